Context: an optimization exercise on an open-source flow, tuned for a short achievable clock period and few clock cycles. The choices shown serve that exercise and are no tape-out recipe. At most, simulation tests tie the RTL to the original design; equivalence was not proved. The runs stand in the order in which they began. Some may have run side by side, so a run need not build on the results above it, and the first need not be the original design. The series may have gaps, and a smaller design here may also do less where the tests do not look. The RTL of runs 1 to 3, 5 and 6 was laid out without a check of its function. The flow treats the clock pin as an ideal source, which a real chip does not have. Power figures rest on the tool's default switching activity, not on a simulated workload.

## flow/run.sh

```bash
#!/bin/bash
# synth_recipe.tcl (not shown) runs the flow's synth.tcl, then flattens the netlist and writes it again
# the make line also repeats each setting of config.mk as NAME=value (left out here)
make -C /OpenROAD-flow-scripts/flow DESIGN_CONFIG=/design/flow/config.mk WORK_HOME=/design/flow/orfs CLKGATE_MAP_FILE= SYNTH_SCRIPT=/design/flow/synth_recipe.tcl finish
```

## flow/config.mk

```make
export PLATFORM = sky130hd
export DESIGN_NAME = CPU
export DESIGN_NICKNAME = CPU
export VERILOG_FILES = /design/flow/design.v
export SDC_FILE = /design/flow/constraint.sdc
export NUM_CORES = 8
export LEC_CHECK = 0
export ABC_CLOCK_PERIOD_IN_PS = 3000
export CAP_MARGIN = 20
export CORE_MARGIN = 2
export CORE_UTILIZATION = 40
export SETUP_SLACK_MARGIN = 5
export SLEW_MARGIN = 20
```

## flow/constraint.sdc

```tcl
create_clock -name core_clock -period 12.0 [get_ports {clk}]
set_input_delay 2.4000 -clock core_clock [delete_from_list [all_inputs] [get_ports {clk}]]
set_output_delay 2.4000 -clock core_clock [all_outputs]
set_load 0.01 [all_outputs]
```

## flow/design.v

```verilog
module CPU(clk,
            rst_n,
            wen_D,
            addr_D,
            wdata_D,
            rdata_D,
            addr_I,
            rdata_I);
    input         clk, rst_n ;
    output        wen_D  ;
    output [31:0] addr_D ;
    output [31:0] wdata_D;
    input  [31:0] rdata_D;
    output [31:0] addr_I ;
    input  [31:0] rdata_I;
    localparam [31:0] RESET_PC = 32'h00010000;
    reg  [31:0] pc_f;
    reg         id_v;
    reg  [31:0] id_ir;
    reg  [31:0] id_pc;
    reg         e_v;
    reg  [4:0]  e_rd;
    reg         e_wr;         
    reg         e_ld, e_st, e_br, e_jalr, e_mul, e_div, e_rem;
    reg  [2:0]  e_f3;
    reg         e_pred;       
    reg  [31:0] e_alt;        
    reg  [31:0] e_imm;
    reg  [31:0] e_pass;       
    reg  [31:0] e_rf1, e_rf2;
    reg  [2:0]  e_fa;         
    reg  [3:0]  e_fb;         
    reg  [2:0]  e_fs;         
    reg  [6:0]  e_op;         
    reg         m_wr;
    reg  [4:0]  m_rd;
    reg         m_ld, m_mul;
    reg  [31:0] m_res;
    reg  [31:0] m_wdata;
    reg         m_wen;
    reg         w_wr;
    reg  [4:0]  w_rd;
    reg  [31:0] w_res;
    wire [31:0] rf [0:31];
    wire [6:0] opc  = id_ir[6:0];
    wire [4:0] d_rd  = id_ir[11:7];
    wire [2:0] d_f3  = id_ir[14:12];
    wire [4:0] d_rs1 = id_ir[19:15];
    wire [4:0] d_rs2 = id_ir[24:20];
    wire d_lui   = (opc == 7'b0110111);
    wire d_auipc = (opc == 7'b0010111);
    wire d_jal   = (opc == 7'b1101111);
    wire d_jalr  = (opc == 7'b1100111);
    wire d_br    = (opc == 7'b1100011);
    wire d_ld    = (opc == 7'b0000011);
    wire d_st    = (opc == 7'b0100011);
    wire d_opi   = (opc == 7'b0010011);
    wire d_op    = (opc == 7'b0110011);
    wire d_md    = d_op & id_ir[25];
    wire d_mul   = d_md & (d_f3 == 3'b000);
    wire d_div   = d_md & d_f3[2];            
    wire d_rem   = d_f3[1];
    wire d_use1  = d_jalr | d_br | d_ld | d_st | d_opi | d_op;
    wire d_use2  = d_br | d_st | d_op;
    wire d_wr    = (d_lui | d_auipc | d_jal | d_jalr | d_ld | d_opi | d_op) & (d_rd != 5'd0);
    wire [31:0] immI = {{20{id_ir[31]}}, id_ir[31:20]};
    wire [31:0] immS = {{20{id_ir[31]}}, id_ir[31:25], id_ir[11:7]};
    wire [31:0] immB = {{19{id_ir[31]}}, id_ir[31], id_ir[7], id_ir[30:25], id_ir[11:8], 1'b0};
    wire [31:0] immU = {id_ir[31:12], 12'b0};
    wire [31:0] immJ = {{11{id_ir[31]}}, id_ir[31], id_ir[19:12], id_ir[20], id_ir[30:21], 1'b0};
    wire [31:0] id_pc4   = id_pc + 32'd4;
    wire [31:0] id_btgt  = id_pc + immB;
    wire [31:0] id_jtgt  = id_pc + immJ;
    wire [31:0] id_auipc = id_pc + immU;
    wire d_sub = d_op & ~id_ir[25] & id_ir[30];
    wire d_sll = d_opi & (d_f3 == 3'b001);
    wire d_srl = d_opi & (d_f3 == 3'b101) & ~id_ir[30];
    wire d_sra = d_opi & (d_f3 == 3'b101) & id_ir[30];
    wire d_slt = d_opi & (d_f3 == 3'b010);
    wire d_pass = d_lui | d_auipc | d_jal | d_jalr;
    wire d_add = ~(d_sub | d_sll | d_srl | d_sra | d_slt | d_pass);
    wire        d_useimm = ~(d_op | d_br);
    wire [31:0] d_imm = d_st ? immS : immI;
    wire [31:0] d_passv = d_lui ? immU : d_auipc ? id_auipc : id_pc4;
    wire [31:0] rf1 = (d_rs1 == 5'd0) ? 32'd0 : (w_wr && w_rd == d_rs1) ? w_res : rf[d_rs1];
    wire [31:0] rf2 = (d_rs2 == 5'd0) ? 32'd0 : (w_wr && w_rd == d_rs2) ? w_res : rf[d_rs2];
    wire hit1_e = e_v & e_wr & (e_rd == d_rs1);
    wire hit2_e = e_v & e_wr & (e_rd == d_rs2);
    wire hit1_m = m_wr & (m_rd == d_rs1);
    wire hit2_m = m_wr & (m_rd == d_rs2);
    wire lu_hazard = e_v & e_wr & (e_ld | e_mul) &
                     ((d_use1 & (e_rd == d_rs1)) | (d_use2 & (e_rd == d_rs2)));
    wire [31:0] ra = ({32{e_fa[2]}} & m_res) | ({32{e_fa[1]}} & w_res) | ({32{e_fa[0]}} & e_rf1);
    wire [31:0] rs = ({32{e_fs[2]}} & m_res) | ({32{e_fs[1]}} & w_res) | ({32{e_fs[0]}} & e_rf2);
    wire [31:0] rb = ({32{e_fb[3]}} & e_imm) | ({32{e_fb[2]}} & m_res) |
                     ({32{e_fb[1]}} & w_res) | ({32{e_fb[0]}} & e_rf2);
    wire [31:0] sum  = ra + rb;
    wire [31:0] diff = ra - rb;
    wire        slt  = $signed(ra) < $signed(rb);
    wire [31:0] shl  = ra << rb[4:0];
    wire [31:0] shr  = ra >> rb[4:0];
    wire [31:0] sha  = $signed(ra) >>> rb[4:0];
    wire [31:0] alu = ({32{e_op[0]}} & sum) | ({32{e_op[1]}} & diff) | ({32{e_op[2]}} & shl) |
                      ({32{e_op[3]}} & shr) | ({32{e_op[4]}} & sha) | {31'd0, e_op[5] & slt} |
                      ({32{e_op[6]}} & e_pass);
    wire br_eq = (ra == rs);
    wire br_lt = $signed(ra) < $signed(rs);
    wire br_taken = e_f3[2] ? (br_lt ^ e_f3[0]) : (br_eq ^ e_f3[0]);
    wire [31:0] jalr_tgt = sum & ~32'd1;
    wire ex_redirect = e_v & ((e_br & (br_taken ^ e_pred)) | e_jalr);
    wire [31:0] ex_target = e_jalr ? jalr_tgt : e_alt;
    reg         dv_busy;
    reg  [31:0] dv_r, dv_d, dv_q;
    reg  [4:0]  dv_n;           
    function [4:0] msb32(input [31:0] x);
        integer i;
        begin
            msb32 = 5'd0;
            for (i = 0; i < 32; i = i + 1)
                if (x[i]) msb32 = i[4:0];
        end
    endfunction
    wire        dv_bz = (rs == 32'd0);
    wire        dv_lt = (ra < rs);
    wire [4:0]  dv_s  = msb32(ra) - msb32(rs);
    wire [31:0] dv_d0 = rs << dv_s;
    localparam DIV_K = 2;
    reg  [31:0] st_r [0:DIV_K];
    reg  [31:0] st_d [0:DIV_K];
    reg  [31:0] st_q [0:DIV_K];
    integer j;
    always @(*) begin
        st_r[0] = dv_r; st_d[0] = dv_d; st_q[0] = dv_q;
        for (j = 0; j < DIV_K; j = j + 1) begin
            if (j <= dv_n) begin
                if (st_r[j] >= st_d[j]) begin
                    st_r[j+1] = st_r[j] - st_d[j];
                    st_q[j+1] = {st_q[j][30:0], 1'b1};
                end else begin
                    st_r[j+1] = st_r[j];
                    st_q[j+1] = {st_q[j][30:0], 1'b0};
                end
                st_d[j+1] = st_d[j] >> 1;
            end else begin
                st_r[j+1] = st_r[j];
                st_q[j+1] = st_q[j];
                st_d[j+1] = st_d[j];
            end
        end
    end
    wire        dv_last = (dv_n < DIV_K);
    wire        e_dv    = e_v & e_div;
    wire        dv_quick = dv_bz | dv_lt;
    wire        dv_done = dv_busy ? dv_last : dv_quick;
    wire [31:0] dv_quick_res = e_rem ? ra : (dv_bz ? 32'hFFFFFFFF : 32'd0);
    wire [31:0] dv_res = dv_busy ? (e_rem ? st_r[DIV_K] : st_q[DIV_K]) : dv_quick_res;
    wire ex_hold = e_dv & ~dv_done;
    always @(posedge clk or negedge rst_n) begin
        if (!rst_n) begin
            dv_busy <= 1'b0;
            dv_r <= 32'd0; dv_d <= 32'd0; dv_q <= 32'd0; dv_n <= 5'd0;
        end else if (e_dv) begin
            if (!dv_busy) begin
                dv_busy <= ~dv_quick;
                dv_r <= ra;
                dv_d <= dv_d0;
                dv_q <= 32'd0;
                dv_n <= dv_s;
            end else begin
                dv_busy <= ~dv_last;
                dv_r <= st_r[DIV_K];
                dv_d <= st_d[DIV_K];
                dv_q <= st_q[DIV_K];
                dv_n <= dv_n - DIV_K;
            end
        end
    end
    wire [75-1:0] mul_rows;
    mul_stage1 mul1(.a(ra), .b(rs), .r(mul_rows));
    reg  [75-1:0] m_mrows;
    wire [31:0] ex_res = e_div ? dv_res : alu;
    wire [31:0] mul_p;
    mul_stage2 mul2(.r(m_mrows), .p(mul_p));
    assign addr_D  = m_res;
    assign wdata_D = m_wdata;
    assign wen_D   = m_wen;
    assign addr_I  = pc_f;
    wire id_stall = id_v & (ex_hold | lu_hazard);
    wire id_go    = id_v & ~id_stall & ~ex_redirect;        
    wire id_redirect = id_go & (d_jal | (d_br & id_ir[31]));
    wire [31:0] id_target = d_jal ? id_jtgt : id_btgt;
    always @(posedge clk or negedge rst_n) begin
        if (!rst_n) begin
            pc_f  <= RESET_PC;
            id_v  <= 1'b0;
            id_ir <= 32'd0;
            id_pc <= 32'd0;
        end else begin
            if (ex_redirect) begin
                pc_f <= ex_target;
                id_v <= 1'b0;
            end else if (id_stall) begin
                pc_f <= pc_f;
            end else if (id_redirect) begin
                pc_f <= id_target;
                id_v <= 1'b0;
            end else begin
                pc_f  <= pc_f + 32'd4;
                id_v  <= 1'b1;
                id_ir <= rdata_I;
                id_pc <= pc_f;
            end
        end
    end
    always @(posedge clk or negedge rst_n) begin
        if (!rst_n) begin
            e_v <= 1'b0; e_rd <= 5'd0; e_wr <= 1'b0;
            e_ld <= 1'b0; e_st <= 1'b0; e_br <= 1'b0; e_jalr <= 1'b0;
            e_mul <= 1'b0; e_div <= 1'b0; e_rem <= 1'b0; e_f3 <= 3'd0; e_pred <= 1'b0;
            e_alt <= 32'd0; e_imm <= 32'd0; e_pass <= 32'd0; e_rf1 <= 32'd0; e_rf2 <= 32'd0;
            e_fa <= 3'd0; e_fb <= 4'd0; e_fs <= 3'd0; e_op <= 7'd0;
        end else if (!ex_hold) begin
            e_v    <= id_go;
            e_rd   <= d_rd;
            e_wr   <= d_wr;
            e_ld   <= d_ld;
            e_st   <= d_st;
            e_br   <= d_br;
            e_jalr <= d_jalr;
            e_mul  <= d_mul;
            e_div  <= d_div;
            e_rem  <= d_rem;
            e_f3   <= d_f3;
            e_pred <= id_ir[31];
            e_alt  <= id_ir[31] ? id_pc4 : id_btgt;
            e_imm  <= d_imm;
            e_pass <= d_passv;
            e_rf1  <= rf1;
            e_rf2  <= rf2;
            e_fa   <= {hit1_e, ~hit1_e & hit1_m, ~hit1_e & ~hit1_m};
            e_fs   <= {hit2_e, ~hit2_e & hit2_m, ~hit2_e & ~hit2_m};
            e_fb   <= d_useimm ? 4'b1000 : {1'b0, hit2_e, ~hit2_e & hit2_m, ~hit2_e & ~hit2_m};
            e_op   <= {d_pass, d_slt, d_sra, d_srl, d_sll, d_sub, d_add};
        end
    end
    always @(posedge clk or negedge rst_n) begin
        if (!rst_n) begin
            m_wr <= 1'b0; m_rd <= 5'd0; m_ld <= 1'b0; m_mul <= 1'b0;
            m_res <= 32'd0; m_wdata <= 32'd0; m_wen <= 1'b0;
            m_mrows <= {75{1'b0}};
        end else begin
            m_wr    <= e_v & e_wr & ~ex_hold;
            m_rd    <= e_rd;
            m_ld    <= e_ld;
            m_mul   <= e_mul;
            m_res   <= ex_res;
            m_wdata <= rs;
            m_wen   <= e_v & e_st;
            m_mrows <= mul_rows;
        end
    end
    always @(posedge clk or negedge rst_n) begin
        if (!rst_n) begin
            w_wr <= 1'b0; w_rd <= 5'd0; w_res <= 32'd0;
        end else begin
            w_wr  <= m_wr;
            w_rd  <= m_rd;
            w_res <= m_ld ? rdata_D : m_mul ? mul_p : m_res;
        end
    end
    assign rf[0] = 32'd0;
    genvar g;
    generate
        for (g = 1; g < 32; g = g + 1) begin : regs
            localparam [31:0] INIT = (g == 2) ? 32'hbffffff0 : (g == 3) ? 32'h10008000 : 32'd0;
            reg [31:0] q;
            always @(posedge clk or negedge rst_n) begin
                if (!rst_n)
                    q <= INIT;
                else if (w_wr && w_rd == g)
                    q <= w_res;
            end
            assign rf[g] = q;
        end
    endgenerate
endmodule
module mul_stage1(input [31:0] a, input [31:0] b, output [74:0] r);
  wire one0 = b[0] ^ 1'b0;
  wire two0 = (b[1] & ~b[0] & ~1'b0) | (~b[1] & b[0] & 1'b0);
  wire neg0 = b[1];
  wire pp0_0 = ((one0 & a[0]) | (two0 & 1'b0)) ^ neg0;
  wire pp0_1 = ((one0 & a[1]) | (two0 & a[0])) ^ neg0;
  wire pp0_2 = ((one0 & a[2]) | (two0 & a[1])) ^ neg0;
  wire pp0_3 = ((one0 & a[3]) | (two0 & a[2])) ^ neg0;
  wire pp0_4 = ((one0 & a[4]) | (two0 & a[3])) ^ neg0;
  wire pp0_5 = ((one0 & a[5]) | (two0 & a[4])) ^ neg0;
  wire pp0_6 = ((one0 & a[6]) | (two0 & a[5])) ^ neg0;
  wire pp0_7 = ((one0 & a[7]) | (two0 & a[6])) ^ neg0;
  wire pp0_8 = ((one0 & a[8]) | (two0 & a[7])) ^ neg0;
  wire pp0_9 = ((one0 & a[9]) | (two0 & a[8])) ^ neg0;
  wire pp0_10 = ((one0 & a[10]) | (two0 & a[9])) ^ neg0;
  wire pp0_11 = ((one0 & a[11]) | (two0 & a[10])) ^ neg0;
  wire pp0_12 = ((one0 & a[12]) | (two0 & a[11])) ^ neg0;
  wire pp0_13 = ((one0 & a[13]) | (two0 & a[12])) ^ neg0;
  wire pp0_14 = ((one0 & a[14]) | (two0 & a[13])) ^ neg0;
  wire pp0_15 = ((one0 & a[15]) | (two0 & a[14])) ^ neg0;
  wire pp0_16 = ((one0 & a[16]) | (two0 & a[15])) ^ neg0;
  wire pp0_17 = ((one0 & a[17]) | (two0 & a[16])) ^ neg0;
  wire pp0_18 = ((one0 & a[18]) | (two0 & a[17])) ^ neg0;
  wire pp0_19 = ((one0 & a[19]) | (two0 & a[18])) ^ neg0;
  wire pp0_20 = ((one0 & a[20]) | (two0 & a[19])) ^ neg0;
  wire pp0_21 = ((one0 & a[21]) | (two0 & a[20])) ^ neg0;
  wire pp0_22 = ((one0 & a[22]) | (two0 & a[21])) ^ neg0;
  wire pp0_23 = ((one0 & a[23]) | (two0 & a[22])) ^ neg0;
  wire pp0_24 = ((one0 & a[24]) | (two0 & a[23])) ^ neg0;
  wire pp0_25 = ((one0 & a[25]) | (two0 & a[24])) ^ neg0;
  wire pp0_26 = ((one0 & a[26]) | (two0 & a[25])) ^ neg0;
  wire pp0_27 = ((one0 & a[27]) | (two0 & a[26])) ^ neg0;
  wire pp0_28 = ((one0 & a[28]) | (two0 & a[27])) ^ neg0;
  wire pp0_29 = ((one0 & a[29]) | (two0 & a[28])) ^ neg0;
  wire pp0_30 = ((one0 & a[30]) | (two0 & a[29])) ^ neg0;
  wire pp0_31 = ((one0 & a[31]) | (two0 & a[30])) ^ neg0;
  wire one1 = b[2] ^ b[1];
  wire two1 = (b[3] & ~b[2] & ~b[1]) | (~b[3] & b[2] & b[1]);
  wire neg1 = b[3];
  wire pp1_2 = ((one1 & a[0]) | (two1 & 1'b0)) ^ neg1;
  wire pp1_3 = ((one1 & a[1]) | (two1 & a[0])) ^ neg1;
  wire pp1_4 = ((one1 & a[2]) | (two1 & a[1])) ^ neg1;
  wire pp1_5 = ((one1 & a[3]) | (two1 & a[2])) ^ neg1;
  wire pp1_6 = ((one1 & a[4]) | (two1 & a[3])) ^ neg1;
  wire pp1_7 = ((one1 & a[5]) | (two1 & a[4])) ^ neg1;
  wire pp1_8 = ((one1 & a[6]) | (two1 & a[5])) ^ neg1;
  wire pp1_9 = ((one1 & a[7]) | (two1 & a[6])) ^ neg1;
  wire pp1_10 = ((one1 & a[8]) | (two1 & a[7])) ^ neg1;
  wire pp1_11 = ((one1 & a[9]) | (two1 & a[8])) ^ neg1;
  wire pp1_12 = ((one1 & a[10]) | (two1 & a[9])) ^ neg1;
  wire pp1_13 = ((one1 & a[11]) | (two1 & a[10])) ^ neg1;
  wire pp1_14 = ((one1 & a[12]) | (two1 & a[11])) ^ neg1;
  wire pp1_15 = ((one1 & a[13]) | (two1 & a[12])) ^ neg1;
  wire pp1_16 = ((one1 & a[14]) | (two1 & a[13])) ^ neg1;
  wire pp1_17 = ((one1 & a[15]) | (two1 & a[14])) ^ neg1;
  wire pp1_18 = ((one1 & a[16]) | (two1 & a[15])) ^ neg1;
  wire pp1_19 = ((one1 & a[17]) | (two1 & a[16])) ^ neg1;
  wire pp1_20 = ((one1 & a[18]) | (two1 & a[17])) ^ neg1;
  wire pp1_21 = ((one1 & a[19]) | (two1 & a[18])) ^ neg1;
  wire pp1_22 = ((one1 & a[20]) | (two1 & a[19])) ^ neg1;
  wire pp1_23 = ((one1 & a[21]) | (two1 & a[20])) ^ neg1;
  wire pp1_24 = ((one1 & a[22]) | (two1 & a[21])) ^ neg1;
  wire pp1_25 = ((one1 & a[23]) | (two1 & a[22])) ^ neg1;
  wire pp1_26 = ((one1 & a[24]) | (two1 & a[23])) ^ neg1;
  wire pp1_27 = ((one1 & a[25]) | (two1 & a[24])) ^ neg1;
  wire pp1_28 = ((one1 & a[26]) | (two1 & a[25])) ^ neg1;
  wire pp1_29 = ((one1 & a[27]) | (two1 & a[26])) ^ neg1;
  wire pp1_30 = ((one1 & a[28]) | (two1 & a[27])) ^ neg1;
  wire pp1_31 = ((one1 & a[29]) | (two1 & a[28])) ^ neg1;
  wire one2 = b[4] ^ b[3];
  wire two2 = (b[5] & ~b[4] & ~b[3]) | (~b[5] & b[4] & b[3]);
  wire neg2 = b[5];
  wire pp2_4 = ((one2 & a[0]) | (two2 & 1'b0)) ^ neg2;
  wire pp2_5 = ((one2 & a[1]) | (two2 & a[0])) ^ neg2;
  wire pp2_6 = ((one2 & a[2]) | (two2 & a[1])) ^ neg2;
  wire pp2_7 = ((one2 & a[3]) | (two2 & a[2])) ^ neg2;
  wire pp2_8 = ((one2 & a[4]) | (two2 & a[3])) ^ neg2;
  wire pp2_9 = ((one2 & a[5]) | (two2 & a[4])) ^ neg2;
  wire pp2_10 = ((one2 & a[6]) | (two2 & a[5])) ^ neg2;
  wire pp2_11 = ((one2 & a[7]) | (two2 & a[6])) ^ neg2;
  wire pp2_12 = ((one2 & a[8]) | (two2 & a[7])) ^ neg2;
  wire pp2_13 = ((one2 & a[9]) | (two2 & a[8])) ^ neg2;
  wire pp2_14 = ((one2 & a[10]) | (two2 & a[9])) ^ neg2;
  wire pp2_15 = ((one2 & a[11]) | (two2 & a[10])) ^ neg2;
  wire pp2_16 = ((one2 & a[12]) | (two2 & a[11])) ^ neg2;
  wire pp2_17 = ((one2 & a[13]) | (two2 & a[12])) ^ neg2;
  wire pp2_18 = ((one2 & a[14]) | (two2 & a[13])) ^ neg2;
  wire pp2_19 = ((one2 & a[15]) | (two2 & a[14])) ^ neg2;
  wire pp2_20 = ((one2 & a[16]) | (two2 & a[15])) ^ neg2;
  wire pp2_21 = ((one2 & a[17]) | (two2 & a[16])) ^ neg2;
  wire pp2_22 = ((one2 & a[18]) | (two2 & a[17])) ^ neg2;
  wire pp2_23 = ((one2 & a[19]) | (two2 & a[18])) ^ neg2;
  wire pp2_24 = ((one2 & a[20]) | (two2 & a[19])) ^ neg2;
  wire pp2_25 = ((one2 & a[21]) | (two2 & a[20])) ^ neg2;
  wire pp2_26 = ((one2 & a[22]) | (two2 & a[21])) ^ neg2;
  wire pp2_27 = ((one2 & a[23]) | (two2 & a[22])) ^ neg2;
  wire pp2_28 = ((one2 & a[24]) | (two2 & a[23])) ^ neg2;
  wire pp2_29 = ((one2 & a[25]) | (two2 & a[24])) ^ neg2;
  wire pp2_30 = ((one2 & a[26]) | (two2 & a[25])) ^ neg2;
  wire pp2_31 = ((one2 & a[27]) | (two2 & a[26])) ^ neg2;
  wire one3 = b[6] ^ b[5];
  wire two3 = (b[7] & ~b[6] & ~b[5]) | (~b[7] & b[6] & b[5]);
  wire neg3 = b[7];
  wire pp3_6 = ((one3 & a[0]) | (two3 & 1'b0)) ^ neg3;
  wire pp3_7 = ((one3 & a[1]) | (two3 & a[0])) ^ neg3;
  wire pp3_8 = ((one3 & a[2]) | (two3 & a[1])) ^ neg3;
  wire pp3_9 = ((one3 & a[3]) | (two3 & a[2])) ^ neg3;
  wire pp3_10 = ((one3 & a[4]) | (two3 & a[3])) ^ neg3;
  wire pp3_11 = ((one3 & a[5]) | (two3 & a[4])) ^ neg3;
  wire pp3_12 = ((one3 & a[6]) | (two3 & a[5])) ^ neg3;
  wire pp3_13 = ((one3 & a[7]) | (two3 & a[6])) ^ neg3;
  wire pp3_14 = ((one3 & a[8]) | (two3 & a[7])) ^ neg3;
  wire pp3_15 = ((one3 & a[9]) | (two3 & a[8])) ^ neg3;
  wire pp3_16 = ((one3 & a[10]) | (two3 & a[9])) ^ neg3;
  wire pp3_17 = ((one3 & a[11]) | (two3 & a[10])) ^ neg3;
  wire pp3_18 = ((one3 & a[12]) | (two3 & a[11])) ^ neg3;
  wire pp3_19 = ((one3 & a[13]) | (two3 & a[12])) ^ neg3;
  wire pp3_20 = ((one3 & a[14]) | (two3 & a[13])) ^ neg3;
  wire pp3_21 = ((one3 & a[15]) | (two3 & a[14])) ^ neg3;
  wire pp3_22 = ((one3 & a[16]) | (two3 & a[15])) ^ neg3;
  wire pp3_23 = ((one3 & a[17]) | (two3 & a[16])) ^ neg3;
  wire pp3_24 = ((one3 & a[18]) | (two3 & a[17])) ^ neg3;
  wire pp3_25 = ((one3 & a[19]) | (two3 & a[18])) ^ neg3;
  wire pp3_26 = ((one3 & a[20]) | (two3 & a[19])) ^ neg3;
  wire pp3_27 = ((one3 & a[21]) | (two3 & a[20])) ^ neg3;
  wire pp3_28 = ((one3 & a[22]) | (two3 & a[21])) ^ neg3;
  wire pp3_29 = ((one3 & a[23]) | (two3 & a[22])) ^ neg3;
  wire pp3_30 = ((one3 & a[24]) | (two3 & a[23])) ^ neg3;
  wire pp3_31 = ((one3 & a[25]) | (two3 & a[24])) ^ neg3;
  wire one4 = b[8] ^ b[7];
  wire two4 = (b[9] & ~b[8] & ~b[7]) | (~b[9] & b[8] & b[7]);
  wire neg4 = b[9];
  wire pp4_8 = ((one4 & a[0]) | (two4 & 1'b0)) ^ neg4;
  wire pp4_9 = ((one4 & a[1]) | (two4 & a[0])) ^ neg4;
  wire pp4_10 = ((one4 & a[2]) | (two4 & a[1])) ^ neg4;
  wire pp4_11 = ((one4 & a[3]) | (two4 & a[2])) ^ neg4;
  wire pp4_12 = ((one4 & a[4]) | (two4 & a[3])) ^ neg4;
  wire pp4_13 = ((one4 & a[5]) | (two4 & a[4])) ^ neg4;
  wire pp4_14 = ((one4 & a[6]) | (two4 & a[5])) ^ neg4;
  wire pp4_15 = ((one4 & a[7]) | (two4 & a[6])) ^ neg4;
  wire pp4_16 = ((one4 & a[8]) | (two4 & a[7])) ^ neg4;
  wire pp4_17 = ((one4 & a[9]) | (two4 & a[8])) ^ neg4;
  wire pp4_18 = ((one4 & a[10]) | (two4 & a[9])) ^ neg4;
  wire pp4_19 = ((one4 & a[11]) | (two4 & a[10])) ^ neg4;
  wire pp4_20 = ((one4 & a[12]) | (two4 & a[11])) ^ neg4;
  wire pp4_21 = ((one4 & a[13]) | (two4 & a[12])) ^ neg4;
  wire pp4_22 = ((one4 & a[14]) | (two4 & a[13])) ^ neg4;
  wire pp4_23 = ((one4 & a[15]) | (two4 & a[14])) ^ neg4;
  wire pp4_24 = ((one4 & a[16]) | (two4 & a[15])) ^ neg4;
  wire pp4_25 = ((one4 & a[17]) | (two4 & a[16])) ^ neg4;
  wire pp4_26 = ((one4 & a[18]) | (two4 & a[17])) ^ neg4;
  wire pp4_27 = ((one4 & a[19]) | (two4 & a[18])) ^ neg4;
  wire pp4_28 = ((one4 & a[20]) | (two4 & a[19])) ^ neg4;
  wire pp4_29 = ((one4 & a[21]) | (two4 & a[20])) ^ neg4;
  wire pp4_30 = ((one4 & a[22]) | (two4 & a[21])) ^ neg4;
  wire pp4_31 = ((one4 & a[23]) | (two4 & a[22])) ^ neg4;
  wire one5 = b[10] ^ b[9];
  wire two5 = (b[11] & ~b[10] & ~b[9]) | (~b[11] & b[10] & b[9]);
  wire neg5 = b[11];
  wire pp5_10 = ((one5 & a[0]) | (two5 & 1'b0)) ^ neg5;
  wire pp5_11 = ((one5 & a[1]) | (two5 & a[0])) ^ neg5;
  wire pp5_12 = ((one5 & a[2]) | (two5 & a[1])) ^ neg5;
  wire pp5_13 = ((one5 & a[3]) | (two5 & a[2])) ^ neg5;
  wire pp5_14 = ((one5 & a[4]) | (two5 & a[3])) ^ neg5;
  wire pp5_15 = ((one5 & a[5]) | (two5 & a[4])) ^ neg5;
  wire pp5_16 = ((one5 & a[6]) | (two5 & a[5])) ^ neg5;
  wire pp5_17 = ((one5 & a[7]) | (two5 & a[6])) ^ neg5;
  wire pp5_18 = ((one5 & a[8]) | (two5 & a[7])) ^ neg5;
  wire pp5_19 = ((one5 & a[9]) | (two5 & a[8])) ^ neg5;
  wire pp5_20 = ((one5 & a[10]) | (two5 & a[9])) ^ neg5;
  wire pp5_21 = ((one5 & a[11]) | (two5 & a[10])) ^ neg5;
  wire pp5_22 = ((one5 & a[12]) | (two5 & a[11])) ^ neg5;
  wire pp5_23 = ((one5 & a[13]) | (two5 & a[12])) ^ neg5;
  wire pp5_24 = ((one5 & a[14]) | (two5 & a[13])) ^ neg5;
  wire pp5_25 = ((one5 & a[15]) | (two5 & a[14])) ^ neg5;
  wire pp5_26 = ((one5 & a[16]) | (two5 & a[15])) ^ neg5;
  wire pp5_27 = ((one5 & a[17]) | (two5 & a[16])) ^ neg5;
  wire pp5_28 = ((one5 & a[18]) | (two5 & a[17])) ^ neg5;
  wire pp5_29 = ((one5 & a[19]) | (two5 & a[18])) ^ neg5;
  wire pp5_30 = ((one5 & a[20]) | (two5 & a[19])) ^ neg5;
  wire pp5_31 = ((one5 & a[21]) | (two5 & a[20])) ^ neg5;
  wire one6 = b[12] ^ b[11];
  wire two6 = (b[13] & ~b[12] & ~b[11]) | (~b[13] & b[12] & b[11]);
  wire neg6 = b[13];
  wire pp6_12 = ((one6 & a[0]) | (two6 & 1'b0)) ^ neg6;
  wire pp6_13 = ((one6 & a[1]) | (two6 & a[0])) ^ neg6;
  wire pp6_14 = ((one6 & a[2]) | (two6 & a[1])) ^ neg6;
  wire pp6_15 = ((one6 & a[3]) | (two6 & a[2])) ^ neg6;
  wire pp6_16 = ((one6 & a[4]) | (two6 & a[3])) ^ neg6;
  wire pp6_17 = ((one6 & a[5]) | (two6 & a[4])) ^ neg6;
  wire pp6_18 = ((one6 & a[6]) | (two6 & a[5])) ^ neg6;
  wire pp6_19 = ((one6 & a[7]) | (two6 & a[6])) ^ neg6;
  wire pp6_20 = ((one6 & a[8]) | (two6 & a[7])) ^ neg6;
  wire pp6_21 = ((one6 & a[9]) | (two6 & a[8])) ^ neg6;
  wire pp6_22 = ((one6 & a[10]) | (two6 & a[9])) ^ neg6;
  wire pp6_23 = ((one6 & a[11]) | (two6 & a[10])) ^ neg6;
  wire pp6_24 = ((one6 & a[12]) | (two6 & a[11])) ^ neg6;
  wire pp6_25 = ((one6 & a[13]) | (two6 & a[12])) ^ neg6;
  wire pp6_26 = ((one6 & a[14]) | (two6 & a[13])) ^ neg6;
  wire pp6_27 = ((one6 & a[15]) | (two6 & a[14])) ^ neg6;
  wire pp6_28 = ((one6 & a[16]) | (two6 & a[15])) ^ neg6;
  wire pp6_29 = ((one6 & a[17]) | (two6 & a[16])) ^ neg6;
  wire pp6_30 = ((one6 & a[18]) | (two6 & a[17])) ^ neg6;
  wire pp6_31 = ((one6 & a[19]) | (two6 & a[18])) ^ neg6;
  wire one7 = b[14] ^ b[13];
  wire two7 = (b[15] & ~b[14] & ~b[13]) | (~b[15] & b[14] & b[13]);
  wire neg7 = b[15];
  wire pp7_14 = ((one7 & a[0]) | (two7 & 1'b0)) ^ neg7;
  wire pp7_15 = ((one7 & a[1]) | (two7 & a[0])) ^ neg7;
  wire pp7_16 = ((one7 & a[2]) | (two7 & a[1])) ^ neg7;
  wire pp7_17 = ((one7 & a[3]) | (two7 & a[2])) ^ neg7;
  wire pp7_18 = ((one7 & a[4]) | (two7 & a[3])) ^ neg7;
  wire pp7_19 = ((one7 & a[5]) | (two7 & a[4])) ^ neg7;
  wire pp7_20 = ((one7 & a[6]) | (two7 & a[5])) ^ neg7;
  wire pp7_21 = ((one7 & a[7]) | (two7 & a[6])) ^ neg7;
  wire pp7_22 = ((one7 & a[8]) | (two7 & a[7])) ^ neg7;
  wire pp7_23 = ((one7 & a[9]) | (two7 & a[8])) ^ neg7;
  wire pp7_24 = ((one7 & a[10]) | (two7 & a[9])) ^ neg7;
  wire pp7_25 = ((one7 & a[11]) | (two7 & a[10])) ^ neg7;
  wire pp7_26 = ((one7 & a[12]) | (two7 & a[11])) ^ neg7;
  wire pp7_27 = ((one7 & a[13]) | (two7 & a[12])) ^ neg7;
  wire pp7_28 = ((one7 & a[14]) | (two7 & a[13])) ^ neg7;
  wire pp7_29 = ((one7 & a[15]) | (two7 & a[14])) ^ neg7;
  wire pp7_30 = ((one7 & a[16]) | (two7 & a[15])) ^ neg7;
  wire pp7_31 = ((one7 & a[17]) | (two7 & a[16])) ^ neg7;
  wire one8 = b[16] ^ b[15];
  wire two8 = (b[17] & ~b[16] & ~b[15]) | (~b[17] & b[16] & b[15]);
  wire neg8 = b[17];
  wire pp8_16 = ((one8 & a[0]) | (two8 & 1'b0)) ^ neg8;
  wire pp8_17 = ((one8 & a[1]) | (two8 & a[0])) ^ neg8;
  wire pp8_18 = ((one8 & a[2]) | (two8 & a[1])) ^ neg8;
  wire pp8_19 = ((one8 & a[3]) | (two8 & a[2])) ^ neg8;
  wire pp8_20 = ((one8 & a[4]) | (two8 & a[3])) ^ neg8;
  wire pp8_21 = ((one8 & a[5]) | (two8 & a[4])) ^ neg8;
  wire pp8_22 = ((one8 & a[6]) | (two8 & a[5])) ^ neg8;
  wire pp8_23 = ((one8 & a[7]) | (two8 & a[6])) ^ neg8;
  wire pp8_24 = ((one8 & a[8]) | (two8 & a[7])) ^ neg8;
  wire pp8_25 = ((one8 & a[9]) | (two8 & a[8])) ^ neg8;
  wire pp8_26 = ((one8 & a[10]) | (two8 & a[9])) ^ neg8;
  wire pp8_27 = ((one8 & a[11]) | (two8 & a[10])) ^ neg8;
  wire pp8_28 = ((one8 & a[12]) | (two8 & a[11])) ^ neg8;
  wire pp8_29 = ((one8 & a[13]) | (two8 & a[12])) ^ neg8;
  wire pp8_30 = ((one8 & a[14]) | (two8 & a[13])) ^ neg8;
  wire pp8_31 = ((one8 & a[15]) | (two8 & a[14])) ^ neg8;
  wire one9 = b[18] ^ b[17];
  wire two9 = (b[19] & ~b[18] & ~b[17]) | (~b[19] & b[18] & b[17]);
  wire neg9 = b[19];
  wire pp9_18 = ((one9 & a[0]) | (two9 & 1'b0)) ^ neg9;
  wire pp9_19 = ((one9 & a[1]) | (two9 & a[0])) ^ neg9;
  wire pp9_20 = ((one9 & a[2]) | (two9 & a[1])) ^ neg9;
  wire pp9_21 = ((one9 & a[3]) | (two9 & a[2])) ^ neg9;
  wire pp9_22 = ((one9 & a[4]) | (two9 & a[3])) ^ neg9;
  wire pp9_23 = ((one9 & a[5]) | (two9 & a[4])) ^ neg9;
  wire pp9_24 = ((one9 & a[6]) | (two9 & a[5])) ^ neg9;
  wire pp9_25 = ((one9 & a[7]) | (two9 & a[6])) ^ neg9;
  wire pp9_26 = ((one9 & a[8]) | (two9 & a[7])) ^ neg9;
  wire pp9_27 = ((one9 & a[9]) | (two9 & a[8])) ^ neg9;
  wire pp9_28 = ((one9 & a[10]) | (two9 & a[9])) ^ neg9;
  wire pp9_29 = ((one9 & a[11]) | (two9 & a[10])) ^ neg9;
  wire pp9_30 = ((one9 & a[12]) | (two9 & a[11])) ^ neg9;
  wire pp9_31 = ((one9 & a[13]) | (two9 & a[12])) ^ neg9;
  wire one10 = b[20] ^ b[19];
  wire two10 = (b[21] & ~b[20] & ~b[19]) | (~b[21] & b[20] & b[19]);
  wire neg10 = b[21];
  wire pp10_20 = ((one10 & a[0]) | (two10 & 1'b0)) ^ neg10;
  wire pp10_21 = ((one10 & a[1]) | (two10 & a[0])) ^ neg10;
  wire pp10_22 = ((one10 & a[2]) | (two10 & a[1])) ^ neg10;
  wire pp10_23 = ((one10 & a[3]) | (two10 & a[2])) ^ neg10;
  wire pp10_24 = ((one10 & a[4]) | (two10 & a[3])) ^ neg10;
  wire pp10_25 = ((one10 & a[5]) | (two10 & a[4])) ^ neg10;
  wire pp10_26 = ((one10 & a[6]) | (two10 & a[5])) ^ neg10;
  wire pp10_27 = ((one10 & a[7]) | (two10 & a[6])) ^ neg10;
  wire pp10_28 = ((one10 & a[8]) | (two10 & a[7])) ^ neg10;
  wire pp10_29 = ((one10 & a[9]) | (two10 & a[8])) ^ neg10;
  wire pp10_30 = ((one10 & a[10]) | (two10 & a[9])) ^ neg10;
  wire pp10_31 = ((one10 & a[11]) | (two10 & a[10])) ^ neg10;
  wire one11 = b[22] ^ b[21];
  wire two11 = (b[23] & ~b[22] & ~b[21]) | (~b[23] & b[22] & b[21]);
  wire neg11 = b[23];
  wire pp11_22 = ((one11 & a[0]) | (two11 & 1'b0)) ^ neg11;
  wire pp11_23 = ((one11 & a[1]) | (two11 & a[0])) ^ neg11;
  wire pp11_24 = ((one11 & a[2]) | (two11 & a[1])) ^ neg11;
  wire pp11_25 = ((one11 & a[3]) | (two11 & a[2])) ^ neg11;
  wire pp11_26 = ((one11 & a[4]) | (two11 & a[3])) ^ neg11;
  wire pp11_27 = ((one11 & a[5]) | (two11 & a[4])) ^ neg11;
  wire pp11_28 = ((one11 & a[6]) | (two11 & a[5])) ^ neg11;
  wire pp11_29 = ((one11 & a[7]) | (two11 & a[6])) ^ neg11;
  wire pp11_30 = ((one11 & a[8]) | (two11 & a[7])) ^ neg11;
  wire pp11_31 = ((one11 & a[9]) | (two11 & a[8])) ^ neg11;
  wire one12 = b[24] ^ b[23];
  wire two12 = (b[25] & ~b[24] & ~b[23]) | (~b[25] & b[24] & b[23]);
  wire neg12 = b[25];
  wire pp12_24 = ((one12 & a[0]) | (two12 & 1'b0)) ^ neg12;
  wire pp12_25 = ((one12 & a[1]) | (two12 & a[0])) ^ neg12;
  wire pp12_26 = ((one12 & a[2]) | (two12 & a[1])) ^ neg12;
  wire pp12_27 = ((one12 & a[3]) | (two12 & a[2])) ^ neg12;
  wire pp12_28 = ((one12 & a[4]) | (two12 & a[3])) ^ neg12;
  wire pp12_29 = ((one12 & a[5]) | (two12 & a[4])) ^ neg12;
  wire pp12_30 = ((one12 & a[6]) | (two12 & a[5])) ^ neg12;
  wire pp12_31 = ((one12 & a[7]) | (two12 & a[6])) ^ neg12;
  wire one13 = b[26] ^ b[25];
  wire two13 = (b[27] & ~b[26] & ~b[25]) | (~b[27] & b[26] & b[25]);
  wire neg13 = b[27];
  wire pp13_26 = ((one13 & a[0]) | (two13 & 1'b0)) ^ neg13;
  wire pp13_27 = ((one13 & a[1]) | (two13 & a[0])) ^ neg13;
  wire pp13_28 = ((one13 & a[2]) | (two13 & a[1])) ^ neg13;
  wire pp13_29 = ((one13 & a[3]) | (two13 & a[2])) ^ neg13;
  wire pp13_30 = ((one13 & a[4]) | (two13 & a[3])) ^ neg13;
  wire pp13_31 = ((one13 & a[5]) | (two13 & a[4])) ^ neg13;
  wire one14 = b[28] ^ b[27];
  wire two14 = (b[29] & ~b[28] & ~b[27]) | (~b[29] & b[28] & b[27]);
  wire neg14 = b[29];
  wire pp14_28 = ((one14 & a[0]) | (two14 & 1'b0)) ^ neg14;
  wire pp14_29 = ((one14 & a[1]) | (two14 & a[0])) ^ neg14;
  wire pp14_30 = ((one14 & a[2]) | (two14 & a[1])) ^ neg14;
  wire pp14_31 = ((one14 & a[3]) | (two14 & a[2])) ^ neg14;
  wire one15 = b[30] ^ b[29];
  wire two15 = (b[31] & ~b[30] & ~b[29]) | (~b[31] & b[30] & b[29]);
  wire neg15 = b[31];
  wire pp15_30 = ((one15 & a[0]) | (two15 & 1'b0)) ^ neg15;
  wire pp15_31 = ((one15 & a[1]) | (two15 & a[0])) ^ neg15;
  wire xs1;
  assign xs1 = pp0_2 ^ pp1_2 ^ neg1;
  wire xc2;
  assign xc2 = (pp0_2 & pp1_2) | (pp0_2 & neg1) | (pp1_2 & neg1);
  wire xs3;
  assign xs3 = pp0_4 ^ pp1_4 ^ pp2_4;
  wire xc4;
  assign xc4 = (pp0_4 & pp1_4) | (pp0_4 & pp2_4) | (pp1_4 & pp2_4);
  wire xs5;
  assign xs5 = pp0_5 ^ pp1_5 ^ pp2_5;
  wire xc6;
  assign xc6 = (pp0_5 & pp1_5) | (pp0_5 & pp2_5) | (pp1_5 & pp2_5);
  wire xs7;
  assign xs7 = pp0_6 ^ pp1_6 ^ pp2_6;
  wire xc8;
  assign xc8 = (pp0_6 & pp1_6) | (pp0_6 & pp2_6) | (pp1_6 & pp2_6);
  wire xs9;
  assign xs9 = pp3_6 ^ neg3;
  wire xc10;
  assign xc10 = pp3_6 & neg3;
  wire xs11;
  assign xs11 = pp0_7 ^ pp1_7 ^ pp2_7;
  wire xc12;
  assign xc12 = (pp0_7 & pp1_7) | (pp0_7 & pp2_7) | (pp1_7 & pp2_7);
  wire xs13;
  assign xs13 = pp0_8 ^ pp1_8 ^ pp2_8;
  wire xc14;
  assign xc14 = (pp0_8 & pp1_8) | (pp0_8 & pp2_8) | (pp1_8 & pp2_8);
  wire xs15;
  assign xs15 = pp3_8 ^ pp4_8 ^ neg4;
  wire xc16;
  assign xc16 = (pp3_8 & pp4_8) | (pp3_8 & neg4) | (pp4_8 & neg4);
  wire xs17;
  assign xs17 = pp0_9 ^ pp1_9 ^ pp2_9;
  wire xc18;
  assign xc18 = (pp0_9 & pp1_9) | (pp0_9 & pp2_9) | (pp1_9 & pp2_9);
  wire xs19;
  assign xs19 = pp3_9 ^ pp4_9;
  wire xc20;
  assign xc20 = pp3_9 & pp4_9;
  wire xs21;
  assign xs21 = pp0_10 ^ pp1_10 ^ pp2_10;
  wire xc22;
  assign xc22 = (pp0_10 & pp1_10) | (pp0_10 & pp2_10) | (pp1_10 & pp2_10);
  wire xs23;
  assign xs23 = pp3_10 ^ pp4_10 ^ pp5_10;
  wire xc24;
  assign xc24 = (pp3_10 & pp4_10) | (pp3_10 & pp5_10) | (pp4_10 & pp5_10);
  wire xs25;
  assign xs25 = pp0_11 ^ pp1_11 ^ pp2_11;
  wire xc26;
  assign xc26 = (pp0_11 & pp1_11) | (pp0_11 & pp2_11) | (pp1_11 & pp2_11);
  wire xs27;
  assign xs27 = pp3_11 ^ pp4_11 ^ pp5_11;
  wire xc28;
  assign xc28 = (pp3_11 & pp4_11) | (pp3_11 & pp5_11) | (pp4_11 & pp5_11);
  wire xs29;
  assign xs29 = pp0_12 ^ pp1_12 ^ pp2_12;
  wire xc30;
  assign xc30 = (pp0_12 & pp1_12) | (pp0_12 & pp2_12) | (pp1_12 & pp2_12);
  wire xs31;
  assign xs31 = pp3_12 ^ pp4_12 ^ pp5_12;
  wire xc32;
  assign xc32 = (pp3_12 & pp4_12) | (pp3_12 & pp5_12) | (pp4_12 & pp5_12);
  wire xs33;
  assign xs33 = pp6_12 ^ neg6;
  wire xc34;
  assign xc34 = pp6_12 & neg6;
  wire xs35;
  assign xs35 = pp0_13 ^ pp1_13 ^ pp2_13;
  wire xc36;
  assign xc36 = (pp0_13 & pp1_13) | (pp0_13 & pp2_13) | (pp1_13 & pp2_13);
  wire xs37;
  assign xs37 = pp3_13 ^ pp4_13 ^ pp5_13;
  wire xc38;
  assign xc38 = (pp3_13 & pp4_13) | (pp3_13 & pp5_13) | (pp4_13 & pp5_13);
  wire xs39;
  assign xs39 = pp0_14 ^ pp1_14 ^ pp2_14;
  wire xc40;
  assign xc40 = (pp0_14 & pp1_14) | (pp0_14 & pp2_14) | (pp1_14 & pp2_14);
  wire xs41;
  assign xs41 = pp3_14 ^ pp4_14 ^ pp5_14;
  wire xc42;
  assign xc42 = (pp3_14 & pp4_14) | (pp3_14 & pp5_14) | (pp4_14 & pp5_14);
  wire xs43;
  assign xs43 = pp6_14 ^ pp7_14 ^ neg7;
  wire xc44;
  assign xc44 = (pp6_14 & pp7_14) | (pp6_14 & neg7) | (pp7_14 & neg7);
  wire xs45;
  assign xs45 = pp0_15 ^ pp1_15 ^ pp2_15;
  wire xc46;
  assign xc46 = (pp0_15 & pp1_15) | (pp0_15 & pp2_15) | (pp1_15 & pp2_15);
  wire xs47;
  assign xs47 = pp3_15 ^ pp4_15 ^ pp5_15;
  wire xc48;
  assign xc48 = (pp3_15 & pp4_15) | (pp3_15 & pp5_15) | (pp4_15 & pp5_15);
  wire xs49;
  assign xs49 = pp6_15 ^ pp7_15;
  wire xc50;
  assign xc50 = pp6_15 & pp7_15;
  wire xs51;
  assign xs51 = pp0_16 ^ pp1_16 ^ pp2_16;
  wire xc52;
  assign xc52 = (pp0_16 & pp1_16) | (pp0_16 & pp2_16) | (pp1_16 & pp2_16);
  wire xs53;
  assign xs53 = pp3_16 ^ pp4_16 ^ pp5_16;
  wire xc54;
  assign xc54 = (pp3_16 & pp4_16) | (pp3_16 & pp5_16) | (pp4_16 & pp5_16);
  wire xs55;
  assign xs55 = pp6_16 ^ pp7_16 ^ pp8_16;
  wire xc56;
  assign xc56 = (pp6_16 & pp7_16) | (pp6_16 & pp8_16) | (pp7_16 & pp8_16);
  wire xs57;
  assign xs57 = pp0_17 ^ pp1_17 ^ pp2_17;
  wire xc58;
  assign xc58 = (pp0_17 & pp1_17) | (pp0_17 & pp2_17) | (pp1_17 & pp2_17);
  wire xs59;
  assign xs59 = pp3_17 ^ pp4_17 ^ pp5_17;
  wire xc60;
  assign xc60 = (pp3_17 & pp4_17) | (pp3_17 & pp5_17) | (pp4_17 & pp5_17);
  wire xs61;
  assign xs61 = pp6_17 ^ pp7_17 ^ pp8_17;
  wire xc62;
  assign xc62 = (pp6_17 & pp7_17) | (pp6_17 & pp8_17) | (pp7_17 & pp8_17);
  wire xs63;
  assign xs63 = pp0_18 ^ pp1_18 ^ pp2_18;
  wire xc64;
  assign xc64 = (pp0_18 & pp1_18) | (pp0_18 & pp2_18) | (pp1_18 & pp2_18);
  wire xs65;
  assign xs65 = pp3_18 ^ pp4_18 ^ pp5_18;
  wire xc66;
  assign xc66 = (pp3_18 & pp4_18) | (pp3_18 & pp5_18) | (pp4_18 & pp5_18);
  wire xs67;
  assign xs67 = pp6_18 ^ pp7_18 ^ pp8_18;
  wire xc68;
  assign xc68 = (pp6_18 & pp7_18) | (pp6_18 & pp8_18) | (pp7_18 & pp8_18);
  wire xs69;
  assign xs69 = pp9_18 ^ neg9;
  wire xc70;
  assign xc70 = pp9_18 & neg9;
  wire xs71;
  assign xs71 = pp0_19 ^ pp1_19 ^ pp2_19;
  wire xc72;
  assign xc72 = (pp0_19 & pp1_19) | (pp0_19 & pp2_19) | (pp1_19 & pp2_19);
  wire xs73;
  assign xs73 = pp3_19 ^ pp4_19 ^ pp5_19;
  wire xc74;
  assign xc74 = (pp3_19 & pp4_19) | (pp3_19 & pp5_19) | (pp4_19 & pp5_19);
  wire xs75;
  assign xs75 = pp6_19 ^ pp7_19 ^ pp8_19;
  wire xc76;
  assign xc76 = (pp6_19 & pp7_19) | (pp6_19 & pp8_19) | (pp7_19 & pp8_19);
  wire xs77;
  assign xs77 = pp0_20 ^ pp1_20 ^ pp2_20;
  wire xc78;
  assign xc78 = (pp0_20 & pp1_20) | (pp0_20 & pp2_20) | (pp1_20 & pp2_20);
  wire xs79;
  assign xs79 = pp3_20 ^ pp4_20 ^ pp5_20;
  wire xc80;
  assign xc80 = (pp3_20 & pp4_20) | (pp3_20 & pp5_20) | (pp4_20 & pp5_20);
  wire xs81;
  assign xs81 = pp6_20 ^ pp7_20 ^ pp8_20;
  wire xc82;
  assign xc82 = (pp6_20 & pp7_20) | (pp6_20 & pp8_20) | (pp7_20 & pp8_20);
  wire xs83;
  assign xs83 = pp9_20 ^ pp10_20 ^ neg10;
  wire xc84;
  assign xc84 = (pp9_20 & pp10_20) | (pp9_20 & neg10) | (pp10_20 & neg10);
  wire xs85;
  assign xs85 = pp0_21 ^ pp1_21 ^ pp2_21;
  wire xc86;
  assign xc86 = (pp0_21 & pp1_21) | (pp0_21 & pp2_21) | (pp1_21 & pp2_21);
  wire xs87;
  assign xs87 = pp3_21 ^ pp4_21 ^ pp5_21;
  wire xc88;
  assign xc88 = (pp3_21 & pp4_21) | (pp3_21 & pp5_21) | (pp4_21 & pp5_21);
  wire xs89;
  assign xs89 = pp6_21 ^ pp7_21 ^ pp8_21;
  wire xc90;
  assign xc90 = (pp6_21 & pp7_21) | (pp6_21 & pp8_21) | (pp7_21 & pp8_21);
  wire xs91;
  assign xs91 = pp9_21 ^ pp10_21;
  wire xc92;
  assign xc92 = pp9_21 & pp10_21;
  wire xs93;
  assign xs93 = pp0_22 ^ pp1_22 ^ pp2_22;
  wire xc94;
  assign xc94 = (pp0_22 & pp1_22) | (pp0_22 & pp2_22) | (pp1_22 & pp2_22);
  wire xs95;
  assign xs95 = pp3_22 ^ pp4_22 ^ pp5_22;
  wire xc96;
  assign xc96 = (pp3_22 & pp4_22) | (pp3_22 & pp5_22) | (pp4_22 & pp5_22);
  wire xs97;
  assign xs97 = pp6_22 ^ pp7_22 ^ pp8_22;
  wire xc98;
  assign xc98 = (pp6_22 & pp7_22) | (pp6_22 & pp8_22) | (pp7_22 & pp8_22);
  wire xs99;
  assign xs99 = pp9_22 ^ pp10_22 ^ pp11_22;
  wire xc100;
  assign xc100 = (pp9_22 & pp10_22) | (pp9_22 & pp11_22) | (pp10_22 & pp11_22);
  wire xs101;
  assign xs101 = pp0_23 ^ pp1_23 ^ pp2_23;
  wire xc102;
  assign xc102 = (pp0_23 & pp1_23) | (pp0_23 & pp2_23) | (pp1_23 & pp2_23);
  wire xs103;
  assign xs103 = pp3_23 ^ pp4_23 ^ pp5_23;
  wire xc104;
  assign xc104 = (pp3_23 & pp4_23) | (pp3_23 & pp5_23) | (pp4_23 & pp5_23);
  wire xs105;
  assign xs105 = pp6_23 ^ pp7_23 ^ pp8_23;
  wire xc106;
  assign xc106 = (pp6_23 & pp7_23) | (pp6_23 & pp8_23) | (pp7_23 & pp8_23);
  wire xs107;
  assign xs107 = pp9_23 ^ pp10_23 ^ pp11_23;
  wire xc108;
  assign xc108 = (pp9_23 & pp10_23) | (pp9_23 & pp11_23) | (pp10_23 & pp11_23);
  wire xs109;
  assign xs109 = pp0_24 ^ pp1_24 ^ pp2_24;
  wire xc110;
  assign xc110 = (pp0_24 & pp1_24) | (pp0_24 & pp2_24) | (pp1_24 & pp2_24);
  wire xs111;
  assign xs111 = pp3_24 ^ pp4_24 ^ pp5_24;
  wire xc112;
  assign xc112 = (pp3_24 & pp4_24) | (pp3_24 & pp5_24) | (pp4_24 & pp5_24);
  wire xs113;
  assign xs113 = pp6_24 ^ pp7_24 ^ pp8_24;
  wire xc114;
  assign xc114 = (pp6_24 & pp7_24) | (pp6_24 & pp8_24) | (pp7_24 & pp8_24);
  wire xs115;
  assign xs115 = pp9_24 ^ pp10_24 ^ pp11_24;
  wire xc116;
  assign xc116 = (pp9_24 & pp10_24) | (pp9_24 & pp11_24) | (pp10_24 & pp11_24);
  wire xs117;
  assign xs117 = pp12_24 ^ neg12;
  wire xc118;
  assign xc118 = pp12_24 & neg12;
  wire xs119;
  assign xs119 = pp0_25 ^ pp1_25 ^ pp2_25;
  wire xc120;
  assign xc120 = (pp0_25 & pp1_25) | (pp0_25 & pp2_25) | (pp1_25 & pp2_25);
  wire xs121;
  assign xs121 = pp3_25 ^ pp4_25 ^ pp5_25;
  wire xc122;
  assign xc122 = (pp3_25 & pp4_25) | (pp3_25 & pp5_25) | (pp4_25 & pp5_25);
  wire xs123;
  assign xs123 = pp6_25 ^ pp7_25 ^ pp8_25;
  wire xc124;
  assign xc124 = (pp6_25 & pp7_25) | (pp6_25 & pp8_25) | (pp7_25 & pp8_25);
  wire xs125;
  assign xs125 = pp9_25 ^ pp10_25 ^ pp11_25;
  wire xc126;
  assign xc126 = (pp9_25 & pp10_25) | (pp9_25 & pp11_25) | (pp10_25 & pp11_25);
  wire xs127;
  assign xs127 = pp0_26 ^ pp1_26 ^ pp2_26;
  wire xc128;
  assign xc128 = (pp0_26 & pp1_26) | (pp0_26 & pp2_26) | (pp1_26 & pp2_26);
  wire xs129;
  assign xs129 = pp3_26 ^ pp4_26 ^ pp5_26;
  wire xc130;
  assign xc130 = (pp3_26 & pp4_26) | (pp3_26 & pp5_26) | (pp4_26 & pp5_26);
  wire xs131;
  assign xs131 = pp6_26 ^ pp7_26 ^ pp8_26;
  wire xc132;
  assign xc132 = (pp6_26 & pp7_26) | (pp6_26 & pp8_26) | (pp7_26 & pp8_26);
  wire xs133;
  assign xs133 = pp9_26 ^ pp10_26 ^ pp11_26;
  wire xc134;
  assign xc134 = (pp9_26 & pp10_26) | (pp9_26 & pp11_26) | (pp10_26 & pp11_26);
  wire xs135;
  assign xs135 = pp12_26 ^ pp13_26 ^ neg13;
  wire xc136;
  assign xc136 = (pp12_26 & pp13_26) | (pp12_26 & neg13) | (pp13_26 & neg13);
  wire xs137;
  assign xs137 = pp0_27 ^ pp1_27 ^ pp2_27;
  wire xc138;
  assign xc138 = (pp0_27 & pp1_27) | (pp0_27 & pp2_27) | (pp1_27 & pp2_27);
  wire xs139;
  assign xs139 = pp3_27 ^ pp4_27 ^ pp5_27;
  wire xc140;
  assign xc140 = (pp3_27 & pp4_27) | (pp3_27 & pp5_27) | (pp4_27 & pp5_27);
  wire xs141;
  assign xs141 = pp6_27 ^ pp7_27 ^ pp8_27;
  wire xc142;
  assign xc142 = (pp6_27 & pp7_27) | (pp6_27 & pp8_27) | (pp7_27 & pp8_27);
  wire xs143;
  assign xs143 = pp9_27 ^ pp10_27 ^ pp11_27;
  wire xc144;
  assign xc144 = (pp9_27 & pp10_27) | (pp9_27 & pp11_27) | (pp10_27 & pp11_27);
  wire xs145;
  assign xs145 = pp12_27 ^ pp13_27;
  wire xc146;
  assign xc146 = pp12_27 & pp13_27;
  wire xs147;
  assign xs147 = pp0_28 ^ pp1_28 ^ pp2_28;
  wire xc148;
  assign xc148 = (pp0_28 & pp1_28) | (pp0_28 & pp2_28) | (pp1_28 & pp2_28);
  wire xs149;
  assign xs149 = pp3_28 ^ pp4_28 ^ pp5_28;
  wire xc150;
  assign xc150 = (pp3_28 & pp4_28) | (pp3_28 & pp5_28) | (pp4_28 & pp5_28);
  wire xs151;
  assign xs151 = pp6_28 ^ pp7_28 ^ pp8_28;
  wire xc152;
  assign xc152 = (pp6_28 & pp7_28) | (pp6_28 & pp8_28) | (pp7_28 & pp8_28);
  wire xs153;
  assign xs153 = pp9_28 ^ pp10_28 ^ pp11_28;
  wire xc154;
  assign xc154 = (pp9_28 & pp10_28) | (pp9_28 & pp11_28) | (pp10_28 & pp11_28);
  wire xs155;
  assign xs155 = pp12_28 ^ pp13_28 ^ pp14_28;
  wire xc156;
  assign xc156 = (pp12_28 & pp13_28) | (pp12_28 & pp14_28) | (pp13_28 & pp14_28);
  wire xs157;
  assign xs157 = pp0_29 ^ pp1_29 ^ pp2_29;
  wire xc158;
  assign xc158 = (pp0_29 & pp1_29) | (pp0_29 & pp2_29) | (pp1_29 & pp2_29);
  wire xs159;
  assign xs159 = pp3_29 ^ pp4_29 ^ pp5_29;
  wire xc160;
  assign xc160 = (pp3_29 & pp4_29) | (pp3_29 & pp5_29) | (pp4_29 & pp5_29);
  wire xs161;
  assign xs161 = pp6_29 ^ pp7_29 ^ pp8_29;
  wire xc162;
  assign xc162 = (pp6_29 & pp7_29) | (pp6_29 & pp8_29) | (pp7_29 & pp8_29);
  wire xs163;
  assign xs163 = pp9_29 ^ pp10_29 ^ pp11_29;
  wire xc164;
  assign xc164 = (pp9_29 & pp10_29) | (pp9_29 & pp11_29) | (pp10_29 & pp11_29);
  wire xs165;
  assign xs165 = pp12_29 ^ pp13_29 ^ pp14_29;
  wire xc166;
  assign xc166 = (pp12_29 & pp13_29) | (pp12_29 & pp14_29) | (pp13_29 & pp14_29);
  wire xs167;
  assign xs167 = pp0_30 ^ pp1_30 ^ pp2_30;
  wire xc168;
  assign xc168 = (pp0_30 & pp1_30) | (pp0_30 & pp2_30) | (pp1_30 & pp2_30);
  wire xs169;
  assign xs169 = pp3_30 ^ pp4_30 ^ pp5_30;
  wire xc170;
  assign xc170 = (pp3_30 & pp4_30) | (pp3_30 & pp5_30) | (pp4_30 & pp5_30);
  wire xs171;
  assign xs171 = pp6_30 ^ pp7_30 ^ pp8_30;
  wire xc172;
  assign xc172 = (pp6_30 & pp7_30) | (pp6_30 & pp8_30) | (pp7_30 & pp8_30);
  wire xs173;
  assign xs173 = pp9_30 ^ pp10_30 ^ pp11_30;
  wire xc174;
  assign xc174 = (pp9_30 & pp10_30) | (pp9_30 & pp11_30) | (pp10_30 & pp11_30);
  wire xs175;
  assign xs175 = pp12_30 ^ pp13_30 ^ pp14_30;
  wire xc176;
  assign xc176 = (pp12_30 & pp13_30) | (pp12_30 & pp14_30) | (pp13_30 & pp14_30);
  wire xs177;
  assign xs177 = pp15_30 ^ neg15;
  wire xc178;
  assign xc178 = pp15_30 & neg15;
  wire xs179;
  assign xs179 = pp0_31 ^ pp1_31 ^ pp2_31;
  wire xs180;
  assign xs180 = pp3_31 ^ pp4_31 ^ pp5_31;
  wire xs181;
  assign xs181 = pp6_31 ^ pp7_31 ^ pp8_31;
  wire xs182;
  assign xs182 = pp9_31 ^ pp10_31 ^ pp11_31;
  wire xs183;
  assign xs183 = pp12_31 ^ pp13_31 ^ pp14_31;
  wire xs184;
  assign xs184 = xc2 ^ pp0_3 ^ pp1_3;
  wire xc185;
  assign xc185 = (xc2 & pp0_3) | (xc2 & pp1_3) | (pp0_3 & pp1_3);
  wire xs186;
  assign xs186 = xc6 ^ xs7 ^ xs9;
  wire xc187;
  assign xc187 = (xc6 & xs7) | (xc6 & xs9) | (xs7 & xs9);
  wire xs188;
  assign xs188 = xc8 ^ xc10 ^ xs11;
  wire xc189;
  assign xc189 = (xc8 & xc10) | (xc8 & xs11) | (xc10 & xs11);
  wire xs190;
  assign xs190 = xc12 ^ xs13 ^ xs15;
  wire xc191;
  assign xc191 = (xc12 & xs13) | (xc12 & xs15) | (xs13 & xs15);
  wire xs192;
  assign xs192 = xc14 ^ xc16 ^ xs17;
  wire xc193;
  assign xc193 = (xc14 & xc16) | (xc14 & xs17) | (xc16 & xs17);
  wire xs194;
  assign xs194 = xc18 ^ xc20 ^ xs21;
  wire xc195;
  assign xc195 = (xc18 & xc20) | (xc18 & xs21) | (xc20 & xs21);
  wire xs196;
  assign xs196 = xs23 ^ neg5;
  wire xc197;
  assign xc197 = xs23 & neg5;
  wire xs198;
  assign xs198 = xc22 ^ xc24 ^ xs25;
  wire xc199;
  assign xc199 = (xc22 & xc24) | (xc22 & xs25) | (xc24 & xs25);
  wire xs200;
  assign xs200 = xc26 ^ xc28 ^ xs29;
  wire xc201;
  assign xc201 = (xc26 & xc28) | (xc26 & xs29) | (xc28 & xs29);
  wire xs202;
  assign xs202 = xs31 ^ xs33;
  wire xc203;
  assign xc203 = xs31 & xs33;
  wire xs204;
  assign xs204 = xc30 ^ xc32 ^ xc34;
  wire xc205;
  assign xc205 = (xc30 & xc32) | (xc30 & xc34) | (xc32 & xc34);
  wire xs206;
  assign xs206 = xs35 ^ xs37 ^ pp6_13;
  wire xc207;
  assign xc207 = (xs35 & xs37) | (xs35 & pp6_13) | (xs37 & pp6_13);
  wire xs208;
  assign xs208 = xc36 ^ xc38 ^ xs39;
  wire xc209;
  assign xc209 = (xc36 & xc38) | (xc36 & xs39) | (xc38 & xs39);
  wire xs210;
  assign xs210 = xs41 ^ xs43;
  wire xc211;
  assign xc211 = xs41 & xs43;
  wire xs212;
  assign xs212 = xc40 ^ xc42 ^ xc44;
  wire xc213;
  assign xc213 = (xc40 & xc42) | (xc40 & xc44) | (xc42 & xc44);
  wire xs214;
  assign xs214 = xs45 ^ xs47 ^ xs49;
  wire xc215;
  assign xc215 = (xs45 & xs47) | (xs45 & xs49) | (xs47 & xs49);
  wire xs216;
  assign xs216 = xc46 ^ xc48 ^ xc50;
  wire xc217;
  assign xc217 = (xc46 & xc48) | (xc46 & xc50) | (xc48 & xc50);
  wire xs218;
  assign xs218 = xs51 ^ xs53 ^ xs55;
  wire xc219;
  assign xc219 = (xs51 & xs53) | (xs51 & xs55) | (xs53 & xs55);
  wire xs220;
  assign xs220 = xc52 ^ xc54 ^ xc56;
  wire xc221;
  assign xc221 = (xc52 & xc54) | (xc52 & xc56) | (xc54 & xc56);
  wire xs222;
  assign xs222 = xs57 ^ xs59 ^ xs61;
  wire xc223;
  assign xc223 = (xs57 & xs59) | (xs57 & xs61) | (xs59 & xs61);
  wire xs224;
  assign xs224 = xc58 ^ xc60 ^ xc62;
  wire xc225;
  assign xc225 = (xc58 & xc60) | (xc58 & xc62) | (xc60 & xc62);
  wire xs226;
  assign xs226 = xs63 ^ xs65 ^ xs67;
  wire xc227;
  assign xc227 = (xs63 & xs65) | (xs63 & xs67) | (xs65 & xs67);
  wire xs228;
  assign xs228 = xc64 ^ xc66 ^ xc68;
  wire xc229;
  assign xc229 = (xc64 & xc66) | (xc64 & xc68) | (xc66 & xc68);
  wire xs230;
  assign xs230 = xc70 ^ xs71 ^ xs73;
  wire xc231;
  assign xc231 = (xc70 & xs71) | (xc70 & xs73) | (xs71 & xs73);
  wire xs232;
  assign xs232 = xs75 ^ pp9_19;
  wire xc233;
  assign xc233 = xs75 & pp9_19;
  wire xs234;
  assign xs234 = xc72 ^ xc74 ^ xc76;
  wire xc235;
  assign xc235 = (xc72 & xc74) | (xc72 & xc76) | (xc74 & xc76);
  wire xs236;
  assign xs236 = xs77 ^ xs79 ^ xs81;
  wire xc237;
  assign xc237 = (xs77 & xs79) | (xs77 & xs81) | (xs79 & xs81);
  wire xs238;
  assign xs238 = xc78 ^ xc80 ^ xc82;
  wire xc239;
  assign xc239 = (xc78 & xc80) | (xc78 & xc82) | (xc80 & xc82);
  wire xs240;
  assign xs240 = xc84 ^ xs85 ^ xs87;
  wire xc241;
  assign xc241 = (xc84 & xs85) | (xc84 & xs87) | (xs85 & xs87);
  wire xs242;
  assign xs242 = xs89 ^ xs91;
  wire xc243;
  assign xc243 = xs89 & xs91;
  wire xs244;
  assign xs244 = xc86 ^ xc88 ^ xc90;
  wire xc245;
  assign xc245 = (xc86 & xc88) | (xc86 & xc90) | (xc88 & xc90);
  wire xs246;
  assign xs246 = xc92 ^ xs93 ^ xs95;
  wire xc247;
  assign xc247 = (xc92 & xs93) | (xc92 & xs95) | (xs93 & xs95);
  wire xs248;
  assign xs248 = xs97 ^ xs99 ^ neg11;
  wire xc249;
  assign xc249 = (xs97 & xs99) | (xs97 & neg11) | (xs99 & neg11);
  wire xs250;
  assign xs250 = xc94 ^ xc96 ^ xc98;
  wire xc251;
  assign xc251 = (xc94 & xc96) | (xc94 & xc98) | (xc96 & xc98);
  wire xs252;
  assign xs252 = xc100 ^ xs101 ^ xs103;
  wire xc253;
  assign xc253 = (xc100 & xs101) | (xc100 & xs103) | (xs101 & xs103);
  wire xs254;
  assign xs254 = xs105 ^ xs107;
  wire xc255;
  assign xc255 = xs105 & xs107;
  wire xs256;
  assign xs256 = xc102 ^ xc104 ^ xc106;
  wire xc257;
  assign xc257 = (xc102 & xc104) | (xc102 & xc106) | (xc104 & xc106);
  wire xs258;
  assign xs258 = xc108 ^ xs109 ^ xs111;
  wire xc259;
  assign xc259 = (xc108 & xs109) | (xc108 & xs111) | (xs109 & xs111);
  wire xs260;
  assign xs260 = xs113 ^ xs115 ^ xs117;
  wire xc261;
  assign xc261 = (xs113 & xs115) | (xs113 & xs117) | (xs115 & xs117);
  wire xs262;
  assign xs262 = xc110 ^ xc112 ^ xc114;
  wire xc263;
  assign xc263 = (xc110 & xc112) | (xc110 & xc114) | (xc112 & xc114);
  wire xs264;
  assign xs264 = xc116 ^ xc118 ^ xs119;
  wire xc265;
  assign xc265 = (xc116 & xc118) | (xc116 & xs119) | (xc118 & xs119);
  wire xs266;
  assign xs266 = xs121 ^ xs123 ^ xs125;
  wire xc267;
  assign xc267 = (xs121 & xs123) | (xs121 & xs125) | (xs123 & xs125);
  wire xs268;
  assign xs268 = xc120 ^ xc122 ^ xc124;
  wire xc269;
  assign xc269 = (xc120 & xc122) | (xc120 & xc124) | (xc122 & xc124);
  wire xs270;
  assign xs270 = xc126 ^ xs127 ^ xs129;
  wire xc271;
  assign xc271 = (xc126 & xs127) | (xc126 & xs129) | (xs127 & xs129);
  wire xs272;
  assign xs272 = xs131 ^ xs133 ^ xs135;
  wire xc273;
  assign xc273 = (xs131 & xs133) | (xs131 & xs135) | (xs133 & xs135);
  wire xs274;
  assign xs274 = xc128 ^ xc130 ^ xc132;
  wire xc275;
  assign xc275 = (xc128 & xc130) | (xc128 & xc132) | (xc130 & xc132);
  wire xs276;
  assign xs276 = xc134 ^ xc136 ^ xs137;
  wire xc277;
  assign xc277 = (xc134 & xc136) | (xc134 & xs137) | (xc136 & xs137);
  wire xs278;
  assign xs278 = xs139 ^ xs141 ^ xs143;
  wire xc279;
  assign xc279 = (xs139 & xs141) | (xs139 & xs143) | (xs141 & xs143);
  wire xs280;
  assign xs280 = xc138 ^ xc140 ^ xc142;
  wire xc281;
  assign xc281 = (xc138 & xc140) | (xc138 & xc142) | (xc140 & xc142);
  wire xs282;
  assign xs282 = xc144 ^ xc146 ^ xs147;
  wire xc283;
  assign xc283 = (xc144 & xc146) | (xc144 & xs147) | (xc146 & xs147);
  wire xs284;
  assign xs284 = xs149 ^ xs151 ^ xs153;
  wire xc285;
  assign xc285 = (xs149 & xs151) | (xs149 & xs153) | (xs151 & xs153);
  wire xs286;
  assign xs286 = xs155 ^ neg14;
  wire xc287;
  assign xc287 = xs155 & neg14;
  wire xs288;
  assign xs288 = xc148 ^ xc150 ^ xc152;
  wire xc289;
  assign xc289 = (xc148 & xc150) | (xc148 & xc152) | (xc150 & xc152);
  wire xs290;
  assign xs290 = xc154 ^ xc156 ^ xs157;
  wire xc291;
  assign xc291 = (xc154 & xc156) | (xc154 & xs157) | (xc156 & xs157);
  wire xs292;
  assign xs292 = xs159 ^ xs161 ^ xs163;
  wire xc293;
  assign xc293 = (xs159 & xs161) | (xs159 & xs163) | (xs161 & xs163);
  wire xs294;
  assign xs294 = xc158 ^ xc160 ^ xc162;
  wire xc295;
  assign xc295 = (xc158 & xc160) | (xc158 & xc162) | (xc160 & xc162);
  wire xs296;
  assign xs296 = xc164 ^ xc166 ^ xs167;
  wire xc297;
  assign xc297 = (xc164 & xc166) | (xc164 & xs167) | (xc166 & xs167);
  wire xs298;
  assign xs298 = xs169 ^ xs171 ^ xs173;
  wire xc299;
  assign xc299 = (xs169 & xs171) | (xs169 & xs173) | (xs171 & xs173);
  wire xs300;
  assign xs300 = xs175 ^ xs177;
  wire xc301;
  assign xc301 = xs175 & xs177;
  wire xs302;
  assign xs302 = xc168 ^ xc170 ^ xc172;
  wire xs303;
  assign xs303 = xc174 ^ xc176 ^ xc178;
  wire xs304;
  assign xs304 = xs179 ^ xs180 ^ xs181;
  wire xs305;
  assign xs305 = xs182 ^ xs183 ^ pp15_31;
  wire xs306;
  assign xs306 = xc185 ^ xs3 ^ neg2;
  wire xc307;
  assign xc307 = (xc185 & xs3) | (xc185 & neg2) | (xs3 & neg2);
  wire xs308;
  assign xs308 = xc187 ^ xs188 ^ pp3_7;
  wire xc309;
  assign xc309 = (xc187 & xs188) | (xc187 & pp3_7) | (xs188 & pp3_7);
  wire xs310;
  assign xs310 = xc191 ^ xs192 ^ xs19;
  wire xc311;
  assign xc311 = (xc191 & xs192) | (xc191 & xs19) | (xs192 & xs19);
  wire xs312;
  assign xs312 = xc193 ^ xs194 ^ xs196;
  wire xc313;
  assign xc313 = (xc193 & xs194) | (xc193 & xs196) | (xs194 & xs196);
  wire xs314;
  assign xs314 = xc195 ^ xc197 ^ xs198;
  wire xc315;
  assign xc315 = (xc195 & xc197) | (xc195 & xs198) | (xc197 & xs198);
  wire xs316;
  assign xs316 = xc199 ^ xs200 ^ xs202;
  wire xc317;
  assign xc317 = (xc199 & xs200) | (xc199 & xs202) | (xs200 & xs202);
  wire xs318;
  assign xs318 = xc201 ^ xc203 ^ xs204;
  wire xc319;
  assign xc319 = (xc201 & xc203) | (xc201 & xs204) | (xc203 & xs204);
  wire xs320;
  assign xs320 = xc205 ^ xc207 ^ xs208;
  wire xc321;
  assign xc321 = (xc205 & xc207) | (xc205 & xs208) | (xc207 & xs208);
  wire xs322;
  assign xs322 = xc209 ^ xc211 ^ xs212;
  wire xc323;
  assign xc323 = (xc209 & xc211) | (xc209 & xs212) | (xc211 & xs212);
  wire xs324;
  assign xs324 = xc213 ^ xc215 ^ xs216;
  wire xc325;
  assign xc325 = (xc213 & xc215) | (xc213 & xs216) | (xc215 & xs216);
  wire xs326;
  assign xs326 = xs218 ^ neg8;
  wire xc327;
  assign xc327 = xs218 & neg8;
  wire xs328;
  assign xs328 = xc217 ^ xc219 ^ xs220;
  wire xc329;
  assign xc329 = (xc217 & xc219) | (xc217 & xs220) | (xc219 & xs220);
  wire xs330;
  assign xs330 = xc221 ^ xc223 ^ xs224;
  wire xc331;
  assign xc331 = (xc221 & xc223) | (xc221 & xs224) | (xc223 & xs224);
  wire xs332;
  assign xs332 = xs226 ^ xs69;
  wire xc333;
  assign xc333 = xs226 & xs69;
  wire xs334;
  assign xs334 = xc225 ^ xc227 ^ xs228;
  wire xc335;
  assign xc335 = (xc225 & xc227) | (xc225 & xs228) | (xc227 & xs228);
  wire xs336;
  assign xs336 = xs230 ^ xs232;
  wire xc337;
  assign xc337 = xs230 & xs232;
  wire xs338;
  assign xs338 = xc229 ^ xc231 ^ xc233;
  wire xc339;
  assign xc339 = (xc229 & xc231) | (xc229 & xc233) | (xc231 & xc233);
  wire xs340;
  assign xs340 = xs234 ^ xs236 ^ xs83;
  wire xc341;
  assign xc341 = (xs234 & xs236) | (xs234 & xs83) | (xs236 & xs83);
  wire xs342;
  assign xs342 = xc235 ^ xc237 ^ xs238;
  wire xc343;
  assign xc343 = (xc235 & xc237) | (xc235 & xs238) | (xc237 & xs238);
  wire xs344;
  assign xs344 = xs240 ^ xs242;
  wire xc345;
  assign xc345 = xs240 & xs242;
  wire xs346;
  assign xs346 = xc239 ^ xc241 ^ xc243;
  wire xc347;
  assign xc347 = (xc239 & xc241) | (xc239 & xc243) | (xc241 & xc243);
  wire xs348;
  assign xs348 = xs244 ^ xs246 ^ xs248;
  wire xc349;
  assign xc349 = (xs244 & xs246) | (xs244 & xs248) | (xs246 & xs248);
  wire xs350;
  assign xs350 = xc245 ^ xc247 ^ xc249;
  wire xc351;
  assign xc351 = (xc245 & xc247) | (xc245 & xc249) | (xc247 & xc249);
  wire xs352;
  assign xs352 = xs250 ^ xs252 ^ xs254;
  wire xc353;
  assign xc353 = (xs250 & xs252) | (xs250 & xs254) | (xs252 & xs254);
  wire xs354;
  assign xs354 = xc251 ^ xc253 ^ xc255;
  wire xc355;
  assign xc355 = (xc251 & xc253) | (xc251 & xc255) | (xc253 & xc255);
  wire xs356;
  assign xs356 = xs256 ^ xs258 ^ xs260;
  wire xc357;
  assign xc357 = (xs256 & xs258) | (xs256 & xs260) | (xs258 & xs260);
  wire xs358;
  assign xs358 = xc257 ^ xc259 ^ xc261;
  wire xc359;
  assign xc359 = (xc257 & xc259) | (xc257 & xc261) | (xc259 & xc261);
  wire xs360;
  assign xs360 = xs262 ^ xs264 ^ xs266;
  wire xc361;
  assign xc361 = (xs262 & xs264) | (xs262 & xs266) | (xs264 & xs266);
  wire xs362;
  assign xs362 = xc263 ^ xc265 ^ xc267;
  wire xc363;
  assign xc363 = (xc263 & xc265) | (xc263 & xc267) | (xc265 & xc267);
  wire xs364;
  assign xs364 = xs268 ^ xs270 ^ xs272;
  wire xc365;
  assign xc365 = (xs268 & xs270) | (xs268 & xs272) | (xs270 & xs272);
  wire xs366;
  assign xs366 = xc269 ^ xc271 ^ xc273;
  wire xc367;
  assign xc367 = (xc269 & xc271) | (xc269 & xc273) | (xc271 & xc273);
  wire xs368;
  assign xs368 = xs274 ^ xs276 ^ xs278;
  wire xc369;
  assign xc369 = (xs274 & xs276) | (xs274 & xs278) | (xs276 & xs278);
  wire xs370;
  assign xs370 = xc275 ^ xc277 ^ xc279;
  wire xc371;
  assign xc371 = (xc275 & xc277) | (xc275 & xc279) | (xc277 & xc279);
  wire xs372;
  assign xs372 = xs280 ^ xs282 ^ xs284;
  wire xc373;
  assign xc373 = (xs280 & xs282) | (xs280 & xs284) | (xs282 & xs284);
  wire xs374;
  assign xs374 = xc281 ^ xc283 ^ xc285;
  wire xc375;
  assign xc375 = (xc281 & xc283) | (xc281 & xc285) | (xc283 & xc285);
  wire xs376;
  assign xs376 = xc287 ^ xs288 ^ xs290;
  wire xc377;
  assign xc377 = (xc287 & xs288) | (xc287 & xs290) | (xs288 & xs290);
  wire xs378;
  assign xs378 = xs292 ^ xs165;
  wire xc379;
  assign xc379 = xs292 & xs165;
  wire xs380;
  assign xs380 = xc289 ^ xc291 ^ xc293;
  wire xc381;
  assign xc381 = (xc289 & xc291) | (xc289 & xc293) | (xc291 & xc293);
  wire xs382;
  assign xs382 = xs294 ^ xs296 ^ xs298;
  wire xc383;
  assign xc383 = (xs294 & xs296) | (xs294 & xs298) | (xs296 & xs298);
  wire xs384;
  assign xs384 = xc295 ^ xc297 ^ xc299;
  wire xs385;
  assign xs385 = xc301 ^ xs302 ^ xs303;
  wire xs386;
  assign xs386 = xs304 ^ xs305;
  wire xs387;
  assign xs387 = xc307 ^ xc4 ^ xs5;
  wire xc388;
  assign xc388 = (xc307 & xc4) | (xc307 & xs5) | (xc4 & xs5);
  wire xs389;
  assign xs389 = xc309 ^ xc189 ^ xs190;
  wire xc390;
  assign xc390 = (xc309 & xc189) | (xc309 & xs190) | (xc189 & xs190);
  wire xs391;
  assign xs391 = xc313 ^ xs314 ^ xs27;
  wire xc392;
  assign xc392 = (xc313 & xs314) | (xc313 & xs27) | (xs314 & xs27);
  wire xs393;
  assign xs393 = xc317 ^ xs318 ^ xs206;
  wire xc394;
  assign xc394 = (xc317 & xs318) | (xc317 & xs206) | (xs318 & xs206);
  wire xs395;
  assign xs395 = xc319 ^ xs320 ^ xs210;
  wire xc396;
  assign xc396 = (xc319 & xs320) | (xc319 & xs210) | (xs320 & xs210);
  wire xs397;
  assign xs397 = xc321 ^ xs322 ^ xs214;
  wire xc398;
  assign xc398 = (xc321 & xs322) | (xc321 & xs214) | (xs322 & xs214);
  wire xs399;
  assign xs399 = xc323 ^ xs324 ^ xs326;
  wire xc400;
  assign xc400 = (xc323 & xs324) | (xc323 & xs326) | (xs324 & xs326);
  wire xs401;
  assign xs401 = xc325 ^ xc327 ^ xs328;
  wire xc402;
  assign xc402 = (xc325 & xc327) | (xc325 & xs328) | (xc327 & xs328);
  wire xs403;
  assign xs403 = xc329 ^ xs330 ^ xs332;
  wire xc404;
  assign xc404 = (xc329 & xs330) | (xc329 & xs332) | (xs330 & xs332);
  wire xs405;
  assign xs405 = xc331 ^ xc333 ^ xs334;
  wire xc406;
  assign xc406 = (xc331 & xc333) | (xc331 & xs334) | (xc333 & xs334);
  wire xs407;
  assign xs407 = xc335 ^ xc337 ^ xs338;
  wire xc408;
  assign xc408 = (xc335 & xc337) | (xc335 & xs338) | (xc337 & xs338);
  wire xs409;
  assign xs409 = xc339 ^ xc341 ^ xs342;
  wire xc410;
  assign xc410 = (xc339 & xc341) | (xc339 & xs342) | (xc341 & xs342);
  wire xs411;
  assign xs411 = xc343 ^ xc345 ^ xs346;
  wire xc412;
  assign xc412 = (xc343 & xc345) | (xc343 & xs346) | (xc345 & xs346);
  wire xs413;
  assign xs413 = xc347 ^ xc349 ^ xs350;
  wire xc414;
  assign xc414 = (xc347 & xc349) | (xc347 & xs350) | (xc349 & xs350);
  wire xs415;
  assign xs415 = xc351 ^ xc353 ^ xs354;
  wire xc416;
  assign xc416 = (xc351 & xc353) | (xc351 & xs354) | (xc353 & xs354);
  wire xs417;
  assign xs417 = xc355 ^ xc357 ^ xs358;
  wire xc418;
  assign xc418 = (xc355 & xc357) | (xc355 & xs358) | (xc357 & xs358);
  wire xs419;
  assign xs419 = xs360 ^ pp12_25;
  wire xc420;
  assign xc420 = xs360 & pp12_25;
  wire xs421;
  assign xs421 = xc359 ^ xc361 ^ xs362;
  wire xc422;
  assign xc422 = (xc359 & xc361) | (xc359 & xs362) | (xc361 & xs362);
  wire xs423;
  assign xs423 = xc363 ^ xc365 ^ xs366;
  wire xc424;
  assign xc424 = (xc363 & xc365) | (xc363 & xs366) | (xc365 & xs366);
  wire xs425;
  assign xs425 = xs368 ^ xs145;
  wire xc426;
  assign xc426 = xs368 & xs145;
  wire xs427;
  assign xs427 = xc367 ^ xc369 ^ xs370;
  wire xc428;
  assign xc428 = (xc367 & xc369) | (xc367 & xs370) | (xc369 & xs370);
  wire xs429;
  assign xs429 = xs372 ^ xs286;
  wire xc430;
  assign xc430 = xs372 & xs286;
  wire xs431;
  assign xs431 = xc371 ^ xc373 ^ xs374;
  wire xc432;
  assign xc432 = (xc371 & xc373) | (xc371 & xs374) | (xc373 & xs374);
  wire xs433;
  assign xs433 = xs376 ^ xs378;
  wire xc434;
  assign xc434 = xs376 & xs378;
  wire xs435;
  assign xs435 = xc375 ^ xc377 ^ xc379;
  wire xc436;
  assign xc436 = (xc375 & xc377) | (xc375 & xc379) | (xc377 & xc379);
  wire xs437;
  assign xs437 = xs380 ^ xs382 ^ xs300;
  wire xc438;
  assign xc438 = (xs380 & xs382) | (xs380 & xs300) | (xs382 & xs300);
  wire xs439;
  assign xs439 = xc381 ^ xc383 ^ xs384;
  wire xs440;
  assign xs440 = xs385 ^ xs386;
  assign r[0] = pp0_0;
  assign r[1] = neg0;
  assign r[2] = pp0_1;
  assign r[3] = xs1;
  assign r[4] = xs184;
  assign r[5] = xs306;
  assign r[6] = xs387;
  assign r[7] = xc388;
  assign r[8] = xs186;
  assign r[9] = xs308;
  assign r[10] = xs389;
  assign r[11] = xc390;
  assign r[12] = xs310;
  assign r[13] = xc311;
  assign r[14] = xs312;
  assign r[15] = xs391;
  assign r[16] = xc392;
  assign r[17] = xc315;
  assign r[18] = xs316;
  assign r[19] = xs393;
  assign r[20] = xc394;
  assign r[21] = xs395;
  assign r[22] = xc396;
  assign r[23] = xs397;
  assign r[24] = xc398;
  assign r[25] = xs399;
  assign r[26] = xc400;
  assign r[27] = xs401;
  assign r[28] = xs222;
  assign r[29] = xc402;
  assign r[30] = xs403;
  assign r[31] = xc404;
  assign r[32] = xs405;
  assign r[33] = xs336;
  assign r[34] = xc406;
  assign r[35] = xs407;
  assign r[36] = xs340;
  assign r[37] = xc408;
  assign r[38] = xs409;
  assign r[39] = xs344;
  assign r[40] = xc410;
  assign r[41] = xs411;
  assign r[42] = xs348;
  assign r[43] = xc412;
  assign r[44] = xs413;
  assign r[45] = xs352;
  assign r[46] = xc414;
  assign r[47] = xs415;
  assign r[48] = xs356;
  assign r[49] = xc416;
  assign r[50] = xs417;
  assign r[51] = xs419;
  assign r[52] = xc418;
  assign r[53] = xc420;
  assign r[54] = xs421;
  assign r[55] = xs364;
  assign r[56] = xc422;
  assign r[57] = xs423;
  assign r[58] = xs425;
  assign r[59] = xc424;
  assign r[60] = xc426;
  assign r[61] = xs427;
  assign r[62] = xs429;
  assign r[63] = xc428;
  assign r[64] = xc430;
  assign r[65] = xs431;
  assign r[66] = xs433;
  assign r[67] = xc432;
  assign r[68] = xc434;
  assign r[69] = xs435;
  assign r[70] = xs437;
  assign r[71] = xc436;
  assign r[72] = xc438;
  assign r[73] = xs439;
  assign r[74] = xs440;
endmodule
module mul_stage2(input [74:0] r, output [31:0] p);
  wire ys441;
  assign ys441 = r[16] ^ r[17] ^ r[18];
  wire yc442;
  assign yc442 = (r[16] & r[17]) | (r[16] & r[18]) | (r[17] & r[18]);
  wire ys443;
  assign ys443 = r[26] ^ r[27] ^ r[28];
  wire yc444;
  assign yc444 = (r[26] & r[27]) | (r[26] & r[28]) | (r[27] & r[28]);
  wire ys445;
  assign ys445 = r[31] ^ r[32] ^ r[33];
  wire yc446;
  assign yc446 = (r[31] & r[32]) | (r[31] & r[33]) | (r[32] & r[33]);
  wire ys447;
  assign ys447 = r[34] ^ r[35] ^ r[36];
  wire yc448;
  assign yc448 = (r[34] & r[35]) | (r[34] & r[36]) | (r[35] & r[36]);
  wire ys449;
  assign ys449 = r[37] ^ r[38] ^ r[39];
  wire yc450;
  assign yc450 = (r[37] & r[38]) | (r[37] & r[39]) | (r[38] & r[39]);
  wire ys451;
  assign ys451 = r[40] ^ r[41] ^ r[42];
  wire yc452;
  assign yc452 = (r[40] & r[41]) | (r[40] & r[42]) | (r[41] & r[42]);
  wire ys453;
  assign ys453 = r[43] ^ r[44] ^ r[45];
  wire yc454;
  assign yc454 = (r[43] & r[44]) | (r[43] & r[45]) | (r[44] & r[45]);
  wire ys455;
  assign ys455 = r[46] ^ r[47] ^ r[48];
  wire yc456;
  assign yc456 = (r[46] & r[47]) | (r[46] & r[48]) | (r[47] & r[48]);
  wire ys457;
  assign ys457 = r[49] ^ r[50] ^ r[51];
  wire yc458;
  assign yc458 = (r[49] & r[50]) | (r[49] & r[51]) | (r[50] & r[51]);
  wire ys459;
  assign ys459 = r[52] ^ r[53] ^ r[54];
  wire yc460;
  assign yc460 = (r[52] & r[53]) | (r[52] & r[54]) | (r[53] & r[54]);
  wire ys461;
  assign ys461 = r[56] ^ r[57] ^ r[58];
  wire yc462;
  assign yc462 = (r[56] & r[57]) | (r[56] & r[58]) | (r[57] & r[58]);
  wire ys463;
  assign ys463 = r[59] ^ r[60] ^ r[61];
  wire yc464;
  assign yc464 = (r[59] & r[60]) | (r[59] & r[61]) | (r[60] & r[61]);
  wire ys465;
  assign ys465 = r[63] ^ r[64] ^ r[65];
  wire yc466;
  assign yc466 = (r[63] & r[64]) | (r[63] & r[65]) | (r[64] & r[65]);
  wire ys467;
  assign ys467 = r[67] ^ r[68] ^ r[69];
  wire yc468;
  assign yc468 = (r[67] & r[68]) | (r[67] & r[69]) | (r[68] & r[69]);
  wire ys469;
  assign ys469 = r[71] ^ r[72] ^ r[73];
  wire ys470;
  assign ys470 = yc444 ^ r[29] ^ r[30];
  wire yc471;
  assign yc471 = (yc444 & r[29]) | (yc444 & r[30]) | (r[29] & r[30]);
  wire ys472;
  assign ys472 = yc458 ^ ys459 ^ r[55];
  wire yc473;
  assign yc473 = (yc458 & ys459) | (yc458 & r[55]) | (ys459 & r[55]);
  wire ys474;
  assign ys474 = yc462 ^ ys463 ^ r[62];
  wire yc475;
  assign yc475 = (yc462 & ys463) | (yc462 & r[62]) | (ys463 & r[62]);
  wire ys476;
  assign ys476 = yc464 ^ ys465 ^ r[66];
  wire yc477;
  assign yc477 = (yc464 & ys465) | (yc464 & r[66]) | (ys465 & r[66]);
  wire ys478;
  assign ys478 = yc466 ^ ys467 ^ r[70];
  wire yc479;
  assign yc479 = (yc466 & ys467) | (yc466 & r[70]) | (ys467 & r[70]);
  wire ys480;
  assign ys480 = yc468 ^ ys469 ^ r[74];
  wire ys481;
  assign ys481 = yc473 ^ yc460 ^ ys461;
  wire yc482;
  assign yc482 = (yc473 & yc460) | (yc473 & ys461) | (yc460 & ys461);
  wire [31:0] sa = {yc479, yc477, yc475, yc482, ys481, ys472, yc456, yc454, yc452, yc450, yc448, yc446, yc471, ys470, ys443, r[24], r[22], r[20], yc442, ys441, r[15], r[13], r[11], r[10], r[9], r[7], r[6], r[5], r[4], r[3], r[2], r[0]};
  wire [31:0] sb = {ys480, ys478, ys476, ys474, 1'b0, 1'b0, ys457, ys455, ys453, ys451, ys449, ys447, ys445, 1'b0, 1'b0, r[25], r[23], r[21], r[19], 1'b0, 1'b0, r[14], r[12], 1'b0, 1'b0, r[8], 1'b0, 1'b0, 1'b0, 1'b0, 1'b0, r[1]};
  assign p = sa + sb;
endmodule
```

==> out/qor.txt, run 1 <==
CP required - 12.64 ns
Crit-path cells - a22oi_1 > and2_2 > buf_4 > inv_1 > buf_4 > ha_1 > inv_1 > a21oi_1 > o31ai_1 > a311oi_1 > o311ai_0 > o41ai_1 > nor2_1 > mux2i_1 > nor4_1 > a211oi_1
Area grow syn2layout - 11.07%
Syn_nets - 12,046
Critical path's top delay family - compound AO/OA/AOI/OAI gates
CTS root buf - clkbuf_16
Fraction of layout cells with a size suffix above 1 - 17.39%
Drt pass-1 iters - 14
Critical-path top delay cell - o41ai_1
Clk sinks - 1,549
Slew headroom - 17.05%
Vias in the first global route - 99,598
DRC viols - 0
Setup crit start - m_res[11]
Dominant cell type by area after synthesis - dfrtp_1
Top post-synthesis cells by area - dfrtp_1 36%, mux2_2 11%, a22oi_1 4.6%
Mapped Cells - 11,502
Initial core utilization - 40.14%
Leakage power - 51.31 nW
Synth Flop Type - dfrtp_1
CTS Buffer Depth - 4
Iter 0 DRT Violations - 18,549
R2R depth - 16
Worst-Margin Slew - 1.210 ns
Final Max Tran Viols - 0
Arrival time worst endpoint - 7.50 ns
Period utilisation layout - 57.16%
Avg Vias per Cell - 7.083
FF+latch count, synth - 1,549
Share of synthesized registers carrying an async set or reset - 100.0%
Fill cells - 25,438
Finish-stage setup viols - 0
Core footprint - 264,900 um^2
Storage element area - 38,820 um^2
Congestion Overflow GR - 0
Crit Path Max Fanout - 36
Remaining antenna violation count - 0
Seq/Total Area, Yosys - 36.50%
EDFF count, synth - 0
Setup tns final - 0 ns
Warnings, synthesis - 4
Outcome - finished clean
Hold Path End - m_ld
Reg-to-reg slack, setup - 5.14 ns
First-pass GRT wire length - 761,900 um
Worst-path clk slew - 0.06 ns
Initial antenna violation count - 43
Max frequency - 0.1458 GHz
Post-DR wirelength/cell - 36.89 um
Worst stage delay on the critical path - 0.93 ns
Critical path class - reg2reg
Pwr Density - 216.2 nW/um^2
Die width - 519.5 um
Nets - 11,656
Port bufs - 162
Worst-Skew Late Latency - 0.92 ns
Crit path buf inv count - 4
Worst R2R End - m_res[29]
Overall power - 25.52 mW
Hold depth - 0
TritonCTS clock tree - built
Post-Route WL - 546,400 um
Mean post-synth cell area - 9.243 um^2
Post-synth top area share - 35.75%
Multi-input logic area - 62,690 um^2
Pin count of the biggest net entering global routing - 163
CP startpoint kind - flop
FP Rows - 189
# IOs - 163
Number of max-cap violations - 0
Die area - 269,900 um^2
H-tree depth - 4
Worst vdd ir - 0.2585 mV
Endpoint class of the critical path - flop
Hold path start - e_ld
Worst R2R Start - m_res[11]
Die Y - 519.5 um
Mapped Area - 106,300 um^2
Unique masters post-synth - 96
GRT Total Usage - 38.92%
Routability cong. - 1.027
Fin. Hold Viols - 0
Minimum clock period - 6.859 ns
CTS Buf Count - 185
# hold bufs at CTS - 0
Clk_skew - 0.1174 ns
Hpwl dp - 344,800 um
Vias post-DR - 104,905
RSZ-0062 raised after global routing - false
Hold Crit Class - reg2reg
[cells in the mapped netlist, types with 114 or more instances]
| cell type | instances |
|---|---|
| dfrtp_1 | 1519 |
| mux2_2 | 1040 |
| nand2_1 | 965 |
| a21oi_1 | 952 |
| clkbuf_1 | 905 |
| o21ai_0 | 797 |
| a22oi_1 | 646 |
| nor2_1 | 623 |
| inv_1 | 370 |
| ha_1 | 268 |
| xnor2_1 | 248 |
| nand4_1 | 220 |
| fa_1 | 210 |
| o22ai_1 | 208 |
| nand3_1 | 204 |
| nor3_1 | 195 |
| a221oi_1 | 182 |
| mux2i_1 | 166 |
| a22o_1 | 160 |
| buf_1 | 145 |
| xor2_1 | 133 |
| a222oi_1 | 114 |
[cells in the final DEF (no fill, tap or decap), types with 267 or more instances in the layout]
| cell | Yosys | final |
|---|---|---|
| a22oi_1 | 646 | 646 |
| nor2_1 | 623 | 548 |
| mux2_2 | 1040 | 1040 |
| o21ai_0 | 797 | 789 |
| ha_1 | 268 | 267 |
| buf_4 | 4 | 346 |
| nand2_1 | 965 | 950 |
| dfrtp_1 | 1519 | 1504 |
| a21oi_1 | 952 | 949 |
| inv_1 | 370 | 366 |
[cell families after synthesis]
| logic type | share of synthesized area, % |
|---|---|
| flops | 36.50 |
| fa+ha+maj | 7.363 |
| xor+xnor | 3.139 |
| mux | 13.56 |
| compound gates | 23.24 |
| buf+inv | 5.362 |
| simple gates | 10.84 |
[power breakdown]
| group | total (mW) | internal (mW) | switching (mW) |
|---|---|---|---|
| Combinational | 12.8 | 4.66 | 8.19 |
| Sequential | 6.84 | 5.87 | 0.964 |
| Clock | 5.84 | 3.40 | 2.44 |
| Total | 25.5 | 13.9 | 11.6 |
[metal layers]
metal	GRT usage [%]	share of wire, %	vias to the layer above
met3	13.88	13	2748
li1	-	-	41850
met1	48.43	36	51547
met5	0.5441	0.090	-
met2	55.09	41	8717
met4	29.12	9.4	43
[registers in the layout (all words and copies together), names as in the netlist, 4 cells and up]
signal	flops
id_ir	32
e_pass	32
w_res	32
m_res	32
id_pc	32
e_fb	4
e_rf1	32
e_rf2	32
w_rd	5
dv_n	5
pc_f	32
dv_r	32
m_rd	5
e_imm	11
e_op	7
m_mrows	75
dv_q	32
regs.q	992
dv_d	32
e_alt	32
e_rd	5
m_wdata	31
[what timing repair did]
item | 4_1_cts | 5_1_grt
resized for setup | 13 | 21
endpoints found under the setup margin | 141 | 168
buffers inserted | 0 | 14
pin swaps | 0 | 3
[metrics by stage]
| stage | instances | utilization, % | hold slack, ns | instance area [um^2] | worst slack, ns |
|---|---|---|---|---|---|
| finish | 14810 | 44.58 | 0.4141 | 118100 | 5.141 |
| global route | 14790 | 44.56 | 0.4264 | 118000 | 5.005 |
| CTS | 14774 | 44.46 | 0.4122 | 117800 | 5.011 |
| detailed placement | 14443 | 42.14 | 0.3850 | 111600 | 4.157 |
| global placement | 14443 | 42.13 | 0.3875 | 111600 | 4.273 |
| floorplan | 11502 | - | 0.3660 | 106300 | 5.898 |
[cell type report]
| cell class | instances | area share, % |
|---|---|---|
| multi-input cells | 8463 | 53.09 |
| flip-flops and latches | 1549 | 32.88 |
| clock inverters | 71 | 0.7227 |
| clock buffers | 260 | 4.457 |
| diodes | 21 | 0.04451 |
| repair buffers | 521 | 3.810 |
| inverters | 392 | 1.253 |
| well taps | 3533 | 3.744 |
[how the worst max path moves through the flow]
stage | to | slack [ns] | cells after the start
after floorplan | m_res[18] | 5.90 | 26
after global placement | dv_d[6] | 4.27 | 19
after detailed placement | dv_d[6] | 4.16 | 19
after CTS | id_pc[1] | 5.01 | 15
after global routing | m_res[29] | 5.00 | 25
final | m_res[29] | 5.14 | 16
==> run 2: changes to the inputs <==
==> flow/flow/run.sh (new file) <==
#!/bin/bash
set -euo pipefail
MARGIN=$(cat flow/margin.txt)
bash standard.sh SETUP_SLACK_MARGIN=$MARGIN finish > flow_make.log 2>&1
==> flow/flow/margin.txt (new file) <==
8.3
==> flow/standard.sh (new file) <==
#!/bin/bash
# synth_recipe.tcl (not shown) runs the flow's synth.tcl, then flattens the netlist and writes it again
# the make line also repeats each setting of config.mk as NAME=value (left out here)
make -C /OpenROAD-flow-scripts/flow DESIGN_CONFIG=/design/flow/config.mk WORK_HOME=/design/flow/orfs CLKGATE_MAP_FILE= SYNTH_SCRIPT=/design/flow/synth_recipe.tcl "${@:-finish}"
==> flow/config.mk (replaced) <==
export PLATFORM = sky130hd
export DESIGN_NAME = CPU
export DESIGN_NICKNAME = CPU
export VERILOG_FILES = /design/flow/design.v
export SDC_FILE = /design/flow/constraint.sdc
export NUM_CORES = 8
export LEC_CHECK = 0
export ABC_CLOCK_PERIOD_IN_PS = 3500
export CAP_MARGIN = 20
export CORE_MARGIN = 2
export CORE_UTILIZATION = 40
export SLEW_MARGIN = 20
removed: flow/run.sh
==> out/qor.txt, run 2 <==
Largest register FFs - 992 (unchanged)
Share of synthesized registers carrying an async set or reset - 100.0% (unchanged)
CTS root buf - clkbuf_16
Die width - 519.5 um (unchanged)
DP Cell Count - 14,484 (+0.28%)
Pin count of the biggest net entering global routing - 184 (+13%)
Finish-stage setup viols - 0 (unchanged)
Multi-input logic area - 68,350 um^2 (+9.0%)
Slew headroom - 7.601% (-9.5 points)
CTS Buffer Depth - 4 (unchanged)
Crit Path Max Fanout - 5 (-86%)
Pwr Density - 250.2 nW/um^2 (+16%)
Sequential share of power - 20.1% (-6.7 points)
Leakage power - 59.62 nW (+16%)
Mapped Area - 106,300 um^2 (unchanged)
Worst-Skew Late Latency - 0.95 ns (+0.03 ns)
Outcome - finished clean
Nets - 12,528 (+7.5%)
Warnings, synthesis - 4 (unchanged)
Worst-path clk slew - 0.07 ns (about the same)
CTS Buf Count - 182 (-1.6%)
Seq/Total Area, Yosys - 36.50% (unchanged)
Clock network power share - 17.3% (-5.6 points)
Port bufs - 162 (unchanged)
Fraction of layout cells with a size suffix above 1 - 32.61% (+15 points)
Dominant cell type by area after synthesis - dfrtp_1
Top-count cell post-synth - dfrtp_1
Worst stage delay on the critical path - 0.85 ns (-0.08 ns)
CP startpoint kind - flop
Critical path's top delay family - compound AO/OA/AOI/OAI gates
Final std cells w/o fill - 15,710 (+6.1%)
Worst vdd ir - 0.3999 mV (+55%)
Number of max-cap violations - 0 (unchanged)
Arrival time worst endpoint - 6.56 ns (-0.94 ns)
CP required - 12.71 ns (+0.07 ns)
P_int - 18.71 mW (+34%)
Period utilisation layout - 48.80% (-8.4 points)
Psw - 15.21 mW (+31%)
First-pass GRT wire length - 846,000 um (+11%)
Sw frac - 44.84% (-0.59 points)
Congestion Overflow GR - 0 (unchanged)
FP Rows - 189 (unchanged)
Clk_skew - 0.1144 ns (-0.002983 ns)
Syn_nets - 12,046 (unchanged)
Most common cell after layout, fill and taps aside - dfrtp_1
Post-Route WL - 622,300 um (+14%)
Setup tns final - 0 ns (unchanged)
GRT Total Usage - 43.78% (+4.9 points)
Post-synth top area share - 35.75% (unchanged)
Storage element area - 38,950 um^2 (+0.32%)
Overall power - 33.92 mW (+33%)
Most frequent cells in the layout - 1,424 x dfrtp_1, 1,021 x mux2_2, 846 x a21oi_1
Endpoint class of the critical path - flop
Drt pass-1 iters - 22 (+8)
Commonest cells in the netlist - 1,519 x dfrtp_1, 1,040 x mux2_2, 965 x nand2_1
DRC viols - 0 (unchanged)
Minimum clock period - 5.857 ns (-1.003 ns)
RSZ-0062 raised after global routing - true
Fill cells - 23,710 (-6.8%)
Die area - 269,900 um^2 (unchanged)
EDFF count, synth - 0 (unchanged)
Vias in the first global route - 106,380 (+6.8%)
FF+latch count, synth - 1,549 (unchanged)
CP dominant cell by count - o21ai_1
Routability cong. - 1.022 (-0.44%)
Synth Flop Type - dfrtp_1
Top Registers - regs.q: 992 flops, m_mrows: 75 flops
Top post-synthesis cells by area - dfrtp_1 36%, mux2_2 11%, a22oi_1 4.6%
Final Max Tran Viols - 0 (unchanged)
Vias post-DR - 114,715 (+9.4%)
Core footprint - 264,900 um^2 (unchanged)
Mean post-synth cell area - 9.243 um^2 (unchanged)
Worst-Margin Slew - 1.377 ns (+0.1671 ns)
Area grow syn2layout - 27.49%
Die Y - 519.5 um (unchanged)
Critical-path top delay cell - fa_4
TritonCTS clock tree - built
Comb pwr share - 62.6% (+12 points)
Initial antenna violation count - 45 (+4.7%)
Post-DR wirelength/cell - 39.61 um (+7.4%)
Crit path buf inv count - 5 (+1)
Hold Crit Class - reg2reg
Clk sinks - 1,549 (unchanged)
Hpwl dp - 364,300 um (+5.7%)
Iter 0 DRT Violations - 22,921 (+24%)
Max frequency - 0.1708 GHz (+17%)
Fin. Hold Viols - 0 (unchanged)
Final WS setup - 6.143 ns (+1.003 ns)
Mapped Cells - 11,502 (unchanged)
Initial core utilization - 40.14% (unchanged)
Remaining antenna violation count - 0 (unchanged)
H-tree depth - 4 (unchanged)
Avg Vias per Cell - 7.302 (+3.1%)
Setup WS pre-CTS - 4.432 ns (+0.2754 ns)
# IOs - 163 (unchanged)
Most flop-heavy register - regs.q
Critical path class - reg2reg
Unique masters post-synth - 96 (unchanged)
==> run 2: cell counts after synthesis <==
Identical to the previous run, type by type.
==> run 2: area by class of cell <==
type	instances	share of cell area, %
Multi-Input combinational cell	8475	50.43
Inverter	392	1.195
Tap cell	3533	3.262
Sequential cell	1549	28.74
Clock inverter	66	0.6167
Clock buffer	258	3.851
Timing Repair Buffer	1384	11.81
Antenna cell	53	0.09785
==> run 2: metrics by stage <==
step                      instance area (um^2)  hold WS, ns  util, %
after detailed placement                113100       0.3807    42.69
after global placement                  113100       0.3825    42.68
after CTS                               131300       0.3940    49.56
after floorplan                         108300       0.3660        -
after global routing                    135400       0.4091    51.13
final                                   135500       0.3914    51.17
==> run 2: kinds of logic after synthesis <==
| family | count (synthesis) | synth area share, % |
|---|---|---|
| buffers and inverters | 1490 | 5.362 |
| AO/OA/AOI/OAI | 3769 | 23.24 |
| adder cells (fa/ha/maj) | 505 | 7.363 |
| multiplexers | 1280 | 13.56 |
| AND/OR/NAND/NOR | 2528 | 10.84 |
| XOR/XNOR | 381 | 3.139 |
| flip-flops | 1549 | 36.50 |
==> run 2: routing by layer <==
metal | track usage, % | share of wire [%] | up-vias
li1 | - | - | 43705
met1 | 53.38 | 35 | 55901
met2 | 58.15 | 38 | 11271
met3 | 21.72 | 16 | 3790
met4 | 33.72 | 11 | 48
met5 | 1.211 | 0.11 | -
==> run 2: final timing paths <==
kind,start,to,slack [ns],depth (start not counted)
setup reg to reg,e_fs[0],dv_d[19],6.14,25
setup / recovery,e_fs[0],dv_d[19],6.14,25
hold / removal,m_wr,w_wr,0.39,0
hold reg to reg,m_wr,w_wr,0.39,0
max in group asynchronous,rst_n,regs[28].q[3],8.54,3
min in group asynchronous,rst_n,regs[19].q[14],1.47,1
==> run 2: power groups by stage <==
| stage | sequential, mW | clock, mW | combinational [mW] |
|---|---|---|---|
| after floorplan | 6.41 | 0 | 9.03 |
| after global placement | 6.87 | 0 | 12.6 |
| after detailed placement | 6.88 | 0 | 12.7 |
| after CTS | 6.71 | 5.83 | 18.9 |
| after global routing | 6.83 | 6.04 | 22.0 |
| final | 6.82 | 5.85 | 21.2 |
==> run 2: repair_timing <==
| action | 4_1_cts | 5_1_grt |
|---|---|---|
| hold endpoints to repair | 0 | 0 |
| resized for setup | 1680 | 675 |
| buffers inserted | 580 | 145 |
| cloned | 103 | 20 |
| pin swaps | 295 | 293 |
| hold buffers | 0 | 0 |
| endpoints found under the setup margin | 797 | 1379 |
==> run 3: changes to the inputs <==
==> flow/design.v (replaced) <==
module CPU(clk,
            rst_n,
            wen_D,
            addr_D,
            wdata_D,
            rdata_D,
            addr_I,
            rdata_I);
    input         clk, rst_n ;
    output        wen_D  ;
    output [31:0] addr_D ;
    output [31:0] wdata_D;
    input  [31:0] rdata_D;
    output [31:0] addr_I ;
    input  [31:0] rdata_I;
    localparam [31:0] RESET_PC = 32'h00010000;
    reg  [31:0] pc_f;
    reg         x_v;
    reg  [4:0]  x_rd;
    reg         x_wr;         
    reg         x_ld, x_st, x_br, x_jalr, x_jrok, x_mul, x_div, x_rem, x_pop;
    reg  [2:0]  x_f3;
    reg         x_pred;       
    reg  [31:0] x_alt;        
    reg  [31:0] x_imm;
    reg  [31:0] x_pass;       
    reg  [31:0] x_rf1, x_rf2;
    reg  [3:0]  x_fa;         
    reg  [3:0]  x_fs;         
    reg         x_useimm;
    reg  [5:0]  x_op;         
    reg         m_wr;
    reg  [4:0]  m_rd;
    reg         m_ld, m_mul;
    reg  [31:0] m_res;
    reg  [31:0] m_wdata;
    reg         m_wen;
    reg         w_wr;
    reg  [4:0]  w_rd;
    reg  [31:0] w_res;
    wire [31:0] rf [0:31];
    wire [31:0] fi = rdata_I;
    wire [6:0] opc   = fi[6:0];
    wire [4:0] f_rd  = fi[11:7];
    wire [2:0] f_f3  = fi[14:12];
    wire [4:0] f_rs1 = fi[19:15];
    wire [4:0] f_rs2 = fi[24:20];
    wire f_lui   = (opc == 7'b0110111);
    wire f_auipc = (opc == 7'b0010111);
    wire f_jal   = (opc == 7'b1101111);
    wire f_jalr  = (opc == 7'b1100111);
    wire f_br    = (opc == 7'b1100011);
    wire f_ld    = (opc == 7'b0000011);
    wire f_st    = (opc == 7'b0100011);
    wire f_opi   = (opc == 7'b0010011);
    wire f_op    = (opc == 7'b0110011);
    wire f_md    = f_op & fi[25];
    wire f_mul   = f_md & ~f_f3[2];
    wire f_div   = f_md & f_f3[2];            
    wire f_pop   = f_lui | f_auipc | f_jal | f_jalr;    
    wire f_use1  = f_jalr | f_br | f_ld | f_st | f_opi | f_op;
    wire f_use2  = f_br | f_st | f_op;
    wire f_wr    = (f_pop | f_ld | f_opi | f_op) & (f_rd != 5'd0);
    wire [31:0] immI = {{20{fi[31]}}, fi[31:20]};
    wire [31:0] immS = {{20{fi[31]}}, fi[31:25], fi[11:7]};
    wire [31:0] immB = {{19{fi[31]}}, fi[31], fi[7], fi[30:25], fi[11:8], 1'b0};
    wire [31:0] immU = {fi[31:12], 12'b0};
    wire [31:0] immJ = {{11{fi[31]}}, fi[31], fi[19:12], fi[20], fi[30:21], 1'b0};
    wire [31:0] f_pc4   = pc_f + 32'd4;
    wire [31:0] f_btgt  = pc_f + immB;
    wire [31:0] f_jtgt  = pc_f + immJ;
    wire [31:0] f_auipcv = pc_f + immU;
    wire f_sub = f_op & ~fi[25] & fi[30];
    wire f_sll = f_opi & (f_f3 == 3'b001);
    wire f_srl = f_opi & (f_f3 == 3'b101) & ~fi[30];
    wire f_sra = f_opi & (f_f3 == 3'b101) & fi[30];
    wire f_slt = f_opi & (f_f3 == 3'b010);
    wire f_add = ~(f_sub | f_sll | f_srl | f_sra | f_slt);
    wire [31:0] rf1 = (w_wr && w_rd == f_rs1) ? w_res : rf[f_rs1];
    wire [31:0] rf2 = (w_wr && w_rd == f_rs2) ? w_res : rf[f_rs2];
    wire hit1_x = x_v & x_wr & (x_rd == f_rs1);
    wire hit2_x = x_v & x_wr & (x_rd == f_rs2);
    wire hit1_m = m_wr & (m_rd == f_rs1);
    wire hit2_m = m_wr & (m_rd == f_rs2);
    wire f_dep_x = (f_use1 & hit1_x) | (f_use2 & hit2_x);
    wire f_haz   = f_dep_x & (x_mul | (x_ld & f_md));
    wire jr_x = x_v & x_wr & (x_rd == f_rs1);
    wire jr_m = m_wr & (m_rd == f_rs1);
    wire jr_w = w_wr & (w_rd == f_rs1);
    wire jr_0 = (f_rs1 == 5'd0);
    wire jr_1 = (f_rs1 == 5'd1);
    wire jsel_x = jr_x & x_pop;
    wire jsel_m = ~jr_x & jr_m & ~(m_ld | m_mul);
    wire jsel_w = ~jr_x & ~jr_m & jr_w;
    wire jsel_0 = jr_0;
    wire jsel_1 = ~jr_x & ~jr_m & ~jr_w & jr_1;
    wire [31:0] jt_x = x_pass + immI;
    wire [31:0] jt_m = m_res + immI;
    wire [31:0] jt_w = w_res + immI;
    wire [31:0] jt_1 = rf[1] + immI;
    wire f_jrok = f_jalr & (jsel_x | jsel_m | jsel_w | jsel_0 | jsel_1);
    wire f_bt = f_br & fi[31];
    wire f_take = f_jal | f_bt | f_jrok;
    wire [31:0] f_tgt = ({32{f_jal}} & f_jtgt) | ({32{f_bt}} & f_btgt) |
                        ({32{f_jalr}} & ((({32{jsel_x}} & jt_x) | ({32{jsel_m}} & jt_m) |
                                          ({32{jsel_w}} & jt_w) | ({32{jsel_1}} & jt_1) |
                                          ({32{jsel_0}} & immI)) & ~32'd1));
    wire [31:0] mul_p;                  
    reg  [119-1:0] m_mrows;
    mul_stage2 mul2(.r(m_mrows), .p(mul_p));
    wire [31:0] ra_e = ({32{x_fa[2]}} & m_res) | ({32{x_fa[1]}} & w_res) | ({32{x_fa[0]}} & x_rf1);
    wire [31:0] rs_e = ({32{x_fs[2]}} & m_res) | ({32{x_fs[1]}} & w_res) | ({32{x_fs[0]}} & x_rf2);
    wire [31:0] ra = ({32{x_fa[3]}} & rdata_D) | ra_e;
    wire [31:0] rs = ({32{x_fs[3]}} & rdata_D) | rs_e;
    wire [31:0] rb = x_useimm ? x_imm : rs;
    wire [31:0] sum  = ra + rb;
    wire [31:0] diff = ra - rs;
    wire        slt  = $signed(ra) < $signed(x_imm);
    wire [31:0] shl  = ra << x_imm[4:0];
    wire [31:0] shr  = ra >> x_imm[4:0];
    wire [31:0] sha  = $signed(ra) >>> x_imm[4:0];
    wire [31:0] alu = ({32{x_op[0]}} & sum) | ({32{x_op[1]}} & diff) | ({32{x_op[2]}} & shl) |
                      ({32{x_op[3]}} & shr) | ({32{x_op[4]}} & sha) | {31'd0, x_op[5] & slt};
    wire br_eq = (ra == rs);
    wire br_lt = $signed(ra) < $signed(rs);
    wire br_taken = x_f3[2] ? (br_lt ^ x_f3[0]) : (br_eq ^ x_f3[0]);
    wire [31:0] jalr_tgt = sum & ~32'd1;
    wire x_redirect = x_v & ((x_br & (br_taken ^ x_pred)) | (x_jalr & ~x_jrok));
    wire [31:0] x_target = x_jalr ? jalr_tgt : x_alt;
    reg         dv_busy;
    reg  [31:0] dv_r;           
    reg  [31:0] dv_a;           
    reg  [31:0] dv_q;           
    reg  [2:0]  dv_n;           
    reg  [35:0] dv_m1, dv_m3, dv_m5, dv_m7, dv_m9, dv_m11, dv_m13, dv_m15;    
    wire [31:0] da = ra_e;
    wire [31:0] db = rs_e;
    wire        dv_bz  = (db == 32'd0);
    wire        dv_lt  = (da < db);
    wire        dv_one = (da[31:1] < db);              
    wire [31:0] dv_a1  = da - db;
    wire        dv_quick = dv_bz | dv_one;
    wire [31:0] dv_qq = dv_bz ? 32'hFFFFFFFF : {31'd0, ~dv_lt};
    wire [31:0] dv_qr = (dv_bz | dv_lt) ? da : dv_a1;
    wire [8:1]  dv_fit;
    genvar gn;
    generate
        for (gn = 1; gn < 8; gn = gn + 1) begin : dfit
            assign dv_fit[gn] = ((da >> (4 * gn)) < db);
        end
    endgenerate
    assign dv_fit[8] = 1'b1;
    wire [8:1]  dv_nd = dv_fit & ~{dv_fit[7:1], 1'b0};      
    reg  [2:0]  dv_nd1;
    reg  [31:0] dv_r0, dv_a0;
    integer u;
    always @(*) begin
        dv_nd1 = 3'd0; dv_r0 = 32'd0; dv_a0 = 32'd0;
        for (u = 1; u < 8; u = u + 1) begin
            dv_nd1 = dv_nd1 | ({3{dv_nd[u]}} & (u - 1));
            dv_r0  = dv_r0  | ({32{dv_nd[u]}} & (da >> (4 * u)));
            dv_a0  = dv_a0  | ({32{dv_nd[u]}} & (da << (32 - 4 * u)));
        end
        dv_nd1 = dv_nd1 | {3{dv_nd[8]}};
        dv_a0  = dv_a0  | ({32{dv_nd[8]}} & da);
    end
    wire [35:0] b1  = {4'd0, db};
    wire [35:0] b3  = b1 + {b1[34:0], 1'b0};
    wire [35:0] b5  = b1 + {b1[33:0], 2'b0};
    wire [35:0] b7  = {b1[32:0], 3'b0} - b1;
    wire [35:0] b9  = {b1[32:0], 3'b0} + b1;
    wire [35:0] b11 = {b1[32:0], 3'b0} + b3;
    wire [35:0] b13 = {b1[32:0], 3'b0} + b5;
    wire [35:0] b15 = {b1[31:0], 4'b0} - b1;
    wire [35:0] rx = {dv_r, dv_a[31:28]};
    wire [35:0] mk [1:15];
    assign mk[1] = dv_m1;  assign mk[2] = {dv_m1[34:0], 1'b0};  assign mk[3] = dv_m3;
    assign mk[4] = {dv_m1[33:0], 2'b0};  assign mk[5] = dv_m5;  assign mk[6] = {dv_m3[34:0], 1'b0};
    assign mk[7] = dv_m7;  assign mk[8] = {dv_m1[32:0], 3'b0};  assign mk[9] = dv_m9;
    assign mk[10] = {dv_m5[34:0], 1'b0};  assign mk[11] = dv_m11;  assign mk[12] = {dv_m3[33:0], 2'b0};
    assign mk[13] = dv_m13;  assign mk[14] = {dv_m7[34:0], 1'b0};  assign mk[15] = dv_m15;
    wire [36:0] dt [1:15];
    wire [15:0] ge;
    assign ge[0] = 1'b1;
    genvar gk;
    generate
        for (gk = 1; gk < 16; gk = gk + 1) begin : dsub
            assign dt[gk] = {1'b0, rx} - {1'b0, mk[gk]};
            assign ge[gk] = ~dt[gk][36];
        end
    endgenerate
    reg  [3:0]  dv_dig;
    reg  [31:0] dv_rn;
    integer t;
    always @(*) begin
        dv_dig = 4'd0;
        dv_rn  = rx[31:0];
        for (t = 1; t < 16; t = t + 1)
            if (ge[t]) begin
                dv_dig = t[3:0];
                dv_rn  = dt[t][31:0];
            end
    end
    wire        dv_last = (dv_n == 3'd0);
    wire [31:0] dv_qn   = {dv_q[27:0], dv_dig};
    wire        x_dv    = x_v & x_div;
    wire        dv_done = dv_busy ? dv_last : dv_quick;
    wire [31:0] dv_res  = dv_busy ? (x_rem ? dv_rn : dv_qn) : (x_rem ? dv_qr : dv_qq);
    wire        x_hold  = x_dv & ~dv_done;
    always @(posedge clk or negedge rst_n) begin
        if (!rst_n) begin
            dv_busy <= 1'b0;
            dv_r <= 32'd0; dv_a <= 32'd0; dv_q <= 32'd0; dv_n <= 3'd0;
            dv_m1 <= 36'd0; dv_m3 <= 36'd0; dv_m5 <= 36'd0; dv_m7 <= 36'd0;
            dv_m9 <= 36'd0; dv_m11 <= 36'd0; dv_m13 <= 36'd0; dv_m15 <= 36'd0;
        end else if (x_dv) begin
            if (!dv_busy) begin
                dv_busy <= ~dv_quick;
                dv_r  <= dv_r0;
                dv_a  <= dv_a0;
                dv_q  <= 32'd0;
                dv_n  <= dv_nd1;
                dv_m1 <= b1;  dv_m3 <= b3;  dv_m5 <= b5;  dv_m7 <= b7;
                dv_m9 <= b9;  dv_m11 <= b11;  dv_m13 <= b13;  dv_m15 <= b15;
            end else begin
                dv_busy <= ~dv_last;
                dv_r  <= dv_rn;
                dv_a  <= {dv_a[27:0], 4'd0};
                dv_q  <= dv_qn;
                dv_n  <= dv_n - 3'd1;
            end
        end
    end
    wire [119-1:0] mul_rows;
    mul_stage1 mul1(.a(ra_e), .b(rs_e), .r(mul_rows));
    wire [31:0] x_res = x_div ? dv_res : x_pop ? x_pass : alu;
    assign addr_D  = m_res;
    assign wdata_D = m_wdata;
    assign wen_D   = m_wen;
    assign addr_I  = pc_f;
    wire f_stall = x_hold | f_haz;
    wire f_go    = ~f_stall & ~x_redirect;       
    always @(posedge clk or negedge rst_n) begin
        if (!rst_n)
            pc_f <= RESET_PC;
        else if (x_redirect)
            pc_f <= x_target;
        else if (f_stall)
            pc_f <= pc_f;
        else if (f_take)
            pc_f <= f_tgt;
        else
            pc_f <= f_pc4;
    end
    always @(posedge clk or negedge rst_n) begin
        if (!rst_n) begin
            x_v <= 1'b0; x_rd <= 5'd0; x_wr <= 1'b0;
            x_ld <= 1'b0; x_st <= 1'b0; x_br <= 1'b0; x_jalr <= 1'b0; x_jrok <= 1'b0;
            x_mul <= 1'b0; x_div <= 1'b0; x_rem <= 1'b0; x_pop <= 1'b0; x_f3 <= 3'd0;
            x_pred <= 1'b0; x_alt <= 32'd0; x_imm <= 32'd0; x_pass <= 32'd0;
            x_rf1 <= 32'd0; x_rf2 <= 32'd0;
            x_fa <= 4'd0; x_fs <= 4'd0; x_useimm <= 1'b0; x_op <= 6'd0;
        end else if (!x_hold) begin
            x_v    <= f_go;
            x_rd   <= f_rd;
            x_wr   <= f_wr;
            x_ld   <= f_ld;
            x_st   <= f_st;
            x_br   <= f_br;
            x_jalr <= f_jalr;
            x_jrok <= f_jrok;
            x_mul  <= f_mul;
            x_div  <= f_div;
            x_rem  <= f_f3[1];
            x_pop  <= f_pop;
            x_f3   <= f_f3;
            x_pred <= fi[31];
            x_alt  <= fi[31] ? f_pc4 : f_btgt;
            x_imm  <= f_st ? immS : immI;
            x_pass <= f_lui ? immU : f_auipc ? f_auipcv : f_pc4;
            x_rf1  <= rf1;
            x_rf2  <= rf2;
            x_fa   <= {hit1_x & x_ld, hit1_x & ~x_ld, ~hit1_x & hit1_m, ~hit1_x & ~hit1_m};
            x_fs   <= {hit2_x & x_ld, hit2_x & ~x_ld, ~hit2_x & hit2_m, ~hit2_x & ~hit2_m};
            x_useimm <= ~(f_op | f_br);
            x_op   <= {f_slt, f_sra, f_srl, f_sll, f_sub, f_add};
        end
    end
    always @(posedge clk or negedge rst_n) begin
        if (!rst_n) begin
            m_wr <= 1'b0; m_rd <= 5'd0; m_ld <= 1'b0; m_mul <= 1'b0;
            m_res <= 32'd0; m_wdata <= 32'd0; m_wen <= 1'b0;
            m_mrows <= {119{1'b0}};
        end else begin
            m_wr    <= x_v & x_wr & ~x_hold;
            m_rd    <= x_rd;
            m_ld    <= x_ld;
            m_mul   <= x_mul;
            m_res   <= x_res;
            m_wdata <= rs;
            m_wen   <= x_v & x_st;
            m_mrows <= mul_rows;
        end
    end
    always @(posedge clk or negedge rst_n) begin
        if (!rst_n) begin
            w_wr <= 1'b0; w_rd <= 5'd0; w_res <= 32'd0;
        end else begin
            w_wr  <= m_wr;
            w_rd  <= m_rd;
            w_res <= m_ld ? rdata_D : m_mul ? mul_p : m_res;
        end
    end
    assign rf[0] = 32'd0;
    genvar g;
    generate
        for (g = 1; g < 32; g = g + 1) begin : regs
            localparam [31:0] INIT = (g == 2) ? 32'hbffffff0 : (g == 3) ? 32'h10008000 : 32'd0;
            reg [31:0] q;
            always @(posedge clk or negedge rst_n) begin
                if (!rst_n)
                    q <= INIT;
                else if (w_wr && w_rd == g)
                    q <= w_res;
            end
            assign rf[g] = q;
        end
    endgenerate
endmodule
module mul_stage1(input [31:0] a, input [31:0] b, output [118:0] r);
  wire one0 = b[0] ^ 1'b0;
  wire two0 = (b[1] & ~b[0] & ~1'b0) | (~b[1] & b[0] & 1'b0);
  wire neg0 = b[1];
  wire pp0_0 = ((one0 & a[0]) | (two0 & 1'b0)) ^ neg0;
  wire pp0_1 = ((one0 & a[1]) | (two0 & a[0])) ^ neg0;
  wire pp0_2 = ((one0 & a[2]) | (two0 & a[1])) ^ neg0;
  wire pp0_3 = ((one0 & a[3]) | (two0 & a[2])) ^ neg0;
  wire pp0_4 = ((one0 & a[4]) | (two0 & a[3])) ^ neg0;
  wire pp0_5 = ((one0 & a[5]) | (two0 & a[4])) ^ neg0;
  wire pp0_6 = ((one0 & a[6]) | (two0 & a[5])) ^ neg0;
  wire pp0_7 = ((one0 & a[7]) | (two0 & a[6])) ^ neg0;
  wire pp0_8 = ((one0 & a[8]) | (two0 & a[7])) ^ neg0;
  wire pp0_9 = ((one0 & a[9]) | (two0 & a[8])) ^ neg0;
  wire pp0_10 = ((one0 & a[10]) | (two0 & a[9])) ^ neg0;
  wire pp0_11 = ((one0 & a[11]) | (two0 & a[10])) ^ neg0;
  wire pp0_12 = ((one0 & a[12]) | (two0 & a[11])) ^ neg0;
  wire pp0_13 = ((one0 & a[13]) | (two0 & a[12])) ^ neg0;
  wire pp0_14 = ((one0 & a[14]) | (two0 & a[13])) ^ neg0;
  wire pp0_15 = ((one0 & a[15]) | (two0 & a[14])) ^ neg0;
  wire pp0_16 = ((one0 & a[16]) | (two0 & a[15])) ^ neg0;
  wire pp0_17 = ((one0 & a[17]) | (two0 & a[16])) ^ neg0;
  wire pp0_18 = ((one0 & a[18]) | (two0 & a[17])) ^ neg0;
  wire pp0_19 = ((one0 & a[19]) | (two0 & a[18])) ^ neg0;
  wire pp0_20 = ((one0 & a[20]) | (two0 & a[19])) ^ neg0;
  wire pp0_21 = ((one0 & a[21]) | (two0 & a[20])) ^ neg0;
  wire pp0_22 = ((one0 & a[22]) | (two0 & a[21])) ^ neg0;
  wire pp0_23 = ((one0 & a[23]) | (two0 & a[22])) ^ neg0;
  wire pp0_24 = ((one0 & a[24]) | (two0 & a[23])) ^ neg0;
  wire pp0_25 = ((one0 & a[25]) | (two0 & a[24])) ^ neg0;
  wire pp0_26 = ((one0 & a[26]) | (two0 & a[25])) ^ neg0;
  wire pp0_27 = ((one0 & a[27]) | (two0 & a[26])) ^ neg0;
  wire pp0_28 = ((one0 & a[28]) | (two0 & a[27])) ^ neg0;
  wire pp0_29 = ((one0 & a[29]) | (two0 & a[28])) ^ neg0;
  wire pp0_30 = ((one0 & a[30]) | (two0 & a[29])) ^ neg0;
  wire pp0_31 = ((one0 & a[31]) | (two0 & a[30])) ^ neg0;
  wire one1 = b[2] ^ b[1];
  wire two1 = (b[3] & ~b[2] & ~b[1]) | (~b[3] & b[2] & b[1]);
  wire neg1 = b[3];
  wire pp1_2 = ((one1 & a[0]) | (two1 & 1'b0)) ^ neg1;
  wire pp1_3 = ((one1 & a[1]) | (two1 & a[0])) ^ neg1;
  wire pp1_4 = ((one1 & a[2]) | (two1 & a[1])) ^ neg1;
  wire pp1_5 = ((one1 & a[3]) | (two1 & a[2])) ^ neg1;
  wire pp1_6 = ((one1 & a[4]) | (two1 & a[3])) ^ neg1;
  wire pp1_7 = ((one1 & a[5]) | (two1 & a[4])) ^ neg1;
  wire pp1_8 = ((one1 & a[6]) | (two1 & a[5])) ^ neg1;
  wire pp1_9 = ((one1 & a[7]) | (two1 & a[6])) ^ neg1;
  wire pp1_10 = ((one1 & a[8]) | (two1 & a[7])) ^ neg1;
  wire pp1_11 = ((one1 & a[9]) | (two1 & a[8])) ^ neg1;
  wire pp1_12 = ((one1 & a[10]) | (two1 & a[9])) ^ neg1;
  wire pp1_13 = ((one1 & a[11]) | (two1 & a[10])) ^ neg1;
  wire pp1_14 = ((one1 & a[12]) | (two1 & a[11])) ^ neg1;
  wire pp1_15 = ((one1 & a[13]) | (two1 & a[12])) ^ neg1;
  wire pp1_16 = ((one1 & a[14]) | (two1 & a[13])) ^ neg1;
  wire pp1_17 = ((one1 & a[15]) | (two1 & a[14])) ^ neg1;
  wire pp1_18 = ((one1 & a[16]) | (two1 & a[15])) ^ neg1;
  wire pp1_19 = ((one1 & a[17]) | (two1 & a[16])) ^ neg1;
  wire pp1_20 = ((one1 & a[18]) | (two1 & a[17])) ^ neg1;
  wire pp1_21 = ((one1 & a[19]) | (two1 & a[18])) ^ neg1;
  wire pp1_22 = ((one1 & a[20]) | (two1 & a[19])) ^ neg1;
  wire pp1_23 = ((one1 & a[21]) | (two1 & a[20])) ^ neg1;
  wire pp1_24 = ((one1 & a[22]) | (two1 & a[21])) ^ neg1;
  wire pp1_25 = ((one1 & a[23]) | (two1 & a[22])) ^ neg1;
  wire pp1_26 = ((one1 & a[24]) | (two1 & a[23])) ^ neg1;
  wire pp1_27 = ((one1 & a[25]) | (two1 & a[24])) ^ neg1;
  wire pp1_28 = ((one1 & a[26]) | (two1 & a[25])) ^ neg1;
  wire pp1_29 = ((one1 & a[27]) | (two1 & a[26])) ^ neg1;
  wire pp1_30 = ((one1 & a[28]) | (two1 & a[27])) ^ neg1;
  wire pp1_31 = ((one1 & a[29]) | (two1 & a[28])) ^ neg1;
  wire one2 = b[4] ^ b[3];
  wire two2 = (b[5] & ~b[4] & ~b[3]) | (~b[5] & b[4] & b[3]);
  wire neg2 = b[5];
  wire pp2_4 = ((one2 & a[0]) | (two2 & 1'b0)) ^ neg2;
  wire pp2_5 = ((one2 & a[1]) | (two2 & a[0])) ^ neg2;
  wire pp2_6 = ((one2 & a[2]) | (two2 & a[1])) ^ neg2;
  wire pp2_7 = ((one2 & a[3]) | (two2 & a[2])) ^ neg2;
  wire pp2_8 = ((one2 & a[4]) | (two2 & a[3])) ^ neg2;
  wire pp2_9 = ((one2 & a[5]) | (two2 & a[4])) ^ neg2;
  wire pp2_10 = ((one2 & a[6]) | (two2 & a[5])) ^ neg2;
  wire pp2_11 = ((one2 & a[7]) | (two2 & a[6])) ^ neg2;
  wire pp2_12 = ((one2 & a[8]) | (two2 & a[7])) ^ neg2;
  wire pp2_13 = ((one2 & a[9]) | (two2 & a[8])) ^ neg2;
  wire pp2_14 = ((one2 & a[10]) | (two2 & a[9])) ^ neg2;
  wire pp2_15 = ((one2 & a[11]) | (two2 & a[10])) ^ neg2;
  wire pp2_16 = ((one2 & a[12]) | (two2 & a[11])) ^ neg2;
  wire pp2_17 = ((one2 & a[13]) | (two2 & a[12])) ^ neg2;
  wire pp2_18 = ((one2 & a[14]) | (two2 & a[13])) ^ neg2;
  wire pp2_19 = ((one2 & a[15]) | (two2 & a[14])) ^ neg2;
  wire pp2_20 = ((one2 & a[16]) | (two2 & a[15])) ^ neg2;
  wire pp2_21 = ((one2 & a[17]) | (two2 & a[16])) ^ neg2;
  wire pp2_22 = ((one2 & a[18]) | (two2 & a[17])) ^ neg2;
  wire pp2_23 = ((one2 & a[19]) | (two2 & a[18])) ^ neg2;
  wire pp2_24 = ((one2 & a[20]) | (two2 & a[19])) ^ neg2;
  wire pp2_25 = ((one2 & a[21]) | (two2 & a[20])) ^ neg2;
  wire pp2_26 = ((one2 & a[22]) | (two2 & a[21])) ^ neg2;
  wire pp2_27 = ((one2 & a[23]) | (two2 & a[22])) ^ neg2;
  wire pp2_28 = ((one2 & a[24]) | (two2 & a[23])) ^ neg2;
  wire pp2_29 = ((one2 & a[25]) | (two2 & a[24])) ^ neg2;
  wire pp2_30 = ((one2 & a[26]) | (two2 & a[25])) ^ neg2;
  wire pp2_31 = ((one2 & a[27]) | (two2 & a[26])) ^ neg2;
  wire one3 = b[6] ^ b[5];
  wire two3 = (b[7] & ~b[6] & ~b[5]) | (~b[7] & b[6] & b[5]);
  wire neg3 = b[7];
  wire pp3_6 = ((one3 & a[0]) | (two3 & 1'b0)) ^ neg3;
  wire pp3_7 = ((one3 & a[1]) | (two3 & a[0])) ^ neg3;
  wire pp3_8 = ((one3 & a[2]) | (two3 & a[1])) ^ neg3;
  wire pp3_9 = ((one3 & a[3]) | (two3 & a[2])) ^ neg3;
  wire pp3_10 = ((one3 & a[4]) | (two3 & a[3])) ^ neg3;
  wire pp3_11 = ((one3 & a[5]) | (two3 & a[4])) ^ neg3;
  wire pp3_12 = ((one3 & a[6]) | (two3 & a[5])) ^ neg3;
  wire pp3_13 = ((one3 & a[7]) | (two3 & a[6])) ^ neg3;
  wire pp3_14 = ((one3 & a[8]) | (two3 & a[7])) ^ neg3;
  wire pp3_15 = ((one3 & a[9]) | (two3 & a[8])) ^ neg3;
  wire pp3_16 = ((one3 & a[10]) | (two3 & a[9])) ^ neg3;
  wire pp3_17 = ((one3 & a[11]) | (two3 & a[10])) ^ neg3;
  wire pp3_18 = ((one3 & a[12]) | (two3 & a[11])) ^ neg3;
  wire pp3_19 = ((one3 & a[13]) | (two3 & a[12])) ^ neg3;
  wire pp3_20 = ((one3 & a[14]) | (two3 & a[13])) ^ neg3;
  wire pp3_21 = ((one3 & a[15]) | (two3 & a[14])) ^ neg3;
  wire pp3_22 = ((one3 & a[16]) | (two3 & a[15])) ^ neg3;
  wire pp3_23 = ((one3 & a[17]) | (two3 & a[16])) ^ neg3;
  wire pp3_24 = ((one3 & a[18]) | (two3 & a[17])) ^ neg3;
  wire pp3_25 = ((one3 & a[19]) | (two3 & a[18])) ^ neg3;
  wire pp3_26 = ((one3 & a[20]) | (two3 & a[19])) ^ neg3;
  wire pp3_27 = ((one3 & a[21]) | (two3 & a[20])) ^ neg3;
  wire pp3_28 = ((one3 & a[22]) | (two3 & a[21])) ^ neg3;
  wire pp3_29 = ((one3 & a[23]) | (two3 & a[22])) ^ neg3;
  wire pp3_30 = ((one3 & a[24]) | (two3 & a[23])) ^ neg3;
  wire pp3_31 = ((one3 & a[25]) | (two3 & a[24])) ^ neg3;
  wire one4 = b[8] ^ b[7];
  wire two4 = (b[9] & ~b[8] & ~b[7]) | (~b[9] & b[8] & b[7]);
  wire neg4 = b[9];
  wire pp4_8 = ((one4 & a[0]) | (two4 & 1'b0)) ^ neg4;
  wire pp4_9 = ((one4 & a[1]) | (two4 & a[0])) ^ neg4;
  wire pp4_10 = ((one4 & a[2]) | (two4 & a[1])) ^ neg4;
  wire pp4_11 = ((one4 & a[3]) | (two4 & a[2])) ^ neg4;
  wire pp4_12 = ((one4 & a[4]) | (two4 & a[3])) ^ neg4;
  wire pp4_13 = ((one4 & a[5]) | (two4 & a[4])) ^ neg4;
  wire pp4_14 = ((one4 & a[6]) | (two4 & a[5])) ^ neg4;
  wire pp4_15 = ((one4 & a[7]) | (two4 & a[6])) ^ neg4;
  wire pp4_16 = ((one4 & a[8]) | (two4 & a[7])) ^ neg4;
  wire pp4_17 = ((one4 & a[9]) | (two4 & a[8])) ^ neg4;
  wire pp4_18 = ((one4 & a[10]) | (two4 & a[9])) ^ neg4;
  wire pp4_19 = ((one4 & a[11]) | (two4 & a[10])) ^ neg4;
  wire pp4_20 = ((one4 & a[12]) | (two4 & a[11])) ^ neg4;
  wire pp4_21 = ((one4 & a[13]) | (two4 & a[12])) ^ neg4;
  wire pp4_22 = ((one4 & a[14]) | (two4 & a[13])) ^ neg4;
  wire pp4_23 = ((one4 & a[15]) | (two4 & a[14])) ^ neg4;
  wire pp4_24 = ((one4 & a[16]) | (two4 & a[15])) ^ neg4;
  wire pp4_25 = ((one4 & a[17]) | (two4 & a[16])) ^ neg4;
  wire pp4_26 = ((one4 & a[18]) | (two4 & a[17])) ^ neg4;
  wire pp4_27 = ((one4 & a[19]) | (two4 & a[18])) ^ neg4;
  wire pp4_28 = ((one4 & a[20]) | (two4 & a[19])) ^ neg4;
  wire pp4_29 = ((one4 & a[21]) | (two4 & a[20])) ^ neg4;
  wire pp4_30 = ((one4 & a[22]) | (two4 & a[21])) ^ neg4;
  wire pp4_31 = ((one4 & a[23]) | (two4 & a[22])) ^ neg4;
  wire one5 = b[10] ^ b[9];
  wire two5 = (b[11] & ~b[10] & ~b[9]) | (~b[11] & b[10] & b[9]);
  wire neg5 = b[11];
  wire pp5_10 = ((one5 & a[0]) | (two5 & 1'b0)) ^ neg5;
  wire pp5_11 = ((one5 & a[1]) | (two5 & a[0])) ^ neg5;
  wire pp5_12 = ((one5 & a[2]) | (two5 & a[1])) ^ neg5;
  wire pp5_13 = ((one5 & a[3]) | (two5 & a[2])) ^ neg5;
  wire pp5_14 = ((one5 & a[4]) | (two5 & a[3])) ^ neg5;
  wire pp5_15 = ((one5 & a[5]) | (two5 & a[4])) ^ neg5;
  wire pp5_16 = ((one5 & a[6]) | (two5 & a[5])) ^ neg5;
  wire pp5_17 = ((one5 & a[7]) | (two5 & a[6])) ^ neg5;
  wire pp5_18 = ((one5 & a[8]) | (two5 & a[7])) ^ neg5;
  wire pp5_19 = ((one5 & a[9]) | (two5 & a[8])) ^ neg5;
  wire pp5_20 = ((one5 & a[10]) | (two5 & a[9])) ^ neg5;
  wire pp5_21 = ((one5 & a[11]) | (two5 & a[10])) ^ neg5;
  wire pp5_22 = ((one5 & a[12]) | (two5 & a[11])) ^ neg5;
  wire pp5_23 = ((one5 & a[13]) | (two5 & a[12])) ^ neg5;
  wire pp5_24 = ((one5 & a[14]) | (two5 & a[13])) ^ neg5;
  wire pp5_25 = ((one5 & a[15]) | (two5 & a[14])) ^ neg5;
  wire pp5_26 = ((one5 & a[16]) | (two5 & a[15])) ^ neg5;
  wire pp5_27 = ((one5 & a[17]) | (two5 & a[16])) ^ neg5;
  wire pp5_28 = ((one5 & a[18]) | (two5 & a[17])) ^ neg5;
  wire pp5_29 = ((one5 & a[19]) | (two5 & a[18])) ^ neg5;
  wire pp5_30 = ((one5 & a[20]) | (two5 & a[19])) ^ neg5;
  wire pp5_31 = ((one5 & a[21]) | (two5 & a[20])) ^ neg5;
  wire one6 = b[12] ^ b[11];
  wire two6 = (b[13] & ~b[12] & ~b[11]) | (~b[13] & b[12] & b[11]);
  wire neg6 = b[13];
  wire pp6_12 = ((one6 & a[0]) | (two6 & 1'b0)) ^ neg6;
  wire pp6_13 = ((one6 & a[1]) | (two6 & a[0])) ^ neg6;
  wire pp6_14 = ((one6 & a[2]) | (two6 & a[1])) ^ neg6;
  wire pp6_15 = ((one6 & a[3]) | (two6 & a[2])) ^ neg6;
  wire pp6_16 = ((one6 & a[4]) | (two6 & a[3])) ^ neg6;
  wire pp6_17 = ((one6 & a[5]) | (two6 & a[4])) ^ neg6;
  wire pp6_18 = ((one6 & a[6]) | (two6 & a[5])) ^ neg6;
  wire pp6_19 = ((one6 & a[7]) | (two6 & a[6])) ^ neg6;
  wire pp6_20 = ((one6 & a[8]) | (two6 & a[7])) ^ neg6;
  wire pp6_21 = ((one6 & a[9]) | (two6 & a[8])) ^ neg6;
  wire pp6_22 = ((one6 & a[10]) | (two6 & a[9])) ^ neg6;
  wire pp6_23 = ((one6 & a[11]) | (two6 & a[10])) ^ neg6;
  wire pp6_24 = ((one6 & a[12]) | (two6 & a[11])) ^ neg6;
  wire pp6_25 = ((one6 & a[13]) | (two6 & a[12])) ^ neg6;
  wire pp6_26 = ((one6 & a[14]) | (two6 & a[13])) ^ neg6;
  wire pp6_27 = ((one6 & a[15]) | (two6 & a[14])) ^ neg6;
  wire pp6_28 = ((one6 & a[16]) | (two6 & a[15])) ^ neg6;
  wire pp6_29 = ((one6 & a[17]) | (two6 & a[16])) ^ neg6;
  wire pp6_30 = ((one6 & a[18]) | (two6 & a[17])) ^ neg6;
  wire pp6_31 = ((one6 & a[19]) | (two6 & a[18])) ^ neg6;
  wire one7 = b[14] ^ b[13];
  wire two7 = (b[15] & ~b[14] & ~b[13]) | (~b[15] & b[14] & b[13]);
  wire neg7 = b[15];
  wire pp7_14 = ((one7 & a[0]) | (two7 & 1'b0)) ^ neg7;
  wire pp7_15 = ((one7 & a[1]) | (two7 & a[0])) ^ neg7;
  wire pp7_16 = ((one7 & a[2]) | (two7 & a[1])) ^ neg7;
  wire pp7_17 = ((one7 & a[3]) | (two7 & a[2])) ^ neg7;
  wire pp7_18 = ((one7 & a[4]) | (two7 & a[3])) ^ neg7;
  wire pp7_19 = ((one7 & a[5]) | (two7 & a[4])) ^ neg7;
  wire pp7_20 = ((one7 & a[6]) | (two7 & a[5])) ^ neg7;
  wire pp7_21 = ((one7 & a[7]) | (two7 & a[6])) ^ neg7;
  wire pp7_22 = ((one7 & a[8]) | (two7 & a[7])) ^ neg7;
  wire pp7_23 = ((one7 & a[9]) | (two7 & a[8])) ^ neg7;
  wire pp7_24 = ((one7 & a[10]) | (two7 & a[9])) ^ neg7;
  wire pp7_25 = ((one7 & a[11]) | (two7 & a[10])) ^ neg7;
  wire pp7_26 = ((one7 & a[12]) | (two7 & a[11])) ^ neg7;
  wire pp7_27 = ((one7 & a[13]) | (two7 & a[12])) ^ neg7;
  wire pp7_28 = ((one7 & a[14]) | (two7 & a[13])) ^ neg7;
  wire pp7_29 = ((one7 & a[15]) | (two7 & a[14])) ^ neg7;
  wire pp7_30 = ((one7 & a[16]) | (two7 & a[15])) ^ neg7;
  wire pp7_31 = ((one7 & a[17]) | (two7 & a[16])) ^ neg7;
  wire one8 = b[16] ^ b[15];
  wire two8 = (b[17] & ~b[16] & ~b[15]) | (~b[17] & b[16] & b[15]);
  wire neg8 = b[17];
  wire pp8_16 = ((one8 & a[0]) | (two8 & 1'b0)) ^ neg8;
  wire pp8_17 = ((one8 & a[1]) | (two8 & a[0])) ^ neg8;
  wire pp8_18 = ((one8 & a[2]) | (two8 & a[1])) ^ neg8;
  wire pp8_19 = ((one8 & a[3]) | (two8 & a[2])) ^ neg8;
  wire pp8_20 = ((one8 & a[4]) | (two8 & a[3])) ^ neg8;
  wire pp8_21 = ((one8 & a[5]) | (two8 & a[4])) ^ neg8;
  wire pp8_22 = ((one8 & a[6]) | (two8 & a[5])) ^ neg8;
  wire pp8_23 = ((one8 & a[7]) | (two8 & a[6])) ^ neg8;
  wire pp8_24 = ((one8 & a[8]) | (two8 & a[7])) ^ neg8;
  wire pp8_25 = ((one8 & a[9]) | (two8 & a[8])) ^ neg8;
  wire pp8_26 = ((one8 & a[10]) | (two8 & a[9])) ^ neg8;
  wire pp8_27 = ((one8 & a[11]) | (two8 & a[10])) ^ neg8;
  wire pp8_28 = ((one8 & a[12]) | (two8 & a[11])) ^ neg8;
  wire pp8_29 = ((one8 & a[13]) | (two8 & a[12])) ^ neg8;
  wire pp8_30 = ((one8 & a[14]) | (two8 & a[13])) ^ neg8;
  wire pp8_31 = ((one8 & a[15]) | (two8 & a[14])) ^ neg8;
  wire one9 = b[18] ^ b[17];
  wire two9 = (b[19] & ~b[18] & ~b[17]) | (~b[19] & b[18] & b[17]);
  wire neg9 = b[19];
  wire pp9_18 = ((one9 & a[0]) | (two9 & 1'b0)) ^ neg9;
  wire pp9_19 = ((one9 & a[1]) | (two9 & a[0])) ^ neg9;
  wire pp9_20 = ((one9 & a[2]) | (two9 & a[1])) ^ neg9;
  wire pp9_21 = ((one9 & a[3]) | (two9 & a[2])) ^ neg9;
  wire pp9_22 = ((one9 & a[4]) | (two9 & a[3])) ^ neg9;
  wire pp9_23 = ((one9 & a[5]) | (two9 & a[4])) ^ neg9;
  wire pp9_24 = ((one9 & a[6]) | (two9 & a[5])) ^ neg9;
  wire pp9_25 = ((one9 & a[7]) | (two9 & a[6])) ^ neg9;
  wire pp9_26 = ((one9 & a[8]) | (two9 & a[7])) ^ neg9;
  wire pp9_27 = ((one9 & a[9]) | (two9 & a[8])) ^ neg9;
  wire pp9_28 = ((one9 & a[10]) | (two9 & a[9])) ^ neg9;
  wire pp9_29 = ((one9 & a[11]) | (two9 & a[10])) ^ neg9;
  wire pp9_30 = ((one9 & a[12]) | (two9 & a[11])) ^ neg9;
  wire pp9_31 = ((one9 & a[13]) | (two9 & a[12])) ^ neg9;
  wire one10 = b[20] ^ b[19];
  wire two10 = (b[21] & ~b[20] & ~b[19]) | (~b[21] & b[20] & b[19]);
  wire neg10 = b[21];
  wire pp10_20 = ((one10 & a[0]) | (two10 & 1'b0)) ^ neg10;
  wire pp10_21 = ((one10 & a[1]) | (two10 & a[0])) ^ neg10;
  wire pp10_22 = ((one10 & a[2]) | (two10 & a[1])) ^ neg10;
  wire pp10_23 = ((one10 & a[3]) | (two10 & a[2])) ^ neg10;
  wire pp10_24 = ((one10 & a[4]) | (two10 & a[3])) ^ neg10;
  wire pp10_25 = ((one10 & a[5]) | (two10 & a[4])) ^ neg10;
  wire pp10_26 = ((one10 & a[6]) | (two10 & a[5])) ^ neg10;
  wire pp10_27 = ((one10 & a[7]) | (two10 & a[6])) ^ neg10;
  wire pp10_28 = ((one10 & a[8]) | (two10 & a[7])) ^ neg10;
  wire pp10_29 = ((one10 & a[9]) | (two10 & a[8])) ^ neg10;
  wire pp10_30 = ((one10 & a[10]) | (two10 & a[9])) ^ neg10;
  wire pp10_31 = ((one10 & a[11]) | (two10 & a[10])) ^ neg10;
  wire one11 = b[22] ^ b[21];
  wire two11 = (b[23] & ~b[22] & ~b[21]) | (~b[23] & b[22] & b[21]);
  wire neg11 = b[23];
  wire pp11_22 = ((one11 & a[0]) | (two11 & 1'b0)) ^ neg11;
  wire pp11_23 = ((one11 & a[1]) | (two11 & a[0])) ^ neg11;
  wire pp11_24 = ((one11 & a[2]) | (two11 & a[1])) ^ neg11;
  wire pp11_25 = ((one11 & a[3]) | (two11 & a[2])) ^ neg11;
  wire pp11_26 = ((one11 & a[4]) | (two11 & a[3])) ^ neg11;
  wire pp11_27 = ((one11 & a[5]) | (two11 & a[4])) ^ neg11;
  wire pp11_28 = ((one11 & a[6]) | (two11 & a[5])) ^ neg11;
  wire pp11_29 = ((one11 & a[7]) | (two11 & a[6])) ^ neg11;
  wire pp11_30 = ((one11 & a[8]) | (two11 & a[7])) ^ neg11;
  wire pp11_31 = ((one11 & a[9]) | (two11 & a[8])) ^ neg11;
  wire one12 = b[24] ^ b[23];
  wire two12 = (b[25] & ~b[24] & ~b[23]) | (~b[25] & b[24] & b[23]);
  wire neg12 = b[25];
  wire pp12_24 = ((one12 & a[0]) | (two12 & 1'b0)) ^ neg12;
  wire pp12_25 = ((one12 & a[1]) | (two12 & a[0])) ^ neg12;
  wire pp12_26 = ((one12 & a[2]) | (two12 & a[1])) ^ neg12;
  wire pp12_27 = ((one12 & a[3]) | (two12 & a[2])) ^ neg12;
  wire pp12_28 = ((one12 & a[4]) | (two12 & a[3])) ^ neg12;
  wire pp12_29 = ((one12 & a[5]) | (two12 & a[4])) ^ neg12;
  wire pp12_30 = ((one12 & a[6]) | (two12 & a[5])) ^ neg12;
  wire pp12_31 = ((one12 & a[7]) | (two12 & a[6])) ^ neg12;
  wire one13 = b[26] ^ b[25];
  wire two13 = (b[27] & ~b[26] & ~b[25]) | (~b[27] & b[26] & b[25]);
  wire neg13 = b[27];
  wire pp13_26 = ((one13 & a[0]) | (two13 & 1'b0)) ^ neg13;
  wire pp13_27 = ((one13 & a[1]) | (two13 & a[0])) ^ neg13;
  wire pp13_28 = ((one13 & a[2]) | (two13 & a[1])) ^ neg13;
  wire pp13_29 = ((one13 & a[3]) | (two13 & a[2])) ^ neg13;
  wire pp13_30 = ((one13 & a[4]) | (two13 & a[3])) ^ neg13;
  wire pp13_31 = ((one13 & a[5]) | (two13 & a[4])) ^ neg13;
  wire one14 = b[28] ^ b[27];
  wire two14 = (b[29] & ~b[28] & ~b[27]) | (~b[29] & b[28] & b[27]);
  wire neg14 = b[29];
  wire pp14_28 = ((one14 & a[0]) | (two14 & 1'b0)) ^ neg14;
  wire pp14_29 = ((one14 & a[1]) | (two14 & a[0])) ^ neg14;
  wire pp14_30 = ((one14 & a[2]) | (two14 & a[1])) ^ neg14;
  wire pp14_31 = ((one14 & a[3]) | (two14 & a[2])) ^ neg14;
  wire one15 = b[30] ^ b[29];
  wire two15 = (b[31] & ~b[30] & ~b[29]) | (~b[31] & b[30] & b[29]);
  wire neg15 = b[31];
  wire pp15_30 = ((one15 & a[0]) | (two15 & 1'b0)) ^ neg15;
  wire pp15_31 = ((one15 & a[1]) | (two15 & a[0])) ^ neg15;
  wire xs1;
  assign xs1 = pp0_24 ^ pp1_24;
  wire xc2;
  assign xc2 = pp0_24 & pp1_24;
  wire xs3;
  assign xs3 = pp0_25 ^ pp1_25;
  wire xc4;
  assign xc4 = pp0_25 & pp1_25;
  wire xs5;
  assign xs5 = pp0_26 ^ pp1_26 ^ pp2_26;
  wire xc6;
  assign xc6 = (pp0_26 & pp1_26) | (pp0_26 & pp2_26) | (pp1_26 & pp2_26);
  wire xs7;
  assign xs7 = pp3_26 ^ pp4_26;
  wire xc8;
  assign xc8 = pp3_26 & pp4_26;
  wire xs9;
  assign xs9 = pp0_27 ^ pp1_27 ^ pp2_27;
  wire xc10;
  assign xc10 = (pp0_27 & pp1_27) | (pp0_27 & pp2_27) | (pp1_27 & pp2_27);
  wire xs11;
  assign xs11 = pp3_27 ^ pp4_27;
  wire xc12;
  assign xc12 = pp3_27 & pp4_27;
  wire xs13;
  assign xs13 = pp0_28 ^ pp1_28 ^ pp2_28;
  wire xc14;
  assign xc14 = (pp0_28 & pp1_28) | (pp0_28 & pp2_28) | (pp1_28 & pp2_28);
  wire xs15;
  assign xs15 = pp3_28 ^ pp4_28 ^ pp5_28;
  wire xc16;
  assign xc16 = (pp3_28 & pp4_28) | (pp3_28 & pp5_28) | (pp4_28 & pp5_28);
  wire xs17;
  assign xs17 = pp6_28 ^ pp7_28;
  wire xc18;
  assign xc18 = pp6_28 & pp7_28;
  wire xs19;
  assign xs19 = pp0_29 ^ pp1_29 ^ pp2_29;
  wire xc20;
  assign xc20 = (pp0_29 & pp1_29) | (pp0_29 & pp2_29) | (pp1_29 & pp2_29);
  wire xs21;
  assign xs21 = pp3_29 ^ pp4_29 ^ pp5_29;
  wire xc22;
  assign xc22 = (pp3_29 & pp4_29) | (pp3_29 & pp5_29) | (pp4_29 & pp5_29);
  wire xs23;
  assign xs23 = pp6_29 ^ pp7_29;
  wire xc24;
  assign xc24 = pp6_29 & pp7_29;
  wire xs25;
  assign xs25 = pp0_30 ^ pp1_30 ^ pp2_30;
  wire xc26;
  assign xc26 = (pp0_30 & pp1_30) | (pp0_30 & pp2_30) | (pp1_30 & pp2_30);
  wire xs27;
  assign xs27 = pp3_30 ^ pp4_30 ^ pp5_30;
  wire xc28;
  assign xc28 = (pp3_30 & pp4_30) | (pp3_30 & pp5_30) | (pp4_30 & pp5_30);
  wire xs29;
  assign xs29 = pp6_30 ^ pp7_30 ^ pp8_30;
  wire xc30;
  assign xc30 = (pp6_30 & pp7_30) | (pp6_30 & pp8_30) | (pp7_30 & pp8_30);
  wire xs31;
  assign xs31 = pp9_30 ^ pp10_30;
  wire xc32;
  assign xc32 = pp9_30 & pp10_30;
  wire xs33;
  assign xs33 = pp0_31 ^ pp1_31 ^ pp2_31;
  wire xs34;
  assign xs34 = pp3_31 ^ pp4_31 ^ pp5_31;
  wire xs35;
  assign xs35 = pp6_31 ^ pp7_31 ^ pp8_31;
  wire xs36;
  assign xs36 = pp9_31 ^ pp10_31;
  wire xs37;
  assign xs37 = pp0_16 ^ pp1_16;
  wire xc38;
  assign xc38 = pp0_16 & pp1_16;
  wire xs39;
  assign xs39 = pp0_17 ^ pp1_17;
  wire xc40;
  assign xc40 = pp0_17 & pp1_17;
  wire xs41;
  assign xs41 = pp0_18 ^ pp1_18 ^ pp2_18;
  wire xc42;
  assign xc42 = (pp0_18 & pp1_18) | (pp0_18 & pp2_18) | (pp1_18 & pp2_18);
  wire xs43;
  assign xs43 = pp3_18 ^ pp4_18;
  wire xc44;
  assign xc44 = pp3_18 & pp4_18;
  wire xs45;
  assign xs45 = pp0_19 ^ pp1_19 ^ pp2_19;
  wire xc46;
  assign xc46 = (pp0_19 & pp1_19) | (pp0_19 & pp2_19) | (pp1_19 & pp2_19);
  wire xs47;
  assign xs47 = pp3_19 ^ pp4_19;
  wire xc48;
  assign xc48 = pp3_19 & pp4_19;
  wire xs49;
  assign xs49 = pp0_20 ^ pp1_20 ^ pp2_20;
  wire xc50;
  assign xc50 = (pp0_20 & pp1_20) | (pp0_20 & pp2_20) | (pp1_20 & pp2_20);
  wire xs51;
  assign xs51 = pp3_20 ^ pp4_20 ^ pp5_20;
  wire xc52;
  assign xc52 = (pp3_20 & pp4_20) | (pp3_20 & pp5_20) | (pp4_20 & pp5_20);
  wire xs53;
  assign xs53 = pp6_20 ^ pp7_20;
  wire xc54;
  assign xc54 = pp6_20 & pp7_20;
  wire xs55;
  assign xs55 = pp0_21 ^ pp1_21 ^ pp2_21;
  wire xc56;
  assign xc56 = (pp0_21 & pp1_21) | (pp0_21 & pp2_21) | (pp1_21 & pp2_21);
  wire xs57;
  assign xs57 = pp3_21 ^ pp4_21 ^ pp5_21;
  wire xc58;
  assign xc58 = (pp3_21 & pp4_21) | (pp3_21 & pp5_21) | (pp4_21 & pp5_21);
  wire xs59;
  assign xs59 = pp6_21 ^ pp7_21;
  wire xc60;
  assign xc60 = pp6_21 & pp7_21;
  wire xs61;
  assign xs61 = pp0_22 ^ pp1_22 ^ pp2_22;
  wire xc62;
  assign xc62 = (pp0_22 & pp1_22) | (pp0_22 & pp2_22) | (pp1_22 & pp2_22);
  wire xs63;
  assign xs63 = pp3_22 ^ pp4_22 ^ pp5_22;
  wire xc64;
  assign xc64 = (pp3_22 & pp4_22) | (pp3_22 & pp5_22) | (pp4_22 & pp5_22);
  wire xs65;
  assign xs65 = pp6_22 ^ pp7_22 ^ pp8_22;
  wire xc66;
  assign xc66 = (pp6_22 & pp7_22) | (pp6_22 & pp8_22) | (pp7_22 & pp8_22);
  wire xs67;
  assign xs67 = pp9_22 ^ pp10_22;
  wire xc68;
  assign xc68 = pp9_22 & pp10_22;
  wire xs69;
  assign xs69 = pp0_23 ^ pp1_23 ^ pp2_23;
  wire xc70;
  assign xc70 = (pp0_23 & pp1_23) | (pp0_23 & pp2_23) | (pp1_23 & pp2_23);
  wire xs71;
  assign xs71 = pp3_23 ^ pp4_23 ^ pp5_23;
  wire xc72;
  assign xc72 = (pp3_23 & pp4_23) | (pp3_23 & pp5_23) | (pp4_23 & pp5_23);
  wire xs73;
  assign xs73 = pp6_23 ^ pp7_23 ^ pp8_23;
  wire xc74;
  assign xc74 = (pp6_23 & pp7_23) | (pp6_23 & pp8_23) | (pp7_23 & pp8_23);
  wire xs75;
  assign xs75 = pp9_23 ^ pp10_23;
  wire xc76;
  assign xc76 = pp9_23 & pp10_23;
  wire xs77;
  assign xs77 = xs1 ^ pp2_24 ^ pp3_24;
  wire xc78;
  assign xc78 = (xs1 & pp2_24) | (xs1 & pp3_24) | (pp2_24 & pp3_24);
  wire xs79;
  assign xs79 = pp4_24 ^ pp5_24 ^ pp6_24;
  wire xc80;
  assign xc80 = (pp4_24 & pp5_24) | (pp4_24 & pp6_24) | (pp5_24 & pp6_24);
  wire xs81;
  assign xs81 = pp7_24 ^ pp8_24 ^ pp9_24;
  wire xc82;
  assign xc82 = (pp7_24 & pp8_24) | (pp7_24 & pp9_24) | (pp8_24 & pp9_24);
  wire xs83;
  assign xs83 = pp10_24 ^ pp11_24 ^ pp12_24;
  wire xc84;
  assign xc84 = (pp10_24 & pp11_24) | (pp10_24 & pp12_24) | (pp11_24 & pp12_24);
  wire xs85;
  assign xs85 = xc2 ^ xs3 ^ pp2_25;
  wire xc86;
  assign xc86 = (xc2 & xs3) | (xc2 & pp2_25) | (xs3 & pp2_25);
  wire xs87;
  assign xs87 = pp3_25 ^ pp4_25 ^ pp5_25;
  wire xc88;
  assign xc88 = (pp3_25 & pp4_25) | (pp3_25 & pp5_25) | (pp4_25 & pp5_25);
  wire xs89;
  assign xs89 = pp6_25 ^ pp7_25 ^ pp8_25;
  wire xc90;
  assign xc90 = (pp6_25 & pp7_25) | (pp6_25 & pp8_25) | (pp7_25 & pp8_25);
  wire xs91;
  assign xs91 = pp9_25 ^ pp10_25 ^ pp11_25;
  wire xc92;
  assign xc92 = (pp9_25 & pp10_25) | (pp9_25 & pp11_25) | (pp10_25 & pp11_25);
  wire xs93;
  assign xs93 = xc4 ^ xs5 ^ xs7;
  wire xc94;
  assign xc94 = (xc4 & xs5) | (xc4 & xs7) | (xs5 & xs7);
  wire xs95;
  assign xs95 = pp5_26 ^ pp6_26 ^ pp7_26;
  wire xc96;
  assign xc96 = (pp5_26 & pp6_26) | (pp5_26 & pp7_26) | (pp6_26 & pp7_26);
  wire xs97;
  assign xs97 = pp8_26 ^ pp9_26 ^ pp10_26;
  wire xc98;
  assign xc98 = (pp8_26 & pp9_26) | (pp8_26 & pp10_26) | (pp9_26 & pp10_26);
  wire xs99;
  assign xs99 = pp11_26 ^ pp12_26 ^ pp13_26;
  wire xc100;
  assign xc100 = (pp11_26 & pp12_26) | (pp11_26 & pp13_26) | (pp12_26 & pp13_26);
  wire xs101;
  assign xs101 = xc6 ^ xc8 ^ xs9;
  wire xc102;
  assign xc102 = (xc6 & xc8) | (xc6 & xs9) | (xc8 & xs9);
  wire xs103;
  assign xs103 = xs11 ^ pp5_27 ^ pp6_27;
  wire xc104;
  assign xc104 = (xs11 & pp5_27) | (xs11 & pp6_27) | (pp5_27 & pp6_27);
  wire xs105;
  assign xs105 = pp7_27 ^ pp8_27 ^ pp9_27;
  wire xc106;
  assign xc106 = (pp7_27 & pp8_27) | (pp7_27 & pp9_27) | (pp8_27 & pp9_27);
  wire xs107;
  assign xs107 = pp10_27 ^ pp11_27 ^ pp12_27;
  wire xc108;
  assign xc108 = (pp10_27 & pp11_27) | (pp10_27 & pp12_27) | (pp11_27 & pp12_27);
  wire xs109;
  assign xs109 = xc10 ^ xc12 ^ xs13;
  wire xc110;
  assign xc110 = (xc10 & xc12) | (xc10 & xs13) | (xc12 & xs13);
  wire xs111;
  assign xs111 = xs15 ^ xs17 ^ pp8_28;
  wire xc112;
  assign xc112 = (xs15 & xs17) | (xs15 & pp8_28) | (xs17 & pp8_28);
  wire xs113;
  assign xs113 = pp9_28 ^ pp10_28 ^ pp11_28;
  wire xc114;
  assign xc114 = (pp9_28 & pp10_28) | (pp9_28 & pp11_28) | (pp10_28 & pp11_28);
  wire xs115;
  assign xs115 = pp12_28 ^ pp13_28 ^ pp14_28;
  wire xc116;
  assign xc116 = (pp12_28 & pp13_28) | (pp12_28 & pp14_28) | (pp13_28 & pp14_28);
  wire xs117;
  assign xs117 = xc14 ^ xc16 ^ xc18;
  wire xc118;
  assign xc118 = (xc14 & xc16) | (xc14 & xc18) | (xc16 & xc18);
  wire xs119;
  assign xs119 = xs19 ^ xs21 ^ xs23;
  wire xc120;
  assign xc120 = (xs19 & xs21) | (xs19 & xs23) | (xs21 & xs23);
  wire xs121;
  assign xs121 = pp8_29 ^ pp9_29 ^ pp10_29;
  wire xc122;
  assign xc122 = (pp8_29 & pp9_29) | (pp8_29 & pp10_29) | (pp9_29 & pp10_29);
  wire xs123;
  assign xs123 = pp11_29 ^ pp12_29 ^ pp13_29;
  wire xc124;
  assign xc124 = (pp11_29 & pp12_29) | (pp11_29 & pp13_29) | (pp12_29 & pp13_29);
  wire xs125;
  assign xs125 = xc20 ^ xc22 ^ xc24;
  wire xc126;
  assign xc126 = (xc20 & xc22) | (xc20 & xc24) | (xc22 & xc24);
  wire xs127;
  assign xs127 = xs25 ^ xs27 ^ xs29;
  wire xc128;
  assign xc128 = (xs25 & xs27) | (xs25 & xs29) | (xs27 & xs29);
  wire xs129;
  assign xs129 = xs31 ^ pp11_30 ^ pp12_30;
  wire xc130;
  assign xc130 = (xs31 & pp11_30) | (xs31 & pp12_30) | (pp11_30 & pp12_30);
  wire xs131;
  assign xs131 = pp13_30 ^ pp14_30 ^ pp15_30;
  wire xc132;
  assign xc132 = (pp13_30 & pp14_30) | (pp13_30 & pp15_30) | (pp14_30 & pp15_30);
  wire xs133;
  assign xs133 = xc26 ^ xc28 ^ xc30;
  wire xs134;
  assign xs134 = xc32 ^ xs33 ^ xs34;
  wire xs135;
  assign xs135 = xs35 ^ xs36 ^ pp11_31;
  wire xs136;
  assign xs136 = pp12_31 ^ pp13_31 ^ pp14_31;
  wire xs137;
  assign xs137 = pp0_10 ^ pp1_10;
  wire xc138;
  assign xc138 = pp0_10 & pp1_10;
  wire xs139;
  assign xs139 = pp0_11 ^ pp1_11;
  wire xc140;
  assign xc140 = pp0_11 & pp1_11;
  wire xs141;
  assign xs141 = pp0_12 ^ pp1_12 ^ pp2_12;
  wire xc142;
  assign xc142 = (pp0_12 & pp1_12) | (pp0_12 & pp2_12) | (pp1_12 & pp2_12);
  wire xs143;
  assign xs143 = pp3_12 ^ pp4_12;
  wire xc144;
  assign xc144 = pp3_12 & pp4_12;
  wire xs145;
  assign xs145 = pp0_13 ^ pp1_13 ^ pp2_13;
  wire xc146;
  assign xc146 = (pp0_13 & pp1_13) | (pp0_13 & pp2_13) | (pp1_13 & pp2_13);
  wire xs147;
  assign xs147 = pp3_13 ^ pp4_13;
  wire xc148;
  assign xc148 = pp3_13 & pp4_13;
  wire xs149;
  assign xs149 = pp0_14 ^ pp1_14 ^ pp2_14;
  wire xc150;
  assign xc150 = (pp0_14 & pp1_14) | (pp0_14 & pp2_14) | (pp1_14 & pp2_14);
  wire xs151;
  assign xs151 = pp3_14 ^ pp4_14 ^ pp5_14;
  wire xc152;
  assign xc152 = (pp3_14 & pp4_14) | (pp3_14 & pp5_14) | (pp4_14 & pp5_14);
  wire xs153;
  assign xs153 = pp6_14 ^ pp7_14;
  wire xc154;
  assign xc154 = pp6_14 & pp7_14;
  wire xs155;
  assign xs155 = pp0_15 ^ pp1_15 ^ pp2_15;
  wire xc156;
  assign xc156 = (pp0_15 & pp1_15) | (pp0_15 & pp2_15) | (pp1_15 & pp2_15);
  wire xs157;
  assign xs157 = pp3_15 ^ pp4_15 ^ pp5_15;
  wire xc158;
  assign xc158 = (pp3_15 & pp4_15) | (pp3_15 & pp5_15) | (pp4_15 & pp5_15);
  wire xs159;
  assign xs159 = pp6_15 ^ pp7_15;
  wire xc160;
  assign xc160 = pp6_15 & pp7_15;
  wire xs161;
  assign xs161 = xs37 ^ pp2_16 ^ pp3_16;
  wire xc162;
  assign xc162 = (xs37 & pp2_16) | (xs37 & pp3_16) | (pp2_16 & pp3_16);
  wire xs163;
  assign xs163 = pp4_16 ^ pp5_16 ^ pp6_16;
  wire xc164;
  assign xc164 = (pp4_16 & pp5_16) | (pp4_16 & pp6_16) | (pp5_16 & pp6_16);
  wire xs165;
  assign xs165 = pp7_16 ^ pp8_16 ^ neg8;
  wire xc166;
  assign xc166 = (pp7_16 & pp8_16) | (pp7_16 & neg8) | (pp8_16 & neg8);
  wire xs167;
  assign xs167 = xc38 ^ xs39 ^ pp2_17;
  wire xc168;
  assign xc168 = (xc38 & xs39) | (xc38 & pp2_17) | (xs39 & pp2_17);
  wire xs169;
  assign xs169 = pp3_17 ^ pp4_17 ^ pp5_17;
  wire xc170;
  assign xc170 = (pp3_17 & pp4_17) | (pp3_17 & pp5_17) | (pp4_17 & pp5_17);
  wire xs171;
  assign xs171 = pp6_17 ^ pp7_17 ^ pp8_17;
  wire xc172;
  assign xc172 = (pp6_17 & pp7_17) | (pp6_17 & pp8_17) | (pp7_17 & pp8_17);
  wire xs173;
  assign xs173 = xc40 ^ xs41 ^ xs43;
  wire xc174;
  assign xc174 = (xc40 & xs41) | (xc40 & xs43) | (xs41 & xs43);
  wire xs175;
  assign xs175 = pp5_18 ^ pp6_18 ^ pp7_18;
  wire xc176;
  assign xc176 = (pp5_18 & pp6_18) | (pp5_18 & pp7_18) | (pp6_18 & pp7_18);
  wire xs177;
  assign xs177 = pp8_18 ^ pp9_18 ^ neg9;
  wire xc178;
  assign xc178 = (pp8_18 & pp9_18) | (pp8_18 & neg9) | (pp9_18 & neg9);
  wire xs179;
  assign xs179 = xc42 ^ xc44 ^ xs45;
  wire xc180;
  assign xc180 = (xc42 & xc44) | (xc42 & xs45) | (xc44 & xs45);
  wire xs181;
  assign xs181 = xs47 ^ pp5_19 ^ pp6_19;
  wire xc182;
  assign xc182 = (xs47 & pp5_19) | (xs47 & pp6_19) | (pp5_19 & pp6_19);
  wire xs183;
  assign xs183 = pp7_19 ^ pp8_19 ^ pp9_19;
  wire xc184;
  assign xc184 = (pp7_19 & pp8_19) | (pp7_19 & pp9_19) | (pp8_19 & pp9_19);
  wire xs185;
  assign xs185 = xc46 ^ xc48 ^ xs49;
  wire xc186;
  assign xc186 = (xc46 & xc48) | (xc46 & xs49) | (xc48 & xs49);
  wire xs187;
  assign xs187 = xs51 ^ xs53 ^ pp8_20;
  wire xc188;
  assign xc188 = (xs51 & xs53) | (xs51 & pp8_20) | (xs53 & pp8_20);
  wire xs189;
  assign xs189 = pp9_20 ^ pp10_20 ^ neg10;
  wire xc190;
  assign xc190 = (pp9_20 & pp10_20) | (pp9_20 & neg10) | (pp10_20 & neg10);
  wire xs191;
  assign xs191 = xc50 ^ xc52 ^ xc54;
  wire xc192;
  assign xc192 = (xc50 & xc52) | (xc50 & xc54) | (xc52 & xc54);
  wire xs193;
  assign xs193 = xs55 ^ xs57 ^ xs59;
  wire xc194;
  assign xc194 = (xs55 & xs57) | (xs55 & xs59) | (xs57 & xs59);
  wire xs195;
  assign xs195 = pp8_21 ^ pp9_21 ^ pp10_21;
  wire xc196;
  assign xc196 = (pp8_21 & pp9_21) | (pp8_21 & pp10_21) | (pp9_21 & pp10_21);
  wire xs197;
  assign xs197 = xc56 ^ xc58 ^ xc60;
  wire xc198;
  assign xc198 = (xc56 & xc58) | (xc56 & xc60) | (xc58 & xc60);
  wire xs199;
  assign xs199 = xs61 ^ xs63 ^ xs65;
  wire xc200;
  assign xc200 = (xs61 & xs63) | (xs61 & xs65) | (xs63 & xs65);
  wire xs201;
  assign xs201 = xs67 ^ pp11_22 ^ neg11;
  wire xc202;
  assign xc202 = (xs67 & pp11_22) | (xs67 & neg11) | (pp11_22 & neg11);
  wire xs203;
  assign xs203 = xc62 ^ xc64 ^ xc66;
  wire xc204;
  assign xc204 = (xc62 & xc64) | (xc62 & xc66) | (xc64 & xc66);
  wire xs205;
  assign xs205 = xc68 ^ xs69 ^ xs71;
  wire xc206;
  assign xc206 = (xc68 & xs69) | (xc68 & xs71) | (xs69 & xs71);
  wire xs207;
  assign xs207 = xs73 ^ xs75 ^ pp11_23;
  wire xc208;
  assign xc208 = (xs73 & xs75) | (xs73 & pp11_23) | (xs75 & pp11_23);
  wire xs209;
  assign xs209 = xc70 ^ xc72 ^ xc74;
  wire xc210;
  assign xc210 = (xc70 & xc72) | (xc70 & xc74) | (xc72 & xc74);
  wire xs211;
  assign xs211 = xc76 ^ xs77 ^ xs79;
  wire xc212;
  assign xc212 = (xc76 & xs77) | (xc76 & xs79) | (xs77 & xs79);
  wire xs213;
  assign xs213 = xs81 ^ xs83 ^ neg12;
  wire xc214;
  assign xc214 = (xs81 & xs83) | (xs81 & neg12) | (xs83 & neg12);
  wire xs215;
  assign xs215 = xc78 ^ xc80 ^ xc82;
  wire xc216;
  assign xc216 = (xc78 & xc80) | (xc78 & xc82) | (xc80 & xc82);
  wire xs217;
  assign xs217 = xc84 ^ xs85 ^ xs87;
  wire xc218;
  assign xc218 = (xc84 & xs85) | (xc84 & xs87) | (xs85 & xs87);
  wire xs219;
  assign xs219 = xs89 ^ xs91 ^ pp12_25;
  wire xc220;
  assign xc220 = (xs89 & xs91) | (xs89 & pp12_25) | (xs91 & pp12_25);
  wire xs221;
  assign xs221 = xc86 ^ xc88 ^ xc90;
  wire xc222;
  assign xc222 = (xc86 & xc88) | (xc86 & xc90) | (xc88 & xc90);
  wire xs223;
  assign xs223 = xc92 ^ xs93 ^ xs95;
  wire xc224;
  assign xc224 = (xc92 & xs93) | (xc92 & xs95) | (xs93 & xs95);
  wire xs225;
  assign xs225 = xs97 ^ xs99 ^ neg13;
  wire xc226;
  assign xc226 = (xs97 & xs99) | (xs97 & neg13) | (xs99 & neg13);
  wire xs227;
  assign xs227 = xc94 ^ xc96 ^ xc98;
  wire xc228;
  assign xc228 = (xc94 & xc96) | (xc94 & xc98) | (xc96 & xc98);
  wire xs229;
  assign xs229 = xc100 ^ xs101 ^ xs103;
  wire xc230;
  assign xc230 = (xc100 & xs101) | (xc100 & xs103) | (xs101 & xs103);
  wire xs231;
  assign xs231 = xs105 ^ xs107 ^ pp13_27;
  wire xc232;
  assign xc232 = (xs105 & xs107) | (xs105 & pp13_27) | (xs107 & pp13_27);
  wire xs233;
  assign xs233 = xc102 ^ xc104 ^ xc106;
  wire xc234;
  assign xc234 = (xc102 & xc104) | (xc102 & xc106) | (xc104 & xc106);
  wire xs235;
  assign xs235 = xc108 ^ xs109 ^ xs111;
  wire xc236;
  assign xc236 = (xc108 & xs109) | (xc108 & xs111) | (xs109 & xs111);
  wire xs237;
  assign xs237 = xs113 ^ xs115 ^ neg14;
  wire xc238;
  assign xc238 = (xs113 & xs115) | (xs113 & neg14) | (xs115 & neg14);
  wire xs239;
  assign xs239 = xc110 ^ xc112 ^ xc114;
  wire xc240;
  assign xc240 = (xc110 & xc112) | (xc110 & xc114) | (xc112 & xc114);
  wire xs241;
  assign xs241 = xc116 ^ xs117 ^ xs119;
  wire xc242;
  assign xc242 = (xc116 & xs117) | (xc116 & xs119) | (xs117 & xs119);
  wire xs243;
  assign xs243 = xs121 ^ xs123 ^ pp14_29;
  wire xc244;
  assign xc244 = (xs121 & xs123) | (xs121 & pp14_29) | (xs123 & pp14_29);
  wire xs245;
  assign xs245 = xc118 ^ xc120 ^ xc122;
  wire xc246;
  assign xc246 = (xc118 & xc120) | (xc118 & xc122) | (xc120 & xc122);
  wire xs247;
  assign xs247 = xc124 ^ xs125 ^ xs127;
  wire xc248;
  assign xc248 = (xc124 & xs125) | (xc124 & xs127) | (xs125 & xs127);
  wire xs249;
  assign xs249 = xs129 ^ xs131 ^ neg15;
  wire xc250;
  assign xc250 = (xs129 & xs131) | (xs129 & neg15) | (xs131 & neg15);
  wire xs251;
  assign xs251 = xc126 ^ xc128 ^ xc130;
  wire xs252;
  assign xs252 = xc132 ^ xs133 ^ xs134;
  wire xs253;
  assign xs253 = xs135 ^ xs136 ^ pp15_31;
  wire xs254;
  assign xs254 = pp0_6 ^ pp1_6;
  wire xc255;
  assign xc255 = pp0_6 & pp1_6;
  wire xs256;
  assign xs256 = pp0_7 ^ pp1_7;
  wire xc257;
  assign xc257 = pp0_7 & pp1_7;
  wire xs258;
  assign xs258 = pp0_8 ^ pp1_8 ^ pp2_8;
  wire xc259;
  assign xc259 = (pp0_8 & pp1_8) | (pp0_8 & pp2_8) | (pp1_8 & pp2_8);
  wire xs260;
  assign xs260 = pp3_8 ^ pp4_8;
  wire xc261;
  assign xc261 = pp3_8 & pp4_8;
  wire xs262;
  assign xs262 = pp0_9 ^ pp1_9 ^ pp2_9;
  wire xc263;
  assign xc263 = (pp0_9 & pp1_9) | (pp0_9 & pp2_9) | (pp1_9 & pp2_9);
  wire xs264;
  assign xs264 = pp3_9 ^ pp4_9;
  wire xc265;
  assign xc265 = pp3_9 & pp4_9;
  wire xs266;
  assign xs266 = xs137 ^ pp2_10 ^ pp3_10;
  wire xc267;
  assign xc267 = (xs137 & pp2_10) | (xs137 & pp3_10) | (pp2_10 & pp3_10);
  wire xs268;
  assign xs268 = pp4_10 ^ pp5_10 ^ neg5;
  wire xc269;
  assign xc269 = (pp4_10 & pp5_10) | (pp4_10 & neg5) | (pp5_10 & neg5);
  wire xs270;
  assign xs270 = xc138 ^ xs139 ^ pp2_11;
  wire xc271;
  assign xc271 = (xc138 & xs139) | (xc138 & pp2_11) | (xs139 & pp2_11);
  wire xs272;
  assign xs272 = pp3_11 ^ pp4_11 ^ pp5_11;
  wire xc273;
  assign xc273 = (pp3_11 & pp4_11) | (pp3_11 & pp5_11) | (pp4_11 & pp5_11);
  wire xs274;
  assign xs274 = xc140 ^ xs141 ^ xs143;
  wire xc275;
  assign xc275 = (xc140 & xs141) | (xc140 & xs143) | (xs141 & xs143);
  wire xs276;
  assign xs276 = pp5_12 ^ pp6_12 ^ neg6;
  wire xc277;
  assign xc277 = (pp5_12 & pp6_12) | (pp5_12 & neg6) | (pp6_12 & neg6);
  wire xs278;
  assign xs278 = xc142 ^ xc144 ^ xs145;
  wire xc279;
  assign xc279 = (xc142 & xc144) | (xc142 & xs145) | (xc144 & xs145);
  wire xs280;
  assign xs280 = xs147 ^ pp5_13 ^ pp6_13;
  wire xc281;
  assign xc281 = (xs147 & pp5_13) | (xs147 & pp6_13) | (pp5_13 & pp6_13);
  wire xs282;
  assign xs282 = xc146 ^ xc148 ^ xs149;
  wire xc283;
  assign xc283 = (xc146 & xc148) | (xc146 & xs149) | (xc148 & xs149);
  wire xs284;
  assign xs284 = xs151 ^ xs153 ^ neg7;
  wire xc285;
  assign xc285 = (xs151 & xs153) | (xs151 & neg7) | (xs153 & neg7);
  wire xs286;
  assign xs286 = xc150 ^ xc152 ^ xc154;
  wire xc287;
  assign xc287 = (xc150 & xc152) | (xc150 & xc154) | (xc152 & xc154);
  wire xs288;
  assign xs288 = xs155 ^ xs157 ^ xs159;
  wire xc289;
  assign xc289 = (xs155 & xs157) | (xs155 & xs159) | (xs157 & xs159);
  wire xs290;
  assign xs290 = xc156 ^ xc158 ^ xc160;
  wire xc291;
  assign xc291 = (xc156 & xc158) | (xc156 & xc160) | (xc158 & xc160);
  wire xs292;
  assign xs292 = xs161 ^ xs163 ^ xs165;
  wire xc293;
  assign xc293 = (xs161 & xs163) | (xs161 & xs165) | (xs163 & xs165);
  wire xs294;
  assign xs294 = xc162 ^ xc164 ^ xc166;
  wire xc295;
  assign xc295 = (xc162 & xc164) | (xc162 & xc166) | (xc164 & xc166);
  wire xs296;
  assign xs296 = xs167 ^ xs169 ^ xs171;
  wire xc297;
  assign xc297 = (xs167 & xs169) | (xs167 & xs171) | (xs169 & xs171);
  wire xs298;
  assign xs298 = xc168 ^ xc170 ^ xc172;
  wire xc299;
  assign xc299 = (xc168 & xc170) | (xc168 & xc172) | (xc170 & xc172);
  wire xs300;
  assign xs300 = xs173 ^ xs175 ^ xs177;
  wire xc301;
  assign xc301 = (xs173 & xs175) | (xs173 & xs177) | (xs175 & xs177);
  wire xs302;
  assign xs302 = xc174 ^ xc176 ^ xc178;
  wire xc303;
  assign xc303 = (xc174 & xc176) | (xc174 & xc178) | (xc176 & xc178);
  wire xs304;
  assign xs304 = xs179 ^ xs181 ^ xs183;
  wire xc305;
  assign xc305 = (xs179 & xs181) | (xs179 & xs183) | (xs181 & xs183);
  wire xs306;
  assign xs306 = xc180 ^ xc182 ^ xc184;
  wire xc307;
  assign xc307 = (xc180 & xc182) | (xc180 & xc184) | (xc182 & xc184);
  wire xs308;
  assign xs308 = xs185 ^ xs187 ^ xs189;
  wire xc309;
  assign xc309 = (xs185 & xs187) | (xs185 & xs189) | (xs187 & xs189);
  wire xs310;
  assign xs310 = xc186 ^ xc188 ^ xc190;
  wire xc311;
  assign xc311 = (xc186 & xc188) | (xc186 & xc190) | (xc188 & xc190);
  wire xs312;
  assign xs312 = xs191 ^ xs193 ^ xs195;
  wire xc313;
  assign xc313 = (xs191 & xs193) | (xs191 & xs195) | (xs193 & xs195);
  wire xs314;
  assign xs314 = xc192 ^ xc194 ^ xc196;
  wire xc315;
  assign xc315 = (xc192 & xc194) | (xc192 & xc196) | (xc194 & xc196);
  wire xs316;
  assign xs316 = xs197 ^ xs199 ^ xs201;
  wire xc317;
  assign xc317 = (xs197 & xs199) | (xs197 & xs201) | (xs199 & xs201);
  wire xs318;
  assign xs318 = xc198 ^ xc200 ^ xc202;
  wire xc319;
  assign xc319 = (xc198 & xc200) | (xc198 & xc202) | (xc200 & xc202);
  wire xs320;
  assign xs320 = xs203 ^ xs205 ^ xs207;
  wire xc321;
  assign xc321 = (xs203 & xs205) | (xs203 & xs207) | (xs205 & xs207);
  wire xs322;
  assign xs322 = xc204 ^ xc206 ^ xc208;
  wire xc323;
  assign xc323 = (xc204 & xc206) | (xc204 & xc208) | (xc206 & xc208);
  wire xs324;
  assign xs324 = xs209 ^ xs211 ^ xs213;
  wire xc325;
  assign xc325 = (xs209 & xs211) | (xs209 & xs213) | (xs211 & xs213);
  wire xs326;
  assign xs326 = xc210 ^ xc212 ^ xc214;
  wire xc327;
  assign xc327 = (xc210 & xc212) | (xc210 & xc214) | (xc212 & xc214);
  wire xs328;
  assign xs328 = xs215 ^ xs217 ^ xs219;
  wire xc329;
  assign xc329 = (xs215 & xs217) | (xs215 & xs219) | (xs217 & xs219);
  wire xs330;
  assign xs330 = xc216 ^ xc218 ^ xc220;
  wire xc331;
  assign xc331 = (xc216 & xc218) | (xc216 & xc220) | (xc218 & xc220);
  wire xs332;
  assign xs332 = xs221 ^ xs223 ^ xs225;
  wire xc333;
  assign xc333 = (xs221 & xs223) | (xs221 & xs225) | (xs223 & xs225);
  wire xs334;
  assign xs334 = xc222 ^ xc224 ^ xc226;
  wire xc335;
  assign xc335 = (xc222 & xc224) | (xc222 & xc226) | (xc224 & xc226);
  wire xs336;
  assign xs336 = xs227 ^ xs229 ^ xs231;
  wire xc337;
  assign xc337 = (xs227 & xs229) | (xs227 & xs231) | (xs229 & xs231);
  wire xs338;
  assign xs338 = xc228 ^ xc230 ^ xc232;
  wire xc339;
  assign xc339 = (xc228 & xc230) | (xc228 & xc232) | (xc230 & xc232);
  wire xs340;
  assign xs340 = xs233 ^ xs235 ^ xs237;
  wire xc341;
  assign xc341 = (xs233 & xs235) | (xs233 & xs237) | (xs235 & xs237);
  wire xs342;
  assign xs342 = xc234 ^ xc236 ^ xc238;
  wire xc343;
  assign xc343 = (xc234 & xc236) | (xc234 & xc238) | (xc236 & xc238);
  wire xs344;
  assign xs344 = xs239 ^ xs241 ^ xs243;
  wire xc345;
  assign xc345 = (xs239 & xs241) | (xs239 & xs243) | (xs241 & xs243);
  wire xs346;
  assign xs346 = xc240 ^ xc242 ^ xc244;
  wire xc347;
  assign xc347 = (xc240 & xc242) | (xc240 & xc244) | (xc242 & xc244);
  wire xs348;
  assign xs348 = xs245 ^ xs247 ^ xs249;
  wire xc349;
  assign xc349 = (xs245 & xs247) | (xs245 & xs249) | (xs247 & xs249);
  wire xs350;
  assign xs350 = xc246 ^ xc248 ^ xc250;
  wire xs351;
  assign xs351 = xs251 ^ xs252 ^ xs253;
  assign r[0] = pp0_0;
  assign r[1] = neg0;
  assign r[2] = pp0_1;
  assign r[3] = pp0_2;
  assign r[4] = pp1_2;
  assign r[5] = neg1;
  assign r[6] = pp0_3;
  assign r[7] = pp1_3;
  assign r[8] = pp0_4;
  assign r[9] = pp1_4;
  assign r[10] = pp2_4;
  assign r[11] = neg2;
  assign r[12] = pp0_5;
  assign r[13] = pp1_5;
  assign r[14] = pp2_5;
  assign r[15] = xs254;
  assign r[16] = pp2_6;
  assign r[17] = pp3_6;
  assign r[18] = neg3;
  assign r[19] = xc255;
  assign r[20] = xs256;
  assign r[21] = pp2_7;
  assign r[22] = pp3_7;
  assign r[23] = xc257;
  assign r[24] = xs258;
  assign r[25] = xs260;
  assign r[26] = neg4;
  assign r[27] = xc259;
  assign r[28] = xc261;
  assign r[29] = xs262;
  assign r[30] = xs264;
  assign r[31] = xc263;
  assign r[32] = xc265;
  assign r[33] = xs266;
  assign r[34] = xs268;
  assign r[35] = xc267;
  assign r[36] = xc269;
  assign r[37] = xs270;
  assign r[38] = xs272;
  assign r[39] = xc271;
  assign r[40] = xc273;
  assign r[41] = xs274;
  assign r[42] = xs276;
  assign r[43] = xc275;
  assign r[44] = xc277;
  assign r[45] = xs278;
  assign r[46] = xs280;
  assign r[47] = xc279;
  assign r[48] = xc281;
  assign r[49] = xs282;
  assign r[50] = xs284;
  assign r[51] = xc283;
  assign r[52] = xc285;
  assign r[53] = xs286;
  assign r[54] = xs288;
  assign r[55] = xc287;
  assign r[56] = xc289;
  assign r[57] = xs290;
  assign r[58] = xs292;
  assign r[59] = xc291;
  assign r[60] = xc293;
  assign r[61] = xs294;
  assign r[62] = xs296;
  assign r[63] = xc295;
  assign r[64] = xc297;
  assign r[65] = xs298;
  assign r[66] = xs300;
  assign r[67] = xc299;
  assign r[68] = xc301;
  assign r[69] = xs302;
  assign r[70] = xs304;
  assign r[71] = xc303;
  assign r[72] = xc305;
  assign r[73] = xs306;
  assign r[74] = xs308;
  assign r[75] = xc307;
  assign r[76] = xc309;
  assign r[77] = xs310;
  assign r[78] = xs312;
  assign r[79] = xc311;
  assign r[80] = xc313;
  assign r[81] = xs314;
  assign r[82] = xs316;
  assign r[83] = xc315;
  assign r[84] = xc317;
  assign r[85] = xs318;
  assign r[86] = xs320;
  assign r[87] = xc319;
  assign r[88] = xc321;
  assign r[89] = xs322;
  assign r[90] = xs324;
  assign r[91] = xc323;
  assign r[92] = xc325;
  assign r[93] = xs326;
  assign r[94] = xs328;
  assign r[95] = xc327;
  assign r[96] = xc329;
  assign r[97] = xs330;
  assign r[98] = xs332;
  assign r[99] = xc331;
  assign r[100] = xc333;
  assign r[101] = xs334;
  assign r[102] = xs336;
  assign r[103] = xc335;
  assign r[104] = xc337;
  assign r[105] = xs338;
  assign r[106] = xs340;
  assign r[107] = xc339;
  assign r[108] = xc341;
  assign r[109] = xs342;
  assign r[110] = xs344;
  assign r[111] = xc343;
  assign r[112] = xc345;
  assign r[113] = xs346;
  assign r[114] = xs348;
  assign r[115] = xc347;
  assign r[116] = xc349;
  assign r[117] = xs350;
  assign r[118] = xs351;
endmodule
module mul_stage2(input [118:0] r, output [31:0] p);
  wire ys352;
  assign ys352 = r[8] ^ r[9];
  wire yc353;
  assign yc353 = r[8] & r[9];
  wire ys354;
  assign ys354 = r[12] ^ r[13];
  wire yc355;
  assign yc355 = r[12] & r[13];
  wire ys356;
  assign ys356 = r[15] ^ r[16] ^ r[17];
  wire yc357;
  assign yc357 = (r[15] & r[16]) | (r[15] & r[17]) | (r[16] & r[17]);
  wire ys358;
  assign ys358 = r[19] ^ r[20] ^ r[21];
  wire yc359;
  assign yc359 = (r[19] & r[20]) | (r[19] & r[21]) | (r[20] & r[21]);
  wire ys360;
  assign ys360 = r[23] ^ r[24] ^ r[25];
  wire yc361;
  assign yc361 = (r[23] & r[24]) | (r[23] & r[25]) | (r[24] & r[25]);
  wire ys362;
  assign ys362 = r[27] ^ r[28] ^ r[29];
  wire yc363;
  assign yc363 = (r[27] & r[28]) | (r[27] & r[29]) | (r[28] & r[29]);
  wire ys364;
  assign ys364 = r[31] ^ r[32] ^ r[33];
  wire yc365;
  assign yc365 = (r[31] & r[32]) | (r[31] & r[33]) | (r[32] & r[33]);
  wire ys366;
  assign ys366 = r[35] ^ r[36] ^ r[37];
  wire yc367;
  assign yc367 = (r[35] & r[36]) | (r[35] & r[37]) | (r[36] & r[37]);
  wire ys368;
  assign ys368 = r[39] ^ r[40] ^ r[41];
  wire yc369;
  assign yc369 = (r[39] & r[40]) | (r[39] & r[41]) | (r[40] & r[41]);
  wire ys370;
  assign ys370 = r[43] ^ r[44] ^ r[45];
  wire yc371;
  assign yc371 = (r[43] & r[44]) | (r[43] & r[45]) | (r[44] & r[45]);
  wire ys372;
  assign ys372 = r[47] ^ r[48] ^ r[49];
  wire yc373;
  assign yc373 = (r[47] & r[48]) | (r[47] & r[49]) | (r[48] & r[49]);
  wire ys374;
  assign ys374 = r[51] ^ r[52] ^ r[53];
  wire yc375;
  assign yc375 = (r[51] & r[52]) | (r[51] & r[53]) | (r[52] & r[53]);
  wire ys376;
  assign ys376 = r[55] ^ r[56] ^ r[57];
  wire yc377;
  assign yc377 = (r[55] & r[56]) | (r[55] & r[57]) | (r[56] & r[57]);
  wire ys378;
  assign ys378 = r[59] ^ r[60] ^ r[61];
  wire yc379;
  assign yc379 = (r[59] & r[60]) | (r[59] & r[61]) | (r[60] & r[61]);
  wire ys380;
  assign ys380 = r[63] ^ r[64] ^ r[65];
  wire yc381;
  assign yc381 = (r[63] & r[64]) | (r[63] & r[65]) | (r[64] & r[65]);
  wire ys382;
  assign ys382 = r[67] ^ r[68] ^ r[69];
  wire yc383;
  assign yc383 = (r[67] & r[68]) | (r[67] & r[69]) | (r[68] & r[69]);
  wire ys384;
  assign ys384 = r[71] ^ r[72] ^ r[73];
  wire yc385;
  assign yc385 = (r[71] & r[72]) | (r[71] & r[73]) | (r[72] & r[73]);
  wire ys386;
  assign ys386 = r[75] ^ r[76] ^ r[77];
  wire yc387;
  assign yc387 = (r[75] & r[76]) | (r[75] & r[77]) | (r[76] & r[77]);
  wire ys388;
  assign ys388 = r[79] ^ r[80] ^ r[81];
  wire yc389;
  assign yc389 = (r[79] & r[80]) | (r[79] & r[81]) | (r[80] & r[81]);
  wire ys390;
  assign ys390 = r[83] ^ r[84] ^ r[85];
  wire yc391;
  assign yc391 = (r[83] & r[84]) | (r[83] & r[85]) | (r[84] & r[85]);
  wire ys392;
  assign ys392 = r[87] ^ r[88] ^ r[89];
  wire yc393;
  assign yc393 = (r[87] & r[88]) | (r[87] & r[89]) | (r[88] & r[89]);
  wire ys394;
  assign ys394 = r[91] ^ r[92] ^ r[93];
  wire yc395;
  assign yc395 = (r[91] & r[92]) | (r[91] & r[93]) | (r[92] & r[93]);
  wire ys396;
  assign ys396 = r[95] ^ r[96] ^ r[97];
  wire yc397;
  assign yc397 = (r[95] & r[96]) | (r[95] & r[97]) | (r[96] & r[97]);
  wire ys398;
  assign ys398 = r[99] ^ r[100] ^ r[101];
  wire yc399;
  assign yc399 = (r[99] & r[100]) | (r[99] & r[101]) | (r[100] & r[101]);
  wire ys400;
  assign ys400 = r[103] ^ r[104] ^ r[105];
  wire yc401;
  assign yc401 = (r[103] & r[104]) | (r[103] & r[105]) | (r[104] & r[105]);
  wire ys402;
  assign ys402 = r[107] ^ r[108] ^ r[109];
  wire yc403;
  assign yc403 = (r[107] & r[108]) | (r[107] & r[109]) | (r[108] & r[109]);
  wire ys404;
  assign ys404 = r[111] ^ r[112] ^ r[113];
  wire yc405;
  assign yc405 = (r[111] & r[112]) | (r[111] & r[113]) | (r[112] & r[113]);
  wire ys406;
  assign ys406 = r[115] ^ r[116] ^ r[117];
  wire ys407;
  assign ys407 = r[3] ^ r[4];
  wire yc408;
  assign yc408 = r[3] & r[4];
  wire ys409;
  assign ys409 = r[6] ^ r[7];
  wire yc410;
  assign yc410 = r[6] & r[7];
  wire ys411;
  assign ys411 = ys352 ^ r[10] ^ r[11];
  wire yc412;
  assign yc412 = (ys352 & r[10]) | (ys352 & r[11]) | (r[10] & r[11]);
  wire ys413;
  assign ys413 = yc353 ^ ys354 ^ r[14];
  wire yc414;
  assign yc414 = (yc353 & ys354) | (yc353 & r[14]) | (ys354 & r[14]);
  wire ys415;
  assign ys415 = yc355 ^ ys356 ^ r[18];
  wire yc416;
  assign yc416 = (yc355 & ys356) | (yc355 & r[18]) | (ys356 & r[18]);
  wire ys417;
  assign ys417 = yc357 ^ ys358 ^ r[22];
  wire yc418;
  assign yc418 = (yc357 & ys358) | (yc357 & r[22]) | (ys358 & r[22]);
  wire ys419;
  assign ys419 = yc359 ^ ys360 ^ r[26];
  wire yc420;
  assign yc420 = (yc359 & ys360) | (yc359 & r[26]) | (ys360 & r[26]);
  wire ys421;
  assign ys421 = yc361 ^ ys362 ^ r[30];
  wire yc422;
  assign yc422 = (yc361 & ys362) | (yc361 & r[30]) | (ys362 & r[30]);
  wire ys423;
  assign ys423 = yc363 ^ ys364 ^ r[34];
  wire yc424;
  assign yc424 = (yc363 & ys364) | (yc363 & r[34]) | (ys364 & r[34]);
  wire ys425;
  assign ys425 = yc365 ^ ys366 ^ r[38];
  wire yc426;
  assign yc426 = (yc365 & ys366) | (yc365 & r[38]) | (ys366 & r[38]);
  wire ys427;
  assign ys427 = yc367 ^ ys368 ^ r[42];
  wire yc428;
  assign yc428 = (yc367 & ys368) | (yc367 & r[42]) | (ys368 & r[42]);
  wire ys429;
  assign ys429 = yc369 ^ ys370 ^ r[46];
  wire yc430;
  assign yc430 = (yc369 & ys370) | (yc369 & r[46]) | (ys370 & r[46]);
  wire ys431;
  assign ys431 = yc371 ^ ys372 ^ r[50];
  wire yc432;
  assign yc432 = (yc371 & ys372) | (yc371 & r[50]) | (ys372 & r[50]);
  wire ys433;
  assign ys433 = yc373 ^ ys374 ^ r[54];
  wire yc434;
  assign yc434 = (yc373 & ys374) | (yc373 & r[54]) | (ys374 & r[54]);
  wire ys435;
  assign ys435 = yc375 ^ ys376 ^ r[58];
  wire yc436;
  assign yc436 = (yc375 & ys376) | (yc375 & r[58]) | (ys376 & r[58]);
  wire ys437;
  assign ys437 = yc377 ^ ys378 ^ r[62];
  wire yc438;
  assign yc438 = (yc377 & ys378) | (yc377 & r[62]) | (ys378 & r[62]);
  wire ys439;
  assign ys439 = yc379 ^ ys380 ^ r[66];
  wire yc440;
  assign yc440 = (yc379 & ys380) | (yc379 & r[66]) | (ys380 & r[66]);
  wire ys441;
  assign ys441 = yc381 ^ ys382 ^ r[70];
  wire yc442;
  assign yc442 = (yc381 & ys382) | (yc381 & r[70]) | (ys382 & r[70]);
  wire ys443;
  assign ys443 = yc383 ^ ys384 ^ r[74];
  wire yc444;
  assign yc444 = (yc383 & ys384) | (yc383 & r[74]) | (ys384 & r[74]);
  wire ys445;
  assign ys445 = yc385 ^ ys386 ^ r[78];
  wire yc446;
  assign yc446 = (yc385 & ys386) | (yc385 & r[78]) | (ys386 & r[78]);
  wire ys447;
  assign ys447 = yc387 ^ ys388 ^ r[82];
  wire yc448;
  assign yc448 = (yc387 & ys388) | (yc387 & r[82]) | (ys388 & r[82]);
  wire ys449;
  assign ys449 = yc389 ^ ys390 ^ r[86];
  wire yc450;
  assign yc450 = (yc389 & ys390) | (yc389 & r[86]) | (ys390 & r[86]);
  wire ys451;
  assign ys451 = yc391 ^ ys392 ^ r[90];
  wire yc452;
  assign yc452 = (yc391 & ys392) | (yc391 & r[90]) | (ys392 & r[90]);
  wire ys453;
  assign ys453 = yc393 ^ ys394 ^ r[94];
  wire yc454;
  assign yc454 = (yc393 & ys394) | (yc393 & r[94]) | (ys394 & r[94]);
  wire ys455;
  assign ys455 = yc395 ^ ys396 ^ r[98];
  wire yc456;
  assign yc456 = (yc395 & ys396) | (yc395 & r[98]) | (ys396 & r[98]);
  wire ys457;
  assign ys457 = yc397 ^ ys398 ^ r[102];
  wire yc458;
  assign yc458 = (yc397 & ys398) | (yc397 & r[102]) | (ys398 & r[102]);
  wire ys459;
  assign ys459 = yc399 ^ ys400 ^ r[106];
  wire yc460;
  assign yc460 = (yc399 & ys400) | (yc399 & r[106]) | (ys400 & r[106]);
  wire ys461;
  assign ys461 = yc401 ^ ys402 ^ r[110];
  wire yc462;
  assign yc462 = (yc401 & ys402) | (yc401 & r[110]) | (ys402 & r[110]);
  wire ys463;
  assign ys463 = yc403 ^ ys404 ^ r[114];
  wire yc464;
  assign yc464 = (yc403 & ys404) | (yc403 & r[114]) | (ys404 & r[114]);
  wire ys465;
  assign ys465 = yc405 ^ ys406 ^ r[118];
  wire [31:0] sa = {yc464, yc462, yc460, yc458, yc456, yc454, yc452, yc450, yc448, yc446, yc444, yc442, yc440, yc438, yc436, yc434, yc432, yc430, yc428, yc426, yc424, yc422, yc420, yc418, yc416, yc414, yc412, yc410, yc408, ys407, r[2], r[0]};
  wire [31:0] sb = {ys465, ys463, ys461, ys459, ys457, ys455, ys453, ys451, ys449, ys447, ys445, ys443, ys441, ys439, ys437, ys435, ys433, ys431, ys429, ys427, ys425, ys423, ys421, ys419, ys417, ys415, ys413, ys411, ys409, r[5], 1'b0, r[1]};
  assign p = sa + sb;
endmodule
==> flow/flow/margin.txt (replaced) <==
8.4
==> out/qor.txt, run 3 <==
Outcome - finished clean
Avg Vias per Cell - 7.046 (-3.5%)
EDFF count, synth - 0 (unchanged)
Critical-path top delay cell - or4_1
Die width - 628.6 um (+21%)
Finish-stage setup viols - 0 (unchanged)
Post-synthesis compound-gate area fraction - 26.26% (+3.0 points)
Most common cell after layout, fill and taps aside - dfrtp_1
Worst stage delay on the critical path - 0.48 ns (-0.37 ns)
Commonest cells in the netlist - 1,757 x dfrtp_1, 1,441 x nand2_1, 1,251 x ha_1
Post-Route WL - 952,900 um (+53%)
Initial antenna violation count - 88 (+96%)
Endpoint class of the critical path - flop
First-pass GRT wire length - 1,275,000 um (+51%)
Worst vdd ir - 0.2995 mV (-25%)
Mean post-synth cell area - 8.835 um^2 (-4.4%)
Clk_skew - 0.1175 ns (+0.003093 ns)
Clock network power share - 16.3% (-1.0 points)
RSZ-0062 raised after global routing - true
Most frequent cells in the layout - 1,670 x dfrtp_1, 1,209 x buf_4, 1,174 x nand2_1
Die Y - 628.6 um (+21%)
Post-Synth Simple-Gate Area - 12.40% (+1.6 points)
Period utilisation layout - 54.26% (+5.5 points)
Comb pwr share - 67.7% (+5.1 points)
Fin. Hold Viols - 0 (unchanged)
Hpwl dp - 617,300 um (+69%)
Most flop-heavy register - regs.q
Top Registers - regs.q: 992 flops, m_mrows: 119 flops, dv_m13: 36 flops
P_int - 22.44 mW (+20%)
Crit Path Max Fanout - 18 (+13)
Setup tns final - 0 ns (unchanged)
Top-count cell post-synth - dfrtp_1
Port bufs - 162 (unchanged)
Clk sinks - 1,787 (+15%)
Mapped Area - 156,000 um^2 (+47%)
CTS Buf Count - 216 (+19%)
Iter 0 DRT Violations - 27,531 (+20%)
Post-synth top area share - 28.18% (-7.6 points)
Hold Slack - 0.4095 ns (+0.01814 ns)
Max frequency - 0.1536 GHz (-10%)
Initial core utilization - 40.13% (about the same)
Warnings, synthesis - 1 (-3)
H-tree depth - 4 (unchanged)
TritonCTS clock tree - built
Dominant cell type by area after synthesis - dfrtp_1
Sw frac - 50.53% (+5.7 points)
Drt pass-1 iters - 17 (-23%)
Area grow syn2layout - 32.59%
Slew headroom - 16.31% (+8.7 points)
CP startpoint kind - flop
Multiplexer share of the synthesized area - 8.853% (-4.7 points)
DRC viols - 0 (unchanged)
Mapped Cells - 17,660 (+54%)
Fill cells - 34,861 (+47%)
Psw - 22.92 mW (+51%)
# IOs - 163 (unchanged)
Main combinational cell family by area after synthesis - compound AO/OA/AOI/OAI gates
Worst-path clk slew - 0.06 ns (about the same)
Arrival time worst endpoint - 7.32 ns (+0.76 ns)
Worst-Skew Late Latency - 1.01 ns (+0.06 ns)
Leakage power - 92.16 nW (+55%)
Routability cong. - 1.080 (+5.7%)
Fraction of layout cells with a size suffix above 1 - 33.03% (+0.42 points)
Overall power - 45.36 mW (+34%)
FF+latch count, synth - 1,787 (+15%)
Nets - 20,381 (+63%)
Number of max-cap violations - 0 (unchanged)
Seq/Total Area, Yosys - 28.68% (-7.8 points)
FP Rows - 229 (+21%)
Top post-synthesis cells by area - dfrtp_1 28%, ha_1 10%, mux2_2 7.8%
# hold bufs at CTS - 0 (unchanged)
CP required - 12.81 ns (+0.10 ns)
Largest register FFs - 992 (unchanged)
Minimum clock period - 6.511 ns (+0.6549 ns)
Final std cells w/o fill - 24,283 (+55%)
Adder-cell share of the synthesized area - 12.75% (+5.4 points)
GRT Total Usage - 45.41% (+1.6 points)
Remaining antenna violation count - 0 (unchanged)
Synth Flop Type - dfrtp_1
Pin count of the biggest net entering global routing - 189 (+2.7%)
Hold Crit Class - reg2reg
Congestion Overflow GR - 0 (unchanged)
CTS Buffer Depth - 4 (unchanged)
Unique masters post-synth - 109 (+14%)
CTS root buf - clkbuf_16
Vias post-DR - 171,089 (+49%)
Final Max Tran Viols - 0 (unchanged)
Core footprint - 388,800 um^2 (+47%)
DP Cell Count - 22,408 (+55%)
Syn_nets - 19,189 (+59%)
Share of synthesized registers carrying an async set or reset - 100.0% (unchanged)
Post-DR wirelength/cell - 39.24 um (-0.93%)
Post-synthesis xor/xnor area fraction - 6.449% (+3.3 points)
Vias in the first global route - 158,910 (+49%)
Worst-Margin Slew - 1.251 ns (-0.1259 ns)
Critical path class - reg2reg
Pwr Density - 219.3 nW/um^2 (-12%)
Die area - 395,100 um^2 (+46%)
Sequential share of power - 16.0% (-4.1 points)
## run 3: cell count changes in the layout (fill, tap and decap cells not counted), moves of 178 or more
cell and change:
a21o_1 +321, a221oi_2 +225, buf_4 +484, dfrtp_1 +246, ha_1 +828, inv_1 +304
nand2_1 +378, nand3_1 +222, nor2_1 +295, o21a_1 +187, o21ai_1 +214, xnor2_1 +498
xor2_1 +178
## run 3: cell type report
class	count	area [um^2]	share of cell area, %
Multi-Input combinational cell	14017	120800	58.37
Tap cell	5197	6502	3.143
Sequential cell	1787	44890	21.70
Antenna cell	50	125.1	0.06048
Clock buffer	298	6226	3.009
Timing Repair Buffer	2091	23820	11.51
Clock inverter	104	1471	0.7112
Timing Repair inverter	2	25.02	0.01210
Inverter	737	3062	1.480
## run 3: path summary, 6_finish.rpt
kind / start / endpoint / slack (ns) / cells past startpoint
max in group asynchronous: rst_n / dv_m5[30] / 8.50 / 3
worst min-delay path: m_wr / w_wr / 0.41 / 0
worst max-delay path: x_fs[2] / dv_m11[34] / 5.49 / 29
worst max register to register: x_fs[2] / dv_m11[34] / 5.49 / 29
worst min register to register: m_wr / w_wr / 0.41 / 0
min in group asynchronous: rst_n / m_wdata[25] / 1.33 / 1
## run 3: cells by family after synthesis
logic type	Yosys count
adders and majority gates	1463
muxes	1241
xor gates and xnor gates	1149
DFF	1787
AOI/OAI and AO/OA	5993
buffers and inverters	1872
and+or+nand+nor	4155
## run 3: routing by layer
layer  up-vias  GRT usage, %  share of wire, %
met5         -        0.6763             0.069
met4        62         40.00                11
met3      4734         18.20                14
met2     13823         62.02                39
met1     83902         54.72                36
li1      68568             -                 -
## run 3: power groups by stage
stage / Clock, mW / Sequential (mW) / Combinational (mW)
2_1_floorplan: 0 / 7.04 / 12.4
4_1_cts: 7.35 / 7.19 / 27.5
3_5_place_dp: 0 / 7.39 / 21.0
6_report: 7.39 / 7.28 / 30.7
3_3_place_gp: 0 / 7.38 / 21.1
5_1_grt: 7.60 / 7.27 / 31.0
## run 3: worst max-delay path: cells and delay by family, from the launching register on
family | cells | cell delay, ns
simple gates | 5 | 0.85
fa+ha+maj | 2 | 0.57
compound gates | 15 | 3.21
xor+xnor | 2 | 0.22
buf+inv | 5 | 0.99
flops | 1 | 0.43
## run 3: repair_timing
| action | in CTS | in global routing |
|---|---|---|
| gates resized for setup | 3515 | 1014 |
| pin swaps | 849 | 645 |
| setup buffers | 881 | 418 |
| setup endpoints to repair | 945 | 1582 |
| gates cloned | 105 | 19 |
## run 3: metrics by stage
step	area, um^2	worst slack, ns	utilization, %
after floorplan	161800	5.396	-
after global placement	168000	4.029	43.21
after detailed placement	168100	4.167	43.23
after CTS	198500	5.665	51.04
after global routing	206800	5.392	53.18
final	206900	5.489	53.21
==> run 4: changes to the inputs <==
--- a/flow/design.v
+++ b/flow/design.v
@@ -14,11 +14,14 @@
     output [31:0] addr_I ;
     input  [31:0] rdata_I;
     localparam [31:0] RESET_PC = 32'h00010000;
-    reg  [31:0] pc_f;
+    reg  [31:0] pc_f;         
+    reg  [31:0] pc_n;         
     reg         x_v;
     reg  [4:0]  x_rd;
     reg         x_wr;         
     reg         x_ld, x_st, x_br, x_jalr, x_jrok, x_mul, x_div, x_rem, x_pop;
+    reg         x_jlong;      
+    reg  [31:0] x_pc;
     reg  [2:0]  x_f3;
     reg         x_pred;       
     reg  [31:0] x_alt;        
@@ -33,6 +36,7 @@
     reg  [4:0]  m_rd;
     reg         m_ld, m_mul;
     reg  [31:0] m_res;
+    reg  [31:0] m_addr;       
     reg  [31:0] m_wdata;
     reg         m_wen;
     reg         w_wr;
@@ -66,10 +70,22 @@
     wire [31:0] immB = {{19{fi[31]}}, fi[31], fi[7], fi[30:25], fi[11:8], 1'b0};
     wire [31:0] immU = {fi[31:12], 12'b0};
     wire [31:0] immJ = {{11{fi[31]}}, fi[31], fi[19:12], fi[20], fi[30:21], 1'b0};
-    wire [31:0] f_pc4   = pc_f + 32'd4;
-    wire [31:0] f_btgt  = pc_f + immB;
-    wire [31:0] f_jtgt  = pc_f + immJ;
-    wire [31:0] f_auipcv = pc_f + immU;
+    wire [31:0] pc      = ~pc_n;
+    wire [31:0] f_pc4   = pc + 32'd4;
+    wire [31:0] f_auipcv = pc + immU;
+    function [31:0] sadd(input [31:0] base, input [18:0] hp1, input [18:0] hm1, input [12:0] off);
+        reg [13:0] lo;
+        begin
+            lo = {1'b0, base[12:0]} + {1'b0, off};
+            sadd[12:0] = lo[12:0];
+            sadd[31:13] = (lo[13] & ~off[12]) ? hp1 : (~lo[13] & off[12]) ? hm1 : base[31:13];
+        end
+    endfunction
+    wire [18:0] pc_hp1 = pc[31:13] + 19'd1;
+    wire [18:0] pc_hm1 = pc[31:13] - 19'd1;
+    wire [31:0] f_btgt  = sadd(pc, pc_hp1, pc_hm1, immB[12:0]);
+    wire [31:0] f_jtgt  = sadd(pc, pc_hp1, pc_hm1, immJ[12:0]);
+    wire        f_jfit  = (immJ[20:13] == {8{immJ[12]}});    
     wire f_sub = f_op & ~fi[25] & fi[30];
     wire f_sll = f_opi & (f_f3 == 3'b001);
     wire f_srl = f_opi & (f_f3 == 3'b101) & ~fi[30];
@@ -82,8 +98,8 @@
     wire hit2_x = x_v & x_wr & (x_rd == f_rs2);
     wire hit1_m = m_wr & (m_rd == f_rs1);
     wire hit2_m = m_wr & (m_rd == f_rs2);
-    wire f_dep_x = (f_use1 & hit1_x) | (f_use2 & hit2_x);
-    wire f_haz   = f_dep_x & (x_mul | (x_ld & f_md));
+    wire f_dep_x = (f_use1 & hit1_x) | (f_use2 & ~f_st & hit2_x);
+    wire f_haz   = (f_dep_x & (x_mul | x_ld)) | (f_st & hit2_x & x_mul);
     wire jr_x = x_v & x_wr & (x_rd == f_rs1);
     wire jr_m = m_wr & (m_rd == f_rs1);
     wire jr_w = w_wr & (w_rd == f_rs1);
@@ -94,24 +110,30 @@
     wire jsel_w = ~jr_x & ~jr_m & jr_w;
     wire jsel_0 = jr_0;
     wire jsel_1 = ~jr_x & ~jr_m & ~jr_w & jr_1;
-    wire [31:0] jt_x = x_pass + immI;
-    wire [31:0] jt_m = m_res + immI;
-    wire [31:0] jt_w = w_res + immI;
-    wire [31:0] jt_1 = rf[1] + immI;
+    wire [18:0] xp_hp1 = x_pass[31:13] + 19'd1, xp_hm1 = x_pass[31:13] - 19'd1;
+    wire [18:0] mr_hp1 = m_res[31:13] + 19'd1,  mr_hm1 = m_res[31:13] - 19'd1;
+    wire [18:0] wr_hp1 = w_res[31:13] + 19'd1,  wr_hm1 = w_res[31:13] - 19'd1;
+    wire [18:0] r1_hp1 = rf[1][31:13] + 19'd1,  r1_hm1 = rf[1][31:13] - 19'd1;
+    wire [31:0] jt_x = sadd(x_pass, xp_hp1, xp_hm1, immI[12:0]);
+    wire [31:0] jt_m = sadd(m_res,  mr_hp1, mr_hm1, immI[12:0]);
+    wire [31:0] jt_w = sadd(w_res,  wr_hp1, wr_hm1, immI[12:0]);
+    wire [31:0] jt_1 = sadd(rf[1],  r1_hp1, r1_hm1, immI[12:0]);
     wire f_jrok = f_jalr & (jsel_x | jsel_m | jsel_w | jsel_0 | jsel_1);
-    wire f_bt = f_br & fi[31];
-    wire f_take = f_jal | f_bt | f_jrok;
+    wire f_jok = f_jal & f_jfit;
+    wire f_bt = f_br & (fi[31] | (f_f3 == 3'b001));    
+    wire f_take = f_jok | f_bt | f_jrok;
     wire [31:0] f_tgt = ({32{f_jal}} & f_jtgt) | ({32{f_bt}} & f_btgt) |
                         ({32{f_jalr}} & ((({32{jsel_x}} & jt_x) | ({32{jsel_m}} & jt_m) |
                                           ({32{jsel_w}} & jt_w) | ({32{jsel_1}} & jt_1) |
                                           ({32{jsel_0}} & immI)) & ~32'd1));
     wire [31:0] mul_p;                  
-    reg  [119-1:0] m_mrows;
+    reg  [167-1:0] m_mrows;
     mul_stage2 mul2(.r(m_mrows), .p(mul_p));
     wire [31:0] ra_e = ({32{x_fa[2]}} & m_res) | ({32{x_fa[1]}} & w_res) | ({32{x_fa[0]}} & x_rf1);
     wire [31:0] rs_e = ({32{x_fs[2]}} & m_res) | ({32{x_fs[1]}} & w_res) | ({32{x_fs[0]}} & x_rf2);
-    wire [31:0] ra = ({32{x_fa[3]}} & rdata_D) | ra_e;
-    wire [31:0] rs = ({32{x_fs[3]}} & rdata_D) | rs_e;
+    wire [31:0] ra = ra_e;
+    wire [31:0] rs = rs_e;
+    wire [31:0] st_data = x_fs[3] ? rdata_D : rs_e;      
     wire [31:0] rb = x_useimm ? x_imm : rs;
     wire [31:0] sum  = ra + rb;
     wire [31:0] diff = ra - rs;
@@ -125,8 +147,9 @@
     wire br_lt = $signed(ra) < $signed(rs);
     wire br_taken = x_f3[2] ? (br_lt ^ x_f3[0]) : (br_eq ^ x_f3[0]);
     wire [31:0] jalr_tgt = sum & ~32'd1;
-    wire x_redirect = x_v & ((x_br & (br_taken ^ x_pred)) | (x_jalr & ~x_jrok));
-    wire [31:0] x_target = x_jalr ? jalr_tgt : x_alt;
+    wire [31:0] jlong_tgt = x_pc + x_imm;
+    wire x_redirect = x_v & ((x_br & (br_taken ^ x_pred)) | (x_jalr & ~x_jrok) | x_jlong);
+    wire [31:0] x_target = x_jalr ? jalr_tgt : x_jlong ? jlong_tgt : x_alt;
     reg         dv_busy;
     reg  [31:0] dv_r;           
     reg  [31:0] dv_a;           
@@ -169,8 +192,12 @@
     wire [35:0] b5  = b1 + {b1[33:0], 2'b0};
     wire [35:0] b7  = {b1[32:0], 3'b0} - b1;
     wire [35:0] b9  = {b1[32:0], 3'b0} + b1;
-    wire [35:0] b11 = {b1[32:0], 3'b0} + b3;
-    wire [35:0] b13 = {b1[32:0], 3'b0} + b5;
+    wire [35:0] c11s = {b1[32:0], 3'b0} ^ {b1[34:0], 1'b0} ^ b1;
+    wire [35:0] c11c = ({b1[32:0], 3'b0} & {b1[34:0], 1'b0}) | ({b1[32:0], 3'b0} & b1) | ({b1[34:0], 1'b0} & b1);
+    wire [35:0] c13s = {b1[32:0], 3'b0} ^ {b1[33:0], 2'b0} ^ b1;
+    wire [35:0] c13c = ({b1[32:0], 3'b0} & {b1[33:0], 2'b0}) | ({b1[32:0], 3'b0} & b1) | ({b1[33:0], 2'b0} & b1);
+    wire [35:0] b11 = c11s + {c11c[34:0], 1'b0};
+    wire [35:0] b13 = c13s + {c13c[34:0], 1'b0};
     wire [35:0] b15 = {b1[31:0], 4'b0} - b1;
     wire [35:0] rx = {dv_r, dv_a[31:28]};
     wire [35:0] mk [1:15];
@@ -231,31 +258,30 @@
             end
         end
     end
-    wire [119-1:0] mul_rows;
+    wire [167-1:0] mul_rows;
     mul_stage1 mul1(.a(ra_e), .b(rs_e), .r(mul_rows));
     wire [31:0] x_res = x_div ? dv_res : x_pop ? x_pass : alu;
-    assign addr_D  = m_res;
+    assign addr_D  = m_addr;
     assign wdata_D = m_wdata;
     assign wen_D   = m_wen;
     assign addr_I  = pc_f;
     wire f_stall = x_hold | f_haz;
     wire f_go    = ~f_stall & ~x_redirect;       
+    wire [31:0] pc_next = x_redirect ? x_target : f_stall ? pc : f_take ? f_tgt : f_pc4;
     always @(posedge clk or negedge rst_n) begin
-        if (!rst_n)
+        if (!rst_n) begin
             pc_f <= RESET_PC;
-        else if (x_redirect)
-            pc_f <= x_target;
-        else if (f_stall)
-            pc_f <= pc_f;
-        else if (f_take)
-            pc_f <= f_tgt;
-        else
-            pc_f <= f_pc4;
+            pc_n <= ~RESET_PC;
+        end else begin
+            pc_f <= pc_next;
+            pc_n <= ~pc_next;
+        end
     end
     always @(posedge clk or negedge rst_n) begin
         if (!rst_n) begin
             x_v <= 1'b0; x_rd <= 5'd0; x_wr <= 1'b0;
             x_ld <= 1'b0; x_st <= 1'b0; x_br <= 1'b0; x_jalr <= 1'b0; x_jrok <= 1'b0;
+            x_jlong <= 1'b0; x_pc <= 32'd0;
             x_mul <= 1'b0; x_div <= 1'b0; x_rem <= 1'b0; x_pop <= 1'b0; x_f3 <= 3'd0;
             x_pred <= 1'b0; x_alt <= 32'd0; x_imm <= 32'd0; x_pass <= 32'd0;
             x_rf1 <= 32'd0; x_rf2 <= 32'd0;
@@ -269,18 +295,20 @@
             x_br   <= f_br;
             x_jalr <= f_jalr;
             x_jrok <= f_jrok;
+            x_jlong <= f_jal & ~f_jfit;
+            x_pc   <= pc;
             x_mul  <= f_mul;
             x_div  <= f_div;
             x_rem  <= f_f3[1];
             x_pop  <= f_pop;
             x_f3   <= f_f3;
-            x_pred <= fi[31];
-            x_alt  <= fi[31] ? f_pc4 : f_btgt;
-            x_imm  <= f_st ? immS : immI;
+            x_pred <= f_bt;
+            x_alt  <= f_bt ? f_pc4 : f_btgt;
+            x_imm  <= f_st ? immS : f_jal ? immJ : immI;
             x_pass <= f_lui ? immU : f_auipc ? f_auipcv : f_pc4;
             x_rf1  <= rf1;
             x_rf2  <= rf2;
-            x_fa   <= {hit1_x & x_ld, hit1_x & ~x_ld, ~hit1_x & hit1_m, ~hit1_x & ~hit1_m};
+            x_fa   <= {1'b0, hit1_x & ~x_ld, ~hit1_x & hit1_m, ~hit1_x & ~hit1_m};
             x_fs   <= {hit2_x & x_ld, hit2_x & ~x_ld, ~hit2_x & hit2_m, ~hit2_x & ~hit2_m};
             x_useimm <= ~(f_op | f_br);
             x_op   <= {f_slt, f_sra, f_srl, f_sll, f_sub, f_add};
@@ -289,15 +317,17 @@
     always @(posedge clk or negedge rst_n) begin
         if (!rst_n) begin
             m_wr <= 1'b0; m_rd <= 5'd0; m_ld <= 1'b0; m_mul <= 1'b0;
-            m_res <= 32'd0; m_wdata <= 32'd0; m_wen <= 1'b0;
-            m_mrows <= {119{1'b0}};
+            m_res <= 32'd0; m_addr <= 32'd0; m_wdata <= 32'd0; m_wen <= 1'b0;
+            m_mrows <= {167{1'b0}};
         end else begin
             m_wr    <= x_v & x_wr & ~x_hold;
             m_rd    <= x_rd;
             m_ld    <= x_ld;
             m_mul   <= x_mul;
             m_res   <= x_res;
-            m_wdata <= rs;
+            if (x_ld | x_st)
+                m_addr <= sum;
+            m_wdata <= st_data;
             m_wen   <= x_v & x_st;
             m_mrows <= mul_rows;
         end
@@ -327,7 +357,7 @@
         end
     endgenerate
 endmodule
-module mul_stage1(input [31:0] a, input [31:0] b, output [118:0] r);
+module mul_stage1(input [31:0] a, input [31:0] b, output [166:0] r);
   wire one0 = b[0] ^ 1'b0;
   wire two0 = (b[1] & ~b[0] & ~1'b0) | (~b[1] & b[0] & 1'b0);
   wire neg0 = b[1];
@@ -1154,202 +1184,6 @@
   assign xs252 = xc132 ^ xs133 ^ xs134;
   wire xs253;
   assign xs253 = xs135 ^ xs136 ^ pp15_31;
-  wire xs254;
-  assign xs254 = pp0_6 ^ pp1_6;
-  wire xc255;
-  assign xc255 = pp0_6 & pp1_6;
-  wire xs256;
-  assign xs256 = pp0_7 ^ pp1_7;
-  wire xc257;
-  assign xc257 = pp0_7 & pp1_7;
-  wire xs258;
-  assign xs258 = pp0_8 ^ pp1_8 ^ pp2_8;
-  wire xc259;
-  assign xc259 = (pp0_8 & pp1_8) | (pp0_8 & pp2_8) | (pp1_8 & pp2_8);
-  wire xs260;
-  assign xs260 = pp3_8 ^ pp4_8;
-  wire xc261;
-  assign xc261 = pp3_8 & pp4_8;
-  wire xs262;
-  assign xs262 = pp0_9 ^ pp1_9 ^ pp2_9;
-  wire xc263;
-  assign xc263 = (pp0_9 & pp1_9) | (pp0_9 & pp2_9) | (pp1_9 & pp2_9);
-  wire xs264;
-  assign xs264 = pp3_9 ^ pp4_9;
-  wire xc265;
-  assign xc265 = pp3_9 & pp4_9;
-  wire xs266;
-  assign xs266 = xs137 ^ pp2_10 ^ pp3_10;
-  wire xc267;
-  assign xc267 = (xs137 & pp2_10) | (xs137 & pp3_10) | (pp2_10 & pp3_10);
-  wire xs268;
-  assign xs268 = pp4_10 ^ pp5_10 ^ neg5;
-  wire xc269;
-  assign xc269 = (pp4_10 & pp5_10) | (pp4_10 & neg5) | (pp5_10 & neg5);
-  wire xs270;
-  assign xs270 = xc138 ^ xs139 ^ pp2_11;
-  wire xc271;
-  assign xc271 = (xc138 & xs139) | (xc138 & pp2_11) | (xs139 & pp2_11);
-  wire xs272;
-  assign xs272 = pp3_11 ^ pp4_11 ^ pp5_11;
-  wire xc273;
-  assign xc273 = (pp3_11 & pp4_11) | (pp3_11 & pp5_11) | (pp4_11 & pp5_11);
-  wire xs274;
-  assign xs274 = xc140 ^ xs141 ^ xs143;
-  wire xc275;
-  assign xc275 = (xc140 & xs141) | (xc140 & xs143) | (xs141 & xs143);
-  wire xs276;
-  assign xs276 = pp5_12 ^ pp6_12 ^ neg6;
-  wire xc277;
-  assign xc277 = (pp5_12 & pp6_12) | (pp5_12 & neg6) | (pp6_12 & neg6);
-  wire xs278;
-  assign xs278 = xc142 ^ xc144 ^ xs145;
-  wire xc279;
-  assign xc279 = (xc142 & xc144) | (xc142 & xs145) | (xc144 & xs145);
-  wire xs280;
-  assign xs280 = xs147 ^ pp5_13 ^ pp6_13;
-  wire xc281;
-  assign xc281 = (xs147 & pp5_13) | (xs147 & pp6_13) | (pp5_13 & pp6_13);
-  wire xs282;
-  assign xs282 = xc146 ^ xc148 ^ xs149;
-  wire xc283;
-  assign xc283 = (xc146 & xc148) | (xc146 & xs149) | (xc148 & xs149);
-  wire xs284;
-  assign xs284 = xs151 ^ xs153 ^ neg7;
-  wire xc285;
-  assign xc285 = (xs151 & xs153) | (xs151 & neg7) | (xs153 & neg7);
-  wire xs286;
-  assign xs286 = xc150 ^ xc152 ^ xc154;
-  wire xc287;
-  assign xc287 = (xc150 & xc152) | (xc150 & xc154) | (xc152 & xc154);
-  wire xs288;
-  assign xs288 = xs155 ^ xs157 ^ xs159;
-  wire xc289;
-  assign xc289 = (xs155 & xs157) | (xs155 & xs159) | (xs157 & xs159);
-  wire xs290;
-  assign xs290 = xc156 ^ xc158 ^ xc160;
-  wire xc291;
-  assign xc291 = (xc156 & xc158) | (xc156 & xc160) | (xc158 & xc160);
-  wire xs292;
-  assign xs292 = xs161 ^ xs163 ^ xs165;
-  wire xc293;
-  assign xc293 = (xs161 & xs163) | (xs161 & xs165) | (xs163 & xs165);
-  wire xs294;
-  assign xs294 = xc162 ^ xc164 ^ xc166;
-  wire xc295;
-  assign xc295 = (xc162 & xc164) | (xc162 & xc166) | (xc164 & xc166);
-  wire xs296;
-  assign xs296 = xs167 ^ xs169 ^ xs171;
-  wire xc297;
-  assign xc297 = (xs167 & xs169) | (xs167 & xs171) | (xs169 & xs171);
-  wire xs298;
-  assign xs298 = xc168 ^ xc170 ^ xc172;
-  wire xc299;
-  assign xc299 = (xc168 & xc170) | (xc168 & xc172) | (xc170 & xc172);
-  wire xs300;
-  assign xs300 = xs173 ^ xs175 ^ xs177;
-  wire xc301;
-  assign xc301 = (xs173 & xs175) | (xs173 & xs177) | (xs175 & xs177);
-  wire xs302;
-  assign xs302 = xc174 ^ xc176 ^ xc178;
-  wire xc303;
-  assign xc303 = (xc174 & xc176) | (xc174 & xc178) | (xc176 & xc178);
-  wire xs304;
-  assign xs304 = xs179 ^ xs181 ^ xs183;
-  wire xc305;
-  assign xc305 = (xs179 & xs181) | (xs179 & xs183) | (xs181 & xs183);
-  wire xs306;
-  assign xs306 = xc180 ^ xc182 ^ xc184;
-  wire xc307;
-  assign xc307 = (xc180 & xc182) | (xc180 & xc184) | (xc182 & xc184);
-  wire xs308;
-  assign xs308 = xs185 ^ xs187 ^ xs189;
-  wire xc309;
-  assign xc309 = (xs185 & xs187) | (xs185 & xs189) | (xs187 & xs189);
-  wire xs310;
-  assign xs310 = xc186 ^ xc188 ^ xc190;
-  wire xc311;
-  assign xc311 = (xc186 & xc188) | (xc186 & xc190) | (xc188 & xc190);
-  wire xs312;
-  assign xs312 = xs191 ^ xs193 ^ xs195;
-  wire xc313;
-  assign xc313 = (xs191 & xs193) | (xs191 & xs195) | (xs193 & xs195);
-  wire xs314;
-  assign xs314 = xc192 ^ xc194 ^ xc196;
-  wire xc315;
-  assign xc315 = (xc192 & xc194) | (xc192 & xc196) | (xc194 & xc196);
-  wire xs316;
-  assign xs316 = xs197 ^ xs199 ^ xs201;
-  wire xc317;
-  assign xc317 = (xs197 & xs199) | (xs197 & xs201) | (xs199 & xs201);
-  wire xs318;
-  assign xs318 = xc198 ^ xc200 ^ xc202;
-  wire xc319;
-  assign xc319 = (xc198 & xc200) | (xc198 & xc202) | (xc200 & xc202);
-  wire xs320;
-  assign xs320 = xs203 ^ xs205 ^ xs207;
-  wire xc321;
-  assign xc321 = (xs203 & xs205) | (xs203 & xs207) | (xs205 & xs207);
-  wire xs322;
-  assign xs322 = xc204 ^ xc206 ^ xc208;
-  wire xc323;
-  assign xc323 = (xc204 & xc206) | (xc204 & xc208) | (xc206 & xc208);
-  wire xs324;
-  assign xs324 = xs209 ^ xs211 ^ xs213;
-  wire xc325;
-  assign xc325 = (xs209 & xs211) | (xs209 & xs213) | (xs211 & xs213);
-  wire xs326;
-  assign xs326 = xc210 ^ xc212 ^ xc214;
-  wire xc327;
-  assign xc327 = (xc210 & xc212) | (xc210 & xc214) | (xc212 & xc214);
-  wire xs328;
-  assign xs328 = xs215 ^ xs217 ^ xs219;
-  wire xc329;
-  assign xc329 = (xs215 & xs217) | (xs215 & xs219) | (xs217 & xs219);
-  wire xs330;
-  assign xs330 = xc216 ^ xc218 ^ xc220;
-  wire xc331;
-  assign xc331 = (xc216 & xc218) | (xc216 & xc220) | (xc218 & xc220);
-  wire xs332;
-  assign xs332 = xs221 ^ xs223 ^ xs225;
-  wire xc333;
-  assign xc333 = (xs221 & xs223) | (xs221 & xs225) | (xs223 & xs225);
-  wire xs334;
-  assign xs334 = xc222 ^ xc224 ^ xc226;
-  wire xc335;
-  assign xc335 = (xc222 & xc224) | (xc222 & xc226) | (xc224 & xc226);
-  wire xs336;
-  assign xs336 = xs227 ^ xs229 ^ xs231;
-  wire xc337;
-  assign xc337 = (xs227 & xs229) | (xs227 & xs231) | (xs229 & xs231);
-  wire xs338;
-  assign xs338 = xc228 ^ xc230 ^ xc232;
-  wire xc339;
-  assign xc339 = (xc228 & xc230) | (xc228 & xc232) | (xc230 & xc232);
-  wire xs340;
-  assign xs340 = xs233 ^ xs235 ^ xs237;
-  wire xc341;
-  assign xc341 = (xs233 & xs235) | (xs233 & xs237) | (xs235 & xs237);
-  wire xs342;
-  assign xs342 = xc234 ^ xc236 ^ xc238;
-  wire xc343;
-  assign xc343 = (xc234 & xc236) | (xc234 & xc238) | (xc236 & xc238);
-  wire xs344;
-  assign xs344 = xs239 ^ xs241 ^ xs243;
-  wire xc345;
-  assign xc345 = (xs239 & xs241) | (xs239 & xs243) | (xs241 & xs243);
-  wire xs346;
-  assign xs346 = xc240 ^ xc242 ^ xc244;
-  wire xc347;
-  assign xc347 = (xc240 & xc242) | (xc240 & xc244) | (xc242 & xc244);
-  wire xs348;
-  assign xs348 = xs245 ^ xs247 ^ xs249;
-  wire xc349;
-  assign xc349 = (xs245 & xs247) | (xs245 & xs249) | (xs247 & xs249);
-  wire xs350;
-  assign xs350 = xc246 ^ xc248 ^ xc250;
-  wire xs351;
-  assign xs351 = xs251 ^ xs252 ^ xs253;
   assign r[0] = pp0_0;
   assign r[1] = neg0;
   assign r[2] = pp0_1;
@@ -1365,112 +1199,356 @@
   assign r[12] = pp0_5;
   assign r[13] = pp1_5;
   assign r[14] = pp2_5;
-  assign r[15] = xs254;
-  assign r[16] = pp2_6;
-  assign r[17] = pp3_6;
-  assign r[18] = neg3;
-  assign r[19] = xc255;
-  assign r[20] = xs256;
-  assign r[21] = pp2_7;
-  assign r[22] = pp3_7;
-  assign r[23] = xc257;
-  assign r[24] = xs258;
-  assign r[25] = xs260;
-  assign r[26] = neg4;
-  assign r[27] = xc259;
-  assign r[28] = xc261;
-  assign r[29] = xs262;
-  assign r[30] = xs264;
-  assign r[31] = xc263;
-  assign r[32] = xc265;
-  assign r[33] = xs266;
-  assign r[34] = xs268;
-  assign r[35] = xc267;
-  assign r[36] = xc269;
-  assign r[37] = xs270;
-  assign r[38] = xs272;
-  assign r[39] = xc271;
-  assign r[40] = xc273;
-  assign r[41] = xs274;
-  assign r[42] = xs276;
-  assign r[43] = xc275;
-  assign r[44] = xc277;
-  assign r[45] = xs278;
-  assign r[46] = xs280;
-  assign r[47] = xc279;
-  assign r[48] = xc281;
-  assign r[49] = xs282;
-  assign r[50] = xs284;
-  assign r[51] = xc283;
-  assign r[52] = xc285;
-  assign r[53] = xs286;
-  assign r[54] = xs288;
-  assign r[55] = xc287;
-  assign r[56] = xc289;
-  assign r[57] = xs290;
-  assign r[58] = xs292;
-  assign r[59] = xc291;
-  assign r[60] = xc293;
-  assign r[61] = xs294;
-  assign r[62] = xs296;
-  assign r[63] = xc295;
-  assign r[64] = xc297;
-  assign r[65] = xs298;
-  assign r[66] = xs300;
-  assign r[67] = xc299;
-  assign r[68] = xc301;
-  assign r[69] = xs302;
-  assign r[70] = xs304;
-  assign r[71] = xc303;
-  assign r[72] = xc305;
-  assign r[73] = xs306;
-  assign r[74] = xs308;
-  assign r[75] = xc307;
-  assign r[76] = xc309;
-  assign r[77] = xs310;
-  assign r[78] = xs312;
-  assign r[79] = xc311;
-  assign r[80] = xc313;
-  assign r[81] = xs314;
-  assign r[82] = xs316;
-  assign r[83] = xc315;
-  assign r[84] = xc317;
-  assign r[85] = xs318;
-  assign r[86] = xs320;
-  assign r[87] = xc319;
-  assign r[88] = xc321;
-  assign r[89] = xs322;
-  assign r[90] = xs324;
-  assign r[91] = xc323;
-  assign r[92] = xc325;
-  assign r[93] = xs326;
-  assign r[94] = xs328;
-  assign r[95] = xc327;
-  assign r[96] = xc329;
-  assign r[97] = xs330;
-  assign r[98] = xs332;
-  assign r[99] = xc331;
-  assign r[100] = xc333;
-  assign r[101] = xs334;
-  assign r[102] = xs336;
-  assign r[103] = xc335;
-  assign r[104] = xc337;
-  assign r[105] = xs338;
-  assign r[106] = xs340;
-  assign r[107] = xc339;
-  assign r[108] = xc341;
-  assign r[109] = xs342;
-  assign r[110] = xs344;
-  assign r[111] = xc343;
-  assign r[112] = xc345;
-  assign r[113] = xs346;
-  assign r[114] = xs348;
-  assign r[115] = xc347;
-  assign r[116] = xc349;
-  assign r[117] = xs350;
-  assign r[118] = xs351;
+  assign r[15] = pp0_6;
+  assign r[16] = pp1_6;
+  assign r[17] = pp2_6;
+  assign r[18] = pp3_6;
+  assign r[19] = neg3;
+  assign r[20] = pp0_7;
+  assign r[21] = pp1_7;
+  assign r[22] = pp2_7;
+  assign r[23] = pp3_7;
+  assign r[24] = pp0_8;
+  assign r[25] = pp1_8;
+  assign r[26] = pp2_8;
+  assign r[27] = pp3_8;
+  assign r[28] = pp4_8;
+  assign r[29] = neg4;
+  assign r[30] = pp0_9;
+  assign r[31] = pp1_9;
+  assign r[32] = pp2_9;
+  assign r[33] = pp3_9;
+  assign r[34] = pp4_9;
+  assign r[35] = xs137;
+  assign r[36] = pp2_10;
+  assign r[37] = pp3_10;
+  assign r[38] = pp4_10;
+  assign r[39] = pp5_10;
+  assign r[40] = neg5;
+  assign r[41] = xc138;
+  assign r[42] = xs139;
+  assign r[43] = pp2_11;
+  assign r[44] = pp3_11;
+  assign r[45] = pp4_11;
+  assign r[46] = pp5_11;
+  assign r[47] = xc140;
+  assign r[48] = xs141;
+  assign r[49] = xs143;
+  assign r[50] = pp5_12;
+  assign r[51] = pp6_12;
+  assign r[52] = neg6;
+  assign r[53] = xc142;
+  assign r[54] = xc144;
+  assign r[55] = xs145;
+  assign r[56] = xs147;
+  assign r[57] = pp5_13;
+  assign r[58] = pp6_13;
+  assign r[59] = xc146;
+  assign r[60] = xc148;
+  assign r[61] = xs149;
+  assign r[62] = xs151;
+  assign r[63] = xs153;
+  assign r[64] = neg7;
+  assign r[65] = xc150;
+  assign r[66] = xc152;
+  assign r[67] = xc154;
+  assign r[68] = xs155;
+  assign r[69] = xs157;
+  assign r[70] = xs159;
+  assign r[71] = xc156;
+  assign r[72] = xc158;
+  assign r[73] = xc160;
+  assign r[74] = xs161;
+  assign r[75] = xs163;
+  assign r[76] = xs165;
+  assign r[77] = xc162;
+  assign r[78] = xc164;
+  assign r[79] = xc166;
+  assign r[80] = xs167;
+  assign r[81] = xs169;
+  assign r[82] = xs171;
+  assign r[83] = xc168;
+  assign r[84] = xc170;
+  assign r[85] = xc172;
+  assign r[86] = xs173;
+  assign r[87] = xs175;
+  assign r[88] = xs177;
+  assign r[89] = xc174;
+  assign r[90] = xc176;
+  assign r[91] = xc178;
+  assign r[92] = xs179;
+  assign r[93] = xs181;
+  assign r[94] = xs183;
+  assign r[95] = xc180;
+  assign r[96] = xc182;
+  assign r[97] = xc184;
+  assign r[98] = xs185;
+  assign r[99] = xs187;
+  assign r[100] = xs189;
+  assign r[101] = xc186;
+  assign r[102] = xc188;
+  assign r[103] = xc190;
+  assign r[104] = xs191;
+  assign r[105] = xs193;
+  assign r[106] = xs195;
+  assign r[107] = xc192;
+  assign r[108] = xc194;
+  assign r[109] = xc196;
+  assign r[110] = xs197;
+  assign r[111] = xs199;
+  assign r[112] = xs201;
+  assign r[113] = xc198;
+  assign r[114] = xc200;
+  assign r[115] = xc202;
+  assign r[116] = xs203;
+  assign r[117] = xs205;
+  assign r[118] = xs207;
+  assign r[119] = xc204;
+  assign r[120] = xc206;
+  assign r[121] = xc208;
+  assign r[122] = xs209;
+  assign r[123] = xs211;
+  assign r[124] = xs213;
+  assign r[125] = xc210;
+  assign r[126] = xc212;
+  assign r[127] = xc214;
+  assign r[128] = xs215;
+  assign r[129] = xs217;
+  assign r[130] = xs219;
+  assign r[131] = xc216;
+  assign r[132] = xc218;
+  assign r[133] = xc220;
+  assign r[134] = xs221;
+  assign r[135] = xs223;
+  assign r[136] = xs225;
+  assign r[137] = xc222;
+  assign r[138] = xc224;
+  assign r[139] = xc226;
+  assign r[140] = xs227;
+  assign r[141] = xs229;
+  assign r[142] = xs231;
+  assign r[143] = xc228;
+  assign r[144] = xc230;
+  assign r[145] = xc232;
+  assign r[146] = xs233;
+  assign r[147] = xs235;
+  assign r[148] = xs237;
+  assign r[149] = xc234;
+  assign r[150] = xc236;
+  assign r[151] = xc238;
+  assign r[152] = xs239;
+  assign r[153] = xs241;
+  assign r[154] = xs243;
+  assign r[155] = xc240;
+  assign r[156] = xc242;
+  assign r[157] = xc244;
+  assign r[158] = xs245;
+  assign r[159] = xs247;
+  assign r[160] = xs249;
+  assign r[161] = xc246;
+  assign r[162] = xc248;
+  assign r[163] = xc250;
+  assign r[164] = xs251;
+  assign r[165] = xs252;
+  assign r[166] = xs253;
 endmodule
-module mul_stage2(input [118:0] r, output [31:0] p);
+module mul_stage2(input [166:0] r, output [31:0] p);
+  wire ys254;
+  assign ys254 = r[15] ^ r[16];
+  wire yc255;
+  assign yc255 = r[15] & r[16];
+  wire ys256;
+  assign ys256 = r[20] ^ r[21];
+  wire yc257;
+  assign yc257 = r[20] & r[21];
+  wire ys258;
+  assign ys258 = r[24] ^ r[25] ^ r[26];
+  wire yc259;
+  assign yc259 = (r[24] & r[25]) | (r[24] & r[26]) | (r[25] & r[26]);
+  wire ys260;
+  assign ys260 = r[27] ^ r[28];
+  wire yc261;
+  assign yc261 = r[27] & r[28];
+  wire ys262;
+  assign ys262 = r[30] ^ r[31] ^ r[32];
+  wire yc263;
+  assign yc263 = (r[30] & r[31]) | (r[30] & r[32]) | (r[31] & r[32]);
+  wire ys264;
+  assign ys264 = r[33] ^ r[34];
+  wire yc265;
+  assign yc265 = r[33] & r[34];
+  wire ys266;
+  assign ys266 = r[35] ^ r[36] ^ r[37];
+  wire yc267;
+  assign yc267 = (r[35] & r[36]) | (r[35] & r[37]) | (r[36] & r[37]);
+  wire ys268;
+  assign ys268 = r[38] ^ r[39] ^ r[40];
+  wire yc269;
+  assign yc269 = (r[38] & r[39]) | (r[38] & r[40]) | (r[39] & r[40]);
+  wire ys270;
+  assign ys270 = r[41] ^ r[42] ^ r[43];
+  wire yc271;
+  assign yc271 = (r[41] & r[42]) | (r[41] & r[43]) | (r[42] & r[43]);
+  wire ys272;
+  assign ys272 = r[44] ^ r[45] ^ r[46];
+  wire yc273;
+  assign yc273 = (r[44] & r[45]) | (r[44] & r[46]) | (r[45] & r[46]);
+  wire ys274;
+  assign ys274 = r[47] ^ r[48] ^ r[49];
+  wire yc275;
+  assign yc275 = (r[47] & r[48]) | (r[47] & r[49]) | (r[48] & r[49]);
+  wire ys276;
+  assign ys276 = r[50] ^ r[51] ^ r[52];
+  wire yc277;
+  assign yc277 = (r[50] & r[51]) | (r[50] & r[52]) | (r[51] & r[52]);
+  wire ys278;
+  assign ys278 = r[53] ^ r[54] ^ r[55];
+  wire yc279;
+  assign yc279 = (r[53] & r[54]) | (r[53] & r[55]) | (r[54] & r[55]);
+  wire ys280;
+  assign ys280 = r[56] ^ r[57] ^ r[58];
+  wire yc281;
+  assign yc281 = (r[56] & r[57]) | (r[56] & r[58]) | (r[57] & r[58]);
+  wire ys282;
+  assign ys282 = r[59] ^ r[60] ^ r[61];
+  wire yc283;
+  assign yc283 = (r[59] & r[60]) | (r[59] & r[61]) | (r[60] & r[61]);
+  wire ys284;
+  assign ys284 = r[62] ^ r[63] ^ r[64];
+  wire yc285;
+  assign yc285 = (r[62] & r[63]) | (r[62] & r[64]) | (r[63] & r[64]);
+  wire ys286;
+  assign ys286 = r[65] ^ r[66] ^ r[67];
+  wire yc287;
+  assign yc287 = (r[65] & r[66]) | (r[65] & r[67]) | (r[66] & r[67]);
+  wire ys288;
+  assign ys288 = r[68] ^ r[69] ^ r[70];
+  wire yc289;
+  assign yc289 = (r[68] & r[69]) | (r[68] & r[70]) | (r[69] & r[70]);
+  wire ys290;
+  assign ys290 = r[71] ^ r[72] ^ r[73];
+  wire yc291;
+  assign yc291 = (r[71] & r[72]) | (r[71] & r[73]) | (r[72] & r[73]);
+  wire ys292;
+  assign ys292 = r[74] ^ r[75] ^ r[76];
+  wire yc293;
+  assign yc293 = (r[74] & r[75]) | (r[74] & r[76]) | (r[75] & r[76]);
+  wire ys294;
+  assign ys294 = r[77] ^ r[78] ^ r[79];
+  wire yc295;
+  assign yc295 = (r[77] & r[78]) | (r[77] & r[79]) | (r[78] & r[79]);
+  wire ys296;
+  assign ys296 = r[80] ^ r[81] ^ r[82];
+  wire yc297;
+  assign yc297 = (r[80] & r[81]) | (r[80] & r[82]) | (r[81] & r[82]);
+  wire ys298;
+  assign ys298 = r[83] ^ r[84] ^ r[85];
+  wire yc299;
+  assign yc299 = (r[83] & r[84]) | (r[83] & r[85]) | (r[84] & r[85]);
+  wire ys300;
+  assign ys300 = r[86] ^ r[87] ^ r[88];
+  wire yc301;
+  assign yc301 = (r[86] & r[87]) | (r[86] & r[88]) | (r[87] & r[88]);
+  wire ys302;
+  assign ys302 = r[89] ^ r[90] ^ r[91];
+  wire yc303;
+  assign yc303 = (r[89] & r[90]) | (r[89] & r[91]) | (r[90] & r[91]);
+  wire ys304;
+  assign ys304 = r[92] ^ r[93] ^ r[94];
+  wire yc305;
+  assign yc305 = (r[92] & r[93]) | (r[92] & r[94]) | (r[93] & r[94]);
+  wire ys306;
+  assign ys306 = r[95] ^ r[96] ^ r[97];
+  wire yc307;
+  assign yc307 = (r[95] & r[96]) | (r[95] & r[97]) | (r[96] & r[97]);
+  wire ys308;
+  assign ys308 = r[98] ^ r[99] ^ r[100];
+  wire yc309;
+  assign yc309 = (r[98] & r[99]) | (r[98] & r[100]) | (r[99] & r[100]);
+  wire ys310;
+  assign ys310 = r[101] ^ r[102] ^ r[103];
+  wire yc311;
+  assign yc311 = (r[101] & r[102]) | (r[101] & r[103]) | (r[102] & r[103]);
+  wire ys312;
+  assign ys312 = r[104] ^ r[105] ^ r[106];
+  wire yc313;
+  assign yc313 = (r[104] & r[105]) | (r[104] & r[106]) | (r[105] & r[106]);
+  wire ys314;
+  assign ys314 = r[107] ^ r[108] ^ r[109];
+  wire yc315;
+  assign yc315 = (r[107] & r[108]) | (r[107] & r[109]) | (r[108] & r[109]);
+  wire ys316;
+  assign ys316 = r[110] ^ r[111] ^ r[112];
+  wire yc317;
+  assign yc317 = (r[110] & r[111]) | (r[110] & r[112]) | (r[111] & r[112]);
+  wire ys318;
+  assign ys318 = r[113] ^ r[114] ^ r[115];
+  wire yc319;
+  assign yc319 = (r[113] & r[114]) | (r[113] & r[115]) | (r[114] & r[115]);
+  wire ys320;
+  assign ys320 = r[116] ^ r[117] ^ r[118];
+  wire yc321;
+  assign yc321 = (r[116] & r[117]) | (r[116] & r[118]) | (r[117] & r[118]);
+  wire ys322;
+  assign ys322 = r[119] ^ r[120] ^ r[121];
+  wire yc323;
+  assign yc323 = (r[119] & r[120]) | (r[119] & r[121]) | (r[120] & r[121]);
+  wire ys324;
+  assign ys324 = r[122] ^ r[123] ^ r[124];
+  wire yc325;
+  assign yc325 = (r[122] & r[123]) | (r[122] & r[124]) | (r[123] & r[124]);
+  wire ys326;
+  assign ys326 = r[125] ^ r[126] ^ r[127];
+  wire yc327;
+  assign yc327 = (r[125] & r[126]) | (r[125] & r[127]) | (r[126] & r[127]);
+  wire ys328;
+  assign ys328 = r[128] ^ r[129] ^ r[130];
+  wire yc329;
+  assign yc329 = (r[128] & r[129]) | (r[128] & r[130]) | (r[129] & r[130]);
+  wire ys330;
+  assign ys330 = r[131] ^ r[132] ^ r[133];
+  wire yc331;
+  assign yc331 = (r[131] & r[132]) | (r[131] & r[133]) | (r[132] & r[133]);
+  wire ys332;
+  assign ys332 = r[134] ^ r[135] ^ r[136];
+  wire yc333;
+  assign yc333 = (r[134] & r[135]) | (r[134] & r[136]) | (r[135] & r[136]);
+  wire ys334;
+  assign ys334 = r[137] ^ r[138] ^ r[139];
+  wire yc335;
+  assign yc335 = (r[137] & r[138]) | (r[137] & r[139]) | (r[138] & r[139]);
+  wire ys336;
+  assign ys336 = r[140] ^ r[141] ^ r[142];
+  wire yc337;
+  assign yc337 = (r[140] & r[141]) | (r[140] & r[142]) | (r[141] & r[142]);
+  wire ys338;
+  assign ys338 = r[143] ^ r[144] ^ r[145];
+  wire yc339;
+  assign yc339 = (r[143] & r[144]) | (r[143] & r[145]) | (r[144] & r[145]);
+  wire ys340;
+  assign ys340 = r[146] ^ r[147] ^ r[148];
+  wire yc341;
+  assign yc341 = (r[146] & r[147]) | (r[146] & r[148]) | (r[147] & r[148]);
+  wire ys342;
+  assign ys342 = r[149] ^ r[150] ^ r[151];
+  wire yc343;
+  assign yc343 = (r[149] & r[150]) | (r[149] & r[151]) | (r[150] & r[151]);
+  wire ys344;
+  assign ys344 = r[152] ^ r[153] ^ r[154];
+  wire yc345;
+  assign yc345 = (r[152] & r[153]) | (r[152] & r[154]) | (r[153] & r[154]);
+  wire ys346;
+  assign ys346 = r[155] ^ r[156] ^ r[157];
+  wire yc347;
+  assign yc347 = (r[155] & r[156]) | (r[155] & r[157]) | (r[156] & r[157]);
+  wire ys348;
+  assign ys348 = r[158] ^ r[159] ^ r[160];
+  wire yc349;
+  assign yc349 = (r[158] & r[159]) | (r[158] & r[160]) | (r[159] & r[160]);
+  wire ys350;
+  assign ys350 = r[161] ^ r[162] ^ r[163];
+  wire ys351;
+  assign ys351 = r[164] ^ r[165] ^ r[166];
   wire ys352;
   assign ys352 = r[8] ^ r[9];
   wire yc353;
@@ -1480,107 +1558,107 @@
   wire yc355;
   assign yc355 = r[12] & r[13];
   wire ys356;
-  assign ys356 = r[15] ^ r[16] ^ r[17];
+  assign ys356 = ys254 ^ r[17] ^ r[18];
   wire yc357;
-  assign yc357 = (r[15] & r[16]) | (r[15] & r[17]) | (r[16] & r[17]);
+  assign yc357 = (ys254 & r[17]) | (ys254 & r[18]) | (r[17] & r[18]);
   wire ys358;
-  assign ys358 = r[19] ^ r[20] ^ r[21];
+  assign ys358 = yc255 ^ ys256 ^ r[22];
   wire yc359;
-  assign yc359 = (r[19] & r[20]) | (r[19] & r[21]) | (r[20] & r[21]);
+  assign yc359 = (yc255 & ys256) | (yc255 & r[22]) | (ys256 & r[22]);
   wire ys360;
-  assign ys360 = r[23] ^ r[24] ^ r[25];
+  assign ys360 = yc257 ^ ys258 ^ ys260;
   wire yc361;
-  assign yc361 = (r[23] & r[24]) | (r[23] & r[25]) | (r[24] & r[25]);
+  assign yc361 = (yc257 & ys258) | (yc257 & ys260) | (ys258 & ys260);
   wire ys362;
-  assign ys362 = r[27] ^ r[28] ^ r[29];
+  assign ys362 = yc259 ^ yc261 ^ ys262;
   wire yc363;
-  assign yc363 = (r[27] & r[28]) | (r[27] & r[29]) | (r[28] & r[29]);
+  assign yc363 = (yc259 & yc261) | (yc259 & ys262) | (yc261 & ys262);
   wire ys364;
-  assign ys364 = r[31] ^ r[32] ^ r[33];
+  assign ys364 = yc263 ^ yc265 ^ ys266;
   wire yc365;
-  assign yc365 = (r[31] & r[32]) | (r[31] & r[33]) | (r[32] & r[33]);
+  assign yc365 = (yc263 & yc265) | (yc263 & ys266) | (yc265 & ys266);
   wire ys366;
-  assign ys366 = r[35] ^ r[36] ^ r[37];
+  assign ys366 = yc267 ^ yc269 ^ ys270;
   wire yc367;
-  assign yc367 = (r[35] & r[36]) | (r[35] & r[37]) | (r[36] & r[37]);
+  assign yc367 = (yc267 & yc269) | (yc267 & ys270) | (yc269 & ys270);
   wire ys368;
-  assign ys368 = r[39] ^ r[40] ^ r[41];
+  assign ys368 = yc271 ^ yc273 ^ ys274;
   wire yc369;
-  assign yc369 = (r[39] & r[40]) | (r[39] & r[41]) | (r[40] & r[41]);
+  assign yc369 = (yc271 & yc273) | (yc271 & ys274) | (yc273 & ys274);
   wire ys370;
-  assign ys370 = r[43] ^ r[44] ^ r[45];
+  assign ys370 = yc275 ^ yc277 ^ ys278;
   wire yc371;
-  assign yc371 = (r[43] & r[44]) | (r[43] & r[45]) | (r[44] & r[45]);
+  assign yc371 = (yc275 & yc277) | (yc275 & ys278) | (yc277 & ys278);
   wire ys372;
-  assign ys372 = r[47] ^ r[48] ^ r[49];
+  assign ys372 = yc279 ^ yc281 ^ ys282;
   wire yc373;
-  assign yc373 = (r[47] & r[48]) | (r[47] & r[49]) | (r[48] & r[49]);
+  assign yc373 = (yc279 & yc281) | (yc279 & ys282) | (yc281 & ys282);
   wire ys374;
-  assign ys374 = r[51] ^ r[52] ^ r[53];
+  assign ys374 = yc283 ^ yc285 ^ ys286;
   wire yc375;
-  assign yc375 = (r[51] & r[52]) | (r[51] & r[53]) | (r[52] & r[53]);
+  assign yc375 = (yc283 & yc285) | (yc283 & ys286) | (yc285 & ys286);
   wire ys376;
-  assign ys376 = r[55] ^ r[56] ^ r[57];
+  assign ys376 = yc287 ^ yc289 ^ ys290;
   wire yc377;
-  assign yc377 = (r[55] & r[56]) | (r[55] & r[57]) | (r[56] & r[57]);
+  assign yc377 = (yc287 & yc289) | (yc287 & ys290) | (yc289 & ys290);
   wire ys378;
-  assign ys378 = r[59] ^ r[60] ^ r[61];
+  assign ys378 = yc291 ^ yc293 ^ ys294;
   wire yc379;
-  assign yc379 = (r[59] & r[60]) | (r[59] & r[61]) | (r[60] & r[61]);
+  assign yc379 = (yc291 & yc293) | (yc291 & ys294) | (yc293 & ys294);
   wire ys380;
-  assign ys380 = r[63] ^ r[64] ^ r[65];
+  assign ys380 = yc295 ^ yc297 ^ ys298;
   wire yc381;
-  assign yc381 = (r[63] & r[64]) | (r[63] & r[65]) | (r[64] & r[65]);
+  assign yc381 = (yc295 & yc297) | (yc295 & ys298) | (yc297 & ys298);
   wire ys382;
-  assign ys382 = r[67] ^ r[68] ^ r[69];
+  assign ys382 = yc299 ^ yc301 ^ ys302;
   wire yc383;
-  assign yc383 = (r[67] & r[68]) | (r[67] & r[69]) | (r[68] & r[69]);
+  assign yc383 = (yc299 & yc301) | (yc299 & ys302) | (yc301 & ys302);
   wire ys384;
-  assign ys384 = r[71] ^ r[72] ^ r[73];
+  assign ys384 = yc303 ^ yc305 ^ ys306;
   wire yc385;
-  assign yc385 = (r[71] & r[72]) | (r[71] & r[73]) | (r[72] & r[73]);
+  assign yc385 = (yc303 & yc305) | (yc303 & ys306) | (yc305 & ys306);
   wire ys386;
-  assign ys386 = r[75] ^ r[76] ^ r[77];
+  assign ys386 = yc307 ^ yc309 ^ ys310;
   wire yc387;
-  assign yc387 = (r[75] & r[76]) | (r[75] & r[77]) | (r[76] & r[77]);
+  assign yc387 = (yc307 & yc309) | (yc307 & ys310) | (yc309 & ys310);
   wire ys388;
-  assign ys388 = r[79] ^ r[80] ^ r[81];
+  assign ys388 = yc311 ^ yc313 ^ ys314;
   wire yc389;
-  assign yc389 = (r[79] & r[80]) | (r[79] & r[81]) | (r[80] & r[81]);
+  assign yc389 = (yc311 & yc313) | (yc311 & ys314) | (yc313 & ys314);
   wire ys390;
-  assign ys390 = r[83] ^ r[84] ^ r[85];
+  assign ys390 = yc315 ^ yc317 ^ ys318;
   wire yc391;
-  assign yc391 = (r[83] & r[84]) | (r[83] & r[85]) | (r[84] & r[85]);
+  assign yc391 = (yc315 & yc317) | (yc315 & ys318) | (yc317 & ys318);
   wire ys392;
-  assign ys392 = r[87] ^ r[88] ^ r[89];
+  assign ys392 = yc319 ^ yc321 ^ ys322;
   wire yc393;
-  assign yc393 = (r[87] & r[88]) | (r[87] & r[89]) | (r[88] & r[89]);
+  assign yc393 = (yc319 & yc321) | (yc319 & ys322) | (yc321 & ys322);
   wire ys394;
-  assign ys394 = r[91] ^ r[92] ^ r[93];
+  assign ys394 = yc323 ^ yc325 ^ ys326;
   wire yc395;
-  assign yc395 = (r[91] & r[92]) | (r[91] & r[93]) | (r[92] & r[93]);
+  assign yc395 = (yc323 & yc325) | (yc323 & ys326) | (yc325 & ys326);
   wire ys396;
-  assign ys396 = r[95] ^ r[96] ^ r[97];
+  assign ys396 = yc327 ^ yc329 ^ ys330;
   wire yc397;
-  assign yc397 = (r[95] & r[96]) | (r[95] & r[97]) | (r[96] & r[97]);
+  assign yc397 = (yc327 & yc329) | (yc327 & ys330) | (yc329 & ys330);
   wire ys398;
-  assign ys398 = r[99] ^ r[100] ^ r[101];
+  assign ys398 = yc331 ^ yc333 ^ ys334;
   wire yc399;
-  assign yc399 = (r[99] & r[100]) | (r[99] & r[101]) | (r[100] & r[101]);
+  assign yc399 = (yc331 & yc333) | (yc331 & ys334) | (yc333 & ys334);
   wire ys400;
-  assign ys400 = r[103] ^ r[104] ^ r[105];
+  assign ys400 = yc335 ^ yc337 ^ ys338;
   wire yc401;
-  assign yc401 = (r[103] & r[104]) | (r[103] & r[105]) | (r[104] & r[105]);
+  assign yc401 = (yc335 & yc337) | (yc335 & ys338) | (yc337 & ys338);
   wire ys402;
-  assign ys402 = r[107] ^ r[108] ^ r[109];
+  assign ys402 = yc339 ^ yc341 ^ ys342;
   wire yc403;
-  assign yc403 = (r[107] & r[108]) | (r[107] & r[109]) | (r[108] & r[109]);
+  assign yc403 = (yc339 & yc341) | (yc339 & ys342) | (yc341 & ys342);
   wire ys404;
-  assign ys404 = r[111] ^ r[112] ^ r[113];
+  assign ys404 = yc343 ^ yc345 ^ ys346;
   wire yc405;
-  assign yc405 = (r[111] & r[112]) | (r[111] & r[113]) | (r[112] & r[113]);
+  assign yc405 = (yc343 & yc345) | (yc343 & ys346) | (yc345 & ys346);
   wire ys406;
-  assign ys406 = r[115] ^ r[116] ^ r[117];
+  assign ys406 = yc347 ^ yc349 ^ ys350;
   wire ys407;
   assign ys407 = r[3] ^ r[4];
   wire yc408;
@@ -1598,107 +1676,107 @@
   wire yc414;
   assign yc414 = (yc353 & ys354) | (yc353 & r[14]) | (ys354 & r[14]);
   wire ys415;
-  assign ys415 = yc355 ^ ys356 ^ r[18];
+  assign ys415 = yc355 ^ ys356 ^ r[19];
   wire yc416;
-  assign yc416 = (yc355 & ys356) | (yc355 & r[18]) | (ys356 & r[18]);
+  assign yc416 = (yc355 & ys356) | (yc355 & r[19]) | (ys356 & r[19]);
   wire ys417;
-  assign ys417 = yc357 ^ ys358 ^ r[22];
+  assign ys417 = yc357 ^ ys358 ^ r[23];
   wire yc418;
-  assign yc418 = (yc357 & ys358) | (yc357 & r[22]) | (ys358 & r[22]);
+  assign yc418 = (yc357 & ys358) | (yc357 & r[23]) | (ys358 & r[23]);
   wire ys419;
-  assign ys419 = yc359 ^ ys360 ^ r[26];
+  assign ys419 = yc359 ^ ys360 ^ r[29];
   wire yc420;
-  assign yc420 = (yc359 & ys360) | (yc359 & r[26]) | (ys360 & r[26]);
+  assign yc420 = (yc359 & ys360) | (yc359 & r[29]) | (ys360 & r[29]);
   wire ys421;
-  assign ys421 = yc361 ^ ys362 ^ r[30];
+  assign ys421 = yc361 ^ ys362 ^ ys264;
   wire yc422;
-  assign yc422 = (yc361 & ys362) | (yc361 & r[30]) | (ys362 & r[30]);
+  assign yc422 = (yc361 & ys362) | (yc361 & ys264) | (ys362 & ys264);
   wire ys423;
-  assign ys423 = yc363 ^ ys364 ^ r[34];
+  assign ys423 = yc363 ^ ys364 ^ ys268;
   wire yc424;
-  assign yc424 = (yc363 & ys364) | (yc363 & r[34]) | (ys364 & r[34]);
+  assign yc424 = (yc363 & ys364) | (yc363 & ys268) | (ys364 & ys268);
   wire ys425;
-  assign ys425 = yc365 ^ ys366 ^ r[38];
+  assign ys425 = yc365 ^ ys366 ^ ys272;
   wire yc426;
-  assign yc426 = (yc365 & ys366) | (yc365 & r[38]) | (ys366 & r[38]);
+  assign yc426 = (yc365 & ys366) | (yc365 & ys272) | (ys366 & ys272);
   wire ys427;
-  assign ys427 = yc367 ^ ys368 ^ r[42];
+  assign ys427 = yc367 ^ ys368 ^ ys276;
   wire yc428;
-  assign yc428 = (yc367 & ys368) | (yc367 & r[42]) | (ys368 & r[42]);
+  assign yc428 = (yc367 & ys368) | (yc367 & ys276) | (ys368 & ys276);
   wire ys429;
-  assign ys429 = yc369 ^ ys370 ^ r[46];
+  assign ys429 = yc369 ^ ys370 ^ ys280;
   wire yc430;
-  assign yc430 = (yc369 & ys370) | (yc369 & r[46]) | (ys370 & r[46]);
+  assign yc430 = (yc369 & ys370) | (yc369 & ys280) | (ys370 & ys280);
   wire ys431;
-  assign ys431 = yc371 ^ ys372 ^ r[50];
+  assign ys431 = yc371 ^ ys372 ^ ys284;
   wire yc432;
-  assign yc432 = (yc371 & ys372) | (yc371 & r[50]) | (ys372 & r[50]);
+  assign yc432 = (yc371 & ys372) | (yc371 & ys284) | (ys372 & ys284);
   wire ys433;
-  assign ys433 = yc373 ^ ys374 ^ r[54];
+  assign ys433 = yc373 ^ ys374 ^ ys288;
   wire yc434;
-  assign yc434 = (yc373 & ys374) | (yc373 & r[54]) | (ys374 & r[54]);
+  assign yc434 = (yc373 & ys374) | (yc373 & ys288) | (ys374 & ys288);
   wire ys435;
-  assign ys435 = yc375 ^ ys376 ^ r[58];
+  assign ys435 = yc375 ^ ys376 ^ ys292;
   wire yc436;
-  assign yc436 = (yc375 & ys376) | (yc375 & r[58]) | (ys376 & r[58]);
+  assign yc436 = (yc375 & ys376) | (yc375 & ys292) | (ys376 & ys292);
   wire ys437;
-  assign ys437 = yc377 ^ ys378 ^ r[62];
+  assign ys437 = yc377 ^ ys378 ^ ys296;
   wire yc438;
-  assign yc438 = (yc377 & ys378) | (yc377 & r[62]) | (ys378 & r[62]);
+  assign yc438 = (yc377 & ys378) | (yc377 & ys296) | (ys378 & ys296);
   wire ys439;
-  assign ys439 = yc379 ^ ys380 ^ r[66];
+  assign ys439 = yc379 ^ ys380 ^ ys300;
   wire yc440;
-  assign yc440 = (yc379 & ys380) | (yc379 & r[66]) | (ys380 & r[66]);
+  assign yc440 = (yc379 & ys380) | (yc379 & ys300) | (ys380 & ys300);
   wire ys441;
-  assign ys441 = yc381 ^ ys382 ^ r[70];
+  assign ys441 = yc381 ^ ys382 ^ ys304;
   wire yc442;
-  assign yc442 = (yc381 & ys382) | (yc381 & r[70]) | (ys382 & r[70]);
+  assign yc442 = (yc381 & ys382) | (yc381 & ys304) | (ys382 & ys304);
   wire ys443;
-  assign ys443 = yc383 ^ ys384 ^ r[74];
+  assign ys443 = yc383 ^ ys384 ^ ys308;
   wire yc444;
-  assign yc444 = (yc383 & ys384) | (yc383 & r[74]) | (ys384 & r[74]);
+  assign yc444 = (yc383 & ys384) | (yc383 & ys308) | (ys384 & ys308);
   wire ys445;
-  assign ys445 = yc385 ^ ys386 ^ r[78];
+  assign ys445 = yc385 ^ ys386 ^ ys312;
   wire yc446;
-  assign yc446 = (yc385 & ys386) | (yc385 & r[78]) | (ys386 & r[78]);
+  assign yc446 = (yc385 & ys386) | (yc385 & ys312) | (ys386 & ys312);
   wire ys447;
-  assign ys447 = yc387 ^ ys388 ^ r[82];
+  assign ys447 = yc387 ^ ys388 ^ ys316;
   wire yc448;
-  assign yc448 = (yc387 & ys388) | (yc387 & r[82]) | (ys388 & r[82]);
+  assign yc448 = (yc387 & ys388) | (yc387 & ys316) | (ys388 & ys316);
   wire ys449;
-  assign ys449 = yc389 ^ ys390 ^ r[86];
+  assign ys449 = yc389 ^ ys390 ^ ys320;
   wire yc450;
-  assign yc450 = (yc389 & ys390) | (yc389 & r[86]) | (ys390 & r[86]);
+  assign yc450 = (yc389 & ys390) | (yc389 & ys320) | (ys390 & ys320);
   wire ys451;
-  assign ys451 = yc391 ^ ys392 ^ r[90];
+  assign ys451 = yc391 ^ ys392 ^ ys324;
   wire yc452;
-  assign yc452 = (yc391 & ys392) | (yc391 & r[90]) | (ys392 & r[90]);
+  assign yc452 = (yc391 & ys392) | (yc391 & ys324) | (ys392 & ys324);
   wire ys453;
-  assign ys453 = yc393 ^ ys394 ^ r[94];
+  assign ys453 = yc393 ^ ys394 ^ ys328;
   wire yc454;
-  assign yc454 = (yc393 & ys394) | (yc393 & r[94]) | (ys394 & r[94]);
+  assign yc454 = (yc393 & ys394) | (yc393 & ys328) | (ys394 & ys328);
   wire ys455;
-  assign ys455 = yc395 ^ ys396 ^ r[98];
+  assign ys455 = yc395 ^ ys396 ^ ys332;
   wire yc456;
-  assign yc456 = (yc395 & ys396) | (yc395 & r[98]) | (ys396 & r[98]);
+  assign yc456 = (yc395 & ys396) | (yc395 & ys332) | (ys396 & ys332);
   wire ys457;
-  assign ys457 = yc397 ^ ys398 ^ r[102];
+  assign ys457 = yc397 ^ ys398 ^ ys336;
   wire yc458;
-  assign yc458 = (yc397 & ys398) | (yc397 & r[102]) | (ys398 & r[102]);
+  assign yc458 = (yc397 & ys398) | (yc397 & ys336) | (ys398 & ys336);
   wire ys459;
-  assign ys459 = yc399 ^ ys400 ^ r[106];
+  assign ys459 = yc399 ^ ys400 ^ ys340;
   wire yc460;
-  assign yc460 = (yc399 & ys400) | (yc399 & r[106]) | (ys400 & r[106]);
+  assign yc460 = (yc399 & ys400) | (yc399 & ys340) | (ys400 & ys340);
   wire ys461;
-  assign ys461 = yc401 ^ ys402 ^ r[110];
+  assign ys461 = yc401 ^ ys402 ^ ys344;
   wire yc462;
-  assign yc462 = (yc401 & ys402) | (yc401 & r[110]) | (ys402 & r[110]);
+  assign yc462 = (yc401 & ys402) | (yc401 & ys344) | (ys402 & ys344);
   wire ys463;
-  assign ys463 = yc403 ^ ys404 ^ r[114];
+  assign ys463 = yc403 ^ ys404 ^ ys348;
   wire yc464;
-  assign yc464 = (yc403 & ys404) | (yc403 & r[114]) | (ys404 & r[114]);
+  assign yc464 = (yc403 & ys404) | (yc403 & ys348) | (ys404 & ys348);
   wire ys465;
-  assign ys465 = yc405 ^ ys406 ^ r[118];
+  assign ys465 = yc405 ^ ys406 ^ ys351;
   wire [31:0] sa = {yc464, yc462, yc460, yc458, yc456, yc454, yc452, yc450, yc448, yc446, yc444, yc442, yc440, yc438, yc436, yc434, yc432, yc430, yc428, yc426, yc424, yc422, yc420, yc418, yc416, yc414, yc412, yc410, yc408, ys407, r[2], r[0]};
   wire [31:0] sb = {ys465, ys463, ys461, ys459, ys457, ys455, ys453, ys451, ys449, ys447, ys445, ys443, ys441, ys439, ys437, ys435, ys433, ys431, ys429, ys427, ys425, ys423, ys421, ys419, ys417, ys415, ys413, ys411, ys409, r[5], 1'b0, r[1]};
   assign p = sa + sb;
==> flow/flow/margin.txt (replaced) <==
7.8
==> out/qor.txt, run 4 <==
Outcome - finished clean
Die Y - 636.8 um (+1.3%)
Hold depth - 0 (unchanged)
Unique masters post-synth - 97 (-11%)
First-pass GRT wire length - 1,283,000 um (+0.61%)
Largest register FFs - 992 (unchanged)
Critical path class - reg2reg
CP startpoint kind - flop
Setup WS pre-CTS - 3.748 ns (-0.4191 ns)
Final WS setup - 6.640 ns (+1.152 ns)
Met2 wire length - 382,100 um (+3.9%)
Fraction of layout cells with a size suffix above 1 - 28.97% (-4.1 points)
Clk sinks - 1,940 (+8.6%)
Initial core utilization - 40.14% (about the same)
Iter 0 DRT Violations - 26,406 (-4.1%)
# hold bufs at CTS - 0 (unchanged)
Most common cell after layout, fill and taps aside - dfrtp_1
Hold path start - m_rd[4]
Worst-path clk slew - 0.07 ns (about the same)
# IOs - 163 (unchanged)
Max frequency - 0.1866 GHz (+21%)
EDFF count, synth - 0 (unchanged)
Fill cells - 35,963 (+3.2%)
Multi-input logic area - 118,000 um^2 (-2.2%)
Warnings, synthesis - 1 (unchanged)
TritonCTS clock tree - built
Syn_nets - 19,427 (+1.2%)
DRC viols - 0 (unchanged)
Post-route cell area - 209,000 um^2 (+1.0%)
H-tree depth - 4 (unchanged)
Vias in the first global route - 163,306 (+2.8%)
CTS Buffer Depth - 4 (unchanged)
Hpwl dp - 592,000 um (-4.1%)
Finish-stage setup viols - 0 (unchanged)
Reg-to-reg slack, setup - 6.64 ns (+1.15 ns)
Die area - 405,600 um^2 (+2.6%)
Mapped Area - 160,200 um^2 (+2.7%)
Mean post-synth cell area - 8.941 um^2 (+1.2%)
RSZ-0062 raised after global routing - true
DR top layer - met5
CTS root buf - clkbuf_16
Mapped Cells - 17,916 (+1.4%)
Port bufs - 162 (unchanged)
Setup tns final - 0 ns (unchanged)
Met1 wire length - 313,700 um (-7.5%)
Core footprint - 399,100 um^2 (+2.7%)
Nets - 20,487 (+0.52%)
GRT Total Usage - 44.33% (-1.1 points)
Post-Route WL - 944,700 um (-0.86%)
Worst R2R End - x_pass[13]
Top Registers - regs.q: 992 flops, m_mrows: 167 flops, dv_m13: 36 flops
Post-synth top area share - 29.35% (+1.2 points)
Commonest cells in the netlist - 1,879 x dfrtp_1, 1,389 x nand2_1, 1,225 x o21ai_0
R2R depth - 14 (-52%)
Hold Crit Class - reg2reg
Vias post-DR - 172,135 (+0.61%)
FF+latch count, synth - 1,940 (+8.6%)
Most frequent cells in the layout - 1,825 x dfrtp_1, 1,257 x nand2_1, 1,034 x buf_4
CP required - 12.80 ns (about the same)
Final Max Tran Viols - 0 (unchanged)
Avg Vias per Cell - 7.021 (-0.35%)
Worst-Skew Late Latency - 1.08 ns (+0.07 ns)
Slew headroom - 9.856% (-6.5 points)
Hold Slack - 0.4579 ns (+0.04837 ns)
Crit Path Max Fanout - 43 (+25)
Dominant cell type by area after synthesis - dfrtp_1
Endpoint class of the critical path - flop
Drt pass-1 iters - 14 (-3)
Clk_skew - 0.1420 ns (+0.02445 ns)
Worst-Margin Slew - 1.348 ns (+0.09681 ns)
Synth Flop Type - dfrtp_1
Area grow syn2layout - 30.46%
Remaining antenna violation count - 0 (unchanged)
Seq/Total Area, Yosys - 30.35% (+1.7 points)
DP Area - 170,600 um^2 (+1.5%)
Pwr Density - 199.6 nW/um^2 (-8.9%)
Post-DR wirelength/cell - 38.53 um (-1.8%)
Overall power - 41.72 mW (-8.0%)
Top-count cell post-synth - dfrtp_1
Hold Path End - w_rd[4]
Die width - 636.8 um (+1.3%)
Worst R2R Start - x_v
Pin count of the biggest net entering global routing - 168 (-11%)
Met3 wire len - 124,800 um (-9.3%)
Storage element area - 48,700 um^2 (+8.5%)
Congestion Overflow GR - 0 (unchanged)
Number of max-cap violations - 0 (unchanged)
Most flop-heavy register - regs.q
Worst vdd ir - 0.1626 mV (-46%)
Top post-synthesis cells by area - dfrtp_1 29%, ha_1 9.2%, mux2_2 7.2%
Minimum clock period - 5.360 ns (-1.152 ns)
Period utilisation layout - 44.67% (-9.6 points)
Share of synthesized registers carrying an async set or reset - 100.0% (unchanged)
Initial antenna violation count - 74 (-16%)
Leakage power - 93.51 nW (+1.5%)
FP Rows - 232 (+1.3%)
CTS Buf Count - 230 (+6.5%)
Routability cong. - 1.100 (+1.9%)
Arrival time worst endpoint - 6.16 ns (-1.16 ns)
Fin. Hold Viols - 0 (unchanged)
run 4: repair_timing:
item,CTS,global route
buffers inserted,843,317
setup endpoints to repair,784,746
endpoints found under the hold margin,0,0
pin swaps,758,726
gates resized for setup,2834,1057
cloned,134,13
run 4: cell families after synthesis:
family          after synthesis  share of synthesized area [%]
simple gates               4027                          11.64
compound gates             5963                          25.58
xor+xnor                   1186                          6.484
flops                      1940                          30.35
buf+inv                    2165                          5.088
fa+ha+maj                  1447                          12.58
mux                        1188                          8.281
run 4: area by class of cell:
type                    instances  area share, %
multi-input cells           13821          56.48
flip-flops and latches       1940          23.30
repair buffers               1985          11.18
clock buffers                 322          3.159
well taps                    5265          3.152
inverters                     997          1.942
clock inverters               112         0.6861
diodes                         74        0.08861
repair inverters                1       0.004191
run 4: through the flow:
stage | cells | util (%)
3_3_place_gp | 22697 | 42.74
2_1_floorplan | 17916 | -
6_report | 24517 | 52.36
3_5_place_dp | 22699 | 42.74
4_1_cts | 24110 | 50.37
5_1_grt | 24459 | 52.32
run 4: layer usage:
layer  vias up  GRT usage (%)
met5         -         0.4017
met4        42          43.47
met3      5643          16.89
met2     13924          64.17
met1     83778          49.28
li1      68748              -
run 4: worst max-delay path by stage:
stage                      startpoint          to  slack, ns  cells after the start
after floorplan           rdata_I[26]    pc_f[30]       6.66                     16
final                             x_v  x_pass[13]       6.64                     14
after global routing          x_fs[2]  dv_m13[30]       6.64                     21
after global placement    rdata_I[15]    pc_f[30]       3.88                     14
after detailed placement  rdata_I[15]    pc_f[30]       3.75                     14
after CTS                     x_fa[2]   m_res[30]       6.81                     23
run 4: report_power, final:
group / total [mW] / switching [mW] / internal (mW)
Sequential: 8.59 / 1.18 / 7.41
Clock: 7.71 / 3.34 / 4.37
Combinational: 25.4 / 15.5 / 9.92
run 4: worst max-delay path: stages (launching register included):
cell and delay (ns):
dfrtp_1 0.53, buf_4 0.34, and2_2 0.54, buf_4 0.76, nand2_1 0.16, a21oi_1 0.90
a211oi_1 0.20, o21ai_4 0.15, a21oi_4 0.07, a31o_4 0.33, buf_6 0.16, buf_16 0.13
buf_16 0.14, o211ai_1 0.50, o21ai_1 0.15
Testbench counts for the RTL of run 4, summed over its fixed seeds: cycles 57,178.
==> run 5: changes to the inputs <==
--- a/flow/design.v
+++ b/flow/design.v
@@ -24,18 +24,24 @@
     reg  [31:0] x_pc;
     reg  [2:0]  x_f3;
     reg         x_pred;       
+    reg  [3:0]  x_rdc;        
     reg  [31:0] x_alt;        
     reg  [31:0] x_imm;
     reg  [31:0] x_pass;       
     reg  [31:0] x_rf1, x_rf2;
-    reg  [3:0]  x_fa;         
-    reg  [3:0]  x_fs;         
+    reg  [4:0]  x_fa;         
+    reg  [4:0]  x_fs;         
+    reg  [3:0]  x_fam, x_fsm;   
+    reg  [3:0]  x_fad, x_fsd;   
+    reg         x_issum;      
     reg         x_useimm;
     reg  [5:0]  x_op;         
     reg         m_wr;
     reg  [4:0]  m_rd;
     reg         m_ld, m_mul;
-    reg  [31:0] m_res;
+    reg  [31:0] m_sum;        
+    reg  [31:0] m_oth;        
+    reg         m_issum;
     reg  [31:0] m_addr;       
     reg  [31:0] m_wdata;
     reg         m_wen;
@@ -98,6 +104,8 @@
     wire hit2_x = x_v & x_wr & (x_rd == f_rs2);
     wire hit1_m = m_wr & (m_rd == f_rs1);
     wire hit2_m = m_wr & (m_rd == f_rs2);
+    wire [3:0] src1 = {hit1_x & ~x_ld & x_issum, hit1_x & ~x_ld & ~x_issum, ~hit1_x & hit1_m, ~hit1_x & ~hit1_m};
+    wire [3:0] src2 = {hit2_x & ~x_ld & x_issum, hit2_x & ~x_ld & ~x_issum, ~hit2_x & hit2_m, ~hit2_x & ~hit2_m};
     wire f_dep_x = (f_use1 & hit1_x) | (f_use2 & ~f_st & hit2_x);
     wire f_haz   = (f_dep_x & (x_mul | x_ld)) | (f_st & hit2_x & x_mul);
     wire jr_x = x_v & x_wr & (x_rd == f_rs1);
@@ -122,18 +130,22 @@
     wire f_jok = f_jal & f_jfit;
     wire f_bt = f_br & (fi[31] | (f_f3 == 3'b001));    
     wire f_take = f_jok | f_bt | f_jrok;
-    wire [31:0] f_tgt = ({32{f_jal}} & f_jtgt) | ({32{f_bt}} & f_btgt) |
-                        ({32{f_jalr}} & ((({32{jsel_x}} & jt_x) | ({32{jsel_m}} & jt_m) |
-                                          ({32{jsel_w}} & jt_w) | ({32{jsel_1}} & jt_1) |
-                                          ({32{jsel_0}} & immI)) & ~32'd1));
+    wire [31:0] m_res = m_issum ? m_sum : m_oth;
     wire [31:0] mul_p;                  
-    reg  [167-1:0] m_mrows;
+    reg  [119-1:0] m_mrows;
     mul_stage2 mul2(.r(m_mrows), .p(mul_p));
-    wire [31:0] ra_e = ({32{x_fa[2]}} & m_res) | ({32{x_fa[1]}} & w_res) | ({32{x_fa[0]}} & x_rf1);
-    wire [31:0] rs_e = ({32{x_fs[2]}} & m_res) | ({32{x_fs[1]}} & w_res) | ({32{x_fs[0]}} & x_rf2);
+    function [31:0] fwd(input [3:0] sel, input [31:0] a, input [31:0] b, input [31:0] c, input [31:0] d);
+        fwd = ({32{sel[3]}} & a) | ({32{sel[2]}} & b) | ({32{sel[1]}} & c) | ({32{sel[0]}} & d);
+    endfunction
+    wire [31:0] ra_e = fwd(x_fa[3:0], m_sum, m_oth, w_res, x_rf1);
+    wire [31:0] rs_e = fwd(x_fs[3:0], m_sum, m_oth, w_res, x_rf2);
     wire [31:0] ra = ra_e;
     wire [31:0] rs = rs_e;
-    wire [31:0] st_data = x_fs[3] ? rdata_D : rs_e;      
+    wire [31:0] ma = fwd(x_fam, m_sum, m_oth, w_res, x_rf1);
+    wire [31:0] mb = fwd(x_fsm, m_sum, m_oth, w_res, x_rf2);
+    wire [31:0] da = fwd(x_fad, m_sum, m_oth, w_res, x_rf1);
+    wire [31:0] db = fwd(x_fsd, m_sum, m_oth, w_res, x_rf2);
+    wire [31:0] st_data = x_fs[4] ? rdata_D : rs_e;      
     wire [31:0] rb = x_useimm ? x_imm : rs;
     wire [31:0] sum  = ra + rb;
     wire [31:0] diff = ra - rs;
@@ -141,133 +153,148 @@
     wire [31:0] shl  = ra << x_imm[4:0];
     wire [31:0] shr  = ra >> x_imm[4:0];
     wire [31:0] sha  = $signed(ra) >>> x_imm[4:0];
-    wire [31:0] alu = ({32{x_op[0]}} & sum) | ({32{x_op[1]}} & diff) | ({32{x_op[2]}} & shl) |
-                      ({32{x_op[3]}} & shr) | ({32{x_op[4]}} & sha) | {31'd0, x_op[5] & slt};
+    wire [31:0] alu;
     wire br_eq = (ra == rs);
     wire br_lt = $signed(ra) < $signed(rs);
     wire br_taken = x_f3[2] ? (br_lt ^ x_f3[0]) : (br_eq ^ x_f3[0]);
     wire [31:0] jalr_tgt = sum & ~32'd1;
     wire [31:0] jlong_tgt = x_pc + x_imm;
-    wire x_redirect = x_v & ((x_br & (br_taken ^ x_pred)) | (x_jalr & ~x_jrok) | x_jlong);
+    wire x_redirect = x_v & ~x_hold & ((x_rdc[3] & br_eq) | (x_rdc[2] & ~br_eq) | (x_rdc[1] & br_lt) |
+                                       (x_rdc[0] & ~br_lt) | (x_jalr & ~x_jrok) | x_jlong);
     wire [31:0] x_target = x_jalr ? jalr_tgt : x_jlong ? jlong_tgt : x_alt;
     reg         dv_busy;
+    reg         dv_setup;
+    reg  [31:0] dv_x, dv_y;     
     reg  [31:0] dv_r;           
-    reg  [31:0] dv_a;           
+    reg  [32:0] dv_a;           
     reg  [31:0] dv_q;           
-    reg  [2:0]  dv_n;           
-    reg  [35:0] dv_m1, dv_m3, dv_m5, dv_m7, dv_m9, dv_m11, dv_m13, dv_m15;    
-    wire [31:0] da = ra_e;
-    wire [31:0] db = rs_e;
-    wire        dv_bz  = (db == 32'd0);
-    wire        dv_lt  = (da < db);
-    wire        dv_one = (da[31:1] < db);              
-    wire [31:0] dv_a1  = da - db;
+    reg  [3:0]  dv_n;           
+    reg  [34:0] dv_m1, dv_m3, dv_m5, dv_m7;    
+    reg         dv_rem, dv_wr;
+    reg  [4:0]  dv_rd;
+    wire        dv_bz  = (dv_y == 32'd0);
+    wire        dv_lt  = (dv_x < dv_y);
+    wire        dv_one = (dv_x[31:1] < dv_y);            
+    wire [31:0] dv_a1  = dv_x - dv_y;
     wire        dv_quick = dv_bz | dv_one;
     wire [31:0] dv_qq = dv_bz ? 32'hFFFFFFFF : {31'd0, ~dv_lt};
-    wire [31:0] dv_qr = (dv_bz | dv_lt) ? da : dv_a1;
-    wire [8:1]  dv_fit;
+    wire [31:0] dv_qr = (dv_bz | dv_lt) ? dv_x : dv_a1;
+    wire [31:0] dv_qres = dv_rem ? dv_qr : dv_qq;
+    wire [11:1] dv_fit;
     genvar gn;
     generate
-        for (gn = 1; gn < 8; gn = gn + 1) begin : dfit
-            assign dv_fit[gn] = ((da >> (4 * gn)) < db);
+        for (gn = 1; gn < 11; gn = gn + 1) begin : dfit
+            assign dv_fit[gn] = ((dv_x >> (3 * gn)) < dv_y);
         end
     endgenerate
-    assign dv_fit[8] = 1'b1;
-    wire [8:1]  dv_nd = dv_fit & ~{dv_fit[7:1], 1'b0};      
-    reg  [2:0]  dv_nd1;
-    reg  [31:0] dv_r0, dv_a0;
+    assign dv_fit[11] = 1'b1;
+    wire [11:1] dv_nd = dv_fit & ~{dv_fit[10:1], 1'b0};    
+    reg  [3:0]  dv_nd1;
+    reg  [31:0] dv_r0;
+    reg  [32:0] dv_a0;
     integer u;
     always @(*) begin
-        dv_nd1 = 3'd0; dv_r0 = 32'd0; dv_a0 = 32'd0;
-        for (u = 1; u < 8; u = u + 1) begin
-            dv_nd1 = dv_nd1 | ({3{dv_nd[u]}} & (u - 1));
-            dv_r0  = dv_r0  | ({32{dv_nd[u]}} & (da >> (4 * u)));
-            dv_a0  = dv_a0  | ({32{dv_nd[u]}} & (da << (32 - 4 * u)));
+        dv_nd1 = 4'd0; dv_r0 = 32'd0; dv_a0 = 33'd0;
+        for (u = 1; u < 11; u = u + 1) begin
+            dv_nd1 = dv_nd1 | ({4{dv_nd[u]}} & (u - 1));
+            dv_r0  = dv_r0  | ({32{dv_nd[u]}} & (dv_x >> (3 * u)));
+            dv_a0  = dv_a0  | ({33{dv_nd[u]}} & ({1'b0, dv_x} << (33 - 3 * u)));
         end
-        dv_nd1 = dv_nd1 | {3{dv_nd[8]}};
-        dv_a0  = dv_a0  | ({32{dv_nd[8]}} & da);
+        dv_nd1 = dv_nd1 | ({4{dv_nd[11]}} & 4'd10);
+        dv_a0  = dv_a0  | ({33{dv_nd[11]}} & {1'b0, dv_x});
     end
-    wire [35:0] b1  = {4'd0, db};
-    wire [35:0] b3  = b1 + {b1[34:0], 1'b0};
-    wire [35:0] b5  = b1 + {b1[33:0], 2'b0};
-    wire [35:0] b7  = {b1[32:0], 3'b0} - b1;
-    wire [35:0] b9  = {b1[32:0], 3'b0} + b1;
-    wire [35:0] c11s = {b1[32:0], 3'b0} ^ {b1[34:0], 1'b0} ^ b1;
-    wire [35:0] c11c = ({b1[32:0], 3'b0} & {b1[34:0], 1'b0}) | ({b1[32:0], 3'b0} & b1) | ({b1[34:0], 1'b0} & b1);
-    wire [35:0] c13s = {b1[32:0], 3'b0} ^ {b1[33:0], 2'b0} ^ b1;
-    wire [35:0] c13c = ({b1[32:0], 3'b0} & {b1[33:0], 2'b0}) | ({b1[32:0], 3'b0} & b1) | ({b1[33:0], 2'b0} & b1);
-    wire [35:0] b11 = c11s + {c11c[34:0], 1'b0};
-    wire [35:0] b13 = c13s + {c13c[34:0], 1'b0};
-    wire [35:0] b15 = {b1[31:0], 4'b0} - b1;
-    wire [35:0] rx = {dv_r, dv_a[31:28]};
-    wire [35:0] mk [1:15];
-    assign mk[1] = dv_m1;  assign mk[2] = {dv_m1[34:0], 1'b0};  assign mk[3] = dv_m3;
-    assign mk[4] = {dv_m1[33:0], 2'b0};  assign mk[5] = dv_m5;  assign mk[6] = {dv_m3[34:0], 1'b0};
-    assign mk[7] = dv_m7;  assign mk[8] = {dv_m1[32:0], 3'b0};  assign mk[9] = dv_m9;
-    assign mk[10] = {dv_m5[34:0], 1'b0};  assign mk[11] = dv_m11;  assign mk[12] = {dv_m3[33:0], 2'b0};
-    assign mk[13] = dv_m13;  assign mk[14] = {dv_m7[34:0], 1'b0};  assign mk[15] = dv_m15;
-    wire [36:0] dt [1:15];
-    wire [15:0] ge;
+    wire [34:0] b1 = {3'd0, dv_y};
+    wire [34:0] b3 = b1 + {b1[33:0], 1'b0};
+    wire [34:0] b5 = b1 + {b1[32:0], 2'b0};
+    wire [34:0] b7 = {b1[31:0], 3'b0} - b1;
+    wire [34:0] rx = {dv_r, dv_a[32:30]};
+    wire [34:0] mk [1:7];
+    assign mk[1] = dv_m1;  assign mk[2] = {dv_m1[33:0], 1'b0};  assign mk[3] = dv_m3;
+    assign mk[4] = {dv_m1[32:0], 2'b0};  assign mk[5] = dv_m5;  assign mk[6] = {dv_m3[33:0], 1'b0};
+    assign mk[7] = dv_m7;
+    wire [35:0] dt [1:7];
+    wire [7:0]  ge;
     assign ge[0] = 1'b1;
     genvar gk;
     generate
-        for (gk = 1; gk < 16; gk = gk + 1) begin : dsub
+        for (gk = 1; gk < 8; gk = gk + 1) begin : dsub
             assign dt[gk] = {1'b0, rx} - {1'b0, mk[gk]};
-            assign ge[gk] = ~dt[gk][36];
+            assign ge[gk] = (rx >= mk[gk]);
         end
     endgenerate
-    reg  [3:0]  dv_dig;
+    wire [7:0]  dv_sel = ge & ~{1'b0, ge[7:1]};          
+    reg  [2:0]  dv_dig;
     reg  [31:0] dv_rn;
     integer t;
     always @(*) begin
-        dv_dig = 4'd0;
-        dv_rn  = rx[31:0];
-        for (t = 1; t < 16; t = t + 1)
-            if (ge[t]) begin
-                dv_dig = t[3:0];
-                dv_rn  = dt[t][31:0];
-            end
+        dv_dig = 3'd0;
+        dv_rn  = {32{dv_sel[0]}} & rx[31:0];
+        for (t = 1; t < 8; t = t + 1) begin
+            dv_dig = dv_dig | ({3{dv_sel[t]}} & t[2:0]);
+            dv_rn  = dv_rn  | ({32{dv_sel[t]}} & dt[t][31:0]);
+        end
     end
-    wire        dv_last = (dv_n == 3'd0);
-    wire [31:0] dv_qn   = {dv_q[27:0], dv_dig};
-    wire        x_dv    = x_v & x_div;
-    wire        dv_done = dv_busy ? dv_last : dv_quick;
-    wire [31:0] dv_res  = dv_busy ? (x_rem ? dv_rn : dv_qn) : (x_rem ? dv_qr : dv_qq);
-    wire        x_hold  = x_dv & ~dv_done;
+    wire        dv_last = (dv_n == 4'd0);
+    wire [31:0] dv_qn   = {dv_q[28:0], dv_dig};
+    wire [31:0] dv_out  = dv_rem ? dv_rn : dv_qn;
+    wire        x_hold  = dv_busy;
+    wire        x_dv    = x_v & x_div & ~dv_busy;           
+    wire        dv_give = dv_busy & (dv_setup ? dv_quick : dv_last);
+    wire [31:0] dv_res  = dv_setup ? dv_qres : dv_out;
     always @(posedge clk or negedge rst_n) begin
         if (!rst_n) begin
-            dv_busy <= 1'b0;
-            dv_r <= 32'd0; dv_a <= 32'd0; dv_q <= 32'd0; dv_n <= 3'd0;
-            dv_m1 <= 36'd0; dv_m3 <= 36'd0; dv_m5 <= 36'd0; dv_m7 <= 36'd0;
-            dv_m9 <= 36'd0; dv_m11 <= 36'd0; dv_m13 <= 36'd0; dv_m15 <= 36'd0;
-        end else if (x_dv) begin
-            if (!dv_busy) begin
+            dv_busy <= 1'b0; dv_setup <= 1'b0; dv_rem <= 1'b0; dv_wr <= 1'b0; dv_rd <= 5'd0;
+            dv_x <= 32'd0; dv_y <= 32'd0;
+            dv_r <= 32'd0; dv_a <= 33'd0; dv_q <= 32'd0; dv_n <= 4'd0;
+            dv_m1 <= 35'd0; dv_m3 <= 35'd0; dv_m5 <= 35'd0; dv_m7 <= 35'd0;
+        end else if (dv_busy) begin
+            if (dv_setup) begin
+                dv_setup <= 1'b0;
                 dv_busy <= ~dv_quick;
                 dv_r  <= dv_r0;
                 dv_a  <= dv_a0;
                 dv_q  <= 32'd0;
                 dv_n  <= dv_nd1;
                 dv_m1 <= b1;  dv_m3 <= b3;  dv_m5 <= b5;  dv_m7 <= b7;
-                dv_m9 <= b9;  dv_m11 <= b11;  dv_m13 <= b13;  dv_m15 <= b15;
             end else begin
                 dv_busy <= ~dv_last;
                 dv_r  <= dv_rn;
-                dv_a  <= {dv_a[27:0], 4'd0};
+                dv_a  <= {dv_a[29:0], 3'd0};
                 dv_q  <= dv_qn;
-                dv_n  <= dv_n - 3'd1;
+                dv_n  <= dv_n - 4'd1;
             end
+        end else if (x_dv) begin
+            dv_busy  <= 1'b1;
+            dv_setup <= 1'b1;
+            dv_rem <= x_rem;
+            dv_wr  <= x_wr;
+            dv_rd  <= x_rd;
+            dv_x   <= da;
+            dv_y   <= db;
         end
     end
-    wire [167-1:0] mul_rows;
-    mul_stage1 mul1(.a(ra_e), .b(rs_e), .r(mul_rows));
-    wire [31:0] x_res = x_div ? dv_res : x_pop ? x_pass : alu;
+    wire [119-1:0] mul_rows;
+    mul_stage1 mul1(.a(ma), .b(mb), .r(mul_rows));
+    wire xs_on = ~x_hold;
+    assign alu = ({32{xs_on & x_op[1]}} & diff) | ({32{xs_on & x_op[2]}} & shl) |
+                 ({32{xs_on & x_op[3]}} & shr) | ({32{xs_on & x_op[4]}} & sha) |
+                 {31'd0, xs_on & x_op[5] & slt} | ({32{xs_on & x_pop}} & x_pass) |
+                 ({32{x_hold}} & dv_res);
     assign addr_D  = m_addr;
     assign wdata_D = m_wdata;
     assign wen_D   = m_wen;
     assign addr_I  = pc_f;
     wire f_stall = x_hold | f_haz;
     wire f_go    = ~f_stall & ~x_redirect;       
-    wire [31:0] pc_next = x_redirect ? x_target : f_stall ? pc : f_take ? f_tgt : f_pc4;
+    wire [31:0] pc_fnext = ({32{f_stall}} & pc) |
+                           ({32{~f_stall & f_jok}} & f_jtgt) | ({32{~f_stall & f_bt}} & f_btgt) |
+                           ({32{~f_stall & f_jalr & jsel_x}} & (jt_x & ~32'd1)) |
+                           ({32{~f_stall & f_jalr & jsel_m}} & (jt_m & ~32'd1)) |
+                           ({32{~f_stall & f_jalr & jsel_w}} & (jt_w & ~32'd1)) |
+                           ({32{~f_stall & f_jalr & jsel_1}} & (jt_1 & ~32'd1)) |
+                           ({32{~f_stall & f_jalr & jsel_0}} & (immI & ~32'd1)) |
+                           ({32{~f_stall & ~f_take}} & f_pc4);
+    wire [31:0] pc_next = x_redirect ? x_target : pc_fnext;
     always @(posedge clk or negedge rst_n) begin
         if (!rst_n) begin
             pc_f <= RESET_PC;
@@ -283,10 +310,19 @@
             x_ld <= 1'b0; x_st <= 1'b0; x_br <= 1'b0; x_jalr <= 1'b0; x_jrok <= 1'b0;
             x_jlong <= 1'b0; x_pc <= 32'd0;
             x_mul <= 1'b0; x_div <= 1'b0; x_rem <= 1'b0; x_pop <= 1'b0; x_f3 <= 3'd0;
-            x_pred <= 1'b0; x_alt <= 32'd0; x_imm <= 32'd0; x_pass <= 32'd0;
+            x_pred <= 1'b0; x_rdc <= 4'd0; x_alt <= 32'd0; x_imm <= 32'd0; x_pass <= 32'd0;
             x_rf1 <= 32'd0; x_rf2 <= 32'd0;
-            x_fa <= 4'd0; x_fs <= 4'd0; x_useimm <= 1'b0; x_op <= 6'd0;
-        end else if (!x_hold) begin
+            x_fa <= 5'd0; x_fs <= 5'd0; x_fam <= 4'd0; x_fsm <= 4'd0; x_fad <= 4'd0; x_fsd <= 4'd0; x_issum <= 1'b0; x_useimm <= 1'b0; x_op <= 6'd0;
+        end else if (x_hold) begin
+            if (x_fa[1]) begin
+                x_rf1 <= w_res; x_fa <= 5'b00001;
+                x_fam <= {3'b000, x_fam[1]}; x_fad <= {3'b000, x_fad[1]};
+            end
+            if (x_fs[1]) begin
+                x_rf2 <= w_res; x_fs <= 5'b00001;
+                x_fsm <= {3'b000, x_fsm[1]}; x_fsd <= {3'b000, x_fsd[1]};
+            end
+        end else begin
             x_v    <= f_go;
             x_rd   <= f_rd;
             x_wr   <= f_wr;
@@ -303,13 +339,20 @@
             x_pop  <= f_pop;
             x_f3   <= f_f3;
             x_pred <= f_bt;
+            x_rdc  <= {4{f_br}} & {~f_f3[2] & (f_f3[0] ~^ f_bt), ~f_f3[2] & (f_f3[0] ^ f_bt),
+                                   f_f3[2] & (f_f3[0] ~^ f_bt),  f_f3[2] & (f_f3[0] ^ f_bt)};
             x_alt  <= f_bt ? f_pc4 : f_btgt;
             x_imm  <= f_st ? immS : f_jal ? immJ : immI;
             x_pass <= f_lui ? immU : f_auipc ? f_auipcv : f_pc4;
             x_rf1  <= rf1;
             x_rf2  <= rf2;
-            x_fa   <= {1'b0, hit1_x & ~x_ld, ~hit1_x & hit1_m, ~hit1_x & ~hit1_m};
-            x_fs   <= {hit2_x & x_ld, hit2_x & ~x_ld, ~hit2_x & hit2_m, ~hit2_x & ~hit2_m};
+            x_fa   <= {1'b0, src1};
+            x_fs   <= {hit2_x & x_ld, src2};
+            x_fam  <= {4{f_mul}} & src1;
+            x_fsm  <= {4{f_mul}} & src2;
+            x_fad  <= {4{f_div}} & src1;
+            x_fsd  <= {4{f_div}} & src2;
+            x_issum <= f_add & ~f_pop & ~f_md;
             x_useimm <= ~(f_op | f_br);
             x_op   <= {f_slt, f_sra, f_srl, f_sll, f_sub, f_add};
         end
@@ -317,18 +360,25 @@
     always @(posedge clk or negedge rst_n) begin
         if (!rst_n) begin
             m_wr <= 1'b0; m_rd <= 5'd0; m_ld <= 1'b0; m_mul <= 1'b0;
-            m_res <= 32'd0; m_addr <= 32'd0; m_wdata <= 32'd0; m_wen <= 1'b0;
-            m_mrows <= {167{1'b0}};
+            m_sum <= 32'd0; m_oth <= 32'd0; m_issum <= 1'b0; m_addr <= 32'd0; m_wdata <= 32'd0; m_wen <= 1'b0;
+            m_mrows <= {119{1'b0}};
         end else begin
-            m_wr    <= x_v & x_wr & ~x_hold;
-            m_rd    <= x_rd;
-            m_ld    <= x_ld;
-            m_mul   <= x_mul;
-            m_res   <= x_res;
+            if (x_hold) begin
+                m_wr  <= dv_give & dv_wr;
+                m_rd  <= dv_rd;
+            end else begin
+                m_wr  <= x_v & x_wr & ~x_div;
+                m_rd  <= x_rd;
+            end
+            m_oth <= alu;
+            m_sum   <= sum;
+            m_issum <= x_issum & ~x_hold;
+            m_ld    <= x_v & x_ld & ~x_hold;
+            m_mul   <= x_v & x_mul & ~x_hold;
+            m_wen   <= x_v & x_st & ~x_hold;
             if (x_ld | x_st)
                 m_addr <= sum;
             m_wdata <= st_data;
-            m_wen   <= x_v & x_st;
             m_mrows <= mul_rows;
         end
     end
@@ -357,7 +407,7 @@
         end
     endgenerate
 endmodule
-module mul_stage1(input [31:0] a, input [31:0] b, output [166:0] r);
+module mul_stage1(input [31:0] a, input [31:0] b, output [118:0] r);
   wire one0 = b[0] ^ 1'b0;
   wire two0 = (b[1] & ~b[0] & ~1'b0) | (~b[1] & b[0] & 1'b0);
   wire neg0 = b[1];
@@ -1184,6 +1234,202 @@
   assign xs252 = xc132 ^ xs133 ^ xs134;
   wire xs253;
   assign xs253 = xs135 ^ xs136 ^ pp15_31;
+  wire xs254;
+  assign xs254 = pp0_6 ^ pp1_6;
+  wire xc255;
+  assign xc255 = pp0_6 & pp1_6;
+  wire xs256;
+  assign xs256 = pp0_7 ^ pp1_7;
+  wire xc257;
+  assign xc257 = pp0_7 & pp1_7;
+  wire xs258;
+  assign xs258 = pp0_8 ^ pp1_8 ^ pp2_8;
+  wire xc259;
+  assign xc259 = (pp0_8 & pp1_8) | (pp0_8 & pp2_8) | (pp1_8 & pp2_8);
+  wire xs260;
+  assign xs260 = pp3_8 ^ pp4_8;
+  wire xc261;
+  assign xc261 = pp3_8 & pp4_8;
+  wire xs262;
+  assign xs262 = pp0_9 ^ pp1_9 ^ pp2_9;
+  wire xc263;
+  assign xc263 = (pp0_9 & pp1_9) | (pp0_9 & pp2_9) | (pp1_9 & pp2_9);
+  wire xs264;
+  assign xs264 = pp3_9 ^ pp4_9;
+  wire xc265;
+  assign xc265 = pp3_9 & pp4_9;
+  wire xs266;
+  assign xs266 = xs137 ^ pp2_10 ^ pp3_10;
+  wire xc267;
+  assign xc267 = (xs137 & pp2_10) | (xs137 & pp3_10) | (pp2_10 & pp3_10);
+  wire xs268;
+  assign xs268 = pp4_10 ^ pp5_10 ^ neg5;
+  wire xc269;
+  assign xc269 = (pp4_10 & pp5_10) | (pp4_10 & neg5) | (pp5_10 & neg5);
+  wire xs270;
+  assign xs270 = xc138 ^ xs139 ^ pp2_11;
+  wire xc271;
+  assign xc271 = (xc138 & xs139) | (xc138 & pp2_11) | (xs139 & pp2_11);
+  wire xs272;
+  assign xs272 = pp3_11 ^ pp4_11 ^ pp5_11;
+  wire xc273;
+  assign xc273 = (pp3_11 & pp4_11) | (pp3_11 & pp5_11) | (pp4_11 & pp5_11);
+  wire xs274;
+  assign xs274 = xc140 ^ xs141 ^ xs143;
+  wire xc275;
+  assign xc275 = (xc140 & xs141) | (xc140 & xs143) | (xs141 & xs143);
+  wire xs276;
+  assign xs276 = pp5_12 ^ pp6_12 ^ neg6;
+  wire xc277;
+  assign xc277 = (pp5_12 & pp6_12) | (pp5_12 & neg6) | (pp6_12 & neg6);
+  wire xs278;
+  assign xs278 = xc142 ^ xc144 ^ xs145;
+  wire xc279;
+  assign xc279 = (xc142 & xc144) | (xc142 & xs145) | (xc144 & xs145);
+  wire xs280;
+  assign xs280 = xs147 ^ pp5_13 ^ pp6_13;
+  wire xc281;
+  assign xc281 = (xs147 & pp5_13) | (xs147 & pp6_13) | (pp5_13 & pp6_13);
+  wire xs282;
+  assign xs282 = xc146 ^ xc148 ^ xs149;
+  wire xc283;
+  assign xc283 = (xc146 & xc148) | (xc146 & xs149) | (xc148 & xs149);
+  wire xs284;
+  assign xs284 = xs151 ^ xs153 ^ neg7;
+  wire xc285;
+  assign xc285 = (xs151 & xs153) | (xs151 & neg7) | (xs153 & neg7);
+  wire xs286;
+  assign xs286 = xc150 ^ xc152 ^ xc154;
+  wire xc287;
+  assign xc287 = (xc150 & xc152) | (xc150 & xc154) | (xc152 & xc154);
+  wire xs288;
+  assign xs288 = xs155 ^ xs157 ^ xs159;
+  wire xc289;
+  assign xc289 = (xs155 & xs157) | (xs155 & xs159) | (xs157 & xs159);
+  wire xs290;
+  assign xs290 = xc156 ^ xc158 ^ xc160;
+  wire xc291;
+  assign xc291 = (xc156 & xc158) | (xc156 & xc160) | (xc158 & xc160);
+  wire xs292;
+  assign xs292 = xs161 ^ xs163 ^ xs165;
+  wire xc293;
+  assign xc293 = (xs161 & xs163) | (xs161 & xs165) | (xs163 & xs165);
+  wire xs294;
+  assign xs294 = xc162 ^ xc164 ^ xc166;
+  wire xc295;
+  assign xc295 = (xc162 & xc164) | (xc162 & xc166) | (xc164 & xc166);
+  wire xs296;
+  assign xs296 = xs167 ^ xs169 ^ xs171;
+  wire xc297;
+  assign xc297 = (xs167 & xs169) | (xs167 & xs171) | (xs169 & xs171);
+  wire xs298;
+  assign xs298 = xc168 ^ xc170 ^ xc172;
+  wire xc299;
+  assign xc299 = (xc168 & xc170) | (xc168 & xc172) | (xc170 & xc172);
+  wire xs300;
+  assign xs300 = xs173 ^ xs175 ^ xs177;
+  wire xc301;
+  assign xc301 = (xs173 & xs175) | (xs173 & xs177) | (xs175 & xs177);
+  wire xs302;
+  assign xs302 = xc174 ^ xc176 ^ xc178;
+  wire xc303;
+  assign xc303 = (xc174 & xc176) | (xc174 & xc178) | (xc176 & xc178);
+  wire xs304;
+  assign xs304 = xs179 ^ xs181 ^ xs183;
+  wire xc305;
+  assign xc305 = (xs179 & xs181) | (xs179 & xs183) | (xs181 & xs183);
+  wire xs306;
+  assign xs306 = xc180 ^ xc182 ^ xc184;
+  wire xc307;
+  assign xc307 = (xc180 & xc182) | (xc180 & xc184) | (xc182 & xc184);
+  wire xs308;
+  assign xs308 = xs185 ^ xs187 ^ xs189;
+  wire xc309;
+  assign xc309 = (xs185 & xs187) | (xs185 & xs189) | (xs187 & xs189);
+  wire xs310;
+  assign xs310 = xc186 ^ xc188 ^ xc190;
+  wire xc311;
+  assign xc311 = (xc186 & xc188) | (xc186 & xc190) | (xc188 & xc190);
+  wire xs312;
+  assign xs312 = xs191 ^ xs193 ^ xs195;
+  wire xc313;
+  assign xc313 = (xs191 & xs193) | (xs191 & xs195) | (xs193 & xs195);
+  wire xs314;
+  assign xs314 = xc192 ^ xc194 ^ xc196;
+  wire xc315;
+  assign xc315 = (xc192 & xc194) | (xc192 & xc196) | (xc194 & xc196);
+  wire xs316;
+  assign xs316 = xs197 ^ xs199 ^ xs201;
+  wire xc317;
+  assign xc317 = (xs197 & xs199) | (xs197 & xs201) | (xs199 & xs201);
+  wire xs318;
+  assign xs318 = xc198 ^ xc200 ^ xc202;
+  wire xc319;
+  assign xc319 = (xc198 & xc200) | (xc198 & xc202) | (xc200 & xc202);
+  wire xs320;
+  assign xs320 = xs203 ^ xs205 ^ xs207;
+  wire xc321;
+  assign xc321 = (xs203 & xs205) | (xs203 & xs207) | (xs205 & xs207);
+  wire xs322;
+  assign xs322 = xc204 ^ xc206 ^ xc208;
+  wire xc323;
+  assign xc323 = (xc204 & xc206) | (xc204 & xc208) | (xc206 & xc208);
+  wire xs324;
+  assign xs324 = xs209 ^ xs211 ^ xs213;
+  wire xc325;
+  assign xc325 = (xs209 & xs211) | (xs209 & xs213) | (xs211 & xs213);
+  wire xs326;
+  assign xs326 = xc210 ^ xc212 ^ xc214;
+  wire xc327;
+  assign xc327 = (xc210 & xc212) | (xc210 & xc214) | (xc212 & xc214);
+  wire xs328;
+  assign xs328 = xs215 ^ xs217 ^ xs219;
+  wire xc329;
+  assign xc329 = (xs215 & xs217) | (xs215 & xs219) | (xs217 & xs219);
+  wire xs330;
+  assign xs330 = xc216 ^ xc218 ^ xc220;
+  wire xc331;
+  assign xc331 = (xc216 & xc218) | (xc216 & xc220) | (xc218 & xc220);
+  wire xs332;
+  assign xs332 = xs221 ^ xs223 ^ xs225;
+  wire xc333;
+  assign xc333 = (xs221 & xs223) | (xs221 & xs225) | (xs223 & xs225);
+  wire xs334;
+  assign xs334 = xc222 ^ xc224 ^ xc226;
+  wire xc335;
+  assign xc335 = (xc222 & xc224) | (xc222 & xc226) | (xc224 & xc226);
+  wire xs336;
+  assign xs336 = xs227 ^ xs229 ^ xs231;
+  wire xc337;
+  assign xc337 = (xs227 & xs229) | (xs227 & xs231) | (xs229 & xs231);
+  wire xs338;
+  assign xs338 = xc228 ^ xc230 ^ xc232;
+  wire xc339;
+  assign xc339 = (xc228 & xc230) | (xc228 & xc232) | (xc230 & xc232);
+  wire xs340;
+  assign xs340 = xs233 ^ xs235 ^ xs237;
+  wire xc341;
+  assign xc341 = (xs233 & xs235) | (xs233 & xs237) | (xs235 & xs237);
+  wire xs342;
+  assign xs342 = xc234 ^ xc236 ^ xc238;
+  wire xc343;
+  assign xc343 = (xc234 & xc236) | (xc234 & xc238) | (xc236 & xc238);
+  wire xs344;
+  assign xs344 = xs239 ^ xs241 ^ xs243;
+  wire xc345;
+  assign xc345 = (xs239 & xs241) | (xs239 & xs243) | (xs241 & xs243);
+  wire xs346;
+  assign xs346 = xc240 ^ xc242 ^ xc244;
+  wire xc347;
+  assign xc347 = (xc240 & xc242) | (xc240 & xc244) | (xc242 & xc244);
+  wire xs348;
+  assign xs348 = xs245 ^ xs247 ^ xs249;
+  wire xc349;
+  assign xc349 = (xs245 & xs247) | (xs245 & xs249) | (xs247 & xs249);
+  wire xs350;
+  assign xs350 = xc246 ^ xc248 ^ xc250;
+  wire xs351;
+  assign xs351 = xs251 ^ xs252 ^ xs253;
   assign r[0] = pp0_0;
   assign r[1] = neg0;
   assign r[2] = pp0_1;
@@ -1199,356 +1445,112 @@
   assign r[12] = pp0_5;
   assign r[13] = pp1_5;
   assign r[14] = pp2_5;
-  assign r[15] = pp0_6;
-  assign r[16] = pp1_6;
-  assign r[17] = pp2_6;
-  assign r[18] = pp3_6;
-  assign r[19] = neg3;
-  assign r[20] = pp0_7;
-  assign r[21] = pp1_7;
-  assign r[22] = pp2_7;
-  assign r[23] = pp3_7;
-  assign r[24] = pp0_8;
-  assign r[25] = pp1_8;
-  assign r[26] = pp2_8;
-  assign r[27] = pp3_8;
-  assign r[28] = pp4_8;
-  assign r[29] = neg4;
-  assign r[30] = pp0_9;
-  assign r[31] = pp1_9;
-  assign r[32] = pp2_9;
-  assign r[33] = pp3_9;
-  assign r[34] = pp4_9;
-  assign r[35] = xs137;
-  assign r[36] = pp2_10;
-  assign r[37] = pp3_10;
-  assign r[38] = pp4_10;
-  assign r[39] = pp5_10;
-  assign r[40] = neg5;
-  assign r[41] = xc138;
-  assign r[42] = xs139;
-  assign r[43] = pp2_11;
-  assign r[44] = pp3_11;
-  assign r[45] = pp4_11;
-  assign r[46] = pp5_11;
-  assign r[47] = xc140;
-  assign r[48] = xs141;
-  assign r[49] = xs143;
-  assign r[50] = pp5_12;
-  assign r[51] = pp6_12;
-  assign r[52] = neg6;
-  assign r[53] = xc142;
-  assign r[54] = xc144;
-  assign r[55] = xs145;
-  assign r[56] = xs147;
-  assign r[57] = pp5_13;
-  assign r[58] = pp6_13;
-  assign r[59] = xc146;
-  assign r[60] = xc148;
-  assign r[61] = xs149;
-  assign r[62] = xs151;
-  assign r[63] = xs153;
-  assign r[64] = neg7;
-  assign r[65] = xc150;
-  assign r[66] = xc152;
-  assign r[67] = xc154;
-  assign r[68] = xs155;
-  assign r[69] = xs157;
-  assign r[70] = xs159;
-  assign r[71] = xc156;
-  assign r[72] = xc158;
-  assign r[73] = xc160;
-  assign r[74] = xs161;
-  assign r[75] = xs163;
-  assign r[76] = xs165;
-  assign r[77] = xc162;
-  assign r[78] = xc164;
-  assign r[79] = xc166;
-  assign r[80] = xs167;
-  assign r[81] = xs169;
-  assign r[82] = xs171;
-  assign r[83] = xc168;
-  assign r[84] = xc170;
-  assign r[85] = xc172;
-  assign r[86] = xs173;
-  assign r[87] = xs175;
-  assign r[88] = xs177;
-  assign r[89] = xc174;
-  assign r[90] = xc176;
-  assign r[91] = xc178;
-  assign r[92] = xs179;
-  assign r[93] = xs181;
-  assign r[94] = xs183;
-  assign r[95] = xc180;
-  assign r[96] = xc182;
-  assign r[97] = xc184;
-  assign r[98] = xs185;
-  assign r[99] = xs187;
-  assign r[100] = xs189;
-  assign r[101] = xc186;
-  assign r[102] = xc188;
-  assign r[103] = xc190;
-  assign r[104] = xs191;
-  assign r[105] = xs193;
-  assign r[106] = xs195;
-  assign r[107] = xc192;
-  assign r[108] = xc194;
-  assign r[109] = xc196;
-  assign r[110] = xs197;
-  assign r[111] = xs199;
-  assign r[112] = xs201;
-  assign r[113] = xc198;
-  assign r[114] = xc200;
-  assign r[115] = xc202;
-  assign r[116] = xs203;
-  assign r[117] = xs205;
-  assign r[118] = xs207;
-  assign r[119] = xc204;
-  assign r[120] = xc206;
-  assign r[121] = xc208;
-  assign r[122] = xs209;
-  assign r[123] = xs211;
-  assign r[124] = xs213;
-  assign r[125] = xc210;
-  assign r[126] = xc212;
-  assign r[127] = xc214;
-  assign r[128] = xs215;
-  assign r[129] = xs217;
-  assign r[130] = xs219;
-  assign r[131] = xc216;
-  assign r[132] = xc218;
-  assign r[133] = xc220;
-  assign r[134] = xs221;
-  assign r[135] = xs223;
-  assign r[136] = xs225;
-  assign r[137] = xc222;
-  assign r[138] = xc224;
-  assign r[139] = xc226;
-  assign r[140] = xs227;
-  assign r[141] = xs229;
-  assign r[142] = xs231;
-  assign r[143] = xc228;
-  assign r[144] = xc230;
-  assign r[145] = xc232;
-  assign r[146] = xs233;
-  assign r[147] = xs235;
-  assign r[148] = xs237;
-  assign r[149] = xc234;
-  assign r[150] = xc236;
-  assign r[151] = xc238;
-  assign r[152] = xs239;
-  assign r[153] = xs241;
-  assign r[154] = xs243;
-  assign r[155] = xc240;
-  assign r[156] = xc242;
-  assign r[157] = xc244;
-  assign r[158] = xs245;
-  assign r[159] = xs247;
-  assign r[160] = xs249;
-  assign r[161] = xc246;
-  assign r[162] = xc248;
-  assign r[163] = xc250;
-  assign r[164] = xs251;
-  assign r[165] = xs252;
-  assign r[166] = xs253;
+  assign r[15] = xs254;
+  assign r[16] = pp2_6;
+  assign r[17] = pp3_6;
+  assign r[18] = neg3;
+  assign r[19] = xc255;
+  assign r[20] = xs256;
+  assign r[21] = pp2_7;
+  assign r[22] = pp3_7;
+  assign r[23] = xc257;
+  assign r[24] = xs258;
+  assign r[25] = xs260;
+  assign r[26] = neg4;
+  assign r[27] = xc259;
+  assign r[28] = xc261;
+  assign r[29] = xs262;
+  assign r[30] = xs264;
+  assign r[31] = xc263;
+  assign r[32] = xc265;
+  assign r[33] = xs266;
+  assign r[34] = xs268;
+  assign r[35] = xc267;
+  assign r[36] = xc269;
+  assign r[37] = xs270;
+  assign r[38] = xs272;
+  assign r[39] = xc271;
+  assign r[40] = xc273;
+  assign r[41] = xs274;
+  assign r[42] = xs276;
+  assign r[43] = xc275;
+  assign r[44] = xc277;
+  assign r[45] = xs278;
+  assign r[46] = xs280;
+  assign r[47] = xc279;
+  assign r[48] = xc281;
+  assign r[49] = xs282;
+  assign r[50] = xs284;
+  assign r[51] = xc283;
+  assign r[52] = xc285;
+  assign r[53] = xs286;
+  assign r[54] = xs288;
+  assign r[55] = xc287;
+  assign r[56] = xc289;
+  assign r[57] = xs290;
+  assign r[58] = xs292;
+  assign r[59] = xc291;
+  assign r[60] = xc293;
+  assign r[61] = xs294;
+  assign r[62] = xs296;
+  assign r[63] = xc295;
+  assign r[64] = xc297;
+  assign r[65] = xs298;
+  assign r[66] = xs300;
+  assign r[67] = xc299;
+  assign r[68] = xc301;
+  assign r[69] = xs302;
+  assign r[70] = xs304;
+  assign r[71] = xc303;
+  assign r[72] = xc305;
+  assign r[73] = xs306;
+  assign r[74] = xs308;
+  assign r[75] = xc307;
+  assign r[76] = xc309;
+  assign r[77] = xs310;
+  assign r[78] = xs312;
+  assign r[79] = xc311;
+  assign r[80] = xc313;
+  assign r[81] = xs314;
+  assign r[82] = xs316;
+  assign r[83] = xc315;
+  assign r[84] = xc317;
+  assign r[85] = xs318;
+  assign r[86] = xs320;
+  assign r[87] = xc319;
+  assign r[88] = xc321;
+  assign r[89] = xs322;
+  assign r[90] = xs324;
+  assign r[91] = xc323;
+  assign r[92] = xc325;
+  assign r[93] = xs326;
+  assign r[94] = xs328;
+  assign r[95] = xc327;
+  assign r[96] = xc329;
+  assign r[97] = xs330;
+  assign r[98] = xs332;
+  assign r[99] = xc331;
+  assign r[100] = xc333;
+  assign r[101] = xs334;
+  assign r[102] = xs336;
+  assign r[103] = xc335;
+  assign r[104] = xc337;
+  assign r[105] = xs338;
+  assign r[106] = xs340;
+  assign r[107] = xc339;
+  assign r[108] = xc341;
+  assign r[109] = xs342;
+  assign r[110] = xs344;
+  assign r[111] = xc343;
+  assign r[112] = xc345;
+  assign r[113] = xs346;
+  assign r[114] = xs348;
+  assign r[115] = xc347;
+  assign r[116] = xc349;
+  assign r[117] = xs350;
+  assign r[118] = xs351;
 endmodule
-module mul_stage2(input [166:0] r, output [31:0] p);
-  wire ys254;
-  assign ys254 = r[15] ^ r[16];
-  wire yc255;
-  assign yc255 = r[15] & r[16];
-  wire ys256;
-  assign ys256 = r[20] ^ r[21];
-  wire yc257;
-  assign yc257 = r[20] & r[21];
-  wire ys258;
-  assign ys258 = r[24] ^ r[25] ^ r[26];
-  wire yc259;
-  assign yc259 = (r[24] & r[25]) | (r[24] & r[26]) | (r[25] & r[26]);
-  wire ys260;
-  assign ys260 = r[27] ^ r[28];
-  wire yc261;
-  assign yc261 = r[27] & r[28];
-  wire ys262;
-  assign ys262 = r[30] ^ r[31] ^ r[32];
-  wire yc263;
-  assign yc263 = (r[30] & r[31]) | (r[30] & r[32]) | (r[31] & r[32]);
-  wire ys264;
-  assign ys264 = r[33] ^ r[34];
-  wire yc265;
-  assign yc265 = r[33] & r[34];
-  wire ys266;
-  assign ys266 = r[35] ^ r[36] ^ r[37];
-  wire yc267;
-  assign yc267 = (r[35] & r[36]) | (r[35] & r[37]) | (r[36] & r[37]);
-  wire ys268;
-  assign ys268 = r[38] ^ r[39] ^ r[40];
-  wire yc269;
-  assign yc269 = (r[38] & r[39]) | (r[38] & r[40]) | (r[39] & r[40]);
-  wire ys270;
-  assign ys270 = r[41] ^ r[42] ^ r[43];
-  wire yc271;
-  assign yc271 = (r[41] & r[42]) | (r[41] & r[43]) | (r[42] & r[43]);
-  wire ys272;
-  assign ys272 = r[44] ^ r[45] ^ r[46];
-  wire yc273;
-  assign yc273 = (r[44] & r[45]) | (r[44] & r[46]) | (r[45] & r[46]);
-  wire ys274;
-  assign ys274 = r[47] ^ r[48] ^ r[49];
-  wire yc275;
-  assign yc275 = (r[47] & r[48]) | (r[47] & r[49]) | (r[48] & r[49]);
-  wire ys276;
-  assign ys276 = r[50] ^ r[51] ^ r[52];
-  wire yc277;
-  assign yc277 = (r[50] & r[51]) | (r[50] & r[52]) | (r[51] & r[52]);
-  wire ys278;
-  assign ys278 = r[53] ^ r[54] ^ r[55];
-  wire yc279;
-  assign yc279 = (r[53] & r[54]) | (r[53] & r[55]) | (r[54] & r[55]);
-  wire ys280;
-  assign ys280 = r[56] ^ r[57] ^ r[58];
-  wire yc281;
-  assign yc281 = (r[56] & r[57]) | (r[56] & r[58]) | (r[57] & r[58]);
-  wire ys282;
-  assign ys282 = r[59] ^ r[60] ^ r[61];
-  wire yc283;
-  assign yc283 = (r[59] & r[60]) | (r[59] & r[61]) | (r[60] & r[61]);
-  wire ys284;
-  assign ys284 = r[62] ^ r[63] ^ r[64];
-  wire yc285;
-  assign yc285 = (r[62] & r[63]) | (r[62] & r[64]) | (r[63] & r[64]);
-  wire ys286;
-  assign ys286 = r[65] ^ r[66] ^ r[67];
-  wire yc287;
-  assign yc287 = (r[65] & r[66]) | (r[65] & r[67]) | (r[66] & r[67]);
-  wire ys288;
-  assign ys288 = r[68] ^ r[69] ^ r[70];
-  wire yc289;
-  assign yc289 = (r[68] & r[69]) | (r[68] & r[70]) | (r[69] & r[70]);
-  wire ys290;
-  assign ys290 = r[71] ^ r[72] ^ r[73];
-  wire yc291;
-  assign yc291 = (r[71] & r[72]) | (r[71] & r[73]) | (r[72] & r[73]);
-  wire ys292;
-  assign ys292 = r[74] ^ r[75] ^ r[76];
-  wire yc293;
-  assign yc293 = (r[74] & r[75]) | (r[74] & r[76]) | (r[75] & r[76]);
-  wire ys294;
-  assign ys294 = r[77] ^ r[78] ^ r[79];
-  wire yc295;
-  assign yc295 = (r[77] & r[78]) | (r[77] & r[79]) | (r[78] & r[79]);
-  wire ys296;
-  assign ys296 = r[80] ^ r[81] ^ r[82];
-  wire yc297;
-  assign yc297 = (r[80] & r[81]) | (r[80] & r[82]) | (r[81] & r[82]);
-  wire ys298;
-  assign ys298 = r[83] ^ r[84] ^ r[85];
-  wire yc299;
-  assign yc299 = (r[83] & r[84]) | (r[83] & r[85]) | (r[84] & r[85]);
-  wire ys300;
-  assign ys300 = r[86] ^ r[87] ^ r[88];
-  wire yc301;
-  assign yc301 = (r[86] & r[87]) | (r[86] & r[88]) | (r[87] & r[88]);
-  wire ys302;
-  assign ys302 = r[89] ^ r[90] ^ r[91];
-  wire yc303;
-  assign yc303 = (r[89] & r[90]) | (r[89] & r[91]) | (r[90] & r[91]);
-  wire ys304;
-  assign ys304 = r[92] ^ r[93] ^ r[94];
-  wire yc305;
-  assign yc305 = (r[92] & r[93]) | (r[92] & r[94]) | (r[93] & r[94]);
-  wire ys306;
-  assign ys306 = r[95] ^ r[96] ^ r[97];
-  wire yc307;
-  assign yc307 = (r[95] & r[96]) | (r[95] & r[97]) | (r[96] & r[97]);
-  wire ys308;
-  assign ys308 = r[98] ^ r[99] ^ r[100];
-  wire yc309;
-  assign yc309 = (r[98] & r[99]) | (r[98] & r[100]) | (r[99] & r[100]);
-  wire ys310;
-  assign ys310 = r[101] ^ r[102] ^ r[103];
-  wire yc311;
-  assign yc311 = (r[101] & r[102]) | (r[101] & r[103]) | (r[102] & r[103]);
-  wire ys312;
-  assign ys312 = r[104] ^ r[105] ^ r[106];
-  wire yc313;
-  assign yc313 = (r[104] & r[105]) | (r[104] & r[106]) | (r[105] & r[106]);
-  wire ys314;
-  assign ys314 = r[107] ^ r[108] ^ r[109];
-  wire yc315;
-  assign yc315 = (r[107] & r[108]) | (r[107] & r[109]) | (r[108] & r[109]);
-  wire ys316;
-  assign ys316 = r[110] ^ r[111] ^ r[112];
-  wire yc317;
-  assign yc317 = (r[110] & r[111]) | (r[110] & r[112]) | (r[111] & r[112]);
-  wire ys318;
-  assign ys318 = r[113] ^ r[114] ^ r[115];
-  wire yc319;
-  assign yc319 = (r[113] & r[114]) | (r[113] & r[115]) | (r[114] & r[115]);
-  wire ys320;
-  assign ys320 = r[116] ^ r[117] ^ r[118];
-  wire yc321;
-  assign yc321 = (r[116] & r[117]) | (r[116] & r[118]) | (r[117] & r[118]);
-  wire ys322;
-  assign ys322 = r[119] ^ r[120] ^ r[121];
-  wire yc323;
-  assign yc323 = (r[119] & r[120]) | (r[119] & r[121]) | (r[120] & r[121]);
-  wire ys324;
-  assign ys324 = r[122] ^ r[123] ^ r[124];
-  wire yc325;
-  assign yc325 = (r[122] & r[123]) | (r[122] & r[124]) | (r[123] & r[124]);
-  wire ys326;
-  assign ys326 = r[125] ^ r[126] ^ r[127];
-  wire yc327;
-  assign yc327 = (r[125] & r[126]) | (r[125] & r[127]) | (r[126] & r[127]);
-  wire ys328;
-  assign ys328 = r[128] ^ r[129] ^ r[130];
-  wire yc329;
-  assign yc329 = (r[128] & r[129]) | (r[128] & r[130]) | (r[129] & r[130]);
-  wire ys330;
-  assign ys330 = r[131] ^ r[132] ^ r[133];
-  wire yc331;
-  assign yc331 = (r[131] & r[132]) | (r[131] & r[133]) | (r[132] & r[133]);
-  wire ys332;
-  assign ys332 = r[134] ^ r[135] ^ r[136];
-  wire yc333;
-  assign yc333 = (r[134] & r[135]) | (r[134] & r[136]) | (r[135] & r[136]);
-  wire ys334;
-  assign ys334 = r[137] ^ r[138] ^ r[139];
-  wire yc335;
-  assign yc335 = (r[137] & r[138]) | (r[137] & r[139]) | (r[138] & r[139]);
-  wire ys336;
-  assign ys336 = r[140] ^ r[141] ^ r[142];
-  wire yc337;
-  assign yc337 = (r[140] & r[141]) | (r[140] & r[142]) | (r[141] & r[142]);
-  wire ys338;
-  assign ys338 = r[143] ^ r[144] ^ r[145];
-  wire yc339;
-  assign yc339 = (r[143] & r[144]) | (r[143] & r[145]) | (r[144] & r[145]);
-  wire ys340;
-  assign ys340 = r[146] ^ r[147] ^ r[148];
-  wire yc341;
-  assign yc341 = (r[146] & r[147]) | (r[146] & r[148]) | (r[147] & r[148]);
-  wire ys342;
-  assign ys342 = r[149] ^ r[150] ^ r[151];
-  wire yc343;
-  assign yc343 = (r[149] & r[150]) | (r[149] & r[151]) | (r[150] & r[151]);
-  wire ys344;
-  assign ys344 = r[152] ^ r[153] ^ r[154];
-  wire yc345;
-  assign yc345 = (r[152] & r[153]) | (r[152] & r[154]) | (r[153] & r[154]);
-  wire ys346;
-  assign ys346 = r[155] ^ r[156] ^ r[157];
-  wire yc347;
-  assign yc347 = (r[155] & r[156]) | (r[155] & r[157]) | (r[156] & r[157]);
-  wire ys348;
-  assign ys348 = r[158] ^ r[159] ^ r[160];
-  wire yc349;
-  assign yc349 = (r[158] & r[159]) | (r[158] & r[160]) | (r[159] & r[160]);
-  wire ys350;
-  assign ys350 = r[161] ^ r[162] ^ r[163];
-  wire ys351;
-  assign ys351 = r[164] ^ r[165] ^ r[166];
+module mul_stage2(input [118:0] r, output [31:0] p);
   wire ys352;
   assign ys352 = r[8] ^ r[9];
   wire yc353;
@@ -1558,107 +1560,107 @@
   wire yc355;
   assign yc355 = r[12] & r[13];
   wire ys356;
-  assign ys356 = ys254 ^ r[17] ^ r[18];
+  assign ys356 = r[15] ^ r[16] ^ r[17];
   wire yc357;
-  assign yc357 = (ys254 & r[17]) | (ys254 & r[18]) | (r[17] & r[18]);
+  assign yc357 = (r[15] & r[16]) | (r[15] & r[17]) | (r[16] & r[17]);
   wire ys358;
-  assign ys358 = yc255 ^ ys256 ^ r[22];
+  assign ys358 = r[19] ^ r[20] ^ r[21];
   wire yc359;
-  assign yc359 = (yc255 & ys256) | (yc255 & r[22]) | (ys256 & r[22]);
+  assign yc359 = (r[19] & r[20]) | (r[19] & r[21]) | (r[20] & r[21]);
   wire ys360;
-  assign ys360 = yc257 ^ ys258 ^ ys260;
+  assign ys360 = r[23] ^ r[24] ^ r[25];
   wire yc361;
-  assign yc361 = (yc257 & ys258) | (yc257 & ys260) | (ys258 & ys260);
+  assign yc361 = (r[23] & r[24]) | (r[23] & r[25]) | (r[24] & r[25]);
   wire ys362;
-  assign ys362 = yc259 ^ yc261 ^ ys262;
+  assign ys362 = r[27] ^ r[28] ^ r[29];
   wire yc363;
-  assign yc363 = (yc259 & yc261) | (yc259 & ys262) | (yc261 & ys262);
+  assign yc363 = (r[27] & r[28]) | (r[27] & r[29]) | (r[28] & r[29]);
   wire ys364;
-  assign ys364 = yc263 ^ yc265 ^ ys266;
+  assign ys364 = r[31] ^ r[32] ^ r[33];
   wire yc365;
-  assign yc365 = (yc263 & yc265) | (yc263 & ys266) | (yc265 & ys266);
+  assign yc365 = (r[31] & r[32]) | (r[31] & r[33]) | (r[32] & r[33]);
   wire ys366;
-  assign ys366 = yc267 ^ yc269 ^ ys270;
+  assign ys366 = r[35] ^ r[36] ^ r[37];
   wire yc367;
-  assign yc367 = (yc267 & yc269) | (yc267 & ys270) | (yc269 & ys270);
+  assign yc367 = (r[35] & r[36]) | (r[35] & r[37]) | (r[36] & r[37]);
   wire ys368;
-  assign ys368 = yc271 ^ yc273 ^ ys274;
+  assign ys368 = r[39] ^ r[40] ^ r[41];
   wire yc369;
-  assign yc369 = (yc271 & yc273) | (yc271 & ys274) | (yc273 & ys274);
+  assign yc369 = (r[39] & r[40]) | (r[39] & r[41]) | (r[40] & r[41]);
   wire ys370;
-  assign ys370 = yc275 ^ yc277 ^ ys278;
+  assign ys370 = r[43] ^ r[44] ^ r[45];
   wire yc371;
-  assign yc371 = (yc275 & yc277) | (yc275 & ys278) | (yc277 & ys278);
+  assign yc371 = (r[43] & r[44]) | (r[43] & r[45]) | (r[44] & r[45]);
   wire ys372;
-  assign ys372 = yc279 ^ yc281 ^ ys282;
+  assign ys372 = r[47] ^ r[48] ^ r[49];
   wire yc373;
-  assign yc373 = (yc279 & yc281) | (yc279 & ys282) | (yc281 & ys282);
+  assign yc373 = (r[47] & r[48]) | (r[47] & r[49]) | (r[48] & r[49]);
   wire ys374;
-  assign ys374 = yc283 ^ yc285 ^ ys286;
+  assign ys374 = r[51] ^ r[52] ^ r[53];
   wire yc375;
-  assign yc375 = (yc283 & yc285) | (yc283 & ys286) | (yc285 & ys286);
+  assign yc375 = (r[51] & r[52]) | (r[51] & r[53]) | (r[52] & r[53]);
   wire ys376;
-  assign ys376 = yc287 ^ yc289 ^ ys290;
+  assign ys376 = r[55] ^ r[56] ^ r[57];
   wire yc377;
-  assign yc377 = (yc287 & yc289) | (yc287 & ys290) | (yc289 & ys290);
+  assign yc377 = (r[55] & r[56]) | (r[55] & r[57]) | (r[56] & r[57]);
   wire ys378;
-  assign ys378 = yc291 ^ yc293 ^ ys294;
+  assign ys378 = r[59] ^ r[60] ^ r[61];
   wire yc379;
-  assign yc379 = (yc291 & yc293) | (yc291 & ys294) | (yc293 & ys294);
+  assign yc379 = (r[59] & r[60]) | (r[59] & r[61]) | (r[60] & r[61]);
   wire ys380;
-  assign ys380 = yc295 ^ yc297 ^ ys298;
+  assign ys380 = r[63] ^ r[64] ^ r[65];
   wire yc381;
-  assign yc381 = (yc295 & yc297) | (yc295 & ys298) | (yc297 & ys298);
+  assign yc381 = (r[63] & r[64]) | (r[63] & r[65]) | (r[64] & r[65]);
   wire ys382;
-  assign ys382 = yc299 ^ yc301 ^ ys302;
+  assign ys382 = r[67] ^ r[68] ^ r[69];
   wire yc383;
-  assign yc383 = (yc299 & yc301) | (yc299 & ys302) | (yc301 & ys302);
+  assign yc383 = (r[67] & r[68]) | (r[67] & r[69]) | (r[68] & r[69]);
   wire ys384;
-  assign ys384 = yc303 ^ yc305 ^ ys306;
+  assign ys384 = r[71] ^ r[72] ^ r[73];
   wire yc385;
-  assign yc385 = (yc303 & yc305) | (yc303 & ys306) | (yc305 & ys306);
+  assign yc385 = (r[71] & r[72]) | (r[71] & r[73]) | (r[72] & r[73]);
   wire ys386;
-  assign ys386 = yc307 ^ yc309 ^ ys310;
+  assign ys386 = r[75] ^ r[76] ^ r[77];
   wire yc387;
-  assign yc387 = (yc307 & yc309) | (yc307 & ys310) | (yc309 & ys310);
+  assign yc387 = (r[75] & r[76]) | (r[75] & r[77]) | (r[76] & r[77]);
   wire ys388;
-  assign ys388 = yc311 ^ yc313 ^ ys314;
+  assign ys388 = r[79] ^ r[80] ^ r[81];
   wire yc389;
-  assign yc389 = (yc311 & yc313) | (yc311 & ys314) | (yc313 & ys314);
+  assign yc389 = (r[79] & r[80]) | (r[79] & r[81]) | (r[80] & r[81]);
   wire ys390;
-  assign ys390 = yc315 ^ yc317 ^ ys318;
+  assign ys390 = r[83] ^ r[84] ^ r[85];
   wire yc391;
-  assign yc391 = (yc315 & yc317) | (yc315 & ys318) | (yc317 & ys318);
+  assign yc391 = (r[83] & r[84]) | (r[83] & r[85]) | (r[84] & r[85]);
   wire ys392;
-  assign ys392 = yc319 ^ yc321 ^ ys322;
+  assign ys392 = r[87] ^ r[88] ^ r[89];
   wire yc393;
-  assign yc393 = (yc319 & yc321) | (yc319 & ys322) | (yc321 & ys322);
+  assign yc393 = (r[87] & r[88]) | (r[87] & r[89]) | (r[88] & r[89]);
   wire ys394;
-  assign ys394 = yc323 ^ yc325 ^ ys326;
+  assign ys394 = r[91] ^ r[92] ^ r[93];
   wire yc395;
-  assign yc395 = (yc323 & yc325) | (yc323 & ys326) | (yc325 & ys326);
+  assign yc395 = (r[91] & r[92]) | (r[91] & r[93]) | (r[92] & r[93]);
   wire ys396;
-  assign ys396 = yc327 ^ yc329 ^ ys330;
+  assign ys396 = r[95] ^ r[96] ^ r[97];
   wire yc397;
-  assign yc397 = (yc327 & yc329) | (yc327 & ys330) | (yc329 & ys330);
+  assign yc397 = (r[95] & r[96]) | (r[95] & r[97]) | (r[96] & r[97]);
   wire ys398;
-  assign ys398 = yc331 ^ yc333 ^ ys334;
+  assign ys398 = r[99] ^ r[100] ^ r[101];
   wire yc399;
-  assign yc399 = (yc331 & yc333) | (yc331 & ys334) | (yc333 & ys334);
+  assign yc399 = (r[99] & r[100]) | (r[99] & r[101]) | (r[100] & r[101]);
   wire ys400;
-  assign ys400 = yc335 ^ yc337 ^ ys338;
+  assign ys400 = r[103] ^ r[104] ^ r[105];
   wire yc401;
-  assign yc401 = (yc335 & yc337) | (yc335 & ys338) | (yc337 & ys338);
+  assign yc401 = (r[103] & r[104]) | (r[103] & r[105]) | (r[104] & r[105]);
   wire ys402;
-  assign ys402 = yc339 ^ yc341 ^ ys342;
+  assign ys402 = r[107] ^ r[108] ^ r[109];
   wire yc403;
-  assign yc403 = (yc339 & yc341) | (yc339 & ys342) | (yc341 & ys342);
+  assign yc403 = (r[107] & r[108]) | (r[107] & r[109]) | (r[108] & r[109]);
   wire ys404;
-  assign ys404 = yc343 ^ yc345 ^ ys346;
+  assign ys404 = r[111] ^ r[112] ^ r[113];
   wire yc405;
-  assign yc405 = (yc343 & yc345) | (yc343 & ys346) | (yc345 & ys346);
+  assign yc405 = (r[111] & r[112]) | (r[111] & r[113]) | (r[112] & r[113]);
   wire ys406;
-  assign ys406 = yc347 ^ yc349 ^ ys350;
+  assign ys406 = r[115] ^ r[116] ^ r[117];
   wire ys407;
   assign ys407 = r[3] ^ r[4];
   wire yc408;
@@ -1676,107 +1678,107 @@
   wire yc414;
   assign yc414 = (yc353 & ys354) | (yc353 & r[14]) | (ys354 & r[14]);
   wire ys415;
-  assign ys415 = yc355 ^ ys356 ^ r[19];
+  assign ys415 = yc355 ^ ys356 ^ r[18];
   wire yc416;
-  assign yc416 = (yc355 & ys356) | (yc355 & r[19]) | (ys356 & r[19]);
+  assign yc416 = (yc355 & ys356) | (yc355 & r[18]) | (ys356 & r[18]);
   wire ys417;
-  assign ys417 = yc357 ^ ys358 ^ r[23];
+  assign ys417 = yc357 ^ ys358 ^ r[22];
   wire yc418;
-  assign yc418 = (yc357 & ys358) | (yc357 & r[23]) | (ys358 & r[23]);
+  assign yc418 = (yc357 & ys358) | (yc357 & r[22]) | (ys358 & r[22]);
   wire ys419;
-  assign ys419 = yc359 ^ ys360 ^ r[29];
+  assign ys419 = yc359 ^ ys360 ^ r[26];
   wire yc420;
-  assign yc420 = (yc359 & ys360) | (yc359 & r[29]) | (ys360 & r[29]);
+  assign yc420 = (yc359 & ys360) | (yc359 & r[26]) | (ys360 & r[26]);
   wire ys421;
-  assign ys421 = yc361 ^ ys362 ^ ys264;
+  assign ys421 = yc361 ^ ys362 ^ r[30];
   wire yc422;
-  assign yc422 = (yc361 & ys362) | (yc361 & ys264) | (ys362 & ys264);
+  assign yc422 = (yc361 & ys362) | (yc361 & r[30]) | (ys362 & r[30]);
   wire ys423;
-  assign ys423 = yc363 ^ ys364 ^ ys268;
+  assign ys423 = yc363 ^ ys364 ^ r[34];
   wire yc424;
-  assign yc424 = (yc363 & ys364) | (yc363 & ys268) | (ys364 & ys268);
+  assign yc424 = (yc363 & ys364) | (yc363 & r[34]) | (ys364 & r[34]);
   wire ys425;
-  assign ys425 = yc365 ^ ys366 ^ ys272;
+  assign ys425 = yc365 ^ ys366 ^ r[38];
   wire yc426;
-  assign yc426 = (yc365 & ys366) | (yc365 & ys272) | (ys366 & ys272);
+  assign yc426 = (yc365 & ys366) | (yc365 & r[38]) | (ys366 & r[38]);
   wire ys427;
-  assign ys427 = yc367 ^ ys368 ^ ys276;
+  assign ys427 = yc367 ^ ys368 ^ r[42];
   wire yc428;
-  assign yc428 = (yc367 & ys368) | (yc367 & ys276) | (ys368 & ys276);
+  assign yc428 = (yc367 & ys368) | (yc367 & r[42]) | (ys368 & r[42]);
   wire ys429;
-  assign ys429 = yc369 ^ ys370 ^ ys280;
+  assign ys429 = yc369 ^ ys370 ^ r[46];
   wire yc430;
-  assign yc430 = (yc369 & ys370) | (yc369 & ys280) | (ys370 & ys280);
+  assign yc430 = (yc369 & ys370) | (yc369 & r[46]) | (ys370 & r[46]);
   wire ys431;
-  assign ys431 = yc371 ^ ys372 ^ ys284;
+  assign ys431 = yc371 ^ ys372 ^ r[50];
   wire yc432;
-  assign yc432 = (yc371 & ys372) | (yc371 & ys284) | (ys372 & ys284);
+  assign yc432 = (yc371 & ys372) | (yc371 & r[50]) | (ys372 & r[50]);
   wire ys433;
-  assign ys433 = yc373 ^ ys374 ^ ys288;
+  assign ys433 = yc373 ^ ys374 ^ r[54];
   wire yc434;
-  assign yc434 = (yc373 & ys374) | (yc373 & ys288) | (ys374 & ys288);
+  assign yc434 = (yc373 & ys374) | (yc373 & r[54]) | (ys374 & r[54]);
   wire ys435;
-  assign ys435 = yc375 ^ ys376 ^ ys292;
+  assign ys435 = yc375 ^ ys376 ^ r[58];
   wire yc436;
-  assign yc436 = (yc375 & ys376) | (yc375 & ys292) | (ys376 & ys292);
+  assign yc436 = (yc375 & ys376) | (yc375 & r[58]) | (ys376 & r[58]);
   wire ys437;
-  assign ys437 = yc377 ^ ys378 ^ ys296;
+  assign ys437 = yc377 ^ ys378 ^ r[62];
   wire yc438;
-  assign yc438 = (yc377 & ys378) | (yc377 & ys296) | (ys378 & ys296);
+  assign yc438 = (yc377 & ys378) | (yc377 & r[62]) | (ys378 & r[62]);
   wire ys439;
-  assign ys439 = yc379 ^ ys380 ^ ys300;
+  assign ys439 = yc379 ^ ys380 ^ r[66];
   wire yc440;
-  assign yc440 = (yc379 & ys380) | (yc379 & ys300) | (ys380 & ys300);
+  assign yc440 = (yc379 & ys380) | (yc379 & r[66]) | (ys380 & r[66]);
   wire ys441;
-  assign ys441 = yc381 ^ ys382 ^ ys304;
+  assign ys441 = yc381 ^ ys382 ^ r[70];
   wire yc442;
-  assign yc442 = (yc381 & ys382) | (yc381 & ys304) | (ys382 & ys304);
+  assign yc442 = (yc381 & ys382) | (yc381 & r[70]) | (ys382 & r[70]);
   wire ys443;
-  assign ys443 = yc383 ^ ys384 ^ ys308;
+  assign ys443 = yc383 ^ ys384 ^ r[74];
   wire yc444;
-  assign yc444 = (yc383 & ys384) | (yc383 & ys308) | (ys384 & ys308);
+  assign yc444 = (yc383 & ys384) | (yc383 & r[74]) | (ys384 & r[74]);
   wire ys445;
-  assign ys445 = yc385 ^ ys386 ^ ys312;
+  assign ys445 = yc385 ^ ys386 ^ r[78];
   wire yc446;
-  assign yc446 = (yc385 & ys386) | (yc385 & ys312) | (ys386 & ys312);
+  assign yc446 = (yc385 & ys386) | (yc385 & r[78]) | (ys386 & r[78]);
   wire ys447;
-  assign ys447 = yc387 ^ ys388 ^ ys316;
+  assign ys447 = yc387 ^ ys388 ^ r[82];
   wire yc448;
-  assign yc448 = (yc387 & ys388) | (yc387 & ys316) | (ys388 & ys316);
+  assign yc448 = (yc387 & ys388) | (yc387 & r[82]) | (ys388 & r[82]);
   wire ys449;
-  assign ys449 = yc389 ^ ys390 ^ ys320;
+  assign ys449 = yc389 ^ ys390 ^ r[86];
   wire yc450;
-  assign yc450 = (yc389 & ys390) | (yc389 & ys320) | (ys390 & ys320);
+  assign yc450 = (yc389 & ys390) | (yc389 & r[86]) | (ys390 & r[86]);
   wire ys451;
-  assign ys451 = yc391 ^ ys392 ^ ys324;
+  assign ys451 = yc391 ^ ys392 ^ r[90];
   wire yc452;
-  assign yc452 = (yc391 & ys392) | (yc391 & ys324) | (ys392 & ys324);
+  assign yc452 = (yc391 & ys392) | (yc391 & r[90]) | (ys392 & r[90]);
   wire ys453;
-  assign ys453 = yc393 ^ ys394 ^ ys328;
+  assign ys453 = yc393 ^ ys394 ^ r[94];
   wire yc454;
-  assign yc454 = (yc393 & ys394) | (yc393 & ys328) | (ys394 & ys328);
+  assign yc454 = (yc393 & ys394) | (yc393 & r[94]) | (ys394 & r[94]);
   wire ys455;
-  assign ys455 = yc395 ^ ys396 ^ ys332;
+  assign ys455 = yc395 ^ ys396 ^ r[98];
   wire yc456;
-  assign yc456 = (yc395 & ys396) | (yc395 & ys332) | (ys396 & ys332);
+  assign yc456 = (yc395 & ys396) | (yc395 & r[98]) | (ys396 & r[98]);
   wire ys457;
-  assign ys457 = yc397 ^ ys398 ^ ys336;
+  assign ys457 = yc397 ^ ys398 ^ r[102];
   wire yc458;
-  assign yc458 = (yc397 & ys398) | (yc397 & ys336) | (ys398 & ys336);
+  assign yc458 = (yc397 & ys398) | (yc397 & r[102]) | (ys398 & r[102]);
   wire ys459;
-  assign ys459 = yc399 ^ ys400 ^ ys340;
+  assign ys459 = yc399 ^ ys400 ^ r[106];
   wire yc460;
-  assign yc460 = (yc399 & ys400) | (yc399 & ys340) | (ys400 & ys340);
+  assign yc460 = (yc399 & ys400) | (yc399 & r[106]) | (ys400 & r[106]);
   wire ys461;
-  assign ys461 = yc401 ^ ys402 ^ ys344;
+  assign ys461 = yc401 ^ ys402 ^ r[110];
   wire yc462;
-  assign yc462 = (yc401 & ys402) | (yc401 & ys344) | (ys402 & ys344);
+  assign yc462 = (yc401 & ys402) | (yc401 & r[110]) | (ys402 & r[110]);
   wire ys463;
-  assign ys463 = yc403 ^ ys404 ^ ys348;
+  assign ys463 = yc403 ^ ys404 ^ r[114];
   wire yc464;
-  assign yc464 = (yc403 & ys404) | (yc403 & ys348) | (ys404 & ys348);
+  assign yc464 = (yc403 & ys404) | (yc403 & r[114]) | (ys404 & r[114]);
   wire ys465;
-  assign ys465 = yc405 ^ ys406 ^ ys351;
+  assign ys465 = yc405 ^ ys406 ^ r[118];
   wire [31:0] sa = {yc464, yc462, yc460, yc458, yc456, yc454, yc452, yc450, yc448, yc446, yc444, yc442, yc440, yc438, yc436, yc434, yc432, yc430, yc428, yc426, yc424, yc422, yc420, yc418, yc416, yc414, yc412, yc410, yc408, ys407, r[2], r[0]};
   wire [31:0] sb = {ys465, ys463, ys461, ys459, ys457, ys455, ys453, ys451, ys449, ys447, ys445, ys443, ys441, ys439, ys437, ys435, ys433, ys431, ys429, ys427, ys425, ys423, ys421, ys419, ys417, ys415, ys413, ys411, ys409, r[5], 1'b0, r[1]};
   assign p = sa + sb;
==> out/qor.txt, run 5 <==
Clk sinks - 1,885 (-2.8%)
Worst-Skew Late Latency - 1.06 ns (-0.02 ns)
DRC viols - 0 (unchanged)
Syn_nets - 17,216 (-11%)
Hpwl dp - 555,700 um (-6.1%)
Finish-stage setup viols - 0 (unchanged)
Port bufs - 162 (unchanged)
Post-DR wirelength/cell - 39.31 um (+2.0%)
Crit Path Max Fanout - 7 (-84%)
FF+latch count, synth - 1,885 (-2.8%)
CTS Buffer Depth - 4 (unchanged)
Die area - 366,900 um^2 (-9.5%)
Hold path start - dv_a[23]
Pin count of the biggest net entering global routing - 181 (+7.7%)
Most common cell after layout, fill and taps aside - dfrtp_1
Met2 wire length - 335,100 um (-12%)
Psw - 15.57 mW (-22%)
CTS root buf - clkbuf_16
Most flop-heavy register - regs.q
Slew headroom - 5.710% (-4.1 points)
Unique masters post-synth - 116 (+20%)
Max frequency - 0.1946 GHz (+4.3%)
Final WS setup - 6.860 ns (+0.2200 ns)
Worst-path clk slew - 0.06 ns (about the same)
TritonCTS clock tree - built
Clock network power share - 22.1% (+3.6 points)
P_int - 18.67 mW (-14%)
Sw frac - 45.47% (-2.5 points)
Most frequent cells in the layout - 1,685 x dfrtp_1, 1,146 x nand2_1, 1,058 x mux2_2
Post-synth top area share - 31.51% (+2.2 points)
Period utilisation layout - 42.83% (-1.8 points)
Die Y - 605.7 um (-4.9%)
Core footprint - 359,800 um^2 (-9.9%)
Worst R2R Start - x_fa[1]
Pwr Density - 192.4 nW/um^2 (-3.6%)
Area grow syn2layout - 22.86%
Mapped Area - 144,800 um^2 (-9.6%)
Top post-synthesis cells by area - dfrtp_1 32%, mux2_2 8.3%, ha_1 7.2%
# IOs - 163 (unchanged)
Sequential share of power - 26.1% (+5.5 points)
Congestion Overflow GR - 0 (unchanged)
Die width - 605.7 um (-4.9%)
Clk_skew - 0.1328 ns (-0.009152 ns)
Setup crit start - x_fa[1]
Overall power - 34.23 mW (-18%)
Seq/Total Area, Yosys - 32.62% (+2.3 points)
H-tree depth - 4 (unchanged)
Fraction of layout cells with a size suffix above 1 - 26.21% (-2.8 points)
GRT Total Usage - 44.22% (-0.11 points)
Comb pwr share - 51.8% (-9.1 points)
Dominant cell type by area after synthesis - dfrtp_1
CP required - 12.89 ns (+0.09 ns)
RSZ-0062 raised after global routing - true
CP startpoint kind - flop
Setup tns final - 0 ns (unchanged)
Remaining antenna violation count - 0 (unchanged)
Fin. Hold Viols - 0 (unchanged)
Warnings, synthesis - 1 (unchanged)
Post-Route WL - 844,500 um (-11%)
Top-count cell post-synth - dfrtp_1
Setup WS pre-CTS - 4.513 ns (+0.7646 ns)
Arrival time worst endpoint - 6.03 ns (-0.13 ns)
Vias in the first global route - 141,161 (-14%)
Top Registers - regs.q: 992 flops, m_mrows: 119 flops, dv_m5: 35 flops
Final Max Tran Viols - 0 (unchanged)
FP Rows - 220 (-5.2%)
Worst vdd ir - 0.1637 mV (+0.65%)
Initial antenna violation count - 97 (+31%)
Largest register FFs - 992 (unchanged)
Share of synthesized registers carrying an async set or reset - 100.0% (unchanged)
Leakage power - 78.06 nW (-17%)
Minimum clock period - 5.140 ns (-0.2200 ns)
Routability cong. - 1.083 (-1.6%)
Avg Vias per Cell - 7.157 (+1.9%)
CTS Buf Count - 221 (-3.9%)
Synth Flop Type - dfrtp_1
Post-Route Utilization - 49.46% (-2.9 points)
Number of max-cap violations - 0 (unchanged)
Mean post-synth cell area - 8.989 um^2 (+0.53%)
First-pass GRT wire length - 1,146,000 um (-11%)
Drt pass-1 iters - 14 (unchanged)
Initial core utilization - 40.26% (+0.12 points)
Worst-Margin Slew - 1.405 ns (+0.05733 ns)
Critical path class - reg2reg
Vias post-DR - 153,749 (-11%)
Endpoint class of the critical path - flop
# hold bufs at CTS - 0 (unchanged)
Met3 wire len - 118,300 um (-5.2%)
Mapped Cells - 16,113 (-10%)
Commonest cells in the netlist - 1,824 x dfrtp_1, 1,280 x nand2_1, 1,204 x clkbuf_1
Met1 wire length - 293,500 um (-6.4%)
Iter 0 DRT Violations - 26,543 (+0.52%)
Hold Crit Class - reg2reg
Outcome - finished clean
Nets - 17,570 (-14%)
EDFF count, synth - 0 (unchanged)
DR top layer - met5
## run 5: cells by family after synthesis
| family | Yosys count | synth area share [%] |
|---|---|---|
| adders and majority gates | 1045 | 10.09 |
| buffers and inverters | 1938 | 5.096 |
| AOI/OAI and AO/OA | 5775 | 27.41 |
| DFF | 1885 | 32.62 |
| muxes | 1158 | 8.933 |
| xor gates and xnor gates | 700 | 4.233 |
| and+or+nand+nor | 3612 | 11.62 |
## run 5: worst max-delay path, stage by stage (launching register included)
cell       delay, ns
dfrtp_2         0.48
buf_12          0.18
buf_12          0.13
a22oi_1         0.34
nand2_2         0.25
ha_1            0.46
nand2_1         0.22
nor4_4          0.50
a31oi_1         0.20
or4_4           0.51
o211a_4         0.27
buf_12          0.15
a21o_4          0.23
a2111oi_2       0.34
o211ai_1        0.16
a221o_1         0.40
o21ai_2         0.11
or2_1           0.12
## run 5: final timing paths
path                                 to  slack [ns]  depth (start not counted)
min in group asynchronous     dv_m3[30]        1.34                          1
min                            dv_a[23]        0.48                          1
max in group asynchronous  regs[7].q[5]        8.23                          3
max                            pc_n[24]        6.86                         17
max reg2reg                    pc_n[24]        6.86                         17
min reg2reg                    dv_a[23]        0.48                          1
## run 5: final cells by class
| type | instances | area (um^2) |
|---|---|---|
| clock inverter | 108 | 1570 |
| timing repair buffer | 1445 | 15100 |
| tap | 4773 | 5972 |
| fill | 33754 | 181800 |
| inverter | 616 | 2506 |
| sequential | 1885 | 47440 |
| multi-input combinational | 12296 | 98850 |
| antenna | 57 | 142.6 |
| clock buffer | 300 | 6331 |
| timing repair inverter | 2 | 22.52 |
## run 5: per-layer routing
metal	vias to the layer above	global-route usage (%)
met1	74941	51.89
li1	61514	-
met3	4472	17.91
met4	78	38.37
met2	12744	62.15
met5	-	1.411
## run 5: stage by stage
step / cells / hold WS [ns] / cell area, um^2
finish: 21482 / 0.4765 / 177900
global route: 21439 / 0.4959 / 177800
CTS: 21182 / 0.4778 / 172600
detailed placement: 20258 / 0.4667 / 153000
global placement: 20257 / 0.4605 / 153000
floorplan: 16113 / 0.3796 / 145800
## run 5: power by group through the flow
stage / registers (mW) / clock network (mW) / logic [mW]
2_1_floorplan: 7.94 / 0 / 7.94
3_3_place_gp: 8.85 / 0 / 12.9
3_5_place_dp: 8.85 / 0 / 12.9
4_1_cts: 8.77 / 7.58 / 15.8
5_1_grt: 8.89 / 7.83 / 18.3
6_report: 8.94 / 7.57 / 17.7
## run 5: timing repair
item | 4_1_cts | 5_1_grt
gates cloned | 43 | 22
resized for setup | 1735 | 677
endpoints found under the setup margin | 541 | 319
buffers inserted | 473 | 216
pin swaps | 403 | 374
==> run 6: changes to the inputs <==
--- a/flow/design.v
+++ b/flow/design.v
@@ -15,7 +15,6 @@
     input  [31:0] rdata_I;
     localparam [31:0] RESET_PC = 32'h00010000;
     reg  [31:0] pc_f;         
-    reg  [31:0] pc_n;         
     reg         x_v;
     reg  [4:0]  x_rd;
     reg         x_wr;         
@@ -29,12 +28,14 @@
     reg  [31:0] x_imm;
     reg  [31:0] x_pass;       
     reg  [31:0] x_rf1, x_rf2;
-    reg  [4:0]  x_fa;         
-    reg  [4:0]  x_fs;         
-    reg  [3:0]  x_fam, x_fsm;   
-    reg  [3:0]  x_fad, x_fsd;   
+    reg  [5:0]  x_fa;         
+    reg  [5:0]  x_fs;         
+    reg  [4:0]  x_fam, x_fsm;   
+    reg  [4:0]  x_fad, x_fsd;   
+    reg  [4:0]  x_fab, x_fsb;   
     reg         x_issum;      
     reg         x_useimm;
+    reg  [5:0]  x_fb;         
     reg  [5:0]  x_op;         
     reg         m_wr;
     reg  [4:0]  m_rd;
@@ -42,7 +43,9 @@
     reg  [31:0] m_sum;        
     reg  [31:0] m_oth;        
     reg         m_issum;
-    reg  [31:0] m_addr;       
+    reg         m_jr;         
+    reg  [31:0] m_jrt;
+    reg  [31:0] m_addr_n;     
     reg  [31:0] m_wdata;
     reg         m_wen;
     reg         w_wr;
@@ -76,7 +79,7 @@
     wire [31:0] immB = {{19{fi[31]}}, fi[31], fi[7], fi[30:25], fi[11:8], 1'b0};
     wire [31:0] immU = {fi[31:12], 12'b0};
     wire [31:0] immJ = {{11{fi[31]}}, fi[31], fi[19:12], fi[20], fi[30:21], 1'b0};
-    wire [31:0] pc      = ~pc_n;
+    wire [31:0] pc      = pc_f;
     wire [31:0] f_pc4   = pc + 32'd4;
     wire [31:0] f_auipcv = pc + immU;
     function [31:0] sadd(input [31:0] base, input [18:0] hp1, input [18:0] hm1, input [12:0] off);
@@ -98,35 +101,38 @@
     wire f_sra = f_opi & (f_f3 == 3'b101) & fi[30];
     wire f_slt = f_opi & (f_f3 == 3'b010);
     wire f_add = ~(f_sub | f_sll | f_srl | f_sra | f_slt);
-    wire [31:0] rf1 = (w_wr && w_rd == f_rs1) ? w_res : rf[f_rs1];
-    wire [31:0] rf2 = (w_wr && w_rd == f_rs2) ? w_res : rf[f_rs2];
+    wire dv_w1 = dv_give & dv_wr & (dv_rd == f_rs1);
+    wire dv_w2 = dv_give & dv_wr & (dv_rd == f_rs2);
+    wire [31:0] rf1 = (dvr_v && dvr_rd == f_rs1) ? dvr : (w_wr && w_rd == f_rs1) ? w_res : rf[f_rs1];
+    wire [31:0] rf2 = (dvr_v && dvr_rd == f_rs2) ? dvr : (w_wr && w_rd == f_rs2) ? w_res : rf[f_rs2];
     wire hit1_x = x_v & x_wr & (x_rd == f_rs1);
     wire hit2_x = x_v & x_wr & (x_rd == f_rs2);
     wire hit1_m = m_wr & (m_rd == f_rs1);
     wire hit2_m = m_wr & (m_rd == f_rs2);
-    wire [3:0] src1 = {hit1_x & ~x_ld & x_issum, hit1_x & ~x_ld & ~x_issum, ~hit1_x & hit1_m, ~hit1_x & ~hit1_m};
-    wire [3:0] src2 = {hit2_x & ~x_ld & x_issum, hit2_x & ~x_ld & ~x_issum, ~hit2_x & hit2_m, ~hit2_x & ~hit2_m};
+    wire [4:0] src1 = {hit1_x & ~x_ld & x_issum, hit1_x & ~x_ld & ~x_issum, ~hit1_x & hit1_m,
+                       ~hit1_x & ~hit1_m & dv_w1, ~hit1_x & ~hit1_m & ~dv_w1};
+    wire [4:0] src2 = {hit2_x & ~x_ld & x_issum, hit2_x & ~x_ld & ~x_issum, ~hit2_x & hit2_m,
+                       ~hit2_x & ~hit2_m & dv_w2, ~hit2_x & ~hit2_m & ~dv_w2};
     wire f_dep_x = (f_use1 & hit1_x) | (f_use2 & ~f_st & hit2_x);
-    wire f_haz   = (f_dep_x & (x_mul | x_ld)) | (f_st & hit2_x & x_mul);
-    wire jr_x = x_v & x_wr & (x_rd == f_rs1);
-    wire jr_m = m_wr & (m_rd == f_rs1);
-    wire jr_w = w_wr & (w_rd == f_rs1);
-    wire jr_0 = (f_rs1 == 5'd0);
-    wire jr_1 = (f_rs1 == 5'd1);
-    wire jsel_x = jr_x & x_pop;
-    wire jsel_m = ~jr_x & jr_m & ~(m_ld | m_mul);
-    wire jsel_w = ~jr_x & ~jr_m & jr_w;
-    wire jsel_0 = jr_0;
-    wire jsel_1 = ~jr_x & ~jr_m & ~jr_w & jr_1;
-    wire [18:0] xp_hp1 = x_pass[31:13] + 19'd1, xp_hm1 = x_pass[31:13] - 19'd1;
-    wire [18:0] mr_hp1 = m_res[31:13] + 19'd1,  mr_hm1 = m_res[31:13] - 19'd1;
-    wire [18:0] wr_hp1 = w_res[31:13] + 19'd1,  wr_hm1 = w_res[31:13] - 19'd1;
-    wire [18:0] r1_hp1 = rf[1][31:13] + 19'd1,  r1_hm1 = rf[1][31:13] - 19'd1;
-    wire [31:0] jt_x = sadd(x_pass, xp_hp1, xp_hm1, immI[12:0]);
-    wire [31:0] jt_m = sadd(m_res,  mr_hp1, mr_hm1, immI[12:0]);
-    wire [31:0] jt_w = sadd(w_res,  wr_hp1, wr_hm1, immI[12:0]);
-    wire [31:0] jt_1 = sadd(rf[1],  r1_hp1, r1_hm1, immI[12:0]);
-    wire f_jrok = f_jalr & (jsel_x | jsel_m | jsel_w | jsel_0 | jsel_1);
+    wire dv_pend = dv_busy & ~dv_give;
+    wire f_dvhaz = (f_dep_x & x_div) | (f_st & hit2_x & x_div) |
+                   (dv_pend & dv_wr & ((f_use1 & (dv_rd == f_rs1)) | (f_use2 & (dv_rd == f_rs2)))) |
+                   (f_div & ((x_v & x_div) | dv_pend));
+    wire dv_kill_x = f_wr & x_v & x_div & (x_rd == f_rd);      
+    wire dv_kill_p = f_wr & dv_pend & (dv_rd == f_rd);        
+    wire f_haz   = (f_dep_x & (x_mul | x_ld)) | (f_st & hit2_x & x_mul) | f_dvhaz;
+    reg         ra_lv;
+    reg  [31:0] ra_pc;
+    wire x1_x    = x_v & x_wr & (x_rd == 5'd1);
+    wire x1_busy = (m_wr & (m_rd == 5'd1)) | (w_wr & (w_rd == 5'd1)) |
+                   (dv_busy & dv_wr & (dv_rd == 5'd1)) | (dvr_v & (dvr_rd == 5'd1));
+    wire [31:0] ra_val = ra_lv ? ra_pc : rf[1];
+    wire f_ret  = f_jalr & (fi[31:15] == 17'd1) & ~x1_x & (ra_lv | ~x1_busy);    
+    wire f_jrx  = f_jalr & x_v & x_wr & x_pop & (x_rd == f_rs1);
+    wire [18:0] xp_hp1 = x_pass[31:13] + 19'd1;
+    wire [18:0] xp_hm1 = x_pass[31:13] - 19'd1;
+    wire [31:0] f_jrxt = sadd(x_pass, xp_hp1, xp_hm1, immI[12:0]);
+    wire f_jrok = f_ret | f_jrx;
     wire f_jok = f_jal & f_jfit;
     wire f_bt = f_br & (fi[31] | (f_f3 == 3'b001));    
     wire f_take = f_jok | f_bt | f_jrok;
@@ -134,19 +140,21 @@
     wire [31:0] mul_p;                  
     reg  [119-1:0] m_mrows;
     mul_stage2 mul2(.r(m_mrows), .p(mul_p));
-    function [31:0] fwd(input [3:0] sel, input [31:0] a, input [31:0] b, input [31:0] c, input [31:0] d);
-        fwd = ({32{sel[3]}} & a) | ({32{sel[2]}} & b) | ({32{sel[1]}} & c) | ({32{sel[0]}} & d);
+    function [31:0] fwd(input [4:0] sel, input [31:0] a, input [31:0] b, input [31:0] c,
+                        input [31:0] d, input [31:0] e);
+        fwd = ({32{sel[4]}} & a) | ({32{sel[3]}} & b) | ({32{sel[2]}} & c) | ({32{sel[1]}} & d) |
+              ({32{sel[0]}} & e);
     endfunction
-    wire [31:0] ra_e = fwd(x_fa[3:0], m_sum, m_oth, w_res, x_rf1);
-    wire [31:0] rs_e = fwd(x_fs[3:0], m_sum, m_oth, w_res, x_rf2);
+    wire [31:0] ra_e = fwd(x_fa[4:0], m_sum, m_oth, w_res, dvr, x_rf1);
+    wire [31:0] rs_e = fwd(x_fs[4:0], m_sum, m_oth, w_res, dvr, x_rf2);
     wire [31:0] ra = ra_e;
     wire [31:0] rs = rs_e;
-    wire [31:0] ma = fwd(x_fam, m_sum, m_oth, w_res, x_rf1);
-    wire [31:0] mb = fwd(x_fsm, m_sum, m_oth, w_res, x_rf2);
-    wire [31:0] da = fwd(x_fad, m_sum, m_oth, w_res, x_rf1);
-    wire [31:0] db = fwd(x_fsd, m_sum, m_oth, w_res, x_rf2);
-    wire [31:0] st_data = x_fs[4] ? rdata_D : rs_e;      
-    wire [31:0] rb = x_useimm ? x_imm : rs;
+    wire [31:0] ma = fwd(x_fam, m_sum, m_oth, w_res, dvr, x_rf1);
+    wire [31:0] mb = fwd(x_fsm, m_sum, m_oth, w_res, dvr, x_rf2);
+    wire [31:0] da = fwd(x_fad, m_sum, m_oth, w_res, dvr, x_rf1);
+    wire [31:0] db = fwd(x_fsd, m_sum, m_oth, w_res, dvr, x_rf2);
+    wire [31:0] st_data = x_fs[5] ? rdata_D : rs_e;      
+    wire [31:0] rb = ({32{x_fb[5]}} & x_imm) | fwd(x_fb[4:0], m_sum, m_oth, w_res, dvr, x_rf2);
     wire [31:0] sum  = ra + rb;
     wire [31:0] diff = ra - rs;
     wire        slt  = $signed(ra) < $signed(x_imm);
@@ -154,14 +162,16 @@
     wire [31:0] shr  = ra >> x_imm[4:0];
     wire [31:0] sha  = $signed(ra) >>> x_imm[4:0];
     wire [31:0] alu;
-    wire br_eq = (ra == rs);
-    wire br_lt = $signed(ra) < $signed(rs);
+    wire [31:0] ba = fwd(x_fab, m_sum, m_oth, w_res, dvr, x_rf1);
+    wire [31:0] bb = fwd(x_fsb, m_sum, m_oth, w_res, dvr, x_rf2);
+    wire br_eq = (ba == bb);
+    wire br_lt = $signed(ba) < $signed(bb);
     wire br_taken = x_f3[2] ? (br_lt ^ x_f3[0]) : (br_eq ^ x_f3[0]);
-    wire [31:0] jalr_tgt = sum & ~32'd1;
+    wire x_jr = x_v & x_jalr & ~x_jrok;
     wire [31:0] jlong_tgt = x_pc + x_imm;
-    wire x_redirect = x_v & ~x_hold & ((x_rdc[3] & br_eq) | (x_rdc[2] & ~br_eq) | (x_rdc[1] & br_lt) |
-                                       (x_rdc[0] & ~br_lt) | (x_jalr & ~x_jrok) | x_jlong);
-    wire [31:0] x_target = x_jalr ? jalr_tgt : x_jlong ? jlong_tgt : x_alt;
+    wire x_redirect = x_v & ((x_rdc[3] & br_eq) | (x_rdc[2] & ~br_eq) | (x_rdc[1] & br_lt) |
+                                       (x_rdc[0] & ~br_lt) | x_jlong);
+    wire [31:0] x_target = x_jlong ? jlong_tgt : x_alt;
     reg         dv_busy;
     reg         dv_setup;
     reg  [31:0] dv_x, dv_y;     
@@ -172,6 +182,9 @@
     reg  [34:0] dv_m1, dv_m3, dv_m5, dv_m7;    
     reg         dv_rem, dv_wr;
     reg  [4:0]  dv_rd;
+    reg  [31:0] dvr;            
+    reg         dvr_v;
+    reg  [4:0]  dvr_rd;
     wire        dv_bz  = (dv_y == 32'd0);
     wire        dv_lt  = (dv_x < dv_y);
     wire        dv_one = (dv_x[31:1] < dv_y);            
@@ -237,7 +250,6 @@
     wire        dv_last = (dv_n == 4'd0);
     wire [31:0] dv_qn   = {dv_q[28:0], dv_dig};
     wire [31:0] dv_out  = dv_rem ? dv_rn : dv_qn;
-    wire        x_hold  = dv_busy;
     wire        x_dv    = x_v & x_div & ~dv_busy;           
     wire        dv_give = dv_busy & (dv_setup ? dv_quick : dv_last);
     wire [31:0] dv_res  = dv_setup ? dv_qres : dv_out;
@@ -248,6 +260,8 @@
             dv_r <= 32'd0; dv_a <= 33'd0; dv_q <= 32'd0; dv_n <= 4'd0;
             dv_m1 <= 35'd0; dv_m3 <= 35'd0; dv_m5 <= 35'd0; dv_m7 <= 35'd0;
         end else if (dv_busy) begin
+            if (dv_kill_p & f_go)
+                dv_wr <= 1'b0;
             if (dv_setup) begin
                 dv_setup <= 1'b0;
                 dv_busy <= ~dv_quick;
@@ -267,41 +281,52 @@
             dv_busy  <= 1'b1;
             dv_setup <= 1'b1;
             dv_rem <= x_rem;
-            dv_wr  <= x_wr;
+            dv_wr  <= x_wr & ~(dv_kill_x & f_go);
             dv_rd  <= x_rd;
             dv_x   <= da;
             dv_y   <= db;
         end
     end
+    always @(posedge clk or negedge rst_n) begin
+        if (!rst_n) begin
+            dvr <= 32'd0; dvr_v <= 1'b0; dvr_rd <= 5'd0;
+        end else begin
+            dvr    <= dv_res;
+            dvr_v  <= dv_give & dv_wr & ~(dv_kill_p & f_go);
+            dvr_rd <= dv_rd;
+        end
+    end
     wire [119-1:0] mul_rows;
     mul_stage1 mul1(.a(ma), .b(mb), .r(mul_rows));
-    wire xs_on = ~x_hold;
-    assign alu = ({32{xs_on & x_op[1]}} & diff) | ({32{xs_on & x_op[2]}} & shl) |
-                 ({32{xs_on & x_op[3]}} & shr) | ({32{xs_on & x_op[4]}} & sha) |
-                 {31'd0, xs_on & x_op[5] & slt} | ({32{xs_on & x_pop}} & x_pass) |
-                 ({32{x_hold}} & dv_res);
-    assign addr_D  = m_addr;
+    assign alu = ({32{x_op[1]}} & diff) | ({32{x_op[2]}} & shl) |
+                 ({32{x_op[3]}} & shr) | ({32{x_op[4]}} & sha) |
+                 {31'd0, x_op[5] & slt} | ({32{x_pop}} & x_pass);
+    assign addr_D  = ~m_addr_n;
     assign wdata_D = m_wdata;
     assign wen_D   = m_wen;
     assign addr_I  = pc_f;
-    wire f_stall = x_hold | f_haz;
+    wire f_stall = f_haz | x_jr | m_jr;
     wire f_go    = ~f_stall & ~x_redirect;       
-    wire [31:0] pc_fnext = ({32{f_stall}} & pc) |
+    wire [31:0] pc_fnext = ({32{m_jr}} & m_jrt) | ({32{~m_jr & f_stall}} & pc) |
                            ({32{~f_stall & f_jok}} & f_jtgt) | ({32{~f_stall & f_bt}} & f_btgt) |
-                           ({32{~f_stall & f_jalr & jsel_x}} & (jt_x & ~32'd1)) |
-                           ({32{~f_stall & f_jalr & jsel_m}} & (jt_m & ~32'd1)) |
-                           ({32{~f_stall & f_jalr & jsel_w}} & (jt_w & ~32'd1)) |
-                           ({32{~f_stall & f_jalr & jsel_1}} & (jt_1 & ~32'd1)) |
-                           ({32{~f_stall & f_jalr & jsel_0}} & (immI & ~32'd1)) |
+                           ({32{~f_stall & f_ret}} & (ra_val & ~32'd1)) |
+                           ({32{~f_stall & f_jrx}} & (f_jrxt & ~32'd1)) |
                            ({32{~f_stall & ~f_take}} & f_pc4);
     wire [31:0] pc_next = x_redirect ? x_target : pc_fnext;
     always @(posedge clk or negedge rst_n) begin
         if (!rst_n) begin
             pc_f <= RESET_PC;
-            pc_n <= ~RESET_PC;
         end else begin
             pc_f <= pc_next;
-            pc_n <= ~pc_next;
+        end
+    end
+    always @(posedge clk or negedge rst_n) begin
+        if (!rst_n) begin
+            ra_lv <= 1'b0;
+            ra_pc <= 32'd0;
+        end else if (x1_x) begin
+            ra_lv <= x_pop;
+            ra_pc <= x_pass;
         end
     end
     always @(posedge clk or negedge rst_n) begin
@@ -312,16 +337,7 @@
             x_mul <= 1'b0; x_div <= 1'b0; x_rem <= 1'b0; x_pop <= 1'b0; x_f3 <= 3'd0;
             x_pred <= 1'b0; x_rdc <= 4'd0; x_alt <= 32'd0; x_imm <= 32'd0; x_pass <= 32'd0;
             x_rf1 <= 32'd0; x_rf2 <= 32'd0;
-            x_fa <= 5'd0; x_fs <= 5'd0; x_fam <= 4'd0; x_fsm <= 4'd0; x_fad <= 4'd0; x_fsd <= 4'd0; x_issum <= 1'b0; x_useimm <= 1'b0; x_op <= 6'd0;
-        end else if (x_hold) begin
-            if (x_fa[1]) begin
-                x_rf1 <= w_res; x_fa <= 5'b00001;
-                x_fam <= {3'b000, x_fam[1]}; x_fad <= {3'b000, x_fad[1]};
-            end
-            if (x_fs[1]) begin
-                x_rf2 <= w_res; x_fs <= 5'b00001;
-                x_fsm <= {3'b000, x_fsm[1]}; x_fsd <= {3'b000, x_fsd[1]};
-            end
+            x_fa <= 6'd0; x_fs <= 6'd0; x_fam <= 5'd0; x_fsm <= 5'd0; x_fad <= 5'd0; x_fsd <= 5'd0; x_fab <= 5'd0; x_fsb <= 5'd0; x_issum <= 1'b0; x_useimm <= 1'b0; x_fb <= 6'd0; x_op <= 6'd0;
         end else begin
             x_v    <= f_go;
             x_rd   <= f_rd;
@@ -348,36 +364,35 @@
             x_rf2  <= rf2;
             x_fa   <= {1'b0, src1};
             x_fs   <= {hit2_x & x_ld, src2};
-            x_fam  <= {4{f_mul}} & src1;
-            x_fsm  <= {4{f_mul}} & src2;
-            x_fad  <= {4{f_div}} & src1;
-            x_fsd  <= {4{f_div}} & src2;
+            x_fam  <= {5{f_mul}} & src1;
+            x_fsm  <= {5{f_mul}} & src2;
+            x_fad  <= {5{f_div}} & src1;
+            x_fsd  <= {5{f_div}} & src2;
+            x_fab  <= {5{f_br}} & src1;
+            x_fsb  <= {5{f_br}} & src2;
             x_issum <= f_add & ~f_pop & ~f_md;
             x_useimm <= ~(f_op | f_br);
+            x_fb   <= (f_op | f_br) ? {1'b0, src2} : 6'b100000;
             x_op   <= {f_slt, f_sra, f_srl, f_sll, f_sub, f_add};
         end
     end
     always @(posedge clk or negedge rst_n) begin
         if (!rst_n) begin
             m_wr <= 1'b0; m_rd <= 5'd0; m_ld <= 1'b0; m_mul <= 1'b0;
-            m_sum <= 32'd0; m_oth <= 32'd0; m_issum <= 1'b0; m_addr <= 32'd0; m_wdata <= 32'd0; m_wen <= 1'b0;
+            m_sum <= 32'd0; m_jr <= 1'b0; m_jrt <= 32'd0; m_oth <= 32'd0; m_issum <= 1'b0; m_addr_n <= 32'hFFFFFFFF; m_wdata <= 32'd0; m_wen <= 1'b0;
             m_mrows <= {119{1'b0}};
         end else begin
-            if (x_hold) begin
-                m_wr  <= dv_give & dv_wr;
-                m_rd  <= dv_rd;
-            end else begin
-                m_wr  <= x_v & x_wr & ~x_div;
-                m_rd  <= x_rd;
-            end
+            m_wr    <= x_v & x_wr & ~x_div;
+            m_rd    <= x_rd;
             m_oth <= alu;
             m_sum   <= sum;
-            m_issum <= x_issum & ~x_hold;
-            m_ld    <= x_v & x_ld & ~x_hold;
-            m_mul   <= x_v & x_mul & ~x_hold;
-            m_wen   <= x_v & x_st & ~x_hold;
-            if (x_ld | x_st)
-                m_addr <= sum;
+            m_jr    <= x_jr;
+            m_jrt   <= sum & ~32'd1;
+            m_issum <= x_issum;
+            m_ld    <= x_v & x_ld;
+            m_mul   <= x_v & x_mul;
+            m_wen   <= x_v & x_st;
+            m_addr_n <= ~sum;
             m_wdata <= st_data;
             m_mrows <= mul_rows;
         end
@@ -400,6 +415,8 @@
             always @(posedge clk or negedge rst_n) begin
                 if (!rst_n)
                     q <= INIT;
+                else if (dvr_v && dvr_rd == g)
+                    q <= dvr;                  
                 else if (w_wr && w_rd == g)
                     q <= w_res;
             end
==> flow/flow/run.sh (replaced) <==
#!/bin/bash
# The standard layout (standard.sh, with its synthesis unchanged). The resizer's setup
# repair after clock tree synthesis and after global routing is done in steps (stepped.tcl,
# through ORFS's PRE_CTS_TCL and PRE_GLOBAL_ROUTE_TCL hooks), so that it works towards a
# shorter period than the design's. make's output goes to flow_make.log; ORFS keeps each
# step's log under orfs/logs.
set -euo pipefail
MARGIN=$(cat flow/margin.txt)
HOOK=$(pwd)/flow/stepped.tcl
bash standard.sh SETUP_SLACK_MARGIN=$MARGIN PRE_CTS_TCL=$HOOK PRE_GLOBAL_ROUTE_TCL=$HOOK finish > flow_make.log 2>&1
==> flow/flow/margin.txt (replaced) <==
7.5
==> flow/flow/stepped.tcl (new file) <==
# Sourced through ORFS's PRE_CTS_TCL and PRE_GLOBAL_ROUTE_TCL hooks: replaces the repair step the
# stage then runs (repair_timing_helper), to work towards a shorter period than the design's.
#  1. repair_timing asking for a margin far above reach (big_margin): it improves every
#     endpoint but stalls on the worst one;
#  2. repair_timing with the margin raised in steps from just above the worst slack reached,
#     until the steps stop gaining;
#  3. greedy sizing of the cells on the worst paths (greedy_size, below);
#  4. hold repair, keeping the setup slack reached.
# The stage then legalizes the placement (and, after global routing, reroutes what changed) as
# it does after its own repair.
set ::big_margin 8.2

proc stepped_setup { } {
  set ws [sta::worst_slack -max]
  set m [expr {$ws + 0.05}]
  set idle 0
  for {set i 0} {$i < 60 && $idle < 3} {incr i} {
    repair_timing -setup -setup_margin $m -repair_tns 100 -match_cell_footprint
    set now [sta::worst_slack -max]
    puts [format "stepped repair: margin %.2f -> worst slack %.3f" $m $now]
    if {$now < $ws + 0.01} { incr idle } else { set idle 0 }
    if {$now > $ws} { set ws $now }
    set m [expr {$ws + 0.1}]
  }
}

# the next drive strength of the same cell family, not on the don't-use list
proc gs_bigger { cell } {
  if { ![regexp {^(.*)_([0-9]+)$} $cell -> fam d] } { return "" }
  set best ""
  set bd 1000
  foreach lc [get_lib_cells -quiet ${fam}_*] {
    set n [get_name $lc]
    if { [regexp "^${fam}_(\[0-9\]+)\$" $n -> dd] && $dd > $d && $dd < $bd } {
      if { [info exists ::gs_dont_use($n)] } { continue }
      set best $n
      set bd $dd
    }
  }
  return $best
}

# For each cell driving a point of the worst paths, try the next drive strength and keep it
# if that path's endpoint slack improves and the worst slack does not get worse.
proc greedy_size { npaths rounds } {
  if { [info exists ::env(DONT_USE_CELLS)] } {
    foreach c [get_lib_cells -quiet $::env(DONT_USE_CELLS)] { set ::gs_dont_use([get_name $c]) 1 }
  }
  for { set r 0 } { $r < $rounds } { incr r } {
    set kept 0
    set tried 0
    # names first: path objects do not survive changes to the netlist
    set work {}
    foreach pe [find_timing_paths -path_delay max -group_path_count $npaths -endpoint_path_count 1] {
      set ep [get_full_name [get_property $pe endpoint]]
      if { [string match *RESET_B $ep] || [string match *SET_B $ep] } { continue }
      if { [llength [get_pins -quiet $ep]] == 0 } { continue }
      set insts {}
      foreach pt [get_property $pe points] {
        set pin [get_property $pt pin]
        if { [get_property $pin direction] ne "output" } { continue }
        set inst [get_cells -quiet -of_objects $pin]
        if { [llength $inst] == 0 } { continue }
        lappend insts [get_full_name $inst]
      }
      lappend work [list $ep $insts]
    }
    foreach item $work {
      lassign $item ep insts
      foreach iname $insts {
        set inst [get_cells $iname]
        set cell [get_property $inst ref_name]
        set big [gs_bigger $cell]
        if { $big eq "" } { continue }
        set s0 [get_property [get_pins $ep] slack_max]
        set w0 [sta::worst_slack -max]
        replace_cell $inst $big
        incr tried
        set s1 [get_property [get_pins $ep] slack_max]
        set w1 [sta::worst_slack -max]
        if { $s1 > $s0 + 0.001 && $w1 >= $w0 - 0.0001 } {
          incr kept
        } else {
          replace_cell $inst $cell
        }
      }
    }
    puts [format "greedy_size round %d: kept %d of %d, worst slack %.3f" $r $kept $tried [sta::worst_slack -max]]
    if { $kept == 0 } { break }
  }
}

proc repair_timing_helper { args } {
  repair_timing -setup -setup_margin $::big_margin -repair_tns 100 -match_cell_footprint
  puts [format "stepped repair: margin %.2f -> worst slack %.3f" $::big_margin [sta::worst_slack -max]]
  stepped_setup
  greedy_size 300 8
  stepped_setup
  set ws [sta::worst_slack -max]
  repair_timing -hold -setup_margin [expr {$ws - 0.05}] -hold_margin 0 -match_cell_footprint
  puts [format "stepped repair: after hold repair worst slack %.3f, hold %.3f" [sta::worst_slack -max] [sta::worst_slack -min]]
}
--- a/flow/config.mk
+++ b/flow/config.mk
@@ -7,6 +7,8 @@
 export LEC_CHECK = 0
 export ABC_CLOCK_PERIOD_IN_PS = 3500
 export CAP_MARGIN = 20
+export CELL_PAD_IN_SITES_DETAIL_PLACEMENT = 1
+export CELL_PAD_IN_SITES_GLOBAL_PLACEMENT = 2
 export CORE_MARGIN = 2
 export CORE_UTILIZATION = 40
 export SLEW_MARGIN = 20
==> out/qor.txt, run 6 <==
Outcome - stopped before the end
Fail Step - global routing (5_1_grt)
Stop err - [ERROR RSZ-0074] Failed to build tree from global routes for pin '_19501_/X' and net '_16368_' at grid (58650, 93150): found route to 3 pins, expected 4
Port bufs - 162 (unchanged)
WEP type - sequential cell input
Pin count of the biggest net entering global routing - 148
Post-synth top area share - 30.46% (-1.1 points)
GR repair worst EP - pc_f[28]$_DFF_PN0_/D
Top post-synthesis cells by area - dfrtp_1 30%, mux2i_1 7.4%, ha_1 6.6%
Unique masters post-synth - 111 (-4.3%)
Seq/Total Area, Yosys - 31.51% (-1.1 points)
Synth Flop Type - dfrtp_1
Dominant cell type by area after synthesis - dfrtp_1
# IOs - 163 (unchanged)
FF+latch count, synth - 1,945 (+3.2%)
CTS Buf Count - 238 (+7.7%)
Warnings, synthesis - 1 (unchanged)
DP Cell Count - 22,627 (+12%)
Die width - 625.9 um (+3.3%)
Mapped Area - 154,700 um^2 (+6.8%)
Routability cong. - 1.049 (-3.1%)
EDFF count, synth - 0 (unchanged)
Share of synthesized registers carrying an async set or reset - 100.0% (unchanged)
# hold bufs at CTS - 0 (unchanged)
Top-count cell post-synth - dfrtp_1
Mapped Cells - 18,371 (+14%)
Commonest cells in the netlist - 1,883 x dfrtp_1, 1,733 x nand2_1, 1,587 x a21oi_1
Mean post-synth cell area - 8.421 um^2 (-6.3%)
Syn_nets - 19,459 (+13%)
Die Y - 625.9 um (+3.3%)
Clk sinks - 1,945 (+3.2%)
FP Rows - 228 (+3.6%)
Initial core utilization - 40.14% (-0.12 points)
Hpwl dp - 675,000 um (+21%)
[run 6: cell types whose count changed after synthesis, sizes merged, moves of 224 or more]
cell / change
nand2: +454
a222oi: +224
nor2: +517
clkbuf: +273
a22oi: +390
a21oi: +426
a22o: -248
mux2: -997
mux2i: +1053
[run 6: kinds of logic after synthesis]
group                    Yosys count  synth area share (%)
AND/OR/NAND/NOR                 4630                 13.44
buffers and inverters           2357                 5.765
XOR/XNOR                         645                 3.652
adder cells (fa/ha/maj)         1025                 9.280
flip-flops                      1945                 31.51
multiplexers                    1216                 7.948
AO/OA/AOI/OAI                   6553                 28.41
[run 6: how the worst min path moves through the flow]
stage          startpoint        end  slack (ns)  cells after the start
4_1_cts            x_jrok       m_jr        0.36                      1
3_5_place_dp      x_issum    m_issum        0.41                      0
3_3_place_gp      x_issum    m_issum        0.41                      0
2_1_floorplan    dv_rd[4]  dvr_rd[4]        0.35                      0
[run 6: per-stage QoR]
step | setup WS [ns] | cell area (um^2) | hold slack (ns) | util [%]
4_1_cts | 7.632 | 201200 | 0.3634 | 52.19
3_5_place_dp | 5.034 | 162900 | 0.4052 | 42.26
3_3_place_gp | 5.152 | 162700 | 0.4129 | 42.22
2_1_floorplan | 6.800 | 155200 | 0.3519 | -
[run 6: repair_timing]
action	CTS
buffers inserted	999
setup endpoints to repair	647
resized for setup	3309
gates cloned	121
pin swaps	875
[run 6: power groups by stage]
stage / clock network (mW) / logic [mW] / registers (mW)
after global placement: 0 / 9.98 / 8.12
after CTS: 7.94 / 12.1 / 7.80
after floorplan: 0 / 5.66 / 7.55
after detailed placement: 0 / 9.99 / 8.12
==> run 7: changes to the inputs <==
--- a/flow/design.v
+++ b/flow/design.v
@@ -103,8 +103,8 @@
     wire f_add = ~(f_sub | f_sll | f_srl | f_sra | f_slt);
     wire dv_w1 = dv_give & dv_wr & (dv_rd == f_rs1);
     wire dv_w2 = dv_give & dv_wr & (dv_rd == f_rs2);
-    wire [31:0] rf1 = (dvr_v && dvr_rd == f_rs1) ? dvr : (w_wr && w_rd == f_rs1) ? w_res : rf[f_rs1];
-    wire [31:0] rf2 = (dvr_v && dvr_rd == f_rs2) ? dvr : (w_wr && w_rd == f_rs2) ? w_res : rf[f_rs2];
+    wire [31:0] rf1 = (w_wr && w_rd == f_rs1) ? w_res : (dvr_v && dvr_rd == f_rs1) ? dvr : rf[f_rs1];
+    wire [31:0] rf2 = (w_wr && w_rd == f_rs2) ? w_res : (dvr_v && dvr_rd == f_rs2) ? dvr : rf[f_rs2];
     wire hit1_x = x_v & x_wr & (x_rd == f_rs1);
     wire hit2_x = x_v & x_wr & (x_rd == f_rs2);
     wire hit1_m = m_wr & (m_rd == f_rs1);
@@ -117,7 +117,7 @@
     wire dv_pend = dv_busy & ~dv_give;
     wire f_dvhaz = (f_dep_x & x_div) | (f_st & hit2_x & x_div) |
                    (dv_pend & dv_wr & ((f_use1 & (dv_rd == f_rs1)) | (f_use2 & (dv_rd == f_rs2)))) |
-                   (f_div & ((x_v & x_div) | dv_pend));
+                   (f_div & ((x_v & x_div) | dv_busy | dvr_v));
     wire dv_kill_x = f_wr & x_v & x_div & (x_rd == f_rd);      
     wire dv_kill_p = f_wr & dv_pend & (dv_rd == f_rd);        
     wire f_haz   = (f_dep_x & (x_mul | x_ld)) | (f_st & hit2_x & x_mul) | f_dvhaz;
@@ -291,9 +291,13 @@
         if (!rst_n) begin
             dvr <= 32'd0; dvr_v <= 1'b0; dvr_rd <= 5'd0;
         end else begin
-            dvr    <= dv_res;
-            dvr_v  <= dv_give & dv_wr & ~(dv_kill_p & f_go);
-            dvr_rd <= dv_rd;
+            if (dv_give) begin
+                dvr    <= dv_res;
+                dvr_v  <= dv_wr & ~(dv_kill_p & f_go);
+                dvr_rd <= dv_rd;
+            end else if (dvr_v & (~w_wr | (w_rd == dvr_rd))) begin
+                dvr_v  <= 1'b0;       
+            end
         end
     end
     wire [119-1:0] mul_rows;
@@ -406,6 +410,9 @@
             w_res <= m_ld ? rdata_D : m_mul ? mul_p : m_res;
         end
     end
+    wire        rf_we = w_wr | dvr_v;
+    wire [4:0]  rf_wa = w_wr ? w_rd : dvr_rd;
+    wire [31:0] rf_wd = w_wr ? w_res : dvr;
     assign rf[0] = 32'd0;
     genvar g;
     generate
@@ -415,10 +422,8 @@
             always @(posedge clk or negedge rst_n) begin
                 if (!rst_n)
                     q <= INIT;
-                else if (dvr_v && dvr_rd == g)
-                    q <= dvr;                  
-                else if (w_wr && w_rd == g)
-                    q <= w_res;
+                else if (rf_we && rf_wa == g)
+                    q <= rf_wd;
             end
             assign rf[g] = q;
         end
==> flow/flow/run.sh (replaced) <==
#!/bin/bash
set -euo pipefail
MARGIN=$(cat flow/margin.txt)
bash standard.sh SETUP_SLACK_MARGIN=$MARGIN finish > flow_make.log 2>&1
==> flow/flow/margin.txt (replaced) <==
7.8
--- a/flow/config.mk
+++ b/flow/config.mk
@@ -7,8 +7,6 @@
 export LEC_CHECK = 0
 export ABC_CLOCK_PERIOD_IN_PS = 3500
 export CAP_MARGIN = 20
-export CELL_PAD_IN_SITES_DETAIL_PLACEMENT = 1
-export CELL_PAD_IN_SITES_GLOBAL_PLACEMENT = 2
 export CORE_MARGIN = 2
-export CORE_UTILIZATION = 40
+export CORE_UTILIZATION = 30
 export SLEW_MARGIN = 20
removed: flow/flow/stepped.tcl
==> out/qor.txt, run 7 <==
Multi-input logic area - 98,130 um^2
CTS Buffer Depth - 4
Psw - 13.84 mW
Most flop-heavy register - regs.q
Comb pwr share - 50.0%
Vias post-DR - 164,411
Top Registers - regs.q: 992 flops, m_mrows: 119 flops, dv_m5: 35 flops
TritonCTS clock tree - built
Setup tns final - 0 ns
Storage element area - 49,060 um^2
Core footprint - 482,700 um^2
Sw frac - 44.69%
Area grow syn2layout - 26.80%
Hold Crit Class - reg2reg
Fin. Hold Viols - 0
Period utilisation layout - 38.84%
Sequential share of power - 24.7%
Endpoint class of the critical path - flop
Warnings, synthesis - 1 (unchanged)
FP Rows - 255 (+12%)
Minimum clock period - 4.661 ns
Initial antenna violation count - 102
Mapped Area - 145,600 um^2 (-5.9%)
Setup WS pre-CTS - 4.979 ns (-0.05482 ns)
Post-Route WL - 943,500 um
Crit Path Max Fanout - 8
Clock network power share - 25.4%
Mean post-synth cell area - 8.400 um^2 (-0.25%)
RSZ-0062 raised after global routing - true
Critical path class - in2reg
CP startpoint kind - input port
Avg Vias per Cell - 6.692
Share of synthesized registers carrying an async set or reset - 100.0% (unchanged)
Worst-path clk slew - 0.06 ns
Worst-Margin Slew - 1.345 ns
Largest register FFs - 992
Number of max-cap violations - 0
Post-synth top area share - 32.36% (+1.9 points)
H-tree depth - 4
Pwr Density - 167.8 nW/um^2
# IOs - 163 (unchanged)
CTS Buf Count - 233 (-2.1%)
Clk_skew - 0.1086 ns
Slew headroom - 7.768%
Hold path start - x_st
Port bufs - 162 (unchanged)
Worst-Skew Late Latency - 1.07 ns
Final Max Tran Viols - 0
Leakage power - 79.05 nW
GRT Total Usage - 36.11%
Commonest cells in the netlist - 2,039 x a21oi_1, 1,883 x dfrtp_1, 1,867 x nor2_1
Setup crit start - rdata_I[24]
Mapped Cells - 17,335 (-5.6%)
Die Y - 700.7 um (+12%)
Post-DR wirelength/cell - 38.40 um
Worst R2R Start - x_fsm[4]
EDFF count, synth - 0 (unchanged)
Hpwl dp - 616,000 um (-8.7%)
Most common cell after layout, fill and taps aside - a21oi_1
Clk sinks - 1,945 (unchanged)
Pin count of the biggest net entering global routing - 163
Initial core utilization - 30.16% (-10 points)
Die area - 491,000 um^2
Routability cong. - 1.032 (-1.6%)
FF+latch count, synth - 1,945 (unchanged)
Top post-synthesis cells by area - dfrtp_1 32%, ha_1 7.0%, a21oi_1 7.0%
Dominant cell type by area after synthesis - dfrtp_1
Iter 0 DRT Violations - 31,763
DRC viols - 0
Die width - 700.7 um (+12%)
Nets - 18,932
Finish-stage setup viols - 0
Arrival time worst endpoint - 5.54 ns
Seq/Total Area, Yosys - 33.48% (+2.0 points)
Max frequency - 0.2145 GHz
Fill cells - 48,469
CP required - 12.87 ns
Top-count cell post-synth - a21oi_1
Drt pass-1 iters - 15
P_int - 17.14 mW
Syn_nets - 18,423 (-5.3%)
Final WS setup - 7.339 ns
Fraction of layout cells with a size suffix above 1 - 20.91%
CTS root buf - clkbuf_16
Unique masters post-synth - 116 (+4.5%)
Remaining antenna violation count - 0
Synth Flop Type - dfrtp_1
First-pass GRT wire length - 1,253,000 um
Most frequent cells in the layout - 1,951 x a21oi_1, 1,725 x nor2_1, 1,723 x dfrtp_1
Outcome - finished clean
Congestion Overflow GR - 0
Vias in the first global route - 148,932
Worst vdd ir - 0.3424 mV
-- run 7: logic make-up (layout without fill, tap and decap cells) --
kind of cell	after synthesis	count (layout)	share of synthesized area [%]
adders and majority gates	1024	1024	9.852
AOI/OAI and AO/OA	6576	6578	30.53
other	0	100	0
buffers and inverters	2169	2867	5.675
and+or+nand+nor	4707	4715	14.66
xor gates and xnor gates	626	626	3.765
muxes	288	288	2.048
DFF	1945	1945	33.48
-- run 7: stage by stage --
| step | hold slack (ns) | instances | power, mW | area (um^2) | utilization, % |
|---|---|---|---|---|---|
| floorplan | 0.3519 | 17335 | 13.66 | 147200 | - |
| global placement | 0.4012 | 23010 | 18.97 | 156000 | 32.32 |
| detailed placement | 0.4005 | 23018 | 18.92 | 156200 | 32.36 |
| CTS | 0.4726 | 24108 | 28.87 | 176600 | 36.59 |
| global route | 0.4870 | 24513 | 31.53 | 184500 | 38.22 |
| finish | 0.4687 | 24568 | 30.98 | 184600 | 38.25 |
-- run 7: worst paths after layout --
kind / endpoint / slack (ns) / cells past startpoint
setup / recovery: pc_f[31] / 7.34 / 17
hold / removal: m_wen / 0.47 / 1
setup reg to reg: m_mrows[102] / 7.35 / 14
hold reg to reg: m_wen / 0.47 / 1
max in group asynchronous: regs[4].q[28] / 8.14 / 3
min in group asynchronous: m_mrows[1] / 1.34 / 1
-- run 7: critical path, stage by stage --
cell	delay [ns]
buf_4	0.16
buf_12	0.16
ha_4	0.32
nand3_2	0.09
nand2_2	0.10
a41oi_4	0.04
buf_12	0.16
a211oi_4	0.31
a211o_1	0.25
o31ai_4	0.10
buf_6	0.16
nor4bb_1	0.28
buf_4	0.22
nand4_1	0.16
and3_4	0.27
o21ai_4	0.22
a211oi_2	0.10
-- run 7: routing by layer --
layer,routed length [um],part of all wire [%],global-route usage [%],up-vias
met3,140300,15,15.36,4229
met1,347600,37,44.88,80287
met4,90350,9.6,26.07,68
met2,364200,39,49.53,13948
li1,-,-,-,65879
met5,931,0.099,0.5784,-
-- run 7: area by class of cell --
type                       count  share of cell area (%)
multi-input combinational  13231                   53.15
sequential                  1945                   26.57
timing repair buffer        1770                   9.927
tap                         6425                   4.354
clock buffer                 320                   3.557
inverter                     661                   1.445
clock inverter               114                  0.8606
antenna                      100                  0.1355
timing repair inverter         2                0.006777
-- run 7: what timing repair did --
item	CTS	global route
setup endpoints to repair	530	319
gates cloned	49	29
hold buffers	0	0
resized for setup	1766	907
pin swaps	433	466
setup buffers	607	320
-- run 7: power groups by stage --
stage	clock (mW)	combinational [mW]	sequential, mW
global placement	0	11.2	7.77
finish	7.86	15.5	7.64
floorplan	0	6.32	7.34
global route	8.09	15.8	7.62
CTS	7.85	13.5	7.57
detailed placement	0	11.2	7.76
Testbench counts for the RTL of run 7, summed over its fixed seeds: cycles 58,583.
==> run 8: changes to the inputs <==
==> flow/flow/run.sh (replaced) <==
#!/bin/bash
# The standard layout (standard.sh, with its synthesis unchanged). The resizer's setup
# repair after clock tree synthesis is done in steps (stepped.tcl, through ORFS's PRE_CTS_TCL
# hook) so that it works towards a shorter period than the design's; the other repairs ask
# for the margin in flow/margin.txt. make's output goes to flow_make.log; ORFS keeps each
# step's log under orfs/logs.
set -euo pipefail
MARGIN=$(cat flow/margin.txt)
HOOK=$(pwd)/flow/stepped.tcl
bash standard.sh SETUP_SLACK_MARGIN=$MARGIN PRE_CTS_TCL=$HOOK finish > flow_make.log 2>&1
==> flow/flow/stepped.tcl (new file) <==
# Sourced through ORFS's PRE_CTS_TCL and PRE_GLOBAL_ROUTE_TCL hooks: replaces the repair step the
# stage then runs (repair_timing_helper). A first pass asks for a margin far above reach
# (big_margin), which improves every endpoint but stalls on the worst one; then the setup margin
# is raised in steps from just above the worst slack reached, until the steps stop gaining.
# Hold is repaired last, keeping the setup slack reached.
set ::big_margin 8.2
proc repair_timing_helper { args } {
  repair_timing -setup -setup_margin $::big_margin -repair_tns 100 -match_cell_footprint
  puts [format "stepped repair: margin %.2f -> worst slack %.3f" $::big_margin [sta::worst_slack -max]]
  set ws [sta::worst_slack -max]
  set m [expr {$ws + 0.05}]
  set idle 0
  for {set i 0} {$i < 60 && $idle < 3} {incr i} {
    repair_timing -setup -setup_margin $m -repair_tns 100 -match_cell_footprint
    set now [sta::worst_slack -max]
    puts [format "stepped repair: margin %.2f -> worst slack %.3f" $m $now]
    if {$now < $ws + 0.01} { incr idle } else { set idle 0 }
    if {$now > $ws} { set ws $now }
    set m [expr {$ws + 0.1}]
  }
  repair_timing -hold -setup_margin [expr {$ws - 0.05}] -hold_margin 0 -match_cell_footprint
  puts [format "stepped repair: after hold repair worst slack %.3f, hold %.3f" [sta::worst_slack -max] [sta::worst_slack -min]]
}
==> out/qor.txt, run 8 <==
FF+latch count, synth - 1,945 (unchanged)
Share of synthesized registers carrying an async set or reset - 100.0% (unchanged)
Psw - 14.35 mW (+3.7%)
Pin count of the biggest net entering global routing - 163 (unchanged)
Sw frac - 44.63% (-0.064 points)
Worst vdd ir - 0.3695 mV (+7.9%)
Area grow syn2layout - 32.63%
CP dominant cell by count - fa_2
Synth Flop Type - dfrtp_1
Warnings, synthesis - 1 (unchanged)
Crit Path Max Fanout - 12 (+4)
# IOs - 163 (unchanged)
Worst-Margin Slew - 1.410 ns (+0.06522 ns)
Unique masters post-synth - 116 (unchanged)
Mapped Cells - 17,335 (unchanged)
Hpwl dp - 616,000 um (unchanged)
Remaining antenna violation count - 0 (unchanged)
Sequential share of power - 23.8% (-0.9 points)
Finish-stage setup viols - 0 (unchanged)
First-pass GRT wire length - 1,322,000 um (+5.6%)
Hold path start - x_st
Post-Route WL - 989,300 um (+4.9%)
Vias post-DR - 170,636 (+3.8%)
Most flop-heavy register - regs.q
Leakage power - 82.73 nW (+4.7%)
Worst-path clk slew - 0.06 ns (about the same)
Final Max Tran Viols - 0 (unchanged)
Minimum clock period - 4.699 ns (+0.03825 ns)
Setup tns final - 0 ns (unchanged)
Crit-path cells - nand2_1 > and4_4 > a222oi_1 > nor2_1 > a221oi_4 > fa_1 > fa_2 > fa_2 > fa_2
Initial antenna violation count - 133 (+30%)
Mapped Area - 145,600 um^2 (unchanged)
Post-synth top area share - 32.36% (unchanged)
Mean post-synth cell area - 8.400 um^2 (unchanged)
Max frequency - 0.2128 GHz (-0.81%)
GRT Total Usage - 38.42% (+2.3 points)
Setup crit start - x_rf1[23]
Avg Vias per Cell - 6.813 (+1.8%)
TritonCTS clock tree - built
Syn_nets - 18,423 (unchanged)
Critical path class - reg2reg
Clk_skew - 0.1492 ns (+0.04057 ns)
Most frequent cells in the layout - 1,922 x a21oi_1, 1,720 x dfrtp_1, 1,716 x nor2_1
Endpoint class of the critical path - flop
# hold bufs at CTS - 0 (unchanged)
Post-DR wirelength/cell - 39.50 um (+2.9%)
Crit path buf inv count - 0 (-5)
Arrival time worst endpoint - 5.59 ns (+0.05 ns)
Critical-path top delay cell - dfrtp_1
Hold Crit Class - reg2reg
P_int - 17.81 mW (+3.9%)
Pwr Density - 166.5 nW/um^2 (-0.76%)
CTS Buf Count - 233 (unchanged)
Vias in the first global route - 154,474 (+3.7%)
Worst-Skew Late Latency - 1.10 ns (+0.03 ns)
Clk sinks - 1,945 (unchanged)
Seq/Total Area, Yosys - 33.48% (unchanged)
Critical path's top delay family - adder cells
R2R depth - 9 (-5)
Period utilisation layout - 39.16% (+0.32 points)
Iter 0 DRT Violations - 34,940 (+10%)
DRC viols - 0 (unchanged)
Die width - 700.7 um (unchanged)
Worst stage delay on the critical path - 0.98 ns (+0.66 ns)
Fraction of layout cells with a size suffix above 1 - 24.62% (+3.7 points)
Largest register FFs - 992 (unchanged)
Core footprint - 482,700 um^2 (unchanged)
Congestion Overflow GR - 0 (unchanged)
EDFF count, synth - 0 (unchanged)
Die area - 491,000 um^2 (unchanged)
Drt pass-1 iters - 20 (+5)
Comb pwr share - 51.7% (+1.7 points)
CP Depth - 9 (-8)
Die Y - 700.7 um (unchanged)
Commonest cells in the netlist - 2,039 x a21oi_1, 1,883 x dfrtp_1, 1,867 x nor2_1
Nets - 19,354 (+2.2%)
Dominant cell type by area after synthesis - dfrtp_1
Fin. Hold Viols - 0 (unchanged)
Top-count cell post-synth - a21oi_1
Initial core utilization - 30.16% (unchanged)
Worst R2R Start - x_rf1[23]
Most common cell after layout, fill and taps aside - a21oi_1
Top post-synthesis cells by area - dfrtp_1 32%, ha_1 7.0%, a21oi_1 7.0%
Clock network power share - 24.5% (-0.9 points)
Outcome - finished clean
CP required - 12.89 ns (+0.02 ns)
Top Registers - regs.q: 992 flops, m_mrows: 119 flops, dv_m5: 35 flops
FP Rows - 255 (unchanged)
Routability cong. - 1.032 (unchanged)
CP startpoint kind - flop
Number of max-cap violations - 0 (unchanged)
Final WS setup - 7.301 ns (-0.03825 ns)
Hold depth - 1 (unchanged)
Setup WS pre-CTS - 4.979 ns (unchanged)
RSZ-0062 raised after global routing - true
Slew headroom - 3.296% (-4.5 points)
Port bufs - 162 (unchanged)
[run 8: worst paths after layout]
kind	to	slack, ns
max	m_mrows[106]	7.30
max reg2reg	m_mrows[106]	7.30
min reg2reg	m_wen	0.47
min in group asynchronous	m_mrows[1]	1.35
min	m_wen	0.47
max in group asynchronous	regs[12].q[15]	8.32
[run 8: cell families (layout without fill, tap and decap cells)]
| logic type | count (synthesis) | after routing | synth area share, % |
|---|---|---|---|
| multiplexers | 288 | 288 | 2.048 |
| XOR/XNOR | 626 | 626 | 3.765 |
| buffers and inverters | 2169 | 3289 | 5.675 |
| AO/OA/AOI/OAI | 6576 | 6578 | 30.53 |
| AND/OR/NAND/NOR | 4707 | 4715 | 14.66 |
| other | 0 | 157 | 0 |
| adder cells (fa/ha/maj) | 1024 | 1024 | 9.852 |
| flip-flops | 1945 | 1945 | 33.48 |
[run 8: routing by layer]
layer | global-route usage, % | share of wire [%] | vias up
met1 | 45.67 | 36 | 82795
met5 | 4.431 | 0.35 | -
met3 | 19.80 | 16 | 5291
li1 | - | - | 66890
met4 | 29.73 | 10 | 114
met2 | 51.27 | 38 | 15546
[run 8: cell type report]
type | instances | area, um^2
Tap cell | 6425 | 8039
Sequential cell | 1945 | 49060
Antenna cell | 157 | 392.9
Fill cell | 47431 | 289600
Timing Repair inverter | 2 | 15.01
Clock inverter | 114 | 1589
Clock buffer | 320 | 6568
Inverter | 661 | 2664
Multi-Input combinational cell | 13231 | 99940
Timing Repair Buffer | 2192 | 24860
[run 8: metrics by stage]
step	power, mW	instance area, um^2	hold slack (ns)	utilization (%)	cells
final	32.16	193100	0.4685	40.01	25047
after global routing	32.66	192900	0.4869	39.97	24963
after CTS	30.50	188700	0.4726	39.09	24660
after detailed placement	18.92	156200	0.4005	32.36	23018
after global placement	18.97	156000	0.4012	32.32	23010
after floorplan	13.66	147200	0.3519	-	17335
[run 8: power by group through the flow]
| stage | Clock (mW) | Sequential (mW) | Combinational [mW] |
|---|---|---|---|
| 2_1_floorplan | 0 | 7.34 | 6.32 |
| 3_3_place_gp | 0 | 7.77 | 11.2 |
| 3_5_place_dp | 0 | 7.76 | 11.2 |
| 4_1_cts | 7.85 | 7.58 | 15.1 |
| 5_1_grt | 8.10 | 7.62 | 16.9 |
| 6_report | 7.89 | 7.65 | 16.6 |
[run 8: timing repair]
action	CTS	global route
endpoints found under the setup margin	818	197
setup buffers	1097	206
gates resized for setup	3269	364
pin swaps	955	355
gates cloned	111	13

-- afterwards: timing with drivers on the ports --
The results above use ideal ports. As a check the final layouts listed here were re-extracted and re-timed, cells and wires unchanged. Step 1 assumes that a clkbuf_16 drives the clock port and a buf_2 every other input. Step 2 also shifts input and output timing later by t, the mid clock arrival at the registers, as if the neighbouring blocks saw the same clock. Three values: ideal ports, drivers, drivers and shift; two values: the first two.
run | t, ns | setup slack, ns | clock arrival spread, ns
run 1 | 0.962 | 5.141 / 5.141 / 5.141 | 0.138 / 0.137
run 2 | 0.978 | 6.143 / 6.143 / 6.143 | 0.120 / 0.120
run 3 | 1.072 | 5.489 / 5.489 / 5.489 | 0.123 / 0.123
run 4 | 1.131 | 6.640 / 6.640 / 5.775 | 0.147 / 0.147
run 5 | 1.121 | 6.860 / 6.860 / 5.862 | 0.133 / 0.134
run 7 | 1.128 | 7.339 / 7.348 / 6.299 | 0.115 / 0.115
run 8 | 1.142 | 7.301 / 7.301 / 6.343 | 0.154 / 0.154
After both steps setup and hold are still met in every run listed. For run 7, which loses most, drivers alone change the setup slack by +0.009 ns; drivers and shift together by -1.040 ns.
